Background: an optimization exercise with open tools, aiming at small area and a short achievable clock period. Do not read the settings as production practice.
RTL that was checked went through simulation tests only; none was proved equivalent to the original.
The runs stand in the order in which they began. Some may have run side by side, so a run need not build on the results above it, and the first need not be the original design.
Some runs may be left out. An edit can pass the tests and still lose a function that they never use.
Function not checked in runs 2 to 4: the RTL went through the layout flow alone.

==> flow/design.v <==
module IIR(clk, rst, Start, load, DIn, RAddr, data_done, WEN, Yn, WAddr, Finish);
	parameter n = 16;
	parameter m = 20;
	input clk, rst;
	input Start;
	input data_done;
	input [n-1:0]DIn;
	output WEN, load;
	output Finish;
	output [n-1:0]Yn;
	output [m-1:0]RAddr;
	output [m-1:0]WAddr;
	wire control_state;
	control_FSM control(
		.clk(clk), .rst(rst),
		.start(Start), .data_done(data_done), .load(load), .RAddr(RAddr), .state(control_state)
	);
	datapath dp(
		.clk(clk), .rst(rst),
		.command(control_state), .RAddr(RAddr), .DIn(DIn), .WEN(WEN), .Yn(Yn), .WAddr(WAddr), .finish(Finish)
	);
endmodule
module control_FSM(clk, rst, start, data_done, load, RAddr, state);
	parameter m = 20;
	parameter idle = 1'b0;
	parameter read = 1'b1;
	input clk, rst, start, data_done;
	output load, state;
	output [m-1:0]RAddr;
	reg load, state;
	reg [m-1:0]RAddr;
	reg next_load, next_state;
	reg [m-1:0]next_RAddr;
	always@(*) begin
		next_state = idle;
		next_load = 1'b0;
		next_RAddr = 0;
		case(state)
			idle: begin
				next_state = idle;
				next_RAddr = 0;
				next_load = 1'b0;
				if(start) begin
					next_state = read;
					next_RAddr = 0;
					next_load = 1'b1;
				end
			end
			read: begin
				next_state = read;
				next_RAddr = RAddr + 1;
				next_load = 1'b1;
				if(data_done) begin
					next_state = idle;
					next_RAddr = 0;
					next_load = 1'b0;
				end
			end
		endcase
	end
	always@(posedge clk or posedge rst) begin  
		if(rst)begin
			state <= 1'b0;
			load <= 1'b0;
			RAddr <= {m{1'b0}};
		end else begin
			state <= next_state;
			load <= next_load;
			RAddr <= next_RAddr;
		end
	end
endmodule
module datapath(clk, rst, command, RAddr, DIn, WEN, Yn, WAddr, finish);
	parameter idle = 1'b0;
	parameter write = 1'b1;
	parameter n = 16;
	parameter m = 20;
	input clk, rst, command;
	input [m-1:0]RAddr;
	input [n-1:0]DIn;
	output WEN, finish;
	output [n-1:0]Yn;
	output [m-1:0]WAddr;
	reg WEN, finish, state;
	reg [m-1:0]WAddr;
	reg next_WEN, next_finish, next_state;
	reg [m-1:0]next_WAddr;
	reg [n-1:0]x0, x1, x2, x3, x4, x5;
	reg [n-1:0]y0, y1, y2, y3, y4;
	wire [n-1:0]next_x0, next_x1, next_x2, next_x3, next_x4, next_x5;
	wire [n-1:0]next_y0, next_y1, next_y2, next_y3, next_y4;
	wire [n+6:0]a0, a1, a2, a3, a4, a5, b0, a_all;
	wire [n+8:0]b1, b2, b3, b4, b_all;
	wire [n-1:0]DIn_fix = ~command ? {n{1'b0}} : DIn;
	wire [n-1:0]x0_abs, x1_abs, x2_abs, x3_abs, x4_abs, x5_abs;
	wire [n-1:0]y0_abs, y1_abs, y2_abs, y3_abs, y4_abs;
	assign x0_abs = x0[n-1] ? (~x0 + 1) : x0;
	assign x1_abs = x1[n-1] ? (~x1 + 1) : x1;
	assign x2_abs = x2[n-1] ? (~x2 + 1) : x2;
	assign x3_abs = x3[n-1] ? (~x3 + 1) : x3;
	assign x4_abs = x4[n-1] ? (~x4 + 1) : x4;
	assign x5_abs = x5[n-1] ? (~x5 + 1) : x5;
	assign y0_abs = y0[n-1] ? (~y0 + 1) : y0;
	assign y1_abs = y1[n-1] ? (~y1 + 1) : y1;
	assign y2_abs = y2[n-1] ? (~y2 + 1) : y2;
	assign y3_abs = y3[n-1] ? (~y3 + 1) : y3;
	assign y4_abs = y4[n-1] ? (~y4 + 1) : y4;
	assign a_all = (x0[n-1] ? (~a0 + 1) : a0) +
				   (x1[n-1] ? (~a1 + 1) : a1) +
				   (x2[n-1] ? (~a2 + 1) : a2) +
				   (x3[n-1] ? (~a3 + 1) : a3) +
				   (x4[n-1] ? (~a4 + 1) : a4) +
				   (x5[n-1] ? (~a5 + 1) : a5) +
				   (y0[n-1] ? (~b0 + 1) : b0);
	assign b_all = (y1[n-1] ? b1 : (~b1 + 1)) +
				   (y2[n-1] ? (~b2 + 1) : b2) +
				   (y3[n-1] ? b3 : (~b3 + 1)) +
				   (y4[n-1] ? (~b4 + 1) : b4);
	assign Yn = a_all[n+6:7] + {b_all[n+8], b_all[n+5:7]};
	assign a0 = {x0_abs[n-1],
				( {x0_abs[n-2:0], 7'd0} >> 6 )+
				( {x0_abs[n-2:0], 7'd0} >> 9 )+
				( {x0_abs[n-2:0], 7'd0} >> 10)+
				( {x0_abs[n-2:0], 7'd0} >> 11)+
				( {x0_abs[n-2:0], 7'd0} >> 12)+
				( {x0_abs[n-2:0], 7'd0} >> 13) };
	assign a1 = {x1_abs[n-1],
				( {x1_abs[n-2:0], 7'd0} >> 6 )+
				( {x1_abs[n-2:0], 7'd0} >> 8 )+
				( {x1_abs[n-2:0], 7'd0} >> 10)+
				( {x1_abs[n-2:0], 7'd0} >> 11)+
				( {x1_abs[n-2:0], 7'd0} >> 14) };
	assign a2 = {x2_abs[n-1],
				( {x2_abs[n-2:0], 7'd0} >> 5 )+
				( {x2_abs[n-2:0], 7'd0} >> 8 )+
				( {x2_abs[n-2:0], 7'd0} >> 9 )+
				( {x2_abs[n-2:0], 7'd0} >> 11)+
				( {x2_abs[n-2:0], 7'd0} >> 14) };
	assign a3 = {x3_abs[n-1],
				( {x3_abs[n-2:0], 7'd0} >> 5 )+
				( {x3_abs[n-2:0], 7'd0} >> 8 )+
				( {x3_abs[n-2:0], 7'd0} >> 9 )+
				( {x3_abs[n-2:0], 7'd0} >> 11)+
				( {x3_abs[n-2:0], 7'd0} >> 14) };
	assign a4 = {x4_abs[n-1],
				( {x4_abs[n-2:0], 7'd0} >> 6 )+
				( {x4_abs[n-2:0], 7'd0} >> 8 )+
				( {x4_abs[n-2:0], 7'd0} >> 10)+
				( {x4_abs[n-2:0], 7'd0} >> 11)+
				( {x4_abs[n-2:0], 7'd0} >> 14) };
	assign a5 = {x5_abs[n-1],
				( {x5_abs[n-2:0], 7'd0} >> 6 )+
				( {x5_abs[n-2:0], 7'd0} >> 9 )+
				( {x5_abs[n-2:0], 7'd0} >> 10)+
				( {x5_abs[n-2:0], 7'd0} >> 11)+
				( {x5_abs[n-2:0], 7'd0} >> 12)+
				( {x5_abs[n-2:0], 7'd0} >> 13) };
	assign b0 = {y0_abs[n-1],
				( {y0_abs[n-2:0], 7'd0} >> 2 )+
				( {y0_abs[n-2:0], 7'd0} >> 3 )+
				( {y0_abs[n-2:0], 7'd0} >> 8 )+
				( {y0_abs[n-2:0], 7'd0} >> 11)+
				( {y0_abs[n-2:0], 7'd0} >> 13)+
				( {y0_abs[n-2:0], 7'd0} >> 14) };
	assign b1 = {y1_abs[n-1],
				( {2'd0, y1_abs[n-2:0], 7'd0}      )+
				( {2'd0, y1_abs[n-2:0], 7'd0} >> 1 )+
				( {2'd0, y1_abs[n-2:0], 7'd0} >> 3 )+
				( {2'd0, y1_abs[n-2:0], 7'd0} >> 6 )+
				( {2'd0, y1_abs[n-2:0], 7'd0} >> 7 )+
				( {2'd0, y1_abs[n-2:0], 7'd0} >> 8 )+
				( {2'd0, y1_abs[n-2:0], 7'd0} >> 10)+
				( {2'd0, y1_abs[n-2:0], 7'd0} >> 11)+
				( {2'd0, y1_abs[n-2:0], 7'd0} >> 12)+
				( {2'd0, y1_abs[n-2:0], 7'd0} >> 13) };
	assign b2 = {y2_abs[n-1],
				( {2'd0, y2_abs[n-2:0], 7'd0} << 1 )+
				( {2'd0, y2_abs[n-2:0], 7'd0}      )+
				( {2'd0, y2_abs[n-2:0], 7'd0} >> 2 )+
				( {2'd0, y2_abs[n-2:0], 7'd0} >> 4 )+
				( {2'd0, y2_abs[n-2:0], 7'd0} >> 5 )+
				( {2'd0, y2_abs[n-2:0], 7'd0} >> 6 )+
				( {2'd0, y2_abs[n-2:0], 7'd0} >> 7 )+
				( {2'd0, y2_abs[n-2:0], 7'd0} >> 8 ) };
	assign b3 = {y3_abs[n-1],
				( {2'd0, y3_abs[n-2:0], 7'd0} << 2 )+
				( {2'd0, y3_abs[n-2:0], 7'd0} >> 7 )+
				( {2'd0, y3_abs[n-2:0], 7'd0} >> 9 )+
				( {2'd0, y3_abs[n-2:0], 7'd0} >> 10)+
				( {2'd0, y3_abs[n-2:0], 7'd0} >> 12) };
	assign b4 = {y4_abs[n-1],
				( {2'd0, y4_abs[n-2:0], 7'd0} << 1 )+
				( {2'd0, y4_abs[n-2:0], 7'd0} >> 1 )+
				( {2'd0, y4_abs[n-2:0], 7'd0} >> 2 )+
				( {2'd0, y4_abs[n-2:0], 7'd0} >> 7 )+
				( {2'd0, y4_abs[n-2:0], 7'd0} >> 13)+
				( {2'd0, y4_abs[n-2:0], 7'd0} >> 14) };
	assign next_x0 = x1;
	assign next_x1 = x2;
	assign next_x2 = x3;
	assign next_x3 = x4;
	assign next_x4 = x5;
	assign next_x5 = DIn_fix;
	assign next_y0 = y1;
	assign next_y1 = y2;
	assign next_y2 = y3;
	assign next_y3 = y4;
	assign next_y4 = Yn;
	always@(*) begin
		next_state = idle;
		next_WEN = 1'b0;
		next_finish = 1'b0;
		next_WAddr = {m{1'b0}};
		case(state)
			idle: begin
				next_state = idle;
				next_WEN = 1'b0;
				next_finish = 1'b0;
				next_WAddr = {m{1'b0}};
				if(command) begin
					next_state = write;
					next_WEN = 1'b1;
					next_finish = 1'b0;
					next_WAddr = {m{1'b0}};
				end
			end
			write: begin
				next_state = write;
				next_WEN = 1'b1;
				next_finish = 1'b0;
				next_WAddr = RAddr;
				if(~command) begin
					next_state = idle;
					next_WEN = 1'b0;
					next_finish = 1'b1;
					next_WAddr = {m{1'b0}};
				end
			end
		endcase
	end
	always@(posedge clk or posedge rst) begin  
		if(rst)begin
			state <= 1'b0;
			WEN <= 1'b0;
			finish <= 1'b0;
			WAddr <= {m{1'b0}};
			x0 <= {n{1'b0}};
			x1 <= {n{1'b0}};
			x2 <= {n{1'b0}};
			x3 <= {n{1'b0}};
			x4 <= {n{1'b0}};
			x5 <= {n{1'b0}};
			y0 <= {n{1'b0}};
			y1 <= {n{1'b0}};
			y2 <= {n{1'b0}};
			y3 <= {n{1'b0}};
			y4 <= {n{1'b0}};
		end else begin
			state <= next_state;
			WEN <= next_WEN;
			finish <= next_finish;
			WAddr <= next_WAddr;
			x0 <= next_x0;
			x1 <= next_x1;
			x2 <= next_x2;
			x3 <= next_x3;
			x4 <= next_x4;
			x5 <= next_x5;
			y0 <= next_y0;
			y1 <= next_y1;
			y2 <= next_y2;
			y3 <= next_y3;
			y4 <= next_y4;
		end
	end
endmodule
==> flow/run.sh <==
#!/bin/bash
# synth_recipe.tcl (not shown) runs the flow's synth.tcl, then flattens the netlist and writes it again
# the make line also repeats each setting of config.mk as NAME=value (left out here)
make -C /OpenROAD-flow-scripts/flow DESIGN_CONFIG=/design/flow/config.mk WORK_HOME=/design/flow/orfs CLKGATE_MAP_FILE= SYNTH_SCRIPT=/design/flow/synth_recipe.tcl finish
==> flow/config.mk <==
export PLATFORM = sky130hd
export DESIGN_NAME = IIR
export DESIGN_NICKNAME = IIR
export VERILOG_FILES = /design/flow/design.v
export SDC_FILE = /design/flow/constraint.sdc
export NUM_CORES = 4
export LEC_CHECK = 0
export CAP_MARGIN = 20
export CORE_MARGIN = 2
export CORE_UTILIZATION = 40
export SLEW_MARGIN = 20
==> flow/constraint.sdc <==
create_clock -name core_clock -period 16.0 [get_ports {clk}]
set_input_delay 3.2000 -clock core_clock [delete_from_list [all_inputs] [get_ports {clk}]]
set_output_delay 3.2000 -clock core_clock [all_outputs]
set_load 0.01 [all_outputs]
==> results of run 1 <==
-- kinds of logic after synthesis --
| kind of cell | share of synthesized area |
|---|---|
| simple gates | 0.134 |
| fa+ha+maj | 0.392 |
| compound gates | 0.148 |
| buf+inv | 0.0632 |
| xor+xnor | 0.133 |
| flops | 0.124 |
| mux | 0.00471 |
-- per-layer routing --
| metal | global-route usage | share of wire | vias up |
|---|---|---|---|
| li1 | - | - | 17000 |
| met1 | 0.305 | 0.48 | 17100 |
| met2 | 0.337 | 0.46 | 675 |
| met3 | 0.0236 | 0.053 | 62 |
| met4 | 0.0221 | 0.0093 | 0 |
| met5 | 0 | 0 | - |
-- through the flow --
step / instances / hold slack [ns] / setup slack [ns] / cell area [µm²] / utilization
after global placement: 6527 / 0.388 / -0.0196 / 47900 / 0.439
after floorplan: 4856 / 0.349 / 0.552 / 44100 / -
after detailed placement: 6527 / 0.407 / -0.208 / 47900 / 0.439
after global routing: 6619 / 0.429 / -0.248 / 50400 / 0.462
after CTS: 6589 / 0.423 / 0.00281 / 49300 / 0.452
final: 6620 / 0.417 / 0.285 / 50400 / 0.462
-- worst max-delay path, delay by kind of cell, from the launching register on --
kind	cells	cell delay, ns
DFF	1	0.37
xor gates and xnor gates	7	1.47
AOI/OAI and AO/OA	12	2.25
buffers and inverters	10	1.02
adders and majority gates	10	4.44
and+or+nand+nor	9	2.37
-- layout by cell type (no fill, tap or decap), types with 88 or more instances in the layout --
cell,count
a21oi_1,196
buf_4,228
dfrtp_1,217
fa_1,514
ha_1,520
inv_1,661
nand2_1,270
nor2_1,267
nor3_1,88
o21ai_0,203
xnor2_1,427
xor2_1,176
-- repair_timing --
action / 4_1_cts / 5_1_grt
cloned: 0 / 0
endpoints found under the hold margin: 0 / 0
hold buffers: 0 / 0
gates resized for setup: 73 / 187
pin swaps: 55 / 117
buffers inserted: 12 / 30
endpoints found under the setup margin: 3 / 6
-- final timing paths --
path / end / slack, ns / cells after the start
setup / recovery: Yn[15] / 0.29 / 48
setup reg to reg: dp.y4[15]$_DFF_PP0_ / 4.09 / 47
min in group asynchronous: dp.WAddr[6]$_DFF_PP0_ / 3.07 / 2
hold / removal: dp.x3[1]$_DFF_PP0_ / 0.42 / 0
hold reg to reg: dp.x3[1]$_DFF_PP0_ / 0.42 / 0
max in group asynchronous: dp.x0[15]$_DFF_PP0_ / 11.48 / 3
-- final cells by class --
class | count | area, µm²
clock inverters | 20 | 290
clock buffers | 31 | 732
fillers | 10400 | 58700
well taps | 1476 | 1850
multi-input cells | 3896 | 37100
inverters | 670 | 2520
diodes | 1 | 2.50
repair buffers | 307 | 2510
flip-flops and latches | 219 | 5480
==> key figures, run 1 <==
Run status
  – Run status: complete, no violations

Yosys
  – Synth warn: 2
  – Synth cell types: 96
  – Mapped cell area: 44,100 µm²
  – Post-synth EDFFs: 0
  – Synth top area cells: fa_1 (24%), ha_1 (15%), dfrtp_1 (12%)
  – Synthesized area per cell: 9.08 µm²
  – Synth area leader: fa_1
  – Most frequent cells after synthesis: inv_1 (668), ha_1 (545), fa_1 (523)
  – Async S/R FF share, synth: 1.00
  – Sequential area share after synthesis: 0.124
  – #FFs+latches synth: 219
  – Synth top area share: 0.237
  – Dominant synthesized flop cell: dfrtp_1
  – Most frequent cell after synthesis: inv_1
  – Post-synthesis cell count: 4,856

Clock tree
  – Sink Count: 219
  – Total clock buffers created by CTS: 28
  – Clock Tree Root: clkbuf_16
  – Max clock buf depth: 3
  – CTS tree: done
  – Clock Latency Late Sink: 0.60 ns
  – Clock transition at the registers of the reported paths: 0.06 ns
  – Htree depth: 1

Finish
  – Share of layout cells above drive strength 1: 0.106
  – P&R area growth vs syn: 14.4%
  – Largest registers: control.RAddr x20, dp.WAddr x20
  – Final #Nets: 6,210

Timing
  – Worst Max-Slew Pin Slew: 0.967 ns
  – Fin. Hold Viols: 0
  – Min cycle time layout: 15.71 ns
  – Relative slew slack: 0.351
  – Slew Limit Fails: 0
  – Fin crit share: 0.982
  – Fin Setup TNS: 0 ns
  – Max Clock Skew: 0.0321 ns
  – Setup-failing EPs final: 0
  – RSZ-0062 raised after global routing: yes
  – Fmax: 63.6 MHz

Floorplan
  – I/O pin total: 79
  – Core area: 109,000 µm²
  – Initial Utilization: 0.404
  – Die X: 336 µm
  – Die Y: 336 µm
  – FP Rows: 121
  – Die area: 113,000 µm²

Route
  – Routed Antenna Nets: 0
  – Drt wl/cell: 17.6 µm
  – Pre-Repair DR Iteration Count: 6
  – Vias/cell: 5.26
  – Routed WL: 117 mm
  – DRC viols: 0
  – Vias: 34,800
  – Iter 0 DRT Violations: 2,131

Worst setup path
  – Critical setup path kind: reg -> out
  – Crit path launch type: flip-flop
  – Worst Path Required: 12.80 ns
  – Crit Path Max Fanout: 3
  – Max incr delay on CP: 0.53 ns
  – CP Capture Type: output pin
  – Crit path top cell by count: fa_1
  – Arr. time, crit path: 12.51 ns
  – R2r startpoint: dp.y0[3]$_DFF_PP0_
  – Crit path max-delay cell type: fa_1
  – CP startpoint: dp.y0[3]$_DFF_PP0_

GRT
  – Total track usage: 0.207
  – Overflow after GRT: 0
  – Pin count of the biggest net entering global routing: 80
  – Initial antenna violation count: 3
  – Vias in the first global route: 34,700
  – First-pass GRT wire length: 188 mm

Job
  – Max cap viols: 0

Min path
  – Hold wc startpoint: dp.x4[1]$_DFF_PP0_
  – Worst hold path type: reg -> reg

Placement
  – Placer Congestion: 0.929
  – Input/output buffers: 78
  – Dpl hpwl: 100 mm
Power of run 1 is left out: the tool's default activity adds up to more than one toggle a clock period on the data nets, which glitch-free logic cannot reach.
--- run 2: outline of the changes from run 1 ---
flow/design.v: 276 -> 1654 lines; modules unchanged: 0
  IIR: edited, 22 -> 1654 lines, shown in part
  removed: control_FSM, datapath
==> module IIR, changes in run 2, first 58 of 1675 lines <==
@@ -1,22 +1,1654 @@
 module IIR(clk, rst, Start, load, DIn, RAddr, data_done, WEN, Yn, WAddr, Finish);
-	parameter n = 16;
-	parameter m = 20;
-	input clk, rst;
-	input Start;
-	input data_done;
-	input [n-1:0]DIn;
-	output WEN, load;
-	output Finish;
-	output [n-1:0]Yn;
-	output [m-1:0]RAddr;
-	output [m-1:0]WAddr;
-	wire control_state;
-	control_FSM control(
-		.clk(clk), .rst(rst),
-		.start(Start), .data_done(data_done), .load(load), .RAddr(RAddr), .state(control_state)
-	);
-	datapath dp(
-		.clk(clk), .rst(rst),
-		.command(control_state), .RAddr(RAddr), .DIn(DIn), .WEN(WEN), .Yn(Yn), .WAddr(WAddr), .finish(Finish)
-	);
+  input clk, rst;
+  input Start;
+  input data_done;
+  input [15:0] DIn;
+  output reg WEN, load;
+  output reg Finish;
+  output [15:0] Yn;
+  output reg [19:0] RAddr;
+  output reg [19:0] WAddr;
+  reg [15:0] Areg, Bsreg, yd1, yd2;
+  reg [22:0] P1, P2, P3, P4, P5;
+  reg [24:0] Q1;
+  wire [15:0] s = DIn & {16{load}};
+  wire [15:0] Y = Areg + Bsreg;
+  assign Yn = Y;
+  wire nzs_1 = s[15] & (|s[0:0]);
+  wire nzs_2 = s[15] & (|s[1:0]);
+  wire nzs_3 = s[15] & (|s[2:0]);
+  wire nzs_4 = s[15] & (|s[3:0]);
+  wire nzs_5 = s[15] & (|s[4:0]);
+  wire nzs_6 = s[15] & (|s[5:0]);
+  wire nzs_7 = s[15] & (|s[6:0]);
+  wire mns_8 = s[15] & ~(|s[14:0]);
+  wire nzY_9 = Y[15] & (|Y[0:0]);
+  wire nzY_10 = Y[15] & (|Y[1:0]);
+  wire nzY_11 = Y[15] & (|Y[2:0]);
+  wire nzY_12 = Y[15] & (|Y[3:0]);
+  wire nzY_13 = Y[15] & (|Y[4:0]);
+  wire nzY_14 = Y[15] & (|Y[5:0]);
+  wire nzY_15 = Y[15] & (|Y[6:0]);
+  wire mnY_16 = Y[15] & ~(|Y[14:0]);
+  wire nzyd1_17 = yd1[15] & (|yd1[0:0]);
+  wire nzyd1_18 = yd1[15] & (|yd1[1:0]);
+  wire nzyd1_19 = yd1[15] & (|yd1[2:0]);
+  wire nzyd1_20 = yd1[15] & (|yd1[3:0]);
+  wire nzyd1_21 = yd1[15] & (|yd1[4:0]);
==> key figures, run 2 <==
Run status
  – Run status: complete, no violations

Route
  – Routed Antenna Nets: 0
  – Pre-Repair DR Iteration Count: 5
  – Vias/cell: 4.78
  – Vias: 19,400
  – DRC viols: 0
  – Iter 0 DRT Violations: 990
  – Drt wl/cell: 18.1 µm
  – Routed WL: 73.9 mm

Worst setup path
  – Worst Path Required: 16.50 ns
  – Crit Path Max Fanout: 10
  – Crit path launch type: input pin
  – Max incr delay on CP: 0.92 ns
  – Arr. time, crit path: 11.32 ns
  – Crit path top cell by count: fa_1
  – CP startpoint: DIn[0]
  – Crit path max-delay cell type: nor4_4
  – Critical setup path kind: in -> reg
  – CP top delay family: adder cells
  – CP Capture Type: flip-flop
  – Reg2reg path depth: 33
  – Worst Path Buf+Inv: 5
  – Number of cells on the critical path: 23
  – CP cell instances: clkdlybuf4s50_1 -> o41ai_1 -> nand2_1 -> nor4_4 -> inv_1 -> fa_1 -> inv_1 -> fa_1 -> fa_1 -> fa_1 -> fa_1 -> fa_1 -> inv_1 -> fa_1 -> inv_1 -> ha_1 -> and2_1 -> a31o_2 -> o31ai_1 -> o21ai_1 -> a21o_1 -> a21oi_1 -> xnor2_1
  – R2r startpoint: yd1[11]$_DFF_PP0_

Yosys
  – Mapped cell area: 31,000 µm²
  – Post-synth EDFFs: 0
  – Sequential area share after synthesis: 0.199
  – Dominant synthesized flop cell: dfrtp_1
  – Synth area leader: fa_1
  – Synth cell types: 69
  – Synth top area cells: fa_1 (40%), dfrtp_1 (20%), ha_1 (12%)
  – Synth warn: 1
  – Post-synthesis cell count: 2,872
  – Synthesized area per cell: 10.8 µm²
  – Synth top area share: 0.398
  – Most frequent cell after synthesis: inv_1
  – Async S/R FF share, synth: 1.00
  – #FFs+latches synth: 247
  – Most frequent cells after synthesis: inv_1 (798), fa_1 (617), ha_1 (295)

Floorplan
  – Die X: 282 µm
  – Initial Utilization: 0.402
  – I/O pin total: 79
  – Die Y: 282 µm
  – Core area: 77,100 µm²
  – Die area: 79,800 µm²
  – FP Rows: 102

GRT
  – Total track usage: 0.200
  – Initial antenna violation count: 0
  – Vias in the first global route: 21,300
  – Pin count of the biggest net entering global routing: 136
  – Overflow after GRT: 0
  – First-pass GRT wire length: 121 mm

Finish
  – Commonest non-fill, non-tap cells in the layout: inv_1 (797), fa_1 (617), ha_1 (295)
  – Share of layout cells above drive strength 1: 0.0396
  – Commonest non-fill, non-tap cell in the layout: inv_1
  – Final Util: 0.448
  – P&R area growth vs syn: 11.5%
  – # diodes: 0
  – Biggest register: Q1
  – Finished Cell Area: 34,600 µm²
  – Final #Nets: 3,940
  – Largest register FFs: 25

Placement
  – Dpl hpwl: 60.1 mm
  – Input/output buffers: 78
  – Placed Area: 33,300 µm²
  – Placer Congestion: 0.900

Timing
  – Max Clock Skew: 0.0465 ns
  – Relative slew slack: 0.289
  – Slew Limit Fails: 0
  – Fmax: 92.4 MHz
  – Fin crit share: 0.676
  – Fin Setup TNS: 0 ns
  – Worst Max-Slew Pin Slew: 1.06 ns
  – Fin. Hold Viols: 0
  – Setup-failing EPs final: 0
  – RSZ-0062 raised after global routing: no
  – Min cycle time layout: 10.82 ns

Clock tree
  – Total clock buffers created by CTS: 36
  – Clock Tree Root: clkbuf_16
  – Sink Count: 247
  – CTS tree: done
  – Post-cts hold buffer count: 0
  – Post-CTS Setup Inserts: 0
  – Clock Latency Late Sink: 0.59 ns
  – Htree depth: 2
  – # resized after CTS: 0
  – Max clock buf depth: 3
  – Clock transition at the registers of the reported paths: 0.06 ns

Min path
  – Min-Delay Path Depth: 0
  – Hold wc startpoint: yd1[12]$_DFF_PP0_
  – Worst hold path type: reg -> reg

Job
  – Max cap viols: 0
## run 2: layout make-up
type | instances | area, µm²
clock buffer | 48 | 1070
clock inverter | 14 | 168
fill | 7311 | 42500
inverter | 802 | 3020
multi-input combinational | 1815 | 21800
sequential | 247 | 6180
tap | 1040 | 1300
timing repair buffer | 106 | 1000
## run 2: final timing paths
path                                            end  slack (ns)
min in group asynchronous       WAddr[17]$_DFF_PP0_        3.25
worst min register to register    yd2[12]$_DFF_PP0_        0.42
max in group asynchronous         yd1[12]$_DFF_PP0_       11.52
worst max register to register     Q1[24]$_DFF_PP0_        5.87
worst max-delay path               P4[22]$_DFF_PP0_        5.18
worst min-delay path              yd2[12]$_DFF_PP0_        0.42
## run 2: cell families (layout without fill, tap and decap cells)
group                      count (synthesis)  count (layout)  share of synthesized area
muxes                                      2               2                   0.000646
AOI/OAI and AO/OA                        303             303                     0.0642
adders and majority gates                917             917                      0.519
DFF                                      247             247                      0.199
and+or+nand+nor                          388             388                     0.0606
buffers and inverters                    810             970                     0.0982
xor gates and xnor gates                 205             205                     0.0579
## run 2: stage by stage
| stage | hold WS [ns] | worst slack (ns) | std cells |
|---|---|---|---|
| 2_1_floorplan | 0.412 | 6.01 | 2872 |
| 3_3_place_gp | 0.427 | 4.69 | 4010 |
| 3_5_place_dp | 0.423 | 4.60 | 4010 |
| 4_1_cts | 0.436 | 5.21 | 4072 |
| 5_1_grt | 0.434 | 4.71 | 4072 |
| 6_report | 0.425 | 5.18 | 4072 |
## run 2: worst reg2reg max path, delay by kind of cell, from the launching register on
kind	cells	cell delay, ns
xor gates and xnor gates	6	1.03
adders and majority gates	16	6.57
DFF	1	0.47
buffers and inverters	7	0.73
and+or+nand+nor	4	1.22
## run 2: per-layer routing
layer,global-route usage,share of wire,vias up
met3,0.0314,0.047,70
met2,0.329,0.48,351
met1,0.281,0.45,10000
met4,0.0410,0.019,0
li1,-,-,8989
met5,0,0,-
Power of run 2 is left out for the same reason.
==> run 3: changes to the inputs <==
--- a/flow/design.v
+++ b/flow/design.v
@@ -137,6 +137,6 @@
   wire s121 = c110 ^ s117 ^ c112;
   wire c122 = (c110 & s117) | (c110 & c112) | (s117 & c112);
-  wire s123 = s119 ^ c114 ^ s121;
-  wire c124 = (s119 & c114) | (s119 & s121) | (c114 & s121);
+  wire s123 = s119 ^ c114;
+  wire c124 = s119 & c114;
   wire s125 = s[10] ^ s[13] ^ s[14];
   wire c126 = (s[10] & s[13]) | (s[10] & s[14]) | (s[13] & s[14]);
@@ -159,10 +159,10 @@
   wire s143 = 1'b1 ^ s[13] ^ c140;
   wire c144 = (1'b1 & s[13]) | (1'b1 & c140) | (s[13] & c140);
-  wire s145 = 1'b1 ^ s[14] ^ c144;
-  wire c146 = (1'b1 & s[14]) | (1'b1 & c144) | (s[14] & c144);
-  wire s147 = ~s[15] ^ mns_8 ^ c146;
-  wire c148 = (~s[15] & mns_8) | (~s[15] & c146) | (mns_8 & c146);
-  wire [22:0] T05_a = {1'b1, 1'b1, 1'b1, 1'b1, 1'b1, 1'b1, s147, s145, s143, s141, c132, c124, s123, c104, c96, c88, c80, c72, c64, c56, c48, c40, s37};
-  wire [22:0] T05_b = {mns_8, 1'b0, 1'b0, 1'b0, 1'b0, c148, 1'b0, 1'b0, c142, c138, s137, s131, 1'b0, s113, s103, s95, s87, s79, s71, s63, s55, s47, s39};
+  wire s145 = 1'b1 ^ s[14];
+  wire c146 = 1'b1 & s[14];
+  wire s147 = ~s[15] ^ c146;
+  wire c148 = ~s[15] & c146;
+  wire [22:0] T05_a = {1'b1, 1'b1, 1'b1, 1'b1, 1'b1, 1'b1, mns_8, s145, s143, s141, c132, c124, s121, c104, c96, c88, c80, c72, c64, c56, c48, c40, s37};
+  wire [22:0] T05_b = {mns_8, 1'b0, 1'b0, 1'b0, 1'b0, c148, s147, c144, c142, c138, s137, s131, s123, s113, s103, s95, s87, s79, s71, s63, s55, s47, s39};
   wire s149 = s[1] ^ s[3] ^ s[4];
   wire c150 = (s[1] & s[3]) | (s[1] & s[4]) | (s[3] & s[4]);
@@ -227,6 +227,6 @@
   wire s209 = c200 ^ s205 ^ s207;
   wire c210 = (c200 & s205) | (c200 & s207) | (s205 & s207);
-  wire s211 = c202 ^ s209 ^ c204;
-  wire c212 = (c202 & s209) | (c202 & c204) | (s209 & c204);
+  wire s211 = c202 ^ s209;
+  wire c212 = c202 & s209;
   wire s213 = 1'b1 ^ s[9] ^ s[11];
   wire c214 = (1'b1 & s[9]) | (1'b1 & s[11]) | (s[9] & s[11]);
@@ -235,6 +235,6 @@
   wire s217 = s213 ^ c208 ^ s215;
   wire c218 = (s213 & c208) | (s213 & s215) | (c208 & s215);
-  wire s219 = c210 ^ s217 ^ c212;
-  wire c220 = (c210 & s217) | (c210 & c212) | (s217 & c212);
+  wire s219 = c210 ^ s217;
+  wire c220 = c210 & s217;
   wire s221 = s[10] ^ s[12] ^ s[14];
   wire c222 = (s[10] & s[12]) | (s[10] & s[14]) | (s[12] & s[14]);
@@ -243,6 +243,6 @@
   wire s225 = s221 ^ c216 ^ s223;
   wire c226 = (s221 & c216) | (s221 & s223) | (c216 & s223);
-  wire s227 = c218 ^ s225 ^ c220;
-  wire c228 = (c218 & s225) | (c218 & c220) | (s225 & c220);
+  wire s227 = c218 ^ s225;
+  wire c228 = c218 & s225;
   wire s229 = s[11] ^ s[13] ^ ~s[15];
   wire c230 = (s[11] & s[13]) | (s[11] & ~s[15]) | (s[13] & ~s[15]);
@@ -257,12 +257,12 @@
   wire s239 = s[13] ^ ~s[15] ^ mns_8;
   wire c240 = (s[13] & ~s[15]) | (s[13] & mns_8) | (~s[15] & mns_8);
-  wire s241 = c236 ^ s239 ^ c238;
-  wire c242 = (c236 & s239) | (c236 & c238) | (s239 & c238);
+  wire s241 = c236 ^ s239;
+  wire c242 = c236 & s239;
   wire s243 = 1'b1 ^ s[14] ^ c240;
   wire c244 = (1'b1 & s[14]) | (1'b1 & c240) | (s[14] & c240);
-  wire s245 = ~s[15] ^ mns_8 ^ c244;
-  wire c246 = (~s[15] & mns_8) | (~s[15] & c244) | (mns_8 & c244);
-  wire [22:0] T14_a = {1'b1, 1'b1, 1'b1, 1'b1, 1'b1, 1'b1, s245, s243, s241, s237, s233, s227, s219, s211, c196, c190, c184, c178, c172, c166, c160, c154, s151};
-  wire [22:0] T14_b = {mns_8, 1'b0, 1'b0, 1'b0, 1'b0, c246, 1'b0, c242, 1'b0, c234, c228, 1'b0, 1'b0, 1'b0, s203, s195, s189, s183, s177, s171, s165, s159, s153};
+  wire s245 = ~s[15] ^ mns_8;
+  wire c246 = ~s[15] & mns_8;
+  wire [22:0] T14_a = {1'b1, 1'b1, 1'b1, 1'b1, 1'b1, 1'b1, s245, c242, s241, s237, c228, c220, c212, c204, c196, c190, c184, c178, c172, c166, c160, c154, s151};
+  wire [22:0] T14_b = {mns_8, 1'b0, 1'b0, 1'b0, 1'b0, c246, c244, s243, c238, c234, s233, s227, s219, s211, s203, s195, s189, s183, s177, s171, s165, s159, s153};
   wire s247 = s[1] ^ s[2] ^ s[4];
   wire c248 = (s[1] & s[2]) | (s[1] & s[4]) | (s[2] & s[4]);
@@ -275,6 +275,6 @@
   wire s255 = s[8] ^ c248 ^ s253;
   wire c256 = (s[8] & c248) | (s[8] & s253) | (c248 & s253);
-  wire s257 = c250 ^ c252 ^ s255;
-  wire c258 = (c250 & c252) | (c250 & s255) | (c252 & s255);
+  wire s257 = c250 ^ c252;
+  wire c258 = c250 & c252;
   wire s259 = s[0] ^ s[3] ^ s[4];
   wire c260 = (s[0] & s[3]) | (s[0] & s[4]) | (s[3] & s[4]);
@@ -327,6 +327,6 @@
   wire s307 = c298 ^ s303 ^ s305;
   wire c308 = (c298 & s303) | (c298 & s305) | (s303 & s305);
-  wire s309 = c300 ^ s307 ^ c302;
-  wire c310 = (c300 & s307) | (c300 & c302) | (s307 & c302);
+  wire s309 = c300 ^ s307;
+  wire c310 = c300 & s307;
   wire s311 = 1'b1 ^ s[8] ^ s[11];
   wire c312 = (1'b1 & s[8]) | (1'b1 & s[11]) | (s[8] & s[11]);
@@ -335,6 +335,6 @@
   wire s315 = s311 ^ c306 ^ s313;
   wire c316 = (s311 & c306) | (s311 & s313) | (c306 & s313);
-  wire s317 = c308 ^ s315 ^ c310;
-  wire c318 = (c308 & s315) | (c308 & c310) | (s315 & c310);
+  wire s317 = c308 ^ s315;
+  wire c318 = c308 & s315;
   wire s319 = s[9] ^ s[12] ^ s[13];
   wire c320 = (s[9] & s[12]) | (s[9] & s[13]) | (s[12] & s[13]);
@@ -343,6 +343,6 @@
   wire s323 = s319 ^ c314 ^ s321;
   wire c324 = (s319 & c314) | (s319 & s321) | (c314 & s321);
-  wire s325 = c316 ^ s323 ^ c318;
-  wire c326 = (c316 & s323) | (c316 & c318) | (s323 & c318);
+  wire s325 = c316 ^ s323;
+  wire c326 = c316 & s323;
   wire s327 = 1'b1 ^ s[10] ^ s[13];
   wire c328 = (1'b1 & s[10]) | (1'b1 & s[13]) | (s[10] & s[13]);
@@ -355,6 +355,6 @@
   wire s335 = mns_8 ^ c328 ^ s333;
   wire c336 = (mns_8 & c328) | (mns_8 & s333) | (c328 & s333);
-  wire s337 = c330 ^ s335 ^ c332;
-  wire c338 = (c330 & s335) | (c330 & c332) | (s335 & c332);
+  wire s337 = c330 ^ s335;
+  wire c338 = c330 & s335;
   wire s339 = s[12] ^ ~s[15] ^ mns_8;
   wire c340 = (s[12] & ~s[15]) | (s[12] & mns_8) | (~s[15] & mns_8);
@@ -363,10 +363,10 @@
   wire s343 = 1'b1 ^ s[13] ^ c340;
   wire c344 = (1'b1 & s[13]) | (1'b1 & c340) | (s[13] & c340);
-  wire s345 = 1'b1 ^ s[14] ^ c344;
-  wire c346 = (1'b1 & s[14]) | (1'b1 & c344) | (s[14] & c344);
-  wire s347 = ~s[15] ^ mns_8 ^ c346;
-  wire c348 = (~s[15] & mns_8) | (~s[15] & c346) | (mns_8 & c346);
-  wire [22:0] T23_a = {1'b1, 1'b1, 1'b1, 1'b1, 1'b1, s347, s345, s343, s341, s337, s331, s325, s317, s309, c294, c288, c282, c276, c270, c264, c258, s257, s249};
-  wire [22:0] T23_b = {mns_8, 1'b0, 1'b0, 1'b0, c348, 1'b0, 1'b0, c342, c338, 1'b0, c326, 1'b0, 1'b0, 1'b0, s301, s293, s287, s281, s275, s269, s263, 1'b0, s251};
+  wire s345 = 1'b1 ^ s[14];
+  wire c346 = 1'b1 & s[14];
+  wire s347 = ~s[15] ^ c346;
+  wire c348 = ~s[15] & c346;
+  wire [22:0] T23_a = {1'b1, 1'b1, 1'b1, 1'b1, 1'b1, mns_8, s345, s343, c338, s337, c326, c318, c310, c302, c294, c288, c282, c276, c270, c264, c258, s255, s249};
+  wire [22:0] T23_b = {mns_8, 1'b0, 1'b0, 1'b0, c348, s347, c344, c342, s341, c332, s331, s325, s317, s309, s301, s293, s287, s281, s275, s269, s263, s257, s251};
   wire s349 = Y[1] ^ Y[4] ^ Y[6];
   wire c350 = (Y[1] & Y[4]) | (Y[1] & Y[6]) | (Y[4] & Y[6]);
@@ -379,18 +379,18 @@
   wire s357 = Y[8] ^ c350 ^ s355;
   wire c358 = (Y[8] & c350) | (Y[8] & s355) | (c350 & s355);
-  wire s359 = c352 ^ c354 ^ s357;
-  wire c360 = (c352 & c354) | (c352 & s357) | (c354 & s357);
+  wire s359 = c352 ^ c354;
+  wire c360 = c352 & c354;
   wire s361 = Y[3] ^ Y[6] ^ Y[8];
   wire c362 = (Y[3] & Y[6]) | (Y[3] & Y[8]) | (Y[6] & Y[8]);
   wire s363 = Y[9] ^ c356 ^ s361;
   wire c364 = (Y[9] & c356) | (Y[9] & s361) | (c356 & s361);
-  wire s365 = c358 ^ s363 ^ c360;
-  wire c366 = (c358 & s363) | (c358 & c360) | (s363 & c360);
+  wire s365 = c358 ^ s363;
+  wire c366 = c358 & s363;
   wire s367 = Y[4] ^ Y[7] ^ Y[9];
   wire c368 = (Y[4] & Y[7]) | (Y[4] & Y[9]) | (Y[7] & Y[9]);
   wire s369 = Y[10] ^ c362 ^ s367;
   wire c370 = (Y[10] & c362) | (Y[10] & s367) | (c362 & s367);
-  wire s371 = c364 ^ s369 ^ c366;
-  wire c372 = (c364 & s369) | (c364 & c366) | (s369 & c366);
+  wire s371 = c364 ^ s369;
+  wire c372 = c364 & s369;
   wire s373 = Y[0] ^ Y[5] ^ Y[8];
   wire c374 = (Y[0] & Y[5]) | (Y[0] & Y[8]) | (Y[5] & Y[8]);
@@ -405,6 +405,6 @@
   wire s383 = c374 ^ s379 ^ s381;
   wire c384 = (c374 & s379) | (c374 & s381) | (s379 & s381);
-  wire s385 = c376 ^ s383 ^ c378;
-  wire c386 = (c376 & s383) | (c376 & c378) | (s383 & c378);
+  wire s385 = c376 ^ s383;
+  wire c386 = c376 & s383;
   wire s387 = Y[1] ^ Y[2] ^ Y[7];
   wire c388 = (Y[1] & Y[2]) | (Y[1] & Y[7]) | (Y[2] & Y[7]);
@@ -441,6 +441,6 @@
   wire s419 = c408 ^ s415 ^ c410;
   wire c420 = (c408 & s415) | (c408 & c410) | (s415 & c410);
-  wire s421 = s417 ^ c412 ^ s419;
-  wire c422 = (s417 & c412) | (s417 & s419) | (c412 & s419);
+  wire s421 = s417 ^ c412;
+  wire c422 = s417 & c412;
   wire s423 = 1'b1 ^ Y[5] ^ Y[6];
   wire c424 = (1'b1 & Y[5]) | (1'b1 & Y[6]) | (Y[5] & Y[6]);
@@ -457,6 +457,6 @@
   wire s435 = s431 ^ c426 ^ s433;
   wire c436 = (s431 & c426) | (s431 & s433) | (c426 & s433);
-  wire s437 = c428 ^ s435 ^ c430;
-  wire c438 = (c428 & s435) | (c428 & c430) | (s435 & c430);
+  wire s437 = c428 ^ s435;
+  wire c438 = c428 & s435;
   wire s439 = 1'b1 ^ Y[7] ^ Y[8];
   wire c440 = (1'b1 & Y[7]) | (1'b1 & Y[8]) | (Y[7] & Y[8]);
@@ -469,12 +469,12 @@
   wire s447 = Y[14] ^ c440 ^ s445;
   wire c448 = (Y[14] & c440) | (Y[14] & s445) | (c440 & s445);
-  wire s449 = c442 ^ s447 ^ c444;
-  wire c450 = (c442 & s447) | (c442 & c444) | (s447 & c444);
+  wire s449 = c442 ^ s447;
+  wire c450 = c442 & s447;
   wire s451 = Y[9] ^ Y[10] ^ ~Y[15];
   wire c452 = (Y[9] & Y[10]) | (Y[9] & ~Y[15]) | (Y[10] & ~Y[15]);
   wire s453 = mnY_16 ^ c446 ^ s451;
   wire c454 = (mnY_16 & c446) | (mnY_16 & s451) | (c446 & s451);
-  wire s455 = c448 ^ s453 ^ c450;
-  wire c456 = (c448 & s453) | (c448 & c450) | (s453 & c450);
+  wire s455 = c448 ^ s453;
+  wire c456 = c448 & s453;
   wire s457 = 1'b1 ^ Y[10] ^ Y[11];
   wire c458 = (1'b1 & Y[10]) | (1'b1 & Y[11]) | (Y[10] & Y[11]);
@@ -483,41 +483,41 @@
   wire s461 = 1'b1 ^ Y[11] ^ Y[12];
   wire c462 = (1'b1 & Y[11]) | (1'b1 & Y[12]) | (Y[11] & Y[12]);
-  wire s463 = c458 ^ s461 ^ c460;
-  wire c464 = (c458 & s461) | (c458 & c460) | (s461 & c460);
+  wire s463 = c458 ^ s461;
+  wire c464 = c458 & s461;
   wire s465 = 1'b1 ^ Y[12] ^ Y[13];
   wire c466 = (1'b1 & Y[12]) | (1'b1 & Y[13]) | (Y[12] & Y[13]);
-  wire s467 = c462 ^ s465 ^ c464;
-  wire c468 = (c462 & s465) | (c462 & c464) | (s465 & c464);
+  wire s467 = c462 ^ s465;
+  wire c468 = c462 & s465;
   wire s469 = 1'b1 ^ Y[13] ^ Y[14];
   wire c470 = (1'b1 & Y[13]) | (1'b1 & Y[14]) | (Y[13] & Y[14]);
-  wire s471 = c466 ^ s469 ^ c468;
-  wire c472 = (c466 & s469) | (c466 & c468) | (s469 & c468);
+  wire s471 = c466 ^ s469;
+  wire c472 = c466 & s469;
   wire s473 = Y[14] ^ ~Y[15] ^ mnY_16;
   wire c474 = (Y[14] & ~Y[15]) | (Y[14] & mnY_16) | (~Y[15] & mnY_16);
-  wire s475 = c470 ^ s473 ^ c472;
-  wire c476 = (c470 & s473) | (c470 & c472) | (s473 & c472);
+  wire s475 = c470 ^ c472;
+  wire c476 = c470 & c472;
   wire s477 = ~Y[15] ^ mnY_16 ^ c474;
   wire c478 = (~Y[15] & mnY_16) | (~Y[15] & c474) | (mnY_16 & c474);
-  wire [22:0] b0_a = {1'b1, 1'b1, s477, s475, s471, s467, s463, s459, s455, s449, s443, s437, c422, s421, c402, c394, s393, s385, s377, s371, s365, s359, s351};
-  wire [22:0] b0_b = {mnY_16, c478, c476, 1'b0, 1'b0, 1'b0, 1'b0, c456, 1'b0, 1'b0, c438, 1'b0, s429, 1'b0, s411, s401, c386, 1'b0, c372, 1'b0, 1'b0, 1'b0, s353};
+  wire [22:0] b0_a = {1'b1, 1'b1, c476, s473, c468, c464, s463, c456, c450, s449, c438, s437, c422, s419, c402, c394, c386, s385, c372, c366, c360, s357, s351};
+  wire [22:0] b0_b = {mnY_16, c478, s477, s475, s471, s467, c460, s459, s455, c444, s443, c430, s429, s421, s411, s401, s393, c378, s377, s371, s365, s359, s353};
   wire [22:0] P5n_cs_a = {T05_a[22], T05_a[21], T05_a[20], T05_a[19], T05_a[18], T05_a[17], T05_a[16], T05_a[15], T05_a[14], T05_a[13], T05_a[12], T05_a[11], T05_a[10], T05_a[9], T05_a[8], T05_a[7], T05_a[6], T05_a[5], T05_a[4], T05_a[3], T05_a[2], T05_a[1], T05_a[0]};
-  wire [22:0] P5n_cs_b = {T05_b[22], T05_b[21], T05_b[20], T05_b[19], T05_b[18], T05_b[17], T05_b[16], T05_b[15], T05_b[14], T05_b[13], T05_b[12], T05_b[11], T05_b[10], T05_b[9], T05_b[8], T05_b[7], T05_b[6], T05_b[5], T05_b[4], T05_b[3], T05_b[2], T05_b[1], T05_b[0]};
+  wire [22:0] P5n_cs_b = {T05_b[22], 1'b0, 1'b0, 1'b0, 1'b0, T05_b[17], T05_b[16], T05_b[15], T05_b[14], T05_b[13], T05_b[12], T05_b[11], T05_b[10], T05_b[9], T05_b[8], T05_b[7], T05_b[6], T05_b[5], T05_b[4], T05_b[3], T05_b[2], T05_b[1], T05_b[0]};
   wire [22:0] P5n = P5n_cs_a + P5n_cs_b;
   wire s479 = P5[0] ^ b0_a[0] ^ b0_b[0];
   wire c480 = (P5[0] & b0_a[0]) | (P5[0] & b0_b[0]) | (b0_a[0] & b0_b[0]);
-  wire s481 = s479 ^ T14_a[0] ^ T14_b[0];
-  wire c482 = (s479 & T14_a[0]) | (s479 & T14_b[0]) | (T14_a[0] & T14_b[0]);
+  wire s481 = s479 ^ T14_a[0];
+  wire c482 = s479 & T14_a[0];
   wire s483 = P5[1] ^ b0_a[1] ^ b0_b[1];
   wire c484 = (P5[1] & b0_a[1]) | (P5[1] & b0_b[1]) | (b0_a[1] & b0_b[1]);
   wire s485 = c480 ^ s483 ^ T14_a[1];
   wire c486 = (c480 & s483) | (c480 & T14_a[1]) | (s483 & T14_a[1]);
-  wire s487 = T14_b[1] ^ c482 ^ s485;
-  wire c488 = (T14_b[1] & c482) | (T14_b[1] & s485) | (c482 & s485);
+  wire s487 = c482 ^ T14_b[1];
+  wire c488 = c482 & T14_b[1];
   wire s489 = P5[2] ^ b0_a[2] ^ b0_b[2];
   wire c490 = (P5[2] & b0_a[2]) | (P5[2] & b0_b[2]) | (b0_a[2] & b0_b[2]);
   wire s491 = c484 ^ s489 ^ T14_a[2];
   wire c492 = (c484 & s489) | (c484 & T14_a[2]) | (s489 & T14_a[2]);
-  wire s493 = T14_b[2] ^ c486 ^ s491;
-  wire c494 = (T14_b[2] & c486) | (T14_b[2] & s491) | (c486 & s491);
+  wire s493 = c486 ^ T14_b[2] ^ c488;
+  wire c494 = (c486 & T14_b[2]) | (c486 & c488) | (T14_b[2] & c488);
   wire s495 = P5[3] ^ b0_a[3] ^ b0_b[3];
   wire c496 = (P5[3] & b0_a[3]) | (P5[3] & b0_b[3]) | (b0_a[3] & b0_b[3]);
@@ -584,12 +584,12 @@
   wire s557 = c550 ^ s555 ^ T14_a[13];
   wire c558 = (c550 & s555) | (c550 & T14_a[13]) | (s555 & T14_a[13]);
-  wire s559 = T14_b[13] ^ c552 ^ s557;
-  wire c560 = (T14_b[13] & c552) | (T14_b[13] & s557) | (c552 & s557);
+  wire s559 = T14_b[13] ^ s557 ^ c552;
+  wire c560 = (T14_b[13] & s557) | (T14_b[13] & c552) | (s557 & c552);
   wire s561 = P5[14] ^ b0_a[14] ^ b0_b[14];
   wire c562 = (P5[14] & b0_a[14]) | (P5[14] & b0_b[14]) | (b0_a[14] & b0_b[14]);
-  wire s563 = c556 ^ s561 ^ T14_a[14];
-  wire c564 = (c556 & s561) | (c556 & T14_a[14]) | (s561 & T14_a[14]);
-  wire s565 = T14_b[14] ^ c558 ^ s563;
-  wire c566 = (T14_b[14] & c558) | (T14_b[14] & s563) | (c558 & s563);
+  wire s563 = s561 ^ c556 ^ T14_a[14];
+  wire c564 = (s561 & c556) | (s561 & T14_a[14]) | (c556 & T14_a[14]);
+  wire s565 = T14_b[14] ^ s563 ^ c558;
+  wire c566 = (T14_b[14] & s563) | (T14_b[14] & c558) | (s563 & c558);
   wire s567 = P5[15] ^ b0_a[15] ^ b0_b[15];
   wire c568 = (P5[15] & b0_a[15]) | (P5[15] & b0_b[15]) | (b0_a[15] & b0_b[15]);
@@ -602,49 +602,49 @@
   wire s575 = c568 ^ s573 ^ T14_a[16];
   wire c576 = (c568 & s573) | (c568 & T14_a[16]) | (s573 & T14_a[16]);
-  wire s577 = T14_b[16] ^ c570 ^ s575;
-  wire c578 = (T14_b[16] & c570) | (T14_b[16] & s575) | (c570 & s575);
-  wire s579 = P5[17] ^ b0_a[17] ^ b0_b[17];
-  wire c580 = (P5[17] & b0_a[17]) | (P5[17] & b0_b[17]) | (b0_a[17] & b0_b[17]);
-  wire s581 = c574 ^ s579 ^ T14_a[17];
-  wire c582 = (c574 & s579) | (c574 & T14_a[17]) | (s579 & T14_a[17]);
-  wire s583 = T14_b[17] ^ c576 ^ s581;
-  wire c584 = (T14_b[17] & c576) | (T14_b[17] & s581) | (c576 & s581);
-  wire s585 = P5[18] ^ b0_a[18] ^ b0_b[18];
-  wire c586 = (P5[18] & b0_a[18]) | (P5[18] & b0_b[18]) | (b0_a[18] & b0_b[18]);
-  wire s587 = c580 ^ s585 ^ T14_a[18];
-  wire c588 = (c580 & s585) | (c580 & T14_a[18]) | (s585 & T14_a[18]);
-  wire s589 = T14_b[18] ^ c582 ^ s587;
-  wire c590 = (T14_b[18] & c582) | (T14_b[18] & s587) | (c582 & s587);
-  wire s591 = P5[19] ^ b0_a[19] ^ b0_b[19];
-  wire c592 = (P5[19] & b0_a[19]) | (P5[19] & b0_b[19]) | (b0_a[19] & b0_b[19]);
-  wire s593 = c586 ^ s591 ^ T14_a[19];
-  wire c594 = (c586 & s591) | (c586 & T14_a[19]) | (s591 & T14_a[19]);
-  wire s595 = T14_b[19] ^ c588 ^ s593;
-  wire c596 = (T14_b[19] & c588) | (T14_b[19] & s593) | (c588 & s593);
-  wire s597 = P5[20] ^ b0_a[20] ^ b0_b[20];
-  wire c598 = (P5[20] & b0_a[20]) | (P5[20] & b0_b[20]) | (b0_a[20] & b0_b[20]);
-  wire s599 = c592 ^ s597 ^ T14_a[20];
-  wire c600 = (c592 & s597) | (c592 & T14_a[20]) | (s597 & T14_a[20]);
-  wire s601 = T14_b[20] ^ c594 ^ s599;
-  wire c602 = (T14_b[20] & c594) | (T14_b[20] & s599) | (c594 & s599);
-  wire s603 = P5[21] ^ b0_a[21] ^ b0_b[21];
-  wire c604 = (P5[21] & b0_a[21]) | (P5[21] & b0_b[21]) | (b0_a[21] & b0_b[21]);
-  wire s605 = c598 ^ s603 ^ T14_a[21];
-  wire c606 = (c598 & s603) | (c598 & T14_a[21]) | (s603 & T14_a[21]);
-  wire s607 = T14_b[21] ^ c600 ^ s605;
-  wire c608 = (T14_b[21] & c600) | (T14_b[21] & s605) | (c600 & s605);
-  wire s609 = P5[22] ^ b0_a[22] ^ b0_b[22];
-  wire c610 = (P5[22] & b0_a[22]) | (P5[22] & b0_b[22]) | (b0_a[22] & b0_b[22]);
-  wire s611 = c604 ^ s609 ^ T14_a[22];
-  wire c612 = (c604 & s609) | (c604 & T14_a[22]) | (s609 & T14_a[22]);
-  wire s613 = T14_b[22] ^ c606 ^ s611;
-  wire c614 = (T14_b[22] & c606) | (T14_b[22] & s611) | (c606 & s611);
-  wire [22:0] P4n_cs_a = {c608, c602, c596, c590, c584, c578, c572, c566, c560, c554, c548, c542, c536, c530, c524, c518, c512, c506, c500, c494, c488, s487, s481};
-  wire [22:0] P4n_cs_b = {s613, s607, s601, s595, s589, s583, s577, s571, s565, s559, s553, s547, s541, s535, s529, s523, s517, s511, s505, s499, s493, 1'b0, 1'b0};
+  wire s577 = s575 ^ T14_b[16] ^ c570;
+  wire c578 = (s575 & T14_b[16]) | (s575 & c570) | (T14_b[16] & c570);
+  wire s579 = T14_a[17] ^ P5[17] ^ b0_a[17];
+  wire c580 = (T14_a[17] & P5[17]) | (T14_a[17] & b0_a[17]) | (P5[17] & b0_a[17]);
+  wire s581 = b0_b[17] ^ s579 ^ c574;
+  wire c582 = (b0_b[17] & s579) | (b0_b[17] & c574) | (s579 & c574);
+  wire s583 = s581 ^ T14_b[17] ^ c576;
+  wire c584 = (s581 & T14_b[17]) | (s581 & c576) | (T14_b[17] & c576);
+  wire s585 = T14_a[18] ^ P5[18] ^ b0_a[18];
+  wire c586 = (T14_a[18] & P5[18]) | (T14_a[18] & b0_a[18]) | (P5[18] & b0_a[18]);
+  wire s587 = b0_b[18] ^ c580 ^ s585;
+  wire c588 = (b0_b[18] & c580) | (b0_b[18] & s585) | (c580 & s585);
+  wire s589 = s587 ^ c582;
+  wire c590 = s587 & c582;
+  wire s591 = T14_a[19] ^ P5[19] ^ b0_a[19];
+  wire c592 = (T14_a[19] & P5[19]) | (T14_a[19] & b0_a[19]) | (P5[19] & b0_a[19]);
+  wire s593 = b0_b[19] ^ c586 ^ s591;
+  wire c594 = (b0_b[19] & c586) | (b0_b[19] & s591) | (c586 & s591);
+  wire s595 = c588 ^ s593;
+  wire c596 = c588 & s593;
+  wire s597 = T14_a[20] ^ P5[20] ^ b0_a[20];
+  wire c598 = (T14_a[20] & P5[20]) | (T14_a[20] & b0_a[20]) | (P5[20] & b0_a[20]);
+  wire s599 = b0_b[20] ^ c592 ^ s597;
+  wire c600 = (b0_b[20] & c592) | (b0_b[20] & s597) | (c592 & s597);
+  wire s601 = c594 ^ s599;
+  wire c602 = c594 & s599;
+  wire s603 = T14_a[21] ^ b0_a[21] ^ P5[21];
+  wire c604 = (T14_a[21] & b0_a[21]) | (T14_a[21] & P5[21]) | (b0_a[21] & P5[21]);
+  wire s605 = s603 ^ b0_b[21] ^ c598;
+  wire c606 = (s603 & b0_b[21]) | (s603 & c598) | (b0_b[21] & c598);
+  wire s607 = c600 ^ s605;
+  wire c608 = c600 & s605;
+  wire s609 = T14_a[22] ^ b0_a[22] ^ P5[22];
+  wire c610 = (T14_a[22] & b0_a[22]) | (T14_a[22] & P5[22]) | (b0_a[22] & P5[22]);
+  wire s611 = c604 ^ s609 ^ b0_b[22];
+  wire c612 = (c604 & s609) | (c604 & b0_b[22]) | (s609 & b0_b[22]);
+  wire s613 = s611 ^ c606 ^ c608;
+  wire c614 = (s611 & c606) | (s611 & c608) | (c606 & c608);
+  wire [22:0] P4n_cs_a = {T14_b[22], s607, c596, s595, s589, s583, c572, s571, s565, c554, c548, c542, c536, c530, c524, c518, c512, c506, c500, c494, s491, s485, T14_b[0]};
+  wire [22:0] P4n_cs_b = {s613, c602, s601, c590, c584, c578, s577, c566, c560, s559, s553, s547, s541, s535, s529, s523, s517, s511, s505, s499, s493, s487, s481};
   wire [22:0] P4n = P4n_cs_a + P4n_cs_b;
-  wire s615 = P4[0] ^ T23_a[0] ^ T23_b[0];
-  wire c616 = (P4[0] & T23_a[0]) | (P4[0] & T23_b[0]) | (T23_a[0] & T23_b[0]);
-  wire s617 = P4[1] ^ T23_a[1] ^ T23_b[1];
-  wire c618 = (P4[1] & T23_a[1]) | (P4[1] & T23_b[1]) | (T23_a[1] & T23_b[1]);
+  wire s615 = P4[0] ^ T23_a[0];
+  wire c616 = P4[0] & T23_a[0];
+  wire s617 = P4[1] ^ T23_a[1] ^ c616;
+  wire c618 = (P4[1] & T23_a[1]) | (P4[1] & c616) | (T23_a[1] & c616);
   wire s619 = P4[2] ^ T23_a[2] ^ T23_b[2];
   wire c620 = (P4[2] & T23_a[2]) | (P4[2] & T23_b[2]) | (T23_a[2] & T23_b[2]);
@@ -679,21 +679,21 @@
   wire s649 = P4[17] ^ T23_a[17] ^ T23_b[17];
   wire c650 = (P4[17] & T23_a[17]) | (P4[17] & T23_b[17]) | (T23_a[17] & T23_b[17]);
-  wire s651 = P4[18] ^ T23_a[18] ^ T23_b[18];
-  wire c652 = (P4[18] & T23_a[18]) | (P4[18] & T23_b[18]) | (T23_a[18] & T23_b[18]);
-  wire s653 = P4[19] ^ T23_a[19] ^ T23_b[19];
-  wire c654 = (P4[19] & T23_a[19]) | (P4[19] & T23_b[19]) | (T23_a[19] & T23_b[19]);
-  wire s655 = P4[20] ^ T23_a[20] ^ T23_b[20];
-  wire c656 = (P4[20] & T23_a[20]) | (P4[20] & T23_b[20]) | (T23_a[20] & T23_b[20]);
-  wire s657 = P4[21] ^ T23_a[21] ^ T23_b[21];
-  wire c658 = (P4[21] & T23_a[21]) | (P4[21] & T23_b[21]) | (T23_a[21] & T23_b[21]);
-  wire s659 = P4[22] ^ T23_a[22] ^ T23_b[22];
-  wire c660 = (P4[22] & T23_a[22]) | (P4[22] & T23_b[22]) | (T23_a[22] & T23_b[22]);
-  wire [22:0] P3n_cs_a = {c658, c656, c654, c652, c650, c648, c646, c644, c642, c640, c638, c636, c634, c632, c630, c628, c626, c624, c622, c620, c618, c616, s615};
-  wire [22:0] P3n_cs_b = {s659, s657, s655, s653, s651, s649, s647, s645, s643, s641, s639, s637, s635, s633, s631, s629, s627, s625, s623, s621, s619, s617, 1'b0};
+  wire s651 = T23_a[18] ^ P4[18] ^ T23_b[18];
+  wire c652 = (T23_a[18] & P4[18]) | (T23_a[18] & T23_b[18]) | (P4[18] & T23_b[18]);
+  wire s653 = T23_a[19] ^ P4[19];
+  wire c654 = T23_a[19] & P4[19];
+  wire s655 = T23_a[20] ^ P4[20];
+  wire c656 = T23_a[20] & P4[20];
+  wire s657 = T23_a[21] ^ P4[21];
+  wire c658 = T23_a[21] & P4[21];
+  wire s659 = T23_a[22] ^ P4[22] ^ c658;
+  wire c660 = (T23_a[22] & P4[22]) | (T23_a[22] & c658) | (P4[22] & c658);
+  wire [22:0] P3n_cs_a = {s659, c656, c654, s653, c650, s649, s647, c644, s643, c640, c638, c636, c634, c632, c630, c628, c626, c624, c622, c620, c618, T23_b[1], T23_b[0]};
+  wire [22:0] P3n_cs_b = {T23_b[22], s657, s655, c652, s651, c648, c646, s645, c642, s641, s639, s637, s635, s633, s631, s629, s627, s625, s623, s621, s619, s617, s615};
   wire [22:0] P3n = P3n_cs_a + P3n_cs_b;
-  wire s661 = P3[0] ^ T23_a[0] ^ T23_b[0];
-  wire c662 = (P3[0] & T23_a[0]) | (P3[0] & T23_b[0]) | (T23_a[0] & T23_b[0]);
-  wire s663 = P3[1] ^ T23_a[1] ^ T23_b[1];
-  wire c664 = (P3[1] & T23_a[1]) | (P3[1] & T23_b[1]) | (T23_a[1] & T23_b[1]);
+  wire s661 = P3[0] ^ T23_a[0];
+  wire c662 = P3[0] & T23_a[0];
+  wire s663 = P3[1] ^ T23_a[1] ^ c662;
+  wire c664 = (P3[1] & T23_a[1]) | (P3[1] & c662) | (T23_a[1] & c662);
   wire s665 = P3[2] ^ T23_a[2] ^ T23_b[2];
   wire c666 = (P3[2] & T23_a[2]) | (P3[2] & T23_b[2]) | (T23_a[2] & T23_b[2]);
@@ -728,21 +728,21 @@
   wire s695 = P3[17] ^ T23_a[17] ^ T23_b[17];
   wire c696 = (P3[17] & T23_a[17]) | (P3[17] & T23_b[17]) | (T23_a[17] & T23_b[17]);
-  wire s697 = P3[18] ^ T23_a[18] ^ T23_b[18];
-  wire c698 = (P3[18] & T23_a[18]) | (P3[18] & T23_b[18]) | (T23_a[18] & T23_b[18]);
-  wire s699 = P3[19] ^ T23_a[19] ^ T23_b[19];
-  wire c700 = (P3[19] & T23_a[19]) | (P3[19] & T23_b[19]) | (T23_a[19] & T23_b[19]);
-  wire s701 = P3[20] ^ T23_a[20] ^ T23_b[20];
-  wire c702 = (P3[20] & T23_a[20]) | (P3[20] & T23_b[20]) | (T23_a[20] & T23_b[20]);
-  wire s703 = P3[21] ^ T23_a[21] ^ T23_b[21];
-  wire c704 = (P3[21] & T23_a[21]) | (P3[21] & T23_b[21]) | (T23_a[21] & T23_b[21]);
-  wire s705 = P3[22] ^ T23_a[22] ^ T23_b[22];
-  wire c706 = (P3[22] & T23_a[22]) | (P3[22] & T23_b[22]) | (T23_a[22] & T23_b[22]);
-  wire [22:0] P2n_cs_a = {c704, c702, c700, c698, c696, c694, c692, c690, c688, c686, c684, c682, c680, c678, c676, c674, c672, c670, c668, c666, c664, c662, s661};
-  wire [22:0] P2n_cs_b = {s705, s703, s701, s699, s697, s695, s693, s691, s689, s687, s685, s683, s681, s679, s677, s675, s673, s671, s669, s667, s665, s663, 1'b0};
+  wire s697 = T23_a[18] ^ P3[18] ^ T23_b[18];
+  wire c698 = (T23_a[18] & P3[18]) | (T23_a[18] & T23_b[18]) | (P3[18] & T23_b[18]);
+  wire s699 = T23_a[19] ^ P3[19];
+  wire c700 = T23_a[19] & P3[19];
+  wire s701 = T23_a[20] ^ P3[20];
+  wire c702 = T23_a[20] & P3[20];
+  wire s703 = T23_a[21] ^ P3[21];
+  wire c704 = T23_a[21] & P3[21];
+  wire s705 = T23_a[22] ^ P3[22] ^ c704;
+  wire c706 = (T23_a[22] & P3[22]) | (T23_a[22] & c704) | (P3[22] & c704);
+  wire [22:0] P2n_cs_a = {s705, c702, c700, s699, c696, s695, s693, c690, s689, c686, c684, c682, c680, c678, c676, c674, c672, c670, c668, c666, c664, T23_b[1], T23_b[0]};
+  wire [22:0] P2n_cs_b = {T23_b[22], s703, s701, c698, s697, c694, c692, s691, c688, s687, s685, s683, s681, s679, s677, s675, s673, s671, s669, s667, s665, s663, s661};
   wire [22:0] P2n = P2n_cs_a + P2n_cs_b;
-  wire s707 = P2[0] ^ T14_a[0] ^ T14_b[0];
-  wire c708 = (P2[0] & T14_a[0]) | (P2[0] & T14_b[0]) | (T14_a[0] & T14_b[0]);
-  wire s709 = P2[1] ^ T14_a[1] ^ T14_b[1];
-  wire c710 = (P2[1] & T14_a[1]) | (P2[1] & T14_b[1]) | (T14_a[1] & T14_b[1]);
+  wire s707 = P2[0] ^ T14_a[0];
+  wire c708 = P2[0] & T14_a[0];
+  wire s709 = P2[1] ^ T14_a[1] ^ c708;
+  wire c710 = (P2[1] & T14_a[1]) | (P2[1] & c708) | (T14_a[1] & c708);
   wire s711 = P2[2] ^ T14_a[2] ^ T14_b[2];
   wire c712 = (P2[2] & T14_a[2]) | (P2[2] & T14_b[2]) | (T14_a[2] & T14_b[2]);
@@ -775,23 +775,23 @@
   wire s739 = P2[16] ^ T14_a[16] ^ T14_b[16];
   wire c740 = (P2[16] & T14_a[16]) | (P2[16] & T14_b[16]) | (T14_a[16] & T14_b[16]);
-  wire s741 = P2[17] ^ T14_a[17] ^ T14_b[17];
-  wire c742 = (P2[17] & T14_a[17]) | (P2[17] & T14_b[17]) | (T14_a[17] & T14_b[17]);
-  wire s743 = P2[18] ^ T14_a[18] ^ T14_b[18];
-  wire c744 = (P2[18] & T14_a[18]) | (P2[18] & T14_b[18]) | (T14_a[18] & T14_b[18]);
-  wire s745 = P2[19] ^ T14_a[19] ^ T14_b[19];
-  wire c746 = (P2[19] & T14_a[19]) | (P2[19] & T14_b[19]) | (T14_a[19] & T14_b[19]);
-  wire s747 = P2[20] ^ T14_a[20] ^ T14_b[20];
-  wire c748 = (P2[20] & T14_a[20]) | (P2[20] & T14_b[20]) | (T14_a[20] & T14_b[20]);
-  wire s749 = P2[21] ^ T14_a[21] ^ T14_b[21];
-  wire c750 = (P2[21] & T14_a[21]) | (P2[21] & T14_b[21]) | (T14_a[21] & T14_b[21]);
-  wire s751 = P2[22] ^ T14_a[22] ^ T14_b[22];
-  wire c752 = (P2[22] & T14_a[22]) | (P2[22] & T14_b[22]) | (T14_a[22] & T14_b[22]);
-  wire [22:0] P1n_cs_a = {c750, c748, c746, c744, c742, c740, c738, c736, c734, c732, c730, c728, c726, c724, c722, c720, c718, c716, c714, c712, c710, c708, s707};
-  wire [22:0] P1n_cs_b = {s751, s749, s747, s745, s743, s741, s739, s737, s735, s733, s731, s729, s727, s725, s723, s721, s719, s717, s715, s713, s711, s709, 1'b0};
+  wire s741 = T14_a[17] ^ P2[17] ^ T14_b[17];
+  wire c742 = (T14_a[17] & P2[17]) | (T14_a[17] & T14_b[17]) | (P2[17] & T14_b[17]);
+  wire s743 = T14_a[18] ^ P2[18];
+  wire c744 = T14_a[18] & P2[18];
+  wire s745 = T14_a[19] ^ P2[19];
+  wire c746 = T14_a[19] & P2[19];
+  wire s747 = T14_a[20] ^ P2[20];
+  wire c748 = T14_a[20] & P2[20];
+  wire s749 = T14_a[21] ^ P2[21];
+  wire c750 = T14_a[21] & P2[21];
+  wire s751 = T14_a[22] ^ P2[22] ^ c750;
+  wire c752 = (T14_a[22] & P2[22]) | (T14_a[22] & c750) | (P2[22] & c750);
+  wire [22:0] P1n_cs_a = {s751, c748, c746, c744, s743, s741, c738, s737, s735, c732, c730, c728, c726, c724, c722, c720, c718, c716, c714, c712, c710, T14_b[1], T14_b[0]};
+  wire [22:0] P1n_cs_b = {T14_b[22], s749, s747, s745, c742, c740, s739, c736, c734, s733, s731, s729, s727, s725, s723, s721, s719, s717, s715, s713, s711, s709, s707};
   wire [22:0] P1n = P1n_cs_a + P1n_cs_b;
-  wire s753 = P1[0] ^ T05_a[0] ^ T05_b[0];
-  wire c754 = (P1[0] & T05_a[0]) | (P1[0] & T05_b[0]) | (T05_a[0] & T05_b[0]);
-  wire s755 = P1[1] ^ T05_a[1] ^ T05_b[1];
-  wire c756 = (P1[1] & T05_a[1]) | (P1[1] & T05_b[1]) | (T05_a[1] & T05_b[1]);
+  wire s753 = P1[0] ^ T05_a[0];
+  wire c754 = P1[0] & T05_a[0];
+  wire s755 = P1[1] ^ c754 ^ T05_a[1];
+  wire c756 = (P1[1] & c754) | (P1[1] & T05_a[1]) | (c754 & T05_a[1]);
   wire s757 = P1[2] ^ T05_a[2] ^ T05_b[2];
   wire c758 = (P1[2] & T05_a[2]) | (P1[2] & T05_b[2]) | (T05_a[2] & T05_b[2]);
@@ -824,18 +824,18 @@
   wire s785 = P1[16] ^ T05_a[16] ^ T05_b[16];
   wire c786 = (P1[16] & T05_a[16]) | (P1[16] & T05_b[16]) | (T05_a[16] & T05_b[16]);
-  wire s787 = P1[17] ^ T05_a[17] ^ T05_b[17];
-  wire c788 = (P1[17] & T05_a[17]) | (P1[17] & T05_b[17]) | (T05_a[17] & T05_b[17]);
-  wire s789 = P1[18] ^ T05_a[18] ^ T05_b[18];
-  wire c790 = (P1[18] & T05_a[18]) | (P1[18] & T05_b[18]) | (T05_a[18] & T05_b[18]);
-  wire s791 = P1[19] ^ T05_a[19] ^ T05_b[19];
-  wire c792 = (P1[19] & T05_a[19]) | (P1[19] & T05_b[19]) | (T05_a[19] & T05_b[19]);
-  wire s793 = P1[20] ^ T05_a[20] ^ T05_b[20];
-  wire c794 = (P1[20] & T05_a[20]) | (P1[20] & T05_b[20]) | (T05_a[20] & T05_b[20]);
-  wire s795 = P1[21] ^ T05_a[21] ^ T05_b[21];
-  wire c796 = (P1[21] & T05_a[21]) | (P1[21] & T05_b[21]) | (T05_a[21] & T05_b[21]);
-  wire s797 = P1[22] ^ T05_a[22] ^ T05_b[22];
-  wire c798 = (P1[22] & T05_a[22]) | (P1[22] & T05_b[22]) | (T05_a[22] & T05_b[22]);
-  wire [22:0] An_cs_a = {c796, c794, c792, c790, c788, c786, c784, c782, c780, c778, c776, c774, c772, c770, c768, c766, c764, c762, c760, c758, c756, c754, s753};
-  wire [22:0] An_cs_b = {s797, s795, s793, s791, s789, s787, s785, s783, s781, s779, s777, s775, s773, s771, s769, s767, s765, s763, s761, s759, s757, s755, 1'b0};
+  wire s787 = T05_a[17] ^ P1[17] ^ T05_b[17];
+  wire c788 = (T05_a[17] & P1[17]) | (T05_a[17] & T05_b[17]) | (P1[17] & T05_b[17]);
+  wire s789 = T05_a[18] ^ P1[18];
+  wire c790 = T05_a[18] & P1[18];
+  wire s791 = T05_a[19] ^ P1[19];
+  wire c792 = T05_a[19] & P1[19];
+  wire s793 = T05_a[20] ^ P1[20];
+  wire c794 = T05_a[20] & P1[20];
+  wire s795 = T05_a[21] ^ P1[21];
+  wire c796 = T05_a[21] & P1[21];
+  wire s797 = T05_a[22] ^ P1[22] ^ c796;
+  wire c798 = (T05_a[22] & P1[22]) | (T05_a[22] & c796) | (P1[22] & c796);
+  wire [22:0] An_cs_a = {s797, c794, c792, c790, s789, c786, s785, s783, s781, c778, c776, c774, c772, c770, c768, c766, c764, c762, c760, c758, c756, T05_b[1], s753};
+  wire [22:0] An_cs_b = {T05_b[22], s795, s793, s791, c788, s787, c784, c782, c780, s779, s777, s775, s773, s771, s769, s767, s765, s763, s761, s759, s757, s755, T05_b[0]};
   wire [22:0] An = An_cs_a + An_cs_b;
   wire ovY_799 = (~Y[15] & (Y[14:0] >= 15'h7fa7)) | (Y[15] & (Y[14:0] <= 15'h0059) & (|Y[14:0]));
@@ -880,6 +880,6 @@
   wire s838 = s832 ^ s834 ^ c817;
   wire c839 = (s832 & s834) | (s832 & c817) | (s834 & c817);
-  wire s840 = c819 ^ s836 ^ s838;
-  wire c841 = (c819 & s836) | (c819 & s838) | (s836 & s838);
+  wire s840 = c819 ^ s836;
+  wire c841 = c819 & s836;
   wire s842 = 1'b1 ^ ~yd2[1] ^ ~yd2[2];
   wire c843 = (1'b1 & ~yd2[1]) | (1'b1 & ~yd2[2]) | (~yd2[1] & ~yd2[2]);
@@ -904,6 +904,6 @@
   wire s862 = c837 ^ s858 ^ s860;
   wire c863 = (c837 & s858) | (c837 & s860) | (s858 & s860);
-  wire s864 = c839 ^ s862 ^ c841;
-  wire c865 = (c839 & s862) | (c839 & c841) | (s862 & c841);
+  wire s864 = c841 ^ c839;
+  wire c865 = c841 & c839;
   wire s866 = ~yd2[2] ^ ~yd2[3] ^ ~yd2[4];
   wire c867 = (~yd2[2] & ~yd2[3]) | (~yd2[2] & ~yd2[4]) | (~yd2[3] & ~yd2[4]);
@@ -928,6 +928,6 @@
   wire s886 = c861 ^ s882 ^ s884;
   wire c887 = (c861 & s882) | (c861 & s884) | (s882 & s884);
-  wire s888 = c863 ^ s886 ^ c865;
-  wire c889 = (c863 & s886) | (c863 & c865) | (s886 & c865);
+  wire s888 = c863 ^ c865;
+  wire c889 = c863 & c865;
   wire s890 = ~yd2[0] ^ ~yd2[3] ^ ~yd2[4];
   wire c891 = (~yd2[0] & ~yd2[3]) | (~yd2[0] & ~yd2[4]) | (~yd2[3] & ~yd2[4]);
@@ -954,6 +954,6 @@
   wire s912 = s908 ^ c885 ^ s910;
   wire c913 = (s908 & c885) | (s908 & s910) | (c885 & s910);
-  wire s914 = c887 ^ s912 ^ c889;
-  wire c915 = (c887 & s912) | (c887 & c889) | (s912 & c889);
+  wire s914 = c887 ^ c889;
+  wire c915 = c887 & c889;
   wire s916 = 1'b1 ^ ~yd2[1] ^ ~yd2[4];
   wire c917 = (1'b1 & ~yd2[1]) | (1'b1 & ~yd2[4]) | (~yd2[1] & ~yd2[4]);
@@ -982,6 +982,6 @@
   wire s940 = s936 ^ c911 ^ s938;
   wire c941 = (s936 & c911) | (s936 & s938) | (c911 & s938);
-  wire s942 = c913 ^ s940 ^ c915;
-  wire c943 = (c913 & s940) | (c913 & c915) | (s940 & c915);
+  wire s942 = c913 ^ s940;
+  wire c943 = c913 & s940;
   wire s944 = ~yd2[0] ^ ~yd2[2] ^ ~yd2[5];
   wire c945 = (~yd2[0] & ~yd2[2]) | (~yd2[0] & ~yd2[5]) | (~yd2[2] & ~yd2[5]);
@@ -1012,6 +1012,6 @@
   wire s970 = s966 ^ c939 ^ s968;
   wire c971 = (s966 & c939) | (s966 & s968) | (c939 & s968);
-  wire s972 = c941 ^ s970 ^ c943;
-  wire c973 = (c941 & s970) | (c941 & c943) | (s970 & c943);
+  wire s972 = c941 ^ s970;
+  wire c973 = c941 & s970;
   wire s974 = ~yd2[0] ^ ~yd2[1] ^ ~yd2[3];
   wire c975 = (~yd2[0] & ~yd2[1]) | (~yd2[0] & ~yd2[3]) | (~yd2[1] & ~yd2[3]);
@@ -1044,6 +1044,6 @@
   wire s1002 = s998 ^ c969 ^ s1000;
   wire c1003 = (s998 & c969) | (s998 & s1000) | (c969 & s1000);
-  wire s1004 = c971 ^ s1002 ^ c973;
-  wire c1005 = (c971 & s1002) | (c971 & c973) | (s1002 & c973);
+  wire s1004 = c971 ^ s1002;
+  wire c1005 = c971 & s1002;
   wire s1006 = 1'b1 ^ ~yd2[1] ^ ~yd2[2];
   wire c1007 = (1'b1 & ~yd2[1]) | (1'b1 & ~yd2[2]) | (~yd2[1] & ~yd2[2]);
@@ -1078,6 +1078,6 @@
   wire s1036 = s1032 ^ c1001 ^ s1034;
   wire c1037 = (s1032 & c1001) | (s1032 & s1034) | (c1001 & s1034);
-  wire s1038 = c1003 ^ s1036 ^ c1005;
-  wire c1039 = (c1003 & s1036) | (c1003 & c1005) | (s1036 & c1005);
+  wire s1038 = c1003 ^ s1036;
+  wire c1039 = c1003 & s1036;
   wire s1040 = ~yd2[2] ^ ~yd2[3] ^ ~yd2[5];
   wire c1041 = (~yd2[2] & ~yd2[3]) | (~yd2[2] & ~yd2[5]) | (~yd2[3] & ~yd2[5]);
@@ -1300,6 +1300,6 @@
   wire s1258 = s1254 ^ c1231 ^ s1256;
   wire c1259 = (s1254 & c1231) | (s1254 & s1256) | (c1231 & s1256);
-  wire s1260 = c1233 ^ s1258 ^ c1235;
-  wire c1261 = (c1233 & s1258) | (c1233 & c1235) | (s1258 & c1235);
+  wire s1260 = c1233 ^ s1258;
+  wire c1261 = c1233 & s1258;
   wire s1262 = ~yd2[9] ^ ~yd2[10] ^ ~yd2[12];
   wire c1263 = (~yd2[9] & ~yd2[10]) | (~yd2[9] & ~yd2[12]) | (~yd2[10] & ~yd2[12]);
@@ -1322,6 +1322,6 @@
   wire s1280 = s1276 ^ c1257 ^ s1278;
   wire c1281 = (s1276 & c1257) | (s1276 & s1278) | (c1257 & s1278);
-  wire s1282 = c1259 ^ s1280 ^ c1261;
-  wire c1283 = (c1259 & s1280) | (c1259 & c1261) | (s1280 & c1261);
+  wire s1282 = c1259 ^ s1280;
+  wire c1283 = c1259 & s1280;
   wire s1284 = ~yd2[10] ^ ~yd2[11] ^ ~yd2[13];
   wire c1285 = (~yd2[10] & ~yd2[11]) | (~yd2[10] & ~yd2[13]) | (~yd2[11] & ~yd2[13]);
@@ -1342,6 +1342,6 @@
   wire s1300 = s1296 ^ c1279 ^ s1298;
   wire c1301 = (s1296 & c1279) | (s1296 & s1298) | (c1279 & s1298);
-  wire s1302 = c1281 ^ s1300 ^ c1283;
-  wire c1303 = (c1281 & s1300) | (c1281 & c1283) | (s1300 & c1283);
+  wire s1302 = c1281 ^ s1300;
+  wire c1303 = c1281 & s1300;
   wire s1304 = 1'b1 ^ ~yd2[11] ^ ~yd2[12];
   wire c1305 = (1'b1 & ~yd2[11]) | (1'b1 & ~yd2[12]) | (~yd2[11] & ~yd2[12]);
@@ -1362,6 +1362,6 @@
   wire s1320 = s1316 ^ c1299 ^ s1318;
   wire c1321 = (s1316 & c1299) | (s1316 & s1318) | (c1299 & s1318);
-  wire s1322 = c1301 ^ s1320 ^ c1303;
-  wire c1323 = (c1301 & s1320) | (c1301 & c1303) | (s1320 & c1303);
+  wire s1322 = c1301 ^ s1320;
+  wire c1323 = c1301 & s1320;
   wire s1324 = 1'b1 ^ ~yd2[12] ^ ~yd2[13];
   wire c1325 = (1'b1 & ~yd2[12]) | (1'b1 & ~yd2[13]) | (~yd2[12] & ~yd2[13]);
@@ -1380,6 +1380,6 @@
   wire s1338 = s1334 ^ c1319 ^ s1336;
   wire c1339 = (s1334 & c1319) | (s1334 & s1336) | (c1319 & s1336);
-  wire s1340 = c1321 ^ s1338 ^ c1323;
-  wire c1341 = (c1321 & s1338) | (c1321 & c1323) | (s1338 & c1323);
+  wire s1340 = c1321 ^ s1338;
+  wire c1341 = c1321 & s1338;
   wire s1342 = ~yd2[13] ^ ~yd2[14] ^ yd1[11];
   wire c1343 = (~yd2[13] & ~yd2[14]) | (~yd2[13] & yd1[11]) | (~yd2[14] & yd1[11]);
@@ -1396,6 +1396,6 @@
   wire s1354 = c1335 ^ s1352 ^ c1337;
   wire c1355 = (c1335 & s1352) | (c1335 & c1337) | (s1352 & c1337);
-  wire s1356 = c1339 ^ s1354 ^ c1341;
-  wire c1357 = (c1339 & s1354) | (c1339 & c1341) | (s1354 & c1341);
+  wire s1356 = c1339 ^ s1354;
+  wire c1357 = c1339 & s1354;
   wire s1358 = 1'b1 ^ ~yd2[14] ^ yd2[15];
   wire c1359 = (1'b1 & ~yd2[14]) | (1'b1 & yd2[15]) | (~yd2[14] & yd2[15]);
@@ -1410,6 +1410,6 @@
   wire s1368 = s1364 ^ c1353 ^ s1366;
   wire c1369 = (s1364 & c1353) | (s1364 & s1366) | (c1353 & s1366);
-  wire s1370 = s1368 ^ c1355 ^ c1357;
-  wire c1371 = (s1368 & c1355) | (s1368 & c1357) | (c1355 & c1357);
+  wire s1370 = s1368 ^ c1355;
+  wire c1371 = s1368 & c1355;
   wire s1372 = 1'b1 ^ yd2[15] ^ yd1[13];
   wire c1373 = (1'b1 & yd2[15]) | (1'b1 & yd1[13]) | (yd2[15] & yd1[13]);
@@ -1422,6 +1422,6 @@
   wire s1380 = c1365 ^ s1378 ^ c1367;
   wire c1381 = (c1365 & s1378) | (c1365 & c1367) | (s1378 & c1367);
-  wire s1382 = c1369 ^ s1380 ^ c1371;
-  wire c1383 = (c1369 & s1380) | (c1369 & c1371) | (s1380 & c1371);
+  wire s1382 = c1369 ^ s1380;
+  wire c1383 = c1369 & s1380;
   wire s1384 = yd1[14] ^ mnyd2_32 ^ mnyd1_24;
   wire c1385 = (yd1[14] & mnyd2_32) | (yd1[14] & mnyd1_24) | (mnyd2_32 & mnyd1_24);
@@ -1432,6 +1432,6 @@
   wire s1390 = c1377 ^ s1388 ^ c1379;
   wire c1391 = (c1377 & s1388) | (c1377 & c1379) | (s1388 & c1379);
-  wire s1392 = s1390 ^ c1381 ^ c1383;
-  wire c1393 = (s1390 & c1381) | (s1390 & c1383) | (c1381 & c1383);
+  wire s1392 = s1390 ^ c1381;
+  wire c1393 = s1390 & c1381;
   wire s1394 = 1'b1 ^ ~yd1[15] ^ mnyd1_24;
   wire c1395 = (1'b1 & ~yd1[15]) | (1'b1 & mnyd1_24) | (~yd1[15] & mnyd1_24);
@@ -1442,8 +1442,8 @@
   wire s1400 = ovY_799 ^ c1389 ^ s1398;
   wire c1401 = (ovY_799 & c1389) | (ovY_799 & s1398) | (c1389 & s1398);
-  wire s1402 = c1391 ^ s1400 ^ c1393;
-  wire c1403 = (c1391 & s1400) | (c1391 & c1393) | (s1400 & c1393);
-  wire [24:0] Q1n_cs_a = {s1402, s1392, s1382, s1370, s1356, s1340, s1322, s1302, s1282, s1260, c1207, c1177, c1145, c1111, s1110, s1074, s1038, s1004, s972, s942, s914, s888, s864, s840, s816};
-  wire [24:0] Q1n_cs_b = {1'b0, 1'b0, 1'b0, 1'b0, 1'b0, 1'b0, 1'b0, 1'b0, 1'b0, 1'b0, s1234, s1206, s1176, s1144, c1075, c1039, 1'b0, 1'b0, 1'b0, 1'b0, 1'b0, 1'b0, 1'b0, 1'b0, s818};
+  wire s1402 = c1391 ^ s1400;
+  wire c1403 = c1391 & s1400;
+  wire [24:0] Q1n_cs_a = {c1393, s1392, s1382, s1370, s1356, c1323, s1322, c1283, c1261, s1260, c1207, c1177, c1145, c1111, s1110, c1039, c1005, c973, c943, c915, s912, s888, s862, s840, s816};
+  wire [24:0] Q1n_cs_b = {s1402, c1383, c1371, c1357, c1341, s1340, c1303, s1302, s1282, c1235, s1234, s1206, s1176, s1144, c1075, s1074, s1038, s1004, s972, s942, s914, s886, s864, s838, s818};
   wire [24:0] Q1n = Q1n_cs_a + Q1n_cs_b;
   wire s1404 = Q1[0] ^ Y[0] ^ Y[6];
@@ -1471,6 +1471,6 @@
   wire s1426 = Y[11] ^ Y[12] ^ c1421;
   wire c1427 = (Y[11] & Y[12]) | (Y[11] & c1421) | (Y[12] & c1421);
-  wire s1428 = s1424 ^ c1423 ^ s1426;
-  wire c1429 = (s1424 & c1423) | (s1424 & s1426) | (c1423 & s1426);
+  wire s1428 = s1424 ^ c1423;
+  wire c1429 = s1424 & c1423;
   wire s1430 = Q1[6] ^ Y[0] ^ Y[1];
   wire c1431 = (Q1[6] & Y[0]) | (Q1[6] & Y[1]) | (Y[0] & Y[1]);
@@ -1479,6 +1479,6 @@
   wire s1434 = c1425 ^ s1430 ^ s1432;
   wire c1435 = (c1425 & s1430) | (c1425 & s1432) | (s1430 & s1432);
-  wire s1436 = c1427 ^ s1434 ^ c1429;
-  wire c1437 = (c1427 & s1434) | (c1427 & c1429) | (s1434 & c1429);
+  wire s1436 = c1427 ^ s1434;
+  wire c1437 = c1427 & s1434;
   wire s1438 = Q1[7] ^ Y[1] ^ Y[2];
   wire c1439 = (Q1[7] & Y[1]) | (Q1[7] & Y[2]) | (Y[1] & Y[2]);
@@ -1499,6 +1499,6 @@
   wire s1454 = s1448 ^ s1450 ^ c1443;
   wire c1455 = (s1448 & s1450) | (s1448 & c1443) | (s1450 & c1443);
-  wire s1456 = s1452 ^ c1445 ^ s1454;
-  wire c1457 = (s1452 & c1445) | (s1452 & s1454) | (c1445 & s1454);
+  wire s1456 = s1452 ^ c1445;
+  wire c1457 = s1452 & c1445;
   wire s1458 = Q1[9] ^ Y[1] ^ Y[3];
   wire c1459 = (Q1[9] & Y[1]) | (Q1[9] & Y[3]) | (Y[1] & Y[3]);
@@ -1511,6 +1511,6 @@
   wire s1466 = c1453 ^ s1462 ^ s1464;
   wire c1467 = (c1453 & s1462) | (c1453 & s1464) | (s1462 & s1464);
-  wire s1468 = c1455 ^ s1466 ^ c1457;
-  wire c1469 = (c1455 & s1466) | (c1455 & c1457) | (s1466 & c1457);
+  wire s1468 = c1455 ^ c1457;
+  wire c1469 = c1455 & c1457;
   wire s1470 = 1'b1 ^ Q1[10] ^ Y[2];
   wire c1471 = (1'b1 & Q1[10]) | (1'b1 & Y[2]) | (Q1[10] & Y[2]);
@@ -1531,6 +1531,6 @@
   wire s1486 = s1482 ^ c1475 ^ s1484;
   wire c1487 = (s1482 & c1475) | (s1482 & s1484) | (c1475 & s1484);
-  wire s1488 = c1477 ^ s1486 ^ c1479;
-  wire c1489 = (c1477 & s1486) | (c1477 & c1479) | (s1486 & c1479);
+  wire s1488 = c1477 ^ s1486;
+  wire c1489 = c1477 & s1486;
   wire s1490 = 1'b1 ^ Q1[12] ^ Y[4];
   wire c1491 = (1'b1 & Q1[12]) | (1'b1 & Y[4]) | (Q1[12] & Y[4]);
@@ -1541,6 +1541,6 @@
   wire s1496 = s1492 ^ c1485 ^ s1494;
   wire c1497 = (s1492 & c1485) | (s1492 & s1494) | (c1485 & s1494);
-  wire s1498 = c1487 ^ s1496 ^ c1489;
-  wire c1499 = (c1487 & s1496) | (c1487 & c1489) | (s1496 & c1489);
+  wire s1498 = c1487 ^ s1496;
+  wire c1499 = c1487 & s1496;
   wire s1500 = 1'b1 ^ Q1[13] ^ Y[5];
   wire c1501 = (1'b1 & Q1[13]) | (1'b1 & Y[5]) | (Q1[13] & Y[5]);
@@ -1551,6 +1551,6 @@
   wire s1506 = s1502 ^ c1495 ^ s1504;
   wire c1507 = (s1502 & c1495) | (s1502 & s1504) | (c1495 & s1504);
-  wire s1508 = c1497 ^ s1506 ^ c1499;
-  wire c1509 = (c1497 & s1506) | (c1497 & c1499) | (s1506 & c1499);
+  wire s1508 = c1497 ^ s1506;
+  wire c1509 = c1497 & s1506;
   wire s1510 = 1'b1 ^ Q1[14] ^ Y[6];
   wire c1511 = (1'b1 & Q1[14]) | (1'b1 & Y[6]) | (Q1[14] & Y[6]);
@@ -1561,6 +1561,6 @@
   wire s1516 = s1512 ^ c1505 ^ s1514;
   wire c1517 = (s1512 & c1505) | (s1512 & s1514) | (c1505 & s1514);
-  wire s1518 = c1507 ^ s1516 ^ c1509;
-  wire c1519 = (c1507 & s1516) | (c1507 & c1509) | (s1516 & c1509);
+  wire s1518 = c1507 ^ s1516;
+  wire c1519 = c1507 & s1516;
   wire s1520 = Q1[15] ^ Y[7] ^ Y[9];
   wire c1521 = (Q1[15] & Y[7]) | (Q1[15] & Y[9]) | (Y[7] & Y[9]);
@@ -1571,6 +1571,6 @@
   wire s1526 = s1522 ^ c1515 ^ s1524;
   wire c1527 = (s1522 & c1515) | (s1522 & s1524) | (c1515 & s1524);
-  wire s1528 = c1517 ^ s1526 ^ c1519;
-  wire c1529 = (c1517 & s1526) | (c1517 & c1519) | (s1526 & c1519);
+  wire s1528 = c1517 ^ s1526;
+  wire c1529 = c1517 & s1526;
   wire s1530 = 1'b1 ^ Q1[16] ^ Y[8];
   wire c1531 = (1'b1 & Q1[16]) | (1'b1 & Y[8]) | (Q1[16] & Y[8]);
@@ -1587,6 +1587,6 @@
   wire s1542 = s1538 ^ c1533 ^ s1540;
   wire c1543 = (s1538 & c1533) | (s1538 & s1540) | (c1533 & s1540);
-  wire s1544 = c1535 ^ s1542 ^ c1537;
-  wire c1545 = (c1535 & s1542) | (c1535 & c1537) | (s1542 & c1537);
+  wire s1544 = c1535 ^ s1542;
+  wire c1545 = c1535 & s1542;
   wire s1546 = 1'b1 ^ Q1[18] ^ Y[10];
   wire c1547 = (1'b1 & Q1[18]) | (1'b1 & Y[10]) | (Q1[18] & Y[10]);
@@ -1595,6 +1595,6 @@
   wire s1550 = s1546 ^ c1541 ^ s1548;
   wire c1551 = (s1546 & c1541) | (s1546 & s1548) | (c1541 & s1548);
-  wire s1552 = c1543 ^ s1550 ^ c1545;
-  wire c1553 = (c1543 & s1550) | (c1543 & c1545) | (s1550 & c1545);
+  wire s1552 = c1543 ^ s1550;
+  wire c1553 = c1543 & s1550;
   wire s1554 = 1'b1 ^ Q1[19] ^ Y[11];
   wire c1555 = (1'b1 & Q1[19]) | (1'b1 & Y[11]) | (Q1[19] & Y[11]);
@@ -1603,6 +1603,6 @@
   wire s1558 = s1554 ^ c1549 ^ s1556;
   wire c1559 = (s1554 & c1549) | (s1554 & s1556) | (c1549 & s1556);
-  wire s1560 = c1551 ^ s1558 ^ c1553;
-  wire c1561 = (c1551 & s1558) | (c1551 & c1553) | (s1558 & c1553);
+  wire s1560 = c1551 ^ s1558;
+  wire c1561 = c1551 & s1558;
   wire s1562 = Q1[20] ^ Y[12] ^ Y[14];
   wire c1563 = (Q1[20] & Y[12]) | (Q1[20] & Y[14]) | (Y[12] & Y[14]);
@@ -1611,6 +1611,6 @@
   wire s1566 = s1562 ^ c1557 ^ s1564;
   wire c1567 = (s1562 & c1557) | (s1562 & s1564) | (c1557 & s1564);
-  wire s1568 = c1559 ^ s1566 ^ c1561;
-  wire c1569 = (c1559 & s1566) | (c1559 & c1561) | (s1566 & c1561);
+  wire s1568 = c1559 ^ s1566;
+  wire c1569 = c1559 & s1566;
   wire s1570 = Q1[21] ^ Y[13] ^ ~Y[15];
   wire c1571 = (Q1[21] & Y[13]) | (Q1[21] & ~Y[15]) | (Y[13] & ~Y[15]);
@@ -1625,12 +1625,12 @@
   wire s1580 = Q1[23] ^ ~Y[15] ^ mnY_16;
   wire c1581 = (Q1[23] & ~Y[15]) | (Q1[23] & mnY_16) | (~Y[15] & mnY_16);
-  wire s1582 = c1577 ^ s1580 ^ c1579;
-  wire c1583 = (c1577 & s1580) | (c1577 & c1579) | (s1580 & c1579);
+  wire s1582 = c1577 ^ s1580;
+  wire c1583 = c1577 & s1580;
   wire s1584 = 1'b1 ^ Q1[24] ^ mnY_16;
   wire c1585 = (1'b1 & Q1[24]) | (1'b1 & mnY_16) | (Q1[24] & mnY_16);
-  wire s1586 = c1581 ^ s1584 ^ c1583;
-  wire c1587 = (c1581 & s1584) | (c1581 & c1583) | (s1584 & c1583);
-  wire [24:0] Bn_cs_a = {s1586, s1582, s1578, s1574, s1568, s1560, s1552, s1544, s1536, s1528, s1518, s1508, s1498, s1488, s1478, s1468, s1456, s1444, s1436, s1428, c1419, c1415, c1411, c1407, s1404};
-  wire [24:0] Bn_cs_b = {1'b0, 1'b0, c1575, c1569, 1'b0, 1'b0, 1'b0, 1'b0, c1529, 1'b0, 1'b0, 1'b0, 1'b0, 1'b0, c1469, 1'b0, 1'b0, c1437, 1'b0, 1'b0, s1422, s1418, s1414, s1410, s1406};
+  wire s1586 = c1581 ^ s1584;
+  wire c1587 = c1581 & s1584;
+  wire [24:0] Bn_cs_a = {c1583, s1582, s1578, c1569, c1561, c1553, c1545, s1544, c1529, c1519, c1509, c1499, c1489, s1488, c1469, s1466, s1454, c1437, c1429, s1426, c1419, c1415, c1411, c1407, s1404};
+  wire [24:0] Bn_cs_b = {s1586, c1579, c1575, s1574, s1568, s1560, s1552, c1537, s1536, s1528, s1518, s1508, s1498, c1479, s1478, s1468, s1456, s1444, s1436, s1428, s1422, s1418, s1414, s1410, s1406};
   wire [24:0] Bn = Bn_cs_a + Bn_cs_b;
   always @(posedge clk or posedge rst) begin
==> key figures, run 3 <==
Clock tree
  – CTS tree: done
  – Post-cts hold buffer count: 0
  – Post-CTS Setup Inserts: 0
  – Clock transition at the registers of the reported paths: 0.05 ns
  – Max clock buf depth: 3
  – Total clock buffers created by CTS: 37
  – Clock Latency Late Sink: 0.57 ns
  – Clock Tree Root: clkbuf_16
  – Sink Count: 247
  – # resized after CTS: 0
  – Htree depth: 2

Floorplan
  – FP Rows: 104
  – Die area: 83,300 µm²
  – Core area: 80,400 µm²
  – Die X: 289 µm
  – Initial Utilization: 0.403
  – I/O pin total: 79
  – Die Y: 289 µm

Finish
  – Biggest register: Q1
  – Largest register FFs: 25
  – Final #Nets: 4,243
  – # diodes: 0
  – P&R area growth vs syn: 11.0%
  – Finished Cell Area: 36,000 µm²
  – Share of layout cells above drive strength 1: 0.0394
  – Commonest non-fill, non-tap cells in the layout: inv_1 (883), fa_1 (591), ha_1 (359)
  – Filler cells: 7,715
  – Commonest non-fill, non-tap cell in the layout: inv_1

GRT
  – Total track usage: 0.200
  – Vias in the first global route: 22,200
  – First-pass GRT wire length: 127 mm
  – Pin count of the biggest net entering global routing: 118
  – Initial antenna violation count: 1
  – Overflow after GRT: 0

Timing
  – Worst Max-Slew Pin Slew: 0.991 ns
  – Fin. Hold Viols: 0
  – Slew Limit Fails: 0
  – Final WS setup: 5.76 ns
  – Fin Setup TNS: 0 ns
  – Max Clock Skew: 0.0289 ns
  – Fin crit share: 0.640
  – Relative slew slack: 0.340
  – Min cycle time layout: 10.24 ns
  – RSZ-0062 raised after global routing: no
  – Fmax: 97.7 MHz
  – Final hold slack: 0.437 ns
  – Setup-failing EPs final: 0

Yosys
  – Synth top area share: 0.365
  – Async S/R FF share, synth: 1.00
  – Post-synth EDFFs: 0
  – Sequential area share after synthesis: 0.191
  – Synth cell types: 80
  – Synth warn: 1
  – Synth top area cells: fa_1 (36%), dfrtp_1 (19%), ha_1 (14%)
  – Synth area leader: fa_1
  – Mapped cell area: 32,400 µm²
  – Most frequent cells after synthesis: inv_1 (884), fa_1 (591), ha_1 (359)
  – Most frequent cell after synthesis: inv_1
  – Dominant synthesized flop cell: dfrtp_1
  – Synthesized area per cell: 10.4 µm²
  – Post-synthesis cell count: 3,132
  – #FFs+latches synth: 247

Route
  – Pre-Repair DR Iteration Count: 6
  – Routed WL: 77.8 mm
  – Vias: 21,000
  – DRC viols: 0
  – Iter 0 DRT Violations: 1,173
  – Drt wl/cell: 17.8 µm
  – Vias/cell: 4.83
  – Routed Antenna Nets: 0

Min path
  – Worst hold path type: reg -> reg
  – Hold EP: WAddr[1]$_DFF_PP0_
  – Hold wc startpoint: RAddr[1]$_DFF_PP0_
  – Min-Delay Path Depth: 0

Worst setup path
  – Crit path launch type: input pin
  – CP startpoint: DIn[6]
  – Arr. time, crit path: 10.71 ns
  – Max incr delay on CP: 0.67 ns
  – R2R setup slack: 7.04 ns
  – Crit path max-delay cell type: fa_1
  – Critical setup path kind: in -> reg
  – R2R Path End: P4[22]$_DFF_PP0_
  – R2r startpoint: Areg[0]$_DFF_PP0_
  – Crit path top cell by count: inv_1
  – Worst Path Required: 16.47 ns
  – Crit Path Max Fanout: 12
  – CP Capture Type: flip-flop
  – Reg2reg path depth: 27

Placement
  – Input/output buffers: 78
  – Setup WS pre-CTS: 5.23 ns
  – Placer Congestion: 0.934
  – Dpl hpwl: 63.2 mm
  – Placed Area: 34,800 µm²

Job
  – Max cap viols: 0

Run status
  – Run status: complete, no violations
run 3: cell families (layout without fill, tap and decap cells):
group | Yosys count | after routing | synth area share
AO/OA/AOI/OAI | 393 | 393 | 0.0816
XOR/XNOR | 198 | 198 | 0.0537
adder cells (fa/ha/maj) | 952 | 952 | 0.504
buffers and inverters | 895 | 1061 | 0.104
flip-flops | 247 | 247 | 0.191
multiplexers | 3 | 3 | 0.000926
other | 1 | 1 | 0.000116
AND/OR/NAND/NOR | 443 | 443 | 0.0652
run 3: per-layer routing:
layer | part of all wire | vias to the layer above | global-route usage
met5 | 0.0014 | - | 0.00966
met4 | 0.023 | 2 | 0.0477
met3 | 0.062 | 96 | 0.0363
met2 | 0.47 | 500 | 0.318
met1 | 0.45 | 10600 | 0.285
li1 | - | 9877 | -
run 3: critical path, delay by kind of cell:
family | cells | cell delay, ns
buffers and inverters | 6 | 1.48
adders and majority gates | 6 | 2.70
xor gates and xnor gates | 1 | 0.11
and+or+nand+nor | 5 | 1.41
AOI/OAI and AO/OA | 8 | 1.78
run 3: layout make-up:
| cell class | count | area, µm² | share of cell area |
|---|---|---|---|
| Inverter | 885 | 3330 | 0.0925 |
| Clock inverter | 13 | 113 | 0.00313 |
| Tap cell | 1060 | 1330 | 0.0369 |
| Clock buffer | 51 | 1050 | 0.0292 |
| Sequential cell | 247 | 6180 | 0.172 |
| Multi-Input combinational cell | 1990 | 22900 | 0.638 |
| Timing Repair Buffer | 112 | 1040 | 0.0289 |
run 3: worst max-delay path by stage:
stage                     depth (start not counted)  slack (ns)                 end
after floorplan                                   1        6.01   Areg[0]$_DFF_PP0_
after global placement                           26        5.29  Areg[15]$_DFF_PP0_
after detailed placement                         26        5.23  Areg[15]$_DFF_PP0_
after CTS                                        26        5.79  Areg[15]$_DFF_PP0_
after global routing                             26        5.34  Areg[15]$_DFF_PP0_
final                                            26        5.76  Areg[15]$_DFF_PP0_
run 3: through the flow:
step                 util  instances
floorplan               -       3132
global placement    0.433       4294
detailed placement  0.433       4294
CTS                 0.447       4358
global route        0.447       4358
finish              0.447       4358
Power of run 3 is left out for the same reason.
==> run 4: too many edits to list; what changed since run 3 <==
flow/design.v: 1654 -> 1837 lines; modules unchanged: 0
  IIR: edited, 1654 -> 1837 lines, shown in part
==> module IIR, changes in run 4, first 48 of 3439 lines <==
@@ -9,9 +9,11 @@
   output reg [19:0] RAddr;
   output reg [19:0] WAddr;
-  reg [15:0] Areg, Bsreg, yd1, yd2;
-  reg [22:0] P1, P2, P3, P4, P5;
-  reg [24:0] Q1;
+  reg [15:0] x5, x4, yd1, yd2;
+  reg [22:0] P1, P2, P3, Y2s, Y2c;
+  reg [24:0] Q;
+  reg xf;
   wire [15:0] s = DIn & {16{load}};
-  wire [15:0] Y = Areg + Bsreg;
+  wire [22:0] Ysum = Y2s + Y2c;
+  wire [15:0] Y = Ysum[22:7] ^ {xf, 15'd0};
   assign Yn = Y;
   wire nzs_1 = s[15] & (|s[0:0]);
@@ -23,1620 +25,1801 @@
   wire nzs_7 = s[15] & (|s[6:0]);
   wire mns_8 = s[15] & ~(|s[14:0]);
-  wire nzY_9 = Y[15] & (|Y[0:0]);
-  wire nzY_10 = Y[15] & (|Y[1:0]);
-  wire nzY_11 = Y[15] & (|Y[2:0]);
-  wire nzY_12 = Y[15] & (|Y[3:0]);
-  wire nzY_13 = Y[15] & (|Y[4:0]);
-  wire nzY_14 = Y[15] & (|Y[5:0]);
-  wire nzY_15 = Y[15] & (|Y[6:0]);
-  wire mnY_16 = Y[15] & ~(|Y[14:0]);
-  wire nzyd1_17 = yd1[15] & (|yd1[0:0]);
-  wire nzyd1_18 = yd1[15] & (|yd1[1:0]);
-  wire nzyd1_19 = yd1[15] & (|yd1[2:0]);
-  wire nzyd1_20 = yd1[15] & (|yd1[3:0]);
-  wire nzyd1_21 = yd1[15] & (|yd1[4:0]);
-  wire nzyd1_22 = yd1[15] & (|yd1[5:0]);
-  wire nzyd1_23 = yd1[15] & (|yd1[6:0]);
-  wire mnyd1_24 = yd1[15] & ~(|yd1[14:0]);
-  wire nzyd2_25 = yd2[15] & (|yd2[0:0]);
-  wire nzyd2_26 = yd2[15] & (|yd2[1:0]);
-  wire nzyd2_27 = yd2[15] & (|yd2[2:0]);
-  wire nzyd2_28 = yd2[15] & (|yd2[3:0]);
-  wire nzyd2_29 = yd2[15] & (|yd2[4:0]);
-  wire nzyd2_30 = yd2[15] & (|yd2[5:0]);
-  wire nzyd2_31 = yd2[15] & (|yd2[6:0]);
-  wire mnyd2_32 = yd2[15] & ~(|yd2[14:0]);
-  wire s33 = s[2] ^ s[3] ^ s[4];
-  wire c34 = (s[2] & s[3]) | (s[2] & s[4]) | (s[3] & s[4]);
-  wire s35 = s[5] ^ s[6] ^ nzs_2;
-  wire c36 = (s[5] & s[6]) | (s[5] & nzs_2) | (s[6] & nzs_2);
-  wire s37 = nzs_3 ^ nzs_4 ^ nzs_5;
==> key figures, run 4 <==
Finish
  – Multi-input gate area: 22,800 µm²
  – Register Area: 6200 µm²
  – Commonest non-fill, non-tap cells in the layout: inv_1 (913), fa_1 (748), ha_1 (240)
  – Final #Nets: 4,056
  – Finished Cell Area: 35,900 µm²
  – # diodes: 0
  – Biggest register: Q
  – Largest register FFs: 25
  – Commonest non-fill, non-tap cell in the layout: inv_1
  – Final Util: 0.447
  – Filler cells: 7,524
  – P&R area growth vs syn: 10.8%
  – Share of layout cells above drive strength 1: 0.0494

Yosys
  – Synth cell types: 70
  – Synthesized area per cell: 11.1 µm²
  – Mapped cell area: 32,400 µm²
  – Synth top area cells: fa_1 (46%), dfrtp_1 (16%), inv_1 (11%)
  – Async S/R FF share, synth: 1.00
  – Post-synth EDFFs: 0
  – Synth top area share: 0.462
  – #FFs+latches synth: 246
  – Synth warn: 1
  – Synth area leader: fa_1
  – Most frequent cell after synthesis: inv_1
  – Most frequent cells after synthesis: inv_1 (914), fa_1 (748), ha_1 (240)
  – Sequential area share after synthesis: 0.191
  – Dominant synthesized flop cell: dfrtp_1
  – Post-synthesis cell count: 2,919

Worst setup path
  – CP startpoint: yd1[8]$_DFF_PP0_
  – Crit path top cell by count: fa_1
  – CP Capture Type: flip-flop
  – Crit path max-delay cell type: dfrtp_1
  – Critical setup path kind: reg -> reg
  – Worst Path Required: 16.49 ns
  – Crit Path Max Fanout: 12
  – Crit path launch type: flip-flop
  – Max incr delay on CP: 0.91 ns
  – R2r startpoint: yd1[8]$_DFF_PP0_
  – Arr. time, crit path: 8.04 ns

GRT
  – Initial antenna violation count: 1
  – Pin count of the biggest net entering global routing: 135
  – Total track usage: 0.209
  – First-pass GRT wire length: 130 mm
  – Vias in the first global route: 21,900
  – Overflow after GRT: 0

Clock tree
  – Max clock buf depth: 3
  – Clock Tree Root: clkbuf_16
  – Total clock buffers created by CTS: 34
  – Post-cts hold buffer count: 0
  – Htree depth: 2
  – # resized after CTS: 0
  – Sink Count: 246
  – CTS tree: done
  – Clock Latency Late Sink: 0.57 ns
  – Clock transition at the registers of the reported paths: 0.06 ns
  – Post-CTS Setup Inserts: 0

Floorplan
  – Die X: 289 µm
  – Die area: 83,400 µm²
  – Initial Utilization: 0.403
  – FP Rows: 104
  – I/O pin total: 79
  – Die Y: 289 µm
  – Core area: 80,400 µm²

Run status
  – Run status: complete, no violations

Min path
  – Hold wc startpoint: RAddr[19]$_DFF_PP0_
  – Worst hold path type: reg -> reg

Placement
  – Placed Area: 34,700 µm²
  – Placer Congestion: 0.926
  – Input/output buffers: 78
  – Dpl hpwl: 68.8 mm

Timing
  – Setup-failing EPs final: 0
  – Min cycle time layout: 7.55 ns
  – Fin crit share: 0.472
  – Fin Setup TNS: 0 ns
  – Slew Limit Fails: 0
  – RSZ-0062 raised after global routing: no
  – Relative slew slack: 0.255
  – Worst Max-Slew Pin Slew: 1.11 ns
  – Max Clock Skew: 0.0208 ns
  – Fin. Hold Viols: 0
  – Fmax: 132 MHz

Route
  – Vias/cell: 4.77
  – Routed Antenna Nets: 0
  – DRC viols: 0
  – Iter 0 DRT Violations: 1,354
  – Routed WL: 82.4 mm
  – Vias: 19,700
  – Drt wl/cell: 19.9 µm
  – Pre-Repair DR Iteration Count: 5

Job
  – Max cap viols: 0
run 4: cell count changes after synthesis, moves of 15 or more:
| cell | previous run | this run |
|---|---|---|
| dfrtp_1 | 247 | 209 |
| nand3_1 | 47 | 31 |
| ha_1 | 359 | 240 |
| nor2_1 | 156 | 97 |
| inv_1 | 884 | 914 |
| a21oi_1 | 108 | 70 |
| a21o_1 | 46 | 31 |
| fa_1 | 591 | 748 |
| xnor2_1 | 145 | 99 |
| o21a_1 | 40 | 19 |
| o21ai_0 | 72 | 43 |
| dfstp_2 | 0 | 37 |
| nor3_1 | 37 | 16 |
run 4: critical path: cells and delay by family, from the launching register on:
| kind | cells | cell delay [ns] |
|---|---|---|
| compound gates | 5 | 0.85 |
| xor+xnor | 2 | 0.28 |
| fa+ha+maj | 9 | 3.84 |
| buf+inv | 6 | 1.08 |
| flops | 1 | 0.91 |
| mux | 1 | 0.24 |
| simple gates | 3 | 0.27 |
run 4: cell type report:
cell class	instances	area share
Timing Repair Buffer	105	0.0277
Inverter	915	0.0958
Clock buffer	47	0.0276
Multi-Input combinational cell	1746	0.634
Clock inverter	15	0.00561
Tap cell	1060	0.0369
Sequential cell	246	0.173
run 4: kinds of logic after synthesis:
| logic type | Yosys count | share of synthesized area |
|---|---|---|
| DFF | 246 | 0.191 |
| buffers and inverters | 927 | 0.107 |
| xor gates and xnor gates | 144 | 0.0389 |
| and+or+nand+nor | 356 | 0.0542 |
| AOI/OAI and AO/OA | 254 | 0.0529 |
| muxes | 3 | 0.000926 |
| other | 1 | 0.000116 |
| adders and majority gates | 988 | 0.554 |
run 4: path summary, 6_finish.rpt:
kind / endpoint / slack, ns / cells after the start
min in group asynchronous: Q[1]$_DFF_PP0_ / 3.15 / 2
hold / removal: WAddr[19]$_DFF_PP0_ / 0.42 / 0
setup reg to reg: xf$_DFF_PP0_ / 8.45 / 26
hold reg to reg: WAddr[19]$_DFF_PP0_ / 0.42 / 0
max in group asynchronous: WAddr[4]$_DFF_PP0_ / 11.42 / 3
setup / recovery: xf$_DFF_PP0_ / 8.45 / 26
run 4: metal layers:
metal | share of wire | track usage
met5 | 0 | 0
met4 | 0.024 | 0.0509
met1 | 0.43 | 0.287
met3 | 0.053 | 0.0331
met2 | 0.49 | 0.350
run 4: per-stage QoR:
step	setup WS [ns]	hold WS [ns]	cells
3_5_place_dp	8.50	0.407	4072
4_1_cts	8.47	0.422	4134
5_1_grt	8.00	0.436	4134
2_1_floorplan	6.10	0.433	2919
6_report	8.45	0.419	4134
3_3_place_gp	8.56	0.411	4072
Power of run 4 is left out for the same reason.
==> run 5: changes to the inputs <==
==> flow/design.v (replaced) <==
module IIR(clk, rst, Start, load, DIn, RAddr, data_done, WEN, Yn, WAddr, Finish);
  input clk, rst;
  input Start;
  input data_done;
  input [15:0] DIn;
  output reg WEN, load;
  output reg Finish;
  output [15:0] Yn;
  output reg [19:0] RAddr;
  output reg [19:0] WAddr;
  reg [15:0] x5, x4, yd1, yd2;
  reg [22:0] P1, P2, P3, Y2s, Y2c;
  reg [24:0] Q;
  reg xf;
  wire [15:0] s = DIn & {16{load}};
  wire [22:0] Ysum = Y2s + Y2c;
  wire [15:0] Y = Ysum[22:7] ^ {xf, 15'd0};
  assign Yn = Y;
  wire nzs_1 = s[15] & (|s[0:0]);
  wire nzs_2 = s[15] & (|s[1:0]);
  wire nzs_3 = s[15] & (|s[2:0]);
  wire nzs_4 = s[15] & (|s[3:0]);
  wire nzs_5 = s[15] & (|s[4:0]);
  wire nzs_6 = s[15] & (|s[5:0]);
  wire nzs_7 = s[15] & (|s[6:0]);
  wire mns_8 = s[15] & ~(|s[14:0]);
  wire nzx5_9 = x5[15] & (|x5[0:0]);
  wire nzx5_10 = x5[15] & (|x5[1:0]);
  wire nzx5_11 = x5[15] & (|x5[2:0]);
  wire nzx5_12 = x5[15] & (|x5[3:0]);
  wire nzx5_13 = x5[15] & (|x5[4:0]);
  wire nzx5_14 = x5[15] & (|x5[5:0]);
  wire nzx5_15 = x5[15] & (|x5[6:0]);
  wire mnx5_16 = x5[15] & ~(|x5[14:0]);
  wire nzx4_17 = x4[15] & (|x4[0:0]);
  wire nzx4_18 = x4[15] & (|x4[1:0]);
  wire nzx4_19 = x4[15] & (|x4[2:0]);
  wire nzx4_20 = x4[15] & (|x4[3:0]);
  wire nzx4_21 = x4[15] & (|x4[4:0]);
  wire nzx4_22 = x4[15] & (|x4[5:0]);
  wire nzx4_23 = x4[15] & (|x4[6:0]);
  wire mnx4_24 = x4[15] & ~(|x4[14:0]);
  wire nzY_25 = Y[15] & (|Y[0:0]);
  wire nzY_26 = Y[15] & (|Y[1:0]);
  wire nzY_27 = Y[15] & (|Y[2:0]);
  wire nzY_28 = Y[15] & (|Y[3:0]);
  wire nzY_29 = Y[15] & (|Y[4:0]);
  wire nzY_30 = Y[15] & (|Y[5:0]);
  wire nzY_31 = Y[15] & (|Y[6:0]);
  wire mnY_32 = Y[15] & ~(|Y[14:0]);
  wire nzyd1_33 = yd1[15] & (|yd1[0:0]);
  wire nzyd1_34 = yd1[15] & (|yd1[1:0]);
  wire nzyd1_35 = yd1[15] & (|yd1[2:0]);
  wire nzyd1_36 = yd1[15] & (|yd1[3:0]);
  wire nzyd1_37 = yd1[15] & (|yd1[4:0]);
  wire nzyd1_38 = yd1[15] & (|yd1[5:0]);
  wire nzyd1_39 = yd1[15] & (|yd1[6:0]);
  wire mnyd1_40 = yd1[15] & ~(|yd1[14:0]);
  wire nzyd2_41 = yd2[15] & (|yd2[0:0]);
  wire nzyd2_42 = yd2[15] & (|yd2[1:0]);
  wire nzyd2_43 = yd2[15] & (|yd2[2:0]);
  wire nzyd2_44 = yd2[15] & (|yd2[3:0]);
  wire nzyd2_45 = yd2[15] & (|yd2[4:0]);
  wire nzyd2_46 = yd2[15] & (|yd2[5:0]);
  wire nzyd2_47 = yd2[15] & (|yd2[6:0]);
  wire mnyd2_48 = yd2[15] & ~(|yd2[14:0]);
  wire s49, c49;
  FA fa49 (x5[1], x5[3], x5[4], s49, c49);
  wire s50, c50;
  FA fa50 (x5[7], nzx5_9, nzx5_11, s50, c50);
  wire s51, c51;
  FA fa51 (nzx5_12, nzx5_15, s49, s51, c51);
  wire s52, c52;
  FA fa52 (x5[0], x5[2], x5[4], s52, c52);
  wire s53, c53;
  FA fa53 (x5[5], x5[8], c49, s53, c53);
  wire s54, c54;
  FA fa54 (s52, c50, c51, s54, c54);
  wire s55, c55;
  FA fa55 (x5[1], x5[3], x5[5], s55, c55);
  wire s56, c56;
  FA fa56 (x5[6], x5[9], c52, s56, c56);
  wire s57, c57;
  FA fa57 (s55, c53, s56, s57, c57);
  wire s58, c58;
  FA fa58 (x5[2], x5[4], x5[6], s58, c58);
  wire s59, c59;
  FA fa59 (x5[7], x5[10], c55, s59, c59);
  wire s60, c60;
  FA fa60 (s58, c56, s59, s60, c60);
  wire s61, c61;
  FA fa61 (x5[3], x5[5], x5[7], s61, c61);
  wire s62, c62;
  FA fa62 (x5[8], x5[11], c58, s62, c62);
  wire s63, c63;
  FA fa63 (s61, c59, s62, s63, c63);
  wire s64, c64;
  FA fa64 (x5[4], x5[6], x5[8], s64, c64);
  wire s65, c65;
  FA fa65 (x5[9], x5[12], c61, s65, c65);
  wire s66, c66;
  FA fa66 (s64, c62, s65, s66, c66);
  wire s67, c67;
  FA fa67 (x5[5], x5[7], x5[9], s67, c67);
  wire s68, c68;
  FA fa68 (x5[10], x5[13], c64, s68, c68);
  wire s69, c69;
  FA fa69 (s67, c65, s68, s69, c69);
  wire s70, c70;
  FA fa70 (x5[6], x5[8], x5[10], s70, c70);
  wire s71, c71;
  FA fa71 (x5[11], x5[14], c67, s71, c71);
  wire s72, c72;
  FA fa72 (s70, c68, s71, s72, c72);
  wire s73, c73;
  FA fa73 (x5[7], x5[9], x5[11], s73, c73);
  wire s74, c74;
  FA fa74 (x5[12], ~x5[15], mnx5_16, s74, c74);
  wire s75, c75;
  FA fa75 (c70, s73, c71, s75, c75);
  wire s76, c76;
  FA fa76 (s74, s75, c72, s76, c76);
  wire s77, c77;
  FA fa77 (x5[8], x5[10], x5[12], s77, c77);
  wire s78, c78;
  FA fa78 (x5[13], c73, s77, s78, c78);
  wire s79, c79;
  FA fa79 (c74, s78, c75, s79, c79);
  wire s80, c80;
  FA fa80 (x5[9], x5[11], x5[13], s80, c80);
  wire s81, c81;
  FA fa81 (x5[14], c77, s80, s81, c81);
  wire s82, c82;
  HA ha82 (c78, s81, s82, c82);
  wire s83, c83;
  FA fa83 (x5[10], x5[12], x5[14], s83, c83);
  wire s84, c84;
  FA fa84 (~x5[15], mnx5_16, c80, s84, c84);
  wire s85, c85;
  FA fa85 (s83, c81, s84, s85, c85);
  wire s86, c86;
  FA fa86 (x5[11], x5[13], ~x5[15], s86, c86);
  wire s87, c87;
  FA fa87 (mnx5_16, c83, s86, s87, c87);
  wire s88, c88;
  HA ha88 (c84, s87, s88, c88);
  wire s89, c89;
  FA fa89 (x5[12], x5[14], c86, s89, c89);
  wire s90, c90;
  HA ha90 (c87, s89, s90, c90);
  wire s91, c91;
  FA fa91 (x5[13], ~x5[15], mnx5_16, s91, c91);
  wire s92, c92;
  HA ha92 (c89, s91, s92, c92);
  wire s93, c93;
  HA ha93 (x5[14], c91, s93, c93);
  wire s94, c94;
  HA ha94 (~x5[15], mnx5_16, s94, c94);
  wire [22:0] T14_a = {mnx5_16, 1'b0, 1'b0, 1'b0, 1'b0, c94, s94, s93, s92, s90, s88, c82, s82, s79, s76, c69, c66, c63, c60, c57, c54, s53, s50};
  wire [22:0] T14_b = {1'b0, 1'b0, 1'b0, 1'b0, 1'b0, 1'b0, c93, c92, c90, c88, c85, s85, c79, c76, 1'b0, s72, s69, s66, s63, s60, s57, s54, s51};
  wire s95, c95;
  FA fa95 (x5[1], x5[2], x5[4], s95, c95);
  wire s96, c96;
  FA fa96 (x5[7], nzx5_9, nzx5_10, s96, c96);
  wire s97, c97;
  FA fa97 (nzx5_12, nzx5_15, s95, s97, c97);
  wire s98, c98;
  FA fa98 (x5[2], x5[3], x5[5], s98, c98);
  wire s99, c99;
  FA fa99 (x5[8], c95, s98, s99, c99);
  wire s100, c100;
  FA fa100 (c96, c97, s99, s100, c100);
  wire s101, c101;
  FA fa101 (x5[0], x5[3], x5[4], s101, c101);
  wire s102, c102;
  FA fa102 (x5[6], x5[9], c98, s102, c102);
  wire s103, c103;
  FA fa103 (s101, c99, s102, s103, c103);
  wire s104, c104;
  FA fa104 (x5[1], x5[4], x5[5], s104, c104);
  wire s105, c105;
  FA fa105 (x5[7], x5[10], c101, s105, c105);
  wire s106, c106;
  FA fa106 (s104, c102, s105, s106, c106);
  wire s107, c107;
  FA fa107 (x5[2], x5[5], x5[6], s107, c107);
  wire s108, c108;
  FA fa108 (x5[8], x5[11], c104, s108, c108);
  wire s109, c109;
  FA fa109 (s107, c105, s108, s109, c109);
  wire s110, c110;
  FA fa110 (x5[3], x5[6], x5[7], s110, c110);
  wire s111, c111;
  FA fa111 (x5[9], x5[12], c107, s111, c111);
  wire s112, c112;
  FA fa112 (s110, c108, s111, s112, c112);
  wire s113, c113;
  FA fa113 (x5[4], x5[7], x5[8], s113, c113);
  wire s114, c114;
  FA fa114 (x5[10], x5[13], c110, s114, c114);
  wire s115, c115;
  FA fa115 (s113, c111, s114, s115, c115);
  wire s116, c116;
  FA fa116 (x5[5], x5[8], x5[9], s116, c116);
  wire s117, c117;
  FA fa117 (x5[11], x5[14], c113, s117, c117);
  wire s118, c118;
  FA fa118 (s116, c114, s117, s118, c118);
  wire s119, c119;
  FA fa119 (x5[6], x5[9], x5[10], s119, c119);
  wire s120, c120;
  FA fa120 (x5[12], ~x5[15], mnx5_16, s120, c120);
  wire s121, c121;
  FA fa121 (c116, s119, c117, s121, c121);
  wire s122, c122;
  FA fa122 (s120, s121, c118, s122, c122);
  wire s123, c123;
  FA fa123 (x5[7], x5[10], x5[11], s123, c123);
  wire s124, c124;
  FA fa124 (x5[13], c119, s123, s124, c124);
  wire s125, c125;
  FA fa125 (c120, s124, c121, s125, c125);
  wire s126, c126;
  FA fa126 (x5[8], x5[11], x5[12], s126, c126);
  wire s127, c127;
  FA fa127 (x5[14], c123, s126, s127, c127);
  wire s128, c128;
  HA ha128 (c124, s127, s128, c128);
  wire s129, c129;
  FA fa129 (x5[9], x5[12], x5[13], s129, c129);
  wire s130, c130;
  FA fa130 (~x5[15], mnx5_16, c126, s130, c130);
  wire s131, c131;
  FA fa131 (s129, c127, s130, s131, c131);
  wire s132, c132;
  FA fa132 (x5[10], x5[13], x5[14], s132, c132);
  wire s133, c133;
  FA fa133 (c129, s132, c130, s133, c133);
  wire s134, c134;
  FA fa134 (x5[11], x5[14], ~x5[15], s134, c134);
  wire s135, c135;
  FA fa135 (mnx5_16, c132, s134, s135, c135);
  wire s136, c136;
  FA fa136 (x5[12], ~x5[15], mnx5_16, s136, c136);
  wire s137, c137;
  FA fa137 (c134, s136, c135, s137, c137);
  wire s138, c138;
  HA ha138 (x5[13], c136, s138, c138);
  wire [22:0] T23_a = {mnx5_16, 1'b0, 1'b0, 1'b0, 1'b0, ~x5[15], x5[14], s138, s137, s135, s133, c128, s128, s125, s122, c115, c112, c109, c106, c103, c100, s100, s96};
  wire [22:0] T23_b = {1'b0, 1'b0, 1'b0, 1'b0, 1'b0, mnx5_16, c138, c137, 1'b0, c133, c131, s131, c125, c122, 1'b0, s118, s115, s112, s109, s106, s103, 1'b0, s97};
  wire s139, c139;
  FA fa139 (x5[1], x5[3], x5[4], s139, c139);
  wire s140, c140;
  FA fa140 (x5[7], x4[2], x4[3], s140, c140);
  wire s141, c141;
  FA fa141 (x4[4], x4[5], x4[6], s141, c141);
  wire s142, c142;
  FA fa142 (yd1[1], yd1[4], yd1[6], s142, c142);
  wire s143, c143;
  FA fa143 (yd1[7], nzx5_9, nzx5_11, s143, c143);
  wire s144, c144;
  FA fa144 (nzx5_12, nzx5_15, nzx4_18, s144, c144);
  wire s145, c145;
  FA fa145 (nzx4_19, nzx4_20, nzx4_21, s145, c145);
  wire s146, c146;
  FA fa146 (nzx4_22, nzyd1_33, nzyd1_36, s146, c146);
  wire s147, c147;
  FA fa147 (nzyd1_38, nzyd1_39, s139, s147, c147);
  wire s148, c148;
  FA fa148 (s140, s141, s142, s148, c148);
  wire s149, c149;
  FA fa149 (s143, s144, s145, s149, c149);
  wire s150, c150;
  FA fa150 (s146, s147, s148, s150, c150);
  wire s151, c151;
  FA fa151 (x5[0], x5[2], x5[4], s151, c151);
  wire s152, c152;
  FA fa152 (x5[5], x5[8], x4[0], s152, c152);
  wire s153, c153;
  FA fa153 (x4[3], x4[4], x4[5], s153, c153);
  wire s154, c154;
  FA fa154 (x4[6], x4[7], yd1[2], s154, c154);
  wire s155, c155;
  FA fa155 (yd1[5], yd1[7], yd1[8], s155, c155);
  wire s156, c156;
  FA fa156 (c139, c140, c141, s156, c156);
  wire s157, c157;
  FA fa157 (c142, s151, s152, s157, c157);
  wire s158, c158;
  FA fa158 (s153, s154, s155, s158, c158);
  wire s159, c159;
  FA fa159 (c143, c144, c145, s159, c159);
  wire s160, c160;
  FA fa160 (c146, c147, c148, s160, c160);
  wire s161, c161;
  FA fa161 (s156, s157, s158, s161, c161);
  wire s162, c162;
  FA fa162 (c149, s159, c150, s162, c162);
  wire s163, c163;
  HA ha163 (s160, s161, s163, c163);
  wire s164, c164;
  FA fa164 (x5[1], x5[3], x5[5], s164, c164);
  wire s165, c165;
  FA fa165 (x5[6], x5[9], x4[1], s165, c165);
  wire s166, c166;
  FA fa166 (x4[4], x4[5], x4[6], s166, c166);
  wire s167, c167;
  FA fa167 (x4[7], x4[8], yd1[3], s167, c167);
  wire s168, c168;
  FA fa168 (yd1[6], yd1[8], yd1[9], s168, c168);
  wire s169, c169;
  FA fa169 (c151, c152, c153, s169, c169);
  wire s170, c170;
  FA fa170 (c154, c155, s164, s170, c170);
  wire s171, c171;
  FA fa171 (s165, s166, s167, s171, c171);
  wire s172, c172;
  FA fa172 (s168, c156, c157, s172, c172);
  wire s173, c173;
  FA fa173 (c158, s169, s170, s173, c173);
  wire s174, c174;
  FA fa174 (s171, c159, c160, s174, c174);
  wire s175, c175;
  FA fa175 (c161, s172, s173, s175, c175);
  wire s176, c176;
  FA fa176 (c163, c162, s174, s176, c176);
  wire s177, c177;
  FA fa177 (x5[2], x5[4], x5[6], s177, c177);
  wire s178, c178;
  FA fa178 (x5[7], x5[10], x4[2], s178, c178);
  wire s179, c179;
  FA fa179 (x4[5], x4[6], x4[7], s179, c179);
  wire s180, c180;
  FA fa180 (x4[8], x4[9], yd1[4], s180, c180);
  wire s181, c181;
  FA fa181 (yd1[7], yd1[9], yd1[10], s181, c181);
  wire s182, c182;
  FA fa182 (c164, c165, c166, s182, c182);
  wire s183, c183;
  FA fa183 (c167, c168, s177, s183, c183);
  wire s184, c184;
  FA fa184 (s178, s179, s180, s184, c184);
  wire s185, c185;
  FA fa185 (s181, c169, c170, s185, c185);
  wire s186, c186;
  FA fa186 (c171, s182, s183, s186, c186);
  wire s187, c187;
  FA fa187 (s184, c172, c173, s187, c187);
  wire s188, c188;
  FA fa188 (s185, s186, c174, s188, c188);
  wire s189, c189;
  FA fa189 (c175, s187, c176, s189, c189);
  wire s190, c190;
  FA fa190 (x5[3], x5[5], x5[7], s190, c190);
  wire s191, c191;
  FA fa191 (x5[8], x5[11], x4[3], s191, c191);
  wire s192, c192;
  FA fa192 (x4[6], x4[7], x4[8], s192, c192);
  wire s193, c193;
  FA fa193 (x4[9], x4[10], yd1[0], s193, c193);
  wire s194, c194;
  FA fa194 (yd1[5], yd1[8], yd1[10], s194, c194);
  wire s195, c195;
  FA fa195 (yd1[11], c177, c178, s195, c195);
  wire s196, c196;
  FA fa196 (c179, c180, c181, s196, c196);
  wire s197, c197;
  FA fa197 (s190, s191, s192, s197, c197);
  wire s198, c198;
  FA fa198 (s193, s194, c182, s198, c198);
  wire s199, c199;
  FA fa199 (c183, c184, s195, s199, c199);
  wire s200, c200;
  FA fa200 (s196, s197, s198, s200, c200);
  wire s201, c201;
  FA fa201 (c185, c186, s199, s201, c201);
  wire s202, c202;
  FA fa202 (s200, c187, s201, s202, c202);
  wire s203, c203;
  HA ha203 (c188, s202, s203, c203);
  wire s204, c204;
  FA fa204 (x5[4], x5[6], x5[8], s204, c204);
  wire s205, c205;
  FA fa205 (x5[9], x5[12], x4[4], s205, c205);
  wire s206, c206;
  FA fa206 (x4[7], x4[8], x4[9], s206, c206);
  wire s207, c207;
  FA fa207 (x4[10], x4[11], yd1[0], s207, c207);
  wire s208, c208;
  FA fa208 (yd1[1], yd1[6], yd1[9], s208, c208);
  wire s209, c209;
  FA fa209 (yd1[11], yd1[12], c190, s209, c209);
  wire s210, c210;
  FA fa210 (c191, c192, c193, s210, c210);
  wire s211, c211;
  FA fa211 (c194, s204, s205, s211, c211);
  wire s212, c212;
  FA fa212 (s206, s207, s208, s212, c212);
  wire s213, c213;
  FA fa213 (c195, c196, c197, s213, c213);
  wire s214, c214;
  FA fa214 (s209, s210, s211, s214, c214);
  wire s215, c215;
  FA fa215 (s212, c198, c199, s215, c215);
  wire s216, c216;
  FA fa216 (s213, s214, c200, s216, c216);
  wire s217, c217;
  FA fa217 (c201, s215, s216, s217, c217);
  wire s218, c218;
  FA fa218 (c202, c203, s217, s218, c218);
  wire s219, c219;
  FA fa219 (x5[5], x5[7], x5[9], s219, c219);
  wire s220, c220;
  FA fa220 (x5[10], x5[13], x4[5], s220, c220);
  wire s221, c221;
  FA fa221 (x4[8], x4[9], x4[10], s221, c221);
  wire s222, c222;
  FA fa222 (x4[11], x4[12], yd1[1], s222, c222);
  wire s223, c223;
  FA fa223 (yd1[2], yd1[7], yd1[10], s223, c223);
  wire s224, c224;
  FA fa224 (yd1[12], yd1[13], c204, s224, c224);
  wire s225, c225;
  FA fa225 (c205, c206, c207, s225, c225);
  wire s226, c226;
  FA fa226 (c208, s219, s220, s226, c226);
  wire s227, c227;
  FA fa227 (s221, s222, s223, s227, c227);
  wire s228, c228;
  FA fa228 (c209, c210, c211, s228, c228);
  wire s229, c229;
  FA fa229 (c212, s224, s225, s229, c229);
  wire s230, c230;
  FA fa230 (s226, s227, c213, s230, c230);
  wire s231, c231;
  FA fa231 (c214, s228, s229, s231, c231);
  wire s232, c232;
  FA fa232 (c215, s230, s231, s232, c232);
  wire s233, c233;
  FA fa233 (c216, s232, c217, s233, c233);
  wire s234, c234;
  FA fa234 (x5[6], x5[8], x5[10], s234, c234);
  wire s235, c235;
  FA fa235 (x5[11], x5[14], x4[6], s235, c235);
  wire s236, c236;
  FA fa236 (x4[9], x4[10], x4[11], s236, c236);
  wire s237, c237;
  FA fa237 (x4[12], x4[13], yd1[2], s237, c237);
  wire s238, c238;
  FA fa238 (yd1[3], yd1[8], yd1[11], s238, c238);
  wire s239, c239;
  FA fa239 (yd1[13], yd1[14], c219, s239, c239);
  wire s240, c240;
  FA fa240 (c220, c221, c222, s240, c240);
  wire s241, c241;
  FA fa241 (c223, s234, s235, s241, c241);
  wire s242, c242;
  FA fa242 (s236, s237, s238, s242, c242);
  wire s243, c243;
  FA fa243 (c224, c225, c226, s243, c243);
  wire s244, c244;
  FA fa244 (c227, s239, s240, s244, c244);
  wire s245, c245;
  FA fa245 (s241, s242, c228, s245, c245);
  wire s246, c246;
  FA fa246 (c229, s243, s244, s246, c246);
  wire s247, c247;
  FA fa247 (c230, c231, s245, s247, c247);
  wire s248, c248;
  FA fa248 (s246, c232, s247, s248, c248);
  wire s249, c249;
  FA fa249 (x5[7], x5[9], x5[11], s249, c249);
  wire s250, c250;
  FA fa250 (x5[12], ~x5[15], x4[7], s250, c250);
  wire s251, c251;
  FA fa251 (x4[10], x4[11], x4[12], s251, c251);
  wire s252, c252;
  FA fa252 (x4[13], x4[14], yd1[3], s252, c252);
  wire s253, c253;
  FA fa253 (yd1[4], yd1[9], yd1[12], s253, c253);
  wire s254, c254;
  FA fa254 (yd1[14], ~yd1[15], mnx5_16, s254, c254);
  wire s255, c255;
  FA fa255 (mnyd1_40, c234, c235, s255, c255);
  wire s256, c256;
  FA fa256 (c236, c237, c238, s256, c256);
  wire s257, c257;
  FA fa257 (s249, s250, s251, s257, c257);
  wire s258, c258;
  FA fa258 (s252, s253, c239, s258, c258);
  wire s259, c259;
  FA fa259 (c240, s254, c241, s259, c259);
  wire s260, c260;
  FA fa260 (c242, s255, s256, s260, c260);
  wire s261, c261;
  FA fa261 (s257, s258, c243, s261, c261);
  wire s262, c262;
  FA fa262 (c244, s259, s260, s262, c262);
  wire s263, c263;
  FA fa263 (c245, c246, s261, s263, c263);
  wire s264, c264;
  FA fa264 (s262, c247, s263, s264, c264);
  wire s265, c265;
  FA fa265 (x5[8], x5[10], x5[12], s265, c265);
  wire s266, c266;
  FA fa266 (x5[13], x4[8], x4[11], s266, c266);
  wire s267, c267;
  FA fa267 (x4[12], x4[13], x4[14], s267, c267);
  wire s268, c268;
  FA fa268 (~x4[15], yd1[4], yd1[5], s268, c268);
  wire s269, c269;
  FA fa269 (yd1[10], yd1[13], ~yd1[15], s269, c269);
  wire s270, c270;
  FA fa270 (mnx4_24, mnyd1_40, c249, s270, c270);
  wire s271, c271;
  FA fa271 (c250, c251, c252, s271, c271);
  wire s272, c272;
  FA fa272 (c253, s265, s266, s272, c272);
  wire s273, c273;
  FA fa273 (s267, s268, s269, s273, c273);
  wire s274, c274;
  FA fa274 (c254, c255, c256, s274, c274);
  wire s275, c275;
  FA fa275 (c257, s270, s271, s275, c275);
  wire s276, c276;
  FA fa276 (s272, s273, c258, s276, c276);
  wire s277, c277;
  FA fa277 (s274, c259, c260, s277, c277);
  wire s278, c278;
  FA fa278 (s275, s276, c261, s278, c278);
  wire s279, c279;
  FA fa279 (c262, s277, c263, s279, c279);
  wire s280, c280;
  FA fa280 (s278, c264, s279, s280, c280);
  wire s281, c281;
  FA fa281 (x5[9], x5[11], x5[13], s281, c281);
  wire s282, c282;
  FA fa282 (x5[14], x4[9], x4[12], s282, c282);
  wire s283, c283;
  FA fa283 (x4[13], x4[14], ~x4[15], s283, c283);
  wire s284, c284;
  FA fa284 (yd1[5], yd1[6], yd1[11], s284, c284);
  wire s285, c285;
  FA fa285 (yd1[14], mnx4_24, c265, s285, c285);
  wire s286, c286;
  FA fa286 (c266, c267, c268, s286, c286);
  wire s287, c287;
  FA fa287 (c269, s281, s282, s287, c287);
  wire s288, c288;
  FA fa288 (s283, s284, c270, s288, c288);
  wire s289, c289;
  FA fa289 (c271, c272, c273, s289, c289);
  wire s290, c290;
  FA fa290 (s285, s286, s287, s290, c290);
  wire s291, c291;
  FA fa291 (c274, s288, c275, s291, c291);
  wire s292, c292;
  FA fa292 (s289, s290, c276, s292, c292);
  wire s293, c293;
  FA fa293 (c277, s291, s292, s293, c293);
  wire s294, c294;
  FA fa294 (c278, s293, c279, s294, c294);
  wire s295, c295;
  FA fa295 (x5[10], x5[12], x5[14], s295, c295);
  wire s296, c296;
  FA fa296 (~x5[15], x4[10], x4[13], s296, c296);
  wire s297, c297;
  FA fa297 (x4[14], ~x4[15], yd1[6], s297, c297);
  wire s298, c298;
  FA fa298 (yd1[7], yd1[12], ~yd1[15], s298, c298);
  wire s299, c299;
  FA fa299 (mnx5_16, mnx4_24, mnyd1_40, s299, c299);
  wire s300, c300;
  FA fa300 (c281, c282, c283, s300, c300);
  wire s301, c301;
  FA fa301 (c284, s295, s296, s301, c301);
  wire s302, c302;
  FA fa302 (s297, s298, c285, s302, c302);
  wire s303, c303;
  FA fa303 (c286, s299, c287, s303, c303);
  wire s304, c304;
  FA fa304 (s300, s301, c288, s304, c304);
  wire s305, c305;
  FA fa305 (s302, c289, c290, s305, c305);
  wire s306, c306;
  FA fa306 (s303, s304, c291, s306, c306);
  wire s307, c307;
  FA fa307 (s305, c292, s306, s307, c307);
  wire s308, c308;
  HA ha308 (c293, s307, s308, c308);
  wire s309, c309;
  FA fa309 (x5[11], x5[13], ~x5[15], s309, c309);
  wire s310, c310;
  FA fa310 (x4[11], x4[14], ~x4[15], s310, c310);
  wire s311, c311;
  FA fa311 (yd1[7], yd1[8], yd1[13], s311, c311);
  wire s312, c312;
  FA fa312 (mnx5_16, mnx4_24, c295, s312, c312);
  wire s313, c313;
  FA fa313 (c296, c297, c298, s313, c313);
  wire s314, c314;
  FA fa314 (s309, s310, s311, s314, c314);
  wire s315, c315;
  FA fa315 (c299, c300, c301, s315, c315);
  wire s316, c316;
  FA fa316 (s312, s313, s314, s316, c316);
  wire s317, c317;
  FA fa317 (c302, c303, s315, s317, c317);
  wire s318, c318;
  FA fa318 (s316, c304, c305, s318, c318);
  wire s319, c319;
  FA fa319 (s317, c306, s318, s319, c319);
  wire s320, c320;
  HA ha320 (c307, s319, s320, c320);
  wire s321, c321;
  FA fa321 (x5[12], x5[14], x4[12], s321, c321);
  wire s322, c322;
  FA fa322 (~x4[15], yd1[8], yd1[9], s322, c322);
  wire s323, c323;
  FA fa323 (yd1[14], mnx4_24, c309, s323, c323);
  wire s324, c324;
  FA fa324 (c310, c311, s321, s324, c324);
  wire s325, c325;
  FA fa325 (s322, c312, c313, s325, c325);
  wire s326, c326;
  FA fa326 (c314, s323, s324, s326, c326);
  wire s327, c327;
  FA fa327 (s325, c315, c316, s327, c327);
  wire s328, c328;
  FA fa328 (s326, c317, s327, s328, c328);
  wire s329, c329;
  FA fa329 (c318, s328, c319, s329, c329);
  wire s330, c330;
  FA fa330 (x5[13], ~x5[15], x4[13], s330, c330);
  wire s331, c331;
  FA fa331 (yd1[9], yd1[10], ~yd1[15], s331, c331);
  wire s332, c332;
  FA fa332 (mnx5_16, mnyd1_40, c321, s332, c332);
  wire s333, c333;
  FA fa333 (c322, s330, s331, s333, c333);
  wire s334, c334;
  FA fa334 (c323, c324, s332, s334, c334);
  wire s335, c335;
  FA fa335 (s333, c325, c326, s335, c335);
  wire s336, c336;
  FA fa336 (s334, c327, s335, s336, c336);
  wire s337, c337;
  HA ha337 (c328, s336, s337, c337);
  wire s338, c338;
  FA fa338 (x5[14], x4[14], yd1[10], s338, c338);
  wire s339, c339;
  FA fa339 (yd1[11], c330, c331, s339, c339);
  wire s340, c340;
  FA fa340 (s338, c332, c333, s340, c340);
  wire s341, c341;
  FA fa341 (s339, c334, s340, s341, c341);
  wire s342, c342;
  FA fa342 (c335, s341, c336, s342, c342);
  wire s343, c343;
  FA fa343 (~x5[15], ~x4[15], yd1[11], s343, c343);
  wire s344, c344;
  FA fa344 (yd1[12], mnx5_16, mnx4_24, s344, c344);
  wire s345, c345;
  FA fa345 (c338, s343, c339, s345, c345);
  wire s346, c346;
  FA fa346 (s344, s345, c340, s346, c346);
  wire s347, c347;
  HA ha347 (c341, s346, s347, c347);
  wire s348, c348;
  FA fa348 (yd1[12], yd1[13], c343, s348, c348);
  wire s349, c349;
  FA fa349 (c344, s348, c345, s349, c349);
  wire s350, c350;
  HA ha350 (s349, c346, s350, c350);
  wire s351, c351;
  FA fa351 (yd1[13], yd1[14], c348, s351, c351);
  wire s352, c352;
  HA ha352 (s351, c349, s352, c352);
  wire s353, c353;
  FA fa353 (yd1[14], ~yd1[15], mnyd1_40, s353, c353);
  wire s354, c354;
  HA ha354 (s353, c351, s354, c354);
  wire s355, c355;
  FA fa355 (~yd1[15], mnyd1_40, c353, s355, c355);
  wire s356, c356;
  FA fa356 (mnx5_16, mnx4_24, mnyd1_40, s356, c356);
  wire [22:0] P3n_cs_a = {s356, c355, s355, s354, s352, s350, s347, c337, s337, c320, c308, s308, c280, s280, c248, s248, c218, s218, c189, s188, s175, s163, s149};
  wire [22:0] P3n_cs_b = {1'b0, 1'b0, c354, c352, c350, c347, c342, s342, c329, s329, s320, c294, s294, 1'b0, s264, c233, s233, 1'b0, s203, s189, s176, s162, s150};
  wire [22:0] P3n = P3n_cs_a + P3n_cs_b;
  wire s357, c357;
  HA ha357 (P3[0], T23_a[0], s357, c357);
  wire s358, c358;
  HA ha358 (P3[1], c357, s358, c358);
  wire s359, c359;
  FA fa359 (P3[2], c358, T23_a[2], s359, c359);
  wire s360, c360;
  FA fa360 (P3[3], T23_a[3], T23_b[3], s360, c360);
  wire s361, c361;
  FA fa361 (P3[4], T23_a[4], T23_b[4], s361, c361);
  wire s362, c362;
  FA fa362 (P3[5], T23_a[5], T23_b[5], s362, c362);
  wire s363, c363;
  FA fa363 (P3[6], T23_a[6], T23_b[6], s363, c363);
  wire s364, c364;
  FA fa364 (P3[7], T23_a[7], T23_b[7], s364, c364);
  wire s365, c365;
  FA fa365 (P3[8], T23_a[8], c364, s365, c365);
  wire s366, c366;
  FA fa366 (P3[9], T23_a[9], T23_b[9], s366, c366);
  wire s367, c367;
  FA fa367 (P3[10], T23_a[10], T23_b[10], s367, c367);
  wire s368, c368;
  FA fa368 (P3[11], T23_a[11], T23_b[11], s368, c368);
  wire s369, c369;
  FA fa369 (P3[12], T23_a[12], T23_b[12], s369, c369);
  wire s370, c370;
  FA fa370 (P3[13], T23_a[13], T23_b[13], s370, c370);
  wire s371, c371;
  HA ha371 (P3[14], T23_a[14], s371, c371);
  wire s372, c372;
  FA fa372 (P3[15], T23_a[15], T23_b[15], s372, c372);
  wire s373, c373;
  FA fa373 (T23_a[16], P3[16], T23_b[16], s373, c373);
  wire s374, c374;
  FA fa374 (T23_a[17], P3[17], T23_b[17], s374, c374);
  wire [22:0] P2n_cs_a = {P3[22], P3[21], P3[20], P3[19], P3[18], s374, s373, c371, c370, s370, c368, s368, s367, c365, s365, c363, c362, c361, c360, c359, T23_b[2], s358, T23_b[0]};
  wire [22:0] P2n_cs_b = {T23_a[22], 1'b0, 1'b0, 1'b0, c374, c373, c372, s372, s371, c369, s369, c367, c366, s366, 1'b0, s364, s363, s362, s361, s360, s359, T23_a[1], s357};
  wire [22:0] P2n = P2n_cs_a + P2n_cs_b;
  wire s375, c375;
  HA ha375 (P2[0], T23_a[0], s375, c375);
  wire s376, c376;
  HA ha376 (P2[1], c375, s376, c376);
  wire s377, c377;
  FA fa377 (P2[2], c376, T23_a[2], s377, c377);
  wire s378, c378;
  FA fa378 (P2[3], T23_a[3], T23_b[3], s378, c378);
  wire s379, c379;
  FA fa379 (P2[4], T23_a[4], T23_b[4], s379, c379);
  wire s380, c380;
  FA fa380 (P2[5], T23_a[5], T23_b[5], s380, c380);
  wire s381, c381;
  FA fa381 (P2[6], T23_a[6], T23_b[6], s381, c381);
  wire s382, c382;
  FA fa382 (P2[7], T23_a[7], T23_b[7], s382, c382);
  wire s383, c383;
  FA fa383 (P2[8], T23_a[8], c382, s383, c383);
  wire s384, c384;
  FA fa384 (P2[9], T23_a[9], T23_b[9], s384, c384);
  wire s385, c385;
  FA fa385 (P2[10], T23_a[10], T23_b[10], s385, c385);
  wire s386, c386;
  FA fa386 (P2[11], T23_a[11], T23_b[11], s386, c386);
  wire s387, c387;
  FA fa387 (P2[12], T23_a[12], T23_b[12], s387, c387);
  wire s388, c388;
  FA fa388 (P2[13], T23_a[13], T23_b[13], s388, c388);
  wire s389, c389;
  HA ha389 (P2[14], T23_a[14], s389, c389);
  wire s390, c390;
  FA fa390 (P2[15], T23_a[15], T23_b[15], s390, c390);
  wire s391, c391;
  FA fa391 (T23_a[16], P2[16], T23_b[16], s391, c391);
  wire s392, c392;
  FA fa392 (T23_a[17], P2[17], T23_b[17], s392, c392);
  wire [22:0] P1n_cs_a = {P2[22], P2[21], P2[20], P2[19], P2[18], s392, s391, c389, c388, s388, c386, s386, s385, c383, s383, c381, c380, c379, c378, c377, T23_b[2], s376, T23_b[0]};
  wire [22:0] P1n_cs_b = {T23_a[22], 1'b0, 1'b0, 1'b0, c392, c391, c390, s390, s389, c387, s387, c385, c384, s384, 1'b0, s382, s381, s380, s379, s378, s377, T23_a[1], s375};
  wire [22:0] P1n = P1n_cs_a + P1n_cs_b;
  wire s393, c393;
  FA fa393 (~yd2[0], ~yd2[1], ~yd2[3], s393, c393);
  wire s394, c394;
  FA fa394 (~yd2[4], ~yd2[5], ~yd2[6], s394, c394);
  wire s395, c395;
  FA fa395 (~yd1[0], yd1[1], ~nzyd2_41, s395, c395);
  wire s396, c396;
  FA fa396 (~nzyd2_43, ~nzyd2_44, ~nzyd2_45, s396, c396);
  wire s397, c397;
  FA fa397 (~nzyd2_46, nzyd1_33, s393, s397, c397);
  wire s398, c398;
  FA fa398 (s394, s395, s396, s398, c398);
  wire s399, c399;
  FA fa399 (~yd2[0], ~yd2[1], ~yd2[2], s399, c399);
  wire s400, c400;
  FA fa400 (~yd2[4], ~yd2[5], ~yd2[6], s400, c400);
  wire s401, c401;
  FA fa401 (~yd2[7], ~yd1[1], yd1[2], s401, c401);
  wire s402, c402;
  FA fa402 (c393, c394, s399, s402, c402);
  wire s403, c403;
  FA fa403 (s400, s401, c395, s403, c403);
  wire s404, c404;
  FA fa404 (c396, c397, s402, s404, c404);
  wire s405, c405;
  HA ha405 (c398, s403, s405, c405);
  wire s406, c406;
  FA fa406 (~yd2[1], ~yd2[2], ~yd2[3], s406, c406);
  wire s407, c407;
  FA fa407 (~yd2[5], ~yd2[6], ~yd2[7], s407, c407);
  wire s408, c408;
  FA fa408 (~yd2[8], ~yd1[2], yd1[3], s408, c408);
  wire s409, c409;
  FA fa409 (c399, c400, c401, s409, c409);
  wire s410, c410;
  FA fa410 (s406, s407, s408, s410, c410);
  wire s411, c411;
  FA fa411 (c402, s409, s410, s411, c411);
  wire s412, c412;
  FA fa412 (c403, c404, c405, s412, c412);
  wire s413, c413;
  FA fa413 (~yd2[2], ~yd2[3], ~yd2[4], s413, c413);
  wire s414, c414;
  FA fa414 (~yd2[6], ~yd2[7], ~yd2[8], s414, c414);
  wire s415, c415;
  FA fa415 (~yd2[9], ~yd1[3], yd1[4], s415, c415);
  wire s416, c416;
  FA fa416 (c406, c407, c408, s416, c416);
  wire s417, c417;
  FA fa417 (s413, s414, s415, s417, c417);
  wire s418, c418;
  FA fa418 (c409, c410, s416, s418, c418);
  wire s419, c419;
  FA fa419 (s417, c411, s418, s419, c419);
  wire s420, c420;
  FA fa420 (~yd2[0], ~yd2[3], ~yd2[4], s420, c420);
  wire s421, c421;
  FA fa421 (~yd2[5], ~yd2[7], ~yd2[8], s421, c421);
  wire s422, c422;
  FA fa422 (~yd2[9], ~yd2[10], ~yd1[0], s422, c422);
  wire s423, c423;
  FA fa423 (~yd1[4], yd1[5], c413, s423, c423);
  wire s424, c424;
  FA fa424 (c414, c415, s420, s424, c424);
  wire s425, c425;
  FA fa425 (s421, s422, c416, s425, c425);
  wire s426, c426;
  FA fa426 (c417, s423, s424, s426, c426);
  wire s427, c427;
  FA fa427 (s425, c418, s426, s427, c427);
  wire s428, c428;
  FA fa428 (~yd2[1], ~yd2[4], ~yd2[5], s428, c428);
  wire s429, c429;
  FA fa429 (~yd2[6], ~yd2[8], ~yd2[9], s429, c429);
  wire s430, c430;
  FA fa430 (~yd2[10], ~yd2[11], ~yd1[1], s430, c430);
  wire s431, c431;
  FA fa431 (~yd1[5], yd1[6], c420, s431, c431);
  wire s432, c432;
  FA fa432 (c421, c422, s428, s432, c432);
  wire s433, c433;
  FA fa433 (s429, s430, c423, s433, c433);
  wire s434, c434;
  FA fa434 (c424, s431, s432, s434, c434);
  wire s435, c435;
  FA fa435 (c425, s433, c426, s435, c435);
  wire s436, c436;
  FA fa436 (s434, c427, s435, s436, c436);
  wire s437, c437;
  FA fa437 (~yd2[0], ~yd2[2], ~yd2[5], s437, c437);
  wire s438, c438;
  FA fa438 (~yd2[6], ~yd2[7], ~yd2[9], s438, c438);
  wire s439, c439;
  FA fa439 (~yd2[10], ~yd2[11], ~yd2[12], s439, c439);
  wire s440, c440;
  FA fa440 (~yd1[0], ~yd1[2], ~yd1[6], s440, c440);
  wire s441, c441;
  FA fa441 (yd1[7], c428, c429, s441, c441);
  wire s442, c442;
  FA fa442 (c430, s437, s438, s442, c442);
  wire s443, c443;
  FA fa443 (s439, s440, c431, s443, c443);
  wire s444, c444;
  FA fa444 (c432, s441, s442, s444, c444);
  wire s445, c445;
  FA fa445 (c433, s443, c434, s445, c445);
  wire s446, c446;
  FA fa446 (s444, c435, s445, s446, c446);
  wire s447, c447;
  FA fa447 (~yd2[0], ~yd2[1], ~yd2[3], s447, c447);
  wire s448, c448;
  FA fa448 (~yd2[6], ~yd2[7], ~yd2[8], s448, c448);
  wire s449, c449;
  FA fa449 (~yd2[10], ~yd2[11], ~yd2[12], s449, c449);
  wire s450, c450;
  FA fa450 (~yd2[13], ~yd1[1], ~yd1[3], s450, c450);
  wire s451, c451;
  FA fa451 (~yd1[7], yd1[8], c437, s451, c451);
  wire s452, c452;
  FA fa452 (c438, c439, c440, s452, c452);
  wire s453, c453;
  FA fa453 (s447, s448, s449, s453, c453);
  wire s454, c454;
  FA fa454 (s450, c441, c442, s454, c454);
  wire s455, c455;
  FA fa455 (s451, s452, s453, s455, c455);
  wire s456, c456;
  FA fa456 (c443, c444, s454, s456, c456);
  wire s457, c457;
  FA fa457 (s455, c445, s456, s457, c457);
  wire s458, c458;
  FA fa458 (~yd2[1], ~yd2[2], ~yd2[4], s458, c458);
  wire s459, c459;
  FA fa459 (~yd2[7], ~yd2[8], ~yd2[9], s459, c459);
  wire s460, c460;
  FA fa460 (~yd2[11], ~yd2[12], ~yd2[13], s460, c460);
  wire s461, c461;
  FA fa461 (~yd2[14], ~yd1[2], ~yd1[4], s461, c461);
  wire s462, c462;
  FA fa462 (~yd1[8], yd1[9], c447, s462, c462);
  wire s463, c463;
  FA fa463 (c448, c449, c450, s463, c463);
  wire s464, c464;
  FA fa464 (s458, s459, s460, s464, c464);
  wire s465, c465;
  FA fa465 (s461, c451, c452, s465, c465);
  wire s466, c466;
  FA fa466 (c453, s462, s463, s466, c466);
  wire s467, c467;
  FA fa467 (s464, s465, c454, s467, c467);
  wire s468, c468;
  FA fa468 (c455, s466, c456, s468, c468);
  wire s469, c469;
  FA fa469 (s467, c457, s468, s469, c469);
  wire s470, c470;
  FA fa470 (~yd2[2], ~yd2[3], ~yd2[5], s470, c470);
  wire s471, c471;
  FA fa471 (~yd2[8], ~yd2[9], ~yd2[10], s471, c471);
  wire s472, c472;
  FA fa472 (~yd2[12], ~yd2[13], ~yd2[14], s472, c472);
  wire s473, c473;
  FA fa473 (yd2[15], yd1[0], ~yd1[3], s473, c473);
  wire s474, c474;
  FA fa474 (~yd1[5], ~yd1[9], yd1[10], s474, c474);
  wire s475, c475;
  FA fa475 (mnyd2_48, c458, c459, s475, c475);
  wire s476, c476;
  FA fa476 (c460, c461, s470, s476, c476);
  wire s477, c477;
  FA fa477 (s471, s472, s473, s477, c477);
  wire s478, c478;
  FA fa478 (s474, c462, c463, s478, c478);
  wire s479, c479;
  FA fa479 (c464, s475, s476, s479, c479);
  wire s480, c480;
  FA fa480 (s477, c465, s478, s480, c480);
  wire s481, c481;
  FA fa481 (c466, s479, c467, s481, c481);
  wire s482, c482;
  FA fa482 (s480, c468, s481, s482, c482);
  wire s483, c483;
  FA fa483 (~yd2[3], ~yd2[4], ~yd2[6], s483, c483);
  wire s484, c484;
  FA fa484 (~yd2[9], ~yd2[10], ~yd2[11], s484, c484);
  wire s485, c485;
  FA fa485 (~yd2[13], ~yd2[14], yd2[15], s485, c485);
  wire s486, c486;
  FA fa486 (yd1[1], ~yd1[4], ~yd1[6], s486, c486);
  wire s487, c487;
  FA fa487 (~yd1[10], yd1[11], c470, s487, c487);
  wire s488, c488;
  FA fa488 (c471, c472, c473, s488, c488);
  wire s489, c489;
  FA fa489 (c474, s483, s484, s489, c489);
  wire s490, c490;
  FA fa490 (s485, s486, c475, s490, c490);
  wire s491, c491;
  FA fa491 (c476, c477, s487, s491, c491);
  wire s492, c492;
  FA fa492 (s488, s489, c478, s492, c492);
  wire s493, c493;
  FA fa493 (s490, c479, s491, s493, c493);
  wire s494, c494;
  FA fa494 (c480, s492, s493, s494, c494);
  wire s495, c495;
  HA ha495 (c481, s494, s495, c495);
  wire s496, c496;
  FA fa496 (~yd2[4], ~yd2[5], ~yd2[7], s496, c496);
  wire s497, c497;
  FA fa497 (~yd2[10], ~yd2[11], ~yd2[12], s497, c497);
  wire s498, c498;
  FA fa498 (~yd2[14], yd2[15], yd1[2], s498, c498);
  wire s499, c499;
  FA fa499 (~yd1[5], ~yd1[7], ~yd1[11], s499, c499);
  wire s500, c500;
  FA fa500 (yd1[12], c483, c484, s500, c500);
  wire s501, c501;
  FA fa501 (c485, c486, s496, s501, c501);
  wire s502, c502;
  FA fa502 (s497, s498, s499, s502, c502);
  wire s503, c503;
  FA fa503 (c487, c488, c489, s503, c503);
  wire s504, c504;
  FA fa504 (s500, s501, s502, s504, c504);
  wire s505, c505;
  FA fa505 (c490, c491, s503, s505, c505);
  wire s506, c506;
  FA fa506 (s504, c492, c493, s506, c506);
  wire s507, c507;
  FA fa507 (s505, c494, s506, s507, c507);
  wire s508, c508;
  FA fa508 (~yd2[5], ~yd2[6], ~yd2[8], s508, c508);
  wire s509, c509;
  FA fa509 (~yd2[11], ~yd2[12], ~yd2[13], s509, c509);
  wire s510, c510;
  FA fa510 (yd2[15], yd1[3], ~yd1[6], s510, c510);
  wire s511, c511;
  FA fa511 (~yd1[8], ~yd1[12], yd1[13], s511, c511);
  wire s512, c512;
  FA fa512 (c496, c497, c498, s512, c512);
  wire s513, c513;
  FA fa513 (c499, s508, s509, s513, c513);
  wire s514, c514;
  FA fa514 (s510, s511, c500, s514, c514);
  wire s515, c515;
  FA fa515 (c501, c502, s512, s515, c515);
  wire s516, c516;
  FA fa516 (s513, s514, c503, s516, c516);
  wire s517, c517;
  FA fa517 (c504, s515, c505, s517, c517);
  wire s518, c518;
  FA fa518 (s516, c506, s517, s518, c518);
  wire s519, c519;
  FA fa519 (~yd2[6], ~yd2[7], ~yd2[9], s519, c519);
  wire s520, c520;
  FA fa520 (~yd2[12], ~yd2[13], ~yd2[14], s520, c520);
  wire s521, c521;
  FA fa521 (yd1[4], ~yd1[7], ~yd1[9], s521, c521);
  wire s522, c522;
  FA fa522 (~yd1[13], yd1[14], mnyd2_48, s522, c522);
  wire s523, c523;
  FA fa523 (c508, c509, c510, s523, c523);
  wire s524, c524;
  FA fa524 (c511, s519, s520, s524, c524);
  wire s525, c525;
  FA fa525 (s521, c512, s522, s525, c525);
  wire s526, c526;
  FA fa526 (c513, s523, s524, s526, c526);
  wire s527, c527;
  FA fa527 (c514, c515, s525, s527, c527);
  wire s528, c528;
  FA fa528 (s526, c516, s527, s528, c528);
  wire s529, c529;
  HA ha529 (c517, s528, s529, c529);
  wire s530, c530;
  FA fa530 (~yd2[7], ~yd2[8], ~yd2[10], s530, c530);
  wire s531, c531;
  FA fa531 (~yd2[13], ~yd2[14], yd2[15], s531, c531);
  wire s532, c532;
  FA fa532 (yd1[5], ~yd1[8], ~yd1[10], s532, c532);
  wire s533, c533;
  FA fa533 (~yd1[14], ~yd1[15], mnyd1_40, s533, c533);
  wire s534, c534;
  FA fa534 (c519, c520, c521, s534, c534);
  wire s535, c535;
  FA fa535 (s530, s531, s532, s535, c535);
  wire s536, c536;
  FA fa536 (c522, c523, s533, s536, c536);
  wire s537, c537;
  FA fa537 (c524, s534, s535, s537, c537);
  wire s538, c538;
  FA fa538 (c525, s536, c526, s538, c538);
  wire s539, c539;
  FA fa539 (s537, c527, s538, s539, c539);
  wire s540, c540;
  HA ha540 (c528, s539, s540, c540);
  wire s541, c541;
  FA fa541 (~yd2[8], ~yd2[9], ~yd2[11], s541, c541);
  wire s542, c542;
  FA fa542 (~yd2[14], yd2[15], yd1[6], s542, c542);
  wire s543, c543;
  FA fa543 (~yd1[9], ~yd1[11], yd1[15], s543, c543);
  wire s544, c544;
  FA fa544 (mnyd1_40, c530, c531, s544, c544);
  wire s545, c545;
  FA fa545 (c532, s541, s542, s545, c545);
  wire s546, c546;
  FA fa546 (s543, c533, c534, s546, c546);
  wire s547, c547;
  FA fa547 (c535, s544, s545, s547, c547);
  wire s548, c548;
  FA fa548 (c536, s546, c537, s548, c548);
  wire s549, c549;
  FA fa549 (s547, c538, s548, s549, c549);
  wire s550, c550;
  HA ha550 (c539, s549, s550, c550);
  wire s551, c551;
  FA fa551 (~yd2[9], ~yd2[10], ~yd2[12], s551, c551);
  wire s552, c552;
  FA fa552 (yd2[15], yd1[7], ~yd1[10], s552, c552);
  wire s553, c553;
  FA fa553 (~yd1[12], mnyd1_40, c541, s553, c553);
  wire s554, c554;
  FA fa554 (c542, c543, s551, s554, c554);
  wire s555, c555;
  FA fa555 (s552, c544, c545, s555, c555);
  wire s556, c556;
  FA fa556 (s553, s554, c546, s556, c556);
  wire s557, c557;
  FA fa557 (c547, s555, s556, s557, c557);
  wire s558, c558;
  FA fa558 (c548, s557, c549, s558, c558);
  wire s559, c559;
  FA fa559 (~yd2[10], ~yd2[11], ~yd2[13], s559, c559);
  wire s560, c560;
  FA fa560 (yd1[8], ~yd1[11], ~yd1[13], s560, c560);
  wire s561, c561;
  FA fa561 (mnyd2_48, mnyd1_40, c551, s561, c561);
  wire s562, c562;
  FA fa562 (c552, s559, s560, s562, c562);
  wire s563, c563;
  FA fa563 (c553, c554, s561, s563, c563);
  wire s564, c564;
  FA fa564 (s562, c555, s563, s564, c564);
  wire s565, c565;
  FA fa565 (c556, s564, c557, s565, c565);
  wire s566, c566;
  FA fa566 (~yd2[11], ~yd2[12], ~yd2[14], s566, c566);
  wire s567, c567;
  FA fa567 (yd1[9], ~yd1[12], ~yd1[14], s567, c567);
  wire s568, c568;
  FA fa568 (mnyd2_48, mnyd1_40, c559, s568, c568);
  wire s569, c569;
  FA fa569 (c560, s566, s567, s569, c569);
  wire s570, c570;
  FA fa570 (c561, c562, s568, s570, c570);
  wire s571, c571;
  FA fa571 (s569, c563, s570, s571, c571);
  wire s572, c572;
  HA ha572 (c564, s571, s572, c572);
  wire s573, c573;
  FA fa573 (~yd2[12], ~yd2[13], yd2[15], s573, c573);
  wire s574, c574;
  FA fa574 (yd1[10], ~yd1[13], yd1[15], s574, c574);
  wire s575, c575;
  FA fa575 (c566, c567, s573, s575, c575);
  wire s576, c576;
  FA fa576 (s574, c568, c569, s576, c576);
  wire s577, c577;
  FA fa577 (s575, c570, s576, s577, c577);
  wire s578, c578;
  HA ha578 (c571, s577, s578, c578);
  wire s579, c579;
  FA fa579 (~yd2[13], ~yd2[14], yd1[11], s579, c579);
  wire s580, c580;
  FA fa580 (~yd1[14], mnyd2_48, mnyd1_40, s580, c580);
  wire s581, c581;
  FA fa581 (c573, c574, s579, s581, c581);
  wire s582, c582;
  FA fa582 (s580, c575, s581, s582, c582);
  wire s583, c583;
  FA fa583 (c576, s582, c577, s583, c583);
  wire s584, c584;
  FA fa584 (~yd2[14], yd2[15], yd1[12], s584, c584);
  wire s585, c585;
  FA fa585 (yd1[15], c579, s584, s585, c585);
  wire s586, c586;
  FA fa586 (c580, c581, s585, s586, c586);
  wire s587, c587;
  HA ha587 (c582, s586, s587, c587);
  wire s588, c588;
  FA fa588 (yd2[15], yd1[13], mnyd1_40, s588, c588);
  wire s589, c589;
  FA fa589 (c584, s588, c585, s589, c589);
  wire s590, c590;
  HA ha590 (c586, s589, s590, c590);
  wire s591, c591;
  FA fa591 (yd1[14], mnyd2_48, mnyd1_40, s591, c591);
  wire s592, c592;
  FA fa592 (c588, s591, c589, s592, c592);
  wire s593, c593;
  FA fa593 (~yd1[15], mnyd1_40, c591, s593, c593);
  wire [24:0] Qn_cs_a = {s593, c590, s590, s587, c578, c572, s572, s565, c550, c540, c529, s529, c507, c495, c482, c469, s469, c446, c436, s436, c419, c412, s411, s404, s397};
  wire [24:0] Qn_cs_b = {c592, s592, c587, c583, s583, s578, c565, c558, s558, s550, s540, c518, s518, s507, s495, s482, 1'b0, s457, s446, 1'b0, s427, s419, s412, s405, s398};
  wire [24:0] Qn = Qn_cs_a + Qn_cs_b;
  wire ovyd1_594 = (~yd1[15] & (yd1[14:0] >= 15'h7fa7)) | (yd1[15] & (yd1[14:0] <= 15'h0059) & (|yd1[14:0]));
  wire s595, c595;
  FA fa595 (1'b1, ~yd1[0], ~yd1[2], s595, c595);
  wire s596, c596;
  FA fa596 (~yd1[3], ~yd1[5], Q[0], s596, c596);
  wire s597, c597;
  FA fa597 (~nzyd1_34, ~nzyd1_35, ~nzyd1_37, s597, c597);
  wire s598, c598;
  FA fa598 (s595, s596, s597, s598, c598);
  wire s599, c599;
  FA fa599 (s598, Y[0], Y[6], s599, c599);
  wire s600, c600;
  FA fa600 (Y[7], nzY_30, nzY_31, s600, c600);
  wire s601, c601;
  FA fa601 (~yd1[1], ~yd1[3], ~yd1[4], s601, c601);
  wire s602, c602;
  FA fa602 (~yd1[6], Q[1], c595, s602, c602);
  wire s603, c603;
  FA fa603 (c596, s601, c597, s603, c603);
  wire s604, c604;
  FA fa604 (s602, c598, s603, s604, c604);
  wire s605, c605;
  FA fa605 (s604, Y[1], Y[7], s605, c605);
  wire s606, c606;
  FA fa606 (Y[8], c599, s605, s606, c606);
  wire s607, c607;
  FA fa607 (1'b1, ~yd1[2], ~yd1[4], s607, c607);
  wire s608, c608;
  FA fa608 (~yd1[5], ~yd1[7], Q[2], s608, c608);
  wire s609, c609;
  FA fa609 (c601, s607, s608, s609, c609);
  wire s610, c610;
  FA fa610 (c602, s609, c603, s610, c610);
  wire s611, c611;
  FA fa611 (c604, s610, Y[2], s611, c611);
  wire s612, c612;
  FA fa612 (Y[8], Y[9], c605, s612, c612);
  wire s613, c613;
  FA fa613 (s611, c606, s612, s613, c613);
  wire s614, c614;
  FA fa614 (~yd1[3], ~yd1[5], ~yd1[6], s614, c614);
  wire s615, c615;
  FA fa615 (~yd1[8], Q[3], c607, s615, c615);
  wire s616, c616;
  FA fa616 (c608, s614, c609, s616, c616);
  wire s617, c617;
  FA fa617 (s615, s616, c610, s617, c617);
  wire s618, c618;
  FA fa618 (s617, Y[3], Y[9], s618, c618);
  wire s619, c619;
  FA fa619 (Y[10], c611, s618, s619, c619);
  wire s620, c620;
  HA ha620 (c612, s619, s620, c620);
  wire s621, c621;
  FA fa621 (~yd1[4], ~yd1[6], ~yd1[7], s621, c621);
  wire s622, c622;
  FA fa622 (~yd1[9], Q[4], c614, s622, c622);
  wire s623, c623;
  FA fa623 (s621, c615, s622, s623, c623);
  wire s624, c624;
  FA fa624 (c616, s623, c617, s624, c624);
  wire s625, c625;
  FA fa625 (Y[4], Y[10], Y[11], s625, c625);
  wire s626, c626;
  FA fa626 (s624, c618, s625, s626, c626);
  wire s627, c627;
  HA ha627 (c619, s626, s627, c627);
  wire s628, c628;
  FA fa628 (1'b1, ~yd1[5], ~yd1[7], s628, c628);
  wire s629, c629;
  FA fa629 (~yd1[8], ~yd1[10], Q[5], s629, c629);
  wire s630, c630;
  FA fa630 (c621, s628, s629, s630, c630);
  wire s631, c631;
  FA fa631 (c622, s630, c623, s631, c631);
  wire s632, c632;
  FA fa632 (s631, Y[0], Y[5], s632, c632);
  wire s633, c633;
  FA fa633 (Y[11], Y[12], c624, s633, c633);
  wire s634, c634;
  FA fa634 (c625, s632, s633, s634, c634);
  wire s635, c635;
  FA fa635 (c626, c627, s634, s635, c635);
  wire s636, c636;
  FA fa636 (~yd1[6], ~yd1[8], ~yd1[9], s636, c636);
  wire s637, c637;
  FA fa637 (~yd1[11], Q[6], c628, s637, c637);
  wire s638, c638;
  FA fa638 (c629, s636, c630, s638, c638);
  wire s639, c639;
  FA fa639 (s637, s638, c631, s639, c639);
  wire s640, c640;
  FA fa640 (Y[0], Y[1], Y[6], s640, c640);
  wire s641, c641;
  FA fa641 (Y[12], Y[13], s639, s641, c641);
  wire s642, c642;
  FA fa642 (c632, s640, s641, s642, c642);
  wire s643, c643;
  FA fa643 (c633, s642, c634, s643, c643);
  wire s644, c644;
  FA fa644 (~yd1[7], ~yd1[9], ~yd1[10], s644, c644);
  wire s645, c645;
  FA fa645 (~yd1[12], Q[7], c636, s645, c645);
  wire s646, c646;
  FA fa646 (s644, c637, s645, s646, c646);
  wire s647, c647;
  FA fa647 (c638, s646, Y[1], s647, c647);
  wire s648, c648;
  FA fa648 (Y[2], Y[7], Y[13], s648, c648);
  wire s649, c649;
  FA fa649 (Y[14], c639, c640, s649, c649);
  wire s650, c650;
  FA fa650 (s647, s648, c641, s650, c650);
  wire s651, c651;
  FA fa651 (s649, c642, s650, s651, c651);
  wire s652, c652;
  FA fa652 (~yd1[8], ~yd1[10], ~yd1[11], s652, c652);
  wire s653, c653;
  FA fa653 (~yd1[13], Q[8], c644, s653, c653);
  wire s654, c654;
  FA fa654 (s652, c645, s653, s654, c654);
  wire s655, c655;
  FA fa655 (c646, s654, Y[0], s655, c655);
  wire s656, c656;
  FA fa656 (Y[2], Y[3], Y[8], s656, c656);
  wire s657, c657;
  FA fa657 (Y[14], ~Y[15], mnY_32, s657, c657);
  wire s658, c658;
  FA fa658 (c647, c648, s655, s658, c658);
  wire s659, c659;
  FA fa659 (s656, c649, s657, s659, c659);
  wire s660, c660;
  FA fa660 (c650, s658, s659, s660, c660);
  wire s661, c661;
  FA fa661 (1'b1, ~yd1[0], ~yd1[9], s661, c661);
  wire s662, c662;
  FA fa662 (~yd1[11], ~yd1[12], ~yd1[14], s662, c662);
  wire s663, c663;
  FA fa663 (Q[9], c652, s661, s663, c663);
  wire s664, c664;
  FA fa664 (s662, c653, s663, s664, c664);
  wire s665, c665;
  FA fa665 (c654, s664, Y[1], s665, c665);
  wire s666, c666;
  FA fa666 (Y[3], Y[4], Y[9], s666, c666);
  wire s667, c667;
  FA fa667 (~Y[15], mnY_32, c655, s667, c667);
  wire s668, c668;
  FA fa668 (c656, s665, s666, s668, c668);
  wire s669, c669;
  FA fa669 (c657, c658, s667, s669, c669);
  wire s670, c670;
  FA fa670 (s668, c659, s669, s670, c670);
  wire s671, c671;
  FA fa671 (1'b1, ~yd1[1], ~yd1[10], s671, c671);
  wire s672, c672;
  FA fa672 (~yd1[12], ~yd1[13], yd1[15], s672, c672);
  wire s673, c673;
  FA fa673 (Q[10], mnyd1_40, c661, s673, c673);
  wire s674, c674;
  FA fa674 (c662, s671, s672, s674, c674);
  wire s675, c675;
  FA fa675 (c663, s673, s674, s675, c675);
  wire s676, c676;
  FA fa676 (c664, s675, Y[2], s676, c676);
  wire s677, c677;
  FA fa677 (Y[4], Y[5], Y[10], s677, c677);
  wire s678, c678;
  FA fa678 (c665, c666, s676, s678, c678);
  wire s679, c679;
  FA fa679 (s677, c667, c668, s679, c679);
  wire s680, c680;
  FA fa680 (s678, c669, s679, s680, c680);
  wire s681, c681;
  FA fa681 (1'b1, ~yd1[2], ~yd1[11], s681, c681);
  wire s682, c682;
  FA fa682 (~yd1[13], ~yd1[14], Q[11], s682, c682);
  wire s683, c683;
  FA fa683 (mnyd1_40, c671, c672, s683, c683);
  wire s684, c684;
  FA fa684 (s681, s682, c673, s684, c684);
  wire s685, c685;
  FA fa685 (c674, s683, s684, s685, c685);
  wire s686, c686;
  FA fa686 (c675, s685, Y[3], s686, c686);
  wire s687, c687;
  FA fa687 (Y[5], Y[6], Y[11], s687, c687);
  wire s688, c688;
  FA fa688 (c676, c677, s686, s688, c688);
  wire s689, c689;
  FA fa689 (s687, c678, s688, s689, c689);
  wire s690, c690;
  HA ha690 (c679, s689, s690, c690);
  wire s691, c691;
  FA fa691 (~yd1[3], ~yd1[12], ~yd1[14], s691, c691);
  wire s692, c692;
  FA fa692 (yd1[15], Q[12], c681, s692, c692);
  wire s693, c693;
  FA fa693 (c682, s691, c683, s693, c693);
  wire s694, c694;
  FA fa694 (s692, c684, s693, s694, c694);
  wire s695, c695;
  FA fa695 (c685, s694, Y[4], s695, c695);
  wire s696, c696;
  FA fa696 (Y[6], Y[7], Y[12], s696, c696);
  wire s697, c697;
  FA fa697 (c686, c687, s695, s697, c697);
  wire s698, c698;
  FA fa698 (s696, c688, s697, s698, c698);
  wire s699, c699;
  HA ha699 (c689, s698, s699, c699);
  wire s700, c700;
  FA fa700 (1'b1, ~yd1[4], ~yd1[13], s700, c700);
  wire s701, c701;
  FA fa701 (yd1[15], Q[13], c691, s701, c701);
  wire s702, c702;
  FA fa702 (s700, c692, s701, s702, c702);
  wire s703, c703;
  FA fa703 (c693, s702, c694, s703, c703);
  wire s704, c704;
  FA fa704 (Y[5], Y[7], Y[8], s704, c704);
  wire s705, c705;
  FA fa705 (Y[13], s703, c695, s705, c705);
  wire s706, c706;
  FA fa706 (c696, s704, c697, s706, c706);
  wire s707, c707;
  FA fa707 (s705, c698, s706, s707, c707);
  wire s708, c708;
  FA fa708 (~yd1[5], ~yd1[14], Q[14], s708, c708);
  wire s709, c709;
  FA fa709 (mnyd1_40, c700, s708, s709, c709);
  wire s710, c710;
  FA fa710 (c701, s709, c702, s710, c710);
  wire s711, c711;
  FA fa711 (s710, Y[6], Y[8], s711, c711);
  wire s712, c712;
  FA fa712 (Y[9], Y[14], c703, s712, c712);
  wire s713, c713;
  FA fa713 (c704, s711, s712, s713, c713);
  wire s714, c714;
  FA fa714 (c705, s713, c706, s714, c714);
  wire s715, c715;
  FA fa715 (~yd1[6], yd1[15], Q[15], s715, c715);
  wire s716, c716;
  FA fa716 (c708, s715, c709, s716, c716);
  wire s717, c717;
  FA fa717 (s716, c710, Y[7], s717, c717);
  wire s718, c718;
  FA fa718 (Y[9], Y[10], ~Y[15], s718, c718);
  wire s719, c719;
  FA fa719 (mnY_32, c711, c712, s719, c719);
  wire s720, c720;
  FA fa720 (s717, s718, c713, s720, c720);
  wire s721, c721;
  HA ha721 (s719, s720, s721, c721);
  wire s722, c722;
  FA fa722 (~yd1[7], Q[16], mnyd1_40, s722, c722);
  wire s723, c723;
  FA fa723 (c715, s722, c716, s723, c723);
  wire s724, c724;
  FA fa724 (s723, Y[8], Y[10], s724, c724);
  wire s725, c725;
  FA fa725 (Y[11], c717, c718, s725, c725);
  wire s726, c726;
  FA fa726 (s724, c719, s725, s726, c726);
  wire s727, c727;
  HA ha727 (c720, s726, s727, c727);
  wire s728, c728;
  FA fa728 (~yd1[8], Q[17], mnyd1_40, s728, c728);
  wire s729, c729;
  FA fa729 (c722, s728, c723, s729, c729);
  wire s730, c730;
  FA fa730 (Y[9], Y[11], Y[12], s730, c730);
  wire s731, c731;
  FA fa731 (s729, c724, s730, s731, c731);
  wire s732, c732;
  FA fa732 (c725, s731, c726, s732, c732);
  wire s733, c733;
  FA fa733 (1'b1, ~yd1[9], Q[18], s733, c733);
  wire s734, c734;
  FA fa734 (mnyd1_40, s733, c728, s734, c734);
  wire s735, c735;
  FA fa735 (s734, Y[10], Y[12], s735, c735);
  wire s736, c736;
  FA fa736 (Y[13], c729, c730, s736, c736);
  wire s737, c737;
  FA fa737 (s735, c731, s736, s737, c737);
  wire s738, c738;
  FA fa738 (1'b1, ~yd1[10], Q[19], s738, c738);
  wire s739, c739;
  FA fa739 (mnyd1_40, c733, s738, s739, c739);
  wire s740, c740;
  FA fa740 (s739, c734, Y[11], s740, c740);
  wire s741, c741;
  FA fa741 (Y[13], Y[14], c735, s741, c741);
  wire s742, c742;
  FA fa742 (s740, c736, s741, s742, c742);
  wire s743, c743;
  FA fa743 (1'b1, ~yd1[11], Q[20], s743, c743);
  wire s744, c744;
  FA fa744 (mnyd1_40, c738, s743, s744, c744);
  wire s745, c745;
  FA fa745 (c739, s744, Y[12], s745, c745);
  wire s746, c746;
  FA fa746 (Y[14], ~Y[15], mnY_32, s746, c746);
  wire s747, c747;
  FA fa747 (c740, s745, c741, s747, c747);
  wire s748, c748;
  FA fa748 (s746, c742, s747, s748, c748);
  wire s749, c749;
  FA fa749 (1'b1, ~yd1[12], Q[21], s749, c749);
  wire s750, c750;
  FA fa750 (mnyd1_40, c743, s749, s750, c750);
  wire s751, c751;
  FA fa751 (c744, s750, Y[13], s751, c751);
  wire s752, c752;
  FA fa752 (~Y[15], mnY_32, c745, s752, c752);
  wire s753, c753;
  FA fa753 (s751, c746, s752, s753, c753);
  wire s754, c754;
  HA ha754 (c747, s753, s754, c754);
  wire s755, c755;
  FA fa755 (~yd1[13], Q[22], mnyd1_40, s755, c755);
  wire s756, c756;
  FA fa756 (c749, s755, c750, s756, c756);
  wire s757, c757;
  FA fa757 (s756, Y[14], c751, s757, c757);
  wire s758, c758;
  FA fa758 (c752, s757, c753, s758, c758);
  wire s759, c759;
  FA fa759 (1'b1, ~yd1[14], Q[23], s759, c759);
  wire s760, c760;
  FA fa760 (mnyd1_40, s759, c755, s760, c760);
  wire s761, c761;
  FA fa761 (s760, c756, ~Y[15], s761, c761);
  wire s762, c762;
  FA fa762 (mnY_32, s761, c757, s762, c762);
  wire s763, c763;
  FA fa763 (yd1[15], Q[24], mnyd1_40, s763, c763);
  wire s764, c764;
  FA fa764 (c759, ovyd1_594, s763, s764, c764);
  wire s765, c765;
  FA fa765 (c760, s764, mnY_32, s765, c765);
  wire s766, c766;
  HA ha766 (c761, s765, s766, c766);
  wire [24:0] B_a = {s766, s762, c754, s754, s748, c737, s737, c727, s727, c714, c707, c699, c690, s690, c670, c660, c651, s651, c635, s635, c620, s620, s613, c600, s599};
  wire [24:0] B_b = {c762, c758, s758, c748, 1'b0, s742, c732, s732, c721, s721, s714, s707, s699, c680, s680, s670, s660, c643, s643, 1'b0, s627, c613, 1'b0, s606, s600};
  wire [24:0] Bfull = B_a + B_b;
  wire [7:0] Blow = B_a[6:0] + B_b[6:0];
  wire s767, c767;
  FA fa767 (P1[0], T14_a[0], T14_b[0], s767, c767);
  wire s768, c768;
  FA fa768 (s767, s[2], s[3], s768, c768);
  wire s769, c769;
  FA fa769 (s[4], s[5], s[6], s769, c769);
  wire s770, c770;
  FA fa770 (nzs_2, nzs_3, nzs_4, s770, c770);
  wire s771, c771;
  FA fa771 (nzs_5, nzs_6, s768, s771, c771);
  wire s772, c772;
  HA ha772 (s769, s770, s772, c772);
  wire s773, c773;
  FA fa773 (P1[1], T14_a[1], T14_b[1], s773, c773);
  wire s774, c774;
  FA fa774 (c767, s773, s[0], s774, c774);
  wire s775, c775;
  FA fa775 (s[3], s[4], s[5], s775, c775);
  wire s776, c776;
  FA fa776 (s[6], s[7], c768, s776, c776);
  wire s777, c777;
  FA fa777 (c769, s774, s775, s777, c777);
  wire s778, c778;
  FA fa778 (c770, c771, s776, s778, c778);
  wire s779, c779;
  HA ha779 (s777, c772, s779, c779);
  wire s780, c780;
  FA fa780 (P1[2], T14_a[2], T14_b[2], s780, c780);
  wire s781, c781;
  FA fa781 (c773, s780, s[1], s781, c781);
  wire s782, c782;
  FA fa782 (s[4], s[5], s[6], s782, c782);
  wire s783, c783;
  FA fa783 (s[7], s[8], c774, s783, c783);
  wire s784, c784;
  FA fa784 (c775, s781, s782, s784, c784);
  wire s785, c785;
  FA fa785 (c776, c777, s783, s785, c785);
  wire s786, c786;
  FA fa786 (s784, c779, c778, s786, c786);
  wire s787, c787;
  FA fa787 (P1[3], T14_a[3], T14_b[3], s787, c787);
  wire s788, c788;
  FA fa788 (c780, s787, s[2], s788, c788);
  wire s789, c789;
  FA fa789 (s[5], s[6], s[7], s789, c789);
  wire s790, c790;
  FA fa790 (s[8], s[9], c781, s790, c790);
  wire s791, c791;
  FA fa791 (c782, s788, s789, s791, c791);
  wire s792, c792;
  FA fa792 (c783, c784, s790, s792, c792);
  wire s793, c793;
  FA fa793 (s791, c785, s792, s793, c793);
  wire s794, c794;
  FA fa794 (P1[4], T14_a[4], T14_b[4], s794, c794);
  wire s795, c795;
  FA fa795 (c787, s794, s[3], s795, c795);
  wire s796, c796;
  FA fa796 (s[6], s[7], s[8], s796, c796);
  wire s797, c797;
  FA fa797 (s[9], s[10], c788, s797, c797);
  wire s798, c798;
  FA fa798 (c789, s795, s796, s798, c798);
  wire s799, c799;
  FA fa799 (c790, c791, s797, s799, c799);
  wire s800, c800;
  FA fa800 (s798, c792, s799, s800, c800);
  wire s801, c801;
  FA fa801 (P1[5], T14_a[5], T14_b[5], s801, c801);
  wire s802, c802;
  FA fa802 (c794, s801, s[4], s802, c802);
  wire s803, c803;
  FA fa803 (s[7], s[8], s[9], s803, c803);
  wire s804, c804;
  FA fa804 (s[10], s[11], c795, s804, c804);
  wire s805, c805;
  FA fa805 (c796, s802, s803, s805, c805);
  wire s806, c806;
  FA fa806 (c797, c798, s804, s806, c806);
  wire s807, c807;
  FA fa807 (s805, c799, s806, s807, c807);
  wire s808, c808;
  FA fa808 (P1[6], T14_a[6], T14_b[6], s808, c808);
  wire s809, c809;
  FA fa809 (c801, s808, s[5], s809, c809);
  wire s810, c810;
  FA fa810 (s[8], s[9], s[10], s810, c810);
  wire s811, c811;
  FA fa811 (s[11], s[12], c802, s811, c811);
  wire s812, c812;
  FA fa812 (c803, s809, s810, s812, c812);
  wire s813, c813;
  FA fa813 (c804, c805, s811, s813, c813);
  wire s814, c814;
  FA fa814 (s812, c806, s813, s814, c814);
  wire s815, c815;
  FA fa815 (P1[7], T14_a[7], T14_b[7], s815, c815);
  wire s816, c816;
  FA fa816 (c808, s815, s[6], s816, c816);
  wire s817, c817;
  FA fa817 (s[9], s[10], s[11], s817, c817);
  wire s818, c818;
  FA fa818 (s[12], s[13], c809, s818, c818);
  wire s819, c819;
  FA fa819 (c810, s816, s817, s819, c819);
  wire s820, c820;
  FA fa820 (c811, B_a[7], B_b[7], s820, c820);
  wire s821, c821;
  FA fa821 (c812, s818, s819, s821, c821);
  wire s822, c822;
  FA fa822 (c813, s820, s821, s822, c822);
  wire s823, c823;
  HA ha823 (c814, s822, s823, c823);
  wire s824, c824;
  FA fa824 (1'b1, P1[8], T14_a[8], s824, c824);
  wire s825, c825;
  FA fa825 (c815, s824, s[7], s825, c825);
  wire s826, c826;
  FA fa826 (s[10], s[11], s[12], s826, c826);
  wire s827, c827;
  FA fa827 (s[13], s[14], c816, s827, c827);
  wire s828, c828;
  FA fa828 (c817, s825, s826, s828, c828);
  wire s829, c829;
  FA fa829 (B_a[8], c818, c819, s829, c829);
  wire s830, c830;
  FA fa830 (s827, s828, B_b[8], s830, c830);
  wire s831, c831;
  FA fa831 (c820, c821, s829, s831, c831);
  wire s832, c832;
  FA fa832 (s830, c822, s831, s832, c832);
  wire s833, c833;
  FA fa833 (P1[9], T14_a[9], T14_b[9], s833, c833);
  wire s834, c834;
  FA fa834 (c824, s833, s[8], s834, c834);
  wire s835, c835;
  FA fa835 (s[11], s[12], s[13], s835, c835);
  wire s836, c836;
  FA fa836 (s[14], ~s[15], mns_8, s836, c836);
  wire s837, c837;
  FA fa837 (c825, c826, s834, s837, c837);
  wire s838, c838;
  FA fa838 (s835, s836, c827, s838, c838);
  wire s839, c839;
  FA fa839 (c828, s837, B_a[9], s839, c839);
  wire s840, c840;
  FA fa840 (B_b[9], c829, s838, s840, c840);
  wire s841, c841;
  FA fa841 (c830, s839, c831, s841, c841);
  wire s842, c842;
  FA fa842 (s840, c832, s841, s842, c842);
  wire s843, c843;
  FA fa843 (1'b1, P1[10], T14_a[10], s843, c843);
  wire s844, c844;
  FA fa844 (T14_b[10], s843, c833, s844, c844);
  wire s845, c845;
  FA fa845 (s844, s[9], s[12], s845, c845);
  wire s846, c846;
  FA fa846 (s[13], s[14], ~s[15], s846, c846);
  wire s847, c847;
  FA fa847 (mns_8, c834, c835, s847, c847);
  wire s848, c848;
  FA fa848 (s845, s846, c836, s848, c848);
  wire s849, c849;
  FA fa849 (c837, s847, B_a[10], s849, c849);
  wire s850, c850;
  FA fa850 (B_b[10], s848, c838, s850, c850);
  wire s851, c851;
  FA fa851 (c839, s849, c840, s851, c851);
  wire s852, c852;
  FA fa852 (s850, c841, s851, s852, c852);
  wire s853, c853;
  FA fa853 (P1[11], T14_a[11], T14_b[11], s853, c853);
  wire s854, c854;
  FA fa854 (c843, s853, c844, s854, c854);
  wire s855, c855;
  FA fa855 (s[10], s[13], s[14], s855, c855);
  wire s856, c856;
  FA fa856 (~s[15], s854, mns_8, s856, c856);
  wire s857, c857;
  FA fa857 (c845, c846, s855, s857, c857);
  wire s858, c858;
  FA fa858 (s856, c847, s857, s858, c858);
  wire s859, c859;
  FA fa859 (B_a[11], B_b[11], c848, s859, c859);
  wire s860, c860;
  FA fa860 (s858, c849, s859, s860, c860);
  wire s861, c861;
  FA fa861 (c850, s860, c851, s861, c861);
  wire s862, c862;
  FA fa862 (1'b1, P1[12], T14_a[12], s862, c862);
  wire s863, c863;
  FA fa863 (T14_b[12], s862, c853, s863, c863);
  wire s864, c864;
  FA fa864 (s863, s[11], s[14], s864, c864);
  wire s865, c865;
  FA fa865 (~s[15], c854, mns_8, s865, c865);
  wire s866, c866;
  FA fa866 (c855, s864, c856, s866, c866);
  wire s867, c867;
  FA fa867 (s865, c857, B_a[12], s867, c867);
  wire s868, c868;
  FA fa868 (B_b[12], s866, c858, s868, c868);
  wire s869, c869;
  FA fa869 (s867, c859, s868, s869, c869);
  wire s870, c870;
  HA ha870 (c860, s869, s870, c870);
  wire s871, c871;
  FA fa871 (1'b1, P1[13], T14_a[13], s871, c871);
  wire s872, c872;
  FA fa872 (T14_b[13], c862, s871, s872, c872);
  wire s873, c873;
  FA fa873 (s872, c863, s[12], s873, c873);
  wire s874, c874;
  FA fa874 (~s[15], mns_8, c864, s874, c874);
  wire s875, c875;
  FA fa875 (s873, c865, s874, s875, c875);
  wire s876, c876;
  FA fa876 (B_a[13], c866, B_b[13], s876, c876);
  wire s877, c877;
  FA fa877 (c867, s875, s876, s877, c877);
  wire s878, c878;
  FA fa878 (c868, s877, c869, s878, c878);
  wire s879, c879;
  FA fa879 (P1[14], T14_a[14], T14_b[14], s879, c879);
  wire s880, c880;
  FA fa880 (c871, s879, c872, s880, c880);
  wire s881, c881;
  FA fa881 (s880, s[13], c873, s881, c881);
  wire s882, c882;
  FA fa882 (c874, s881, B_a[14], s882, c882);
  wire s883, c883;
  FA fa883 (B_b[14], c875, c876, s883, c883);
  wire s884, c884;
  FA fa884 (s882, c877, s883, s884, c884);
  wire s885, c885;
  FA fa885 (1'b1, P1[15], T14_a[15], s885, c885);
  wire s886, c886;
  FA fa886 (T14_b[15], s885, c879, s886, c886);
  wire s887, c887;
  FA fa887 (s886, c880, s[14], s887, c887);
  wire s888, c888;
  FA fa888 (s887, c881, B_a[15], s888, c888);
  wire s889, c889;
  FA fa889 (B_b[15], c882, s888, s889, c889);
  wire s890, c890;
  HA ha890 (c883, s889, s890, c890);
  wire s891, c891;
  FA fa891 (1'b1, P1[16], T14_a[16], s891, c891);
  wire s892, c892;
  FA fa892 (T14_b[16], s891, c885, s892, c892);
  wire s893, c893;
  FA fa893 (s892, c886, ~s[15], s893, c893);
  wire s894, c894;
  FA fa894 (mns_8, c887, s893, s894, c894);
  wire s895, c895;
  FA fa895 (B_a[16], B_b[16], s894, s895, c895);
  wire s896, c896;
  FA fa896 (c888, s895, c889, s896, c896);
  wire s897, c897;
  FA fa897 (P1[17], T14_a[17], c891, s897, c897);
  wire s898, c898;
  FA fa898 (s897, c892, c893, s898, c898);
  wire s899, c899;
  FA fa899 (B_a[17], c894, s898, s899, c899);
  wire s900, c900;
  FA fa900 (B_b[17], c895, s899, s900, c900);
  wire s901, c901;
  FA fa901 (1'b1, P1[18], c897, s901, c901);
  wire s902, c902;
  FA fa902 (s901, B_a[18], c898, s902, c902);
  wire s903, c903;
  FA fa903 (B_b[18], c899, s902, s903, c903);
  wire s904, c904;
  FA fa904 (1'b1, P1[19], c901, s904, c904);
  wire s905, c905;
  FA fa905 (s904, B_a[19], B_b[19], s905, c905);
  wire s906, c906;
  HA ha906 (s905, c902, s906, c906);
  wire s907, c907;
  FA fa907 (1'b1, P1[20], c904, s907, c907);
  wire s908, c908;
  FA fa908 (s907, B_a[20], c905, s908, c908);
  wire s909, c909;
  FA fa909 (P1[21], c907, B_a[21], s909, c909);
  wire s910, c910;
  FA fa910 (B_b[21], s909, c908, s910, c910);
  wire s911, c911;
  FA fa911 (1'b1, P1[22], T14_a[22], s911, c911);
  wire s912, c912;
  FA fa912 (s911, mns_8, B_a[22], s912, c912);
  wire s913, c913;
  FA fa913 (B_b[22], c909, s912, s913, c913);
  wire [22:0] Y2_a = {s913, s910, c906, s906, c900, s900, c890, s890, s884, c870, c861, c852, c842, s842, c823, s823, c807, c800, c793, c786, s785, s779, s771};
  wire [22:0] Y2_b = {c910, 1'b0, s908, c903, s903, c896, s896, c884, c878, s878, s870, s861, s852, 1'b0, s832, 1'b0, s814, s807, s800, s793, s786, s778, s772};
  always @(posedge clk or posedge rst) begin
    if (rst) begin
      load <= 1'b0; RAddr <= 20'd0; WEN <= 1'b0; WAddr <= 20'd0; Finish <= 1'b0;
      x5 <= 16'd0; x4 <= 16'd0; yd1 <= 16'd0; yd2 <= 16'd0;
      P1 <= 23'd2077696; P2 <= 23'd1919744; P3 <= 23'd1761792; Q <= 25'd26385628;
      Y2s <= 23'd0; Y2c <= 23'd0; xf <= 1'b0;
    end else begin
      load <= load ? ~data_done : Start;
      RAddr <= (load & ~data_done) ? RAddr + 20'd1 : 20'd0;
      WEN <= load;
      WAddr <= RAddr;
      Finish <= WEN & ~load;
      x5 <= s; x4 <= x5; yd1 <= Y; yd2 <= yd1;
      P1 <= P1n; P2 <= P2n; P3 <= P3n; Q <= Qn;
      Y2s <= Y2_a;
      Y2c <= {Y2_b[22:8], Blow[7], Y2_b[6:0]};
      xf <= Bfull[22] ^ Bfull[24];
    end
  end
endmodule
module FA(input a, input b, input c, output s, output co);
  assign s = a ^ b ^ c;
  assign co = (a & b) | (a & c) | (b & c);
endmodule
module HA(input a, input b, output s, output co);
  assign s = a ^ b;
  assign co = a & b;
endmodule
--- a/flow/config.mk
+++ b/flow/config.mk
@@ -10,2 +10,4 @@
 export CORE_UTILIZATION = 40
 export SLEW_MARGIN = 20
+export SYNTH_HIERARCHICAL = 1
+export SYNTH_MINIMUM_KEEP_SIZE = 0
==> key figures, run 5 <==
Placement
  – Placer Congestion: 0.880
  – Setup WS pre-CTS: 8.11 ns
  – Dpl hpwl: 59.6 mm
  – Input/output buffers: 78

Run status
  – Run status: complete, no violations

Yosys
  – Most frequent cells after synthesis: fa_1 (822), dfrtp_1 (209), ha_1 (163)
  – Synth cell types: 74
  – Post-synth EDFFs: 0
  – Post-synthesis cell count: 1,990
  – Synth area leader: fa_1
  – #FFs+latches synth: 246
  – Synth top area share: 0.561
  – Dominant synthesized flop cell: dfrtp_1
  – Synthesized area per cell: 14.8 µm²
  – Most frequent cell after synthesis: fa_1
  – Synth top area cells: fa_1 (56%), dfrtp_1 (18%), ha_1 (6.9%)
  – Mapped cell area: 29,400 µm²
  – Synth warn: 7
  – Sequential area share after synthesis: 0.211
  – Async S/R FF share, synth: 1.00

Clock tree
  – Htree depth: 2
  – Sink Count: 246
  – Clock transition at the registers of the reported paths: 0.06 ns
  – CTS tree: done
  – Clock Latency Late Sink: 0.56 ns
  – Clock Tree Root: clkbuf_16
  – # resized after CTS: 0
  – Max clock buf depth: 3
  – Post-CTS Setup Inserts: 0
  – Post-cts hold buffer count: 0
  – Total clock buffers created by CTS: 34

Worst setup path
  – Arr. time, crit path: 8.33 ns
  – Crit path launch type: flip-flop
  – Worst Path Required: 16.42 ns
  – R2r startpoint: yd1[3]$_DFF_PP0_
  – Worst setup endpoint: xf$_DFF_PP0_
  – CP startpoint: yd1[3]$_DFF_PP0_
  – Critical setup path kind: reg -> reg
  – Crit Path Max Fanout: 11
  – R2R setup slack: 8.09 ns
  – CP Capture Type: flip-flop
  – Reg2reg path depth: 22
  – R2R Path End: xf$_DFF_PP0_

Route
  – Routed Antenna Nets: 0
  – DRC viols: 0
  – Vias: 16,700
  – Routed WL: 73.5 mm
  – Vias/cell: 5.32
  – Pre-Repair DR Iteration Count: 6
  – Drt wl/cell: 23.4 µm
  – Iter 0 DRT Violations: 1,145

GRT
  – Initial antenna violation count: 0
  – Vias in the first global route: 19,900
  – Total track usage: 0.211
  – Overflow after GRT: 0
  – First-pass GRT wire length: 118 mm
  – Pin count of the biggest net entering global routing: 148

Timing
  – Relative slew slack: 0.288
  – Final WS setup: 8.09 ns
  – Fin. Hold Viols: 0
  – Min cycle time layout: 7.91 ns
  – Fmax: 126 MHz
  – Worst Max-Slew Pin Slew: 1.07 ns
  – Fin Setup TNS: 0 ns
  – Setup-failing EPs final: 0
  – Fin crit share: 0.494
  – Max Clock Skew: 0.0259 ns
  – Slew Limit Fails: 0
  – RSZ-0062 raised after global routing: no

Finish
  – Commonest non-fill, non-tap cell in the layout: fa_1
  – Commonest non-fill, non-tap cells in the layout: fa_1 (822), dfrtp_1 (209), ha_1 (163)
  – Final #Nets: 3,159
  – Largest register FFs: 25
  – Biggest register: Q
  – Share of layout cells above drive strength 1: 0.0757
  – P&R area growth vs syn: 12.2%
  – # diodes: 0

Floorplan
  – Die Y: 275 µm
  – Initial Utilization: 0.403
  – I/O pin total: 79
  – Die X: 275 µm
  – FP Rows: 99
  – Die area: 75,600 µm²
  – Core area: 72,800 µm²

Job
  – Max cap viols: 0

Min path
  – Min-Delay Path Depth: 0
  – Worst hold path type: reg -> reg
[run 5: logic make-up after synthesis]
group | Yosys count | synth area share
fa+ha+maj | 985 | 0.630
buf+inv | 80 | 0.0102
mux | 1 | 0.000341
other cells | 1 | 0.000128
xor+xnor | 111 | 0.0345
simple gates | 321 | 0.0575
compound gates | 245 | 0.0559
flops | 246 | 0.211
[run 5: layout make-up]
cell class	instances	area, µm²
Fill cell	6386	39900
Multi-Input combinational cell	1685	23000
Sequential cell	246	6200
Tap cell	959	1200
Timing Repair Buffer	110	1030
Clock buffer	43	956
Clock inverter	18	299
Inverter	77	297
[run 5: through the flow]
| stage | hold slack (ns) | cells | area, µm² | utilization |
|---|---|---|---|---|
| after floorplan | 0.411 | 2011 | 29400 | - |
| after CTS | 0.427 | 3138 | 32900 | 0.452 |
| after global placement | 0.411 | 3077 | 31700 | 0.435 |
| after global routing | 0.450 | 3138 | 32900 | 0.452 |
| after detailed placement | 0.413 | 3077 | 31700 | 0.435 |
| final | 0.430 | 3138 | 32900 | 0.452 |
[run 5: worst max-delay path: stages, from the launching register on]
cell and delay (ns):
dfrtp_1 0.65, inv_1 0.61, nand4_1 0.37, nor3_1 0.60, nor3b_2 0.30, buf_4 0.29, fa_1 0.24, fa_1 0.42
fa_1 0.47, fa_1 0.54, fa_1 0.43, fa_1 0.40, fa_1 0.60, ha_1 0.26, nand4_1 0.14, nor2_1 0.06
nor3_1 0.14, a21oi_1 0.09, a211o_1 0.28, a211oi_2 0.35, mux2i_1 0.23, o211ai_1 0.13, xnor2_1 0.14
[run 5: per-module statistics from Yosys (local to each module, per instance)]
| module | cell area (µm²) | flops+latches | cells inside |
|---|---|---|---|
| FA | 20.0 | 0 | 1 |
| HA | 12.5 | 0 | 1 |
| IIR | 12400 | 246 | 1126 |
[run 5: worst min path at each step]
stage	to	slack, ns	startpoint
finish	WAddr[4]$_DFF_PP0_	0.43	RAddr[4]$_DFF_PP0_
global route	WAddr[18]$_DFF_PP0_	0.45	RAddr[18]$_DFF_PP0_
CTS	WAddr[4]$_DFF_PP0_	0.43	RAddr[4]$_DFF_PP0_
detailed placement	WAddr[4]$_DFF_PP0_	0.41	RAddr[4]$_DFF_PP0_
global placement	WAddr[4]$_DFF_PP0_	0.41	RAddr[4]$_DFF_PP0_
floorplan	x4[15]$_DFF_PP0_	0.41	x5[15]$_DFF_PP0_
[run 5: metal layers]
layer,vias to the layer above,routed length (µm),GRT usage
met3,102,4590,0.0443
met2,477,36300,0.349
met1,9192,30900,0.283
met5,-,0,0
li1,6936,-,-
met4,0,1710,0.0556
Power of run 5 is left out for the same reason.
==> run 6: too many edits to list; what changed since run 5 <==
flow/design.v: 1845 -> 1956 lines; modules unchanged: 2
  IIR: edited, 1837 -> 1948 lines, shown in part
==> module IIR, changes in run 6, first 49 of 2995 lines <==
@@ -12,7 +12,10 @@
   reg [22:0] P1, P2, P3, Y2s, Y2c;
   reg [24:0] Q;
-  reg xf;
+  reg [6:0] xg;
+  reg xx0, xx1;
   wire [15:0] s = DIn & {16{load}};
   wire [22:0] Ysum = Y2s + Y2c;
+  wire c22 = xg[1] | (xg[0] & (xg[3] | (xg[2] & (xg[5] | (xg[4] & xg[6])))));
+  wire xf = c22 ? xx1 : xx0;
   wire [15:0] Y = Ysum[22:7] ^ {xf, 15'd0};
   assign Yn = Y;
@@ -49,1777 +52,1882 @@
   wire nzY_31 = Y[15] & (|Y[6:0]);
   wire mnY_32 = Y[15] & ~(|Y[14:0]);
-  wire nzyd1_33 = yd1[15] & (|yd1[0:0]);
-  wire nzyd1_34 = yd1[15] & (|yd1[1:0]);
-  wire nzyd1_35 = yd1[15] & (|yd1[2:0]);
-  wire nzyd1_36 = yd1[15] & (|yd1[3:0]);
-  wire nzyd1_37 = yd1[15] & (|yd1[4:0]);
-  wire nzyd1_38 = yd1[15] & (|yd1[5:0]);
-  wire nzyd1_39 = yd1[15] & (|yd1[6:0]);
-  wire mnyd1_40 = yd1[15] & ~(|yd1[14:0]);
-  wire nzyd2_41 = yd2[15] & (|yd2[0:0]);
-  wire nzyd2_42 = yd2[15] & (|yd2[1:0]);
-  wire nzyd2_43 = yd2[15] & (|yd2[2:0]);
-  wire nzyd2_44 = yd2[15] & (|yd2[3:0]);
-  wire nzyd2_45 = yd2[15] & (|yd2[4:0]);
-  wire nzyd2_46 = yd2[15] & (|yd2[5:0]);
-  wire nzyd2_47 = yd2[15] & (|yd2[6:0]);
-  wire mnyd2_48 = yd2[15] & ~(|yd2[14:0]);
+  reg [7:1] yd1_nz; reg yd1_mn, yd1_ov;
+  wire nzyd2_33 = yd2[15] & (|yd2[0:0]);
+  wire nzyd2_34 = yd2[15] & (|yd2[1:0]);
+  wire nzyd2_35 = yd2[15] & (|yd2[2:0]);
+  wire nzyd2_36 = yd2[15] & (|yd2[3:0]);
+  wire nzyd2_37 = yd2[15] & (|yd2[4:0]);
+  wire nzyd2_38 = yd2[15] & (|yd2[5:0]);
+  wire nzyd2_39 = yd2[15] & (|yd2[6:0]);
+  wire mnyd2_40 = yd2[15] & ~(|yd2[14:0]);
+  wire s41, c41;
+  FA fa41 (x5[1], x5[3], x5[4], s41, c41);
+  wire s42, c42;
+  FA fa42 (x5[7], s41, nzx5_9, s42, c42);
+  wire s43, c43;
+  FA fa43 (nzx5_11, nzx5_12, nzx5_15, s43, c43);
+  wire s44, c44;
+  FA fa44 (x5[0], x5[2], x5[4], s44, c44);
+  wire s45, c45;
==> key figures, run 6 <==
Run status
  – Run status: complete, no violations

Floorplan
  – Die Y: 275 µm
  – Initial Utilization: 0.403
  – FP Rows: 99
  – I/O pin total: 79
  – Core area: 72,800 µm²
  – Die area: 75,600 µm²
  – Die X: 275 µm

GRT
  – Overflow after GRT: 0
  – Initial antenna violation count: 0
  – Total track usage: 0.210
  – First-pass GRT wire length: 122 mm
  – Vias in the first global route: 21,600
  – Pin count of the biggest net entering global routing: 134

Clock tree
  – Clock Latency Late Sink: 0.56 ns
  – Clock transition at the registers of the reported paths: 0.06 ns
  – # resized after CTS: 0
  – Post-cts hold buffer count: 0
  – Clock Tree Root: clkbuf_16
  – Total clock buffers created by CTS: 34
  – Max clock buf depth: 3
  – Htree depth: 2
  – Post-CTS Setup Inserts: 0
  – Sink Count: 263
  – CTS tree: done

Worst setup path
  – Reg2reg path depth: 21
  – R2R setup slack: 8.18 ns
  – Worst Path Required: 16.42 ns
  – R2r startpoint: x4[2]$_DFF_PP0_
  – Crit Path Max Fanout: 29
  – CP Capture Type: flip-flop
  – Arr. time, crit path: 8.24 ns
  – Critical setup path kind: reg -> reg
  – R2R Path End: P3[22]$_DFF_PP1_
  – Crit path launch type: flip-flop

Route
  – Iter 0 DRT Violations: 1,220
  – Routed WL: 73.8 mm
  – DRC viols: 0
  – Vias: 19,000
  – Vias/cell: 5.46
  – Drt wl/cell: 21.2 µm
  – Pre-Repair DR Iteration Count: 5
  – Routed Antenna Nets: 0

Yosys
  – Most frequent cell after synthesis: fa_1
  – Synth area leader: fa_1
  – Synthesized area per cell: 12.3 µm²
  – Post-synth EDFFs: 0
  – Dominant synthesized flop cell: dfrtp_1
  – Synth warn: 7
  – Sequential area share after synthesis: 0.226
  – Post-synthesis cell count: 2,394
  – Synth cell types: 80
  – Async S/R FF share, synth: 1.00
  – Most frequent cells after synthesis: fa_1 (645), dfrtp_1 (221), ha_1 (217)
  – #FFs+latches synth: 263
  – Synth top area share: 0.439
  – Mapped cell area: 29,400 µm²
  – Synth top area cells: fa_1 (44%), dfrtp_1 (19%), ha_1 (9.2%)

Finish
  – # diodes: 0
  – Share of layout cells above drive strength 1: 0.0688
  – Largest register FFs: 25
  – Final #Nets: 3,371
  – Final Util: 0.448
  – Commonest non-fill, non-tap cell in the layout: fa_1
  – P&R area growth vs syn: 11.0%
  – Biggest register: Q
  – Commonest non-fill, non-tap cells in the layout: fa_1 (645), dfrtp_1 (221), ha_1 (217)

Min path
  – Hold EP: WAddr[12]$_DFF_PP0_
  – Worst hold path type: reg -> reg
  – Hold wc startpoint: RAddr[12]$_DFF_PP0_
  – Min-Delay Path Depth: 0

Timing
  – Fmax: 128 MHz
  – Fin. Hold Viols: 0
  – Min cycle time layout: 7.82 ns
  – Max Clock Skew: 0.0329 ns
  – Fin Setup TNS: 0 ns
  – Slew Limit Fails: 0
  – Fin crit share: 0.489
  – Setup-failing EPs final: 0
  – Relative slew slack: 0.309
  – RSZ-0062 raised after global routing: no
  – Worst Max-Slew Pin Slew: 1.03 ns

Placement
  – Placer Congestion: 0.871
  – Input/output buffers: 78
  – Dpl hpwl: 59.0 mm

Job
  – Max cap viols: 0
-- run 6: area by class of cell --
cell class                      instances  area, µm²
Sequential cell                       263       6630
Clock inverter                         12        133
Multi-Input combinational cell       1909      21900
Inverter                              168        638
Tap cell                              959       1200
Fill cell                            6645      40200
Timing Repair Buffer                  113       1060
Clock buffer                           49       1030
-- run 6: cells by family after synthesis --
| family | Yosys count | share of synthesized area |
|---|---|---|
| compound gates | 439 | 0.0963 |
| xor+xnor | 114 | 0.0340 |
| fa+ha+maj | 864 | 0.533 |
| buf+inv | 222 | 0.0287 |
| flops | 263 | 0.226 |
| mux | 15 | 0.00558 |
| simple gates | 477 | 0.0772 |
-- run 6: layer usage --
metal	up-vias	part of all wire	wire length (µm)	GRT usage
met5	-	0	0	0
li1	8273	-	-	-
met4	0	0.022	1630	0.0548
met2	513	0.50	36600	0.350
met1	10100	0.43	31400	0.287
met3	95	0.056	4130	0.0313
-- run 6: metrics by stage --
| step | instance area, µm² | worst slack, ns | hold WS (ns) | std cells |
|---|---|---|---|---|
| finish | 32600 | 8.18 | 0.427 | 3473 |
| global route | 32600 | 7.84 | 0.455 | 3473 |
| CTS | 32600 | 8.40 | 0.429 | 3472 |
| detailed placement | 31400 | 8.41 | 0.416 | 3411 |
| global placement | 31400 | 8.50 | 0.386 | 3411 |
| floorplan | 29400 | 5.63 | 0.411 | 2394 |
-- run 6: worst max-delay path by stage --
stage / start / endpoint / slack [ns]
6_report: x4[2]$_DFF_PP0_ / P3[22]$_DFF_PP1_ / 8.18
3_3_place_gp: DIn[2] / Y2c[13]$_DFF_PP0_ / 8.50
3_5_place_dp: DIn[2] / Y2c[13]$_DFF_PP0_ / 8.41
5_1_grt: x4[2]$_DFF_PP0_ / P3[22]$_DFF_PP1_ / 7.84
4_1_cts: Y2s[4]$_DFF_PP0_ / Yn[15] / 8.40
2_1_floorplan: rst / Finish$_DFF_PP0_ / 5.63
-- run 6: modules after synthesis, one instance, submodules excluded --
| module | cells inside | copies in the design | flip-flops and latches |
|---|---|---|---|
| FA | 1 | 642 | 0 |
| HA | 1 | 46 | 0 |
| IIR | 1706 | 1 | 263 |
-- run 6: critical path, stage by stage, from the launching register on --
cell,delay (ns)
dfrtp_1,0.96
clkinv_1,0.80
o21ai_0,0.28
nand2_1,0.11
a21oi_1,0.24
a31oi_1,0.10
nand2_1,0.11
o21ai_0,0.11
o21ai_0,0.62
fa_1,0.56
fa_1,0.52
fa_1,0.42
ha_1,0.32
nor2b_1,0.14
o21a_1,0.18
o21ai_0,0.23
a21oi_1,0.17
a221oi_1,0.59
o21ai_0,0.35
o21a_1,0.29
a31o_2,0.25
a311oi_1,0.32
Power of run 6 is left out for the same reason.
==> run 7: changes to the inputs <==
==> flow/flow/run.sh (new file) <==
#!/bin/bash
set -uo pipefail
bash standard.sh SETUP_SLACK_MARGIN=9.5 finish > flow_standard.log 2>&1
status=$?
tail -n 40 flow_standard.log
exit $status
==> flow/standard.sh (new file) <==
#!/bin/bash
# synth_recipe.tcl (not shown) runs the flow's synth.tcl, then flattens the netlist and writes it again
# the make line also repeats each setting of config.mk as NAME=value (left out here)
make -C /OpenROAD-flow-scripts/flow DESIGN_CONFIG=/design/flow/config.mk WORK_HOME=/design/flow/orfs CLKGATE_MAP_FILE= SYNTH_SCRIPT=/design/flow/synth_recipe.tcl "${@:-finish}"
removed: flow/run.sh
==> key figures, run 7 <==
Run status
  – Run status: complete, no violations

Yosys
  – Synth top area cells: fa_1 (44%), dfrtp_1 (19%), ha_1 (9.2%)
  – #FFs+latches synth: 263
  – Post-synthesis cell count: 2,394
  – Synth warn: 7
  – Mapped cell area: 29,400 µm²
  – Synthesized area per cell: 12.3 µm²
  – Most frequent cell after synthesis: fa_1
  – Synth area leader: fa_1
  – Sequential area share after synthesis: 0.226
  – Post-synth EDFFs: 0
  – Synth cell types: 80
  – Async S/R FF share, synth: 1.00
  – Most frequent cells after synthesis: fa_1 (645), dfrtp_1 (221), ha_1 (217)
  – Synth top area share: 0.439
  – Dominant synthesized flop cell: dfrtp_1

Clock tree
  – CTS tree: done
  – Sink Count: 263
  – Clock Latency Late Sink: 0.56 ns
  – Htree depth: 2
  – Max clock buf depth: 3
  – Clock Tree Root: clkbuf_16
  – Total clock buffers created by CTS: 35
  – Post-cts hold buffer count: 0
  – Clock transition at the registers of the reported paths: 0.06 ns

Worst setup path
  – Crit path launch type: flip-flop
  – Crit Path Max Fanout: 3
  – R2r startpoint: x4[0]$_DFF_PP0_
  – Worst Path Required: 12.80 ns
  – CP Capture Type: output pin
  – Arr. time, crit path: 3.33 ns
  – CP startpoint: Y2s[2]$_DFF_PP0_
  – Critical setup path kind: reg -> out

Floorplan
  – I/O pin total: 79
  – FP Rows: 99
  – Die Y: 275 µm
  – Die area: 75,600 µm²
  – Initial Utilization: 0.403
  – Core area: 72,800 µm²
  – Die X: 275 µm

Route
  – Vias/cell: 5.42
  – Iter 0 DRT Violations: 1,274
  – Pre-Repair DR Iteration Count: 5
  – Vias: 19,200
  – Drt wl/cell: 21.2 µm
  – DRC viols: 0
  – Routed Antenna Nets: 0
  – Routed WL: 75.1 mm

Min path
  – Worst hold path type: reg -> reg
  – Hold wc startpoint: RAddr[12]$_DFF_PP0_

Timing
  – Slew Limit Fails: 0
  – Fmax: 153 MHz
  – Min cycle time layout: 6.53 ns
  – Setup-failing EPs final: 0
  – Worst Max-Slew Pin Slew: 1.02 ns
  – Relative slew slack: 0.323
  – Fin. Hold Viols: 0
  – Fin Setup TNS: 0 ns
  – Fin crit share: 0.408
  – RSZ-0062 raised after global routing: yes
  – Max Clock Skew: 0.0382 ns

Finish
  – P&R area growth vs syn: 14.0%
  – Commonest non-fill, non-tap cell in the layout: fa_1
  – Share of layout cells above drive strength 1: 0.116
  – Final #Nets: 3,435
  – Filler cells: 6,511
  – Commonest non-fill, non-tap cells in the layout: fa_1 (645), ha_1 (213), dfrtp_1 (204)
  – Multi-input gate area: 22,100 µm²
  – Biggest register: Q
  – Register Area: 6670 µm²
  – # diodes: 0
  – Largest register FFs: 25

GRT
  – Pin count of the biggest net entering global routing: 158
  – Initial antenna violation count: 2
  – Total track usage: 0.211
  – Overflow after GRT: 0
  – Vias in the first global route: 21,700
  – First-pass GRT wire length: 123 mm

Placement
  – Placer Congestion: 0.869
  – Dpl hpwl: 59.1 mm
  – Input/output buffers: 78

Job
  – Max cap viols: 0
## run 7: final timing paths
kind | endpoint | slack (ns) | cells past startpoint
max | Yn[15] | 9.47 | 12
min | WAddr[12]$_DFF_PP0_ | 0.40 | 0
max reg2reg | P3[22]$_DFF_PP1_ | 9.67 | 19
min reg2reg | WAddr[12]$_DFF_PP0_ | 0.40 | 0
max in group asynchronous | yd1[11]$_DFF_PP0_ | 11.28 | 3
min in group asynchronous | WAddr[8]$_DFF_PP0_ | 3.14 | 2
## run 7: per-module statistics from Yosys (local to each module, per instance)
module / cell area (µm²) / flops+latches / cells inside
IIR: 16000 / 263 / 1706
FA: 20.0 / 0 / 1
HA: 12.5 / 0 / 1
## run 7: what timing repair did
action,4_1_cts,5_1_grt
endpoints found under the setup margin,37,37
resized for setup,65,56
setup buffers,29,36
pin swaps,9,14
## run 7: metrics by stage
| stage | area, µm² | worst slack [ns] | cells | utilization | hold slack [ns] |
|---|---|---|---|---|---|
| global route | 33500 | 9.36 | 3539 | 0.460 | 0.413 |
| floorplan | 29400 | 9.36 | 2394 | - | 0.411 |
| finish | 33500 | 9.47 | 3539 | 0.460 | 0.400 |
| global placement | 31400 | 8.41 | 3410 | 0.432 | 0.389 |
| detailed placement | 31400 | 8.34 | 3410 | 0.432 | 0.387 |
| CTS | 33000 | 9.31 | 3503 | 0.453 | 0.400 |
## run 7: cells by family after synthesis
kind of cell,count (synthesis),share of synthesized area
compound gates,439,0.0963
xor+xnor,114,0.0340
fa+ha+maj,864,0.533
buf+inv,222,0.0287
flops,263,0.226
mux,15,0.00558
simple gates,477,0.0772
## run 7: worst max-delay path: stages, from the launching register on
cell,delay (ns)
dfrtp_1,0.40
ha_4,0.25
a21oi_2,0.14
a21oi_2,0.10
o31a_1,0.31
a211oi_4,0.31
buf_12,0.15
o221ai_4,0.12
o311a_1,0.35
o31a_1,0.34
buf_12,0.14
inv_4,0.05
buf_6,0.10
## run 7: cell type report
type,count,area share
Clock buffer,51,0.0310
Sequential cell,263,0.199
Timing Repair Buffer,176,0.0473
Tap cell,959,0.0358
Inverter,168,0.0205
Multi-Input combinational cell,1909,0.661
Clock inverter,13,0.00564
## run 7: routing by layer
layer,GRT usage,wire length (µm)
met5,0,13
met2,0.355,37800
met3,0.0330,4100
met1,0.289,31900
met4,0.0462,1320
Power of run 7 is left out for the same reason.
==> run 8: changes to the inputs <==
==> flow/design.v (replaced) <==
module IIR(clk, rst, Start, load, DIn, RAddr, data_done, WEN, Yn, WAddr, Finish);
  input clk, rst;
  input Start;
  input data_done;
  input [15:0] DIn;
  output reg WEN, load;
  output reg Finish;
  output [15:0] Yn;
  output reg [19:0] RAddr;
  output reg [19:0] WAddr;
  reg [15:0] x5, x4, yd1, yd2;
  reg [22:0] P1, P2, P3, Y2s, Y2c;
  reg [24:0] Q;
  reg [6:0] xg;
  reg xx0, xx1;
  wire [15:0] s = DIn & {16{load}};
  wire [22:0] Ysum = Y2s + Y2c;
  wire c22 = xg[1] | (xg[0] & (xg[3] | (xg[2] & (xg[5] | (xg[4] & xg[6])))));
  wire xf = c22 ? xx1 : xx0;
  wire [15:0] Y = Ysum[22:7] ^ {xf, 15'd0};
  assign Yn = Y;
  wire nzs_1 = s[15] & (|s[0:0]);
  wire nzs_2 = s[15] & (|s[1:0]);
  wire nzs_3 = s[15] & (|s[2:0]);
  wire nzs_4 = s[15] & (|s[3:0]);
  wire nzs_5 = s[15] & (|s[4:0]);
  wire nzs_6 = s[15] & (|s[5:0]);
  wire nzs_7 = s[15] & (|s[6:0]);
  wire mns_8 = s[15] & ~(|s[14:0]);
  wire nzx5_9 = x5[15] & (|x5[0:0]);
  wire nzx5_10 = x5[15] & (|x5[1:0]);
  wire nzx5_11 = x5[15] & (|x5[2:0]);
  wire nzx5_12 = x5[15] & (|x5[3:0]);
  wire nzx5_13 = x5[15] & (|x5[4:0]);
  wire nzx5_14 = x5[15] & (|x5[5:0]);
  wire nzx5_15 = x5[15] & (|x5[6:0]);
  wire mnx5_16 = x5[15] & ~(|x5[14:0]);
  wire nzx4_17 = x4[15] & (|x4[0:0]);
  wire nzx4_18 = x4[15] & (|x4[1:0]);
  wire nzx4_19 = x4[15] & (|x4[2:0]);
  wire nzx4_20 = x4[15] & (|x4[3:0]);
  wire nzx4_21 = x4[15] & (|x4[4:0]);
  wire nzx4_22 = x4[15] & (|x4[5:0]);
  wire nzx4_23 = x4[15] & (|x4[6:0]);
  wire mnx4_24 = x4[15] & ~(|x4[14:0]);
  wire nzY_25 = Y[15] & (|Y[0:0]);
  wire nzY_26 = Y[15] & (|Y[1:0]);
  wire nzY_27 = Y[15] & (|Y[2:0]);
  wire nzY_28 = Y[15] & (|Y[3:0]);
  wire nzY_29 = Y[15] & (|Y[4:0]);
  wire nzY_30 = Y[15] & (|Y[5:0]);
  wire nzY_31 = Y[15] & (|Y[6:0]);
  wire mnY_32 = Y[15] & ~(|Y[14:0]);
  reg [7:1] yd1_nz; reg yd1_mn, yd1_ov;
  reg yd1_sg;
  wire nzyd2_33 = yd2[15] & (|yd2[0:0]);
  wire nzyd2_34 = yd2[15] & (|yd2[1:0]);
  wire nzyd2_35 = yd2[15] & (|yd2[2:0]);
  wire nzyd2_36 = yd2[15] & (|yd2[3:0]);
  wire nzyd2_37 = yd2[15] & (|yd2[4:0]);
  wire nzyd2_38 = yd2[15] & (|yd2[5:0]);
  wire nzyd2_39 = yd2[15] & (|yd2[6:0]);
  wire mnyd2_40 = yd2[15] & ~(|yd2[14:0]);
  wire sgx5_41 = x5[15] & (|x5[14:0]);
  wire s42, c42;
  FA fa42 (x5[1], x5[3], x5[4], s42, c42);
  wire s43, c43;
  FA fa43 (x5[7], s42, nzx5_9, s43, c43);
  wire s44, c44;
  FA fa44 (nzx5_11, nzx5_12, nzx5_15, s44, c44);
  wire s45, c45;
  FA fa45 (x5[0], x5[2], x5[4], s45, c45);
  wire s46, c46;
  FA fa46 (x5[5], x5[8], c42, s46, c46);
  wire s47, c47;
  FA fa47 (s45, s46, c43, s47, c47);
  wire s48, c48;
  FA fa48 (x5[1], x5[3], x5[5], s48, c48);
  wire s49, c49;
  FA fa49 (x5[6], x5[9], c45, s49, c49);
  wire s50, c50;
  FA fa50 (s48, c46, s49, s50, c50);
  wire s51, c51;
  FA fa51 (x5[2], x5[4], x5[6], s51, c51);
  wire s52, c52;
  FA fa52 (x5[7], x5[10], c48, s52, c52);
  wire s53, c53;
  FA fa53 (s51, c49, s52, s53, c53);
  wire s54, c54;
  FA fa54 (x5[3], x5[5], x5[7], s54, c54);
  wire s55, c55;
  FA fa55 (x5[8], x5[11], c51, s55, c55);
  wire s56, c56;
  FA fa56 (s54, c52, s55, s56, c56);
  wire s57, c57;
  FA fa57 (x5[4], x5[6], x5[8], s57, c57);
  wire s58, c58;
  FA fa58 (x5[9], x5[12], c54, s58, c58);
  wire s59, c59;
  FA fa59 (s57, c55, s58, s59, c59);
  wire s60, c60;
  FA fa60 (x5[5], x5[7], x5[9], s60, c60);
  wire s61, c61;
  FA fa61 (x5[10], x5[13], c57, s61, c61);
  wire s62, c62;
  FA fa62 (s60, c58, s61, s62, c62);
  wire s63, c63;
  FA fa63 (x5[6], x5[8], x5[10], s63, c63);
  wire s64, c64;
  FA fa64 (x5[11], x5[14], c60, s64, c64);
  wire s65, c65;
  FA fa65 (s63, c61, s64, s65, c65);
  wire s66, c66;
  FA fa66 (x5[7], x5[9], x5[11], s66, c66);
  wire s67, c67;
  FA fa67 (x5[12], c63, s66, s67, c67);
  wire s68, c68;
  FA fa68 (~sgx5_41, c64, s67, s68, c68);
  wire s69, c69;
  FA fa69 (x5[8], x5[10], x5[12], s69, c69);
  wire s70, c70;
  FA fa70 (x5[13], c66, s69, s70, c70);
  wire s71, c71;
  HA ha71 (c67, s70, s71, c71);
  wire s72, c72;
  FA fa72 (x5[9], x5[11], x5[13], s72, c72);
  wire s73, c73;
  FA fa73 (x5[14], c69, s72, s73, c73);
  wire s74, c74;
  HA ha74 (c70, s73, s74, c74);
  wire s75, c75;
  FA fa75 (x5[10], x5[12], x5[14], s75, c75);
  wire s76, c76;
  FA fa76 (c72, s75, ~sgx5_41, s76, c76);
  wire s77, c77;
  FA fa77 (c73, s76, c74, s77, c77);
  wire s78, c78;
  FA fa78 (x5[11], x5[13], c75, s78, c78);
  wire s79, c79;
  FA fa79 (~sgx5_41, s78, c76, s79, c79);
  wire s80, c80;
  FA fa80 (x5[12], x5[14], c78, s80, c80);
  wire s81, c81;
  HA ha81 (x5[13], ~sgx5_41, s81, c81);
  wire [22:0] T14_a = {mnx5_16, 1'b0, 1'b0, 1'b0, 1'b0, 1'b0, ~sgx5_41, x5[14], s81, s80, s79, s77, c71, s71, c65, c62, c59, c56, c53, c50, s50, c44, s43};
  wire [22:0] T14_b = {1'b0, 1'b0, 1'b0, 1'b0, 1'b0, 1'b0, 1'b0, c81, c80, c79, c77, 1'b0, s74, c68, s68, s65, s62, s59, s56, s53, c47, s47, s44};
  wire s82, c82;
  FA fa82 (x5[1], x5[2], x5[4], s82, c82);
  wire s83, c83;
  FA fa83 (x5[7], s82, nzx5_9, s83, c83);
  wire s84, c84;
  FA fa84 (nzx5_10, nzx5_12, nzx5_15, s84, c84);
  wire s85, c85;
  FA fa85 (x5[2], x5[3], x5[5], s85, c85);
  wire s86, c86;
  FA fa86 (x5[8], c82, s85, s86, c86);
  wire s87, c87;
  FA fa87 (s86, c83, c84, s87, c87);
  wire s88, c88;
  FA fa88 (x5[0], x5[3], x5[4], s88, c88);
  wire s89, c89;
  FA fa89 (x5[6], x5[9], c85, s89, c89);
  wire s90, c90;
  FA fa90 (s88, c86, s89, s90, c90);
  wire s91, c91;
  FA fa91 (x5[1], x5[4], x5[5], s91, c91);
  wire s92, c92;
  FA fa92 (x5[7], x5[10], c88, s92, c92);
  wire s93, c93;
  FA fa93 (s91, c89, s92, s93, c93);
  wire s94, c94;
  FA fa94 (x5[2], x5[5], x5[6], s94, c94);
  wire s95, c95;
  FA fa95 (x5[8], x5[11], c91, s95, c95);
  wire s96, c96;
  FA fa96 (s94, c92, s95, s96, c96);
  wire s97, c97;
  FA fa97 (x5[3], x5[6], x5[7], s97, c97);
  wire s98, c98;
  FA fa98 (x5[9], x5[12], c94, s98, c98);
  wire s99, c99;
  FA fa99 (s97, c95, s98, s99, c99);
  wire s100, c100;
  FA fa100 (x5[4], x5[7], x5[8], s100, c100);
  wire s101, c101;
  FA fa101 (x5[10], x5[13], c97, s101, c101);
  wire s102, c102;
  FA fa102 (s100, c98, s101, s102, c102);
  wire s103, c103;
  FA fa103 (x5[5], x5[8], x5[9], s103, c103);
  wire s104, c104;
  FA fa104 (x5[11], x5[14], c100, s104, c104);
  wire s105, c105;
  FA fa105 (s103, c101, s104, s105, c105);
  wire s106, c106;
  FA fa106 (x5[6], x5[9], x5[10], s106, c106);
  wire s107, c107;
  FA fa107 (x5[12], c103, s106, s107, c107);
  wire s108, c108;
  FA fa108 (~sgx5_41, c104, s107, s108, c108);
  wire s109, c109;
  FA fa109 (x5[7], x5[10], x5[11], s109, c109);
  wire s110, c110;
  FA fa110 (x5[13], c106, s109, s110, c110);
  wire s111, c111;
  HA ha111 (c107, s110, s111, c111);
  wire s112, c112;
  FA fa112 (x5[8], x5[11], x5[12], s112, c112);
  wire s113, c113;
  FA fa113 (x5[14], c109, s112, s113, c113);
  wire s114, c114;
  HA ha114 (c110, s113, s114, c114);
  wire s115, c115;
  FA fa115 (x5[9], x5[12], x5[13], s115, c115);
  wire s116, c116;
  FA fa116 (c112, s115, ~sgx5_41, s116, c116);
  wire s117, c117;
  FA fa117 (c113, s116, c114, s117, c117);
  wire s118, c118;
  FA fa118 (x5[10], x5[13], x5[14], s118, c118);
  wire s119, c119;
  FA fa119 (c115, s118, c116, s119, c119);
  wire s120, c120;
  FA fa120 (x5[11], x5[14], c118, s120, c120);
  wire s121, c121;
  HA ha121 (~sgx5_41, s120, s121, c121);
  wire s122, c122;
  FA fa122 (x5[12], ~sgx5_41, c120, s122, c122);
  wire [22:0] T23_a = {mnx5_16, 1'b0, 1'b0, 1'b0, 1'b0, ~sgx5_41, x5[14], x5[13], c121, s121, s119, s117, c111, s111, c105, c102, c99, c96, c93, c90, s90, s87, s83};
  wire [22:0] T23_b = {1'b0, 1'b0, 1'b0, 1'b0, 1'b0, 1'b0, 1'b0, c122, s122, c119, c117, 1'b0, s114, c108, s108, s105, s102, s99, s96, s93, c87, 1'b0, s84};
  wire sgx4_123 = x4[15] & (|x4[14:0]);
  reg [7:0] H_T05_x4;
  always @(*) begin
    case ({sgx4_123, x4[5:0]})
      7'd0: H_T05_x4 = 8'd0;
      7'd1: H_T05_x4 = 8'd2;
      7'd2: H_T05_x4 = 8'd4;
      7'd3: H_T05_x4 = 8'd6;
      7'd4: H_T05_x4 = 8'd9;
      7'd5: H_T05_x4 = 8'd11;
      7'd6: H_T05_x4 = 8'd13;
      7'd7: H_T05_x4 = 8'd15;
      7'd8: H_T05_x4 = 8'd19;
      7'd9: H_T05_x4 = 8'd21;
      7'd10: H_T05_x4 = 8'd23;
      7'd11: H_T05_x4 = 8'd25;
      7'd12: H_T05_x4 = 8'd28;
      7'd13: H_T05_x4 = 8'd30;
      7'd14: H_T05_x4 = 8'd32;
      7'd15: H_T05_x4 = 8'd34;
      7'd16: H_T05_x4 = 8'd39;
      7'd17: H_T05_x4 = 8'd41;
      7'd18: H_T05_x4 = 8'd43;
      7'd19: H_T05_x4 = 8'd45;
      7'd20: H_T05_x4 = 8'd48;
      7'd21: H_T05_x4 = 8'd50;
      7'd22: H_T05_x4 = 8'd52;
      7'd23: H_T05_x4 = 8'd54;
      7'd24: H_T05_x4 = 8'd58;
      7'd25: H_T05_x4 = 8'd60;
      7'd26: H_T05_x4 = 8'd62;
      7'd27: H_T05_x4 = 8'd64;
      7'd28: H_T05_x4 = 8'd67;
      7'd29: H_T05_x4 = 8'd69;
      7'd30: H_T05_x4 = 8'd71;
      7'd31: H_T05_x4 = 8'd73;
      7'd32: H_T05_x4 = 8'd79;
      7'd33: H_T05_x4 = 8'd81;
      7'd34: H_T05_x4 = 8'd83;
      7'd35: H_T05_x4 = 8'd85;
      7'd36: H_T05_x4 = 8'd88;
      7'd37: H_T05_x4 = 8'd90;
      7'd38: H_T05_x4 = 8'd92;
      7'd39: H_T05_x4 = 8'd94;
      7'd40: H_T05_x4 = 8'd98;
      7'd41: H_T05_x4 = 8'd100;
      7'd42: H_T05_x4 = 8'd102;
      7'd43: H_T05_x4 = 8'd104;
      7'd44: H_T05_x4 = 8'd107;
      7'd45: H_T05_x4 = 8'd109;
      7'd46: H_T05_x4 = 8'd111;
      7'd47: H_T05_x4 = 8'd113;
      7'd48: H_T05_x4 = 8'd118;
      7'd49: H_T05_x4 = 8'd120;
      7'd50: H_T05_x4 = 8'd122;
      7'd51: H_T05_x4 = 8'd124;
      7'd52: H_T05_x4 = 8'd127;
      7'd53: H_T05_x4 = 8'd129;
      7'd54: H_T05_x4 = 8'd131;
      7'd55: H_T05_x4 = 8'd133;
      7'd56: H_T05_x4 = 8'd137;
      7'd57: H_T05_x4 = 8'd139;
      7'd58: H_T05_x4 = 8'd141;
      7'd59: H_T05_x4 = 8'd143;
      7'd60: H_T05_x4 = 8'd146;
      7'd61: H_T05_x4 = 8'd148;
      7'd62: H_T05_x4 = 8'd150;
      7'd63: H_T05_x4 = 8'd152;
      7'd64: H_T05_x4 = 8'd0;
      7'd65: H_T05_x4 = 8'd7;
      7'd66: H_T05_x4 = 8'd9;
      7'd67: H_T05_x4 = 8'd11;
      7'd68: H_T05_x4 = 8'd13;
      7'd69: H_T05_x4 = 8'd16;
      7'd70: H_T05_x4 = 8'd18;
      7'd71: H_T05_x4 = 8'd20;
      7'd72: H_T05_x4 = 8'd22;
      7'd73: H_T05_x4 = 8'd26;
      7'd74: H_T05_x4 = 8'd28;
      7'd75: H_T05_x4 = 8'd30;
      7'd76: H_T05_x4 = 8'd32;
      7'd77: H_T05_x4 = 8'd35;
      7'd78: H_T05_x4 = 8'd37;
      7'd79: H_T05_x4 = 8'd39;
      7'd80: H_T05_x4 = 8'd41;
      7'd81: H_T05_x4 = 8'd46;
      7'd82: H_T05_x4 = 8'd48;
      7'd83: H_T05_x4 = 8'd50;
      7'd84: H_T05_x4 = 8'd52;
      7'd85: H_T05_x4 = 8'd55;
      7'd86: H_T05_x4 = 8'd57;
      7'd87: H_T05_x4 = 8'd59;
      7'd88: H_T05_x4 = 8'd61;
      7'd89: H_T05_x4 = 8'd65;
      7'd90: H_T05_x4 = 8'd67;
      7'd91: H_T05_x4 = 8'd69;
      7'd92: H_T05_x4 = 8'd71;
      7'd93: H_T05_x4 = 8'd74;
      7'd94: H_T05_x4 = 8'd76;
      7'd95: H_T05_x4 = 8'd78;
      7'd96: H_T05_x4 = 8'd80;
      7'd97: H_T05_x4 = 8'd86;
      7'd98: H_T05_x4 = 8'd88;
      7'd99: H_T05_x4 = 8'd90;
      7'd100: H_T05_x4 = 8'd92;
      7'd101: H_T05_x4 = 8'd95;
      7'd102: H_T05_x4 = 8'd97;
      7'd103: H_T05_x4 = 8'd99;
      7'd104: H_T05_x4 = 8'd101;
      7'd105: H_T05_x4 = 8'd105;
      7'd106: H_T05_x4 = 8'd107;
      7'd107: H_T05_x4 = 8'd109;
      7'd108: H_T05_x4 = 8'd111;
      7'd109: H_T05_x4 = 8'd114;
      7'd110: H_T05_x4 = 8'd116;
      7'd111: H_T05_x4 = 8'd118;
      7'd112: H_T05_x4 = 8'd120;
      7'd113: H_T05_x4 = 8'd125;
      7'd114: H_T05_x4 = 8'd127;
      7'd115: H_T05_x4 = 8'd129;
      7'd116: H_T05_x4 = 8'd131;
      7'd117: H_T05_x4 = 8'd134;
      7'd118: H_T05_x4 = 8'd136;
      7'd119: H_T05_x4 = 8'd138;
      7'd120: H_T05_x4 = 8'd140;
      7'd121: H_T05_x4 = 8'd144;
      7'd122: H_T05_x4 = 8'd146;
      7'd123: H_T05_x4 = 8'd148;
      7'd124: H_T05_x4 = 8'd150;
      7'd125: H_T05_x4 = 8'd153;
      7'd126: H_T05_x4 = 8'd155;
      7'd127: H_T05_x4 = 8'd157;
      default: H_T05_x4 = 8'd0;
    endcase
  end
  wire s124, c124;
  FA fa124 (yd1[1], yd1_nz[1], yd1[4], s124, c124);
  wire s125, c125;
  FA fa125 (yd1_nz[4], yd1[6], yd1_nz[6], s125, c125);
  wire s126, c126;
  FA fa126 (yd1[7], yd1_nz[7], s124, s126, c126);
  wire s127, c127;
  FA fa127 (s125, ~x4[6], H_T05_x4[0], s127, c127);
  wire s128, c128;
  FA fa128 (s126, T14_a[0], T14_b[0], s128, c128);
  wire s129 = ~(yd1[2] ^ yd1[5]);
  wire c130 = yd1[2] | yd1[5];
  wire s131, c131;
  FA fa131 (yd1[7], yd1[8], s129, s131, c131);
  wire s132, c132;
  FA fa132 (c124, c125, ~x4[7], s132, c132);
  wire s133, c133;
  FA fa133 (s131, c126, H_T05_x4[1], s133, c133);
  wire s134, c134;
  FA fa134 (s132, T14_a[1], c127, s134, c134);
  wire s135, c135;
  FA fa135 (s133, T14_b[1], c128, s135, c135);
  wire s136, c136;
  FA fa136 (yd1[3], yd1[6], yd1[8], s136, c136);
  wire s137, c137;
  FA fa137 (yd1[9], c130, s136, s137, c137);
  wire s138, c138;
  FA fa138 (~x4[8], c131, H_T05_x4[2], s138, c138);
  wire s139, c139;
  FA fa139 (s137, c132, T14_a[2], s139, c139);
  wire s140, c140;
  FA fa140 (c133, s138, T14_b[2], s140, c140);
  wire s141, c141;
  FA fa141 (c134, s139, c135, s141, c141);
  wire s142, c142;
  FA fa142 (yd1[4], yd1[7], yd1[9], s142, c142);
  wire s143, c143;
  FA fa143 (yd1[10], c136, s142, s143, c143);
  wire s144, c144;
  FA fa144 (~x4[9], c137, H_T05_x4[3], s144, c144);
  wire s145, c145;
  FA fa145 (s143, T14_a[3], T14_b[3], s145, c145);
  wire s146, c146;
  FA fa146 (c138, s144, c139, s146, c146);
  wire s147, c147;
  FA fa147 (s145, c140, s146, s147, c147);
  wire s148, c148;
  FA fa148 (yd1[0], yd1[5], yd1[8], s148, c148);
  wire s149, c149;
  FA fa149 (yd1[10], yd1[11], c142, s149, c149);
  wire s150, c150;
  FA fa150 (s148, ~x4[10], c143, s150, c150);
  wire s151, c151;
  FA fa151 (s149, H_T05_x4[4], T14_a[4], s151, c151);
  wire s152, c152;
  FA fa152 (T14_b[4], c144, s150, s152, c152);
  wire s153, c153;
  FA fa153 (c145, s151, s152, s153, c153);
  wire s154, c154;
  HA ha154 (c146, s153, s154, c154);
  wire s155, c155;
  FA fa155 (yd1[0], yd1[1], yd1[6], s155, c155);
  wire s156, c156;
  FA fa156 (yd1[9], yd1[11], yd1[12], s156, c156);
  wire s157, c157;
  FA fa157 (c148, s155, s156, s157, c157);
  wire s158, c158;
  FA fa158 (~x4[11], x4[6], c149, s158, c158);
  wire s159, c159;
  FA fa159 (H_T05_x4[5], s157, T14_a[5], s159, c159);
  wire s160, c160;
  FA fa160 (c150, s158, T14_b[5], s160, c160);
  wire s161, c161;
  FA fa161 (c151, c152, s159, s161, c161);
  wire s162, c162;
  FA fa162 (s160, c153, s161, s162, c162);
  wire s163, c163;
  FA fa163 (yd1[1], yd1[2], yd1[7], s163, c163);
  wire s164, c164;
  FA fa164 (yd1[10], yd1[12], yd1[13], s164, c164);
  wire s165, c165;
  FA fa165 (c155, c156, s163, s165, c165);
  wire s166, c166;
  FA fa166 (s164, ~x4[12], x4[7], s166, c166);
  wire s167, c167;
  FA fa167 (c157, H_T05_x4[6], s165, s167, c167);
  wire s168, c168;
  FA fa168 (s166, c158, T14_a[6], s168, c168);
  wire s169, c169;
  FA fa169 (T14_b[6], s167, c159, s169, c169);
  wire s170, c170;
  FA fa170 (c160, s168, c161, s170, c170);
  wire s171, c171;
  FA fa171 (s169, c162, s170, s171, c171);
  wire s172, c172;
  FA fa172 (yd1[2], yd1[3], yd1[8], s172, c172);
  wire s173, c173;
  FA fa173 (yd1[11], yd1[13], yd1[14], s173, c173);
  wire s174, c174;
  FA fa174 (c163, c164, s172, s174, c174);
  wire s175, c175;
  FA fa175 (s173, ~x4[13], x4[8], s175, c175);
  wire s176, c176;
  FA fa176 (x4[6], c165, H_T05_x4[7], s176, c176);
  wire s177, c177;
  FA fa177 (s174, c166, s175, s177, c177);
  wire s178, c178;
  FA fa178 (T14_a[7], T14_b[7], c167, s178, c178);
  wire s179, c179;
  FA fa179 (s176, s177, c168, s179, c179);
  wire s180, c180;
  FA fa180 (s178, c169, s179, s180, c180);
  wire s181, c181;
  HA ha181 (c170, s180, s181, c181);
  wire s182 = ~(yd1[3] ^ yd1[4]);
  wire c183 = yd1[3] | yd1[4];
  wire s184, c184;
  FA fa184 (yd1[9], yd1[12], yd1[14], s184, c184);
  wire s185, c185;
  FA fa185 (~yd1_sg, s182, c172, s185, c185);
  wire s186, c186;
  FA fa186 (c173, s184, ~x4[14], s186, c186);
  wire s187, c187;
  FA fa187 (x4[9], x4[7], c174, s187, c187);
  wire s188, c188;
  FA fa188 (s185, c175, s186, s188, c188);
  wire s189, c189;
  FA fa189 (T14_a[8], c176, s187, s189, c189);
  wire s190, c190;
  FA fa190 (T14_b[8], c177, s188, s190, c190);
  wire s191, c191;
  FA fa191 (c178, s189, c179, s191, c191);
  wire s192, c192;
  FA fa192 (s190, c180, s191, s192, c192);
  wire s193, c193;
  FA fa193 (yd1[4], yd1[5], yd1[10], s193, c193);
  wire s194, c194;
  FA fa194 (yd1[13], ~yd1_sg, c183, s194, c194);
  wire s195, c195;
  FA fa195 (c184, s193, sgx4_123, s195, c195);
  wire s196, c196;
  FA fa196 (x4[10], x4[8], s194, s196, c196);
  wire s197, c197;
  FA fa197 (c185, c186, s195, s197, c197);
  wire s198, c198;
  FA fa198 (s196, T14_a[9], c187, s198, c198);
  wire s199, c199;
  FA fa199 (T14_b[9], c188, s197, s199, c199);
  wire s200, c200;
  FA fa200 (c189, s198, c190, s200, c200);
  wire s201, c201;
  FA fa201 (s199, c191, s200, s201, c201);
  wire s202 = ~(yd1[5] ^ yd1[6]);
  wire c203 = yd1[5] | yd1[6];
  wire s204, c204;
  FA fa204 (yd1[11], yd1[14], s202, s204, c204);
  wire s205, c205;
  FA fa205 (c193, x4[11], x4[9], s205, c205);
  wire s206, c206;
  FA fa206 (c194, s204, c195, s206, c206);
  wire s207, c207;
  FA fa207 (s205, c196, T14_a[10], s207, c207);
  wire s208, c208;
  FA fa208 (T14_b[10], c197, s206, s208, c208);
  wire s209, c209;
  FA fa209 (c198, s207, c199, s209, c209);
  wire s210, c210;
  FA fa210 (s208, c200, s209, s210, c210);
  wire s211 = ~(yd1[6] ^ yd1[7]);
  wire c212 = yd1[6] | yd1[7];
  wire s213, c213;
  FA fa213 (yd1[12], ~yd1_sg, c203, s213, c213);
  wire s214, c214;
  FA fa214 (s211, x4[12], x4[10], s214, c214);
  wire s215, c215;
  FA fa215 (c204, s213, c205, s215, c215);
  wire s216, c216;
  FA fa216 (s214, c206, s215, s216, c216);
  wire s217, c217;
  FA fa217 (c207, T14_a[11], c208, s217, c217);
  wire s218, c218;
  FA fa218 (s216, c209, s217, s218, c218);
  wire s219, c219;
  FA fa219 (yd1[7], yd1[8], yd1[13], s219, c219);
  wire s220, c220;
  FA fa220 (c212, s219, x4[13], s220, c220);
  wire s221, c221;
  FA fa221 (x4[11], c213, c214, s221, c221);
  wire s222, c222;
  FA fa222 (s220, c215, T14_a[12], s222, c222);
  wire s223, c223;
  FA fa223 (s221, T14_b[12], c216, s223, c223);
  wire s224, c224;
  FA fa224 (s222, c217, s223, s224, c224);
  wire s225 = ~(yd1[8] ^ yd1[9]);
  wire c226 = yd1[8] | yd1[9];
  wire s227, c227;
  FA fa227 (yd1[14], s225, c219, s227, c227);
  wire s228, c228;
  FA fa228 (x4[14], x4[12], s227, s228, c228);
  wire s229, c229;
  FA fa229 (c220, T14_a[13], s228, s229, c229);
  wire s230, c230;
  FA fa230 (T14_b[13], c221, s229, s230, c230);
  wire s231, c231;
  FA fa231 (c222, s230, c223, s231, c231);
  wire s232, c232;
  FA fa232 (yd1[9], yd1[10], ~yd1_sg, s232, c232);
  wire s233, c233;
  FA fa233 (c226, s232, ~sgx4_123, s233, c233);
  wire s234, c234;
  FA fa234 (x4[13], c227, T14_a[14], s234, c234);
  wire s235, c235;
  FA fa235 (s233, T14_b[14], c228, s235, c235);
  wire s236, c236;
  FA fa236 (s234, c229, s235, s236, c236);
  wire s237, c237;
  HA ha237 (c230, s236, s237, c237);
  wire s238 = ~(T14_a[15] ^ yd1[10]);
  wire c239 = T14_a[15] | yd1[10];
  wire s240, c240;
  FA fa240 (yd1[11], s238, c232, s240, c240);
  wire s241, c241;
  FA fa241 (x4[14], s240, T14_b[15], s241, c241);
  wire s242, c242;
  FA fa242 (c233, c234, s241, s242, c242);
  wire s243, c243;
  FA fa243 (c235, s242, c236, s243, c243);
  wire s244 = ~(yd1[11] ^ yd1[12]);
  wire c245 = yd1[11] | yd1[12];
  wire s246, c246;
  FA fa246 (c239, s244, T14_a[16], s246, c246);
  wire s247, c247;
  FA fa247 (~sgx4_123, c240, s246, s247, c247);
  wire s248, c248;
  FA fa248 (c241, s247, c242, s248, c248);
  wire s249, c249;
  FA fa249 (yd1[12], yd1[13], c245, s249, c249);
  wire s250, c250;
  FA fa250 (s249, c246, c247, s250, c250);
  wire s251 = ~(yd1[13] ^ yd1[14]);
  wire c252 = yd1[13] | yd1[14];
  wire s253, c253;
  HA ha253 (s251, c249, s253, c253);
  wire s254 = ~(yd1[14] ^ ~yd1_sg);
  wire c255 = yd1[14] | ~yd1_sg;
  wire s256, c256;
  HA ha256 (c252, s254, s256, c256);
  wire s257 = ~(~yd1_sg ^ c255);
  wire c258 = ~yd1_sg | c255;
  wire s259 = ~(yd1_mn ^ T14_a[22]);
  wire c260 = yd1_mn | T14_a[22];
  wire [22:0] P3n_cs_a = {mnx4_24, c258, c256, s256, s253, s250, s248, c237, s237, c224, c218, c210, c201, c192, c181, s181, s171, c154, s154, c141, s140, s134, s127};
  wire [22:0] P3n_cs_b = {s259, 1'b0, s257, c253, c250, c248, c243, s243, c231, s231, s224, s218, s210, s201, s192, c171, 1'b0, s162, c147, s147, s141, s135, s128};
  wire [22:0] P3n = P3n_cs_a + P3n_cs_b;
  wire s261, c261;
  FA fa261 (P3[0], T23_a[0], T23_b[0], s261, c261);
  wire s262, c262;
  FA fa262 (P3[1], T23_a[1], c261, s262, c262);
  wire s263, c263;
  FA fa263 (P3[2], T23_a[2], T23_b[2], s263, c263);
  wire s264, c264;
  FA fa264 (P3[3], T23_a[3], T23_b[3], s264, c264);
  wire s265, c265;
  FA fa265 (P3[4], T23_a[4], T23_b[4], s265, c265);
  wire s266, c266;
  FA fa266 (P3[5], T23_a[5], T23_b[5], s266, c266);
  wire s267, c267;
  FA fa267 (P3[6], T23_a[6], T23_b[6], s267, c267);
  wire s268, c268;
  FA fa268 (P3[7], T23_a[7], T23_b[7], s268, c268);
  wire s269, c269;
  FA fa269 (P3[8], T23_a[8], T23_b[8], s269, c269);
  wire s270, c270;
  FA fa270 (P3[9], T23_a[9], T23_b[9], s270, c270);
  wire s271, c271;
  FA fa271 (P3[10], T23_a[10], T23_b[10], s271, c271);
  wire s272, c272;
  FA fa272 (P3[11], c271, T23_a[11], s272, c272);
  wire s273, c273;
  FA fa273 (P3[12], T23_a[12], T23_b[12], s273, c273);
  wire s274, c274;
  FA fa274 (P3[13], T23_a[13], T23_b[13], s274, c274);
  wire s275, c275;
  FA fa275 (P3[14], T23_a[14], T23_b[14], s275, c275);
  wire s276, c276;
  FA fa276 (T23_a[15], P3[15], T23_b[15], s276, c276);
  wire s277, c277;
  HA ha277 (T23_a[16], P3[16], s277, c277);
  wire s278, c278;
  HA ha278 (P3[17], c277, s278, c278);
  wire [22:0] P2n_cs_a = {P3[22], P3[21], P3[20], P3[19], P3[18], s278, s277, c275, s275, s274, c272, s272, s271, c269, c268, c267, c266, c265, c264, s264, c262, s262, s261};
  wire [22:0] P2n_cs_b = {T23_a[22], 1'b0, 1'b0, 1'b0, c278, T23_a[17], c276, s276, c274, c273, s273, 1'b0, c270, s270, s269, s268, s267, s266, s265, c263, s263, 1'b0, 1'b0};
  wire [22:0] P2n = P2n_cs_a + P2n_cs_b;
  wire s279, c279;
  FA fa279 (P2[0], T23_a[0], T23_b[0], s279, c279);
  wire s280, c280;
  FA fa280 (P2[1], T23_a[1], c279, s280, c280);
  wire s281, c281;
  FA fa281 (P2[2], T23_a[2], T23_b[2], s281, c281);
  wire s282, c282;
  FA fa282 (P2[3], T23_a[3], T23_b[3], s282, c282);
  wire s283, c283;
  FA fa283 (P2[4], T23_a[4], T23_b[4], s283, c283);
  wire s284, c284;
  FA fa284 (P2[5], T23_a[5], T23_b[5], s284, c284);
  wire s285, c285;
  FA fa285 (P2[6], T23_a[6], T23_b[6], s285, c285);
  wire s286, c286;
  FA fa286 (P2[7], T23_a[7], T23_b[7], s286, c286);
  wire s287, c287;
  FA fa287 (P2[8], T23_a[8], T23_b[8], s287, c287);
  wire s288, c288;
  FA fa288 (P2[9], T23_a[9], T23_b[9], s288, c288);
  wire s289, c289;
  FA fa289 (P2[10], T23_a[10], T23_b[10], s289, c289);
  wire s290, c290;
  FA fa290 (P2[11], c289, T23_a[11], s290, c290);
  wire s291, c291;
  FA fa291 (P2[12], T23_a[12], T23_b[12], s291, c291);
  wire s292, c292;
  FA fa292 (P2[13], T23_a[13], T23_b[13], s292, c292);
  wire s293, c293;
  FA fa293 (P2[14], T23_a[14], T23_b[14], s293, c293);
  wire s294, c294;
  FA fa294 (T23_a[15], P2[15], T23_b[15], s294, c294);
  wire s295, c295;
  HA ha295 (T23_a[16], P2[16], s295, c295);
  wire s296, c296;
  HA ha296 (P2[17], c295, s296, c296);
  wire [22:0] P1n_cs_a = {P2[22], P2[21], P2[20], P2[19], P2[18], s296, s295, c293, s293, s292, c290, s290, s289, c287, c286, c285, c284, c283, c282, s282, c280, s280, s279};
  wire [22:0] P1n_cs_b = {T23_a[22], 1'b0, 1'b0, 1'b0, c296, T23_a[17], c294, s294, c292, c291, s291, 1'b0, c288, s288, s287, s286, s285, s284, s283, c281, s281, 1'b0, 1'b0};
  wire [22:0] P1n = P1n_cs_a + P1n_cs_b;
  wire sgyd2_297 = yd2[15] & (|yd2[14:0]);
  reg [5:0] H_b1_yd2;
  always @(*) begin
    case ({sgyd2_297, yd2[5:0]})
      7'd0: H_b1_yd2 = 6'd47;
      7'd1: H_b1_yd2 = 6'd47;
      7'd2: H_b1_yd2 = 6'd46;
      7'd3: H_b1_yd2 = 6'd46;
      7'd4: H_b1_yd2 = 6'd45;
      7'd5: H_b1_yd2 = 6'd45;
      7'd6: H_b1_yd2 = 6'd44;
      7'd7: H_b1_yd2 = 6'd44;
      7'd8: H_b1_yd2 = 6'd42;
      7'd9: H_b1_yd2 = 6'd42;
      7'd10: H_b1_yd2 = 6'd41;
      7'd11: H_b1_yd2 = 6'd41;
      7'd12: H_b1_yd2 = 6'd40;
      7'd13: H_b1_yd2 = 6'd40;
      7'd14: H_b1_yd2 = 6'd39;
      7'd15: H_b1_yd2 = 6'd39;
      7'd16: H_b1_yd2 = 6'd36;
      7'd17: H_b1_yd2 = 6'd36;
      7'd18: H_b1_yd2 = 6'd35;
      7'd19: H_b1_yd2 = 6'd35;
      7'd20: H_b1_yd2 = 6'd34;
      7'd21: H_b1_yd2 = 6'd34;
      7'd22: H_b1_yd2 = 6'd33;
      7'd23: H_b1_yd2 = 6'd33;
      7'd24: H_b1_yd2 = 6'd31;
      7'd25: H_b1_yd2 = 6'd31;
      7'd26: H_b1_yd2 = 6'd30;
      7'd27: H_b1_yd2 = 6'd30;
      7'd28: H_b1_yd2 = 6'd29;
      7'd29: H_b1_yd2 = 6'd29;
      7'd30: H_b1_yd2 = 6'd28;
      7'd31: H_b1_yd2 = 6'd28;
      7'd32: H_b1_yd2 = 6'd24;
      7'd33: H_b1_yd2 = 6'd24;
      7'd34: H_b1_yd2 = 6'd23;
      7'd35: H_b1_yd2 = 6'd23;
      7'd36: H_b1_yd2 = 6'd22;
      7'd37: H_b1_yd2 = 6'd22;
      7'd38: H_b1_yd2 = 6'd21;
      7'd39: H_b1_yd2 = 6'd21;
      7'd40: H_b1_yd2 = 6'd19;
      7'd41: H_b1_yd2 = 6'd19;
      7'd42: H_b1_yd2 = 6'd18;
      7'd43: H_b1_yd2 = 6'd18;
      7'd44: H_b1_yd2 = 6'd17;
      7'd45: H_b1_yd2 = 6'd17;
      7'd46: H_b1_yd2 = 6'd16;
      7'd47: H_b1_yd2 = 6'd16;
      7'd48: H_b1_yd2 = 6'd13;
      7'd49: H_b1_yd2 = 6'd13;
      7'd50: H_b1_yd2 = 6'd12;
      7'd51: H_b1_yd2 = 6'd12;
      7'd52: H_b1_yd2 = 6'd11;
      7'd53: H_b1_yd2 = 6'd11;
      7'd54: H_b1_yd2 = 6'd10;
      7'd55: H_b1_yd2 = 6'd10;
      7'd56: H_b1_yd2 = 6'd8;
      7'd57: H_b1_yd2 = 6'd8;
      7'd58: H_b1_yd2 = 6'd7;
      7'd59: H_b1_yd2 = 6'd7;
      7'd60: H_b1_yd2 = 6'd6;
      7'd61: H_b1_yd2 = 6'd6;
      7'd62: H_b1_yd2 = 6'd5;
      7'd63: H_b1_yd2 = 6'd5;
      7'd64: H_b1_yd2 = 6'd47;
      7'd65: H_b1_yd2 = 6'd42;
      7'd66: H_b1_yd2 = 6'd42;
      7'd67: H_b1_yd2 = 6'd41;
      7'd68: H_b1_yd2 = 6'd41;
      7'd69: H_b1_yd2 = 6'd40;
      7'd70: H_b1_yd2 = 6'd40;
      7'd71: H_b1_yd2 = 6'd39;
      7'd72: H_b1_yd2 = 6'd39;
      7'd73: H_b1_yd2 = 6'd37;
      7'd74: H_b1_yd2 = 6'd37;
      7'd75: H_b1_yd2 = 6'd36;
      7'd76: H_b1_yd2 = 6'd36;
      7'd77: H_b1_yd2 = 6'd35;
      7'd78: H_b1_yd2 = 6'd35;
      7'd79: H_b1_yd2 = 6'd34;
      7'd80: H_b1_yd2 = 6'd34;
      7'd81: H_b1_yd2 = 6'd31;
      7'd82: H_b1_yd2 = 6'd31;
      7'd83: H_b1_yd2 = 6'd30;
      7'd84: H_b1_yd2 = 6'd30;
      7'd85: H_b1_yd2 = 6'd29;
      7'd86: H_b1_yd2 = 6'd29;
      7'd87: H_b1_yd2 = 6'd28;
      7'd88: H_b1_yd2 = 6'd28;
      7'd89: H_b1_yd2 = 6'd26;
      7'd90: H_b1_yd2 = 6'd26;
      7'd91: H_b1_yd2 = 6'd25;
      7'd92: H_b1_yd2 = 6'd25;
      7'd93: H_b1_yd2 = 6'd24;
      7'd94: H_b1_yd2 = 6'd24;
      7'd95: H_b1_yd2 = 6'd23;
      7'd96: H_b1_yd2 = 6'd23;
      7'd97: H_b1_yd2 = 6'd19;
      7'd98: H_b1_yd2 = 6'd19;
      7'd99: H_b1_yd2 = 6'd18;
      7'd100: H_b1_yd2 = 6'd18;
      7'd101: H_b1_yd2 = 6'd17;
      7'd102: H_b1_yd2 = 6'd17;
      7'd103: H_b1_yd2 = 6'd16;
      7'd104: H_b1_yd2 = 6'd16;
      7'd105: H_b1_yd2 = 6'd14;
      7'd106: H_b1_yd2 = 6'd14;
      7'd107: H_b1_yd2 = 6'd13;
      7'd108: H_b1_yd2 = 6'd13;
      7'd109: H_b1_yd2 = 6'd12;
      7'd110: H_b1_yd2 = 6'd12;
      7'd111: H_b1_yd2 = 6'd11;
      7'd112: H_b1_yd2 = 6'd11;
      7'd113: H_b1_yd2 = 6'd8;
      7'd114: H_b1_yd2 = 6'd8;
      7'd115: H_b1_yd2 = 6'd7;
      7'd116: H_b1_yd2 = 6'd7;
      7'd117: H_b1_yd2 = 6'd6;
      7'd118: H_b1_yd2 = 6'd6;
      7'd119: H_b1_yd2 = 6'd5;
      7'd120: H_b1_yd2 = 6'd5;
      7'd121: H_b1_yd2 = 6'd3;
      7'd122: H_b1_yd2 = 6'd3;
      7'd123: H_b1_yd2 = 6'd2;
      7'd124: H_b1_yd2 = 6'd2;
      7'd125: H_b1_yd2 = 6'd1;
      7'd126: H_b1_yd2 = 6'd1;
      7'd127: H_b1_yd2 = 6'd0;
      default: H_b1_yd2 = 6'd0;
    endcase
  end
  wire s298, c298;
  FA fa298 (~yd2[0], ~yd1[0], yd1[1], s298, c298);
  wire s299, c299;
  FA fa299 (yd1_nz[1], s298, yd2[6], s299, c299);
  wire s300 = ~(~yd2[0] ^ ~yd2[1]);
  wire c301 = ~yd2[0] | ~yd2[1];
  wire s302, c302;
  FA fa302 (~yd1[1], yd1[2], s300, s302, c302);
  wire s303, c303;
  FA fa303 (c298, yd2[7], s302, s303, c303);
  wire s304, c304;
  HA ha304 (H_b1_yd2[1], c299, s304, c304);
  wire s305 = ~(~yd2[1] ^ ~yd2[2]);
  wire c306 = ~yd2[1] | ~yd2[2];
  wire s307, c307;
  FA fa307 (~yd1[2], yd1[3], c301, s307, c307);
  wire s308, c308;
  FA fa308 (s305, yd2[8], c302, s308, c308);
  wire s309, c309;
  FA fa309 (s307, H_b1_yd2[2], c303, s309, c309);
  wire s310, c310;
  HA ha310 (s308, c304, s310, c310);
  wire s311, c311;
  FA fa311 (~yd2[2], ~yd2[3], ~yd1[3], s311, c311);
  wire s312, c312;
  FA fa312 (yd1[4], c306, s311, s312, c312);
  wire s313, c313;
  FA fa313 (yd2[9], c307, H_b1_yd2[3], s313, c313);
  wire s314, c314;
  FA fa314 (s312, c308, s313, s314, c314);
  wire s315, c315;
  HA ha315 (c309, c310, s315, c315);
  wire s316 = ~(~yd2[0] ^ ~yd2[3]);
  wire c317 = ~yd2[0] | ~yd2[3];
  wire s318, c318;
  FA fa318 (~yd2[4], ~yd1[0], ~yd1[4], s318, c318);
  wire s319, c319;
  FA fa319 (yd1[5], s316, c311, s319, c319);
  wire s320, c320;
  FA fa320 (s318, yd2[10], yd2[6], s320, c320);
  wire s321, c321;
  FA fa321 (c312, s319, H_b1_yd2[4], s321, c321);
  wire s322, c322;
  FA fa322 (s320, c313, s321, s322, c322);
  wire s323, c323;
  FA fa323 (c314, s322, c315, s323, c323);
  wire s324 = ~(~yd2[1] ^ ~yd2[4]);
  wire c325 = ~yd2[1] | ~yd2[4];
  wire s326, c326;
  FA fa326 (~yd2[5], ~yd1[1], ~yd1[5], s326, c326);
  wire s327, c327;
  FA fa327 (yd1[6], c317, s324, s327, c327);
  wire s328, c328;
  FA fa328 (c318, s326, yd2[11], s328, c328);
  wire s329, c329;
  FA fa329 (yd2[7], s327, c319, s329, c329);
  wire s330, c330;
  FA fa330 (H_b1_yd2[5], c320, s328, s330, c330);
  wire s331, c331;
  FA fa331 (s329, c321, s330, s331, c331);
  wire s332, c332;
  HA ha332 (c322, s331, s332, c332);
  wire s333, c333;
  FA fa333 (~yd2[0], ~yd2[2], ~yd2[5], s333, c333);
  wire s334, c334;
  FA fa334 (~yd2[6], ~yd1[0], ~yd1[2], s334, c334);
  wire s335, c335;
  FA fa335 (~yd1[6], yd1[7], c325, s335, c335);
  wire s336, c336;
  FA fa336 (c326, s333, s334, s336, c336);
  wire s337, c337;
  FA fa337 (yd2[12], yd2[8], ~yd2[6], s337, c337);
  wire s338, c338;
  FA fa338 (c327, s335, s336, s338, c338);
  wire s339, c339;
  FA fa339 (c328, s337, c329, s339, c339);
  wire s340, c340;
  FA fa340 (s338, c330, s339, s340, c340);
  wire s341, c341;
  HA ha341 (c331, s340, s341, c341);
  wire s342, c342;
  FA fa342 (~yd2[0], ~yd2[1], ~yd2[3], s342, c342);
  wire s343, c343;
  FA fa343 (~yd2[6], ~yd2[7], ~yd1[1], s343, c343);
  wire s344, c344;
  FA fa344 (~yd1[3], ~yd1[7], yd1[8], s344, c344);
  wire s345, c345;
  FA fa345 (c333, c334, s342, s345, c345);
  wire s346, c346;
  FA fa346 (s343, s344, yd2[13], s346, c346);
  wire s347, c347;
  FA fa347 (yd2[9], ~yd2[7], c335, s347, c347);
  wire s348, c348;
  FA fa348 (c336, s345, c337, s348, c348);
  wire s349, c349;
  FA fa349 (s346, s347, c338, s349, c349);
  wire s350, c350;
  FA fa350 (s348, c339, s349, s350, c350);
  wire s351, c351;
  FA fa351 (c340, s350, c341, s351, c351);
  wire s352, c352;
  FA fa352 (~yd2[1], ~yd2[2], ~yd2[4], s352, c352);
  wire s353, c353;
  FA fa353 (~yd2[7], ~yd2[8], ~yd1[2], s353, c353);
  wire s354, c354;
  FA fa354 (~yd1[4], ~yd1[8], yd1[9], s354, c354);
  wire s355, c355;
  FA fa355 (c342, c343, c344, s355, c355);
  wire s356, c356;
  FA fa356 (s352, s353, s354, s356, c356);
  wire s357, c357;
  FA fa357 (yd2[14], yd2[10], ~yd2[8], s357, c357);
  wire s358, c358;
  FA fa358 (c345, s355, s356, s358, c358);
  wire s359, c359;
  FA fa359 (c346, c347, s357, s359, c359);
  wire s360, c360;
  FA fa360 (s358, c348, s359, s360, c360);
  wire s361, c361;
  FA fa361 (c349, s360, c350, s361, c361);
  wire s362 = ~(~yd2[2] ^ ~yd2[3]);
  wire c363 = ~yd2[2] | ~yd2[3];
  wire s364, c364;
  FA fa364 (~yd2[5], ~yd2[8], ~yd2[9], s364, c364);
  wire s365, c365;
  FA fa365 (yd1[0], ~yd1[3], ~yd1[5], s365, c365);
  wire s366, c366;
  FA fa366 (~yd1[9], yd1[10], s362, s366, c366);
  wire s367, c367;
  FA fa367 (c352, c353, c354, s367, c367);
  wire s368, c368;
  FA fa368 (s364, s365, ~sgyd2_297, s368, c368);
  wire s369, c369;
  FA fa369 (yd2[11], ~yd2[9], s366, s369, c369);
  wire s370, c370;
  FA fa370 (c355, c356, s367, s370, c370);
  wire s371, c371;
  FA fa371 (c357, s368, s369, s371, c371);
  wire s372, c372;
  FA fa372 (c358, s370, c359, s372, c372);
  wire s373, c373;
  FA fa373 (s371, c360, s372, s373, c373);
  wire s374, c374;
  FA fa374 (~yd2[3], ~yd2[4], ~yd2[6], s374, c374);
  wire s375, c375;
  FA fa375 (~yd2[9], ~yd2[10], yd1[1], s375, c375);
  wire s376, c376;
  FA fa376 (~yd1[4], ~yd1[6], ~yd1[10], s376, c376);
  wire s377, c377;
  FA fa377 (yd1[11], c363, c364, s377, c377);
  wire s378, c378;
  FA fa378 (c365, s374, s375, s378, c378);
  wire s379, c379;
  FA fa379 (s376, yd2[12], ~yd2[10], s379, c379);
  wire s380, c380;
  FA fa380 (c366, c367, s377, s380, c380);
  wire s381, c381;
  FA fa381 (s378, c368, s379, s381, c381);
  wire s382, c382;
  FA fa382 (c369, c370, s380, s382, c382);
  wire s383, c383;
  FA fa383 (s381, c371, s382, s383, c383);
  wire s384, c384;
  FA fa384 (c372, s383, c373, s384, c384);
  wire s385 = ~(~yd2[4] ^ ~yd2[5]);
  wire c386 = ~yd2[4] | ~yd2[5];
  wire s387, c387;
  FA fa387 (~yd2[7], ~yd2[10], ~yd2[11], s387, c387);
  wire s388, c388;
  FA fa388 (yd1[2], ~yd1[5], ~yd1[7], s388, c388);
  wire s389, c389;
  FA fa389 (~yd1[11], yd1[12], s385, s389, c389);
  wire s390, c390;
  FA fa390 (c374, c375, c376, s390, c390);
  wire s391, c391;
  FA fa391 (s387, s388, yd2[13], s391, c391);
  wire s392, c392;
  FA fa392 (~yd2[11], s389, c377, s392, c392);
  wire s393, c393;
  FA fa393 (c378, s390, c379, s393, c393);
  wire s394, c394;
  FA fa394 (s391, c380, s392, s394, c394);
  wire s395, c395;
  FA fa395 (c381, s393, c382, s395, c395);
  wire s396, c396;
  FA fa396 (s394, c383, s395, s396, c396);
  wire s397, c397;
  FA fa397 (~yd2[5], ~yd2[6], ~yd2[8], s397, c397);
  wire s398, c398;
  FA fa398 (~yd2[11], ~yd2[12], yd1[3], s398, c398);
  wire s399, c399;
  FA fa399 (~yd1[6], ~yd1[8], ~yd1[12], s399, c399);
  wire s400, c400;
  FA fa400 (yd1[13], c386, c387, s400, c400);
  wire s401, c401;
  FA fa401 (c388, s397, s398, s401, c401);
  wire s402, c402;
  FA fa402 (s399, yd2[14], ~yd2[12], s402, c402);
  wire s403, c403;
  FA fa403 (c389, c390, s400, s403, c403);
  wire s404, c404;
  FA fa404 (s401, c391, s402, s404, c404);
  wire s405, c405;
  FA fa405 (c392, s403, c393, s405, c405);
  wire s406, c406;
  FA fa406 (s404, c394, s405, s406, c406);
  wire s407, c407;
  HA ha407 (c395, s406, s407, c407);
  wire s408 = ~(~yd2[6] ^ ~yd2[7]);
  wire c409 = ~yd2[6] | ~yd2[7];
  wire s410, c410;
  FA fa410 (~yd2[9], ~yd2[12], ~yd2[13], s410, c410);
  wire s411, c411;
  FA fa411 (yd1[4], ~yd1[7], ~yd1[9], s411, c411);
  wire s412, c412;
  FA fa412 (~yd1[13], yd1[14], s408, s412, c412);
  wire s413, c413;
  FA fa413 (c397, c398, c399, s413, c413);
  wire s414, c414;
  FA fa414 (s410, s411, ~sgyd2_297, s414, c414);
  wire s415, c415;
  FA fa415 (~yd2[13], s412, c400, s415, c415);
  wire s416, c416;
  FA fa416 (c401, s413, c402, s416, c416);
  wire s417, c417;
  FA fa417 (s414, c403, s415, s417, c417);
  wire s418, c418;
  FA fa418 (c404, s416, s417, s418, c418);
  wire s419, c419;
  FA fa419 (c405, s418, c406, s419, c419);
  wire s420 = ~(~yd2[7] ^ ~yd2[8]);
  wire c421 = ~yd2[7] | ~yd2[8];
  wire s422, c422;
  FA fa422 (~yd2[10], ~yd2[13], ~yd2[14], s422, c422);
  wire s423, c423;
  FA fa423 (yd1[5], ~yd1[8], ~yd1[10], s423, c423);
  wire s424, c424;
  FA fa424 (~yd1[14], ~yd1_sg, c409, s424, c424);
  wire s425, c425;
  FA fa425 (s420, c410, c411, s425, c425);
  wire s426, c426;
  FA fa426 (s422, s423, ~yd2[14], s426, c426);
  wire s427, c427;
  FA fa427 (c412, s424, c413, s427, c427);
  wire s428, c428;
  FA fa428 (s425, c414, s426, s428, c428);
  wire s429, c429;
  FA fa429 (c415, s427, c416, s429, c429);
  wire s430, c430;
  FA fa430 (s428, c417, s429, s430, c430);
  wire s431, c431;
  HA ha431 (c418, s430, s431, c431);
  wire s432 = ~(~yd2[8] ^ ~yd2[9]);
  wire c433 = ~yd2[8] | ~yd2[9];
  wire s434, c434;
  FA fa434 (~yd2[11], ~yd2[14], yd1[6], s434, c434);
  wire s435, c435;
  FA fa435 (~yd1[9], ~yd1[11], yd1_sg, s435, c435);
  wire s436, c436;
  FA fa436 (c421, s432, c422, s436, c436);
  wire s437, c437;
  FA fa437 (c423, s434, s435, s437, c437);
  wire s438, c438;
  FA fa438 (sgyd2_297, sgyd2_297, c424, s438, c438);
  wire s439, c439;
  FA fa439 (c425, s436, s437, s439, c439);
  wire s440, c440;
  FA fa440 (c426, s438, c427, s440, c440);
  wire s441, c441;
  FA fa441 (s439, c428, s440, s441, c441);
  wire s442, c442;
  FA fa442 (c429, s441, c430, s442, c442);
  wire s443 = ~(~yd2[9] ^ ~yd2[10]);
  wire c444 = ~yd2[9] | ~yd2[10];
  wire s445, c445;
  FA fa445 (~yd2[12], yd1[7], ~yd1[10], s445, c445);
  wire s446, c446;
  FA fa446 (~yd1[12], c433, s443, s446, c446);
  wire s447, c447;
  FA fa447 (c434, c435, s445, s447, c447);
  wire s448, c448;
  FA fa448 (sgyd2_297, s446, c436, s448, c448);
  wire s449, c449;
  FA fa449 (c437, s447, c438, s449, c449);
  wire s450, c450;
  FA fa450 (s448, c439, s449, s450, c450);
  wire s451, c451;
  FA fa451 (c440, s450, c441, s451, c451);
  wire s452 = ~(~yd2[10] ^ ~yd2[11]);
  wire c453 = ~yd2[10] | ~yd2[11];
  wire s454, c454;
  FA fa454 (~yd2[13], yd1[8], ~yd1[11], s454, c454);
  wire s455, c455;
  FA fa455 (~yd1[13], c444, s452, s455, c455);
  wire s456, c456;
  FA fa456 (c445, s454, c446, s456, c456);
  wire s457, c457;
  FA fa457 (s455, c447, s456, s457, c457);
  wire s458, c458;
  FA fa458 (c448, c449, s457, s458, c458);
  wire s459, c459;
  HA ha459 (c450, s458, s459, c459);
  wire s460, c460;
  FA fa460 (~yd2[11], ~yd2[12], ~yd2[14], s460, c460);
  wire s461, c461;
  FA fa461 (yd1[9], ~yd1[12], ~yd1[14], s461, c461);
  wire s462, c462;
  FA fa462 (c453, c454, s460, s462, c462);
  wire s463, c463;
  FA fa463 (s461, c455, s462, s463, c463);
  wire s464, c464;
  FA fa464 (c456, s463, c457, s464, c464);
  wire s465, c465;
  HA ha465 (c458, s464, s465, c465);
  wire s466 = ~(~yd2[12] ^ ~yd2[13]);
  wire c467 = ~yd2[12] | ~yd2[13];
  wire s468, c468;
  FA fa468 (yd1[10], ~yd1[13], yd1_sg, s468, c468);
  wire s469, c469;
  FA fa469 (s466, c460, c461, s469, c469);
  wire s470, c470;
  FA fa470 (s468, sgyd2_297, c462, s470, c470);
  wire s471, c471;
  FA fa471 (s469, c463, s470, s471, c471);
  wire s472, c472;
  HA ha472 (s471, c464, s472, c472);
  wire s473 = ~(~yd2[13] ^ ~yd2[14]);
  wire c474 = ~yd2[13] | ~yd2[14];
  wire s475, c475;
  FA fa475 (yd1[11], ~yd1[14], c467, s475, c475);
  wire s476, c476;
  FA fa476 (s473, c468, s475, s476, c476);
  wire s477, c477;
  FA fa477 (c469, s476, c470, s477, c477);
  wire s478, c478;
  HA ha478 (c471, s477, s478, c478);
  wire s479 = ~(~yd2[14] ^ yd1[12]);
  wire c480 = ~yd2[14] | yd1[12];
  wire s481, c481;
  FA fa481 (yd1_sg, c474, s479, s481, c481);
  wire s482, c482;
  FA fa482 (sgyd2_297, c475, s481, s482, c482);
  wire s483, c483;
  FA fa483 (c476, s482, c477, s483, c483);
  wire s484, c484;
  FA fa484 (yd1[13], c480, sgyd2_297, s484, c484);
  wire s485, c485;
  FA fa485 (c481, s484, c482, s485, c485);
  wire s486 = ~(yd1[14] ^ c484);
  wire c487 = yd1[14] | c484;
  wire s488, c488;
  FA fa488 (~yd1_sg, yd1_mn, mnyd2_40, s488, c488);
  wire [24:0] Qn_cs_a = {c487, s486, s485, c478, s478, s472, s465, s459, s451, c431, s431, c407, c396, s396, s384, s373, s361, s351, c332, c323, s323, s314, s310, s303, H_b1_yd2[0]};
  wire [24:0] Qn_cs_b = {s488, c485, c483, s483, c472, c465, c459, c451, c442, s442, c419, s419, s407, c384, 1'b0, c361, c351, 1'b0, s341, s332, 1'b0, s315, s309, s304, s299};
  wire [24:0] Qn = Qn_cs_a + Qn_cs_b;
  wire sgY_489 = Y[15] & (|Y[14:0]);
  wire s490, c490;
  FA fa490 (~yd1[0], ~yd1[2], ~yd1_nz[2], s490, c490);
  wire s491, c491;
  FA fa491 (~yd1[3], ~yd1_nz[3], ~yd1[5], s491, c491);
  wire s492, c492;
  FA fa492 (~yd1_nz[5], Q[0], s490, s492, c492);
  wire s493, c493;
  FA fa493 (s491, s492, Y[0], s493, c493);
  wire s494, c494;
  FA fa494 (Y[6], Y[7], s493, s494, c494);
  wire s495, c495;
  FA fa495 (nzY_30, nzY_31, s494, s495, c495);
  wire s496, c496;
  FA fa496 (~yd1[1], ~yd1[3], ~yd1[4], s496, c496);
  wire s497, c497;
  FA fa497 (~yd1[6], Q[1], c490, s497, c497);
  wire s498, c498;
  FA fa498 (c491, s496, c492, s498, c498);
  wire s499, c499;
  FA fa499 (s497, s498, Y[1], s499, c499);
  wire s500, c500;
  FA fa500 (Y[7], Y[8], c493, s500, c500);
  wire s501, c501;
  FA fa501 (s499, c494, s500, s501, c501);
  wire s502, c502;
  FA fa502 (~yd1[2], ~yd1[4], ~yd1[5], s502, c502);
  wire s503, c503;
  FA fa503 (~yd1[7], Q[2], c496, s503, c503);
  wire s504, c504;
  FA fa504 (s502, c497, s503, s504, c504);
  wire s505, c505;
  FA fa505 (c498, s504, Y[2], s505, c505);
  wire s506, c506;
  FA fa506 (Y[8], Y[9], c499, s506, c506);
  wire s507, c507;
  FA fa507 (s505, c500, s506, s507, c507);
  wire s508, c508;
  FA fa508 (~yd1[3], ~yd1[5], ~yd1[6], s508, c508);
  wire s509, c509;
  FA fa509 (~yd1[8], Q[3], c502, s509, c509);
  wire s510, c510;
  FA fa510 (s508, c503, s509, s510, c510);
  wire s511, c511;
  FA fa511 (c504, s510, Y[3], s511, c511);
  wire s512, c512;
  FA fa512 (Y[9], Y[10], c505, s512, c512);
  wire s513, c513;
  FA fa513 (s511, c506, s512, s513, c513);
  wire s514, c514;
  FA fa514 (~yd1[4], ~yd1[6], ~yd1[7], s514, c514);
  wire s515, c515;
  FA fa515 (~yd1[9], Q[4], c508, s515, c515);
  wire s516, c516;
  FA fa516 (s514, c509, s515, s516, c516);
  wire s517, c517;
  FA fa517 (c510, s516, Y[4], s517, c517);
  wire s518, c518;
  FA fa518 (Y[10], Y[11], c511, s518, c518);
  wire s519, c519;
  FA fa519 (s517, c512, s518, s519, c519);
  wire s520, c520;
  FA fa520 (~yd1[5], ~yd1[7], ~yd1[8], s520, c520);
  wire s521, c521;
  FA fa521 (~yd1[10], Q[5], c514, s521, c521);
  wire s522, c522;
  FA fa522 (s520, c515, s521, s522, c522);
  wire s523, c523;
  FA fa523 (c516, s522, Y[0], s523, c523);
  wire s524, c524;
  FA fa524 (Y[5], Y[11], Y[12], s524, c524);
  wire s525, c525;
  FA fa525 (c517, s523, s524, s525, c525);
  wire s526, c526;
  HA ha526 (c518, s525, s526, c526);
  wire s527, c527;
  FA fa527 (~yd1[6], ~yd1[8], ~yd1[9], s527, c527);
  wire s528, c528;
  FA fa528 (~yd1[11], Q[6], c520, s528, c528);
  wire s529, c529;
  FA fa529 (s527, c521, s528, s529, c529);
  wire s530, c530;
  FA fa530 (c522, s529, Y[0], s530, c530);
  wire s531, c531;
  FA fa531 (Y[1], Y[6], Y[12], s531, c531);
  wire s532, c532;
  FA fa532 (Y[13], c523, c524, s532, c532);
  wire s533, c533;
  FA fa533 (s530, s531, c525, s533, c533);
  wire s534, c534;
  FA fa534 (s532, c526, s533, s534, c534);
  wire s535, c535;
  FA fa535 (~yd1[7], ~yd1[9], ~yd1[10], s535, c535);
  wire s536, c536;
  FA fa536 (~yd1[12], Q[7], c527, s536, c536);
  wire s537, c537;
  FA fa537 (s535, c528, s536, s537, c537);
  wire s538, c538;
  FA fa538 (c529, s537, Y[1], s538, c538);
  wire s539, c539;
  FA fa539 (Y[2], Y[7], Y[13], s539, c539);
  wire s540, c540;
  FA fa540 (Y[14], c530, c531, s540, c540);
  wire s541, c541;
  FA fa541 (s538, s539, c532, s541, c541);
  wire s542, c542;
  FA fa542 (s540, c533, s541, s542, c542);
  wire s543, c543;
  FA fa543 (~yd1[8], ~yd1[10], ~yd1[11], s543, c543);
  wire s544, c544;
  FA fa544 (~yd1[13], Q[8], c535, s544, c544);
  wire s545, c545;
  FA fa545 (s543, c536, s544, s545, c545);
  wire s546, c546;
  FA fa546 (c537, s545, Y[0], s546, c546);
  wire s547, c547;
  FA fa547 (Y[2], Y[3], Y[8], s547, c547);
  wire s548, c548;
  FA fa548 (Y[14], c538, c539, s548, c548);
  wire s549, c549;
  FA fa549 (s546, s547, ~sgY_489, s549, c549);
  wire s550, c550;
  FA fa550 (c540, s548, s549, s550, c550);
  wire s551, c551;
  FA fa551 (c541, s550, c542, s551, c551);
  wire s552, c552;
  FA fa552 (~yd1[0], ~yd1[9], ~yd1[11], s552, c552);
  wire s553, c553;
  FA fa553 (~yd1[12], ~yd1[14], Q[9], s553, c553);
  wire s554, c554;
  FA fa554 (c543, s552, s553, s554, c554);
  wire s555, c555;
  FA fa555 (c544, s554, c545, s555, c555);
  wire s556, c556;
  FA fa556 (s555, Y[1], Y[3], s556, c556);
  wire s557, c557;
  FA fa557 (Y[4], Y[9], c546, s557, c557);
  wire s558, c558;
  FA fa558 (c547, s556, ~sgY_489, s558, c558);
  wire s559, c559;
  FA fa559 (c548, s557, c549, s559, c559);
  wire s560, c560;
  FA fa560 (s558, c550, s559, s560, c560);
  wire s561, c561;
  FA fa561 (~yd1[1], ~yd1[10], ~yd1[12], s561, c561);
  wire s562, c562;
  FA fa562 (~yd1[13], yd1_sg, Q[10], s562, c562);
  wire s563, c563;
  FA fa563 (c552, c553, s561, s563, c563);
  wire s564, c564;
  FA fa564 (s562, c554, s563, s564, c564);
  wire s565, c565;
  FA fa565 (s564, c555, Y[2], s565, c565);
  wire s566, c566;
  FA fa566 (Y[4], Y[5], Y[10], s566, c566);
  wire s567, c567;
  FA fa567 (c556, s565, s566, s567, c567);
  wire s568, c568;
  FA fa568 (c557, s567, c558, s568, c568);
  wire s569, c569;
  HA ha569 (c559, s568, s569, c569);
  wire s570, c570;
  FA fa570 (~yd1[2], ~yd1[11], ~yd1[13], s570, c570);
  wire s571, c571;
  FA fa571 (~yd1[14], Q[11], c561, s571, c571);
  wire s572, c572;
  FA fa572 (c562, s570, c563, s572, c572);
  wire s573, c573;
  FA fa573 (s571, c564, s572, s573, c573);
  wire s574, c574;
  FA fa574 (s573, Y[3], Y[5], s574, c574);
  wire s575, c575;
  FA fa575 (Y[6], Y[11], c565, s575, c575);
  wire s576, c576;
  FA fa576 (c566, s574, c567, s576, c576);
  wire s577, c577;
  FA fa577 (s575, s576, c568, s577, c577);
  wire s578, c578;
  FA fa578 (~yd1[3], ~yd1[12], ~yd1[14], s578, c578);
  wire s579, c579;
  FA fa579 (yd1_sg, Q[12], c570, s579, c579);
  wire s580, c580;
  FA fa580 (s578, c571, s579, s580, c580);
  wire s581, c581;
  FA fa581 (c572, s580, c573, s581, c581);
  wire s582, c582;
  FA fa582 (s581, Y[4], Y[6], s582, c582);
  wire s583, c583;
  FA fa583 (Y[7], Y[12], c574, s583, c583);
  wire s584, c584;
  FA fa584 (s582, c575, s583, s584, c584);
  wire s585, c585;
  HA ha585 (c576, s584, s585, c585);
  wire s586, c586;
  FA fa586 (~yd1[4], ~yd1[13], yd1_sg, s586, c586);
  wire s587, c587;
  FA fa587 (Q[13], c578, s586, s587, c587);
  wire s588, c588;
  FA fa588 (c579, s587, c580, s588, c588);
  wire s589, c589;
  FA fa589 (s588, c581, Y[5], s589, c589);
  wire s590, c590;
  FA fa590 (Y[7], Y[8], Y[13], s590, c590);
  wire s591, c591;
  FA fa591 (c582, s589, s590, s591, c591);
  wire s592, c592;
  FA fa592 (c583, s591, c584, s592, c592);
  wire s593, c593;
  FA fa593 (~yd1[5], ~yd1[14], Q[14], s593, c593);
  wire s594, c594;
  FA fa594 (c586, s593, c587, s594, c594);
  wire s595, c595;
  FA fa595 (s594, c588, Y[6], s595, c595);
  wire s596, c596;
  FA fa596 (Y[8], Y[9], Y[14], s596, c596);
  wire s597, c597;
  FA fa597 (c589, c590, s595, s597, c597);
  wire s598, c598;
  FA fa598 (s596, c591, s597, s598, c598);
  wire s599, c599;
  FA fa599 (~yd1[6], yd1_sg, Q[15], s599, c599);
  wire s600, c600;
  FA fa600 (c593, s599, c594, s600, c600);
  wire s601, c601;
  FA fa601 (s600, Y[7], Y[9], s601, c601);
  wire s602, c602;
  FA fa602 (Y[10], c595, c596, s602, c602);
  wire s603, c603;
  FA fa603 (s601, ~sgY_489, c597, s603, c603);
  wire s604, c604;
  FA fa604 (s602, c598, s603, s604, c604);
  wire s605, c605;
  FA fa605 (~yd1[7], Q[16], c599, s605, c605);
  wire s606, c606;
  FA fa606 (s605, c600, Y[8], s606, c606);
  wire s607, c607;
  FA fa607 (Y[10], Y[11], c601, s607, c607);
  wire s608, c608;
  FA fa608 (s606, c602, s607, s608, c608);
  wire s609, c609;
  HA ha609 (c603, s608, s609, c609);
  wire s610, c610;
  FA fa610 (~yd1[8], Q[17], c605, s610, c610);
  wire s611, c611;
  FA fa611 (s610, Y[9], Y[11], s611, c611);
  wire s612, c612;
  FA fa612 (Y[12], c606, s611, s612, c612);
  wire s613, c613;
  FA fa613 (c607, s612, c608, s613, c613);
  wire s614, c614;
  FA fa614 (~yd1[9], Q[18], c610, s614, c614);
  wire s615, c615;
  FA fa615 (s614, Y[10], Y[12], s615, c615);
  wire s616, c616;
  FA fa616 (Y[13], c611, s615, s616, c616);
  wire s617, c617;
  HA ha617 (c612, s616, s617, c617);
  wire s618, c618;
  FA fa618 (~yd1[10], Q[19], c614, s618, c618);
  wire s619, c619;
  FA fa619 (s618, Y[11], Y[13], s619, c619);
  wire s620, c620;
  FA fa620 (Y[14], c615, s619, s620, c620);
  wire s621, c621;
  HA ha621 (c616, s620, s621, c621);
  wire s622, c622;
  FA fa622 (~yd1[11], Q[20], c618, s622, c622);
  wire s623, c623;
  FA fa623 (Y[12], Y[14], s622, s623, c623);
  wire s624, c624;
  FA fa624 (c619, s623, ~sgY_489, s624, c624);
  wire s625, c625;
  FA fa625 (c620, s624, c621, s625, c625);
  wire s626, c626;
  FA fa626 (~yd1[12], Q[21], Y[13], s626, c626);
  wire s627, c627;
  FA fa627 (c622, s626, c623, s627, c627);
  wire s628, c628;
  FA fa628 (~sgY_489, s627, c624, s628, c628);
  wire s629, c629;
  FA fa629 (~yd1[13], Q[22], Y[14], s629, c629);
  wire s630, c630;
  FA fa630 (c626, s629, c627, s630, c630);
  wire s631, c631;
  FA fa631 (~yd1[14], Q[23], c629, s631, c631);
  wire s632, c632;
  HA ha632 (~sgY_489, s631, s632, c632);
  wire s633, c633;
  FA fa633 (yd1_sg, yd1_mn, yd1_ov, s633, c633);
  wire s634, c634;
  FA fa634 (Q[24], s633, c631, s634, c634);
  wire s635, c635;
  FA fa635 (mnY_32, c632, s634, s635, c635);
  wire [24:0] B_a = {s635, s632, s630, s628, s625, c617, s617, c609, s609, s604, s598, c585, s585, c569, s569, s560, s551, c534, s534, s526, c513, c507, c501, c495, s495};
  wire [24:0] B_b = {1'b0, c630, c628, c625, 1'b0, s621, c613, s613, c604, 1'b0, c592, s592, c577, s577, c560, c551, 1'b0, s542, 1'b0, c519, s519, s513, s507, s501, 1'b0};
  wire [7:0] Blow = B_a[6:0] + B_b[6:0];
  wire [24:0] Bp = B_a ^ B_b;
  wire [24:0] Bg = B_a & B_b;
  wire [6:0] Bc0 = B_a[5:0] + B_b[5:0];
  wire [6:0] Bc1 = B_a[11:6] + B_b[11:6];
  wire [5:0] Bc2 = B_a[16:12] + B_b[16:12];
  wire [5:0] Bc3 = B_a[21:17] + B_b[21:17];
  wire [6:0] xgn = {Bc0[6], Bc1[6], &Bp[11:6], Bc2[5], &Bp[16:12], Bc3[5], &Bp[21:17]};
  wire xx0n = Bp[22] ^ Bp[24] ^ (Bg[23] | (Bp[23] & Bg[22]));
  wire xx1n = ~Bp[22] ^ Bp[24] ^ (Bg[23] | (Bp[23] & (Bg[22] | Bp[22])));
  wire sgs_636 = s[15] & (|s[14:0]);
  reg [7:0] H_T05_s;
  always @(*) begin
    case ({sgs_636, s[5:0]})
      7'd0: H_T05_s = 8'd0;
      7'd1: H_T05_s = 8'd2;
      7'd2: H_T05_s = 8'd4;
      7'd3: H_T05_s = 8'd6;
      7'd4: H_T05_s = 8'd9;
      7'd5: H_T05_s = 8'd11;
      7'd6: H_T05_s = 8'd13;
      7'd7: H_T05_s = 8'd15;
      7'd8: H_T05_s = 8'd19;
      7'd9: H_T05_s = 8'd21;
      7'd10: H_T05_s = 8'd23;
      7'd11: H_T05_s = 8'd25;
      7'd12: H_T05_s = 8'd28;
      7'd13: H_T05_s = 8'd30;
      7'd14: H_T05_s = 8'd32;
      7'd15: H_T05_s = 8'd34;
      7'd16: H_T05_s = 8'd39;
      7'd17: H_T05_s = 8'd41;
      7'd18: H_T05_s = 8'd43;
      7'd19: H_T05_s = 8'd45;
      7'd20: H_T05_s = 8'd48;
      7'd21: H_T05_s = 8'd50;
      7'd22: H_T05_s = 8'd52;
      7'd23: H_T05_s = 8'd54;
      7'd24: H_T05_s = 8'd58;
      7'd25: H_T05_s = 8'd60;
      7'd26: H_T05_s = 8'd62;
      7'd27: H_T05_s = 8'd64;
      7'd28: H_T05_s = 8'd67;
      7'd29: H_T05_s = 8'd69;
      7'd30: H_T05_s = 8'd71;
      7'd31: H_T05_s = 8'd73;
      7'd32: H_T05_s = 8'd79;
      7'd33: H_T05_s = 8'd81;
      7'd34: H_T05_s = 8'd83;
      7'd35: H_T05_s = 8'd85;
      7'd36: H_T05_s = 8'd88;
      7'd37: H_T05_s = 8'd90;
      7'd38: H_T05_s = 8'd92;
      7'd39: H_T05_s = 8'd94;
      7'd40: H_T05_s = 8'd98;
      7'd41: H_T05_s = 8'd100;
      7'd42: H_T05_s = 8'd102;
      7'd43: H_T05_s = 8'd104;
      7'd44: H_T05_s = 8'd107;
      7'd45: H_T05_s = 8'd109;
      7'd46: H_T05_s = 8'd111;
      7'd47: H_T05_s = 8'd113;
      7'd48: H_T05_s = 8'd118;
      7'd49: H_T05_s = 8'd120;
      7'd50: H_T05_s = 8'd122;
      7'd51: H_T05_s = 8'd124;
      7'd52: H_T05_s = 8'd127;
      7'd53: H_T05_s = 8'd129;
      7'd54: H_T05_s = 8'd131;
      7'd55: H_T05_s = 8'd133;
      7'd56: H_T05_s = 8'd137;
      7'd57: H_T05_s = 8'd139;
      7'd58: H_T05_s = 8'd141;
      7'd59: H_T05_s = 8'd143;
      7'd60: H_T05_s = 8'd146;
      7'd61: H_T05_s = 8'd148;
      7'd62: H_T05_s = 8'd150;
      7'd63: H_T05_s = 8'd152;
      7'd64: H_T05_s = 8'd0;
      7'd65: H_T05_s = 8'd7;
      7'd66: H_T05_s = 8'd9;
      7'd67: H_T05_s = 8'd11;
      7'd68: H_T05_s = 8'd13;
      7'd69: H_T05_s = 8'd16;
      7'd70: H_T05_s = 8'd18;
      7'd71: H_T05_s = 8'd20;
      7'd72: H_T05_s = 8'd22;
      7'd73: H_T05_s = 8'd26;
      7'd74: H_T05_s = 8'd28;
      7'd75: H_T05_s = 8'd30;
      7'd76: H_T05_s = 8'd32;
      7'd77: H_T05_s = 8'd35;
      7'd78: H_T05_s = 8'd37;
      7'd79: H_T05_s = 8'd39;
      7'd80: H_T05_s = 8'd41;
      7'd81: H_T05_s = 8'd46;
      7'd82: H_T05_s = 8'd48;
      7'd83: H_T05_s = 8'd50;
      7'd84: H_T05_s = 8'd52;
      7'd85: H_T05_s = 8'd55;
      7'd86: H_T05_s = 8'd57;
      7'd87: H_T05_s = 8'd59;
      7'd88: H_T05_s = 8'd61;
      7'd89: H_T05_s = 8'd65;
      7'd90: H_T05_s = 8'd67;
      7'd91: H_T05_s = 8'd69;
      7'd92: H_T05_s = 8'd71;
      7'd93: H_T05_s = 8'd74;
      7'd94: H_T05_s = 8'd76;
      7'd95: H_T05_s = 8'd78;
      7'd96: H_T05_s = 8'd80;
      7'd97: H_T05_s = 8'd86;
      7'd98: H_T05_s = 8'd88;
      7'd99: H_T05_s = 8'd90;
      7'd100: H_T05_s = 8'd92;
      7'd101: H_T05_s = 8'd95;
      7'd102: H_T05_s = 8'd97;
      7'd103: H_T05_s = 8'd99;
      7'd104: H_T05_s = 8'd101;
      7'd105: H_T05_s = 8'd105;
      7'd106: H_T05_s = 8'd107;
      7'd107: H_T05_s = 8'd109;
      7'd108: H_T05_s = 8'd111;
      7'd109: H_T05_s = 8'd114;
      7'd110: H_T05_s = 8'd116;
      7'd111: H_T05_s = 8'd118;
      7'd112: H_T05_s = 8'd120;
      7'd113: H_T05_s = 8'd125;
      7'd114: H_T05_s = 8'd127;
      7'd115: H_T05_s = 8'd129;
      7'd116: H_T05_s = 8'd131;
      7'd117: H_T05_s = 8'd134;
      7'd118: H_T05_s = 8'd136;
      7'd119: H_T05_s = 8'd138;
      7'd120: H_T05_s = 8'd140;
      7'd121: H_T05_s = 8'd144;
      7'd122: H_T05_s = 8'd146;
      7'd123: H_T05_s = 8'd148;
      7'd124: H_T05_s = 8'd150;
      7'd125: H_T05_s = 8'd153;
      7'd126: H_T05_s = 8'd155;
      7'd127: H_T05_s = 8'd157;
      default: H_T05_s = 8'd0;
    endcase
  end
  wire s637, c637;
  FA fa637 (P1[0], T14_a[0], T14_b[0], s637, c637);
  wire s638, c638;
  HA ha638 (s637, ~s[6], s638, c638);
  wire s639, c639;
  FA fa639 (P1[1], T14_a[1], T14_b[1], s639, c639);
  wire s640, c640;
  FA fa640 (c637, s639, ~s[7], s640, c640);
  wire s641, c641;
  HA ha641 (H_T05_s[1], c638, s641, c641);
  wire s642, c642;
  FA fa642 (P1[2], T14_a[2], T14_b[2], s642, c642);
  wire s643, c643;
  FA fa643 (c639, s642, ~s[8], s643, c643);
  wire s644, c644;
  FA fa644 (H_T05_s[2], c640, s643, s644, c644);
  wire s645, c645;
  FA fa645 (P1[3], T14_a[3], T14_b[3], s645, c645);
  wire s646, c646;
  FA fa646 (s645, c642, ~s[9], s646, c646);
  wire s647, c647;
  FA fa647 (H_T05_s[3], c643, s646, s647, c647);
  wire s648, c648;
  FA fa648 (P1[4], T14_a[4], T14_b[4], s648, c648);
  wire s649, c649;
  FA fa649 (c645, s648, ~s[10], s649, c649);
  wire s650, c650;
  FA fa650 (H_T05_s[4], c646, s649, s650, c650);
  wire s651, c651;
  FA fa651 (P1[5], T14_a[5], T14_b[5], s651, c651);
  wire s652, c652;
  FA fa652 (c648, s651, ~s[11], s652, c652);
  wire s653, c653;
  FA fa653 (s[6], H_T05_s[5], c649, s653, c653);
  wire s654, c654;
  FA fa654 (s652, c650, s653, s654, c654);
  wire s655, c655;
  FA fa655 (P1[6], T14_a[6], T14_b[6], s655, c655);
  wire s656, c656;
  FA fa656 (c651, s655, ~s[12], s656, c656);
  wire s657, c657;
  FA fa657 (s[7], H_T05_s[6], c652, s657, c657);
  wire s658, c658;
  FA fa658 (s656, c653, s657, s658, c658);
  wire s659, c659;
  FA fa659 (P1[7], T14_a[7], T14_b[7], s659, c659);
  wire s660, c660;
  FA fa660 (c655, s659, ~s[13], s660, c660);
  wire s661, c661;
  FA fa661 (s[8], s[6], H_T05_s[7], s661, c661);
  wire s662, c662;
  FA fa662 (c656, s660, B_a[7], s662, c662);
  wire s663, c663;
  FA fa663 (B_b[7], s661, c657, s663, c663);
  wire s664, c664;
  FA fa664 (s662, c658, s663, s664, c664);
  wire s665, c665;
  FA fa665 (P1[8], T14_a[8], T14_b[8], s665, c665);
  wire s666, c666;
  FA fa666 (c659, s665, ~s[14], s666, c666);
  wire s667, c667;
  FA fa667 (s[9], s[7], c660, s667, c667);
  wire s668, c668;
  FA fa668 (s666, c661, s667, s668, c668);
  wire s669, c669;
  FA fa669 (B_a[8], c662, c663, s669, c669);
  wire s670, c670;
  FA fa670 (s668, c664, s669, s670, c670);
  wire s671, c671;
  FA fa671 (P1[9], T14_a[9], T14_b[9], s671, c671);
  wire s672, c672;
  FA fa672 (c665, s671, sgs_636, s672, c672);
  wire s673, c673;
  FA fa673 (s[10], s[8], c666, s673, c673);
  wire s674, c674;
  FA fa674 (s672, c667, s673, s674, c674);
  wire s675, c675;
  FA fa675 (B_a[9], B_b[9], c668, s675, c675);
  wire s676, c676;
  FA fa676 (s674, c669, s675, s676, c676);
  wire s677, c677;
  FA fa677 (P1[10], T14_a[10], T14_b[10], s677, c677);
  wire s678, c678;
  FA fa678 (s677, c671, s[11], s678, c678);
  wire s679, c679;
  FA fa679 (s[9], c672, s678, s679, c679);
  wire s680, c680;
  FA fa680 (B_a[10], c673, B_b[10], s680, c680);
  wire s681, c681;
  FA fa681 (s679, c674, s680, s681, c681);
  wire s682, c682;
  HA ha682 (c675, s681, s682, c682);
  wire s683, c683;
  FA fa683 (P1[11], c677, T14_a[11], s683, c683);
  wire s684, c684;
  FA fa684 (s683, s[12], s[10], s684, c684);
  wire s685, c685;
  FA fa685 (c678, s684, B_a[11], s685, c685);
  wire s686, c686;
  FA fa686 (B_b[11], c679, s685, s686, c686);
  wire s687, c687;
  FA fa687 (c680, s686, c681, s687, c687);
  wire s688, c688;
  FA fa688 (P1[12], T14_a[12], T14_b[12], s688, c688);
  wire s689, c689;
  FA fa689 (c683, s688, s[13], s689, c689);
  wire s690, c690;
  FA fa690 (s[11], c684, s689, s690, c690);
  wire s691, c691;
  FA fa691 (B_a[12], B_b[12], s690, s691, c691);
  wire s692, c692;
  FA fa692 (c685, s691, c686, s692, c692);
  wire s693, c693;
  FA fa693 (P1[13], T14_a[13], T14_b[13], s693, c693);
  wire s694, c694;
  FA fa694 (s693, c688, s[14], s694, c694);
  wire s695, c695;
  FA fa695 (s[12], c689, s694, s695, c695);
  wire s696, c696;
  FA fa696 (B_a[13], B_b[13], c690, s696, c696);
  wire s697, c697;
  FA fa697 (s695, c691, s696, s697, c697);
  wire s698, c698;
  FA fa698 (P1[14], T14_a[14], T14_b[14], s698, c698);
  wire s699, c699;
  FA fa699 (s698, c693, ~sgs_636, s699, c699);
  wire s700, c700;
  FA fa700 (s[13], B_a[14], c694, s700, c700);
  wire s701, c701;
  FA fa701 (s699, B_b[14], c695, s701, c701);
  wire s702, c702;
  FA fa702 (s700, c696, s701, s702, c702);
  wire s703, c703;
  FA fa703 (T14_a[15], P1[15], T14_b[15], s703, c703);
  wire s704, c704;
  FA fa704 (s703, c698, s[14], s704, c704);
  wire s705, c705;
  FA fa705 (c699, s704, B_a[15], s705, c705);
  wire s706, c706;
  FA fa706 (c700, s705, c701, s706, c706);
  wire s707, c707;
  FA fa707 (P1[16], T14_a[16], c703, s707, c707);
  wire s708, c708;
  FA fa708 (s707, ~sgs_636, c704, s708, c708);
  wire s709, c709;
  FA fa709 (B_a[16], B_b[16], s708, s709, c709);
  wire s710, c710;
  HA ha710 (c705, s709, s710, c710);
  wire s711, c711;
  FA fa711 (P1[17], c707, B_a[17], s711, c711);
  wire s712, c712;
  FA fa712 (B_b[17], c708, s711, s712, c712);
  wire s713, c713;
  HA ha713 (c709, s712, s713, c713);
  wire s714, c714;
  FA fa714 (P1[18], B_a[18], B_b[18], s714, c714);
  wire s715, c715;
  FA fa715 (c711, s714, c712, s715, c715);
  wire s716, c716;
  FA fa716 (P1[19], B_a[19], B_b[19], s716, c716);
  wire s717, c717;
  HA ha717 (s716, c714, s717, c717);
  wire s718, c718;
  FA fa718 (P1[20], c716, B_a[20], s718, c718);
  wire s719, c719;
  FA fa719 (P1[21], B_a[21], B_b[21], s719, c719);
  wire s720, c720;
  FA fa720 (P1[22], T14_a[22], B_a[22], s720, c720);
  wire s721, c721;
  FA fa721 (mns_8, B_b[22], s720, s721, c721);
  wire [22:0] Y2_a = {c719, c718, s718, s717, c713, c710, s710, c702, c697, s697, s692, c682, s682, c670, s670, s664, c654, s654, c647, c644, c641, s640, H_T05_s[0]};
  wire [22:0] Y2_b = {s721, s719, c717, c715, s715, s713, c706, s706, s702, c692, c687, s687, c676, s676, 1'b0, 1'b0, s658, 1'b0, s650, s647, s644, s641, s638};
  always @(posedge clk or posedge rst) begin
    if (rst) begin
      load <= 1'b0; RAddr <= 20'd0; WEN <= 1'b0; WAddr <= 20'd0; Finish <= 1'b0;
      x5 <= 16'd0; x4 <= 16'd0; yd1 <= 16'd0; yd2 <= 16'd0;
      P1 <= 23'd8217857; P2 <= 23'd8059905; P3 <= 23'd7901953; Q <= 25'd5163777;
      Y2s <= 23'd0; Y2c <= 23'd0; xg <= 7'd0; xx0 <= 1'b0; xx1 <= 1'b0;
      yd1_nz <= 7'd0;
      yd1_mn <= 1'b0;
      yd1_sg <= 1'b0;
      yd1_ov <= 1'b0;
    end else begin
      load <= load ? ~data_done : Start;
      RAddr <= (load & ~data_done) ? RAddr + 20'd1 : 20'd0;
      WEN <= load;
      WAddr <= RAddr;
      Finish <= WEN & ~load;
      x5 <= s; x4 <= x5; yd1 <= Y; yd2 <= yd1;
      P1 <= P1n; P2 <= P2n; P3 <= P3n; Q <= Qn;
      Y2s <= Y2_a;
      Y2c <= {Y2_b[22:8], Blow[7], Y2_b[6:0]};
      xg <= xgn; xx0 <= xx0n; xx1 <= xx1n;
      yd1_nz <= {Y[15] & (|Y[6:0]), Y[15] & (|Y[5:0]), Y[15] & (|Y[4:0]), Y[15] & (|Y[3:0]), Y[15] & (|Y[2:0]), Y[15] & (|Y[1:0]), Y[15] & (|Y[0:0])};
      yd1_mn <= Y[15] & ~(|Y[14:0]);
      yd1_sg <= Y[15] & (|Y[14:0]);
      yd1_ov <= (~Y[15] & (Y[14:0] >= 15'h7fa7)) | (Y[15] & (Y[14:0] <= 15'h0059) & (|Y[14:0]));
    end
  end
endmodule
module FA(input a, input b, input c, output s, output co);
  assign s = a ^ b ^ c;
  assign co = (a & b) | (a & c) | (b & c);
endmodule
module HA(input a, input b, output s, output co);
  assign s = a ^ b;
  assign co = a & b;
endmodule
==> key figures, run 8 <==
Worst setup path
  – R2r startpoint: yd1[3]$_DFF_PP0_
  – Crit path launch type: flip-flop
  – Worst Path Required: 12.80 ns
  – R2R setup slack: 9.72 ns
  – CP startpoint: Y2s[7]$_DFF_PP0_
  – Arr. time, crit path: 3.28 ns
  – R2R Path End: Y2c[18]$_DFF_PP0_
  – Critical setup path kind: reg -> out
  – Reg2reg path depth: 14
  – CP Capture Type: output pin
  – Crit Path Max Fanout: 4

Floorplan
  – Die area: 72,600 µm²
  – FP Rows: 97
  – Core area: 69,900 µm²
  – Die X: 269 µm
  – Die Y: 269 µm
  – I/O pin total: 79
  – Initial Utilization: 0.403

Yosys
  – Post-synth EDFFs: 0
  – Sequential area share after synthesis: 0.236
  – Mapped cell area: 28,200 µm²
  – Most frequent cells after synthesis: fa_1 (589), dfrtp_1 (222), ha_1 (210)
  – Synth warn: 7
  – Synth top area share: 0.418
  – Synth top area cells: fa_1 (42%), dfrtp_1 (20%), ha_1 (9.3%)
  – Synth cell types: 79
  – #FFs+latches synth: 264
  – Most frequent cell after synthesis: fa_1
  – Post-synthesis cell count: 2,334
  – Async S/R FF share, synth: 1.00
  – Synthesized area per cell: 12.1 µm²
  – Dominant synthesized flop cell: dfrtp_1
  – Synth area leader: fa_1

Finish
  – Commonest non-fill, non-tap cells in the layout: fa_1 (587), dfrtp_1 (206), ha_1 (197)
  – Final #Nets: 3,346
  – P&R area growth vs syn: 16.2%
  – Multi-input gate area: 21,000 µm²
  – Filler cells: 6,338
  – Commonest non-fill, non-tap cell in the layout: fa_1
  – # diodes: 0
  – Biggest register: Q
  – Largest register FFs: 25
  – Share of layout cells above drive strength 1: 0.132
  – Final Util: 0.468
  – Register Area: 6680 µm²

Route
  – Pre-Repair DR Iteration Count: 5
  – DRC viols: 0
  – Routed Antenna Nets: 0
  – Iter 0 DRT Violations: 1,708
  – Routed WL: 78.8 mm
  – Drt wl/cell: 22.5 µm
  – Vias: 19,100
  – Vias/cell: 5.46

Job
  – Max cap viols: 0

GRT
  – Pin count of the biggest net entering global routing: 70
  – Vias in the first global route: 21,100
  – Total track usage: 0.226
  – Initial antenna violation count: 2
  – Overflow after GRT: 0
  – First-pass GRT wire length: 125 mm

Placement
  – Setup WS pre-CTS: 8.24 ns
  – Input/output buffers: 78
  – Placer Congestion: 0.927
  – Dpl hpwl: 61.2 mm

Timing
  – Relative slew slack: 0.311
  – Worst Max-Slew Pin Slew: 1.03 ns
  – Fin Setup TNS: 0 ns
  – Setup-failing EPs final: 0
  – RSZ-0062 raised after global routing: yes
  – Slew Limit Fails: 0
  – Min cycle time layout: 6.48 ns
  – Fmax: 154 MHz
  – Fin crit share: 0.405
  – Fin. Hold Viols: 0
  – Final WS setup: 9.52 ns
  – Max Clock Skew: 0.0476 ns

Clock tree
  – Total clock buffers created by CTS: 36
  – Sink Count: 264
  – Clock Latency Late Sink: 0.57 ns
  – Post-cts hold buffer count: 0
  – CTS tree: done
  – Max clock buf depth: 3
  – Htree depth: 2
  – Clock transition at the registers of the reported paths: 0.06 ns
  – Clock Tree Root: clkbuf_16

Min path
  – Hold wc startpoint: yd1[15]$_DFF_PP0_
  – Min-Delay Path Depth: 0
  – Hold EP: yd2[15]$_DFF_PP0_
  – Worst hold path type: reg -> reg

Run status
  – Run status: complete, no violations
## run 8: per-stage QoR
step	hold slack [ns]	cell area [µm²]	cells
floorplan	0.331	28200	2334
global placement	0.338	30200	3337
detailed placement	0.343	30200	3337
CTS	0.354	32300	3458
global route	0.365	32700	3495
finish	0.353	32700	3495
## run 8: how the worst max path moves through the flow
stage | depth (start not counted) | end | slack [ns]
CTS | 12 | Yn[15] | 9.40
detailed placement | 14 | Y2s[8]$_DFF_PP0_ | 8.24
floorplan | 1 | Finish$_DFF_PP0_ | 9.35
finish | 12 | Yn[15] | 9.52
global route | 25 | P3[21]$_DFF_PP1_ | 9.37
global placement | 14 | Y2s[8]$_DFF_PP0_ | 8.24
## run 8: layout make-up
class	instances	share of cell area
sequential	264	0.204
multi-input combinational	1844	0.641
tap	940	0.0359
clock inverter	19	0.00715
inverter	176	0.0226
clock buffer	47	0.0313
timing repair buffer	205	0.0579
## run 8: what timing repair did
| action | CTS | global route |
|---|---|---|
| gates resized for setup | 84 | 55 |
| cloned | 2 | 2 |
| endpoints found under the hold margin | 0 | 0 |
| buffers inserted | 53 | 35 |
| setup endpoints to repair | 55 | 35 |
| pin swaps | 10 | 17 |
## run 8: kinds of logic after synthesis
group                    synth area share
AND/OR/NAND/NOR                    0.0770
flip-flops                          0.236
AO/OA/AOI/OAI                       0.103
multiplexers                      0.00400
adder cells (fa/ha/maj)             0.512
XOR/XNOR                           0.0376
buffers and inverters              0.0301
## run 8: critical path: stages (launching register included)
cell,delay [ns]
dfrtp_1,0.41
ha_4,0.33
nand3_4,0.10
or3_4,0.42
o211a_4,0.27
a211oi_4,0.28
buf_4,0.17
o21a_1,0.14
buf_4,0.12
o311ai_2,0.10
buf_6,0.16
clkinvlp_4,0.13
buf_6,0.12
## run 8: per-layer routing
metal	wire (µm)	GRT usage	vias up
met5	13	0	-
met4	2410	0.0684	2
met3	6950	0.0679	126
met2	36200	0.349	640
met1	33200	0.309	10000
li1	-	-	8298
## run 8: modules after synthesis (local to each module, per instance)
module  times used  flip-flops and latches  area [µm²]  cells inside
HA              39                       0        12.5             1
IIR              1                     264       16000          1710
FA             585                       0        20.0             1
Power of run 8 is left out for the same reason.
==> run 9: changes to the inputs <==
--- a/flow/config.mk
+++ b/flow/config.mk
@@ -8,5 +8,5 @@
 export CAP_MARGIN = 20
 export CORE_MARGIN = 2
-export CORE_UTILIZATION = 40
+export CORE_UTILIZATION = 55
 export SLEW_MARGIN = 20
 export SYNTH_HIERARCHICAL = 1
==> key figures, run 9 <==
Run status
  – Run status: complete, no violations

Placement
  – Placed Area: 29,900 µm²
  – Placer Congestion: 0.949
  – Dpl hpwl: 59.6 mm
  – Input/output buffers: 78

Floorplan
  – FP Rows: 82
  – Initial Utilization: 0.559
  – Die X: 230 µm
  – I/O pin total: 79
  – Die Y: 230 µm
  – Core area: 50,400 µm²
  – Die area: 53,100 µm²

Job
  – Max cap viols: 0

Yosys
  – Post-synth EDFFs: 0
  – Synth top area share: 0.418
  – Synth top area cells: fa_1 (42%), dfrtp_1 (20%), ha_1 (9.3%)
  – Mapped cell area: 28,200 µm²
  – Synth warn: 7
  – Most frequent cells after synthesis: fa_1 (589), dfrtp_1 (222), ha_1 (210)
  – Dominant synthesized flop cell: dfrtp_1
  – Synth area leader: fa_1
  – Post-synthesis cell count: 2,334
  – Synthesized area per cell: 12.1 µm²
  – Async S/R FF share, synth: 1.00
  – Sequential area share after synthesis: 0.236
  – Synth cell types: 79
  – #FFs+latches synth: 264
  – Most frequent cell after synthesis: fa_1

Timing
  – Min cycle time layout: 6.51 ns
  – Fmax: 154 MHz
  – Slew Limit Fails: 0
  – Fin Setup TNS: 0 ns
  – RSZ-0062 raised after global routing: yes
  – Fin. Hold Viols: 0
  – Max Clock Skew: 0.0271 ns
  – Worst Max-Slew Pin Slew: 1.04 ns
  – Setup-failing EPs final: 0
  – Relative slew slack: 0.309
  – Fin crit share: 0.407

Worst setup path
  – Crit path max-delay cell type: clkdlybuf4s50_1
  – CP Capture Type: output pin
  – Max incr delay on CP: 0.57 ns
  – Arr. time, crit path: 3.31 ns
  – CP top delay family: compound AO/OA/AOI/OAI gates
  – Crit path launch type: flip-flop
  – Critical setup path kind: reg -> out
  – CP cell instances: ha_4 -> nand4_1 -> a31oi_4 -> o311ai_4 -> o21a_2 -> a21o_1 -> xnor2_1 -> buf_6 -> clkdlybuf4s50_1
  – Worst Path Buf+Inv: 2
  – Worst Path Required: 12.80 ns
  – Crit Path Max Fanout: 10

GRT
  – Vias in the first global route: 20,400
  – First-pass GRT wire length: 121 mm
  – Overflow after GRT: 0
  – Total track usage: 0.306
  – Pin count of the biggest net entering global routing: 171
  – Initial antenna violation count: 1

Route
  – Routed Antenna Nets: 0
  – Vias/cell: 5.92
  – DRC viols: 0
  – Vias: 18,900
  – Routed WL: 76.8 mm
  – Iter 0 DRT Violations: 1,560
  – Pre-Repair DR Iteration Count: 5
  – Drt wl/cell: 24.0 µm

Clock tree
  – Post-cts hold buffer count: 0
  – Htree depth: 2
  – Total clock buffers created by CTS: 35
  – Sink Count: 264
  – CTS tree: done
  – Clock transition at the registers of the reported paths: 0.06 ns
  – Clock Latency Late Sink: 0.56 ns
  – Clock Tree Root: clkbuf_16
  – Max clock buf depth: 3

Finish
  – Commonest non-fill, non-tap cell in the layout: fa_1
  – Largest register FFs: 25
  – Final #Nets: 3,315
  – P&R area growth vs syn: 14.1%
  – Share of layout cells above drive strength 1: 0.122
  – Commonest non-fill, non-tap cells in the layout: fa_1 (584), dfrtp_1 (211), ha_1 (195)
  – Biggest register: Q
  – Filler cells: 3,953
  – Finished Cell Area: 32,200 µm²
  – # diodes: 0

Min path
  – Worst hold path type: reg -> reg
[run 9: cell types whose count changed in the layout (fill, tap and decap cells not counted), moves of 4 or more]
cell,previous run,this run
dfrtp_1,206,211
clkinvlp_4,24,16
buf_4,110,82
clkbuf_16,40,36
dfrtp_2,15,10
[run 9: per-module statistics from Yosys (local to each module, per instance)]
module / area (µm²) / flops+latches / cells inside / times used
IIR: 16000 / 264 / 1710 / 1
FA: 20.0 / 0 / 1 / 585
HA: 12.5 / 0 / 1 / 39
[run 9: worst reg2reg max path: cells and delay by family (launching register included)]
family	cells	cell delay [ns]
adder cells (fa/ha/maj)	10	4.66
flip-flops	1	0.85
buffers and inverters	3	0.66
[run 9: through the flow]
stage / utilization / setup WS, ns / instances / hold WS (ns)
2_1_floorplan: - / 9.35 / 2334 / 0.331
3_3_place_gp: 0.594 / 7.93 / 3073 / 0.338
3_5_place_dp: 0.594 / 7.91 / 3073 / 0.343
4_1_cts: 0.630 / 9.42 / 3169 / 0.359
5_1_grt: 0.638 / 9.38 / 3195 / 0.378
6_report: 0.638 / 9.49 / 3195 / 0.359
[run 9: layout make-up]
cell class | count | area (µm²) | share of cell area
inverters | 176 | 729 | 0.0227
well taps | 672 | 841 | 0.0262
flip-flops and latches | 264 | 6680 | 0.208
multi-input cells | 1844 | 21100 | 0.656
repair buffers | 175 | 1620 | 0.0503
clock inverters | 14 | 193 | 0.00599
clock buffers | 50 | 1000 | 0.0312
[run 9: timing repair]
item,4_1_cts,5_1_grt
gates resized for setup,84,71
gates cloned,1,1
setup endpoints to repair,54,32
buffers inserted,31,25
pin swaps,14,19
[run 9: cells by family (layout without fill, tap and decap cells)]
| logic type | Yosys count | after routing | share of synthesized area |
|---|---|---|---|
| compound gates | 450 | 450 | 0.103 |
| xor+xnor | 121 | 121 | 0.0376 |
| fa+ha+maj | 799 | 799 | 0.512 |
| buf+inv | 226 | 415 | 0.0301 |
| flops | 264 | 264 | 0.236 |
| mux | 10 | 10 | 0.00400 |
| simple gates | 464 | 464 | 0.0770 |
[run 9: worst paths after layout]
| kind | start | endpoint | slack [ns] | depth (start not counted) |
|---|---|---|---|---|
| max in group asynchronous | rst | yd1[14]$_DFF_PP0_ | 11.46 | 3 |
| setup / recovery | Y2c[2]$_DFF_PP0_ | Yn[10] | 9.49 | 9 |
| min in group asynchronous | rst | load$_DFF_PP0_ | 3.09 | 2 |
| hold reg to reg | yd1[15]$_DFF_PP0_ | yd2[15]$_DFF_PP0_ | 0.36 | 0 |
| setup reg to reg | yd1[3]$_DFF_PP0_ | Y2s[8]$_DFF_PP0_ | 9.68 | 13 |
| hold / removal | yd1[15]$_DFF_PP0_ | yd2[15]$_DFF_PP0_ | 0.36 | 0 |
[run 9: per-layer routing]
metal | up-vias | track usage | routed length (µm)
met5 | - | 0 | 13
met4 | 2 | 0.0839 | 2130
met3 | 118 | 0.0778 | 6100
met2 | 619 | 0.458 | 34800
met1 | 9951 | 0.450 | 33700
li1 | 8229 | - | -
Power of run 9 is left out for the same reason.
==> run 10: changes to the inputs <==
==> flow/flow/run.sh (replaced) <==
#!/bin/bash
set -uo pipefail
bash standard.sh SETUP_SLACK_MARGIN=9.75 finish > flow_standard.log 2>&1
status=$?
tail -n 40 flow_standard.log
exit $status
--- a/flow/config.mk
+++ b/flow/config.mk
@@ -8,5 +8,5 @@
 export CAP_MARGIN = 20
 export CORE_MARGIN = 2
-export CORE_UTILIZATION = 55
+export CORE_UTILIZATION = 40
 export SLEW_MARGIN = 20
 export SYNTH_HIERARCHICAL = 1
==> key figures, run 10 <==
Finish
  – Biggest register: Q
  – Share of layout cells above drive strength 1: 0.179
  – P&R area growth vs syn: 18.7%
  – Commonest non-fill, non-tap cells in the layout: fa_1 (573), dfrtp_1 (197), ha_1 (191)
  – Register Area: 6710 µm²
  – Final #Nets: 3,392
  – # diodes: 0
  – Multi-input gate area: 21,300 µm²
  – Commonest non-fill, non-tap cell in the layout: fa_1
  – Finished Cell Area: 33,400 µm²
  – Filler cells: 6,275
  – Largest register FFs: 25

Clock tree
  – Clock transition at the registers of the reported paths: 0.08 ns
  – Total clock buffers created by CTS: 36
  – Max clock buf depth: 3
  – Clock Tree Root: clkbuf_16
  – CTS tree: done
  – Clock Latency Late Sink: 0.59 ns
  – Post-cts hold buffer count: 0
  – Sink Count: 264
  – Htree depth: 2

Yosys
  – Mapped cell area: 28,200 µm²
  – Async S/R FF share, synth: 1.00
  – Most frequent cells after synthesis: fa_1 (589), dfrtp_1 (222), ha_1 (210)
  – Synth top area cells: fa_1 (42%), dfrtp_1 (20%), ha_1 (9.3%)
  – #FFs+latches synth: 264
  – Sequential area share after synthesis: 0.236
  – Synth area leader: fa_1
  – Synth top area share: 0.418
  – Dominant synthesized flop cell: dfrtp_1
  – Most frequent cell after synthesis: fa_1
  – Post-synth EDFFs: 0
  – Post-synthesis cell count: 2,334
  – Synthesized area per cell: 12.1 µm²
  – Synth cell types: 79
  – Synth warn: 7

Route
  – Vias: 19,500
  – Drt wl/cell: 22.8 µm
  – DRC viols: 0
  – Iter 0 DRT Violations: 1,676
  – Routed Antenna Nets: 0
  – Vias/cell: 5.50
  – Pre-Repair DR Iteration Count: 6
  – Routed WL: 80.6 mm

Placement
  – Input/output buffers: 78
  – Placed Area: 30,300 µm²
  – Placer Congestion: 0.947
  – Dpl hpwl: 61.1 mm

Timing
  – Fmax: 155 MHz
  – Slew Limit Fails: 0
  – RSZ-0062 raised after global routing: yes
  – Worst Max-Slew Pin Slew: 1.04 ns
  – Fin. Hold Viols: 0
  – Relative slew slack: 0.306
  – Max Clock Skew: 0.0543 ns
  – Setup-failing EPs final: 0
  – Fin Setup TNS: 0 ns
  – Fin crit share: 0.402
  – Min cycle time layout: 6.44 ns

Job
  – Max cap viols: 0

Floorplan
  – Die area: 72,600 µm²
  – Initial Utilization: 0.403
  – Die Y: 269 µm
  – Die X: 269 µm
  – I/O pin total: 79
  – Core area: 69,900 µm²
  – FP Rows: 97

Worst setup path
  – Crit Path Max Fanout: 4
  – Critical setup path kind: reg -> out
  – Arr. time, crit path: 3.24 ns
  – Worst Path Required: 12.80 ns
  – Crit path launch type: flip-flop
  – CP Capture Type: output pin

GRT
  – Overflow after GRT: 0
  – First-pass GRT wire length: 126 mm
  – Total track usage: 0.229
  – Vias in the first global route: 21,200
  – Pin count of the biggest net entering global routing: 75
  – Initial antenna violation count: 3

Run status
  – Run status: complete, no violations

Min path
  – Worst hold path type: reg -> reg
[run 10: changes by cell type in the layout (fill, tap and decap cells not counted), moves of 4 or more]
cell / before / now
a211oi_2: 0 / 5
a21oi_1: 131 / 125
a21oi_2: 1 / 6
buf_4: 82 / 147
buf_6: 12 / 21
clkdlybuf4s50_1: 68 / 61
clkinvlp_4: 16 / 30
dfrtp_1: 211 / 197
dfrtp_2: 10 / 18
dfrtp_4: 1 / 7
fa_1: 584 / 573
fa_2: 5 / 16
ha_1: 195 / 191
inv_1: 156 / 140
[run 10: per-layer routing]
layer,up-vias,global-route usage,share of wire
li1,8373,-,-
met1,10300,0.320,0.43
met2,723,0.354,0.46
met3,134,0.0544,0.079
met4,2,0.0731,0.031
met5,-,0,0.00015
[run 10: area by class of cell]
| class | count | area share |
|---|---|---|
| multi-input cells | 1844 | 0.636 |
| repair buffers | 251 | 0.0680 |
| well taps | 940 | 0.0352 |
| clock buffers | 48 | 0.0304 |
| clock inverters | 18 | 0.00636 |
| flip-flops and latches | 264 | 0.201 |
| inverters | 176 | 0.0232 |
[run 10: repair_timing]
| action | in CTS | in global routing |
|---|---|---|
| gates resized for setup | 147 | 115 |
| buffers inserted | 65 | 71 |
| gates cloned | 3 | 0 |
| endpoints found under the setup margin | 75 | 46 |
| pin swaps | 21 | 29 |
| hold endpoints to repair | 0 | 0 |
[run 10: cells by family (layout without fill, tap and decap cells)]
family	after synthesis	count (layout)	share of synthesized area
and+or+nand+nor	464	464	0.0770
muxes	10	10	0.00400
DFF	264	264	0.236
buffers and inverters	226	493	0.0301
xor gates and xnor gates	121	121	0.0376
AOI/OAI and AO/OA	450	450	0.103
adders and majority gates	799	799	0.512
[run 10: metrics by stage]
stage,cells,hold WS [ns],util,setup WS (ns)
after global placement,3336,0.334,0.433,8.11
after global routing,3541,0.352,0.478,9.47
after detailed placement,3336,0.341,0.433,8.07
after CTS,3470,0.339,0.465,9.55
after floorplan,2334,0.331,-,9.35
final,3541,0.338,0.478,9.56
[run 10: critical path, stage by stage (launching register included)]
cell        delay [ns]
dfrtp_1           0.40
ha_4              0.32
nand3_4           0.09
or3_4             0.39
o211a_4           0.28
a211oi_4          0.34
o21a_1            0.19
buf_4             0.13
o311ai_4          0.12
buf_6             0.17
clkinvlp_4        0.12
buf_6             0.11
[run 10: final timing paths]
| path | slack [ns] | start | cells past startpoint | endpoint |
|---|---|---|---|---|
| min reg2reg | 0.34 | yd1[15]$_DFF_PP0_ | 0 | yd2[15]$_DFF_PP0_ |
| min in group asynchronous | 3.27 | rst | 3 | WAddr[18]$_DFF_PP0_ |
| min | 0.34 | yd1[15]$_DFF_PP0_ | 0 | yd2[15]$_DFF_PP0_ |
| max | 9.56 | Y2c[7]$_DFF_PP0_ | 11 | Yn[15] |
| max in group asynchronous | 10.45 | rst | 5 | yd1[1]$_DFF_PP0_ |
| max reg2reg | 9.78 | Y2c[7]$_DFF_PP0_ | 19 | Y2s[8]$_DFF_PP0_ |
[run 10: per-module statistics from Yosys, one instance, submodules excluded]
module | flops+latches | cell area, µm²
FA | 0 | 20.0
HA | 0 | 12.5
IIR | 264 | 16000
Power of run 10 is left out for the same reason.
==> run 11: changes to the inputs <==
==> flow/flow/run.sh (replaced) <==
#!/bin/bash
set -uo pipefail
bash standard.sh SETUP_SLACK_MARGIN=9.5 \
  "BUFFER_PORTS_ARGS=-buffer_cell sky130_fd_sc_hd__buf_2" finish > flow_standard.log 2>&1
status=$?
tail -n 40 flow_standard.log
exit $status
==> key figures, run 11 <==
Floorplan
  – I/O pin total: 79
  – Die Y: 269 µm
  – Die area: 72,600 µm²
  – Die X: 269 µm
  – Core area: 69,900 µm²
  – Initial Utilization: 0.403
  – FP Rows: 97

Yosys
  – #FFs+latches synth: 264
  – Post-synthesis cell count: 2,334
  – Sequential area share after synthesis: 0.236
  – Mapped cell area: 28,200 µm²
  – Most frequent cells after synthesis: fa_1 (589), dfrtp_1 (222), ha_1 (210)
  – Synth warn: 7
  – Most frequent cell after synthesis: fa_1
  – Synth top area share: 0.418
  – Synth cell types: 79
  – Synth top area cells: fa_1 (42%), dfrtp_1 (20%), ha_1 (9.3%)
  – Post-synth EDFFs: 0
  – Async S/R FF share, synth: 1.00
  – Synthesized area per cell: 12.1 µm²
  – Synth area leader: fa_1
  – Dominant synthesized flop cell: dfrtp_1

Worst setup path
  – Crit path launch type: flip-flop
  – R2R setup slack: 9.67 ns
  – R2r startpoint: yd2[3]$_DFF_PP0_
  – CP top delay family: compound AO/OA/AOI/OAI gates
  – Critical setup path kind: reg -> out
  – Max incr delay on CP: 0.41 ns
  – R2R Path End: Q[23]$_DFF_PP0_
  – Crit Path Max Fanout: 5
  – Worst Path Buf+Inv: 3
  – Crit path max-delay cell type: or3_4
  – CP Capture Type: output pin
  – CP cell instances: ha_1 -> nand3_2 -> or3_4 -> o211a_4 -> a211oi_4 -> o2111ai_2 -> o311ai_2 -> buf_6 -> clkinvlp_4 -> buf_2
  – Arr. time, crit path: 3.24 ns
  – Reg2reg path depth: 18
  – Worst Path Required: 12.80 ns

Clock tree
  – CTS tree: done
  – Sink Count: 264
  – Clock Tree Root: clkbuf_16
  – Clock Latency Late Sink: 0.57 ns
  – Total clock buffers created by CTS: 37
  – Max clock buf depth: 3
  – Htree depth: 2
  – Clock transition at the registers of the reported paths: 0.06 ns
  – Post-cts hold buffer count: 0

Finish
  – Commonest non-fill, non-tap cell in the layout: fa_1
  – Share of layout cells above drive strength 1: 0.138
  – Commonest non-fill, non-tap cells in the layout: fa_1 (589), dfrtp_1 (211), ha_1 (204)
  – # diodes: 0
  – Largest register FFs: 25
  – P&R area growth vs syn: 13.5%
  – Biggest register: Q
  – Final #Nets: 3,302

GRT
  – First-pass GRT wire length: 124 mm
  – Initial antenna violation count: 1
  – Total track usage: 0.223
  – Vias in the first global route: 20,900
  – Overflow after GRT: 0
  – Pin count of the biggest net entering global routing: 70

Route
  – Pre-Repair DR Iteration Count: 9
  – Iter 0 DRT Violations: 1,408
  – Vias: 19,000
  – Routed Antenna Nets: 0
  – DRC viols: 0
  – Drt wl/cell: 22.5 µm
  – Routed WL: 77.8 mm
  – Vias/cell: 5.50

Min path
  – Hold wc startpoint: yd1[15]$_DFF_PP0_
  – Hold EP: yd2[15]$_DFF_PP0_
  – Worst hold path type: reg -> reg
  – Min-Delay Path Depth: 0

Timing
  – Worst Max-Slew Pin Slew: 1.04 ns
  – Max Clock Skew: 0.0490 ns
  – RSZ-0062 raised after global routing: yes
  – Fmax: 155 MHz
  – Fin crit share: 0.402
  – Slew Limit Fails: 0
  – Relative slew slack: 0.304
  – Min cycle time layout: 6.44 ns
  – Fin. Hold Viols: 0
  – Fin Setup TNS: 0 ns
  – Setup-failing EPs final: 0

Run status
  – Run status: complete, no violations

Placement
  – Input/output buffers: 78
  – Dpl hpwl: 61.3 mm
  – Placer Congestion: 0.938

Job
  – Max cap viols: 0
==> run 11: changes by cell type in the layout (fill, tap and decap cells not counted), moves of 13 or more <==
cell	delta
buf_2	+75
buf_4	-74
buf_6	-16
clkdlybuf4s50_1	-61
clkinvlp_4	-14
dfrtp_1	+14
fa_1	+16
fa_2	-16
ha_1	+13
inv_1	+16
==> run 11: logic make-up after synthesis <==
| logic type | after synthesis | synth area share |
|---|---|---|
| multiplexers | 10 | 0.00400 |
| adder cells (fa/ha/maj) | 799 | 0.512 |
| buffers and inverters | 226 | 0.0301 |
| flip-flops | 264 | 0.236 |
| XOR/XNOR | 121 | 0.0376 |
| AND/OR/NAND/NOR | 464 | 0.0770 |
| AO/OA/AOI/OAI | 450 | 0.103 |
==> run 11: per-stage QoR <==
stage                     instance area [µm²]  hold slack [ns]  utilization  setup slack, ns  instances
final                                   32000            0.347        0.457             9.56       3452
after global routing                    32000            0.349        0.457             9.43       3452
after CTS                               31600            0.348        0.452             9.50       3427
after detailed placement                29800            0.336        0.427             8.45       3336
after global placement                  29800            0.336        0.427             8.52       3336
after floorplan                         28200            0.331            -             9.35       2334
==> run 11: how the worst max path moves through the flow <==
stage               slack [ns]              from  depth (start not counted)           endpoint
floorplan                 9.35               rst                          1   Finish$_DFF_PP0_
global placement          8.52            DIn[3]                         13   Y2s[8]$_DFF_PP0_
detailed placement        8.45            DIn[3]                         13   Y2s[8]$_DFF_PP0_
CTS                       9.50  yd1[9]$_DFF_PP0_                         13  Y2c[15]$_DFF_PP0_
global route              9.43  Y2s[6]$_DFF_PP0_                         10             Yn[15]
finish                    9.56  Y2s[6]$_DFF_PP0_                         10             Yn[15]
==> run 11: Yosys stat by module (local to each module, per instance) <==
module | cell area, µm² | cells | copies in the design | flip-flops and latches
HA | 12.5 | 1 | 39 | 0
FA | 20.0 | 1 | 585 | 0
IIR | 16000 | 1710 | 1 | 264
==> run 11: final cells by class <==
cell class	instances	area [µm²]
tap	940	1180
inverter	176	722
sequential	264	6680
multi-input combinational	1844	20900
clock buffer	51	1080
clock inverter	17	348
fill	6429	37900
timing repair buffer	160	1090
==> run 11: worst reg2reg max path, delay by kind of cell, from the launching register on <==
family	cells	cell delay (ns)
XOR/XNOR	1	0.14
buffers and inverters	3	0.95
AND/OR/NAND/NOR	1	0.13
flip-flops	1	0.58
AO/OA/AOI/OAI	8	2.52
adder cells (fa/ha/maj)	5	1.91
==> run 11: per-layer routing <==
metal / track usage / vias to the layer above / share of wire
met5: 0 / - / 0
met4: 0.0643 / 0 / 0.029
met3: 0.0381 / 130 / 0.065
met2: 0.353 / 643 / 0.47
met1: 0.317 / 10000 / 0.44
li1: - / 8182 / -
==> run 11: repair_timing <==
action	4_1_cts	5_1_grt
pin swaps	2	8
resized for setup	32	41
setup endpoints to repair	46	35
endpoints found under the hold margin	0	0
setup buffers	23	25
Power of run 11 is left out for the same reason.
==> run 12: changes to the inputs <==
--- a/flow/config.mk
+++ b/flow/config.mk
@@ -9,4 +9,6 @@
 export CORE_MARGIN = 2
 export CORE_UTILIZATION = 40
+export CTS_CLUSTER_DIAMETER = 100
+export CTS_CLUSTER_SIZE = 50
 export SLEW_MARGIN = 20
 export SYNTH_HIERARCHICAL = 1
==> key figures, run 12 <==
Run status
  – Run status: complete, no violations

Yosys
  – Most frequent cell after synthesis: fa_1
  – Most frequent cells after synthesis: fa_1 (589), dfrtp_1 (222), ha_1 (210)
  – Post-synthesis cell count: 2,334
  – #FFs+latches synth: 264
  – Synth cell types: 79
  – Post-synth EDFFs: 0
  – Synth top area share: 0.418
  – Synth area leader: fa_1
  – Synth warn: 7
  – Dominant synthesized flop cell: dfrtp_1
  – Async S/R FF share, synth: 1.00
  – Synthesized area per cell: 12.1 µm²
  – Mapped cell area: 28,200 µm²
  – Synth top area cells: fa_1 (42%), dfrtp_1 (20%), ha_1 (9.3%)
  – Sequential area share after synthesis: 0.236

Worst setup path
  – Worst Path Required: 12.80 ns
  – R2R setup slack: 9.73 ns
  – CP Capture Type: output pin
  – Critical setup path kind: reg -> out
  – Crit path launch type: flip-flop
  – R2r startpoint: yd1[2]$_DFF_PP0_
  – Crit Path Max Fanout: 5
  – R2R Path End: Q[23]$_DFF_PP0_
  – Reg2reg path depth: 16
  – Arr. time, crit path: 3.20 ns

Clock tree
  – Post-cts hold buffer count: 0
  – Htree depth: 1
  – Clock Tree Root: clkbuf_16
  – Clock Latency Late Sink: 0.56 ns
  – Sink Count: 264
  – Clock transition at the registers of the reported paths: 0.11 ns
  – Max clock buf depth: 3
  – CTS tree: done
  – Total clock buffers created by CTS: 19

GRT
  – First-pass GRT wire length: 123 mm
  – Overflow after GRT: 0
  – Initial antenna violation count: 1
  – Vias in the first global route: 20,600
  – Pin count of the biggest net entering global routing: 70
  – Total track usage: 0.220

Min path
  – Hold EP: yd2[15]$_DFF_PP0_
  – Min-Delay Path Depth: 0
  – Hold wc startpoint: yd1[15]$_DFF_PP0_
  – Worst hold path type: reg -> reg

Route
  – Drt wl/cell: 22.6 µm
  – Routed Antenna Nets: 0
  – Pre-Repair DR Iteration Count: 6
  – Routed WL: 77.3 mm
  – Vias/cell: 5.48
  – DRC viols: 0
  – Iter 0 DRT Violations: 1,543
  – Vias: 18,700

Floorplan
  – FP Rows: 97
  – Die X: 269 µm
  – Die Y: 269 µm
  – Core area: 69,900 µm²
  – Initial Utilization: 0.403
  – Die area: 72,600 µm²
  – I/O pin total: 79

Finish
  – Share of layout cells above drive strength 1: 0.132
  – Multi-input gate area: 20,900 µm²
  – P&R area growth vs syn: 11.1%
  – Final #Nets: 3,287
  – Register Area: 6680 µm²
  – Largest register FFs: 25
  – # diodes: 0
  – Filler cells: 6,484
  – Biggest register: Q
  – Commonest non-fill, non-tap cell in the layout: fa_1
  – Commonest non-fill, non-tap cells in the layout: fa_1 (589), dfrtp_1 (207), ha_1 (202)

Timing
  – Slew Limit Fails: 0
  – Final hold slack: 0.362 ns
  – RSZ-0062 raised after global routing: yes
  – Fin. Hold Viols: 0
  – Fmax: 156 MHz
  – Fin Setup TNS: 0 ns
  – Max Clock Skew: 0.0260 ns
  – Worst Max-Slew Pin Slew: 1.06 ns
  – Relative slew slack: 0.296
  – Setup-failing EPs final: 0
  – Min cycle time layout: 6.40 ns
  – Fin crit share: 0.400

Placement
  – Dpl hpwl: 61.3 mm
  – Input/output buffers: 78
  – Placer Congestion: 0.938

Job
  – Max cap viols: 0
-- run 12: logic make-up after synthesis --
kind of cell | count (synthesis) | synth area share
xor+xnor | 121 | 0.0376
buf+inv | 226 | 0.0301
flops | 264 | 0.236
mux | 10 | 0.00400
simple gates | 464 | 0.0770
compound gates | 450 | 0.103
fa+ha+maj | 799 | 0.512
-- run 12: cell type report --
class / count / area share
multi-input cells: 1844 / 0.668
flip-flops and latches: 264 / 0.213
well taps: 940 / 0.0376
repair buffers: 163 / 0.0344
inverters: 176 / 0.0231
clock buffers: 19 / 0.0152
clock inverters: 14 / 0.00843
-- run 12: through the flow --
stage          cells   util  area [µm²]  worst slack [ns]
4_1_cts         3391  0.441       30900              9.50
6_report        3420  0.448       31300              9.60
3_5_place_dp    3336  0.427       29800              8.45
3_3_place_gp    3336  0.427       29800              8.52
2_1_floorplan   2334      -       28200              9.35
5_1_grt         3420  0.448       31300              9.41
-- run 12: per-module statistics from Yosys (local to each module, per instance) --
module | flip-flops and latches | cell area [µm²] | copies in the design | cells
IIR | 264 | 16000 | 1 | 1710
FA | 0 | 20.0 | 585 | 1
HA | 0 | 12.5 | 39 | 1
-- run 12: per-layer routing --
layer | share of wire | GRT usage | up-vias
met5 | 0 | 0 | -
met4 | 0.026 | 0.0541 | 0
met3 | 0.059 | 0.0357 | 96
met2 | 0.47 | 0.350 | 540
met1 | 0.44 | 0.316 | 9985
li1 | - | - | 8127
-- run 12: what timing repair did --
action / CTS / global route
pin swaps: 2 / 9
resized for setup: 32 / 50
setup buffers: 22 / 29
cloned: 0 / 0
endpoints found under the setup margin: 46 / 32
-- run 12: worst max-delay path, stage by stage (launching register included) --
cell and delay (ns):
dfrtp_1 0.42, ha_4 0.32, nand3_4 0.11, or3_4 0.40, o211a_4 0.27, a211oi_4 0.35, o21a_1 0.26, o311ai_4 0.12
buf_6 0.16, clkinvlp_4 0.11, buf_2 0.14
-- run 12: worst max path at each step --
stage,endpoint,cells past startpoint,startpoint
finish,Yn[15],10,Y2s[7]$_DFF_PP0_
global route,P3[21]$_DFF_PP1_,25,x4[2]$_DFF_PP0_
CTS,Yn[15],10,Y2s[7]$_DFF_PP0_
detailed placement,Y2s[8]$_DFF_PP0_,13,DIn[3]
global placement,Y2s[8]$_DFF_PP0_,13,DIn[3]
floorplan,Finish$_DFF_PP0_,1,rst
Power of run 12 is left out for the same reason.

[re-timing with driven ports]
The flow's constraints put no driver on any port. The routed layouts listed below were extracted and timed again, unchanged, in two steps. Step 1, drivers: a clkbuf_16 drives clk and a buf_2 each remaining input, both assumed. Step 2 moves the port delays by t, midway between the first and last clock arrival at a register: inputs arrive t later, outputs are due t later. That takes back most of the time a late clock gives input paths. Three values: ideal ports, drivers, drivers and shift; two values: the first two.
| run | t, ns | slack for setup (ns) | hold WS [ns] | slew at the worst register clock pin (ns) | cell pins on the clock port's net |
|---|---|---|---|---|---|
| run 1 | 0.635 | 0.285 / 0.231 / 0.865 | 0.417 / 0.417 / 0.417 | 0.07 / 0.07 | 1 |
| run 2 | 0.625 | 5.177 / 5.204 / 4.579 | 0.425 / 0.425 / 0.425 | 0.06 / 0.06 | 1 |
| run 3 | 0.619 | 5.763 / 5.805 / 5.187 | 0.437 / 0.437 / 0.437 | 0.06 / 0.06 | 1 |
| run 4 | 0.626 | 8.449 / 8.449 / 8.449 | 0.419 / 0.419 / 0.419 | 0.06 / 0.06 | 1 |
| run 5 | 0.607 | 8.088 / 8.088 / 8.088 | 0.430 / 0.430 / 0.430 | 0.06 / 0.06 | 1 |
| run 6 | 0.596 | 8.179 / 8.179 / 8.179 | 0.427 / 0.427 / 0.427 | 0.07 / 0.07 | 1 |
| run 7 | 0.595 | 9.472 / 9.419 / 9.201 | 0.400 / 0.400 / 0.400 | 0.06 / 0.06 | 1 |
| run 8 | 0.605 | 9.515 / 9.455 / 9.048 | 0.353 / 0.353 / 0.353 | 0.07 / 0.07 | 1 |
| run 9 | 0.607 | 9.486 / 9.426 / 9.017 | 0.359 / 0.359 / 0.359 | 0.07 / 0.07 | 1 |
| run 10 | 0.621 | 9.564 / 9.502 / 9.159 | 0.338 / 0.338 / 0.338 | 0.08 / 0.08 | 1 |
| run 11 | 0.614 | 9.562 / 9.498 / 9.061 | 0.347 / 0.347 / 0.347 | 0.07 / 0.07 | 1 |
| run 12 | 0.612 | 9.596 / 9.534 / 9.064 | 0.362 / 0.362 / 0.362 | 0.12 / 0.12 | 1 |
After both steps every run listed still meets setup and hold. The setup slack of run 2, which loses most, moves by +0.027 ns with the drivers and by -0.598 ns with both steps.
